Context: an optimization exercise on an open-source flow, tuned for small area and a short achievable clock period. The choices shown serve that exercise and are no tape-out recipe. Where RTL was checked, it was by simulation tests only, not by an equivalence proof against the original. Order is by start time. A run may have started before the one above it ended, and the first run may already hold edits. Not every run is shown, and edits may drop behaviour that the tests do not exercise. The RTL of runs 2 to 5, 8, 9, 12, 13, 15, 18 to 20, 27, 30 and 31 was laid out without a check of its function. Power is estimated from default activity; no workload was simulated.

==> design/flow/config.mk <==
export PLATFORM = sky130hd
export DESIGN_NAME = mxu_pe
export DESIGN_NICKNAME = mxu_pe
export VERILOG_FILES = /design/flow/design.v
export SDC_FILE = /design/flow/constraint.sdc
export NUM_CORES = 4
export LEC_CHECK = 0
export CAP_MARGIN = 20
export CORE_MARGIN = 2
export CORE_UTILIZATION = 40
export SETUP_SLACK_MARGIN = 2.5
export SLEW_MARGIN = 20
==> design/flow/design.v <==
module mxu_pe_forward #(
    parameter Y_INDEX = 0   
) (
    input wire load_phase,   
    input wire [7:0] load_weight_target_y,   
    input wire [7:0] load_weight,   
    input wire [7:0] weight_mem,   
    input wire [7:0] activation,   
    input wire [23:0] partial_sum,   
    output wire [23:0] result,   
    output wire phase_out,   
    output wire [7:0] load_weight_target_y_out,   
    output wire [7:0] activation_out,   
    output wire [7:0] weight_out,   
    output wire [7:0] weight_mem_out   
);
  localparam NO_OP_PHASE = 1'b0;
  localparam PRELOAD_PHASE = 1'b1;
  wire [15:0] product;
  assign product = $signed(weight_mem) * $signed(activation);
  wire [23:0] product_ext;
  assign product_ext = {{8{product[15]}}, product};
  assign result = partial_sum + product_ext;
  assign phase_out = load_phase;
  assign load_weight_target_y_out = load_weight_target_y;
  assign weight_out = load_weight;
  assign activation_out = activation;
  assign weight_mem_out = (load_phase == PRELOAD_PHASE && load_weight_target_y == Y_INDEX) ? load_weight : weight_mem;
endmodule
module mxu_pe #(
    parameter Y_INDEX = 0   
) (
    input wire clk,   
    input wire rst_n,   
    input wire load_phase,   
    input wire [7:0] load_weight_target_y,   
    input wire [7:0] load_weight,   
    input wire [7:0] activation,   
    input wire [23:0] partial_sum,   
    output reg [23:0] result,   
    output reg phase_out,   
    output reg [7:0] load_weight_target_y_out,   
    output reg [7:0] weight_out,   
    output reg [7:0] activation_out_bw   
);
  reg [7:0] activation_reg;
  reg load_phase_reg;
  reg [7:0] load_weight_target_y_reg;
  reg [7:0] load_weight_reg;
  reg [23:0] partial_sum_reg;
  always @(posedge clk or negedge rst_n) begin
    if (!rst_n) begin
      activation_reg <= 8'b0;
      load_phase_reg <= 1'b0;
      load_weight_target_y_reg <= 8'b0;
      load_weight_reg <= 8'b0;
      partial_sum_reg <= 24'b0;
    end else begin
      activation_reg <= activation;
      load_phase_reg <= load_phase;
      load_weight_target_y_reg <= load_weight_target_y;
      load_weight_reg <= load_weight;
      partial_sum_reg <= partial_sum;
    end
  end
  wire [23:0] stage0_result;
  wire stage0_phase_out;
  wire [7:0] stage0_load_weight_target_y_out;
  wire [7:0] stage0_activation_out;
  wire [7:0] stage0_weight_out;
  wire [7:0] stage0_weight_mem_out;
  reg [23:0] stage1_result;
  reg stage1_phase_out;
  reg [7:0] stage1_load_weight_target_y_out;
  reg [7:0] stage1_activation_out;
  reg [7:0] stage1_weight_out;
  reg [7:0] stage1_weight_mem_out;
  reg [23:0] stage2_result;
  reg stage2_phase_out;
  reg [7:0] stage2_load_weight_target_y_out;
  reg [7:0] stage2_activation_out;
  reg [7:0] stage2_weight_out;
  reg [7:0] stage2_weight_mem_out;
  reg [7:0] stage3_activation_out;
  reg [7:0] stage3_weight_mem_out;
  reg [7:0] stage4_weight_mem_out;
  mxu_pe_forward #(
      .Y_INDEX(Y_INDEX)
  ) forward_pe (
      .load_phase(load_phase_reg),
      .load_weight_target_y(load_weight_target_y_reg),
      .load_weight(load_weight_reg),
      .weight_mem(stage4_weight_mem_out),
      .activation(activation_reg),
      .partial_sum(partial_sum_reg),
      .result(stage0_result),
      .phase_out(stage0_phase_out),
      .load_weight_target_y_out(stage0_load_weight_target_y_out),
      .activation_out(stage0_activation_out),
      .weight_out(stage0_weight_out),
      .weight_mem_out(stage0_weight_mem_out)
  );
  always @(posedge clk or negedge rst_n) begin
    if (!rst_n) begin
      stage1_result <= 24'b0;
      stage1_phase_out <= 1'b0;
      stage1_load_weight_target_y_out <= 8'b0;
      stage1_activation_out <= 8'b0;
      stage1_weight_out <= 8'b0;
      stage1_weight_mem_out <= 8'b0;
    end else begin
      stage1_result <= stage0_result;
      stage1_phase_out <= stage0_phase_out;
      stage1_load_weight_target_y_out <= stage0_load_weight_target_y_out;
      stage1_activation_out <= stage0_activation_out;
      stage1_weight_out <= stage0_weight_out;
      stage1_weight_mem_out <= stage0_weight_mem_out;
    end
  end
  always @(posedge clk or negedge rst_n) begin
    if (!rst_n) begin
      stage2_result <= 24'b0;
      stage2_phase_out <= 1'b0;
      stage2_load_weight_target_y_out <= 8'b0;
      stage2_activation_out <= 8'b0;
      stage2_weight_out <= 8'b0;
      stage2_weight_mem_out <= 8'b0;
    end else begin
      stage2_result <= stage1_result;
      stage2_phase_out <= stage1_phase_out;
      stage2_load_weight_target_y_out <= stage1_load_weight_target_y_out;
      stage2_activation_out <= stage1_activation_out;
      stage2_weight_out <= stage1_weight_out;
      stage2_weight_mem_out <= stage1_weight_mem_out;
    end
  end
  always @(posedge clk or negedge rst_n) begin
    if (!rst_n) begin
      stage3_activation_out <= 8'b0;
      stage3_weight_mem_out <= 8'b0;
    end else begin
      stage3_activation_out <= stage2_activation_out;
      stage3_weight_mem_out <= stage2_weight_mem_out;
    end
  end
  always @(posedge clk or negedge rst_n) begin
    if (!rst_n) begin
      stage4_weight_mem_out <= 8'b0;
    end else begin
      stage4_weight_mem_out <= stage3_weight_mem_out;
    end
  end
  always @(posedge clk or negedge rst_n) begin
    if (!rst_n) begin
      result <= 24'b0;
      phase_out <= 1'b0;
      load_weight_target_y_out <= 8'b0;
      weight_out <= 8'b0;
    end else begin
      result <= stage1_result;
      phase_out <= stage1_phase_out;
      load_weight_target_y_out <= stage1_load_weight_target_y_out;
      weight_out <= stage1_weight_out;
    end
  end
  always @(posedge clk or negedge rst_n) begin
    if (!rst_n) begin
      activation_out_bw <= 8'b0;
    end else begin
      activation_out_bw <= stage3_activation_out;
    end
  end
endmodule
==> design/flow/run.sh <==
#!/bin/bash
# synth_recipe.tcl (not shown) runs the flow's synth.tcl, then flattens the netlist and writes it again
# the make line also repeats each setting of config.mk as NAME=value (left out here)
make -C /OpenROAD-flow-scripts/flow DESIGN_CONFIG=/design/flow/config.mk WORK_HOME=/design/flow/orfs CLKGATE_MAP_FILE= SYNTH_SCRIPT=/design/flow/synth_recipe.tcl finish
==> design/flow/constraint.sdc <==
create_clock -name core_clock -period 6.2 [get_ports {clk}]
set_input_delay 1.2400 -clock core_clock [delete_from_list [all_inputs] [get_ports {clk}]]
set_output_delay 1.2400 -clock core_clock [all_outputs]
set_load 0.01 [all_outputs]
==> run summary, run 1 <==
Worst Hold Class register to register; core area between 20000 and 25000 um^2; final wirelength 16600 um; Max VDD drop 182 uV; Setup Crit Path Kind register to register; router iterations before antenna repair 4; clock latency (worst-skew pair) 0.44 ns; final period utilization 92.9%; Yosys reg bits 195; fmax 174 MHz; Distinct cells, synth between 40 and 50; die span in x 152 um; RSZ-0062 raised after global routing yes; launch point of the worst path activation_reg[4]; Placer Congestion 0.892; sequential element share of the synthesized area between 50% and 60%; Global Route Usage Sum between 15 and 20%; Worst Hold Launch stage1_result[16]; post-synthesis instance area 8800 um^2; initial antenna violation count 0; die height 152 um; Post-Syn Instances approximately 660; final number of hold-violating endpoints 0; top_reg_cell synth dfrtp_1; CP arrival roughly 6 ns; Final setup viols 0; Final Skew 0.0123 ns; pwr dens 282 nW/um^2; routed len/inst ~15 um; grt total ovfl 0; CTS tree yes; Critical Path Sink Type register; Clock Root Buffer clkbuf_16; DP HPWL 11200 um; Register Area 4900 um^2; CTS Hold Bufs 0; starting density of the core between 40 and 50%; Syn Area/Cell 13.3 um^2; Rows 54; # fillers 1771; Tightest Pin Transition 0.792 ns; CTS Buf Count 17; number of max-cap violations 0; asr flop ratio synth 100%; P&R area growth vs syn 34.7%; synth warn 1; Multi-input gate area 4120 um^2; vias in the first global route about 6000; Tmin final 5.76 ns; Worst Hold Margin 0.351 ns; die area 23200 um^2; Slew Viols, Final 0; EDFF count, synth 0; TritonCTS Sinks 195; H-tree levels 4; most frequent cells in the layout dfrtp_1 (181), clkdlybuf4s50_1 (98), inv_1 (93); io pins 100; Residual DRC 0; Critical Path Fanout Max 5; Worst EP required 6.50 ns; CP Launch Type register; status complete, no violations; Max Root-Sink Buffers 2; 1st-iter DRT viols 175; vias per cell 4.70; Final #Nets between 900 and 1000; layout cells sized above 1 23.1%; largest net degree at the start of global routing 85; vias 5321; leak pwr 0.00549 uW; worst flop-to-flop path startpoint activation_reg[4]; clock slew at reported path FFs approximately 0.080 ns; global-route wire length before repair 28300 um; Antenna Diode Count 0; Rel. slew slack 46.8%; Port Buffers 99; commonest non-fill, non-tap cell in the layout dfrtp_1; ANT nets after route 0; setup TNS 0 ns
## power breakdown
| group | switching (uW) | internal (uW) | total (uW) |
|---|---|---|---|
| Sequential | 46.2 | 1410 | 1460 |
| Combinational | 326 | 367 | 693 |
| Clock | 612 | 586 | 1200 |
## worst paths after layout
kind | end | slack, ns | cells after the start
min in group asynchronous | stage1_result[1] | 0.82 | 1
max in group asynchronous | activation_reg[5] | 4.14 | 2
setup / recovery | stage1_result[22] | 0.44 | 25
hold reg to reg | result[16] | 0.35 | 0
hold / removal | result[16] | 0.35 | 0
setup reg to reg | stage1_result[22] | 0.44 | 25
## cell type report
cell class,count,share of cell area [%]
inverter,100,3.19
sequential,195,41.3
tap,280,2.95
timing repair buffer,155,12.2
clock inverter,15,1.98
multi-input combinational,369,34.8
clock buffer,17,3.59
## routing by layer
| metal | up-vias | share of wire (%) | wire length, um | track usage [%] |
|---|---|---|---|---|
| met2 | 140 | 51 | 8400 | 26.0 |
| met3 | 36 | 4.7 | 788 | 3.67 |
| met4 | 0 | 2.7 | 443 | 6.59 |
| met5 | - | 0 | 0 | 0 |
| met1 | 2668 | 42 | 6990 | 18.2 |
| li1 | 2477 | - | - | - |
## through the flow
| stage | power (uW) | instance area (um^2) | setup WS [ns] | util, % | std cells |
|---|---|---|---|---|---|
| CTS | 3340 | 11600 | 0.561 | 53.7 | 1126 |
| floorplan | 1790 | 8930 | 0.713 | - | 663 |
| global placement | 2010 | 10300 | 0.229 | 47.5 | 1044 |
| finish | 3350 | 11900 | 0.440 | 54.7 | 1131 |
| detailed placement | 2040 | 10300 | 0.0592 | 47.5 | 1044 |
| global route | 3510 | 11900 | 0.245 | 54.7 | 1131 |
## kinds of logic after synthesis
family                   after synthesis  share of synthesized area [%]
adder cells (fa/ha/maj)              110                           20.4
buffers and inverters                100                           4.26
multiplexers                          10                           1.27
AND/OR/NAND/NOR                      130                           8.49
flip-flops                           195                           55.4
AO/OA/AOI/OAI                         84                           6.75
XOR/XNOR                              34                           3.38
## cell usage after synthesis, types with 2 or more instances
master    instances  area (um^2)
ha_1             54          676
a21oi_1          23          115
xnor2_1          25          219
a221oi_1          2         17.5
nor3_1            8         40.0
nor2b_1          11         68.8
and3_1            2         12.5
nand2_1          20         75.1
nand3b_1          3         22.5
a211oi_1          2         15.0
o21ai_0          13         65.1
and2_1           46          288
dfrtp_1         195         4880
xor2_1            9         78.8
inv_1           100          375
o21a_1            3         22.5
o21bai_1         12         90.1
o31ai_1           2         15.0
nor4_1            2         12.5
nor2_1           14         52.6
nand4b_1          2         17.5
nand2b_1          9         56.3
a211oi_2          2         25.0
mux2_2            9          101
o211ai_1          3         22.5
nand3_1           5         25.0
fa_1             56         1120
o21ai_1           3         15.0
a21o_1            9         67.6
## critical path, cell delays in order, from the launching register on
cell	delay (ns)
dfrtp_2	0.43
buf_12	0.14
and2_4	0.15
fa_1	0.52
inv_1	0.05
fa_1	0.47
inv_1	0.05
fa_1	0.47
inv_1	0.05
fa_1	0.49
inv_2	0.05
ha_4	0.30
nand2_4	0.06
o21ai_4	0.15
o41ai_4	0.09
buf_4	0.15
o21ba_4	0.19
xnor2_2	0.13
ha_1	0.31
a21o_1	0.18
a21o_1	0.20
a211o_1	0.30
a21oi_2	0.17
o21a_1	0.23
or2_4	0.18
o311ai_4	0.10
## repair_timing
action | CTS | global route
buffers inserted | 49 | 5
setup endpoints to repair | 19 | 19
resized for setup | 61 | 29
pin swaps | 41 | 23
gates cloned | 1 | 0
==> run 2: changes to the inputs <==
==> design/flow/design.v (replaced) <==
module mxu_pe_forward (
    input wire [7:0] w_lo,
    input wire [3:0] act_lo,
    input wire [7:0] w_hi,
    input wire [3:0] act_hi,
    output wire [23:0] mac_lo,
    output wire [23:0] mac_hi
);
  wire signed [12:0] p_lo = $signed(w_lo) * $signed({1'b0, act_lo});
  wire signed [11:0] p_hi = $signed(w_hi) * $signed(act_hi);
  assign mac_lo = {{11{p_lo[12]}}, p_lo};
  assign mac_hi = {{8{p_hi[11]}}, p_hi, 4'b0};
endmodule
module mxu_pe #(
    parameter Y_INDEX = 0   
) (
    input wire clk,
    input wire rst_n,
    input wire load_phase,
    input wire [7:0] load_weight_target_y,
    input wire [7:0] load_weight,
    input wire [7:0] activation,
    input wire [23:0] partial_sum,
    output reg [23:0] result,
    output reg phase_out,
    output reg [7:0] load_weight_target_y_out,
    output reg [7:0] weight_out,
    output reg [7:0] activation_out_bw
);
  reg ld1, ld2;
  reg [7:0] ty1, ty2;
  reg [7:0] lw1, lw2;
  reg [7:0] act1, act2, act3, act4;
  reg [23:0] ps1;
  reg [23:0] mac2;
  reg [7:0] w_cur, w_old, w_nx1, w_nx2;
  wire hit2 = ld2 && (ty2 == Y_INDEX);
  wire [23:0] mac_lo;
  wire [23:0] mac_hi;
  mxu_pe_forward mac (
      .w_lo(w_cur),
      .act_lo(act1[3:0]),
      .w_hi(w_old),
      .act_hi(act2[7:4]),
      .mac_lo(mac_lo),
      .mac_hi(mac_hi)
  );
  always @(posedge clk or negedge rst_n) begin
    if (!rst_n) begin
      ld1 <= 1'b0;
      ty1 <= 8'b0;
      lw1 <= 8'b0;
      ld2 <= 1'b0;
      ty2 <= 8'b0;
      lw2 <= 8'b0;
      phase_out <= 1'b0;
      load_weight_target_y_out <= 8'b0;
      weight_out <= 8'b0;
      act1 <= 8'b0;
      act2 <= 8'b0;
      act3 <= 8'b0;
      act4 <= 8'b0;
      activation_out_bw <= 8'b0;
      ps1 <= 24'b0;
      mac2 <= 24'b0;
      result <= 24'b0;
      w_cur <= 8'b0;
      w_old <= 8'b0;
      w_nx1 <= 8'b0;
      w_nx2 <= 8'b0;
    end else begin
      ld1 <= load_phase;
      ty1 <= load_weight_target_y;
      lw1 <= load_weight;
      ld2 <= ld1;
      ty2 <= ty1;
      lw2 <= lw1;
      phase_out <= ld2;
      load_weight_target_y_out <= ty2;
      weight_out <= lw2;
      act1 <= activation;
      act2 <= act1;
      act3 <= act2;
      act4 <= act3;
      activation_out_bw <= act4;
      ps1 <= partial_sum;
      mac2 <= ps1 + mac_lo;
      result <= mac2 + mac_hi;
      w_nx2 <= hit2 ? lw2 : w_old;
      w_nx1 <= w_nx2;
      w_cur <= w_nx1;
      w_old <= w_cur;
    end
  end
endmodule
==> run 2 against run 1 <==
  * Clock-buffer cell count stayed put
  * Critical path depth is 4 lower
  * Via count is 13% higher
  * Critical endpoint is now result[23]
  * Synthesized cell count is 12% higher
  * Clock skew is 0.0031 ns higher
  * Area after synthesis is 6.8% higher
  * Sequential power is 3% lower
  * Die area is 6.6% higher
  * Still clean on timing, DRC and antenna
  * Hold slack hardly changed
  * Wire length is 17% higher
  * Design area is 9.6% higher
  * Final cell count is 13% higher
==> run summary, run 2 <==
Rows 56 (was 54); final period utilization 81.0% (was 92.9%); Distinct cells, synth 59 (was 48); top_reg_cell synth dfrtp_1 (unchanged); Placer Congestion 0.835 (was 0.892); Overall Power 3330 uW (was 3350 uW); DP HPWL 13400 um (was 11200 um); leak pwr 0.00604 uW (was 0.00549 uW); CTS tree yes (unchanged); Yosys top cell by area dfrtp_1 (unchanged); Tmin final 5.02 ns (was 5.76 ns); synth cell count leaders dfrtp_1 (195), ha_1 (90), inv_1 (66), and2_1 (48), xnor2_1 (46) (was dfrtp_1 (195), inv_1 (100), fa_1 (56), ha_1 (54), and2_1 (46)); Clock Root Buffer clkbuf_16 (unchanged); Setup WS post-layout 1.18 ns (was 0.440 ns); critical path, cell by cell nand2_2, fa_1, fa_1, fa_2, inv_2, ha_4, inv_2, fa_2, nor2b_1, o21a_1, o211ai_1, nand3_1, o211ai_1, xnor2_2, buf_4, ha_1, and3_4, a2111oi_4, o211ai_1, o211ai_1, xnor2_1; count leader, synth dfrtp_1 (unchanged); clock latency (worst-skew pair) 0.43 ns (was 0.44 ns); number of max-cap violations 0 (unchanged); Max VDD drop 195 uV (was 182 uV); most frequent CP cell o211ai_1 (was fa_1); RSZ-0062 raised after global routing yes (unchanged); die area 24700 um^2 (was 23200 um^2); CTS Buf Count 17 (unchanged); H-tree levels 4 (unchanged); grt total ovfl 0 (unchanged); initial antenna violation count 0 (unchanged); clock slew at reported path FFs 0.09 ns (was 0.08 ns); R2R depth 21 (was 25); post-synth top area share 51.9% (was 55.4%); synth warn 1 (unchanged); Reg2Reg Setup Slack 1.18 ns (was 0.44 ns); Crit-path slowest cell fa_1 (unchanged); Post-Syn Instances 745 (was 663); io pins 100 (unchanged); worst reg2reg path endpoint result[23] (was stage1_result[22]); die height 157 um (was 152 um); asr flop ratio synth 100% (unchanged); Tightest Pin Transition 0.841 ns (was 0.792 ns); largest net degree at the start of global routing 110 (was 85); global-route wire length before repair 31900 um (was 28300 um); vias per cell 4.71 (was 4.70); EDFF count, synth 0 (unchanged); Worst Hold Class register to register (unchanged); vias 6011 (was 5321); Rel. slew slack 43.9% (was 46.8%); Syn Area/Cell 12.6 um^2 (was 13.3 um^2); die span in x 157 um (was 152 um); vias in the first global route 6316 (was 5959); post-synthesis instance area 9400 um^2 (was 8800 um^2); Worst Hold Launch mac2[3] (was stage1_result[16]); Critical Path Fanout Max 7 (was 5); pwr dens 256 nW/um^2 (was 282 nW/um^2); Setup Crit Path Kind register to register (unchanged); CP arrival 5.38 ns (was 6.06 ns); layout cells sized above 1 27.4% (was 23.1%); dpl ws 0.793 ns (was 0.0592 ns); Buf/Inv on CP 3 (was 6); core area 23300 um^2 (was 21700 um^2); Residual DRC 0 (unchanged); Antenna Diode Count 0 (unchanged); Worst EP required 6.56 ns (was 6.50 ns); Final setup viols 0 (unchanged); Max stage delay on crit path 0.51 ns (was 0.52 ns); ANT nets after route 0 (unchanged); router iterations before antenna repair 6 (was 4); Area contributors post-synth dfrtp_1 (52%), ha_1 (12%), fa_1 (7.7%) (was dfrtp_1 (55%), fa_1 (13%), ha_1 (7.7%)); Final Skew 0.0154 ns (was 0.0123 ns); P&R area growth vs syn 38.3% (was 34.7%); final number of hold-violating endpoints 0 (unchanged); Final #Nets 1120 (was 999); most frequent cells in the layout dfrtp_1 (186), clkdlybuf4s50_1 (98), buf_4 (63) (was dfrtp_1 (181), clkdlybuf4s50_1 (98), inv_1 (93)); Global Route Usage Sum 16.6% (was 15.1%); crit-path leading delay family adder cells (unchanged); Max Root-Sink Buffers 2 (unchanged); final core utilization 55.9% (was 54.7%); starting density of the core 40.4% (was 40.6%); TritonCTS Sinks 195 (unchanged); worst flop-to-flop path startpoint w_old[2] (was activation_reg[4]); Hold EP result[3] (was result[16]); routed len/inst 15.2 um (was 14.7 um); commonest non-fill, non-tap cell in the layout dfrtp_1 (unchanged); CP Launch Type register (unchanged); Critical Path Sink Type register (unchanged); status complete, no violations (unchanged); 1st-iter DRT viols 241 (was 175); setup TNS 0 ns (unchanged); # fillers 1965 (was 1771); sequential element share of the synthesized area 51.9% (was 55.4%); final wirelength 19400 um (was 16600 um); Slew Viols, Final 0 (unchanged); Port Buffers 99 (unchanged); worst hold path cell count 0 (unchanged); Yosys reg bits 195 (unchanged); fmax 199 MHz (was 174 MHz)
run 2: changes by cell type after synthesis, sizes merged, moves of 5 or more:
| cell | previous run | this run |
|---|---|---|
| inv | 100 | 66 |
| xor2 | 9 | 14 |
| nor2 | 15 | 28 |
| a21oi | 23 | 38 |
| o21a | 3 | 8 |
| fa | 56 | 36 |
| ha | 54 | 90 |
| nand2 | 21 | 28 |
| xnor2 | 25 | 46 |
| and3 | 3 | 8 |
| a21o | 9 | 21 |
run 2: final cells by class:
cell class	instances	area [um^2]	share of cell area, %
Clock buffer	17	425	3.27
Sequential cell	195	4890	37.6
Tap cell	319	399	3.07
Inverter	67	259	1.99
Multi-Input combinational cell	482	5120	39.4
Timing Repair Buffer	180	1670	12.9
Clock inverter	15	231	1.78
run 2: logic make-up after synthesis:
family	synth area share (%)
compound gates	10.2
flops	51.9
simple gates	8.52
mux	1.17
xor+xnor	5.83
fa+ha+maj	19.7
buf+inv	2.72
run 2: worst max-delay path by stage:
| stage | cells after the start | from | endpoint |
|---|---|---|---|
| floorplan | 20 | act1[3] | mac2[22] |
| global placement | 22 | act2[6] | result[23] |
| detailed placement | 22 | act2[6] | result[23] |
| CTS | 22 | w_old[0] | result[23] |
| global route | 22 | w_old[2] | result[23] |
| finish | 21 | w_old[2] | result[23] |
run 2: timing repair:
item | CTS | global route
gates resized for setup | 92 | 43
hold buffers | 0 | 0
setup endpoints to repair | 30 | 32
setup buffers | 68 | 11
cloned | 0 | 0
pin swaps | 80 | 47
run 2: per-layer routing:
layer  up-vias  GRT usage, %  wire (um)
li1       2919             -          -
met2        92          27.4       9510
met4         0          4.29        227
met3        15          3.19        590
met1      2985          22.8       9110
met5         -             0          0
run 2: report_power, final:
part / internal [uW] / switching [uW] / leakage, uW
Combinational: 384 / 316 / 0.00340
Sequential: 1380 / 42.1 / 0.00233
Clock: 586 / 623 / 0.000317
run 2: metrics by stage:
stage | instances | hold WS [ns] | area, um^2
2_1_floorplan | 745 | 0.331 | 9680
3_3_place_gp | 1164 | 0.332 | 11100
3_5_place_dp | 1164 | 0.335 | 11100
4_1_cts | 1264 | 0.352 | 12700
5_1_grt | 1275 | 0.354 | 13000
6_report | 1275 | 0.351 | 13000
==> run 3: changes to the inputs <==
--- a/design/flow/config.mk
+++ b/design/flow/config.mk
@@ -7,6 +7,6 @@
 export LEC_CHECK = 0
 export CAP_MARGIN = 20
 export CORE_MARGIN = 2
-export CORE_UTILIZATION = 40
-export SETUP_SLACK_MARGIN = 2.5
+export CORE_UTILIZATION = 60
+export SETUP_SLACK_MARGIN = 4.0
 export SLEW_MARGIN = 20
==> run 3 against run 2 <==
  * Global-route usage grew 11 points
  * Flip-flop and latch count is the same
  * Sequential power is essentially flat
  * Setup slack lost 0.16 ns
  * Die area shrank 33%
  * Area after synthesis is the same
  * Wire length grew 22%
  * Design area shrank 0.90%
  * Clock power is essentially flat
  * Final cell count shrank 8.9%
  * Clock-buffer cell count is the same
  * Largest power group unchanged
  * Highest routed layer unchanged
==> run summary, run 3 <==
Worst Hold Class register to register (unchanged); core area 15300 um^2 (was 23300 um^2); Post-Syn Instances 745 (unchanged); cell internal pwr 2290 uW (was 2350 uW); Tightest Pin Transition 0.698 ns (was 0.841 ns); clock power share 36.0% (was 36.3%); vias 6503 (was 6011); Max Root-Sink Buffers 2 (unchanged); post-synthesis instance area 9400 um^2 (unchanged); initial antenna violation count 0 (unchanged); final wirelength 23700 um (was 19400 um); 1st-iter DRT viols 382 (was 241); Overall Power 3290 uW (was 3330 uW); global-route wire length before repair 34500 um (was 31900 um); Syn Area/Cell 12.6 um^2 (unchanged); Tmin final 5.18 ns (was 5.02 ns); Port Buffers 99 (unchanged); vias per cell 5.60 (was 4.71); die height 129 um (was 157 um); Worst EP required 6.55 ns (was 6.56 ns); vias in the first global route 6778 (was 6316); Distinct cells, synth 59 (unchanged); combinational share of power 20.6% (was 21.0%); top_reg_cell synth dfrtp_1 (unchanged); critical path, cell by cell nand2b_4, fa_1, fa_1, fa_1, inv_2, ha_4, inv_2, fa_2, nor2b_1, o21a_1, o211ai_1, nand3_1, o211ai_1, xnor2_2, ha_1, a21oi_1, o21bai_1, a21o_1, a2111oi_4, o211ai_1, o211ai_1, xnor2_1 (was nand2_2, fa_1, fa_1, fa_2, inv_2, ha_4, inv_2, fa_2, nor2b_1, o21a_1, o211ai_1, nand3_1, o211ai_1, xnor2_2, buf_4, ha_1, and3_4, a2111oi_4, o211ai_1, o211ai_1, xnor2_1); grt total ovfl 0 (unchanged); TritonCTS Sinks 195 (unchanged); status complete, no violations (unchanged); Placer Congestion 0.870 (was 0.835); Residual DRC 0 (unchanged); Final setup viols 0 (unchanged); clock slew at reported path FFs 0.09 ns (about the same); Final #Nets 1115 (was 1120); synth warn 1 (unchanged); Antenna Diode Count 0 (unchanged); synth cell count leaders dfrtp_1 (195), ha_1 (90), inv_1 (66), and2_1 (48), xnor2_1 (46) (unchanged); EDFF count, synth 0 (unchanged); sequential element share of the synthesized area 51.9% (unchanged); Top Metal Used met4 (unchanged); Setup Crit Path Kind register to register (unchanged); Clock Root Buffer clkbuf_16 (unchanged); clock latency (worst-skew pair) 0.45 ns (was 0.43 ns); io pins 100 (unchanged); final period utilization 83.5% (was 81.0%); CTS tree yes (unchanged); Global Route Usage Sum 27.4% (was 16.6%); H-tree levels 4 (unchanged); number of max-cap violations 0 (unchanged); Slew Viols, Final 0 (unchanged); most frequent cells in the layout dfrtp_1 (185), inv_1 (55), buf_4 (51) (was dfrtp_1 (186), clkdlybuf4s50_1 (98), buf_4 (63)); Area contributors post-synth dfrtp_1 (52%), ha_1 (12%), fa_1 (7.7%) (unchanged); CP Launch Type register (unchanged); Sw Share 30.3% (was 29.5%); CTS Buf Count 17 (unchanged); largest net degree at the start of global routing 83 (was 110); final number of hold-violating endpoints 0 (unchanged); pwr dens 255 nW/um^2 (was 256 nW/um^2); count leader, synth dfrtp_1 (unchanged); Setup WS post-layout 1.02 ns (was 1.18 ns); Sequential Power Share 43.4% (was 42.6%); post-synth top area share 51.9% (unchanged); wire length on met3 997 um (was 590 um); dpl ws 0.727 ns (was 0.793 ns); RSZ-0062 raised after global routing yes (unchanged); Critical Path Fanout Max 4 (was 7); Critical Path Sink Type register (unchanged); commonest non-fill, non-tap cell in the layout dfrtp_1 (unchanged); met2 wire len 12700 um (was 9510 um); CTS Hold Bufs 0 (unchanged); Rel. slew slack 53.5% (was 43.9%); most frequent CP cell o211ai_1 (unchanged); Max stage delay on crit path 0.52 ns (was 0.51 ns); starting density of the core 61.6% (was 40.4%); Final Skew 0.0134 ns (was 0.0154 ns); Max VDD drop 213 uV (was 195 uV); die area 16700 um^2 (was 24700 um^2); Yosys top cell by area dfrtp_1 (unchanged); switching power 995 uW (was 981 uW); layout cells sized above 1 34.7% (was 27.4%); CP arrival 5.52 ns (was 5.38 ns); asr flop ratio synth 100% (unchanged); leak pwr 0.00605 uW (was 0.00604 uW); P&R area growth vs syn 37.0% (was 38.3%); met1 wire length 9220 um (was 9110 um); Yosys reg bits 195 (unchanged); die span in x 129 um (was 157 um); ANT nets after route 0 (unchanged); setup TNS 0 ns (unchanged); routed len/inst 20.4 um (was 15.2 um); DP HPWL 14100 um (was 13400 um); Crit-path slowest cell fa_1 (unchanged); fmax 193 MHz (was 199 MHz); Rows 45 (was 56); router iterations before antenna repair 5 (was 6)
## run 3: cell counts after synthesis
No cell type changed its count.
## run 3: cell type report
cell class,instances,area [um^2]
Inverter,67,259
Multi-Input combinational cell,482,5330
Timing Repair Buffer,175,1480
Clock buffer,17,425
Fill cell,730,2380
Sequential cell,195,4890
Tap cell,211,264
Clock inverter,15,224
## run 3: metal layers
layer,GRT usage (%),vias to the layer above
met1,33.7,3334
met4,11.2,0
li1,-,2908
met3,5.95,64
met2,47.2,197
met5,0,-
## run 3: stage by stage
stage	cells	cell area, um^2	hold slack (ns)	util (%)
floorplan	745	9720	0.331	-
global placement	1056	11000	0.332	72.0
detailed placement	1056	11000	0.335	72.0
CTS	1137	12300	0.349	80.7
global route	1162	12900	0.352	84.4
finish	1162	12900	0.347	84.4
## run 3: power groups by stage
stage	clock [uW]	sequential, uW	combinational [uW]
after CTS	1190	1420	593
after global routing	1250	1440	729
final	1180	1430	676
after detailed placement	0	1450	554
after floorplan	0	1470	292
after global placement	0	1440	543
## run 3: repair_timing
| item | in CTS | in global routing |
|---|---|---|
| resized for setup | 303 | 67 |
| pin swaps | 93 | 79 |
| endpoints found under the setup margin | 89 | 85 |
| buffers inserted | 49 | 25 |
## run 3: critical path: cells and delay by family (launching register included)
kind / cells / cell delay (ns)
compound gates: 9 / 1.51
xor+xnor: 2 / 0.36
fa+ha+maj: 6 / 2.28
buf+inv: 2 / 0.12
flops: 1 / 0.45
simple gates: 3 / 0.36
## run 3: final timing paths
path / to / cells past startpoint / slack (ns) / start
min: act4[5] / 0 / 0.35 / act3[5]
max: result[23] / 22 / 1.02 / w_old[0]
max in group asynchronous: w_cur[0] / 2 / 4.31 / rst_n
min reg2reg: act4[5] / 0 / 0.35 / act3[5]
min in group asynchronous: result[21] / 1 / 0.76 / rst_n
max reg2reg: result[23] / 22 / 1.02 / w_old[0]
## run 3: cell families after synthesis
kind of cell | Yosys count | synth area share [%]
buf+inv | 68 | 2.72
fa+ha+maj | 126 | 19.7
flops | 195 | 51.9
simple gates | 150 | 8.52
xor+xnor | 61 | 5.83
compound gates | 135 | 10.2
mux | 10 | 1.17
==> run 4: changes to the inputs <==
--- a/design/flow/design.v
+++ b/design/flow/design.v
@@ -1,15 +1,174 @@
-module mxu_pe_forward (
-    input wire [7:0] w_lo,
-    input wire [3:0] act_lo,
-    input wire [7:0] w_hi,
-    input wire [3:0] act_hi,
-    output wire [23:0] mac_lo,
-    output wire [23:0] mac_hi
+module mxu_pe_mac_lo (
+    input wire [7:0] w,
+    input wire [3:0] act,
+    input wire [11:0] ps,
+    output wire [11:0] lo,
+    output wire [1:0] t
 );
-  wire signed [12:0] p_lo = $signed(w_lo) * $signed({1'b0, act_lo});
-  wire signed [11:0] p_hi = $signed(w_hi) * $signed(act_hi);
-  assign mac_lo = {{11{p_lo[12]}}, p_lo};
-  assign mac_hi = {{8{p_hi[11]}}, p_hi, 4'b0};
+  wire neg0 = act[1];
+  wire one0 = act[0] ^ 1'b0;
+  wire two0 = (act[1] ^ act[0]) & ~(act[0] ^ 1'b0);
+  wire [8:0] pp0;
+  assign pp0[0] = ((one0 & w[0]) | (two0 & 1'b0)) ^ neg0;
+  assign pp0[1] = ((one0 & w[1]) | (two0 & w[0])) ^ neg0;
+  assign pp0[2] = ((one0 & w[2]) | (two0 & w[1])) ^ neg0;
+  assign pp0[3] = ((one0 & w[3]) | (two0 & w[2])) ^ neg0;
+  assign pp0[4] = ((one0 & w[4]) | (two0 & w[3])) ^ neg0;
+  assign pp0[5] = ((one0 & w[5]) | (two0 & w[4])) ^ neg0;
+  assign pp0[6] = ((one0 & w[6]) | (two0 & w[5])) ^ neg0;
+  assign pp0[7] = ((one0 & w[7]) | (two0 & w[6])) ^ neg0;
+  assign pp0[8] = ((one0 & w[7]) | (two0 & w[7])) ^ neg0;
+  wire neg1 = act[3];
+  wire one1 = act[2] ^ act[1];
+  wire two1 = (act[3] ^ act[2]) & ~(act[2] ^ act[1]);
+  wire [8:0] pp1;
+  assign pp1[0] = ((one1 & w[0]) | (two1 & 1'b0)) ^ neg1;
+  assign pp1[1] = ((one1 & w[1]) | (two1 & w[0])) ^ neg1;
+  assign pp1[2] = ((one1 & w[2]) | (two1 & w[1])) ^ neg1;
+  assign pp1[3] = ((one1 & w[3]) | (two1 & w[2])) ^ neg1;
+  assign pp1[4] = ((one1 & w[4]) | (two1 & w[3])) ^ neg1;
+  assign pp1[5] = ((one1 & w[5]) | (two1 & w[4])) ^ neg1;
+  assign pp1[6] = ((one1 & w[6]) | (two1 & w[5])) ^ neg1;
+  assign pp1[7] = ((one1 & w[7]) | (two1 & w[6])) ^ neg1;
+  assign pp1[8] = ((one1 & w[7]) | (two1 & w[7])) ^ neg1;
+  wire ls1 = ps[2] ^ pp0[2];
+  wire lc2 = ps[2] & pp0[2];
+  wire ls3 = ps[3] ^ pp0[3];
+  wire lc4 = ps[3] & pp0[3];
+  wire ls5 = ps[4] ^ pp0[4];
+  wire lc6 = ps[4] & pp0[4];
+  wire ls7 = ps[5] ^ pp0[5];
+  wire lc8 = ps[5] & pp0[5];
+  wire ls9 = ps[6] ^ pp0[6];
+  wire lc10 = ps[6] & pp0[6];
+  wire ls11 = ps[7] ^ pp0[7];
+  wire lc12 = ps[7] & pp0[7];
+  wire ls13 = ps[8] ^ ~pp0[8] ^ pp1[6];
+  wire lc14 = (ps[8] & ~pp0[8]) | (ps[8] & pp1[6]) | (~pp0[8] & pp1[6]);
+  wire ls15 = ps[9] ^ pp1[7];
+  wire lc16 = ps[9] & pp1[7];
+  wire ls17 = ps[0] ^ pp0[0];
+  wire lc18 = ps[0] & pp0[0];
+  wire ls19 = ps[1] ^ pp0[1];
+  wire lc20 = ps[1] & pp0[1];
+  wire ls21 = ls1 ^ pp1[0] ^ neg1;
+  wire lc22 = (ls1 & pp1[0]) | (ls1 & neg1) | (pp1[0] & neg1);
+  wire ls23 = ls3 ^ pp1[1] ^ lc2;
+  wire lc24 = (ls3 & pp1[1]) | (ls3 & lc2) | (pp1[1] & lc2);
+  wire ls25 = ls5 ^ pp1[2] ^ lc4;
+  wire lc26 = (ls5 & pp1[2]) | (ls5 & lc4) | (pp1[2] & lc4);
+  wire ls27 = ls7 ^ pp1[3] ^ lc6;
+  wire lc28 = (ls7 & pp1[3]) | (ls7 & lc6) | (pp1[3] & lc6);
+  wire ls29 = ls9 ^ pp1[4] ^ lc8;
+  wire lc30 = (ls9 & pp1[4]) | (ls9 & lc8) | (pp1[4] & lc8);
+  wire ls31 = ls11 ^ pp1[5] ^ lc10;
+  wire lc32 = (ls11 & pp1[5]) | (ls11 & lc10) | (pp1[5] & lc10);
+  wire ls33 = ls13 ^ 1'b1 ^ lc12;
+  wire lc34 = (ls13 & 1'b1) | (ls13 & lc12) | (1'b1 & lc12);
+  wire ls35 = ls15 ^ 1'b1 ^ lc14;
+  wire lc36 = (ls15 & 1'b1) | (ls15 & lc14) | (1'b1 & lc14);
+  wire ls37 = ps[10] ^ ~pp1[8] ^ lc16;
+  wire lc38 = (ps[10] & ~pp1[8]) | (ps[10] & lc16) | (~pp1[8] & lc16);
+  wire ls39 = ps[11] ^ 1'b1;
+  wire lc40 = ps[11] & 1'b1;
+  wire [13:0] ra = {1'b0, lc40, ls39, ls37, ls35, ls33, ls31, ls29, ls27, ls25, ls23, ls21, ls19, ls17};
+  wire [13:0] rb = {1'b0, 1'b0, lc38, lc36, lc34, lc32, lc30, lc28, lc26, lc24, lc22, lc20, lc18, neg0};
+  wire [13:0] sum = ra + rb;
+  assign lo = sum[11:0];
+  assign t = {sum[13], ~sum[12]};   
+endmodule
+module mxu_pe_mac_hi (
+    input wire [7:0] w,
+    input wire [7:0] act,
+    input wire [23:0] x,
+    input wire [1:0] t,
+    output wire [23:0] result
+);
+  wire neg2 = act[5];
+  wire one2 = act[4] ^ act[3];
+  wire two2 = (act[5] ^ act[4]) & ~(act[4] ^ act[3]);
+  wire [8:0] pp2;
+  assign pp2[0] = ((one2 & w[0]) | (two2 & 1'b0)) ^ neg2;
+  assign pp2[1] = ((one2 & w[1]) | (two2 & w[0])) ^ neg2;
+  assign pp2[2] = ((one2 & w[2]) | (two2 & w[1])) ^ neg2;
+  assign pp2[3] = ((one2 & w[3]) | (two2 & w[2])) ^ neg2;
+  assign pp2[4] = ((one2 & w[4]) | (two2 & w[3])) ^ neg2;
+  assign pp2[5] = ((one2 & w[5]) | (two2 & w[4])) ^ neg2;
+  assign pp2[6] = ((one2 & w[6]) | (two2 & w[5])) ^ neg2;
+  assign pp2[7] = ((one2 & w[7]) | (two2 & w[6])) ^ neg2;
+  assign pp2[8] = ((one2 & w[7]) | (two2 & w[7])) ^ neg2;
+  wire neg3 = act[7];
+  wire one3 = act[6] ^ act[5];
+  wire two3 = (act[7] ^ act[6]) & ~(act[6] ^ act[5]);
+  wire [8:0] pp3;
+  assign pp3[0] = ((one3 & w[0]) | (two3 & 1'b0)) ^ neg3;
+  assign pp3[1] = ((one3 & w[1]) | (two3 & w[0])) ^ neg3;
+  assign pp3[2] = ((one3 & w[2]) | (two3 & w[1])) ^ neg3;
+  assign pp3[3] = ((one3 & w[3]) | (two3 & w[2])) ^ neg3;
+  assign pp3[4] = ((one3 & w[4]) | (two3 & w[3])) ^ neg3;
+  assign pp3[5] = ((one3 & w[5]) | (two3 & w[4])) ^ neg3;
+  assign pp3[6] = ((one3 & w[6]) | (two3 & w[5])) ^ neg3;
+  assign pp3[7] = ((one3 & w[7]) | (two3 & w[6])) ^ neg3;
+  assign pp3[8] = ((one3 & w[7]) | (two3 & w[7])) ^ neg3;
+  wire hs1 = x[6] ^ pp2[2];
+  wire hc2 = x[6] & pp2[2];
+  wire hs3 = x[7] ^ pp2[3];
+  wire hc4 = x[7] & pp2[3];
+  wire hs5 = x[8] ^ pp2[4];
+  wire hc6 = x[8] & pp2[4];
+  wire hs7 = x[9] ^ pp2[5];
+  wire hc8 = x[9] & pp2[5];
+  wire hs9 = x[10] ^ pp2[6];
+  wire hc10 = x[10] & pp2[6];
+  wire hs11 = x[11] ^ pp2[7];
+  wire hc12 = x[11] & pp2[7];
+  wire hs13 = x[12] ^ ~pp2[8] ^ pp3[6];
+  wire hc14 = (x[12] & ~pp2[8]) | (x[12] & pp3[6]) | (~pp2[8] & pp3[6]);
+  wire hs15 = x[13] ^ pp3[7] ^ t[1];
+  wire hc16 = (x[13] & pp3[7]) | (x[13] & t[1]) | (pp3[7] & t[1]);
+  wire hs17 = x[4] ^ pp2[0];
+  wire hc18 = x[4] & pp2[0];
+  wire hs19 = x[5] ^ pp2[1];
+  wire hc20 = x[5] & pp2[1];
+  wire hs21 = hs1 ^ pp3[0] ^ neg3;
+  wire hc22 = (hs1 & pp3[0]) | (hs1 & neg3) | (pp3[0] & neg3);
+  wire hs23 = hs3 ^ pp3[1] ^ hc2;
+  wire hc24 = (hs3 & pp3[1]) | (hs3 & hc2) | (pp3[1] & hc2);
+  wire hs25 = hs5 ^ pp3[2] ^ hc4;
+  wire hc26 = (hs5 & pp3[2]) | (hs5 & hc4) | (pp3[2] & hc4);
+  wire hs27 = hs7 ^ pp3[3] ^ hc6;
+  wire hc28 = (hs7 & pp3[3]) | (hs7 & hc6) | (pp3[3] & hc6);
+  wire hs29 = hs9 ^ pp3[4] ^ hc8;
+  wire hc30 = (hs9 & pp3[4]) | (hs9 & hc8) | (pp3[4] & hc8);
+  wire hs31 = hs11 ^ pp3[5] ^ hc10;
+  wire hc32 = (hs11 & pp3[5]) | (hs11 & hc10) | (pp3[5] & hc10);
+  wire hs33 = hs13 ^ ~t[0] ^ hc12;
+  wire hc34 = (hs13 & ~t[0]) | (hs13 & hc12) | (~t[0] & hc12);
+  wire hs35 = hs15 ^ 1'b1 ^ hc14;
+  wire hc36 = (hs15 & 1'b1) | (hs15 & hc14) | (1'b1 & hc14);
+  wire hs37 = x[14] ^ ~pp3[8] ^ hc16;
+  wire hc38 = (x[14] & ~pp3[8]) | (x[14] & hc16) | (~pp3[8] & hc16);
+  wire hs39 = x[15] ^ 1'b1;
+  wire hc40 = x[15] & 1'b1;
+  wire hs41 = x[16] ^ 1'b1;
+  wire hc42 = x[16] & 1'b1;
+  wire hs43 = x[17] ^ 1'b1;
+  wire hc44 = x[17] & 1'b1;
+  wire hs45 = x[18] ^ 1'b1;
+  wire hc46 = x[18] & 1'b1;
+  wire hs47 = x[19] ^ 1'b1;
+  wire hc48 = x[19] & 1'b1;
+  wire hs49 = x[20] ^ 1'b1;
+  wire hc50 = x[20] & 1'b1;
+  wire hs51 = x[21] ^ 1'b1;
+  wire hc52 = x[21] & 1'b1;
+  wire hs53 = x[22] ^ 1'b1;
+  wire hc54 = x[22] & 1'b1;
+  wire hs55 = x[23] ^ 1'b1;
+  wire hc56 = x[23] & 1'b1;
+  wire [19:0] ra = {hs55, hs53, hs51, hs49, hs47, hs45, hs43, hs41, hs39, hs37, hs35, hs33, hs31, hs29, hs27, hs25, hs23, hs21, hs19, hs17};
+  wire [19:0] rb = {hc54, hc52, hc50, hc48, hc46, hc44, hc42, hc40, hc38, hc36, hc34, hc32, hc30, hc28, hc26, hc24, hc22, hc20, hc18, neg2};
+  assign result = {ra + rb, x[3:0]};
 endmodule
 module mxu_pe #(
     parameter Y_INDEX = 0   
@@ -33,17 +192,25 @@
   reg [7:0] act1, act2, act3, act4;
   reg [23:0] ps1;
   reg [23:0] mac2;
+  reg [1:0] mac2_t;
   reg [7:0] w_cur, w_old, w_nx1, w_nx2;
   wire hit2 = ld2 && (ty2 == Y_INDEX);
-  wire [23:0] mac_lo;
-  wire [23:0] mac_hi;
-  mxu_pe_forward mac (
-      .w_lo(w_cur),
-      .act_lo(act1[3:0]),
-      .w_hi(w_old),
-      .act_hi(act2[7:4]),
-      .mac_lo(mac_lo),
-      .mac_hi(mac_hi)
+  wire [11:0] lo1;
+  wire [1:0] t1;
+  wire [23:0] sum2;
+  mxu_pe_mac_lo mac_lo (
+      .w(w_cur),
+      .act(act1[3:0]),
+      .ps(ps1[11:0]),
+      .lo(lo1),
+      .t(t1)
+  );
+  mxu_pe_mac_hi mac_hi (
+      .w(w_old),
+      .act(act2),
+      .x(mac2),
+      .t(mac2_t),
+      .result(sum2)
   );
   always @(posedge clk or negedge rst_n) begin
     if (!rst_n) begin
@@ -63,6 +230,7 @@
       activation_out_bw <= 8'b0;
       ps1 <= 24'b0;
       mac2 <= 24'b0;
+      mac2_t <= 2'b0;
       result <= 24'b0;
       w_cur <= 8'b0;
       w_old <= 8'b0;
@@ -84,8 +252,9 @@
       act4 <= act3;
       activation_out_bw <= act4;
       ps1 <= partial_sum;
-      mac2 <= ps1 + mac_lo;
-      result <= mac2 + mac_hi;
+      mac2 <= {ps1[23:12], lo1};
+      mac2_t <= t1;
+      result <= sum2;
       w_nx2 <= hit2 ? lw2 : w_old;
       w_nx1 <= w_nx2;
       w_cur <= w_nx1;
--- a/design/flow/config.mk
+++ b/design/flow/config.mk
@@ -7,6 +7,6 @@
 export LEC_CHECK = 0
 export CAP_MARGIN = 20
 export CORE_MARGIN = 2
-export CORE_UTILIZATION = 60
-export SETUP_SLACK_MARGIN = 4.0
+export CORE_UTILIZATION = 40
+export SETUP_SLACK_MARGIN = 2.5
 export SLEW_MARGIN = 20
==> run 4 against run 3 <==
  * Via count shrank 12%
  * Wire length shrank 29%
  * Setup slack gained 1.5 ns
  * Still clean
  * Clock power shrank 3%
  * Total power grew 22%
  * Critical path type unchanged
  * Area after synthesis shrank 9.6%
  * Clock skew shrank 0.0022 ns
  * Clock-buffer cell count grew 1
==> run summary, run 4 <==
pwr dens 367 nW/um^2 (was 255 nW/um^2); setup TNS 0 ns (unchanged); commonest non-fill, non-tap cell in the layout dfrtp_1 (unchanged); fmax 272 MHz (was 193 MHz); die span in x 150 um (was 129 um); Critical Path Sink Type register (unchanged); starting density of the core 40.6% (was 61.6%); EDFF count, synth 0 (unchanged); post-synthesis instance area 8500 um^2 (was 9400 um^2); crit-path leading delay family compound AO/OA/AOI/OAI gates (was adder cells); routed len/inst 14.9 um (was 20.4 um); # fillers 1810 (was 730); asr flop ratio synth 100% (unchanged); TritonCTS Sinks 197 (was 195); Tightest Pin Transition 0.707 ns (was 0.698 ns); Worst Hold Class register to register (unchanged); Rows 53 (was 45); Syn Area/Cell 11.7 um^2 (was 12.6 um^2); most frequent cells in the layout dfrtp_1 (183), clkdlybuf4s50_1 (98), nand2_1 (69) (was dfrtp_1 (185), inv_1 (55), buf_4 (51)); Yosys top cell by area dfrtp_1 (unchanged); vias in the first global route 5517 (was 6778); global-route wire length before repair 26800 um (was 34500 um); clock latency (worst-skew pair) 0.43 ns (was 0.45 ns); Clock Root Buffer clkbuf_16 (unchanged); Port Buffers 99 (unchanged); critical path, cell by cell buf_6, nor2_4, a21oi_1, nor2_1, a221oi_2, ha_1, inv_1, fa_1, inv_1, ha_4, and3_4, and3_4, a211oi_4, o21ai_4, a2111oi_4, a311oi_2 (was nand2b_4, fa_1, fa_1, fa_1, inv_2, ha_4, inv_2, fa_2, nor2b_1, o21a_1, o211ai_1, nand3_1, o211ai_1, xnor2_2, ha_1, a21oi_1, o21bai_1, a21o_1, a2111oi_4, o211ai_1, o211ai_1, xnor2_1); H-tree levels 4 (unchanged); vias 5743 (was 6503); grt total ovfl 0 (unchanged); ANT nets after route 0 (unchanged); Antenna Diode Count 0 (unchanged); CP Launch Type register (unchanged); Residual DRC 0 (unchanged); Tmin final 3.68 ns (was 5.18 ns); Distinct cells, synth 52 (was 59); CTS tree yes (unchanged); Post-Syn Instances 724 (was 745); Area contributors post-synth dfrtp_1 (58%), ha_1 (7.7%), fa_1 (4.2%) (was dfrtp_1 (52%), ha_1 (12%), fa_1 (7.7%)); Final setup viols 0 (unchanged); die height 150 um (was 129 um); Worst EP required 6.50 ns (was 6.55 ns); DP HPWL 11400 um (was 14100 um); CTS Hold Bufs 0 (unchanged); Placer Congestion 0.854 (was 0.870); Max Root-Sink Buffers 2 (unchanged); synth warn 1 (unchanged); Global Route Usage Sum 15.3% (was 27.4%); Setup Crit Path Kind register to register (unchanged); CTS Buf Count 17 (unchanged); leak pwr 0.00488 uW (was 0.00605 uW); final period utilization 59.3% (was 83.5%); Critical Path Fanout Max 6 (was 4); Final Skew 0.0112 ns (was 0.0134 ns); vias per cell 5.06 (was 5.60); layout cells sized above 1 15.9% (was 34.7%); 1st-iter DRT viols 412 (was 382); io pins 100 (unchanged); post-synth top area share 58.0% (was 51.9%); Final #Nets 967 (was 1115); largest net degree at the start of global routing 91 (was 83); Overall Power 4010 uW (was 3290 uW); count leader, synth dfrtp_1 (unchanged); RSZ-0062 raised after global routing yes (unchanged); initial antenna violation count 0 (unchanged); die area 22400 um^2 (was 16700 um^2); Yosys reg bits 197 (was 195); Max VDD drop 200 uV (was 213 uV); synth cell count leaders dfrtp_1 (197), nand2_1 (70), ha_1 (52), inv_1 (50), a21oi_1 (49) (was dfrtp_1 (195), ha_1 (90), inv_1 (66), and2_1 (48), xnor2_1 (46)); status complete, no violations (unchanged); P&R area growth vs syn 28.5% (was 37.0%); clock slew at reported path FFs 0.08 ns (was 0.09 ns); Max stage delay on crit path 0.52 ns (about the same); CP arrival 3.97 ns (was 5.52 ns); top_reg_cell synth dfrtp_1 (unchanged); final number of hold-violating endpoints 0 (unchanged); number of max-cap violations 0 (unchanged); router iterations before antenna repair 6 (was 5); final wirelength 16800 um (was 23700 um); Buf/Inv on CP 3 (was 2); Reg2Reg Setup Slack 2.52 ns (was 1.02 ns); core area 21000 um^2 (was 15300 um^2); Rel. slew slack 52.8% (was 53.5%); Slew Viols, Final 0 (unchanged); sequential element share of the synthesized area 58.0% (was 51.9%); Crit-path slowest cell fa_1 (unchanged)
## run 4: cell count changes after synthesis, sizes merged, moves of 24 or more
cell and delta:
and2 -46, clkbuf +28, ha -38, nand2 +42, o21ai +33, xnor2 -24
## run 4: cells by family after synthesis
group	Yosys count	share of synthesized area, %
AOI/OAI and AO/OA	167	12.3
xor gates and xnor gates	33	3.40
adders and majority gates	84	13.5
buffers and inverters	83	3.67
DFF	197	58.0
muxes	12	1.56
and+or+nand+nor	148	7.48
## run 4: worst register-to-register path: cells and delay by family, from the launching register on
kind / cells / cell delay [ns]
fa+ha+maj: 3 / 1.03
simple gates: 4 / 0.68
buf+inv: 3 / 0.26
flops: 1 / 0.48
compound gates: 6 / 1.09
## run 4: area by class of cell
| cell class | count | area [um^2] | area share, % |
|---|---|---|---|
| flip-flops and latches | 197 | 4960 | 45.4 |
| multi-input cells | 444 | 3490 | 32.0 |
| repair buffers | 136 | 1300 | 11.9 |
| clock buffers | 18 | 439 | 4.02 |
| well taps | 275 | 344 | 3.15 |
| clock inverters | 14 | 204 | 1.87 |
| inverters | 50 | 188 | 1.72 |
## run 4: path summary, 6_finish.rpt
check / start / endpoint / cells after the start
setup / recovery: act2[4] / result[21] / 16
hold / removal: ld1 / ld2 / 0
setup reg to reg: act2[4] / result[21] / 16
hold reg to reg: ld1 / ld2 / 0
max in group asynchronous: rst_n / act2[6] / 2
min in group asynchronous: rst_n / act1[0] / 1
## run 4: power by group
| part | total, uW | switching, uW | internal (uW) |
|---|---|---|---|
| clock network | 1140 | 537 | 600 |
| logic | 1370 | 697 | 674 |
| registers | 1500 | 60.9 | 1440 |
| total | 4010 | 1300 | 2710 |
## run 4: through the flow
stage / instance area [um^2] / instances / hold WS (ns) / utilization [%] / setup slack [ns]
2_1_floorplan: 8520 / 724 / 0.331 / - / 2.51
3_3_place_gp: 9740 / 1068 / 0.332 / 46.5 / 2.06
3_5_place_dp: 9740 / 1068 / 0.335 / 46.5 / 1.95
4_1_cts: 10500 / 1113 / 0.351 / 50.2 / 2.50
5_1_grt: 10900 / 1134 / 0.354 / 52.1 / 2.42
6_report: 10900 / 1134 / 0.345 / 52.1 / 2.52
## run 4: what timing repair did
action	CTS	global route
setup endpoints to repair	18	13
pin swaps	3	17
gates resized for setup	20	55
setup buffers	13	21
## run 4: per-layer routing
| metal | up-vias | global-route usage [%] | part of all wire, % |
|---|---|---|---|
| li1 | 2707 | - | - |
| met1 | 2818 | 20.0 | 44 |
| met2 | 184 | 25.1 | 49 |
| met3 | 34 | 2.90 | 4.4 |
| met4 | 0 | 6.27 | 2.1 |
| met5 | - | 0 | 0 |
==> run 5: changes to the inputs <==
--- a/design/flow/config.mk
+++ b/design/flow/config.mk
@@ -7,6 +7,6 @@
 export LEC_CHECK = 0
 export CAP_MARGIN = 20
 export CORE_MARGIN = 2
-export CORE_UTILIZATION = 40
-export SETUP_SLACK_MARGIN = 2.5
+export CORE_UTILIZATION = 60
+export SETUP_SLACK_MARGIN = 4.0
 export SLEW_MARGIN = 20
==> run 5 against run 4 <==
  * Sequential power hardly changed
  * First-iteration DRC count is 3.9% higher
  * Area after synthesis stayed put
  * Non-clock buffer count is 28 higher
  * Critical path depth is 1 higher
  * Global-route usage is 10 points higher
  * Final cell count is 5.9% lower
  * Total power is 9.6% higher
  * Maximum frequency is 2.4% lower
  * Clock-buffer cell count stayed put
  * Critical endpoint is now result[17]
  * Largest power group is now combinational logic
==> run summary, run 5 <==
Reg2Reg Setup Slack 2.43 ns (was 2.52 ns); EDFF count, synth 0 (unchanged); Final setup viols 0 (unchanged); Final #Nets 995 (was 967); R2R depth 17 (was 16); 1st-iter DRT viols 428 (was 412); CTS Buf Count 17 (unchanged); ANT nets after route 0 (unchanged); die span in x 123 um (was 150 um); core area 13900 um^2 (was 21000 um^2); Port Buffers 99 (unchanged); die area 15100 um^2 (was 22400 um^2); Antenna Diode Count 0 (unchanged); global-route wire length before repair 29300 um (was 26800 um); router iterations before antenna repair 4 (was 6); CTS tree yes (unchanged); Hold EP act3[1] (was ld2); Distinct cells, synth 52 (unchanged); final number of hold-violating endpoints 0 (unchanged); most frequent cells in the layout dfrtp_1 (183), nand2_1 (65), clkdlybuf4s50_1 (49) (was dfrtp_1 (183), clkdlybuf4s50_1 (98), nand2_1 (69)); critical path, cell by cell and2_4, nand2_1, a21oi_1, nor2_1, a221oi_2, ha_1, inv_1, fa_1, inv_1, ha_4, and3_4, a31o_4, a211oi_4, buf_4, nor3_2, a2111oi_2, nor2_1 (was buf_6, nor2_4, a21oi_1, nor2_1, a221oi_2, ha_1, inv_1, fa_1, inv_1, ha_4, and3_4, and3_4, a211oi_4, o21ai_4, a2111oi_4, a311oi_2); commonest non-fill, non-tap cell in the layout dfrtp_1 (unchanged); worst flop-to-flop path startpoint act2[4] (unchanged); top_reg_cell synth dfrtp_1 (unchanged); Global Route Usage Sum 25.4% (was 15.3%); Worst Hold Class register to register (unchanged); synth cell count leaders dfrtp_1 (197), nand2_1 (70), ha_1 (52), inv_1 (50), a21oi_1 (49) (unchanged); dpl ws 1.92 ns (was 1.95 ns); worst reg2reg path endpoint result[17] (was result[21]); routed len/inst 17.9 um (was 14.9 um); Placer Congestion 0.943 (was 0.854); status complete, no violations (unchanged); Syn Area/Cell 11.7 um^2 (unchanged); clock slew at reported path FFs 0.07 ns (was 0.08 ns); DP HPWL 10800 um (was 11400 um); crit-path leading delay family compound AO/OA/AOI/OAI gates (unchanged); CP arrival 4.08 ns (was 3.97 ns); RSZ-0062 raised after global routing yes (unchanged); final wirelength 19100 um (was 16800 um); setup TNS 0 ns (unchanged); Tmin final 3.77 ns (was 3.68 ns); Yosys top cell by area dfrtp_1 (unchanged); io pins 100 (unchanged); Tightest Pin Transition 0.762 ns (was 0.707 ns); Crit-path slowest cell dfrtp_2 (was fa_1); CP Launch Type register (unchanged); vias in the first global route 6044 (was 5517); Setup WS post-layout 2.43 ns (was 2.52 ns); vias per cell 5.71 (was 5.06); vias 6091 (was 5743); post-synthesis instance area 8500 um^2 (unchanged); Slew Viols, Final 0 (unchanged); Overall Power 4390 uW (was 4010 uW); Critical Path Fanout Max 7 (was 6); Residual DRC 0 (unchanged); Setup Crit Path Kind register to register (unchanged); Worst Hold Launch act2[1] (was ld1); Critical Path Sink Type register (unchanged); Worst Hold Margin 0.349 ns (was 0.345 ns); Post-Syn Instances 724 (unchanged); Max Root-Sink Buffers 2 (unchanged); sequential element share of the synthesized area 58.0% (unchanged); initial antenna violation count 0 (unchanged); asr flop ratio synth 100% (unchanged); Final Skew 0.00938 ns (was 0.0112 ns); P&R area growth vs syn 33.1% (was 28.5%); clock latency (worst-skew pair) 0.44 ns (was 0.43 ns); Max stage delay on crit path 0.48 ns (was 0.52 ns); final period utilization 60.7% (was 59.3%); worst hold path cell count 0 (unchanged); synth warn 1 (unchanged); Area contributors post-synth dfrtp_1 (58%), ha_1 (7.7%), fa_1 (4.2%) (unchanged); Buf/Inv on CP 3 (unchanged); fmax 266 MHz (was 272 MHz); layout cells sized above 1 31.9% (was 15.9%); die height 123 um (was 150 um); count leader, synth dfrtp_1 (unchanged); Max VDD drop 268 uV (was 200 uV); TritonCTS Sinks 197 (unchanged); Clock Root Buffer clkbuf_16 (unchanged); leak pwr 0.00514 uW (was 0.00488 uW); Yosys reg bits 197 (unchanged); pwr dens 388 nW/um^2 (was 367 nW/um^2); CTS Hold Bufs 0 (unchanged); Worst EP required 6.52 ns (was 6.50 ns); grt total ovfl 0 (unchanged); H-tree levels 4 (unchanged); number of max-cap violations 0 (unchanged); largest net degree at the start of global routing 110 (was 91); Rel. slew slack 49.2% (was 52.8%); post-synth top area share 58.0% (unchanged); Rows 43 (was 53); starting density of the core 61.2% (was 40.6%)
[run 5: power by group]
group / internal (uW) / switching (uW)
clock network: 560 / 546
logic: 881 / 896
registers: 1440 / 69.2
[run 5: cells by family (layout without fill, tap and decap cells)]
| family | after synthesis | after routing | share of synthesized area [%] |
|---|---|---|---|
| multiplexers | 12 | 12 | 1.56 |
| adder cells (fa/ha/maj) | 84 | 84 | 13.5 |
| buffers and inverters | 83 | 246 | 3.67 |
| AO/OA/AOI/OAI | 167 | 167 | 12.3 |
| XOR/XNOR | 33 | 33 | 3.40 |
| flip-flops | 197 | 197 | 58.0 |
| AND/OR/NAND/NOR | 148 | 148 | 7.48 |
[run 5: worst max-delay path by stage]
stage	to	start	cells past startpoint	slack, ns
global route	result[17]	act2[6]	15	2.25
global placement	result[17]	act2[5]	13	2.02
floorplan	result[21]	act2[5]	15	2.64
finish	result[17]	act2[4]	17	2.43
CTS	result[21]	act2[6]	13	2.61
detailed placement	result[21]	act2[5]	13	1.92
[run 5: stage by stage]
stage          std cells  cell area (um^2)  utilization (%)
2_1_floorplan        724              8890                -
3_3_place_gp         973              9870             71.1
3_5_place_dp         973              9870             71.1
4_1_cts             1045             10800             78.1
5_1_grt             1067             11300             81.5
6_report            1067             11300             81.5
[run 5: per-layer routing]
layer	part of all wire, %	GRT usage, %	vias to the layer above
met5	0	0	-
met4	2.7	10.6	0
met3	5.5	4.89	62
met2	51	43.0	261
met1	41	32.3	3005
li1	-	-	2763
[run 5: layout make-up]
class | instances | area [um^2]
flip-flops and latches | 197 | 4960
multi-input cells | 444 | 3900
fillers | 745 | 2570
repair buffers | 164 | 1420
clock buffers | 18 | 439
well taps | 180 | 225
inverters | 50 | 188
clock inverters | 14 | 180
[run 5: timing repair]
action / in CTS / in global routing
endpoints found under the setup margin: 81 / 100
cloned: 2 / 0
hold endpoints to repair: 0 / 0
resized for setup: 265 / 74
buffers inserted: 38 / 22
pin swaps: 31 / 34
==> run 6: changes to the inputs <==
==> design/flow/design.v (replaced) <==
module mxu_pe_mac_lo (
    input wire [7:0] w,
    input wire one0, two0, neg0,
    input wire one1, two1, neg1,
    input wire [12:0] ps,
    output wire [12:0] lo,
    output wire t
);
  wire [8:0] pp0;
  assign pp0[0] = (one0 & w[0]) ^ neg0;
  assign pp0[1] = ((one0 & w[1]) | (two0 & w[0])) ^ neg0;
  assign pp0[2] = ((one0 & w[2]) | (two0 & w[1])) ^ neg0;
  assign pp0[3] = ((one0 & w[3]) | (two0 & w[2])) ^ neg0;
  assign pp0[4] = ((one0 & w[4]) | (two0 & w[3])) ^ neg0;
  assign pp0[5] = ((one0 & w[5]) | (two0 & w[4])) ^ neg0;
  assign pp0[6] = ((one0 & w[6]) | (two0 & w[5])) ^ neg0;
  assign pp0[7] = ((one0 & w[7]) | (two0 & w[6])) ^ neg0;
  assign pp0[8] = ((one0 & w[7]) | (two0 & w[7])) ^ neg0;
  wire [8:0] pp1;
  assign pp1[0] = (one1 & w[0]) ^ neg1;
  assign pp1[1] = ((one1 & w[1]) | (two1 & w[0])) ^ neg1;
  assign pp1[2] = ((one1 & w[2]) | (two1 & w[1])) ^ neg1;
  assign pp1[3] = ((one1 & w[3]) | (two1 & w[2])) ^ neg1;
  assign pp1[4] = ((one1 & w[4]) | (two1 & w[3])) ^ neg1;
  assign pp1[5] = ((one1 & w[5]) | (two1 & w[4])) ^ neg1;
  assign pp1[6] = ((one1 & w[6]) | (two1 & w[5])) ^ neg1;
  assign pp1[7] = ((one1 & w[7]) | (two1 & w[6])) ^ neg1;
  assign pp1[8] = ((one1 & w[7]) | (two1 & w[7])) ^ neg1;
  wire ls1 = ps[2] ^ neg1 ^ pp0[2];
  wire lc2 = (ps[2] & neg1) | (ps[2] & pp0[2]) | (neg1 & pp0[2]);
  wire ls3 = ps[3] ^ pp0[3] ^ pp1[1];
  wire lc4 = (ps[3] & pp0[3]) | (ps[3] & pp1[1]) | (pp0[3] & pp1[1]);
  wire ls5 = ps[4] ^ pp0[4] ^ pp1[2];
  wire lc6 = (ps[4] & pp0[4]) | (ps[4] & pp1[2]) | (pp0[4] & pp1[2]);
  wire ls7 = ps[5] ^ pp0[5] ^ pp1[3];
  wire lc8 = (ps[5] & pp0[5]) | (ps[5] & pp1[3]) | (pp0[5] & pp1[3]);
  wire ls9 = ps[6] ^ pp0[6] ^ pp1[4];
  wire lc10 = (ps[6] & pp0[6]) | (ps[6] & pp1[4]) | (pp0[6] & pp1[4]);
  wire ls11 = ps[7] ^ pp0[7] ^ pp1[5];
  wire lc12 = (ps[7] & pp0[7]) | (ps[7] & pp1[5]) | (pp0[7] & pp1[5]);
  wire ls13 = ~ps[8] ^ ~pp0[8] ^ pp1[6];
  wire lc14 = (~ps[8] & ~pp0[8]) | (~ps[8] & pp1[6]) | (~pp0[8] & pp1[6]);
  wire ls15 = ~ps[9] ^ pp1[7] ^ ps[8];
  wire lc16 = (~ps[9] & pp1[7]) | (~ps[9] & ps[8]) | (pp1[7] & ps[8]);
  wire ls17 = ps[10] ^ ~pp1[8] ^ ps[9];
  wire lc18 = (ps[10] & ~pp1[8]) | (ps[10] & ps[9]) | (~pp1[8] & ps[9]);
  wire [13:0] ra = {1'b0, ps[12], ~ps[11], ls17, ls15, ls13, ls11, ls9, ls7, ls5, ls3, ls1, ps[1], ps[0]};
  wire [13:0] rb = {1'b0, ps[11], lc18, lc16, lc14, lc12, lc10, lc8, lc6, lc4, lc2, pp1[0], pp0[1], pp0[0]};
  wire [13:0] sum = ra + rb + {13'b0, neg0};
  assign lo = sum[12:0];
  assign t = sum[13];
endmodule
module mxu_pe_mac_hi (
    input wire [7:0] w,
    input wire one2, two2, neg2,
    input wire one3, two3, neg3,
    input wire [23:0] x,
    input wire t,
    output wire [23:0] result
);
  wire [8:0] pp2;
  assign pp2[0] = (one2 & w[0]) ^ neg2;
  assign pp2[1] = ((one2 & w[1]) | (two2 & w[0])) ^ neg2;
  assign pp2[2] = ((one2 & w[2]) | (two2 & w[1])) ^ neg2;
  assign pp2[3] = ((one2 & w[3]) | (two2 & w[2])) ^ neg2;
  assign pp2[4] = ((one2 & w[4]) | (two2 & w[3])) ^ neg2;
  assign pp2[5] = ((one2 & w[5]) | (two2 & w[4])) ^ neg2;
  assign pp2[6] = ((one2 & w[6]) | (two2 & w[5])) ^ neg2;
  assign pp2[7] = ((one2 & w[7]) | (two2 & w[6])) ^ neg2;
  assign pp2[8] = ((one2 & w[7]) | (two2 & w[7])) ^ neg2;
  wire [8:0] pp3;
  assign pp3[0] = (one3 & w[0]) ^ neg3;
  assign pp3[1] = ((one3 & w[1]) | (two3 & w[0])) ^ neg3;
  assign pp3[2] = ((one3 & w[2]) | (two3 & w[1])) ^ neg3;
  assign pp3[3] = ((one3 & w[3]) | (two3 & w[2])) ^ neg3;
  assign pp3[4] = ((one3 & w[4]) | (two3 & w[3])) ^ neg3;
  assign pp3[5] = ((one3 & w[5]) | (two3 & w[4])) ^ neg3;
  assign pp3[6] = ((one3 & w[6]) | (two3 & w[5])) ^ neg3;
  assign pp3[7] = ((one3 & w[7]) | (two3 & w[6])) ^ neg3;
  assign pp3[8] = ((one3 & w[7]) | (two3 & w[7])) ^ neg3;
  wire hs1 = x[6] ^ neg3 ^ pp2[2];
  wire hc2 = (x[6] & neg3) | (x[6] & pp2[2]) | (neg3 & pp2[2]);
  wire hs3 = x[7] ^ pp2[3] ^ pp3[1];
  wire hc4 = (x[7] & pp2[3]) | (x[7] & pp3[1]) | (pp2[3] & pp3[1]);
  wire hs5 = x[8] ^ pp2[4] ^ pp3[2];
  wire hc6 = (x[8] & pp2[4]) | (x[8] & pp3[2]) | (pp2[4] & pp3[2]);
  wire hs7 = x[9] ^ pp2[5] ^ pp3[3];
  wire hc8 = (x[9] & pp2[5]) | (x[9] & pp3[3]) | (pp2[5] & pp3[3]);
  wire hs9 = x[10] ^ pp2[6] ^ pp3[4];
  wire hc10 = (x[10] & pp2[6]) | (x[10] & pp3[4]) | (pp2[6] & pp3[4]);
  wire hs11 = x[11] ^ pp2[7] ^ pp3[5];
  wire hc12 = (x[11] & pp2[7]) | (x[11] & pp3[5]) | (pp2[7] & pp3[5]);
  wire hs13 = x[12] ^ ~pp2[8] ^ pp3[6];
  wire hc14 = (x[12] & ~pp2[8]) | (x[12] & pp3[6]) | (~pp2[8] & pp3[6]);
  wire hs15 = ~x[13] ^ t ^ pp3[7];
  wire hc16 = (~x[13] & t) | (~x[13] & pp3[7]) | (t & pp3[7]);
  wire hs17 = x[14] ^ ~pp3[8] ^ x[13];
  wire hc18 = (x[14] & ~pp3[8]) | (x[14] & x[13]) | (~pp3[8] & x[13]);
  wire [19:0] ra = {~x[23], ~x[22], ~x[21], ~x[20], ~x[19], ~x[18], ~x[17], ~x[16], ~x[15], hs17, hs15, hs13, hs11, hs9, hs7, hs5, hs3, hs1, x[5], x[4]};
  wire [19:0] rb = {x[22], x[21], x[20], x[19], x[18], x[17], x[16], x[15], hc18, hc16, hc14, hc12, hc10, hc8, hc6, hc4, hc2, pp3[0], pp2[1], pp2[0]};
  wire [19:0] sum = ra + rb + {19'b0, neg2};
  assign result = {sum, x[3:0]};
endmodule
module mxu_pe #(
    parameter Y_INDEX = 0   
) (
    input wire clk,
    input wire rst_n,
    input wire load_phase,
    input wire [7:0] load_weight_target_y,
    input wire [7:0] load_weight,
    input wire [7:0] activation,
    input wire [23:0] partial_sum,
    output reg [23:0] result,
    output reg phase_out,
    output reg [7:0] load_weight_target_y_out,
    output reg [7:0] weight_out,
    output reg [7:0] activation_out_bw
);
  reg ld1, ld2;
  reg [7:0] ty1, ty2;
  reg [7:0] lw1, lw2;
  reg [7:0] act1, act2, act3, act4;
  reg two0_1, one1_1, two1_1;   
  reg one2_2, two2_2, one3_2, two3_2;   
  reg [23:0] ps1;
  reg [23:0] mac2;
  reg mac2_t;
  reg [7:0] w_cur, w_old, w_nx1, w_nx2;
  wire hit2 = ld2 && (ty2 == Y_INDEX);
  wire [12:0] lo1;
  wire t1;
  wire [23:0] x2 = {mac2[23:13], ~mac2[12], mac2[11:0]};
  wire [23:0] sum2;
  mxu_pe_mac_lo mac_lo (
      .w(w_cur),
      .one0(act1[0]),
      .two0(two0_1),
      .neg0(act1[1]),
      .one1(one1_1),
      .two1(two1_1),
      .neg1(act1[3]),
      .ps(ps1[12:0]),
      .lo(lo1),
      .t(t1)
  );
  mxu_pe_mac_hi mac_hi (
      .w(w_old),
      .one2(one2_2),
      .two2(two2_2),
      .neg2(act2[5]),
      .one3(one3_2),
      .two3(two3_2),
      .neg3(act2[7]),
      .x(x2),
      .t(mac2_t),
      .result(sum2)
  );
  always @(posedge clk or negedge rst_n) begin
    if (!rst_n) begin
      ld1 <= 1'b0;
      ty1 <= 8'b0;
      lw1 <= 8'b0;
      ld2 <= 1'b0;
      ty2 <= 8'b0;
      lw2 <= 8'b0;
      phase_out <= 1'b0;
      load_weight_target_y_out <= 8'b0;
      weight_out <= 8'b0;
      act1 <= 8'b0;
      act2 <= 8'b0;
      act3 <= 8'b0;
      act4 <= 8'b0;
      activation_out_bw <= 8'b0;
      two0_1 <= 1'b0;
      one1_1 <= 1'b0;
      two1_1 <= 1'b0;
      one2_2 <= 1'b0;
      two2_2 <= 1'b0;
      one3_2 <= 1'b0;
      two3_2 <= 1'b0;
      ps1 <= 24'b0;
      mac2 <= 24'b0;
      mac2_t <= 1'b0;
      result <= 24'b0;
      w_cur <= 8'b0;
      w_old <= 8'b0;
      w_nx1 <= 8'b0;
      w_nx2 <= 8'b0;
    end else begin
      ld1 <= load_phase;
      ty1 <= load_weight_target_y;
      lw1 <= load_weight;
      ld2 <= ld1;
      ty2 <= ty1;
      lw2 <= lw1;
      phase_out <= ld2;
      load_weight_target_y_out <= ty2;
      weight_out <= lw2;
      act1 <= activation;
      act2 <= act1;
      act3 <= act2;
      act4 <= act3;
      activation_out_bw <= act4;
      two0_1 <= activation[1] & ~activation[0];
      one1_1 <= activation[2] ^ activation[1];
      two1_1 <= (activation[3] ^ activation[2]) & ~(activation[2] ^ activation[1]);
      one2_2 <= act1[4] ^ act1[3];
      two2_2 <= (act1[5] ^ act1[4]) & ~(act1[4] ^ act1[3]);
      one3_2 <= act1[6] ^ act1[5];
      two3_2 <= (act1[7] ^ act1[6]) & ~(act1[6] ^ act1[5]);
      ps1 <= partial_sum;
      mac2 <= {ps1[23:13], ~lo1[12], lo1[11:0]};
      mac2_t <= t1;
      result <= sum2;
      w_nx2 <= hit2 ? lw2 : w_old;
      w_nx1 <= w_nx2;
      w_cur <= w_nx1;
      w_old <= w_cur;
    end
  end
endmodule
==> run 6 against run 5 <==
  * Clock-buffer cell count rose by 10
  * Total power fell by 10%
  * Register-to-register slack improved by 0.50 ns
  * Utilization fell by 0.32 points
  * Critical path type unchanged
  * Still clean on timing, DRC and antenna
  * Maximum frequency rose by 15%
  * Via count fell by 21%
  * Critical endpoint is now result[16]
==> run summary, run 6 <==
Rel. slew slack 59.2% (was 49.2%); pwr dens 380 nW/um^2 (was 388 nW/um^2); synth warn 1 (unchanged); io pins 100 (unchanged); number of max-cap violations 0 (unchanged); H-tree levels 1 (was 4); Port Buffers 99 (unchanged); Syn Area/Cell 13.7 um^2 (was 11.7 um^2); Slew Viols, Final 0 (unchanged); Antenna Diode Count 0 (unchanged); Synth Area in Adders 9.79% (was 13.5%); Yosys top cell by area dfrtp_1 (unchanged); 1st-iter DRT viols 244 (was 428); TritonCTS Sinks 203 (was 197); commonest non-fill, non-tap cell in the layout dfrtp_1 (unchanged); Critical Path Fanout Max 6 (was 7); Tmin final 3.27 ns (was 3.77 ns); Clock Root Buffer clkbuf_16 (unchanged); Critical Path Sink Type register (unchanged); Final setup viols 0 (unchanged); Compound-Gate Fraction of Synth Area 9.54% (was 12.3%); die area 14100 um^2 (was 15100 um^2); router iterations before antenna repair 4 (unchanged); Area contributors post-synth dfrtp_1 (64%), fa_1 (5.1%), ha_1 (4.7%) (was dfrtp_1 (58%), ha_1 (7.7%), fa_1 (4.2%)); synth cell count leaders dfrtp_1 (203), inv_1 (62), xnor2_1 (41), ha_1 (30), a22oi_1 (28) (was dfrtp_1 (197), nand2_1 (70), ha_1 (52), inv_1 (50), a21oi_1 (49)); dpl ws 2.88 ns (was 1.92 ns); Worst Hold Margin 0.338 ns (was 0.349 ns); Yosys reg bits 203 (was 197); Global Route Usage Sum 23.3% (was 25.4%); Worst EP required 6.57 ns (was 6.52 ns); vias per cell 5.24 (was 5.71); global-route wire length before repair 26100 um (was 29300 um); most frequent cells in the layout dfrtp_1 (190), inv_1 (54), clkdlybuf4s50_1 (49) (was dfrtp_1 (183), nand2_1 (65), clkdlybuf4s50_1 (49)); R2R depth 14 (was 17); CP arrival 3.64 ns (was 4.08 ns); final period utilization 52.7% (was 60.7%); clock latency (worst-skew pair) 0.49 ns (was 0.44 ns); Post-Syn Instances 578 (was 724); routed len/inst 17.4 um (was 17.9 um); fmax 306 MHz (was 266 MHz); clock slew at reported path FFs 0.06 ns (was 0.07 ns); Distinct cells, synth 51 (was 52); Final #Nets 829 (was 995); Max Root-Sink Buffers 3 (was 2); post-synthesis instance area 7920 um^2 (was 8500 um^2); largest net degree at the start of global routing 80 (was 110); setup TNS 0 ns (unchanged); CTS Buf Count 21 (was 17); leak pwr 0.00477 uW (was 0.00514 uW); CP Launch Type register (unchanged); simple-gate share of the synthesized area 4.15% (was 7.48%); Tightest Pin Transition 0.613 ns (was 0.762 ns); starting density of the core 62.0% (was 61.2%); layout cells sized above 1 31.2% (was 31.9%); status complete, no violations (unchanged); grt total ovfl 0 (unchanged); worst hold path cell count 0 (unchanged); CTS Hold Bufs 0 (unchanged); vias 4799 (was 6091); Worst Hold Class register to register (unchanged); top_reg_cell synth dfrtp_1 (unchanged); final wirelength 16000 um (was 19100 um); ANT nets after route 0 (unchanged); mux cell area share after synthesis 1.28% (was 1.56%); final core utilization 81.2% (was 81.5%); die height 119 um (was 123 um); Final Skew 0.0183 ns (was 0.00938 ns); Overall Power 3940 uW (was 4390 uW); Setup WS post-layout 2.93 ns (was 2.43 ns); final number of hold-violating endpoints 0 (unchanged); Setup Crit Path Kind register to register (unchanged); initial antenna violation count 0 (unchanged); core area 12800 um^2 (was 13900 um^2); post-synth top area share 64.1% (was 58.0%); asr flop ratio synth 100% (unchanged); largest family of logic cells by synthesized area adder cells (unchanged); sequential element share of the synthesized area 64.1% (was 58.0%); RSZ-0062 raised after global routing yes (unchanged); DP HPWL 9770 um (was 10800 um); EDFF count, synth 0 (unchanged); Max VDD drop 283 uV (was 268 uV); P&R area growth vs syn 30.9% (was 33.1%); Residual DRC 0 (unchanged); post-synthesis xor/xnor area fraction 7.41% (was 3.40%); CTS tree yes (unchanged); count leader, synth dfrtp_1 (unchanged); vias in the first global route 5191 (was 6044); die span in x 119 um (was 123 um); Rows 41 (was 43); Placer Congestion 0.906 (was 0.943)
## run 6: cell types whose count changed after synthesis, sizes merged, moves of 7 or more
cell    delta
nand2     -49
o21ai     -35
a22oi     +28
a21oi     -27
ha        -22
nor2      -21
clkbuf    -19
xnor2     +19
xor2      +15
maj3      -14
inv       +13
a221oi     -9
nand2b     -8
o22ai      -7
## run 6: layer usage
| layer | vias up | GRT usage [%] | routed length [um] |
|---|---|---|---|
| met4 | 0 | 6.85 | 351 |
| met5 | - | 0 | 0 |
| met2 | 157 | 40.2 | 8220 |
| met3 | 38 | 4.07 | 828 |
| li1 | 2208 | - | - |
| met1 | 2396 | 30.8 | 6560 |
## run 6: what timing repair did
item                       4_1_cts  5_1_grt
pin swaps                       34       28
buffers inserted                31        8
setup endpoints to repair       77      200
gates cloned                     0        0
resized for setup              246       32
## run 6: cell families (layout without fill, tap and decap cells)
family | count (synthesis) | after routing
AOI/OAI and AO/OA | 107 | 107
xor gates and xnor gates | 67 | 67
adders and majority gates | 50 | 50
buffers and inverters | 76 | 241
DFF | 203 | 203
muxes | 9 | 9
and+or+nand+nor | 66 | 66
## run 6: area by class of cell
| type | count | area, um^2 |
|---|---|---|
| fillers | 689 | 2400 |
| well taps | 172 | 215 |
| clock inverters | 10 | 87.6 |
| multi-input cells | 299 | 2980 |
| repair buffers | 140 | 1160 |
| inverters | 63 | 236 |
| flip-flops and latches | 203 | 5100 |
| clock buffers | 28 | 602 |
## run 6: final timing paths
check,startpoint,slack [ns],endpoint
min in group asynchronous,rst_n,0.76,act4[4]
worst min register to register,ty1[2],0.34,ty2[2]
worst min-delay path,ty1[2],0.34,ty2[2]
worst max-delay path,one2_2,2.93,result[16]
worst max register to register,one2_2,2.93,result[16]
max in group asynchronous,rst_n,4.41,act1[0]
## run 6: metrics by stage
step | instance area, um^2 | instances
3_5_place_dp | 9300 | 838
4_1_cts | 10200 | 907
2_1_floorplan | 8160 | 578
6_report | 10400 | 915
3_3_place_gp | 9300 | 838
5_1_grt | 10400 | 915
## run 6: report_power, final
group / total (uW) / internal, uW / switching, uW
Clock: 1230 / 728 / 499
Combinational: 1180 / 589 / 588
Sequential: 1540 / 1470 / 63.6
Total: 3940 / 2790 / 1150
## run 6: worst max-delay path, stage by stage, from the launching register on
cell	delay (ns)
dfrtp_2	0.46
a22oi_2	0.20
xor2_1	0.22
fa_1	0.46
inv_2	0.09
ha_4	0.20
a21o_1	0.17
or3_4	0.33
o221a_4	0.24
buf_4	0.14
buf_6	0.11
o21a_1	0.18
o21ai_2	0.14
a21oi_2	0.08
xor2_1	0.14
==> run 7: changes to the inputs <==
==> design/flow/flow/run.sh (new file) <==
#!/bin/bash
# Standard ORFS layout with smaller port buffers and a clock tree without dummy loads.
set -euo pipefail
export BUFFER_PORTS_ARGS="-buffer_cell sky130_fd_sc_hd__buf_1"
export CTS_ARGS="-sink_clustering_enable -repair_clock_nets -dont_use_dummy_load -buf_list sky130_fd_sc_hd__clkbuf_8"
bash standard.sh > standard_flow.log 2>&1
==> design/flow/standard.sh (new file) <==
#!/bin/bash
# synth_recipe.tcl (not shown) runs the flow's synth.tcl, then flattens the netlist and writes it again
# the make line also repeats each setting of config.mk as NAME=value (left out here)
make -C /OpenROAD-flow-scripts/flow DESIGN_CONFIG=/design/flow/config.mk WORK_HOME=/design/flow/orfs CLKGATE_MAP_FILE= SYNTH_SCRIPT=/design/flow/synth_recipe.tcl "${@:-finish}"
removed: design/flow/run.sh
==> run 7 against run 6 <==
  * First-iteration DRC count shrank 45%
  * Non-clock buffer count shrank 17
  * Synthesized cell count unchanged
  * Critical path type unchanged
==> run summary, run 7 <==
sequential element share of the synthesized area 64.1% (unchanged); DP HPWL 9570 um (was 9770 um); P&R area growth vs syn 20.9% (was 30.9%); ANT nets after route 0 (unchanged); largest net degree at the start of global routing 125 (was 80); Yosys reg bits 203 (unchanged); status complete, no violations (unchanged); Post-Syn Instances 578 (unchanged); Tmin final 3.23 ns (was 3.27 ns); Clock Root Buffer clkbuf_8 (was clkbuf_16); post-synthesis instance area 7920 um^2 (unchanged); # fillers 839 (was 689); CTS Buf Count 34 (was 21); EDFF count, synth 0 (unchanged); final period utilization 52.2% (was 52.7%); leak pwr 0.00440 uW (was 0.00477 uW); CTS Hold Bufs 0 (unchanged); synth warn 1 (unchanged); commonest non-fill, non-tap cell in the layout dfrtp_1 (unchanged); Syn Area/Cell 13.7 um^2 (unchanged); most frequent cells in the layout dfrtp_1 (191), buf_1 (59), inv_1 (56) (was dfrtp_1 (190), inv_1 (54), clkdlybuf4s50_1 (49)); final number of hold-violating endpoints 0 (unchanged); 1st-iter DRT viols 135 (was 244); Global Route Usage Sum 20.8% (was 23.3%); setup TNS 0 ns (unchanged); Final Skew 0.0307 ns (was 0.0183 ns); layout cells sized above 1 26.3% (was 31.2%); Final setup viols 0 (unchanged); Rel. slew slack 55.1% (was 59.2%); core area 12800 um^2 (unchanged); Area contributors post-synth dfrtp_1 (64%), fa_1 (5.1%), ha_1 (4.7%) (unchanged); die span in x 119 um (unchanged); TritonCTS Sinks 203 (unchanged); die height 119 um (unchanged); Yosys top cell by area dfrtp_1 (unchanged); Worst EP required 6.59 ns (was 6.57 ns); RSZ-0062 raised after global routing yes (unchanged); Multi-input gate area 2920 um^2 (was 2980 um^2); Critical Path Fanout Max 9 (was 6); global-route wire length before repair 23100 um (was 26100 um); Rows 41 (unchanged); grt total ovfl 0 (unchanged); router iterations before antenna repair 4 (unchanged); number of max-cap violations 0 (unchanged); synth cell count leaders dfrtp_1 (203), inv_1 (62), xnor2_1 (41), ha_1 (30), a22oi_1 (28) (unchanged); starting density of the core 62.0% (unchanged); Critical Path Sink Type register (unchanged); Max VDD drop 257 uV (was 283 uV); Tightest Pin Transition 0.673 ns (was 0.613 ns); count leader, synth dfrtp_1 (unchanged); H-tree levels 2 (was 1); CTS tree yes (unchanged); io pins 100 (unchanged); clock slew at reported path FFs 0.06 ns (about the same); vias 4606 (was 4799); Residual DRC 0 (unchanged); clock latency (worst-skew pair) 0.50 ns (was 0.49 ns); asr flop ratio synth 100% (unchanged); vias in the first global route 4969 (was 5191); CP Launch Type register (unchanged); Worst Hold Class register to register (unchanged); initial antenna violation count 0 (unchanged); vias per cell 5.15 (was 5.24); worst hold path cell count 0 (unchanged); fmax 309 MHz (was 306 MHz); Setup Crit Path Kind register to register (unchanged); Register Area 5090 um^2 (was 5100 um^2); pwr dens 364 nW/um^2 (was 380 nW/um^2); Distinct cells, synth 51 (unchanged); routed len/inst 15.4 um (was 17.4 um); Worst Hold Margin 0.336 ns (was 0.338 ns); Max Root-Sink Buffers 3 (unchanged); Slew Viols, Final 0 (unchanged); Port Buffers 99 (unchanged); Antenna Diode Count 0 (unchanged); CP arrival 3.62 ns (was 3.64 ns); die area 14100 um^2 (unchanged); post-synth top area share 64.1% (unchanged); R2R depth 12 (was 14); top_reg_cell synth dfrtp_1 (unchanged); Placer Congestion 0.858 (was 0.906); Final #Nets 825 (was 829); final wirelength 13800 um (was 16000 um)
run 7: power breakdown:
part           switching, uW  total (uW)  leakage [uW]  internal (uW)
Combinational            536        1030       0.00173            495
Clock                    430         913      0.000244            484
Sequential              65.7        1540       0.00243           1470
Total                   1030        3490       0.00440           2450
run 7: routing by layer:
| metal | routed length [um] | up-vias | track usage [%] |
|---|---|---|---|
| met5 | 0 | - | 0 |
| met4 | 287 | 0 | 7.89 |
| met3 | 667 | 23 | 4.98 |
| met2 | 6940 | 107 | 35.0 |
| met1 | 5910 | 2288 | 26.4 |
| li1 | - | 2188 | - |
run 7: per-stage QoR:
stage | std cells | setup WS, ns | instance area, um^2 | util [%] | power (uW)
final | 894 | 2.97 | 9570 | 74.9 | 3490
after global routing | 894 | 2.81 | 9570 | 74.9 | 3700
after CTS | 890 | 2.95 | 9390 | 73.5 | 3450
after detailed placement | 837 | 2.88 | 8690 | 68.0 | 2440
after global placement | 837 | 2.95 | 8690 | 68.0 | 2410
after floorplan | 578 | 3.13 | 8160 | - | 2220
run 7: worst paths after layout:
path	from	to	slack, ns
worst max-delay path	one3_2	result[22]	2.97
worst min-delay path	ty1[7]	ty2[7]	0.34
worst max register to register	one3_2	result[22]	2.97
worst min register to register	ty1[7]	ty2[7]	0.34
max in group asynchronous	rst_n	w_old[6]	4.31
min in group asynchronous	rst_n	act4[4]	0.77
run 7: logic make-up after synthesis:
logic type / after synthesis / share of synthesized area, %
xor gates and xnor gates: 67 / 7.41
AOI/OAI and AO/OA: 107 / 9.54
adders and majority gates: 50 / 9.79
and+or+nand+nor: 66 / 4.16
DFF: 203 / 64.1
buffers and inverters: 76 / 3.68
muxes: 9 / 1.28
run 7: timing repair:
action                                 in CTS  in global routing
buffers inserted                           19                  4
pin swaps                                  23                 27
endpoints found under the hold margin       0                  0
setup endpoints to repair                  77                193
gates resized for setup                    28                 62
run 7: layout make-up:
cell class	count	share of cell area (%)
repair buffers	123	6.64
clock buffers	34	4.89
multi-input cells	299	30.5
inverters	63	2.47
well taps	172	2.25
flip-flops and latches	203	53.2
run 7: worst max-delay path, cell delays in order, from the launching register on:
cell and delay [ns]:
dfrtp_2 0.46, a22oi_2 0.19, xor2_1 0.19, fa_1 0.44
inv_2 0.08, ha_4 0.20, a21o_1 0.17, or3_1 0.32
o221a_4 0.25, nor4b_4 0.30, o21ai_2 0.13, o41ai_2 0.25
xnor2_1 0.16
==> run 8: changes to the inputs <==
--- a/design/flow/design.v
+++ b/design/flow/design.v
@@ -44,11 +44,9 @@
   wire lc16 = (~ps[9] & pp1[7]) | (~ps[9] & ps[8]) | (pp1[7] & ps[8]);
   wire ls17 = ps[10] ^ ~pp1[8] ^ ps[9];
   wire lc18 = (ps[10] & ~pp1[8]) | (ps[10] & ps[9]) | (~pp1[8] & ps[9]);
-  wire [13:0] ra = {1'b0, ps[12], ~ps[11], ls17, ls15, ls13, ls11, ls9, ls7, ls5, ls3, ls1, ps[1], ps[0]};
-  wire [13:0] rb = {1'b0, ps[11], lc18, lc16, lc14, lc12, lc10, lc8, lc6, lc4, lc2, pp1[0], pp0[1], pp0[0]};
-  wire [13:0] sum = ra + rb + {13'b0, neg0};
-  assign lo = sum[12:0];
-  assign t = sum[13];
+  wire [12:0] ra = {ps[12], ~ps[11], ls17, ls15, ls13, ls11, ls9, ls7, ls5, ls3, ls1, ps[1], ps[0]};
+  wire [12:0] rb = {ps[11], lc18, lc16, lc14, lc12, lc10, lc8, lc6, lc4, lc2, pp1[0], pp0[1], pp0[0]};
+  mxu_pe_add13 add (.a(ra), .b(rb), .cin(neg0), .sum(lo), .cout(t));
 endmodule
 module mxu_pe_mac_hi (
     input wire [7:0] w,
@@ -96,10 +94,346 @@
   wire hc16 = (~x[13] & t) | (~x[13] & pp3[7]) | (t & pp3[7]);
   wire hs17 = x[14] ^ ~pp3[8] ^ x[13];
   wire hc18 = (x[14] & ~pp3[8]) | (x[14] & x[13]) | (~pp3[8] & x[13]);
-  wire [19:0] ra = {~x[23], ~x[22], ~x[21], ~x[20], ~x[19], ~x[18], ~x[17], ~x[16], ~x[15], hs17, hs15, hs13, hs11, hs9, hs7, hs5, hs3, hs1, x[5], x[4]};
-  wire [19:0] rb = {x[22], x[21], x[20], x[19], x[18], x[17], x[16], x[15], hc18, hc16, hc14, hc12, hc10, hc8, hc6, hc4, hc2, pp3[0], pp2[1], pp2[0]};
-  wire [19:0] sum = ra + rb + {19'b0, neg2};
-  assign result = {sum, x[3:0]};
+  wire [10:0] ra = {hs17, hs15, hs13, hs11, hs9, hs7, hs5, hs3, hs1, x[5], x[4]};
+  wire [10:0] rb = {hc16, hc14, hc12, hc10, hc8, hc6, hc4, hc2, pp3[0], pp2[1], pp2[0]};
+  wire [10:0] sum;
+  wire c_add;
+  mxu_pe_add11 add (.a(ra), .b(rb), .cin(neg2), .sum(sum), .cout(c_add));
+  wire c_fa = hc18;
+  wire [8:0] sel0, sel1, hi;
+  mxu_pe_hipre hipre (.xh(x[23:15]), .c(c_fa), .sel0(sel0), .sel1(sel1));
+  mxu_pe_mux9 himux (.sel0(sel0), .sel1(sel1), .s(c_add), .y(hi));
+  assign result = {hi, sum, x[3:0]};
+endmodule
+module mxu_pe_add13 (
+    input wire [12:0] a,
+    input wire [12:0] b,
+    input wire cin,
+    output wire [12:0] sum,
+    output wire cout
+);
+  wire [12:0] x;
+  wire gn0_1, pn0_1;
+  mxu_pe_pg0 u_pg0 (.a(a[0]), .b(b[0]), .gn(gn0_1), .pn(pn0_1));
+  mxu_pe_hx u_x0 (.a(a[0]), .b(b[0]), .x(x[0]));
+  wire gn0_2, pn0_2;
+  mxu_pe_pg0 u_pg1 (.a(a[1]), .b(b[1]), .gn(gn0_2), .pn(pn0_2));
+  mxu_pe_hx u_x1 (.a(a[1]), .b(b[1]), .x(x[1]));
+  wire gn0_3, pn0_3;
+  mxu_pe_pg0 u_pg2 (.a(a[2]), .b(b[2]), .gn(gn0_3), .pn(pn0_3));
+  mxu_pe_hx u_x2 (.a(a[2]), .b(b[2]), .x(x[2]));
+  wire gn0_4, pn0_4;
+  mxu_pe_pg0 u_pg3 (.a(a[3]), .b(b[3]), .gn(gn0_4), .pn(pn0_4));
+  mxu_pe_hx u_x3 (.a(a[3]), .b(b[3]), .x(x[3]));
+  wire gn0_5, pn0_5;
+  mxu_pe_pg0 u_pg4 (.a(a[4]), .b(b[4]), .gn(gn0_5), .pn(pn0_5));
+  mxu_pe_hx u_x4 (.a(a[4]), .b(b[4]), .x(x[4]));
+  wire gn0_6, pn0_6;
+  mxu_pe_pg0 u_pg5 (.a(a[5]), .b(b[5]), .gn(gn0_6), .pn(pn0_6));
+  mxu_pe_hx u_x5 (.a(a[5]), .b(b[5]), .x(x[5]));
+  wire gn0_7, pn0_7;
+  mxu_pe_pg0 u_pg6 (.a(a[6]), .b(b[6]), .gn(gn0_7), .pn(pn0_7));
+  mxu_pe_hx u_x6 (.a(a[6]), .b(b[6]), .x(x[6]));
+  wire gn0_8, pn0_8;
+  mxu_pe_pg0 u_pg7 (.a(a[7]), .b(b[7]), .gn(gn0_8), .pn(pn0_8));
+  mxu_pe_hx u_x7 (.a(a[7]), .b(b[7]), .x(x[7]));
+  wire gn0_9, pn0_9;
+  mxu_pe_pg0 u_pg8 (.a(a[8]), .b(b[8]), .gn(gn0_9), .pn(pn0_9));
+  mxu_pe_hx u_x8 (.a(a[8]), .b(b[8]), .x(x[8]));
+  wire gn0_10, pn0_10;
+  mxu_pe_pg0 u_pg9 (.a(a[9]), .b(b[9]), .gn(gn0_10), .pn(pn0_10));
+  mxu_pe_hx u_x9 (.a(a[9]), .b(b[9]), .x(x[9]));
+  wire gn0_11, pn0_11;
+  mxu_pe_pg0 u_pg10 (.a(a[10]), .b(b[10]), .gn(gn0_11), .pn(pn0_11));
+  mxu_pe_hx u_x10 (.a(a[10]), .b(b[10]), .x(x[10]));
+  wire gn0_12, pn0_12;
+  mxu_pe_pg0 u_pg11 (.a(a[11]), .b(b[11]), .gn(gn0_12), .pn(pn0_12));
+  mxu_pe_hx u_x11 (.a(a[11]), .b(b[11]), .x(x[11]));
+  wire gn0_13, pn0_13;
+  mxu_pe_pg0 u_pg12 (.a(a[12]), .b(b[12]), .gn(gn0_13), .pn(pn0_13));
+  mxu_pe_hx u_x12 (.a(a[12]), .b(b[12]), .x(x[12]));
+  wire cinn = ~cin;
+  wire g1_0 = ~cinn;
+  wire g1_1;
+  mxu_pe_gi u_n1_1 (.gnh(gn0_1), .pnh(pn0_1), .gnl(cinn), .g(g1_1));
+  wire g1_2 = ~gn0_2;
+  wire p1_2 = ~pn0_2;
+  wire g1_3, p1_3;
+  mxu_pe_gpi u_n1_3 (.gnh(gn0_3), .pnh(pn0_3), .gnl(gn0_2), .pnl(pn0_2), .g(g1_3), .p(p1_3));
+  wire g1_4 = ~gn0_4;
+  wire p1_4 = ~pn0_4;
+  wire g1_5, p1_5;
+  mxu_pe_gpi u_n1_5 (.gnh(gn0_5), .pnh(pn0_5), .gnl(gn0_4), .pnl(pn0_4), .g(g1_5), .p(p1_5));
+  wire g1_6 = ~gn0_6;
+  wire p1_6 = ~pn0_6;
+  wire g1_7, p1_7;
+  mxu_pe_gpi u_n1_7 (.gnh(gn0_7), .pnh(pn0_7), .gnl(gn0_6), .pnl(pn0_6), .g(g1_7), .p(p1_7));
+  wire g1_8 = ~gn0_8;
+  wire p1_8 = ~pn0_8;
+  wire g1_9, p1_9;
+  mxu_pe_gpi u_n1_9 (.gnh(gn0_9), .pnh(pn0_9), .gnl(gn0_8), .pnl(pn0_8), .g(g1_9), .p(p1_9));
+  wire g1_10 = ~gn0_10;
+  wire p1_10 = ~pn0_10;
+  wire g1_11, p1_11;
+  mxu_pe_gpi u_n1_11 (.gnh(gn0_11), .pnh(pn0_11), .gnl(gn0_10), .pnl(pn0_10), .g(g1_11), .p(p1_11));
+  wire g1_12 = ~gn0_12;
+  wire p1_12 = ~pn0_12;
+  wire g1_13, p1_13;
+  mxu_pe_gpi u_n1_13 (.gnh(gn0_13), .pnh(pn0_13), .gnl(gn0_12), .pnl(pn0_12), .g(g1_13), .p(p1_13));
+  wire g2_0 = ~g1_0;
+  wire g2_1 = ~g1_1;
+  wire g2_2;
+  mxu_pe_gt u_n2_2 (.gh(g1_2), .ph(p1_2), .gl(g1_1), .gn(g2_2));
+  wire g2_3;
+  mxu_pe_gt u_n2_3 (.gh(g1_3), .ph(p1_3), .gl(g1_1), .gn(g2_3));
+  wire g2_4 = ~g1_4;
+  wire p2_4 = ~p1_4;
+  wire g2_5 = ~g1_5;
+  wire p2_5 = ~p1_5;
+  wire g2_6, p2_6;
+  mxu_pe_gpt u_n2_6 (.gh(g1_6), .ph(p1_6), .gl(g1_5), .pl(p1_5), .gn(g2_6), .pn(p2_6));
+  wire g2_7, p2_7;
+  mxu_pe_gpt u_n2_7 (.gh(g1_7), .ph(p1_7), .gl(g1_5), .pl(p1_5), .gn(g2_7), .pn(p2_7));
+  wire g2_8 = ~g1_8;
+  wire p2_8 = ~p1_8;
+  wire g2_9 = ~g1_9;
+  wire p2_9 = ~p1_9;
+  wire g2_10, p2_10;
+  mxu_pe_gpt u_n2_10 (.gh(g1_10), .ph(p1_10), .gl(g1_9), .pl(p1_9), .gn(g2_10), .pn(p2_10));
+  wire g2_11, p2_11;
+  mxu_pe_gpt u_n2_11 (.gh(g1_11), .ph(p1_11), .gl(g1_9), .pl(p1_9), .gn(g2_11), .pn(p2_11));
+  wire g2_12 = ~g1_12;
+  wire p2_12 = ~p1_12;
+  wire g2_13 = ~g1_13;
+  wire p2_13 = ~p1_13;
+  wire g3_0 = ~g2_0;
+  wire g3_1 = ~g2_1;
+  wire g3_2 = ~g2_2;
+  wire g3_3 = ~g2_3;
+  wire g3_4;
+  mxu_pe_gi u_n3_4 (.gnh(g2_4), .pnh(p2_4), .gnl(g2_3), .g(g3_4));
+  wire g3_5;
+  mxu_pe_gi u_n3_5 (.gnh(g2_5), .pnh(p2_5), .gnl(g2_3), .g(g3_5));
+  wire g3_6;
+  mxu_pe_gi u_n3_6 (.gnh(g2_6), .pnh(p2_6), .gnl(g2_3), .g(g3_6));
+  wire g3_7;
+  mxu_pe_gi u_n3_7 (.gnh(g2_7), .pnh(p2_7), .gnl(g2_3), .g(g3_7));
+  wire g3_8 = ~g2_8;
+  wire p3_8 = ~p2_8;
+  wire g3_9 = ~g2_9;
+  wire p3_9 = ~p2_9;
+  wire g3_10 = ~g2_10;
+  wire p3_10 = ~p2_10;
+  wire g3_11 = ~g2_11;
+  wire p3_11 = ~p2_11;
+  wire g3_12, p3_12;
+  mxu_pe_gpi u_n3_12 (.gnh(g2_12), .pnh(p2_12), .gnl(g2_11), .pnl(p2_11), .g(g3_12), .p(p3_12));
+  wire g3_13, p3_13;
+  mxu_pe_gpi u_n3_13 (.gnh(g2_13), .pnh(p2_13), .gnl(g2_11), .pnl(p2_11), .g(g3_13), .p(p3_13));
+  wire g4_0 = ~g3_0;
+  wire g4_1 = ~g3_1;
+  wire g4_2 = ~g3_2;
+  wire g4_3 = ~g3_3;
+  wire g4_4 = ~g3_4;
+  wire g4_5 = ~g3_5;
+  wire g4_6 = ~g3_6;
+  wire g4_7 = ~g3_7;
+  wire g4_8;
+  mxu_pe_gt u_n4_8 (.gh(g3_8), .ph(p3_8), .gl(g3_7), .gn(g4_8));
+  wire g4_9;
+  mxu_pe_gt u_n4_9 (.gh(g3_9), .ph(p3_9), .gl(g3_7), .gn(g4_9));
+  wire g4_10;
+  mxu_pe_gt u_n4_10 (.gh(g3_10), .ph(p3_10), .gl(g3_7), .gn(g4_10));
+  wire g4_11;
+  mxu_pe_gt u_n4_11 (.gh(g3_11), .ph(p3_11), .gl(g3_7), .gn(g4_11));
+  wire g4_12;
+  mxu_pe_gt u_n4_12 (.gh(g3_12), .ph(p3_12), .gl(g3_7), .gn(g4_12));
+  wire g4_13;
+  mxu_pe_gt u_n4_13 (.gh(g3_13), .ph(p3_13), .gl(g3_7), .gn(g4_13));
+  assign sum[0] = ~(x[0] ^ g4_0);
+  assign sum[1] = ~(x[1] ^ g4_1);
+  assign sum[2] = ~(x[2] ^ g4_2);
+  assign sum[3] = ~(x[3] ^ g4_3);
+  assign sum[4] = ~(x[4] ^ g4_4);
+  assign sum[5] = ~(x[5] ^ g4_5);
+  assign sum[6] = ~(x[6] ^ g4_6);
+  assign sum[7] = ~(x[7] ^ g4_7);
+  assign sum[8] = ~(x[8] ^ g4_8);
+  assign sum[9] = ~(x[9] ^ g4_9);
+  assign sum[10] = ~(x[10] ^ g4_10);
+  assign sum[11] = ~(x[11] ^ g4_11);
+  assign sum[12] = ~(x[12] ^ g4_12);
+  assign cout = ~g4_13;
+endmodule
+module mxu_pe_add11 (
+    input wire [10:0] a,
+    input wire [10:0] b,
+    input wire cin,
+    output wire [10:0] sum,
+    output wire cout
+);
+  wire [10:0] x;
+  wire gn0_1, pn0_1;
+  mxu_pe_pg0 u_pg0 (.a(a[0]), .b(b[0]), .gn(gn0_1), .pn(pn0_1));
+  mxu_pe_hx u_x0 (.a(a[0]), .b(b[0]), .x(x[0]));
+  wire gn0_2, pn0_2;
+  mxu_pe_pg0 u_pg1 (.a(a[1]), .b(b[1]), .gn(gn0_2), .pn(pn0_2));
+  mxu_pe_hx u_x1 (.a(a[1]), .b(b[1]), .x(x[1]));
+  wire gn0_3, pn0_3;
+  mxu_pe_pg0 u_pg2 (.a(a[2]), .b(b[2]), .gn(gn0_3), .pn(pn0_3));
+  mxu_pe_hx u_x2 (.a(a[2]), .b(b[2]), .x(x[2]));
+  wire gn0_4, pn0_4;
+  mxu_pe_pg0 u_pg3 (.a(a[3]), .b(b[3]), .gn(gn0_4), .pn(pn0_4));
+  mxu_pe_hx u_x3 (.a(a[3]), .b(b[3]), .x(x[3]));
+  wire gn0_5, pn0_5;
+  mxu_pe_pg0 u_pg4 (.a(a[4]), .b(b[4]), .gn(gn0_5), .pn(pn0_5));
+  mxu_pe_hx u_x4 (.a(a[4]), .b(b[4]), .x(x[4]));
+  wire gn0_6, pn0_6;
+  mxu_pe_pg0 u_pg5 (.a(a[5]), .b(b[5]), .gn(gn0_6), .pn(pn0_6));
+  mxu_pe_hx u_x5 (.a(a[5]), .b(b[5]), .x(x[5]));
+  wire gn0_7, pn0_7;
+  mxu_pe_pg0 u_pg6 (.a(a[6]), .b(b[6]), .gn(gn0_7), .pn(pn0_7));
+  mxu_pe_hx u_x6 (.a(a[6]), .b(b[6]), .x(x[6]));
+  wire gn0_8, pn0_8;
+  mxu_pe_pg0 u_pg7 (.a(a[7]), .b(b[7]), .gn(gn0_8), .pn(pn0_8));
+  mxu_pe_hx u_x7 (.a(a[7]), .b(b[7]), .x(x[7]));
+  wire gn0_9, pn0_9;
+  mxu_pe_pg0 u_pg8 (.a(a[8]), .b(b[8]), .gn(gn0_9), .pn(pn0_9));
+  mxu_pe_hx u_x8 (.a(a[8]), .b(b[8]), .x(x[8]));
+  wire gn0_10, pn0_10;
+  mxu_pe_pg0 u_pg9 (.a(a[9]), .b(b[9]), .gn(gn0_10), .pn(pn0_10));
+  mxu_pe_hx u_x9 (.a(a[9]), .b(b[9]), .x(x[9]));
+  wire gn0_11, pn0_11;
+  mxu_pe_pg0 u_pg10 (.a(a[10]), .b(b[10]), .gn(gn0_11), .pn(pn0_11));
+  mxu_pe_hx u_x10 (.a(a[10]), .b(b[10]), .x(x[10]));
+  wire cinn = ~cin;
+  wire g1_0 = ~cinn;
+  wire g1_1;
+  mxu_pe_gi u_n1_1 (.gnh(gn0_1), .pnh(pn0_1), .gnl(cinn), .g(g1_1));
+  wire g1_2 = ~gn0_2;
+  wire p1_2 = ~pn0_2;
+  wire g1_3, p1_3;
+  mxu_pe_gpi u_n1_3 (.gnh(gn0_3), .pnh(pn0_3), .gnl(gn0_2), .pnl(pn0_2), .g(g1_3), .p(p1_3));
+  wire g1_4 = ~gn0_4;
+  wire p1_4 = ~pn0_4;
+  wire g1_5, p1_5;
+  mxu_pe_gpi u_n1_5 (.gnh(gn0_5), .pnh(pn0_5), .gnl(gn0_4), .pnl(pn0_4), .g(g1_5), .p(p1_5));
+  wire g1_6 = ~gn0_6;
+  wire p1_6 = ~pn0_6;
+  wire g1_7, p1_7;
+  mxu_pe_gpi u_n1_7 (.gnh(gn0_7), .pnh(pn0_7), .gnl(gn0_6), .pnl(pn0_6), .g(g1_7), .p(p1_7));
+  wire g1_8 = ~gn0_8;
+  wire p1_8 = ~pn0_8;
+  wire g1_9, p1_9;
+  mxu_pe_gpi u_n1_9 (.gnh(gn0_9), .pnh(pn0_9), .gnl(gn0_8), .pnl(pn0_8), .g(g1_9), .p(p1_9));
+  wire g1_10 = ~gn0_10;
+  wire p1_10 = ~pn0_10;
+  wire g1_11, p1_11;
+  mxu_pe_gpi u_n1_11 (.gnh(gn0_11), .pnh(pn0_11), .gnl(gn0_10), .pnl(pn0_10), .g(g1_11), .p(p1_11));
+  wire g2_0 = ~g1_0;
+  wire g2_1 = ~g1_1;
+  wire g2_2;
+  mxu_pe_gt u_n2_2 (.gh(g1_2), .ph(p1_2), .gl(g1_1), .gn(g2_2));
+  wire g2_3;
+  mxu_pe_gt u_n2_3 (.gh(g1_3), .ph(p1_3), .gl(g1_1), .gn(g2_3));
+  wire g2_4 = ~g1_4;
+  wire p2_4 = ~p1_4;
+  wire g2_5 = ~g1_5;
+  wire p2_5 = ~p1_5;
+  wire g2_6, p2_6;
+  mxu_pe_gpt u_n2_6 (.gh(g1_6), .ph(p1_6), .gl(g1_5), .pl(p1_5), .gn(g2_6), .pn(p2_6));
+  wire g2_7, p2_7;
+  mxu_pe_gpt u_n2_7 (.gh(g1_7), .ph(p1_7), .gl(g1_5), .pl(p1_5), .gn(g2_7), .pn(p2_7));
+  wire g2_8 = ~g1_8;
+  wire p2_8 = ~p1_8;
+  wire g2_9 = ~g1_9;
+  wire p2_9 = ~p1_9;
+  wire g2_10, p2_10;
+  mxu_pe_gpt u_n2_10 (.gh(g1_10), .ph(p1_10), .gl(g1_9), .pl(p1_9), .gn(g2_10), .pn(p2_10));
+  wire g2_11, p2_11;
+  mxu_pe_gpt u_n2_11 (.gh(g1_11), .ph(p1_11), .gl(g1_9), .pl(p1_9), .gn(g2_11), .pn(p2_11));
+  wire g3_0 = ~g2_0;
+  wire g3_1 = ~g2_1;
+  wire g3_2 = ~g2_2;
+  wire g3_3 = ~g2_3;
+  wire g3_4;
+  mxu_pe_gi u_n3_4 (.gnh(g2_4), .pnh(p2_4), .gnl(g2_3), .g(g3_4));
+  wire g3_5;
+  mxu_pe_gi u_n3_5 (.gnh(g2_5), .pnh(p2_5), .gnl(g2_3), .g(g3_5));
+  wire g3_6;
+  mxu_pe_gi u_n3_6 (.gnh(g2_6), .pnh(p2_6), .gnl(g2_3), .g(g3_6));
+  wire g3_7;
+  mxu_pe_gi u_n3_7 (.gnh(g2_7), .pnh(p2_7), .gnl(g2_3), .g(g3_7));
+  wire g3_8 = ~g2_8;
+  wire p3_8 = ~p2_8;
+  wire g3_9 = ~g2_9;
+  wire p3_9 = ~p2_9;
+  wire g3_10 = ~g2_10;
+  wire p3_10 = ~p2_10;
+  wire g3_11 = ~g2_11;
+  wire p3_11 = ~p2_11;
+  wire g4_0 = ~g3_0;
+  wire g4_1 = ~g3_1;
+  wire g4_2 = ~g3_2;
+  wire g4_3 = ~g3_3;
+  wire g4_4 = ~g3_4;
+  wire g4_5 = ~g3_5;
+  wire g4_6 = ~g3_6;
+  wire g4_7 = ~g3_7;
+  wire g4_8;
+  mxu_pe_gt u_n4_8 (.gh(g3_8), .ph(p3_8), .gl(g3_7), .gn(g4_8));
+  wire g4_9;
+  mxu_pe_gt u_n4_9 (.gh(g3_9), .ph(p3_9), .gl(g3_7), .gn(g4_9));
+  wire g4_10;
+  mxu_pe_gt u_n4_10 (.gh(g3_10), .ph(p3_10), .gl(g3_7), .gn(g4_10));
+  wire g4_11;
+  mxu_pe_gt u_n4_11 (.gh(g3_11), .ph(p3_11), .gl(g3_7), .gn(g4_11));
+  assign sum[0] = ~(x[0] ^ g4_0);
+  assign sum[1] = ~(x[1] ^ g4_1);
+  assign sum[2] = ~(x[2] ^ g4_2);
+  assign sum[3] = ~(x[3] ^ g4_3);
+  assign sum[4] = ~(x[4] ^ g4_4);
+  assign sum[5] = ~(x[5] ^ g4_5);
+  assign sum[6] = ~(x[6] ^ g4_6);
+  assign sum[7] = ~(x[7] ^ g4_7);
+  assign sum[8] = ~(x[8] ^ g4_8);
+  assign sum[9] = ~(x[9] ^ g4_9);
+  assign sum[10] = ~(x[10] ^ g4_10);
+  assign cout = ~g4_11;
+endmodule
+module mxu_pe_hipre (input wire [8:0] xh, input wire c, output wire [8:0] sel0,
+                     output wire [8:0] sel1);
+  wire [8:0] xh_m1 = xh - 9'd1;
+  wire [8:0] xh_p1 = xh + 9'd1;
+  assign sel0 = c ? xh : xh_m1;
+  assign sel1 = c ? xh_p1 : xh;
+endmodule
+module mxu_pe_mux9 (input wire [8:0] sel0, input wire [8:0] sel1, input wire s,
+                    output wire [8:0] y);
+  assign y = s ? sel1 : sel0;
+endmodule
+module mxu_pe_pg0 (input wire a, input wire b, output wire gn, output wire pn);
+  assign gn = ~(a & b);
+  assign pn = ~(a | b);
+endmodule
+module mxu_pe_hx (input wire a, input wire b, output wire x);
+  assign x = a ^ b;
+endmodule
+module mxu_pe_gpt (input wire gh, input wire ph, input wire gl, input wire pl,
+                   output wire gn, output wire pn);
+  assign gn = ~(gh | (ph & gl));
+  assign pn = ~(ph & pl);
+endmodule
+module mxu_pe_gpi (input wire gnh, input wire pnh, input wire gnl, input wire pnl,
+                   output wire g, output wire p);
+  assign g = ~(gnh & (pnh | gnl));
+  assign p = ~(pnh | pnl);
+endmodule
+module mxu_pe_gt (input wire gh, input wire ph, input wire gl, output wire gn);
+  assign gn = ~(gh | (ph & gl));
+endmodule
+module mxu_pe_gi (input wire gnh, input wire pnh, input wire gnl, output wire g);
+  assign g = ~(gnh & (pnh | gnl));
 endmodule
 module mxu_pe #(
     parameter Y_INDEX = 0   
--- a/design/flow/config.mk
+++ b/design/flow/config.mk
@@ -10,3 +10,4 @@
 export CORE_UTILIZATION = 60
 export SETUP_SLACK_MARGIN = 4.0
 export SLEW_MARGIN = 20
+export SYNTH_HIERARCHICAL = 1
==> run 8 against run 7 <==
  * Still clean
  * Flip-flop and latch count unchanged
  * Sequential power about the same
  * First-iteration DRC count up 58%
  * Design area up 4.1%
  * Critical path depth up 1
  * Synthesized cell count up 5.9%
  * Clock skew up 0.0016 ns
  * Largest cell class unchanged
  * Highest routed layer unchanged
==> run summary, run 8 <==
crit-path leading delay family buffers and inverters (was compound AO/OA/AOI/OAI gates); Critical Path Stages 13 (was 12); clock slew at reported path FFs 0.06 ns (about the same); CP arrival 3.16 ns (was 3.62 ns); Sequential Power Share 44.4% (was 44.2%); Critical Path Sink Type register (unchanged); # fillers 887 (was 839); critical path, cell by cell buf_6, o21ai_4, xnor2_2, fa_2, inv_1, nor2_2, nor2_2, a21oi_2, inv_1, a21oi_4, clkinvlp_4, buf_12, mux2_4 (was a22oi_2, xor2_1, fa_1, inv_2, ha_4, a21o_1, or3_1, o221a_4, nor4b_4, o21ai_2, o41ai_2, xnor2_1); largest net degree at the start of global routing 62 (was 125); top_reg_cell synth dfrtp_1 (unchanged); synth warn 7 (was 1); Setup Crit Path Kind register to register (unchanged); Setup WS post-layout 3.45 ns (was 2.97 ns); worst flop-to-flop path startpoint one3_2 (unchanged); RSZ-0062 raised after global routing yes (unchanged); Yosys reg bits 203 (unchanged); Reg2Reg Setup Slack 3.45 ns (was 2.97 ns); Crit-path slowest cell fa_2 (was dfrtp_2); CP Launch Type register (unchanged); Max VDD drop 201 uV (was 257 uV); Area contributors post-synth dfrtp_1 (62%), xnor2_1 (5.5%), xor2_1 (5.5%) (was dfrtp_1 (64%), fa_1 (5.1%), ha_1 (4.7%)); status complete, no violations (unchanged); asr flop ratio synth 100% (unchanged); Final setup viols 0 (unchanged); initial antenna violation count 0 (unchanged); leak pwr 0.00458 uW (was 0.00440 uW); synth cell count leaders dfrtp_1 (203), inv_1 (60), xnor2_1 (51), xor2_1 (51), nand2_1 (47) (was dfrtp_1 (203), inv_1 (62), xnor2_1 (41), ha_1 (30), a22oi_1 (28)); sequential element share of the synthesized area 62.0% (was 64.1%); Rel. slew slack 47.9% (was 55.1%); pwr dens 355 nW/um^2 (was 364 nW/um^2); post-synth top area share 62.0% (was 64.1%); Rows 42 (was 41); vias per cell 5.03 (was 5.15); clock power share 24.3% (was 26.2%); final period utilization 44.4% (was 52.2%); 1st-iter DRT viols 213 (was 135); die span in x 121 um (was 119 um); CTS tree yes (unchanged); Clock Root Buffer clkbuf_8 (unchanged); Worst Hold Class register to register (unchanged); CTS Buf Count 31 (was 34); R2R depth 13 (was 12); starting density of the core 61.6% (was 62.0%); clock latency (worst-skew pair) 0.55 ns (was 0.50 ns); Tmin final 2.75 ns (was 3.23 ns); CTS Hold Bufs 0 (unchanged); P&R area growth vs syn 21.7% (was 20.9%); Final Skew 0.0322 ns (was 0.0307 ns); Register Area 5110 um^2 (was 5090 um^2); DP HPWL 9490 um (was 9570 um); Multi-input gate area 3100 um^2 (was 2920 um^2); vias 4749 (was 4606); final wirelength 14400 um (was 13800 um); global-route wire length before repair 23800 um (was 23100 um); final number of hold-violating endpoints 0 (unchanged); final core utilization 75.0% (was 74.9%); commonest non-fill, non-tap cell in the layout dfrtp_1 (unchanged); router iterations before antenna repair 4 (unchanged); layout cells sized above 1 37.5% (was 26.3%); Final #Nets 841 (was 825); Antenna Diode Count 0 (unchanged); die area 14600 um^2 (was 14100 um^2); most frequent cells in the layout dfrtp_1 (184), buf_1 (53), inv_1 (52) (was dfrtp_1 (191), buf_1 (59), inv_1 (56)); H-tree levels 1 (was 2); dpl ws 3.18 ns (was 2.88 ns); ANT nets after route 0 (unchanged); post-synthesis instance area 8190 um^2 (was 7920 um^2); Global Route Usage Sum 20.8% (about the same); TritonCTS Sinks 203 (unchanged); grt total ovfl 0 (unchanged); fmax 363 MHz (was 309 MHz); switching power 1080 uW (was 1030 uW); Sw Share 30.4% (was 29.6%); Syn Area/Cell 13.4 um^2 (was 13.7 um^2); cell internal pwr 2460 uW (was 2450 uW); count leader, synth dfrtp_1 (unchanged); number of max-cap violations 0 (unchanged); die height 121 um (was 119 um); launch point of the worst path one3_2 (unchanged); Worst EP required 6.61 ns (was 6.59 ns); Critical Path Fanout Max 9 (unchanged); Distinct cells, synth 34 (was 51); Port Buffers 99 (unchanged); setup TNS 0 ns (unchanged); vias in the first global route 5008 (was 4969); core area 13300 um^2 (was 12800 um^2); crit path capture result[17] (was result[22]); Max stage delay on crit path 0.53 ns (was 0.46 ns); Buf/Inv on CP 5 (was 1); routed len/inst 15.3 um (was 15.4 um); Residual DRC 0 (unchanged); Post-Syn Instances 612 (was 578); Tightest Pin Transition 0.782 ns (was 0.673 ns); EDFF count, synth 0 (unchanged); Placer Congestion 0.809 (was 0.858); io pins 100 (unchanged); Max Root-Sink Buffers 3 (unchanged); Slew Viols, Final 0 (unchanged); Yosys top cell by area dfrtp_1 (unchanged); combinational share of power 31.3% (was 29.6%); worst reg2reg path endpoint result[17] (was result[22]); Overall Power 3540 uW (was 3490 uW)
-- run 8: cell count changes after synthesis, sizes merged, moves of 8 or more --
cell,delta
nand2,+26
xnor2,+10
a21o,-13
xor2,+25
buf,+16
nor2,+22
mux2,+8
ha,-28
clkbuf,-9
o21ai,+14
-- run 8: modules after synthesis, one instance, submodules excluded, a selection --
module	area (um^2)	flops+latches
mxu_pe	5290	203
mxu_pe_mac_lo	641	0
mxu_pe_hipre	344	0
mxu_pe_add13	181	0
mxu_pe_mux9	146	0
mxu_pe_gpi	12.5	0
mxu_pe_gpt	12.5	0
mxu_pe_hx	8.76	0
mxu_pe_gi	5.00	0
-- run 8: stage by stage --
step / hold slack (ns) / std cells / area [um^2]
6_report: 0.323 / 944 / 9970
5_1_grt: 0.303 / 944 / 9970
4_1_cts: 0.302 / 931 / 9600
3_5_place_dp: 0.335 / 870 / 8680
3_3_place_gp: 0.332 / 870 / 8680
2_1_floorplan: 0.331 / 612 / 8240
-- run 8: area by class of cell --
| type | instances | share of cell area [%] |
|---|---|---|
| clock buffers | 31 | 4.28 |
| repair buffers | 145 | 8.90 |
| inverters | 60 | 2.30 |
| well taps | 176 | 2.21 |
| flip-flops and latches | 203 | 51.2 |
| multi-input cells | 329 | 31.1 |
-- run 8: cells by family (layout without fill, tap and decap cells) --
kind of cell,count (synthesis),after routing,synth area share [%]
XOR/XNOR,102,102,10.9
buffers and inverters,80,236,4.94
AND/OR/NAND/NOR,108,108,5.99
adder cells (fa/ha/maj),20,20,4.71
AO/OA/AOI/OAI,81,81,8.54
multiplexers,18,18,2.87
flip-flops,203,203,62.0
-- run 8: repair_timing --
| action | in CTS | in global routing |
|---|---|---|
| gates resized for setup | 63 | 94 |
| pin swaps | 31 | 28 |
| buffers inserted | 30 | 13 |
| endpoints found under the setup margin | 77 | 137 |
-- run 8: power groups by stage --
stage | clock [uW] | sequential [uW] | combinational (uW)
final | 862 | 1570 | 1110
after detailed placement | 0 | 1590 | 816
after floorplan | 0 | 1600 | 629
after global routing | 948 | 1590 | 1210
after global placement | 0 | 1590 | 797
after CTS | 896 | 1570 | 975
-- run 8: how the worst min path moves through the flow --
stage | from | to | slack (ns) | cells after the start
finish | w_nx2[1] | w_nx1[1] | 0.32 | 0
global route | w_nx2[1] | w_nx1[1] | 0.30 | 0
CTS | w_nx2[2] | w_nx1[2] | 0.30 | 0
detailed placement | act4[3] | activation_out_bw[3] | 0.33 | 0
global placement | w_nx2[0] | w_nx1[0] | 0.33 | 0
floorplan | act1[2] | act2[2] | 0.33 | 0
-- run 8: routing by layer --
| layer | wire length [um] | part of all wire (%) | global-route usage (%) |
|---|---|---|---|
| met5 | 0 | 0 | 0 |
| met4 | 410 | 2.8 | 7.92 |
| met3 | 657 | 4.5 | 3.54 |
| met2 | 7220 | 50 | 34.6 |
| met1 | 6150 | 43 | 27.7 |
==> run 9: changes to the inputs <==
--- a/design/flow/config.mk
+++ b/design/flow/config.mk
@@ -8,6 +8,6 @@
 export CAP_MARGIN = 20
 export CORE_MARGIN = 2
 export CORE_UTILIZATION = 60
-export SETUP_SLACK_MARGIN = 4.0
+export SETUP_SLACK_MARGIN = 3.0
 export SLEW_MARGIN = 20
 export SYNTH_HIERARCHICAL = 1
==> run 9 against run 8 <==
  * Still clean
  * Wire length is 9.5% lower
  * Clock-buffer cell count stayed put
  * Synthesized cell count stayed put
  * Hold slack better by 0.010 ns
  * Setup slack worse by 0.26 ns
  * Total power is 8.9% lower
  * Via count is 4.6% lower
==> run summary, run 9 <==
Setup WS post-layout 3.18 ns (was 3.45 ns); Max VDD drop 213 uV (was 201 uV); CTS tree yes (unchanged); fmax 332 MHz (was 363 MHz); vias 4529 (was 4749); EDFF count, synth 0 (unchanged); P&R area growth vs syn 11.0% (was 21.7%); CTS Hold Bufs 0 (unchanged); Syn Area/Cell 13.4 um^2 (unchanged); Worst EP required 6.60 ns (was 6.61 ns); asr flop ratio synth 100% (unchanged); vias per cell 5.03 (about the same); Global Route Usage Sum 19.5% (was 20.8%); Rel. slew slack 37.8% (was 47.9%); simple-gate share of the synthesized area 5.99% (unchanged); Tmin final 3.02 ns (was 2.75 ns); cell internal pwr 2270 uW (was 2460 uW); 1st-iter DRT viols 195 (was 213); clock power share 26.3% (was 24.3%); DP HPWL 9350 um (was 9490 um); Residual DRC 0 (unchanged); Synth Area in Adders 4.71% (unchanged); global-route wire length before repair 22400 um (was 23800 um); clock slew at reported path FFs 0.05 ns (was 0.06 ns); post-synthesis instance area 8190 um^2 (unchanged); ANT nets after route 0 (unchanged); Compound-Gate Fraction of Synth Area 8.54% (unchanged); grt total ovfl 0 (unchanged); router iterations before antenna repair 4 (unchanged); worst flop-to-flop path startpoint one2_2 (was one3_2); sequential element share of the synthesized area 62.0% (unchanged); switching power 952 uW (was 1080 uW); Slew Viols, Final 0 (unchanged); count leader, synth dfrtp_1 (unchanged); dpl ws 2.94 ns (was 3.18 ns); final wirelength 13100 um (was 14400 um); RSZ-0062 raised after global routing no (was yes); combinational share of power 25.0% (was 31.3%); Antenna Diode Count 0 (unchanged); Sw Share 29.5% (was 30.4%); number of max-cap violations 0 (unchanged); worst hold path cell count 0 (unchanged); largest family of logic cells by synthesized area XOR/XNOR gates (unchanged); final period utilization 48.6% (was 44.4%); Worst Hold Class register to register (unchanged); Reg2Reg Setup Slack 3.18 ns (was 3.45 ns); Yosys reg bits 203 (unchanged); Distinct cells, synth 34 (unchanged); post-synth top area share 62.0% (unchanged); die area 14600 um^2 (unchanged); leak pwr 0.00411 uW (was 0.00458 uW); Post-Syn Instances 612 (unchanged); Max Root-Sink Buffers 3 (unchanged); Clock Root Buffer clkbuf_8 (unchanged); Rows 42 (unchanged); H-tree levels 1 (unchanged); post-synthesis xor/xnor area fraction 10.9% (unchanged); synth warn 7 (unchanged); commonest non-fill, non-tap cell in the layout dfrtp_1 (unchanged); routed len/inst 14.5 um (was 15.3 um); Worst Hold Launch act3[7] (was w_nx2[1]); largest net degree at the start of global routing 127 (was 62); worst reg2reg path endpoint result[17] (unchanged); Area contributors post-synth dfrtp_1 (62%), xnor2_1 (5.5%), xor2_1 (5.5%) (unchanged); Port Buffers 99 (unchanged); pwr dens 355 nW/um^2 (about the same); Final #Nets 797 (was 841); initial antenna violation count 0 (unchanged); core area 13300 um^2 (unchanged); die height 121 um (unchanged); Final Skew 0.0172 ns (was 0.0322 ns); Placer Congestion 0.885 (was 0.809); io pins 100 (unchanged); CTS Buf Count 31 (unchanged); setup TNS 0 ns (unchanged); Tightest Pin Transition 0.933 ns (was 0.782 ns); CP arrival 3.41 ns (was 3.16 ns); Yosys top cell by area dfrtp_1 (unchanged); Sequential Power Share 48.7% (was 44.4%); synth cell count leaders dfrtp_1 (203), inv_1 (60), xnor2_1 (51), xor2_1 (51), nand2_1 (47) (unchanged); die span in x 121 um (unchanged); most frequent cells in the layout dfrtp_1 (201), buf_1 (98), inv_1 (59) (was dfrtp_1 (184), buf_1 (53), inv_1 (52)); final core utilization 68.3% (was 75.0%); status complete, no violations (unchanged); vias in the first global route 4674 (was 5008); clock latency (worst-skew pair) 0.52 ns (was 0.55 ns); R2R depth 12 (was 13); top_reg_cell synth dfrtp_1 (unchanged); starting density of the core 61.6% (unchanged); CP Launch Type register (unchanged); final number of hold-violating endpoints 0 (unchanged); TritonCTS Sinks 203 (unchanged); Setup Crit Path Kind register to register (unchanged); mux cell area share after synthesis 2.87% (unchanged); Critical Path Sink Type register (unchanged); Hold EP act4[7] (was w_nx1[1]); Final setup viols 0 (unchanged); Critical Path Fanout Max 9 (unchanged); layout cells sized above 1 15.6% (was 37.5%)
## run 9: cell types whose count changed in the layout (fill, tap and decap cells not counted), sizes merged
cell,before,now
clkbuf,75,31
## run 9: cell families after synthesis
logic type                 count (synthesis)
and+or+nand+nor                          108
xor gates and xnor gates                 102
muxes                                     18
AOI/OAI and AO/OA                         81
buffers and inverters                     80
DFF                                      203
adders and majority gates                 20
## run 9: modules after synthesis (local to each module, per instance)
| module | area (um^2) | cells inside |
|---|---|---|
| mxu_pe_mac_lo | 641 | 61 |
| mxu_pe_pg0 | 7.51 | 2 |
| mxu_pe | 5290 | 231 |
| mxu_pe_hx | 8.76 | 1 |
| mxu_pe_gt | 8.76 | 1 |
| mxu_pe_mac_hi | 599 | 66 |
| mxu_pe_add13 | 181 | 31 |
| mxu_pe_mux9 | 146 | 10 |
| mxu_pe_gpi | 12.5 | 2 |
| mxu_pe_gpt | 12.5 | 2 |
| mxu_pe_hipre | 344 | 48 |
| mxu_pe_add11 | 156 | 27 |
| mxu_pe_gi | 5.00 | 1 |
## run 9: power groups by stage
stage | combinational, uW | clock, uW | sequential, uW
after global placement | 766 | 0 | 1590
after global routing | 910 | 944 | 1590
after detailed placement | 785 | 0 | 1590
after floorplan | 603 | 0 | 1600
after CTS | 793 | 884 | 1570
final | 806 | 848 | 1570
## run 9: worst max path at each step
stage	from	end	slack (ns)	cells after the start
final	one2_2	result[17]	3.18	12
after global routing	one2_2	result[17]	2.98	12
after CTS	act2[7]	result[17]	3.08	10
after detailed placement	act2[7]	result[17]	2.94	10
after global placement	act2[7]	result[16]	3.01	10
after floorplan	one2_2	result[15]	3.44	13
## run 9: worst max-delay path: stages, from the launching register on
cell        delay (ns)
dfrtp_1           0.51
a22oi_2           0.14
xor2_1            0.17
fa_1              0.49
inv_1             0.07
nor2_1            0.16
nor2_1            0.08
a21oi_2           0.27
o21ai_2           0.18
a21oi_2           0.24
clkinvlp_4        0.15
buf_12            0.16
mux2_4            0.29
## run 9: metrics by stage
step	hold WS (ns)	power [uW]	area, um^2	std cells
after floorplan	0.331	2210	8190	612
after global placement	0.331	2360	8620	868
after detailed placement	0.335	2380	8620	868
after CTS	0.338	3250	9050	899
after global routing	0.347	3440	9080	900
final	0.334	3220	9080	900
## run 9: timing repair
| action | in CTS | in global routing |
|---|---|---|
| endpoints found under the setup margin | 9 | 10 |
| setup buffers | 0 | 1 |
| resized for setup | 1 | 4 |
## run 9: metal layers
metal / vias to the layer above / global-route usage (%) / part of all wire (%)
li1: 2149 / - / -
met1: 2210 / 26.3 / 43
met2: 139 / 32.0 / 50
met3: 31 / 3.82 / 4.9
met4: 0 / 6.90 / 2.9
met5: - / 0 / 0
## run 9: cell type report
class / instances / area (um^2)
flip-flops and latches: 203 / 5080
fillers: 960 / 4210
multi-input cells: 329 / 2710
clock buffers: 31 / 427
repair buffers: 101 / 415
inverters: 60 / 229
well taps: 176 / 220
==> run 10: changes to the inputs <==
--- a/design/flow/design.v
+++ b/design/flow/design.v
@@ -26,26 +26,44 @@
   assign pp1[6] = ((one1 & w[6]) | (two1 & w[5])) ^ neg1;
   assign pp1[7] = ((one1 & w[7]) | (two1 & w[6])) ^ neg1;
   assign pp1[8] = ((one1 & w[7]) | (two1 & w[7])) ^ neg1;
-  wire ls1 = ps[2] ^ neg1 ^ pp0[2];
-  wire lc2 = (ps[2] & neg1) | (ps[2] & pp0[2]) | (neg1 & pp0[2]);
-  wire ls3 = ps[3] ^ pp0[3] ^ pp1[1];
-  wire lc4 = (ps[3] & pp0[3]) | (ps[3] & pp1[1]) | (pp0[3] & pp1[1]);
-  wire ls5 = ps[4] ^ pp0[4] ^ pp1[2];
-  wire lc6 = (ps[4] & pp0[4]) | (ps[4] & pp1[2]) | (pp0[4] & pp1[2]);
-  wire ls7 = ps[5] ^ pp0[5] ^ pp1[3];
-  wire lc8 = (ps[5] & pp0[5]) | (ps[5] & pp1[3]) | (pp0[5] & pp1[3]);
-  wire ls9 = ps[6] ^ pp0[6] ^ pp1[4];
-  wire lc10 = (ps[6] & pp0[6]) | (ps[6] & pp1[4]) | (pp0[6] & pp1[4]);
-  wire ls11 = ps[7] ^ pp0[7] ^ pp1[5];
-  wire lc12 = (ps[7] & pp0[7]) | (ps[7] & pp1[5]) | (pp0[7] & pp1[5]);
-  wire ls13 = ~ps[8] ^ ~pp0[8] ^ pp1[6];
-  wire lc14 = (~ps[8] & ~pp0[8]) | (~ps[8] & pp1[6]) | (~pp0[8] & pp1[6]);
-  wire ls15 = ~ps[9] ^ pp1[7] ^ ps[8];
-  wire lc16 = (~ps[9] & pp1[7]) | (~ps[9] & ps[8]) | (pp1[7] & ps[8]);
-  wire ls17 = ps[10] ^ ~pp1[8] ^ ps[9];
-  wire lc18 = (ps[10] & ~pp1[8]) | (ps[10] & ps[9]) | (~pp1[8] & ps[9]);
-  wire [12:0] ra = {ps[12], ~ps[11], ls17, ls15, ls13, ls11, ls9, ls7, ls5, ls3, ls1, ps[1], ps[0]};
-  wire [12:0] rb = {ps[11], lc18, lc16, lc14, lc12, lc10, lc8, lc6, lc4, lc2, pp1[0], pp0[1], pp0[0]};
+  wire ly3, ls1, lc2;
+  mxu_pe_hx u_ly3 (.a(ps[2]), .b(neg1), .x(ly3));
+  mxu_pe_hx u_ls1 (.a(ly3), .b(pp0[2]), .x(ls1));
+  mxu_pe_maj u_lc2 (.a(ps[2]), .b(neg1), .c(pp0[2]), .y(lc2));
+  wire ly6, ls4, lc5;
+  mxu_pe_hx u_ly6 (.a(ps[3]), .b(pp0[3]), .x(ly6));
+  mxu_pe_hx u_ls4 (.a(ly6), .b(pp1[1]), .x(ls4));
+  mxu_pe_maj u_lc5 (.a(ps[3]), .b(pp0[3]), .c(pp1[1]), .y(lc5));
+  wire ly9, ls7, lc8;
+  mxu_pe_hx u_ly9 (.a(ps[4]), .b(pp0[4]), .x(ly9));
+  mxu_pe_hx u_ls7 (.a(ly9), .b(pp1[2]), .x(ls7));
+  mxu_pe_maj u_lc8 (.a(ps[4]), .b(pp0[4]), .c(pp1[2]), .y(lc8));
+  wire ly12, ls10, lc11;
+  mxu_pe_hx u_ly12 (.a(ps[5]), .b(pp0[5]), .x(ly12));
+  mxu_pe_hx u_ls10 (.a(ly12), .b(pp1[3]), .x(ls10));
+  mxu_pe_maj u_lc11 (.a(ps[5]), .b(pp0[5]), .c(pp1[3]), .y(lc11));
+  wire ly15, ls13, lc14;
+  mxu_pe_hx u_ly15 (.a(ps[6]), .b(pp0[6]), .x(ly15));
+  mxu_pe_hx u_ls13 (.a(ly15), .b(pp1[4]), .x(ls13));
+  mxu_pe_maj u_lc14 (.a(ps[6]), .b(pp0[6]), .c(pp1[4]), .y(lc14));
+  wire ly18, ls16, lc17;
+  mxu_pe_hx u_ly18 (.a(ps[7]), .b(pp0[7]), .x(ly18));
+  mxu_pe_hx u_ls16 (.a(ly18), .b(pp1[5]), .x(ls16));
+  mxu_pe_maj u_lc17 (.a(ps[7]), .b(pp0[7]), .c(pp1[5]), .y(lc17));
+  wire ly21, ls19, lc20;
+  mxu_pe_hx u_ly21 (.a(~ps[8]), .b(~pp0[8]), .x(ly21));
+  mxu_pe_hx u_ls19 (.a(ly21), .b(pp1[6]), .x(ls19));
+  mxu_pe_maj u_lc20 (.a(~ps[8]), .b(~pp0[8]), .c(pp1[6]), .y(lc20));
+  wire ly24, ls22, lc23;
+  mxu_pe_hx u_ly24 (.a(~ps[9]), .b(pp1[7]), .x(ly24));
+  mxu_pe_hx u_ls22 (.a(ly24), .b(ps[8]), .x(ls22));
+  mxu_pe_maj u_lc23 (.a(~ps[9]), .b(pp1[7]), .c(ps[8]), .y(lc23));
+  wire ly27, ls25, lc26;
+  mxu_pe_hx u_ly27 (.a(ps[10]), .b(~pp1[8]), .x(ly27));
+  mxu_pe_hx u_ls25 (.a(ly27), .b(ps[9]), .x(ls25));
+  mxu_pe_maj u_lc26 (.a(ps[10]), .b(~pp1[8]), .c(ps[9]), .y(lc26));
+  wire [12:0] ra = {ps[12], ~ps[11], ls25, ls22, ls19, ls16, ls13, ls10, ls7, ls4, ls1, ps[1], ps[0]};
+  wire [12:0] rb = {ps[11], lc26, lc23, lc20, lc17, lc14, lc11, lc8, lc5, lc2, pp1[0], pp0[1], pp0[0]};
   mxu_pe_add13 add (.a(ra), .b(rb), .cin(neg0), .sum(lo), .cout(t));
 endmodule
 module mxu_pe_mac_hi (
@@ -76,34 +94,48 @@
   assign pp3[6] = ((one3 & w[6]) | (two3 & w[5])) ^ neg3;
   assign pp3[7] = ((one3 & w[7]) | (two3 & w[6])) ^ neg3;
   assign pp3[8] = ((one3 & w[7]) | (two3 & w[7])) ^ neg3;
-  wire hs1 = x[6] ^ neg3 ^ pp2[2];
-  wire hc2 = (x[6] & neg3) | (x[6] & pp2[2]) | (neg3 & pp2[2]);
-  wire hs3 = x[7] ^ pp2[3] ^ pp3[1];
-  wire hc4 = (x[7] & pp2[3]) | (x[7] & pp3[1]) | (pp2[3] & pp3[1]);
-  wire hs5 = x[8] ^ pp2[4] ^ pp3[2];
-  wire hc6 = (x[8] & pp2[4]) | (x[8] & pp3[2]) | (pp2[4] & pp3[2]);
-  wire hs7 = x[9] ^ pp2[5] ^ pp3[3];
-  wire hc8 = (x[9] & pp2[5]) | (x[9] & pp3[3]) | (pp2[5] & pp3[3]);
-  wire hs9 = x[10] ^ pp2[6] ^ pp3[4];
-  wire hc10 = (x[10] & pp2[6]) | (x[10] & pp3[4]) | (pp2[6] & pp3[4]);
-  wire hs11 = x[11] ^ pp2[7] ^ pp3[5];
-  wire hc12 = (x[11] & pp2[7]) | (x[11] & pp3[5]) | (pp2[7] & pp3[5]);
-  wire hs13 = x[12] ^ ~pp2[8] ^ pp3[6];
-  wire hc14 = (x[12] & ~pp2[8]) | (x[12] & pp3[6]) | (~pp2[8] & pp3[6]);
-  wire hs15 = ~x[13] ^ t ^ pp3[7];
-  wire hc16 = (~x[13] & t) | (~x[13] & pp3[7]) | (t & pp3[7]);
-  wire hs17 = x[14] ^ ~pp3[8] ^ x[13];
-  wire hc18 = (x[14] & ~pp3[8]) | (x[14] & x[13]) | (~pp3[8] & x[13]);
-  wire [10:0] ra = {hs17, hs15, hs13, hs11, hs9, hs7, hs5, hs3, hs1, x[5], x[4]};
-  wire [10:0] rb = {hc16, hc14, hc12, hc10, hc8, hc6, hc4, hc2, pp3[0], pp2[1], pp2[0]};
-  wire [10:0] sum;
-  wire c_add;
-  mxu_pe_add11 add (.a(ra), .b(rb), .cin(neg2), .sum(sum), .cout(c_add));
-  wire c_fa = hc18;
-  wire [8:0] sel0, sel1, hi;
-  mxu_pe_hipre hipre (.xh(x[23:15]), .c(c_fa), .sel0(sel0), .sel1(sel1));
-  mxu_pe_mux9 himux (.sel0(sel0), .sel1(sel1), .s(c_add), .y(hi));
-  assign result = {hi, sum, x[3:0]};
+  wire hy3, hs1, hc2;
+  mxu_pe_hx u_hy3 (.a(x[6]), .b(neg3), .x(hy3));
+  mxu_pe_hx u_hs1 (.a(hy3), .b(pp2[2]), .x(hs1));
+  mxu_pe_maj u_hc2 (.a(x[6]), .b(neg3), .c(pp2[2]), .y(hc2));
+  wire hy6, hs4, hc5;
+  mxu_pe_hx u_hy6 (.a(x[7]), .b(pp2[3]), .x(hy6));
+  mxu_pe_hx u_hs4 (.a(hy6), .b(pp3[1]), .x(hs4));
+  mxu_pe_maj u_hc5 (.a(x[7]), .b(pp2[3]), .c(pp3[1]), .y(hc5));
+  wire hy9, hs7, hc8;
+  mxu_pe_hx u_hy9 (.a(x[8]), .b(pp2[4]), .x(hy9));
+  mxu_pe_hx u_hs7 (.a(hy9), .b(pp3[2]), .x(hs7));
+  mxu_pe_maj u_hc8 (.a(x[8]), .b(pp2[4]), .c(pp3[2]), .y(hc8));
+  wire hy12, hs10, hc11;
+  mxu_pe_hx u_hy12 (.a(x[9]), .b(pp2[5]), .x(hy12));
+  mxu_pe_hx u_hs10 (.a(hy12), .b(pp3[3]), .x(hs10));
+  mxu_pe_maj u_hc11 (.a(x[9]), .b(pp2[5]), .c(pp3[3]), .y(hc11));
+  wire hy15, hs13, hc14;
+  mxu_pe_hx u_hy15 (.a(x[10]), .b(pp2[6]), .x(hy15));
+  mxu_pe_hx u_hs13 (.a(hy15), .b(pp3[4]), .x(hs13));
+  mxu_pe_maj u_hc14 (.a(x[10]), .b(pp2[6]), .c(pp3[4]), .y(hc14));
+  wire hy18, hs16, hc17;
+  mxu_pe_hx u_hy18 (.a(x[11]), .b(pp2[7]), .x(hy18));
+  mxu_pe_hx u_hs16 (.a(hy18), .b(pp3[5]), .x(hs16));
+  mxu_pe_maj u_hc17 (.a(x[11]), .b(pp2[7]), .c(pp3[5]), .y(hc17));
+  wire hy21, hs19, hc20;
+  mxu_pe_hx u_hy21 (.a(x[12]), .b(~pp2[8]), .x(hy21));
+  mxu_pe_hx u_hs19 (.a(hy21), .b(pp3[6]), .x(hs19));
+  mxu_pe_maj u_hc20 (.a(x[12]), .b(~pp2[8]), .c(pp3[6]), .y(hc20));
+  wire hy24, hs22, hc23;
+  mxu_pe_hx u_hy24 (.a(~x[13]), .b(t), .x(hy24));
+  mxu_pe_hx u_hs22 (.a(hy24), .b(pp3[7]), .x(hs22));
+  mxu_pe_maj u_hc23 (.a(~x[13]), .b(t), .c(pp3[7]), .y(hc23));
+  wire hy27, hs25, hc26;
+  mxu_pe_hx u_hy27 (.a(x[14]), .b(~pp3[8]), .x(hy27));
+  mxu_pe_hx u_hs25 (.a(hy27), .b(x[13]), .x(hs25));
+  mxu_pe_maj u_hc26 (.a(x[14]), .b(~pp3[8]), .c(x[13]), .y(hc26));
+  wire [19:0] ra = {~x[23], ~x[22], ~x[21], ~x[20], ~x[19], ~x[18], ~x[17], ~x[16], ~x[15], hs25, hs22, hs19, hs16, hs13, hs10, hs7, hs4, hs1, x[5], x[4]};
+  wire [19:0] rb = {x[22], x[21], x[20], x[19], x[18], x[17], x[16], x[15], hc26, hc23, hc20, hc17, hc14, hc11, hc8, hc5, hc2, pp3[0], pp2[1], pp2[0]};
+  wire [19:0] sum;
+  wire c_unused;
+  mxu_pe_add20 add (.a(ra), .b(rb), .cin(neg2), .sum(sum), .cout(c_unused));
+  assign result = {sum, x[3:0]};
 endmodule
 module mxu_pe_add13 (
     input wire [12:0] a,
@@ -265,14 +297,14 @@
   assign sum[12] = ~(x[12] ^ g4_12);
   assign cout = ~g4_13;
 endmodule
-module mxu_pe_add11 (
-    input wire [10:0] a,
-    input wire [10:0] b,
+module mxu_pe_add20 (
+    input wire [19:0] a,
+    input wire [19:0] b,
     input wire cin,
-    output wire [10:0] sum,
+    output wire [19:0] sum,
     output wire cout
 );
-  wire [10:0] x;
+  wire [19:0] x;
   wire gn0_1, pn0_1;
   mxu_pe_pg0 u_pg0 (.a(a[0]), .b(b[0]), .gn(gn0_1), .pn(pn0_1));
   mxu_pe_hx u_x0 (.a(a[0]), .b(b[0]), .x(x[0]));
@@ -306,6 +338,33 @@
   wire gn0_11, pn0_11;
   mxu_pe_pg0 u_pg10 (.a(a[10]), .b(b[10]), .gn(gn0_11), .pn(pn0_11));
   mxu_pe_hx u_x10 (.a(a[10]), .b(b[10]), .x(x[10]));
+  wire gn0_12, pn0_12;
+  mxu_pe_pg0 u_pg11 (.a(a[11]), .b(b[11]), .gn(gn0_12), .pn(pn0_12));
+  mxu_pe_hx u_x11 (.a(a[11]), .b(b[11]), .x(x[11]));
+  wire gn0_13, pn0_13;
+  mxu_pe_pg0 u_pg12 (.a(a[12]), .b(b[12]), .gn(gn0_13), .pn(pn0_13));
+  mxu_pe_hx u_x12 (.a(a[12]), .b(b[12]), .x(x[12]));
+  wire gn0_14, pn0_14;
+  mxu_pe_pg0 u_pg13 (.a(a[13]), .b(b[13]), .gn(gn0_14), .pn(pn0_14));
+  mxu_pe_hx u_x13 (.a(a[13]), .b(b[13]), .x(x[13]));
+  wire gn0_15, pn0_15;
+  mxu_pe_pg0 u_pg14 (.a(a[14]), .b(b[14]), .gn(gn0_15), .pn(pn0_15));
+  mxu_pe_hx u_x14 (.a(a[14]), .b(b[14]), .x(x[14]));
+  wire gn0_16, pn0_16;
+  mxu_pe_pg0 u_pg15 (.a(a[15]), .b(b[15]), .gn(gn0_16), .pn(pn0_16));
+  mxu_pe_hx u_x15 (.a(a[15]), .b(b[15]), .x(x[15]));
+  wire gn0_17, pn0_17;
+  mxu_pe_pg0 u_pg16 (.a(a[16]), .b(b[16]), .gn(gn0_17), .pn(pn0_17));
+  mxu_pe_hx u_x16 (.a(a[16]), .b(b[16]), .x(x[16]));
+  wire gn0_18, pn0_18;
+  mxu_pe_pg0 u_pg17 (.a(a[17]), .b(b[17]), .gn(gn0_18), .pn(pn0_18));
+  mxu_pe_hx u_x17 (.a(a[17]), .b(b[17]), .x(x[17]));
+  wire gn0_19, pn0_19;
+  mxu_pe_pg0 u_pg18 (.a(a[18]), .b(b[18]), .gn(gn0_19), .pn(pn0_19));
+  mxu_pe_hx u_x18 (.a(a[18]), .b(b[18]), .x(x[18]));
+  wire gn0_20, pn0_20;
+  mxu_pe_pg0 u_pg19 (.a(a[19]), .b(b[19]), .gn(gn0_20), .pn(pn0_20));
+  mxu_pe_hx u_x19 (.a(a[19]), .b(b[19]), .x(x[19]));
   wire cinn = ~cin;
   wire g1_0 = ~cinn;
   wire g1_1;
@@ -330,6 +389,24 @@
   wire p1_10 = ~pn0_10;
   wire g1_11, p1_11;
   mxu_pe_gpi u_n1_11 (.gnh(gn0_11), .pnh(pn0_11), .gnl(gn0_10), .pnl(pn0_10), .g(g1_11), .p(p1_11));
+  wire g1_12 = ~gn0_12;
+  wire p1_12 = ~pn0_12;
+  wire g1_13, p1_13;
+  mxu_pe_gpi u_n1_13 (.gnh(gn0_13), .pnh(pn0_13), .gnl(gn0_12), .pnl(pn0_12), .g(g1_13), .p(p1_13));
+  wire g1_14 = ~gn0_14;
+  wire p1_14 = ~pn0_14;
+  wire g1_15, p1_15;
+  mxu_pe_gpi u_n1_15 (.gnh(gn0_15), .pnh(pn0_15), .gnl(gn0_14), .pnl(pn0_14), .g(g1_15), .p(p1_15));
+  wire g1_16 = ~gn0_16;
+  wire p1_16 = ~pn0_16;
+  wire g1_17, p1_17;
+  mxu_pe_gpi u_n1_17 (.gnh(gn0_17), .pnh(pn0_17), .gnl(gn0_16), .pnl(pn0_16), .g(g1_17), .p(p1_17));
+  wire g1_18 = ~gn0_18;
+  wire p1_18 = ~pn0_18;
+  wire g1_19, p1_19;
+  mxu_pe_gpi u_n1_19 (.gnh(gn0_19), .pnh(pn0_19), .gnl(gn0_18), .pnl(pn0_18), .g(g1_19), .p(p1_19));
+  wire g1_20 = ~gn0_20;
+  wire p1_20 = ~pn0_20;
   wire g2_0 = ~g1_0;
   wire g2_1 = ~g1_1;
   wire g2_2;
@@ -352,6 +429,24 @@
   mxu_pe_gpt u_n2_10 (.gh(g1_10), .ph(p1_10), .gl(g1_9), .pl(p1_9), .gn(g2_10), .pn(p2_10));
   wire g2_11, p2_11;
   mxu_pe_gpt u_n2_11 (.gh(g1_11), .ph(p1_11), .gl(g1_9), .pl(p1_9), .gn(g2_11), .pn(p2_11));
+  wire g2_12 = ~g1_12;
+  wire p2_12 = ~p1_12;
+  wire g2_13 = ~g1_13;
+  wire p2_13 = ~p1_13;
+  wire g2_14, p2_14;
+  mxu_pe_gpt u_n2_14 (.gh(g1_14), .ph(p1_14), .gl(g1_13), .pl(p1_13), .gn(g2_14), .pn(p2_14));
+  wire g2_15, p2_15;
+  mxu_pe_gpt u_n2_15 (.gh(g1_15), .ph(p1_15), .gl(g1_13), .pl(p1_13), .gn(g2_15), .pn(p2_15));
+  wire g2_16 = ~g1_16;
+  wire p2_16 = ~p1_16;
+  wire g2_17 = ~g1_17;
+  wire p2_17 = ~p1_17;
+  wire g2_18, p2_18;
+  mxu_pe_gpt u_n2_18 (.gh(g1_18), .ph(p1_18), .gl(g1_17), .pl(p1_17), .gn(g2_18), .pn(p2_18));
+  wire g2_19, p2_19;
+  mxu_pe_gpt u_n2_19 (.gh(g1_19), .ph(p1_19), .gl(g1_17), .pl(p1_17), .gn(g2_19), .pn(p2_19));
+  wire g2_20 = ~g1_20;
+  wire p2_20 = ~p1_20;
   wire g3_0 = ~g2_0;
   wire g3_1 = ~g2_1;
   wire g3_2 = ~g2_2;
@@ -372,6 +467,24 @@
   wire p3_10 = ~p2_10;
   wire g3_11 = ~g2_11;
   wire p3_11 = ~p2_11;
+  wire g3_12, p3_12;
+  mxu_pe_gpi u_n3_12 (.gnh(g2_12), .pnh(p2_12), .gnl(g2_11), .pnl(p2_11), .g(g3_12), .p(p3_12));
+  wire g3_13, p3_13;
+  mxu_pe_gpi u_n3_13 (.gnh(g2_13), .pnh(p2_13), .gnl(g2_11), .pnl(p2_11), .g(g3_13), .p(p3_13));
+  wire g3_14, p3_14;
+  mxu_pe_gpi u_n3_14 (.gnh(g2_14), .pnh(p2_14), .gnl(g2_11), .pnl(p2_11), .g(g3_14), .p(p3_14));
+  wire g3_15, p3_15;
+  mxu_pe_gpi u_n3_15 (.gnh(g2_15), .pnh(p2_15), .gnl(g2_11), .pnl(p2_11), .g(g3_15), .p(p3_15));
+  wire g3_16 = ~g2_16;
+  wire p3_16 = ~p2_16;
+  wire g3_17 = ~g2_17;
+  wire p3_17 = ~p2_17;
+  wire g3_18 = ~g2_18;
+  wire p3_18 = ~p2_18;
+  wire g3_19 = ~g2_19;
+  wire p3_19 = ~p2_19;
+  wire g3_20, p3_20;
+  mxu_pe_gpi u_n3_20 (.gnh(g2_20), .pnh(p2_20), .gnl(g2_19), .pnl(p2_19), .g(g3_20), .p(p3_20));
   wire g4_0 = ~g3_0;
   wire g4_1 = ~g3_1;
   wire g4_2 = ~g3_2;
@@ -388,18 +501,71 @@
   mxu_pe_gt u_n4_10 (.gh(g3_10), .ph(p3_10), .gl(g3_7), .gn(g4_10));
   wire g4_11;
   mxu_pe_gt u_n4_11 (.gh(g3_11), .ph(p3_11), .gl(g3_7), .gn(g4_11));
-  assign sum[0] = ~(x[0] ^ g4_0);
-  assign sum[1] = ~(x[1] ^ g4_1);
-  assign sum[2] = ~(x[2] ^ g4_2);
-  assign sum[3] = ~(x[3] ^ g4_3);
-  assign sum[4] = ~(x[4] ^ g4_4);
-  assign sum[5] = ~(x[5] ^ g4_5);
-  assign sum[6] = ~(x[6] ^ g4_6);
-  assign sum[7] = ~(x[7] ^ g4_7);
-  assign sum[8] = ~(x[8] ^ g4_8);
-  assign sum[9] = ~(x[9] ^ g4_9);
-  assign sum[10] = ~(x[10] ^ g4_10);
-  assign cout = ~g4_11;
+  wire g4_12;
+  mxu_pe_gt u_n4_12 (.gh(g3_12), .ph(p3_12), .gl(g3_7), .gn(g4_12));
+  wire g4_13;
+  mxu_pe_gt u_n4_13 (.gh(g3_13), .ph(p3_13), .gl(g3_7), .gn(g4_13));
+  wire g4_14;
+  mxu_pe_gt u_n4_14 (.gh(g3_14), .ph(p3_14), .gl(g3_7), .gn(g4_14));
+  wire g4_15;
+  mxu_pe_gt u_n4_15 (.gh(g3_15), .ph(p3_15), .gl(g3_7), .gn(g4_15));
+  wire g4_16 = ~g3_16;
+  wire p4_16 = ~p3_16;
+  wire g4_17 = ~g3_17;
+  wire p4_17 = ~p3_17;
+  wire g4_18 = ~g3_18;
+  wire p4_18 = ~p3_18;
+  wire g4_19 = ~g3_19;
+  wire p4_19 = ~p3_19;
+  wire g4_20 = ~g3_20;
+  wire p4_20 = ~p3_20;
+  wire g5_0 = ~g4_0;
+  wire g5_1 = ~g4_1;
+  wire g5_2 = ~g4_2;
+  wire g5_3 = ~g4_3;
+  wire g5_4 = ~g4_4;
+  wire g5_5 = ~g4_5;
+  wire g5_6 = ~g4_6;
+  wire g5_7 = ~g4_7;
+  wire g5_8 = ~g4_8;
+  wire g5_9 = ~g4_9;
+  wire g5_10 = ~g4_10;
+  wire g5_11 = ~g4_11;
+  wire g5_12 = ~g4_12;
+  wire g5_13 = ~g4_13;
+  wire g5_14 = ~g4_14;
+  wire g5_15 = ~g4_15;
+  wire g5_16;
+  mxu_pe_gi u_n5_16 (.gnh(g4_16), .pnh(p4_16), .gnl(g4_15), .g(g5_16));
+  wire g5_17;
+  mxu_pe_gi u_n5_17 (.gnh(g4_17), .pnh(p4_17), .gnl(g4_15), .g(g5_17));
+  wire g5_18;
+  mxu_pe_gi u_n5_18 (.gnh(g4_18), .pnh(p4_18), .gnl(g4_15), .g(g5_18));
+  wire g5_19;
+  mxu_pe_gi u_n5_19 (.gnh(g4_19), .pnh(p4_19), .gnl(g4_15), .g(g5_19));
+  wire g5_20;
+  mxu_pe_gi u_n5_20 (.gnh(g4_20), .pnh(p4_20), .gnl(g4_15), .g(g5_20));
+  assign sum[0] = x[0] ^ g5_0;
+  assign sum[1] = x[1] ^ g5_1;
+  assign sum[2] = x[2] ^ g5_2;
+  assign sum[3] = x[3] ^ g5_3;
+  assign sum[4] = x[4] ^ g5_4;
+  assign sum[5] = x[5] ^ g5_5;
+  assign sum[6] = x[6] ^ g5_6;
+  assign sum[7] = x[7] ^ g5_7;
+  assign sum[8] = x[8] ^ g5_8;
+  assign sum[9] = x[9] ^ g5_9;
+  assign sum[10] = x[10] ^ g5_10;
+  assign sum[11] = x[11] ^ g5_11;
+  assign sum[12] = x[12] ^ g5_12;
+  assign sum[13] = x[13] ^ g5_13;
+  assign sum[14] = x[14] ^ g5_14;
+  assign sum[15] = x[15] ^ g5_15;
+  assign sum[16] = x[16] ^ g5_16;
+  assign sum[17] = x[17] ^ g5_17;
+  assign sum[18] = x[18] ^ g5_18;
+  assign sum[19] = x[19] ^ g5_19;
+  assign cout = g5_20;
 endmodule
 module mxu_pe_hipre (input wire [8:0] xh, input wire c, output wire [8:0] sel0,
                      output wire [8:0] sel1);
@@ -416,6 +582,9 @@
   assign gn = ~(a & b);
   assign pn = ~(a | b);
 endmodule
+module mxu_pe_maj (input wire a, input wire b, input wire c, output wire y);
+  assign y = (a & b) | (a & c) | (b & c);
+endmodule
 module mxu_pe_hx (input wire a, input wire b, output wire x);
   assign x = a ^ b;
 endmodule
--- a/design/flow/config.mk
+++ b/design/flow/config.mk
@@ -8,6 +8,6 @@
 export CAP_MARGIN = 20
 export CORE_MARGIN = 2
 export CORE_UTILIZATION = 60
-export SETUP_SLACK_MARGIN = 3.0
+export SETUP_SLACK_MARGIN = 4.0
 export SLEW_MARGIN = 20
 export SYNTH_HIERARCHICAL = 1
==> run 10 against run 9 <==
  * Still clean
  * Flip-flop and latch count did not move
  * Non-clock buffer count up 65
  * Via count grew 12%
  * Total power grew 13%
  * Largest cell class unchanged
==> run summary, run 10 <==
vias in the first global route 5119 (was 4674); vias 5068 (was 4529); # fillers 853 (was 960); RSZ-0062 raised after global routing yes (was no); die height 121 um (about the same); starting density of the core 61.6% (about the same); Residual DRC 0 (unchanged); Tmin final 2.48 ns (was 3.02 ns); Worst Hold Class register to register (unchanged); P&R area growth vs syn 24.6% (was 11.0%); post-synthesis instance area 8190 um^2 (about the same); final period utilization 40.0% (was 48.6%); Tightest Pin Transition 0.766 ns (was 0.933 ns); die span in x 121 um (about the same); Placer Congestion 0.788 (was 0.885); Global Route Usage Sum 19.6% (was 19.5%); Final setup viols 0 (unchanged); Setup Crit Path Kind register to register (unchanged); router iterations before antenna repair 4 (unchanged); leak pwr 0.00469 uW (was 0.00411 uW); DP Area 8730 um^2 (was 8620 um^2); Max stage delay on crit path 0.57 ns (was 0.51 ns); most frequent cells in the layout dfrtp_1 (186), xor2_1 (86), buf_4 (57) (was dfrtp_1 (201), buf_1 (98), inv_1 (59)); synth warn 7 (unchanged); Critical Path Fanout Max 7 (was 9); Clock Root Buffer clkbuf_8 (unchanged); pwr dens 358 nW/um^2 (was 355 nW/um^2); TritonCTS Sinks 203 (unchanged); Port Buffers 99 (unchanged); CTS tree yes (unchanged); number of max-cap violations 0 (unchanged); die area 14600 um^2 (about the same); Worst EP required 6.62 ns (was 6.60 ns); Setup WS post-layout 3.72 ns (was 3.18 ns); DP HPWL 9170 um (was 9350 um); Final Skew 0.0441 ns (was 0.0172 ns); Rows 42 (unchanged); Rel. slew slack 49.0% (was 37.8%); fmax 403 MHz (was 332 MHz); 1st-iter DRT viols 159 (was 195); dpl ws 3.38 ns (was 2.94 ns); io pins 100 (unchanged); initial antenna violation count 0 (unchanged); ANT nets after route 0 (unchanged); Max Root-Sink Buffers 3 (unchanged); clock slew at reported path FFs 0.06 ns (was 0.05 ns); core area 13300 um^2 (unchanged); critical path, cell by cell clkbuf_2, xnor2_4, xor2_2, nor2_2, nor2_1, a21oi_2, o21ai_4, a21oi_4, o21ai_2, xor2_1 (was a22oi_2, xor2_1, fa_1, inv_1, nor2_1, nor2_1, a21oi_2, o21ai_2, a21oi_2, clkinvlp_4, buf_12, mux2_4); routed len/inst 14.4 um (was 14.5 um); global-route wire length before repair 22900 um (was 22400 um); commonest non-fill, non-tap cell in the layout dfrtp_1 (unchanged); clock latency (worst-skew pair) 0.55 ns (was 0.52 ns); grt total ovfl 0 (unchanged); CP arrival 2.90 ns (was 3.41 ns); setup TNS 0 ns (unchanged); CP Launch Type register (unchanged); vias per cell 5.01 (was 5.03); Final #Nets 889 (was 797); final number of hold-violating endpoints 0 (unchanged); Antenna Diode Count 0 (unchanged); layout cells sized above 1 36.8% (was 15.6%); CTS Buf Count 31 (unchanged); Max VDD drop 251 uV (was 213 uV); largest net degree at the start of global routing 146 (was 127); status complete, no violations (unchanged); Slew Viols, Final 0 (unchanged); post-route cell area 10200 um^2 (was 9080 um^2); Critical Path Sink Type register (unchanged); final wirelength 14600 um (was 13100 um); Crit-path slowest cell dfrtp_4 (was dfrtp_1); Syn Area/Cell 12.5 um^2 (was 13.4 um^2); Post-Syn Instances 655 (was 612); H-tree levels 1 (unchanged)
run 10: area by class of cell:
| class | instances | area (um^2) | area share [%] |
|---|---|---|---|
| timing repair buffer | 166 | 1010 | 9.85 |
| sequential | 203 | 5110 | 50.0 |
| tap | 176 | 220 | 2.16 |
| multi-input combinational | 380 | 3240 | 31.7 |
| clock buffer | 31 | 427 | 4.18 |
| inverter | 56 | 210 | 2.06 |
run 10: timing repair:
item,CTS,global route
hold buffers,0,0
hold endpoints to repair,0,0
pin swaps,28,46
gates resized for setup,52,109
setup buffers,46,20
setup endpoints to repair,70,197
cloned,0,0
run 10: final timing paths:
check	slack [ns]	startpoint	depth (start not counted)	to
min	0.33	w_nx1[1]	0	w_cur[1]
max in group asynchronous	4.23	rst_n	2	w_old[7]
max	3.72	act2[5]	10	result[20]
min reg2reg	0.33	w_nx1[1]	0	w_cur[1]
min in group asynchronous	0.76	rst_n	1	result[21]
max reg2reg	3.72	act2[5]	10	result[20]
run 10: through the flow:
step	power [uW]	std cells	utilization (%)	hold slack, ns
after floorplan	2230	655	-	0.331
after global placement	2380	915	65.7	0.331
after detailed placement	2410	915	65.7	0.335
after CTS	3430	992	72.7	0.319
after global routing	3860	1012	76.8	0.304
final	3650	1012	76.8	0.326
run 10: routing by layer:
layer  GRT usage (%)  routed length, um
met1            24.0               5900
met2            34.9               7860
met3            4.23                593
met4            5.81                247
met5               0                  0
run 10: power by group:
| group | switching (uW) | internal [uW] | leakage (uW) |
|---|---|---|---|
| logic | 645 | 574 | 0.00205 |
| registers | 88.7 | 1480 | 0.00242 |
| clock network | 423 | 437 | 0.000223 |
| total | 1160 | 2500 | 0.00469 |
run 10: critical path, delay by kind of cell (launching register included):
family	cells	cell delay (ns)
AOI/OAI and AO/OA	4	0.72
DFF	1	0.57
xor gates and xnor gates	3	0.56
and+or+nand+nor	2	0.25
buffers and inverters	1	0.23
==> run 11: changes to the inputs <==
--- a/design/flow/config.mk
+++ b/design/flow/config.mk
@@ -8,6 +8,6 @@
 export CAP_MARGIN = 20
 export CORE_MARGIN = 2
 export CORE_UTILIZATION = 60
-export SETUP_SLACK_MARGIN = 4.0
+export SETUP_SLACK_MARGIN = 3.6
 export SLEW_MARGIN = 20
 export SYNTH_HIERARCHICAL = 1
==> run 11 against run 10 <==
  * Design area down 6.2%
  * Final cell count down 3.4%
  * Register-to-register slack about the same
  * Global-route usage down 0.64 points
  * Combinational power down 24%
  * Flip-flop and latch count unchanged
  * Clock power up 6.2%
  * Non-clock buffer count down 37
  * Critical path depth up 2
  * Largest cell class unchanged
==> run summary, run 11 <==
DP HPWL 9000 um (was 9170 um); layout cells sized above 1 24.6% (was 36.8%); Final setup viols 0 (unchanged); number of max-cap violations 0 (unchanged); Clock Root Buffer clkbuf_8 (unchanged); CTS Buf Count 34 (was 31); io pins 100 (unchanged); Critical Path Sink Type register (unchanged); Final Skew 0.0571 ns (was 0.0441 ns); Antenna Diode Count 0 (unchanged); synth warn 7 (unchanged); P&R area growth vs syn 16.9% (was 24.6%); ANT nets after route 0 (unchanged); CP Launch Type register (unchanged); global-route wire length before repair 21900 um (was 22900 um); commonest non-fill, non-tap cell in the layout dfrtp_1 (unchanged); Max stage delay on crit path 0.48 ns (was 0.57 ns); die span in x 121 um (unchanged); Rel. slew slack 47.5% (was 49.0%); leak pwr 0.00429 uW (was 0.00469 uW); CTS tree yes (unchanged); Max Root-Sink Buffers 3 (unchanged); Tmin final 2.48 ns (about the same); RSZ-0062 raised after global routing yes (unchanged); Crit-path slowest cell dfrtp_2 (was dfrtp_4); most frequent CP cell xor2_1; clock latency (worst-skew pair) 0.51 ns (was 0.55 ns); routed len/inst 13.3 um (was 14.4 um); router iterations before antenna repair 4 (unchanged); Max VDD drop 218 uV (was 251 uV); vias in the first global route 4878 (was 5119); Port Buffers 99 (unchanged); Syn Area/Cell 12.5 um^2 (unchanged); CP arrival 2.84 ns (was 2.90 ns); Rows 42 (unchanged); 1st-iter DRT viols 119 (was 159); Placer Congestion 0.772 (was 0.788); Worst Hold Class register to register (unchanged); Post-Syn Instances 655 (unchanged); Final #Nets 855 (was 889); final period utilization 40.1% (was 40.0%); die area 14600 um^2 (unchanged); vias 4841 (was 5068); die height 121 um (unchanged); fmax 403 MHz (about the same); core area 13300 um^2 (unchanged); grt total ovfl 0 (unchanged); post-synthesis instance area 8190 um^2 (unchanged); Slew Viols, Final 0 (unchanged); pwr dens 356 nW/um^2 (was 358 nW/um^2); largest net degree at the start of global routing 85 (was 146); status complete, no violations (unchanged); vias per cell 4.95 (was 5.01); initial antenna violation count 0 (unchanged); Setup Crit Path Kind register to register (unchanged); H-tree levels 2 (was 1); Overall Power 3410 uW (was 3650 uW); Critical Path Fanout Max 8 (was 7); Tightest Pin Transition 0.787 ns (was 0.766 ns); setup TNS 0 ns (unchanged); starting density of the core 61.6% (unchanged); Worst EP required 6.55 ns (was 6.62 ns); final number of hold-violating endpoints 0 (unchanged); CTS Hold Bufs 0 (unchanged); clock slew at reported path FFs 0.05 ns (was 0.06 ns); final core utilization 72.1% (was 76.8%); final wirelength 13100 um (was 14600 um); Global Route Usage Sum 19.0% (was 19.6%); most frequent cells in the layout dfrtp_1 (188), buf_1 (98), xor2_1 (87) (was dfrtp_1 (186), xor2_1 (86), buf_4 (57)); critical path, cell by cell o21ai_2, xor2_1, xor2_1, xor2_1, buf_4, nand2_1, o21ai_4, a21oi_4, o21ai_2, a21oi_4, o21ai_1, xor2_1 (was clkbuf_2, xnor2_4, xor2_2, nor2_2, nor2_1, a21oi_2, o21ai_4, a21oi_4, o21ai_2, xor2_1); TritonCTS Sinks 203 (unchanged); Residual DRC 0 (unchanged)
-- run 11: layout make-up --
cell class | count | area, um^2
sequential | 203 | 5100
timing repair buffer | 129 | 606
multi-input combinational | 380 | 2980
inverter | 56 | 210
clock buffer | 34 | 468
fill | 949 | 3710
tap | 176 | 220
-- run 11: final timing paths --
check / end / start / slack [ns] / depth (start not counted)
min: w_nx1[1] / w_nx2[1] / 0.31 / 0
min in group asynchronous: result[21] / rst_n / 0.87 / 1
max in group asynchronous: two2_2 / rst_n / 4.04 / 2
max reg2reg: result[23] / one2_2 / 3.72 / 12
max: result[23] / one2_2 / 3.72 / 12
min reg2reg: w_nx1[1] / w_nx2[1] / 0.31 / 0
-- run 11: power breakdown --
| part | internal (uW) | leakage (uW) | switching [uW] |
|---|---|---|---|
| sequential | 1480 | 0.00242 | 83.8 |
| combinational | 404 | 0.00163 | 523 |
| clock | 484 | 0.000244 | 430 |
| total | 2370 | 0.00429 | 1040 |
-- run 11: timing repair --
action	in CTS	in global routing
setup buffers	3	25
endpoints found under the setup margin	19	20
resized for setup	14	44
pin swaps	1	25
-- run 11: critical path: cells and delay by family, from the launching register on --
kind	cells	cell delay, ns
xor+xnor	4	0.74
simple gates	1	0.10
compound gates	6	0.89
flops	1	0.48
buf+inv	1	0.16
-- run 11: stage by stage --
step                setup WS, ns  std cells  hold WS, ns  area [um^2]
global route                3.56        978        0.313         9580
floorplan                   3.65        655        0.331         8200
finish                      3.72        978        0.314         9580
global placement            3.31        916        0.332         8660
detailed placement          3.23        916        0.335         8660
CTS                         3.60        953        0.317         9210
-- run 11: routing by layer --
layer,up-vias,track usage (%),wire (um)
li1,2371,-,-
met1,2342,23.3,5310
met2,105,32.9,6860
met3,23,4.37,611
met4,0,6.83,269
met5,-,0,0
==> run 12: changes to the inputs <==
--- a/design/flow/design.v
+++ b/design/flow/design.v
@@ -6,64 +6,140 @@
     output wire [12:0] lo,
     output wire t
 );
-  wire [8:0] pp0;
-  assign pp0[0] = (one0 & w[0]) ^ neg0;
-  assign pp0[1] = ((one0 & w[1]) | (two0 & w[0])) ^ neg0;
-  assign pp0[2] = ((one0 & w[2]) | (two0 & w[1])) ^ neg0;
-  assign pp0[3] = ((one0 & w[3]) | (two0 & w[2])) ^ neg0;
-  assign pp0[4] = ((one0 & w[4]) | (two0 & w[3])) ^ neg0;
-  assign pp0[5] = ((one0 & w[5]) | (two0 & w[4])) ^ neg0;
-  assign pp0[6] = ((one0 & w[6]) | (two0 & w[5])) ^ neg0;
-  assign pp0[7] = ((one0 & w[7]) | (two0 & w[6])) ^ neg0;
-  assign pp0[8] = ((one0 & w[7]) | (two0 & w[7])) ^ neg0;
-  wire [8:0] pp1;
-  assign pp1[0] = (one1 & w[0]) ^ neg1;
-  assign pp1[1] = ((one1 & w[1]) | (two1 & w[0])) ^ neg1;
-  assign pp1[2] = ((one1 & w[2]) | (two1 & w[1])) ^ neg1;
-  assign pp1[3] = ((one1 & w[3]) | (two1 & w[2])) ^ neg1;
-  assign pp1[4] = ((one1 & w[4]) | (two1 & w[3])) ^ neg1;
-  assign pp1[5] = ((one1 & w[5]) | (two1 & w[4])) ^ neg1;
-  assign pp1[6] = ((one1 & w[6]) | (two1 & w[5])) ^ neg1;
-  assign pp1[7] = ((one1 & w[7]) | (two1 & w[6])) ^ neg1;
-  assign pp1[8] = ((one1 & w[7]) | (two1 & w[7])) ^ neg1;
-  wire ly3, ls1, lc2;
-  mxu_pe_hx u_ly3 (.a(ps[2]), .b(neg1), .x(ly3));
-  mxu_pe_hx u_ls1 (.a(ly3), .b(pp0[2]), .x(ls1));
-  mxu_pe_maj u_lc2 (.a(ps[2]), .b(neg1), .c(pp0[2]), .y(lc2));
-  wire ly6, ls4, lc5;
-  mxu_pe_hx u_ly6 (.a(ps[3]), .b(pp0[3]), .x(ly6));
-  mxu_pe_hx u_ls4 (.a(ly6), .b(pp1[1]), .x(ls4));
-  mxu_pe_maj u_lc5 (.a(ps[3]), .b(pp0[3]), .c(pp1[1]), .y(lc5));
-  wire ly9, ls7, lc8;
-  mxu_pe_hx u_ly9 (.a(ps[4]), .b(pp0[4]), .x(ly9));
-  mxu_pe_hx u_ls7 (.a(ly9), .b(pp1[2]), .x(ls7));
-  mxu_pe_maj u_lc8 (.a(ps[4]), .b(pp0[4]), .c(pp1[2]), .y(lc8));
-  wire ly12, ls10, lc11;
-  mxu_pe_hx u_ly12 (.a(ps[5]), .b(pp0[5]), .x(ly12));
-  mxu_pe_hx u_ls10 (.a(ly12), .b(pp1[3]), .x(ls10));
-  mxu_pe_maj u_lc11 (.a(ps[5]), .b(pp0[5]), .c(pp1[3]), .y(lc11));
-  wire ly15, ls13, lc14;
-  mxu_pe_hx u_ly15 (.a(ps[6]), .b(pp0[6]), .x(ly15));
-  mxu_pe_hx u_ls13 (.a(ly15), .b(pp1[4]), .x(ls13));
-  mxu_pe_maj u_lc14 (.a(ps[6]), .b(pp0[6]), .c(pp1[4]), .y(lc14));
-  wire ly18, ls16, lc17;
-  mxu_pe_hx u_ly18 (.a(ps[7]), .b(pp0[7]), .x(ly18));
-  mxu_pe_hx u_ls16 (.a(ly18), .b(pp1[5]), .x(ls16));
-  mxu_pe_maj u_lc17 (.a(ps[7]), .b(pp0[7]), .c(pp1[5]), .y(lc17));
-  wire ly21, ls19, lc20;
-  mxu_pe_hx u_ly21 (.a(~ps[8]), .b(~pp0[8]), .x(ly21));
-  mxu_pe_hx u_ls19 (.a(ly21), .b(pp1[6]), .x(ls19));
-  mxu_pe_maj u_lc20 (.a(~ps[8]), .b(~pp0[8]), .c(pp1[6]), .y(lc20));
-  wire ly24, ls22, lc23;
-  mxu_pe_hx u_ly24 (.a(~ps[9]), .b(pp1[7]), .x(ly24));
-  mxu_pe_hx u_ls22 (.a(ly24), .b(ps[8]), .x(ls22));
-  mxu_pe_maj u_lc23 (.a(~ps[9]), .b(pp1[7]), .c(ps[8]), .y(lc23));
-  wire ly27, ls25, lc26;
-  mxu_pe_hx u_ly27 (.a(ps[10]), .b(~pp1[8]), .x(ly27));
-  mxu_pe_hx u_ls25 (.a(ly27), .b(ps[9]), .x(ls25));
-  mxu_pe_maj u_lc26 (.a(ps[10]), .b(~pp1[8]), .c(ps[9]), .y(lc26));
-  wire [12:0] ra = {ps[12], ~ps[11], ls25, ls22, ls19, ls16, ls13, ls10, ls7, ls4, ls1, ps[1], ps[0]};
-  wire [12:0] rb = {ps[11], lc26, lc23, lc20, lc17, lc14, lc11, lc8, lc5, lc2, pp1[0], pp0[1], pp0[0]};
+  wire [8:0] sel0;
+  assign sel0[0] = one0 & w[0];
+  assign sel0[1] = (one0 & w[1]) | (two0 & w[0]);
+  assign sel0[2] = (one0 & w[2]) | (two0 & w[1]);
+  assign sel0[3] = (one0 & w[3]) | (two0 & w[2]);
+  assign sel0[4] = (one0 & w[4]) | (two0 & w[3]);
+  assign sel0[5] = (one0 & w[5]) | (two0 & w[4]);
+  assign sel0[6] = (one0 & w[6]) | (two0 & w[5]);
+  assign sel0[7] = (one0 & w[7]) | (two0 & w[6]);
+  assign sel0[8] = (one0 & w[7]) | (two0 & w[7]);
+  wire [8:0] sel1;
+  assign sel1[0] = one1 & w[0];
+  assign sel1[1] = (one1 & w[1]) | (two1 & w[0]);
+  assign sel1[2] = (one1 & w[2]) | (two1 & w[1]);
+  assign sel1[3] = (one1 & w[3]) | (two1 & w[2]);
+  assign sel1[4] = (one1 & w[4]) | (two1 & w[3]);
+  assign sel1[5] = (one1 & w[5]) | (two1 & w[4]);
+  assign sel1[6] = (one1 & w[6]) | (two1 & w[5]);
+  assign sel1[7] = (one1 & w[7]) | (two1 & w[6]);
+  assign sel1[8] = (one1 & w[7]) | (two1 & w[7]);
+  wire ly1;
+  mxu_pe_hx u_ly1 (.a(ps[2]), .b(neg1), .x(ly1));
+  wire ly2;
+  mxu_pe_hx u_ly2 (.a(ly1), .b(neg0), .x(ly2));
+  wire ly3;
+  mxu_pe_hx u_ly3 (.a(sel0[2]), .b(ly2), .x(ly3));
+  wire ly4;
+  mxu_pe_hx u_ly4 (.a(sel0[2]), .b(neg0), .x(ly4));
+  wire lc5;
+  mxu_pe_maj u_lc5 (.a(ps[2]), .b(neg1), .c(ly4), .y(lc5));
+  wire ly6;
+  mxu_pe_hx u_ly6 (.a(neg0), .b(neg1), .x(ly6));
+  wire ly7;
+  mxu_pe_hx u_ly7 (.a(ps[3]), .b(ly6), .x(ly7));
+  wire ly8;
+  mxu_pe_hx u_ly8 (.a(sel0[3]), .b(sel1[1]), .x(ly8));
+  wire ly9;
+  mxu_pe_hx u_ly9 (.a(ly8), .b(ly7), .x(ly9));
+  wire ly10;
+  mxu_pe_hx u_ly10 (.a(sel0[3]), .b(neg0), .x(ly10));
+  wire ly11;
+  mxu_pe_hx u_ly11 (.a(sel1[1]), .b(neg1), .x(ly11));
+  wire lc12;
+  mxu_pe_maj u_lc12 (.a(ps[3]), .b(ly10), .c(ly11), .y(lc12));
+  wire ly13;
+  mxu_pe_hx u_ly13 (.a(ps[4]), .b(ly6), .x(ly13));
+  wire ly14;
+  mxu_pe_hx u_ly14 (.a(sel0[4]), .b(sel1[2]), .x(ly14));
+  wire ly15;
+  mxu_pe_hx u_ly15 (.a(ly14), .b(ly13), .x(ly15));
+  wire ly16;
+  mxu_pe_hx u_ly16 (.a(sel0[4]), .b(neg0), .x(ly16));
+  wire ly17;
+  mxu_pe_hx u_ly17 (.a(sel1[2]), .b(neg1), .x(ly17));
+  wire lc18;
+  mxu_pe_maj u_lc18 (.a(ps[4]), .b(ly16), .c(ly17), .y(lc18));
+  wire ly19;
+  mxu_pe_hx u_ly19 (.a(ps[5]), .b(ly6), .x(ly19));
+  wire ly20;
+  mxu_pe_hx u_ly20 (.a(sel0[5]), .b(sel1[3]), .x(ly20));
+  wire ly21;
+  mxu_pe_hx u_ly21 (.a(ly20), .b(ly19), .x(ly21));
+  wire ly22;
+  mxu_pe_hx u_ly22 (.a(sel0[5]), .b(neg0), .x(ly22));
+  wire ly23;
+  mxu_pe_hx u_ly23 (.a(sel1[3]), .b(neg1), .x(ly23));
+  wire lc24;
+  mxu_pe_maj u_lc24 (.a(ps[5]), .b(ly22), .c(ly23), .y(lc24));
+  wire ly25;
+  mxu_pe_hx u_ly25 (.a(ps[6]), .b(ly6), .x(ly25));
+  wire ly26;
+  mxu_pe_hx u_ly26 (.a(sel0[6]), .b(sel1[4]), .x(ly26));
+  wire ly27;
+  mxu_pe_hx u_ly27 (.a(ly26), .b(ly25), .x(ly27));
+  wire ly28;
+  mxu_pe_hx u_ly28 (.a(sel0[6]), .b(neg0), .x(ly28));
+  wire ly29;
+  mxu_pe_hx u_ly29 (.a(sel1[4]), .b(neg1), .x(ly29));
+  wire lc30;
+  mxu_pe_maj u_lc30 (.a(ps[6]), .b(ly28), .c(ly29), .y(lc30));
+  wire ly31;
+  mxu_pe_hx u_ly31 (.a(ps[7]), .b(ly6), .x(ly31));
+  wire ly32;
+  mxu_pe_hx u_ly32 (.a(sel0[7]), .b(sel1[5]), .x(ly32));
+  wire ly33;
+  mxu_pe_hx u_ly33 (.a(ly32), .b(ly31), .x(ly33));
+  wire ly34;
+  mxu_pe_hx u_ly34 (.a(sel0[7]), .b(neg0), .x(ly34));
+  wire ly35;
+  mxu_pe_hx u_ly35 (.a(sel1[5]), .b(neg1), .x(ly35));
+  wire lc36;
+  mxu_pe_maj u_lc36 (.a(ps[7]), .b(ly34), .c(ly35), .y(lc36));
+  wire ly37;
+  mxu_pe_hx u_ly37 (.a(neg1), .b(~neg0), .x(ly37));
+  wire ly38;
+  mxu_pe_hx u_ly38 (.a(~ps[8]), .b(ly37), .x(ly38));
+  wire ly39;
+  mxu_pe_hx u_ly39 (.a(sel0[8]), .b(sel1[6]), .x(ly39));
+  wire ly40;
+  mxu_pe_hx u_ly40 (.a(ly39), .b(ly38), .x(ly40));
+  wire ly41;
+  mxu_pe_hx u_ly41 (.a(sel0[8]), .b(~neg0), .x(ly41));
+  wire ly42;
+  mxu_pe_hx u_ly42 (.a(sel1[6]), .b(neg1), .x(ly42));
+  wire lc43;
+  mxu_pe_maj u_lc43 (.a(~ps[8]), .b(ly41), .c(ly42), .y(lc43));
+  wire ly44;
+  mxu_pe_hx u_ly44 (.a(~ps[9]), .b(ps[8]), .x(ly44));
+  wire ly45;
+  mxu_pe_hx u_ly45 (.a(ly44), .b(neg1), .x(ly45));
+  wire ly46;
+  mxu_pe_hx u_ly46 (.a(sel1[7]), .b(ly45), .x(ly46));
+  wire ly47;
+  mxu_pe_hx u_ly47 (.a(sel1[7]), .b(neg1), .x(ly47));
+  wire lc48;
+  mxu_pe_maj u_lc48 (.a(~ps[9]), .b(ps[8]), .c(ly47), .y(lc48));
+  wire ly49;
+  mxu_pe_hx u_ly49 (.a(ps[10]), .b(ps[9]), .x(ly49));
+  wire ly50;
+  mxu_pe_hx u_ly50 (.a(ly49), .b(~neg1), .x(ly50));
+  wire ly51;
+  mxu_pe_hx u_ly51 (.a(sel1[8]), .b(ly50), .x(ly51));
+  wire ly52;
+  mxu_pe_hx u_ly52 (.a(sel1[8]), .b(~neg1), .x(ly52));
+  wire lc53;
+  mxu_pe_maj u_lc53 (.a(ps[10]), .b(ps[9]), .c(ly52), .y(lc53));
+  wire ly54;
+  mxu_pe_hx u_ly54 (.a(sel0[0]), .b(neg0), .x(ly54));
+  wire ly55;
+  mxu_pe_hx u_ly55 (.a(sel0[1]), .b(neg0), .x(ly55));
+  wire ly56;
+  mxu_pe_hx u_ly56 (.a(sel1[0]), .b(neg1), .x(ly56));
+  wire [12:0] ra = {ps[12], ~ps[11], ly51, ly46, ly40, ly33, ly27, ly21, ly15, ly9, ly3, ps[1], ps[0]};
+  wire [12:0] rb = {ps[11], lc53, lc48, lc43, lc36, lc30, lc24, lc18, lc12, lc5, ly56, ly55, ly54};
   mxu_pe_add13 add (.a(ra), .b(rb), .cin(neg0), .sum(lo), .cout(t));
 endmodule
 module mxu_pe_mac_hi (
@@ -74,64 +150,140 @@
     input wire t,
     output wire [23:0] result
 );
-  wire [8:0] pp2;
-  assign pp2[0] = (one2 & w[0]) ^ neg2;
-  assign pp2[1] = ((one2 & w[1]) | (two2 & w[0])) ^ neg2;
-  assign pp2[2] = ((one2 & w[2]) | (two2 & w[1])) ^ neg2;
-  assign pp2[3] = ((one2 & w[3]) | (two2 & w[2])) ^ neg2;
-  assign pp2[4] = ((one2 & w[4]) | (two2 & w[3])) ^ neg2;
-  assign pp2[5] = ((one2 & w[5]) | (two2 & w[4])) ^ neg2;
-  assign pp2[6] = ((one2 & w[6]) | (two2 & w[5])) ^ neg2;
-  assign pp2[7] = ((one2 & w[7]) | (two2 & w[6])) ^ neg2;
-  assign pp2[8] = ((one2 & w[7]) | (two2 & w[7])) ^ neg2;
-  wire [8:0] pp3;
-  assign pp3[0] = (one3 & w[0]) ^ neg3;
-  assign pp3[1] = ((one3 & w[1]) | (two3 & w[0])) ^ neg3;
-  assign pp3[2] = ((one3 & w[2]) | (two3 & w[1])) ^ neg3;
-  assign pp3[3] = ((one3 & w[3]) | (two3 & w[2])) ^ neg3;
-  assign pp3[4] = ((one3 & w[4]) | (two3 & w[3])) ^ neg3;
-  assign pp3[5] = ((one3 & w[5]) | (two3 & w[4])) ^ neg3;
-  assign pp3[6] = ((one3 & w[6]) | (two3 & w[5])) ^ neg3;
-  assign pp3[7] = ((one3 & w[7]) | (two3 & w[6])) ^ neg3;
-  assign pp3[8] = ((one3 & w[7]) | (two3 & w[7])) ^ neg3;
-  wire hy3, hs1, hc2;
-  mxu_pe_hx u_hy3 (.a(x[6]), .b(neg3), .x(hy3));
-  mxu_pe_hx u_hs1 (.a(hy3), .b(pp2[2]), .x(hs1));
-  mxu_pe_maj u_hc2 (.a(x[6]), .b(neg3), .c(pp2[2]), .y(hc2));
-  wire hy6, hs4, hc5;
-  mxu_pe_hx u_hy6 (.a(x[7]), .b(pp2[3]), .x(hy6));
-  mxu_pe_hx u_hs4 (.a(hy6), .b(pp3[1]), .x(hs4));
-  mxu_pe_maj u_hc5 (.a(x[7]), .b(pp2[3]), .c(pp3[1]), .y(hc5));
-  wire hy9, hs7, hc8;
-  mxu_pe_hx u_hy9 (.a(x[8]), .b(pp2[4]), .x(hy9));
-  mxu_pe_hx u_hs7 (.a(hy9), .b(pp3[2]), .x(hs7));
-  mxu_pe_maj u_hc8 (.a(x[8]), .b(pp2[4]), .c(pp3[2]), .y(hc8));
-  wire hy12, hs10, hc11;
-  mxu_pe_hx u_hy12 (.a(x[9]), .b(pp2[5]), .x(hy12));
-  mxu_pe_hx u_hs10 (.a(hy12), .b(pp3[3]), .x(hs10));
-  mxu_pe_maj u_hc11 (.a(x[9]), .b(pp2[5]), .c(pp3[3]), .y(hc11));
-  wire hy15, hs13, hc14;
-  mxu_pe_hx u_hy15 (.a(x[10]), .b(pp2[6]), .x(hy15));
-  mxu_pe_hx u_hs13 (.a(hy15), .b(pp3[4]), .x(hs13));
-  mxu_pe_maj u_hc14 (.a(x[10]), .b(pp2[6]), .c(pp3[4]), .y(hc14));
-  wire hy18, hs16, hc17;
-  mxu_pe_hx u_hy18 (.a(x[11]), .b(pp2[7]), .x(hy18));
-  mxu_pe_hx u_hs16 (.a(hy18), .b(pp3[5]), .x(hs16));
-  mxu_pe_maj u_hc17 (.a(x[11]), .b(pp2[7]), .c(pp3[5]), .y(hc17));
-  wire hy21, hs19, hc20;
-  mxu_pe_hx u_hy21 (.a(x[12]), .b(~pp2[8]), .x(hy21));
-  mxu_pe_hx u_hs19 (.a(hy21), .b(pp3[6]), .x(hs19));
-  mxu_pe_maj u_hc20 (.a(x[12]), .b(~pp2[8]), .c(pp3[6]), .y(hc20));
-  wire hy24, hs22, hc23;
-  mxu_pe_hx u_hy24 (.a(~x[13]), .b(t), .x(hy24));
-  mxu_pe_hx u_hs22 (.a(hy24), .b(pp3[7]), .x(hs22));
-  mxu_pe_maj u_hc23 (.a(~x[13]), .b(t), .c(pp3[7]), .y(hc23));
-  wire hy27, hs25, hc26;
-  mxu_pe_hx u_hy27 (.a(x[14]), .b(~pp3[8]), .x(hy27));
-  mxu_pe_hx u_hs25 (.a(hy27), .b(x[13]), .x(hs25));
-  mxu_pe_maj u_hc26 (.a(x[14]), .b(~pp3[8]), .c(x[13]), .y(hc26));
-  wire [19:0] ra = {~x[23], ~x[22], ~x[21], ~x[20], ~x[19], ~x[18], ~x[17], ~x[16], ~x[15], hs25, hs22, hs19, hs16, hs13, hs10, hs7, hs4, hs1, x[5], x[4]};
-  wire [19:0] rb = {x[22], x[21], x[20], x[19], x[18], x[17], x[16], x[15], hc26, hc23, hc20, hc17, hc14, hc11, hc8, hc5, hc2, pp3[0], pp2[1], pp2[0]};
+  wire [8:0] sel2;
+  assign sel2[0] = one2 & w[0];
+  assign sel2[1] = (one2 & w[1]) | (two2 & w[0]);
+  assign sel2[2] = (one2 & w[2]) | (two2 & w[1]);
+  assign sel2[3] = (one2 & w[3]) | (two2 & w[2]);
+  assign sel2[4] = (one2 & w[4]) | (two2 & w[3]);
+  assign sel2[5] = (one2 & w[5]) | (two2 & w[4]);
+  assign sel2[6] = (one2 & w[6]) | (two2 & w[5]);
+  assign sel2[7] = (one2 & w[7]) | (two2 & w[6]);
+  assign sel2[8] = (one2 & w[7]) | (two2 & w[7]);
+  wire [8:0] sel3;
+  assign sel3[0] = one3 & w[0];
+  assign sel3[1] = (one3 & w[1]) | (two3 & w[0]);
+  assign sel3[2] = (one3 & w[2]) | (two3 & w[1]);
+  assign sel3[3] = (one3 & w[3]) | (two3 & w[2]);
+  assign sel3[4] = (one3 & w[4]) | (two3 & w[3]);
+  assign sel3[5] = (one3 & w[5]) | (two3 & w[4]);
+  assign sel3[6] = (one3 & w[6]) | (two3 & w[5]);
+  assign sel3[7] = (one3 & w[7]) | (two3 & w[6]);
+  assign sel3[8] = (one3 & w[7]) | (two3 & w[7]);
+  wire hy1;
+  mxu_pe_hx u_hy1 (.a(x[6]), .b(neg3), .x(hy1));
+  wire hy2;
+  mxu_pe_hx u_hy2 (.a(hy1), .b(neg2), .x(hy2));
+  wire hy3;
+  mxu_pe_hx u_hy3 (.a(sel2[2]), .b(hy2), .x(hy3));
+  wire hy4;
+  mxu_pe_hx u_hy4 (.a(sel2[2]), .b(neg2), .x(hy4));
+  wire hc5;
+  mxu_pe_maj u_hc5 (.a(x[6]), .b(neg3), .c(hy4), .y(hc5));
+  wire hy6;
+  mxu_pe_hx u_hy6 (.a(neg2), .b(neg3), .x(hy6));
+  wire hy7;
+  mxu_pe_hx u_hy7 (.a(x[7]), .b(hy6), .x(hy7));
+  wire hy8;
+  mxu_pe_hx u_hy8 (.a(sel2[3]), .b(sel3[1]), .x(hy8));
+  wire hy9;
+  mxu_pe_hx u_hy9 (.a(hy8), .b(hy7), .x(hy9));
+  wire hy10;
+  mxu_pe_hx u_hy10 (.a(sel2[3]), .b(neg2), .x(hy10));
+  wire hy11;
+  mxu_pe_hx u_hy11 (.a(sel3[1]), .b(neg3), .x(hy11));
+  wire hc12;
+  mxu_pe_maj u_hc12 (.a(x[7]), .b(hy10), .c(hy11), .y(hc12));
+  wire hy13;
+  mxu_pe_hx u_hy13 (.a(x[8]), .b(hy6), .x(hy13));
+  wire hy14;
+  mxu_pe_hx u_hy14 (.a(sel2[4]), .b(sel3[2]), .x(hy14));
+  wire hy15;
+  mxu_pe_hx u_hy15 (.a(hy14), .b(hy13), .x(hy15));
+  wire hy16;
+  mxu_pe_hx u_hy16 (.a(sel2[4]), .b(neg2), .x(hy16));
+  wire hy17;
+  mxu_pe_hx u_hy17 (.a(sel3[2]), .b(neg3), .x(hy17));
+  wire hc18;
+  mxu_pe_maj u_hc18 (.a(x[8]), .b(hy16), .c(hy17), .y(hc18));
+  wire hy19;
+  mxu_pe_hx u_hy19 (.a(x[9]), .b(hy6), .x(hy19));
+  wire hy20;
+  mxu_pe_hx u_hy20 (.a(sel2[5]), .b(sel3[3]), .x(hy20));
+  wire hy21;
+  mxu_pe_hx u_hy21 (.a(hy20), .b(hy19), .x(hy21));
+  wire hy22;
+  mxu_pe_hx u_hy22 (.a(sel2[5]), .b(neg2), .x(hy22));
+  wire hy23;
+  mxu_pe_hx u_hy23 (.a(sel3[3]), .b(neg3), .x(hy23));
+  wire hc24;
+  mxu_pe_maj u_hc24 (.a(x[9]), .b(hy22), .c(hy23), .y(hc24));
+  wire hy25;
+  mxu_pe_hx u_hy25 (.a(x[10]), .b(hy6), .x(hy25));
+  wire hy26;
+  mxu_pe_hx u_hy26 (.a(sel2[6]), .b(sel3[4]), .x(hy26));
+  wire hy27;
+  mxu_pe_hx u_hy27 (.a(hy26), .b(hy25), .x(hy27));
+  wire hy28;
+  mxu_pe_hx u_hy28 (.a(sel2[6]), .b(neg2), .x(hy28));
+  wire hy29;
+  mxu_pe_hx u_hy29 (.a(sel3[4]), .b(neg3), .x(hy29));
+  wire hc30;
+  mxu_pe_maj u_hc30 (.a(x[10]), .b(hy28), .c(hy29), .y(hc30));
+  wire hy31;
+  mxu_pe_hx u_hy31 (.a(x[11]), .b(hy6), .x(hy31));
+  wire hy32;
+  mxu_pe_hx u_hy32 (.a(sel2[7]), .b(sel3[5]), .x(hy32));
+  wire hy33;
+  mxu_pe_hx u_hy33 (.a(hy32), .b(hy31), .x(hy33));
+  wire hy34;
+  mxu_pe_hx u_hy34 (.a(sel2[7]), .b(neg2), .x(hy34));
+  wire hy35;
+  mxu_pe_hx u_hy35 (.a(sel3[5]), .b(neg3), .x(hy35));
+  wire hc36;
+  mxu_pe_maj u_hc36 (.a(x[11]), .b(hy34), .c(hy35), .y(hc36));
+  wire hy37;
+  mxu_pe_hx u_hy37 (.a(neg3), .b(~neg2), .x(hy37));
+  wire hy38;
+  mxu_pe_hx u_hy38 (.a(x[12]), .b(hy37), .x(hy38));
+  wire hy39;
+  mxu_pe_hx u_hy39 (.a(sel2[8]), .b(sel3[6]), .x(hy39));
+  wire hy40;
+  mxu_pe_hx u_hy40 (.a(hy39), .b(hy38), .x(hy40));
+  wire hy41;
+  mxu_pe_hx u_hy41 (.a(sel2[8]), .b(~neg2), .x(hy41));
+  wire hy42;
+  mxu_pe_hx u_hy42 (.a(sel3[6]), .b(neg3), .x(hy42));
+  wire hc43;
+  mxu_pe_maj u_hc43 (.a(x[12]), .b(hy41), .c(hy42), .y(hc43));
+  wire hy44;
+  mxu_pe_hx u_hy44 (.a(~x[13]), .b(t), .x(hy44));
+  wire hy45;
+  mxu_pe_hx u_hy45 (.a(hy44), .b(neg3), .x(hy45));
+  wire hy46;
+  mxu_pe_hx u_hy46 (.a(sel3[7]), .b(hy45), .x(hy46));
+  wire hy47;
+  mxu_pe_hx u_hy47 (.a(sel3[7]), .b(neg3), .x(hy47));
+  wire hc48;
+  mxu_pe_maj u_hc48 (.a(~x[13]), .b(t), .c(hy47), .y(hc48));
+  wire hy49;
+  mxu_pe_hx u_hy49 (.a(x[14]), .b(x[13]), .x(hy49));
+  wire hy50;
+  mxu_pe_hx u_hy50 (.a(hy49), .b(~neg3), .x(hy50));
+  wire hy51;
+  mxu_pe_hx u_hy51 (.a(sel3[8]), .b(hy50), .x(hy51));
+  wire hy52;
+  mxu_pe_hx u_hy52 (.a(sel3[8]), .b(~neg3), .x(hy52));
+  wire hc53;
+  mxu_pe_maj u_hc53 (.a(x[14]), .b(x[13]), .c(hy52), .y(hc53));
+  wire hy54;
+  mxu_pe_hx u_hy54 (.a(sel2[0]), .b(neg2), .x(hy54));
+  wire hy55;
+  mxu_pe_hx u_hy55 (.a(sel2[1]), .b(neg2), .x(hy55));
+  wire hy56;
+  mxu_pe_hx u_hy56 (.a(sel3[0]), .b(neg3), .x(hy56));
+  wire [19:0] ra = {~x[23], ~x[22], ~x[21], ~x[20], ~x[19], ~x[18], ~x[17], ~x[16], ~x[15], hy51, hy46, hy40, hy33, hy27, hy21, hy15, hy9, hy3, x[5], x[4]};
+  wire [19:0] rb = {x[22], x[21], x[20], x[19], x[18], x[17], x[16], x[15], hc53, hc48, hc43, hc36, hc30, hc24, hc18, hc12, hc5, hy56, hy55, hy54};
   wire [19:0] sum;
   wire c_unused;
   mxu_pe_add20 add (.a(ra), .b(rb), .cin(neg2), .sum(sum), .cout(c_unused));
==> run 12 against run 11 <==
  * Still clean on timing, DRC and antenna
  * Sequential share of layout area fell by 0.95 points
  * Clock skew barely moved
  * Design area increased by 1.8%
  * Clock-buffer cell count grew 1
  * Highest routed layer unchanged
==> run summary, run 12 <==
Max stage delay on crit path 0.54 ns (was 0.48 ns); die height 122 um (was 121 um); io pins 100 (unchanged); TritonCTS Sinks 203 (unchanged); Worst EP required 6.59 ns (was 6.55 ns); number of max-cap violations 0 (unchanged); RSZ-0062 raised after global routing yes (unchanged); die span in x 122 um (was 121 um); CP arrival 2.88 ns (was 2.84 ns); most frequent CP cell xor2_1 (unchanged); final number of hold-violating endpoints 0 (unchanged); core area 13800 um^2 (was 13300 um^2); CP Launch Type register (unchanged); Rel. slew slack 34.6% (was 47.5%); vias in the first global route 4933 (was 4878); pwr dens 354 nW/um^2 (was 356 nW/um^2); starting density of the core 61.0% (was 61.6%); grt total ovfl 0 (unchanged); global-route wire length before repair 22800 um (was 21900 um); Max Root-Sink Buffers 3 (unchanged); Final setup viols 0 (unchanged); vias 4921 (was 4841); layout cells sized above 1 20.3% (was 24.6%); DP HPWL 9790 um (was 9000 um); commonest non-fill, non-tap cell in the layout dfrtp_1 (unchanged); most frequent cells in the layout dfrtp_1 (197), xor2_1 (144), buf_1 (98) (was dfrtp_1 (188), buf_1 (98), xor2_1 (87)); largest net degree at the start of global routing 131 (was 85); Slew Viols, Final 0 (unchanged); Clock Root Buffer clkbuf_8 (unchanged); clock slew at reported path FFs 0.06 ns (was 0.05 ns); setup TNS 0 ns (unchanged); Residual DRC 0 (unchanged); vias per cell 4.88 (was 4.95); Critical Path Fanout Max 7 (was 8); leak pwr 0.00467 uW (was 0.00429 uW); Overall Power 3460 uW (was 3410 uW); router iterations before antenna repair 4 (unchanged); Global Route Usage Sum 19.7% (was 19.0%); Buf/Inv on CP 0 (was 1); H-tree levels 2 (unchanged); Post-Syn Instances 677 (was 655); Final #Nets 881 (was 855); CTS tree yes (unchanged); Crit-path slowest cell dfrtp_4 (was dfrtp_2); 1st-iter DRT viols 196 (was 119); CTS Buf Count 35 (was 34); Rows 43 (was 42); Syn Area/Cell 12.4 um^2 (was 12.5 um^2); Antenna Diode Count 0 (unchanged); initial antenna violation count 0 (unchanged); final period utilization 40.2% (was 40.1%); Setup Crit Path Kind register to register (unchanged); Worst Hold Class register to register (unchanged); ANT nets after route 0 (unchanged); post-synthesis instance area 8410 um^2 (was 8190 um^2); synth warn 7 (unchanged); P&R area growth vs syn 16.0% (was 16.9%); critical path, cell by cell xor2_4, xor2_1, xor2_1, nor2_1, nor2_2, nand2_2, nor2_2, a21oi_4, o21ai_1, xor2_1 (was o21ai_2, xor2_1, xor2_1, xor2_1, buf_4, nand2_1, o21ai_4, a21oi_4, o21ai_2, a21oi_4, o21ai_1, xor2_1); Tmin final 2.49 ns (was 2.48 ns); fmax 401 MHz (was 403 MHz); crit-path leading delay family XOR/XNOR gates (was compound AO/OA/AOI/OAI gates); status complete, no violations (unchanged); final wirelength 14200 um (was 13100 um); Placer Congestion 0.869 (was 0.772); Final Skew 0.0574 ns (was 0.0571 ns); Port Buffers 99 (unchanged); Max VDD drop 286 uV (was 218 uV); clock latency (worst-skew pair) 0.51 ns (about the same); Tightest Pin Transition 0.981 ns (was 0.787 ns); routed len/inst 14.1 um (was 13.3 um); Critical Path Sink Type register (unchanged); die area 15000 um^2 (was 14600 um^2)
==> run 12: changes by cell type in the layout (fill, tap and decap cells not counted), moves of 9 or more <==
cell | previous run | this run
a22o_1 | 0 | 28
a22oi_1 | 18 | 0
a22oi_2 | 10 | 0
dfrtp_1 | 188 | 197
dfrtp_2 | 15 | 2
xnor2_1 | 44 | 17
xor2_1 | 87 | 144
==> run 12: final cells by class <==
| class | instances | area (um^2) |
|---|---|---|
| fillers | 1017 | 4020 |
| clock buffers | 35 | 482 |
| well taps | 180 | 225 |
| flip-flops and latches | 203 | 5100 |
| inverters | 60 | 225 |
| repair buffers | 128 | 616 |
| multi-input cells | 402 | 3110 |
==> run 12: per-layer routing <==
layer	GRT usage, %	vias up	share of wire [%]
li1	-	2446	-
met2	33.0	103	50
met1	24.8	2344	43
met4	7.61	0	2.3
met3	4.83	28	4.2
met5	0	-	0
==> run 12: timing repair <==
| action | 4_1_cts | 5_1_grt |
|---|---|---|
| hold buffers | 0 | 0 |
| cloned | 0 | 0 |
| pin swaps | 1 | 13 |
| gates resized for setup | 11 | 16 |
| endpoints found under the setup margin | 19 | 18 |
| endpoints found under the hold margin | 0 | 0 |
| setup buffers | 6 | 22 |
==> run 12: power by group <==
group	total (uW)	leakage (uW)	switching (uW)	internal, uW
clock network	937	0.000252	440	497
logic	953	0.00199	555	398
registers	1570	0.00244	82.5	1480
==> run 12: final timing paths <==
kind	from	end	slack, ns	cells past startpoint
max	act2[5]	result[20]	3.71	10
min	act4[0]	activation_out_bw[0]	0.30	0
max reg2reg	act2[5]	result[20]	3.71	10
min reg2reg	act4[0]	activation_out_bw[0]	0.30	0
max in group asynchronous	rst_n	act1[3]	4.00	2
min in group asynchronous	rst_n	load_weight_target_y_out[7]	0.90	1
==> run 12: stage by stage <==
stage	setup slack (ns)	cell area [um^2]	util, %	instances	hold WS, ns
3_5_place_dp	3.19	8950	65.0	945	0.335
4_1_cts	3.61	9530	69.2	986	0.305
2_1_floorplan	3.63	8430	-	677	0.331
6_report	3.71	9750	70.8	1008	0.301
3_3_place_gp	3.35	8950	65.0	945	0.332
5_1_grt	3.56	9750	70.8	1008	0.308
==> run 13: changes to the inputs <==
--- a/design/flow/design.v
+++ b/design/flow/design.v
@@ -6,140 +6,46 @@
     output wire [12:0] lo,
     output wire t
 );
-  wire [8:0] sel0;
-  assign sel0[0] = one0 & w[0];
-  assign sel0[1] = (one0 & w[1]) | (two0 & w[0]);
-  assign sel0[2] = (one0 & w[2]) | (two0 & w[1]);
-  assign sel0[3] = (one0 & w[3]) | (two0 & w[2]);
-  assign sel0[4] = (one0 & w[4]) | (two0 & w[3]);
-  assign sel0[5] = (one0 & w[5]) | (two0 & w[4]);
-  assign sel0[6] = (one0 & w[6]) | (two0 & w[5]);
-  assign sel0[7] = (one0 & w[7]) | (two0 & w[6]);
-  assign sel0[8] = (one0 & w[7]) | (two0 & w[7]);
-  wire [8:0] sel1;
-  assign sel1[0] = one1 & w[0];
-  assign sel1[1] = (one1 & w[1]) | (two1 & w[0]);
-  assign sel1[2] = (one1 & w[2]) | (two1 & w[1]);
-  assign sel1[3] = (one1 & w[3]) | (two1 & w[2]);
-  assign sel1[4] = (one1 & w[4]) | (two1 & w[3]);
-  assign sel1[5] = (one1 & w[5]) | (two1 & w[4]);
-  assign sel1[6] = (one1 & w[6]) | (two1 & w[5]);
-  assign sel1[7] = (one1 & w[7]) | (two1 & w[6]);
-  assign sel1[8] = (one1 & w[7]) | (two1 & w[7]);
-  wire ly1;
-  mxu_pe_hx u_ly1 (.a(ps[2]), .b(neg1), .x(ly1));
-  wire ly2;
-  mxu_pe_hx u_ly2 (.a(ly1), .b(neg0), .x(ly2));
-  wire ly3;
-  mxu_pe_hx u_ly3 (.a(sel0[2]), .b(ly2), .x(ly3));
-  wire ly4;
-  mxu_pe_hx u_ly4 (.a(sel0[2]), .b(neg0), .x(ly4));
-  wire lc5;
-  mxu_pe_maj u_lc5 (.a(ps[2]), .b(neg1), .c(ly4), .y(lc5));
-  wire ly6;
-  mxu_pe_hx u_ly6 (.a(neg0), .b(neg1), .x(ly6));
-  wire ly7;
-  mxu_pe_hx u_ly7 (.a(ps[3]), .b(ly6), .x(ly7));
-  wire ly8;
-  mxu_pe_hx u_ly8 (.a(sel0[3]), .b(sel1[1]), .x(ly8));
-  wire ly9;
-  mxu_pe_hx u_ly9 (.a(ly8), .b(ly7), .x(ly9));
-  wire ly10;
-  mxu_pe_hx u_ly10 (.a(sel0[3]), .b(neg0), .x(ly10));
-  wire ly11;
-  mxu_pe_hx u_ly11 (.a(sel1[1]), .b(neg1), .x(ly11));
-  wire lc12;
-  mxu_pe_maj u_lc12 (.a(ps[3]), .b(ly10), .c(ly11), .y(lc12));
-  wire ly13;
-  mxu_pe_hx u_ly13 (.a(ps[4]), .b(ly6), .x(ly13));
-  wire ly14;
-  mxu_pe_hx u_ly14 (.a(sel0[4]), .b(sel1[2]), .x(ly14));
-  wire ly15;
-  mxu_pe_hx u_ly15 (.a(ly14), .b(ly13), .x(ly15));
-  wire ly16;
-  mxu_pe_hx u_ly16 (.a(sel0[4]), .b(neg0), .x(ly16));
-  wire ly17;
-  mxu_pe_hx u_ly17 (.a(sel1[2]), .b(neg1), .x(ly17));
-  wire lc18;
-  mxu_pe_maj u_lc18 (.a(ps[4]), .b(ly16), .c(ly17), .y(lc18));
-  wire ly19;
-  mxu_pe_hx u_ly19 (.a(ps[5]), .b(ly6), .x(ly19));
-  wire ly20;
-  mxu_pe_hx u_ly20 (.a(sel0[5]), .b(sel1[3]), .x(ly20));
-  wire ly21;
-  mxu_pe_hx u_ly21 (.a(ly20), .b(ly19), .x(ly21));
-  wire ly22;
-  mxu_pe_hx u_ly22 (.a(sel0[5]), .b(neg0), .x(ly22));
-  wire ly23;
-  mxu_pe_hx u_ly23 (.a(sel1[3]), .b(neg1), .x(ly23));
-  wire lc24;
-  mxu_pe_maj u_lc24 (.a(ps[5]), .b(ly22), .c(ly23), .y(lc24));
-  wire ly25;
-  mxu_pe_hx u_ly25 (.a(ps[6]), .b(ly6), .x(ly25));
-  wire ly26;
-  mxu_pe_hx u_ly26 (.a(sel0[6]), .b(sel1[4]), .x(ly26));
-  wire ly27;
-  mxu_pe_hx u_ly27 (.a(ly26), .b(ly25), .x(ly27));
-  wire ly28;
-  mxu_pe_hx u_ly28 (.a(sel0[6]), .b(neg0), .x(ly28));
-  wire ly29;
-  mxu_pe_hx u_ly29 (.a(sel1[4]), .b(neg1), .x(ly29));
-  wire lc30;
-  mxu_pe_maj u_lc30 (.a(ps[6]), .b(ly28), .c(ly29), .y(lc30));
-  wire ly31;
-  mxu_pe_hx u_ly31 (.a(ps[7]), .b(ly6), .x(ly31));
-  wire ly32;
-  mxu_pe_hx u_ly32 (.a(sel0[7]), .b(sel1[5]), .x(ly32));
-  wire ly33;
-  mxu_pe_hx u_ly33 (.a(ly32), .b(ly31), .x(ly33));
-  wire ly34;
-  mxu_pe_hx u_ly34 (.a(sel0[7]), .b(neg0), .x(ly34));
-  wire ly35;
-  mxu_pe_hx u_ly35 (.a(sel1[5]), .b(neg1), .x(ly35));
-  wire lc36;
-  mxu_pe_maj u_lc36 (.a(ps[7]), .b(ly34), .c(ly35), .y(lc36));
-  wire ly37;
-  mxu_pe_hx u_ly37 (.a(neg1), .b(~neg0), .x(ly37));
-  wire ly38;
-  mxu_pe_hx u_ly38 (.a(~ps[8]), .b(ly37), .x(ly38));
-  wire ly39;
-  mxu_pe_hx u_ly39 (.a(sel0[8]), .b(sel1[6]), .x(ly39));
-  wire ly40;
-  mxu_pe_hx u_ly40 (.a(ly39), .b(ly38), .x(ly40));
-  wire ly41;
-  mxu_pe_hx u_ly41 (.a(sel0[8]), .b(~neg0), .x(ly41));
-  wire ly42;
-  mxu_pe_hx u_ly42 (.a(sel1[6]), .b(neg1), .x(ly42));
-  wire lc43;
-  mxu_pe_maj u_lc43 (.a(~ps[8]), .b(ly41), .c(ly42), .y(lc43));
-  wire ly44;
-  mxu_pe_hx u_ly44 (.a(~ps[9]), .b(ps[8]), .x(ly44));
-  wire ly45;
-  mxu_pe_hx u_ly45 (.a(ly44), .b(neg1), .x(ly45));
-  wire ly46;
-  mxu_pe_hx u_ly46 (.a(sel1[7]), .b(ly45), .x(ly46));
-  wire ly47;
-  mxu_pe_hx u_ly47 (.a(sel1[7]), .b(neg1), .x(ly47));
-  wire lc48;
-  mxu_pe_maj u_lc48 (.a(~ps[9]), .b(ps[8]), .c(ly47), .y(lc48));
-  wire ly49;
-  mxu_pe_hx u_ly49 (.a(ps[10]), .b(ps[9]), .x(ly49));
-  wire ly50;
-  mxu_pe_hx u_ly50 (.a(ly49), .b(~neg1), .x(ly50));
-  wire ly51;
-  mxu_pe_hx u_ly51 (.a(sel1[8]), .b(ly50), .x(ly51));
-  wire ly52;
-  mxu_pe_hx u_ly52 (.a(sel1[8]), .b(~neg1), .x(ly52));
-  wire lc53;
-  mxu_pe_maj u_lc53 (.a(ps[10]), .b(ps[9]), .c(ly52), .y(lc53));
-  wire ly54;
-  mxu_pe_hx u_ly54 (.a(sel0[0]), .b(neg0), .x(ly54));
-  wire ly55;
-  mxu_pe_hx u_ly55 (.a(sel0[1]), .b(neg0), .x(ly55));
-  wire ly56;
-  mxu_pe_hx u_ly56 (.a(sel1[0]), .b(neg1), .x(ly56));
-  wire [12:0] ra = {ps[12], ~ps[11], ly51, ly46, ly40, ly33, ly27, ly21, ly15, ly9, ly3, ps[1], ps[0]};
-  wire [12:0] rb = {ps[11], lc53, lc48, lc43, lc36, lc30, lc24, lc18, lc12, lc5, ly56, ly55, ly54};
+  wire [8:0] pp0;
+  assign pp0[0] = (one0 & w[0]) ^ neg0;
+  assign pp0[1] = ((one0 & w[1]) | (two0 & w[0])) ^ neg0;
+  assign pp0[2] = ((one0 & w[2]) | (two0 & w[1])) ^ neg0;
+  assign pp0[3] = ((one0 & w[3]) | (two0 & w[2])) ^ neg0;
+  assign pp0[4] = ((one0 & w[4]) | (two0 & w[3])) ^ neg0;
+  assign pp0[5] = ((one0 & w[5]) | (two0 & w[4])) ^ neg0;
+  assign pp0[6] = ((one0 & w[6]) | (two0 & w[5])) ^ neg0;
+  assign pp0[7] = ((one0 & w[7]) | (two0 & w[6])) ^ neg0;
+  assign pp0[8] = ((one0 & w[7]) | (two0 & w[7])) ^ neg0;
+  wire [8:0] pp1;
+  assign pp1[0] = (one1 & w[0]) ^ neg1;
+  assign pp1[1] = ((one1 & w[1]) | (two1 & w[0])) ^ neg1;
+  assign pp1[2] = ((one1 & w[2]) | (two1 & w[1])) ^ neg1;
+  assign pp1[3] = ((one1 & w[3]) | (two1 & w[2])) ^ neg1;
+  assign pp1[4] = ((one1 & w[4]) | (two1 & w[3])) ^ neg1;
+  assign pp1[5] = ((one1 & w[5]) | (two1 & w[4])) ^ neg1;
+  assign pp1[6] = ((one1 & w[6]) | (two1 & w[5])) ^ neg1;
+  assign pp1[7] = ((one1 & w[7]) | (two1 & w[6])) ^ neg1;
+  assign pp1[8] = ((one1 & w[7]) | (two1 & w[7])) ^ neg1;
+  wire ls1 = ps[2] ^ neg1 ^ pp0[2];
+  wire lc2 = (ps[2] & neg1) | (ps[2] & pp0[2]) | (neg1 & pp0[2]);
+  wire ls3 = ps[3] ^ pp0[3] ^ pp1[1];
+  wire lc4 = (ps[3] & pp0[3]) | (ps[3] & pp1[1]) | (pp0[3] & pp1[1]);
+  wire ls5 = ps[4] ^ pp0[4] ^ pp1[2];
+  wire lc6 = (ps[4] & pp0[4]) | (ps[4] & pp1[2]) | (pp0[4] & pp1[2]);
+  wire ls7 = ps[5] ^ pp0[5] ^ pp1[3];
+  wire lc8 = (ps[5] & pp0[5]) | (ps[5] & pp1[3]) | (pp0[5] & pp1[3]);
+  wire ls9 = ps[6] ^ pp0[6] ^ pp1[4];
+  wire lc10 = (ps[6] & pp0[6]) | (ps[6] & pp1[4]) | (pp0[6] & pp1[4]);
+  wire ls11 = ps[7] ^ pp0[7] ^ pp1[5];
+  wire lc12 = (ps[7] & pp0[7]) | (ps[7] & pp1[5]) | (pp0[7] & pp1[5]);
+  wire ls13 = ~ps[8] ^ ~pp0[8] ^ pp1[6];
+  wire lc14 = (~ps[8] & ~pp0[8]) | (~ps[8] & pp1[6]) | (~pp0[8] & pp1[6]);
+  wire ls15 = ~ps[9] ^ pp1[7] ^ ps[8];
+  wire lc16 = (~ps[9] & pp1[7]) | (~ps[9] & ps[8]) | (pp1[7] & ps[8]);
+  wire ls17 = ps[10] ^ ~pp1[8] ^ ps[9];
+  wire lc18 = (ps[10] & ~pp1[8]) | (ps[10] & ps[9]) | (~pp1[8] & ps[9]);
+  wire [12:0] ra = {ps[12], ~ps[11], ls17, ls15, ls13, ls11, ls9, ls7, ls5, ls3, ls1, ps[1], ps[0]};
+  wire [12:0] rb = {ps[11], lc18, lc16, lc14, lc12, lc10, lc8, lc6, lc4, lc2, pp1[0], pp0[1], pp0[0]};
   mxu_pe_add13 add (.a(ra), .b(rb), .cin(neg0), .sum(lo), .cout(t));
 endmodule
 module mxu_pe_mac_hi (
@@ -150,140 +56,46 @@
     input wire t,
     output wire [23:0] result
 );
-  wire [8:0] sel2;
-  assign sel2[0] = one2 & w[0];
-  assign sel2[1] = (one2 & w[1]) | (two2 & w[0]);
-  assign sel2[2] = (one2 & w[2]) | (two2 & w[1]);
-  assign sel2[3] = (one2 & w[3]) | (two2 & w[2]);
-  assign sel2[4] = (one2 & w[4]) | (two2 & w[3]);
-  assign sel2[5] = (one2 & w[5]) | (two2 & w[4]);
-  assign sel2[6] = (one2 & w[6]) | (two2 & w[5]);
-  assign sel2[7] = (one2 & w[7]) | (two2 & w[6]);
-  assign sel2[8] = (one2 & w[7]) | (two2 & w[7]);
-  wire [8:0] sel3;
-  assign sel3[0] = one3 & w[0];
-  assign sel3[1] = (one3 & w[1]) | (two3 & w[0]);
-  assign sel3[2] = (one3 & w[2]) | (two3 & w[1]);
-  assign sel3[3] = (one3 & w[3]) | (two3 & w[2]);
-  assign sel3[4] = (one3 & w[4]) | (two3 & w[3]);
-  assign sel3[5] = (one3 & w[5]) | (two3 & w[4]);
-  assign sel3[6] = (one3 & w[6]) | (two3 & w[5]);
-  assign sel3[7] = (one3 & w[7]) | (two3 & w[6]);
-  assign sel3[8] = (one3 & w[7]) | (two3 & w[7]);
-  wire hy1;
-  mxu_pe_hx u_hy1 (.a(x[6]), .b(neg3), .x(hy1));
-  wire hy2;
-  mxu_pe_hx u_hy2 (.a(hy1), .b(neg2), .x(hy2));
-  wire hy3;
-  mxu_pe_hx u_hy3 (.a(sel2[2]), .b(hy2), .x(hy3));
-  wire hy4;
-  mxu_pe_hx u_hy4 (.a(sel2[2]), .b(neg2), .x(hy4));
-  wire hc5;
-  mxu_pe_maj u_hc5 (.a(x[6]), .b(neg3), .c(hy4), .y(hc5));
-  wire hy6;
-  mxu_pe_hx u_hy6 (.a(neg2), .b(neg3), .x(hy6));
-  wire hy7;
-  mxu_pe_hx u_hy7 (.a(x[7]), .b(hy6), .x(hy7));
-  wire hy8;
-  mxu_pe_hx u_hy8 (.a(sel2[3]), .b(sel3[1]), .x(hy8));
-  wire hy9;
-  mxu_pe_hx u_hy9 (.a(hy8), .b(hy7), .x(hy9));
-  wire hy10;
-  mxu_pe_hx u_hy10 (.a(sel2[3]), .b(neg2), .x(hy10));
-  wire hy11;
-  mxu_pe_hx u_hy11 (.a(sel3[1]), .b(neg3), .x(hy11));
-  wire hc12;
-  mxu_pe_maj u_hc12 (.a(x[7]), .b(hy10), .c(hy11), .y(hc12));
-  wire hy13;
-  mxu_pe_hx u_hy13 (.a(x[8]), .b(hy6), .x(hy13));
-  wire hy14;
-  mxu_pe_hx u_hy14 (.a(sel2[4]), .b(sel3[2]), .x(hy14));
-  wire hy15;
-  mxu_pe_hx u_hy15 (.a(hy14), .b(hy13), .x(hy15));
-  wire hy16;
-  mxu_pe_hx u_hy16 (.a(sel2[4]), .b(neg2), .x(hy16));
-  wire hy17;
-  mxu_pe_hx u_hy17 (.a(sel3[2]), .b(neg3), .x(hy17));
-  wire hc18;
-  mxu_pe_maj u_hc18 (.a(x[8]), .b(hy16), .c(hy17), .y(hc18));
-  wire hy19;
-  mxu_pe_hx u_hy19 (.a(x[9]), .b(hy6), .x(hy19));
-  wire hy20;
-  mxu_pe_hx u_hy20 (.a(sel2[5]), .b(sel3[3]), .x(hy20));
-  wire hy21;
-  mxu_pe_hx u_hy21 (.a(hy20), .b(hy19), .x(hy21));
-  wire hy22;
-  mxu_pe_hx u_hy22 (.a(sel2[5]), .b(neg2), .x(hy22));
-  wire hy23;
-  mxu_pe_hx u_hy23 (.a(sel3[3]), .b(neg3), .x(hy23));
-  wire hc24;
-  mxu_pe_maj u_hc24 (.a(x[9]), .b(hy22), .c(hy23), .y(hc24));
-  wire hy25;
-  mxu_pe_hx u_hy25 (.a(x[10]), .b(hy6), .x(hy25));
-  wire hy26;
-  mxu_pe_hx u_hy26 (.a(sel2[6]), .b(sel3[4]), .x(hy26));
-  wire hy27;
-  mxu_pe_hx u_hy27 (.a(hy26), .b(hy25), .x(hy27));
-  wire hy28;
-  mxu_pe_hx u_hy28 (.a(sel2[6]), .b(neg2), .x(hy28));
-  wire hy29;
-  mxu_pe_hx u_hy29 (.a(sel3[4]), .b(neg3), .x(hy29));
-  wire hc30;
-  mxu_pe_maj u_hc30 (.a(x[10]), .b(hy28), .c(hy29), .y(hc30));
-  wire hy31;
-  mxu_pe_hx u_hy31 (.a(x[11]), .b(hy6), .x(hy31));
-  wire hy32;
-  mxu_pe_hx u_hy32 (.a(sel2[7]), .b(sel3[5]), .x(hy32));
-  wire hy33;
-  mxu_pe_hx u_hy33 (.a(hy32), .b(hy31), .x(hy33));
-  wire hy34;
-  mxu_pe_hx u_hy34 (.a(sel2[7]), .b(neg2), .x(hy34));
-  wire hy35;
-  mxu_pe_hx u_hy35 (.a(sel3[5]), .b(neg3), .x(hy35));
-  wire hc36;
-  mxu_pe_maj u_hc36 (.a(x[11]), .b(hy34), .c(hy35), .y(hc36));
-  wire hy37;
-  mxu_pe_hx u_hy37 (.a(neg3), .b(~neg2), .x(hy37));
-  wire hy38;
-  mxu_pe_hx u_hy38 (.a(x[12]), .b(hy37), .x(hy38));
-  wire hy39;
-  mxu_pe_hx u_hy39 (.a(sel2[8]), .b(sel3[6]), .x(hy39));
-  wire hy40;
-  mxu_pe_hx u_hy40 (.a(hy39), .b(hy38), .x(hy40));
-  wire hy41;
-  mxu_pe_hx u_hy41 (.a(sel2[8]), .b(~neg2), .x(hy41));
-  wire hy42;
-  mxu_pe_hx u_hy42 (.a(sel3[6]), .b(neg3), .x(hy42));
-  wire hc43;
-  mxu_pe_maj u_hc43 (.a(x[12]), .b(hy41), .c(hy42), .y(hc43));
-  wire hy44;
-  mxu_pe_hx u_hy44 (.a(~x[13]), .b(t), .x(hy44));
-  wire hy45;
-  mxu_pe_hx u_hy45 (.a(hy44), .b(neg3), .x(hy45));
-  wire hy46;
-  mxu_pe_hx u_hy46 (.a(sel3[7]), .b(hy45), .x(hy46));
-  wire hy47;
-  mxu_pe_hx u_hy47 (.a(sel3[7]), .b(neg3), .x(hy47));
-  wire hc48;
-  mxu_pe_maj u_hc48 (.a(~x[13]), .b(t), .c(hy47), .y(hc48));
-  wire hy49;
-  mxu_pe_hx u_hy49 (.a(x[14]), .b(x[13]), .x(hy49));
-  wire hy50;
-  mxu_pe_hx u_hy50 (.a(hy49), .b(~neg3), .x(hy50));
-  wire hy51;
-  mxu_pe_hx u_hy51 (.a(sel3[8]), .b(hy50), .x(hy51));
-  wire hy52;
-  mxu_pe_hx u_hy52 (.a(sel3[8]), .b(~neg3), .x(hy52));
-  wire hc53;
-  mxu_pe_maj u_hc53 (.a(x[14]), .b(x[13]), .c(hy52), .y(hc53));
-  wire hy54;
-  mxu_pe_hx u_hy54 (.a(sel2[0]), .b(neg2), .x(hy54));
-  wire hy55;
-  mxu_pe_hx u_hy55 (.a(sel2[1]), .b(neg2), .x(hy55));
-  wire hy56;
-  mxu_pe_hx u_hy56 (.a(sel3[0]), .b(neg3), .x(hy56));
-  wire [19:0] ra = {~x[23], ~x[22], ~x[21], ~x[20], ~x[19], ~x[18], ~x[17], ~x[16], ~x[15], hy51, hy46, hy40, hy33, hy27, hy21, hy15, hy9, hy3, x[5], x[4]};
-  wire [19:0] rb = {x[22], x[21], x[20], x[19], x[18], x[17], x[16], x[15], hc53, hc48, hc43, hc36, hc30, hc24, hc18, hc12, hc5, hy56, hy55, hy54};
+  wire [8:0] pp2;
+  assign pp2[0] = (one2 & w[0]) ^ neg2;
+  assign pp2[1] = ((one2 & w[1]) | (two2 & w[0])) ^ neg2;
+  assign pp2[2] = ((one2 & w[2]) | (two2 & w[1])) ^ neg2;
+  assign pp2[3] = ((one2 & w[3]) | (two2 & w[2])) ^ neg2;
+  assign pp2[4] = ((one2 & w[4]) | (two2 & w[3])) ^ neg2;
+  assign pp2[5] = ((one2 & w[5]) | (two2 & w[4])) ^ neg2;
+  assign pp2[6] = ((one2 & w[6]) | (two2 & w[5])) ^ neg2;
+  assign pp2[7] = ((one2 & w[7]) | (two2 & w[6])) ^ neg2;
+  assign pp2[8] = ((one2 & w[7]) | (two2 & w[7])) ^ neg2;
+  wire [8:0] pp3;
+  assign pp3[0] = (one3 & w[0]) ^ neg3;
+  assign pp3[1] = ((one3 & w[1]) | (two3 & w[0])) ^ neg3;
+  assign pp3[2] = ((one3 & w[2]) | (two3 & w[1])) ^ neg3;
+  assign pp3[3] = ((one3 & w[3]) | (two3 & w[2])) ^ neg3;
+  assign pp3[4] = ((one3 & w[4]) | (two3 & w[3])) ^ neg3;
+  assign pp3[5] = ((one3 & w[5]) | (two3 & w[4])) ^ neg3;
+  assign pp3[6] = ((one3 & w[6]) | (two3 & w[5])) ^ neg3;
+  assign pp3[7] = ((one3 & w[7]) | (two3 & w[6])) ^ neg3;
+  assign pp3[8] = ((one3 & w[7]) | (two3 & w[7])) ^ neg3;
+  wire hs1 = x[6] ^ neg3 ^ pp2[2];
+  wire hc2 = (x[6] & neg3) | (x[6] & pp2[2]) | (neg3 & pp2[2]);
+  wire hs3 = x[7] ^ pp2[3] ^ pp3[1];
+  wire hc4 = (x[7] & pp2[3]) | (x[7] & pp3[1]) | (pp2[3] & pp3[1]);
+  wire hs5 = x[8] ^ pp2[4] ^ pp3[2];
+  wire hc6 = (x[8] & pp2[4]) | (x[8] & pp3[2]) | (pp2[4] & pp3[2]);
+  wire hs7 = x[9] ^ pp2[5] ^ pp3[3];
+  wire hc8 = (x[9] & pp2[5]) | (x[9] & pp3[3]) | (pp2[5] & pp3[3]);
+  wire hs9 = x[10] ^ pp2[6] ^ pp3[4];
+  wire hc10 = (x[10] & pp2[6]) | (x[10] & pp3[4]) | (pp2[6] & pp3[4]);
+  wire hs11 = x[11] ^ pp2[7] ^ pp3[5];
+  wire hc12 = (x[11] & pp2[7]) | (x[11] & pp3[5]) | (pp2[7] & pp3[5]);
+  wire hs13 = x[12] ^ ~pp2[8] ^ pp3[6];
+  wire hc14 = (x[12] & ~pp2[8]) | (x[12] & pp3[6]) | (~pp2[8] & pp3[6]);
+  wire hs15 = ~x[13] ^ t ^ pp3[7];
+  wire hc16 = (~x[13] & t) | (~x[13] & pp3[7]) | (t & pp3[7]);
+  wire hs17 = x[14] ^ ~pp3[8] ^ x[13];
+  wire hc18 = (x[14] & ~pp3[8]) | (x[14] & x[13]) | (~pp3[8] & x[13]);
+  wire [19:0] ra = {~x[23], ~x[22], ~x[21], ~x[20], ~x[19], ~x[18], ~x[17], ~x[16], ~x[15], hs17, hs15, hs13, hs11, hs9, hs7, hs5, hs3, hs1, x[5], x[4]};
+  wire [19:0] rb = {x[22], x[21], x[20], x[19], x[18], x[17], x[16], x[15], hc18, hc16, hc14, hc12, hc10, hc8, hc6, hc4, hc2, pp3[0], pp2[1], pp2[0]};
   wire [19:0] sum;
   wire c_unused;
   mxu_pe_add20 add (.a(ra), .b(rb), .cin(neg2), .sum(sum), .cout(c_unused));
==> run 13 against run 12 <==
  * Register-to-register slack worse by 0.09 ns
  * Total power fell by 1.9%
  * Synthesized cell count is 6.1% lower
  * Sequential share of layout area up 1.0 points
  * Non-clock buffer count shrank 3
  * Setup slack worse by 0.093 ns
  * Highest routed layer unchanged
  * Still clean on timing, DRC and antenna
==> run summary, run 13 <==
commonest non-fill, non-tap cell in the layout dfrtp_1 (unchanged); Max Root-Sink Buffers 3 (unchanged); die span in x 121 um (was 122 um); P&R area growth vs syn 16.5% (was 16.0%); CTS tree yes (unchanged); Rel. slew slack 38.8% (was 34.6%); Slew Viols, Final 0 (unchanged); starting density of the core 61.8% (was 61.0%); pwr dens 354 nW/um^2 (about the same); Max VDD drop 187 uV (was 286 uV); Clock Root Buffer clkbuf_8 (unchanged); Crit-path slowest cell fa_2 (was dfrtp_4); router iterations before antenna repair 4 (unchanged); Overall Power 3390 uW (was 3460 uW); CP Launch Type register (unchanged); clock slew at reported path FFs 0.06 ns (about the same); CTS Buf Count 30 (was 35); Non-Filler Instances 951 (was 1008); final period utilization 41.7% (was 40.2%); number of max-cap violations 0 (unchanged); clock power share 24.5% (was 27.1%); initial antenna violation count 0 (unchanged); grt total ovfl 0 (unchanged); Final setup viols 0 (unchanged); Antenna Diode Count 0 (unchanged); dpl ws 3.24 ns (was 3.19 ns); largest net degree at the start of global routing 129 (was 131); RSZ-0062 raised after global routing yes (unchanged); Setup Crit Path Kind register to register (unchanged); worst reg2reg path endpoint result[19] (was result[20]); leak pwr 0.00434 uW (was 0.00467 uW); Critical Path Fanout Max 6 (was 7); Tmin final 2.58 ns (was 2.49 ns); CTS Hold Bufs 0 (unchanged); Sequential Power Share 46.2% (was 45.3%); critical path, cell by cell buf_6, a22oi_2, xnor2_2, fa_2, nor2_1, nor2_2, nand2_1, o21ai_4, a21oi_4, buf_4, xnor2_2 (was xor2_4, xor2_1, xor2_1, nor2_1, nor2_2, nand2_2, nor2_2, a21oi_4, o21ai_1, xor2_1); Rows 42 (was 43); core area 13300 um^2 (was 13800 um^2); worst flop-to-flop path startpoint one2_2 (was act2[5]); placed instance count 896 (was 945); clock latency (worst-skew pair) 0.53 ns (was 0.51 ns); io pins 100 (unchanged); Final #Nets 846 (was 881); Placer Congestion 0.844 (was 0.869); Port Buffers 99 (unchanged); setup TNS 0 ns (unchanged); Post-Syn Instances 636 (was 677); synth warn 7 (unchanged); status complete, no violations (unchanged); Sw Share 31.2% (about the same); Tightest Pin Transition 0.917 ns (was 0.981 ns); vias 4705 (was 4921); switching power 1060 uW (was 1080 uW); crit-path leading delay family adder cells (was XOR/XNOR gates); Hold EP w_nx1[2] (was activation_out_bw[0]); Buf/Inv on CP 2 (was 0); die height 121 um (was 122 um); Global Route Usage Sum 18.9% (was 19.7%); layout cells sized above 1 25.5% (was 20.3%); final wirelength 13700 um (was 14200 um); Worst Hold Margin 0.328 ns (was 0.301 ns); combinational share of power 29.3% (was 27.6%); Worst Hold Launch w_nx2[2] (was act4[0]); Final Skew 0.0369 ns (was 0.0574 ns); routed len/inst 14.4 um (was 14.1 um); Syn Area/Cell 12.9 um^2 (was 12.4 um^2); Residual DRC 0 (unchanged); CP arrival 2.96 ns (was 2.88 ns); cell internal pwr 2330 uW (was 2380 uW); ANT nets after route 0 (unchanged); most frequent cells in the layout dfrtp_1 (187), buf_1 (98), inv_1 (72) (was dfrtp_1 (197), xor2_1 (144), buf_1 (98)); Max stage delay on crit path 0.61 ns (was 0.54 ns); Reg2Reg Setup Slack 3.62 ns (was 3.71 ns); most frequent CP cell xnor2_2 (was xor2_1); DP HPWL 9440 um (was 9790 um); vias per cell 4.95 (was 4.88); R2R depth 11 (was 10); Setup WS post-layout 3.62 ns (was 3.71 ns); final number of hold-violating endpoints 0 (unchanged); vias in the first global route 4835 (was 4933); fmax 387 MHz (was 401 MHz); Worst EP required 6.58 ns (was 6.59 ns); post-synthesis instance area 8220 um^2 (was 8410 um^2); Critical Path Sink Type register (unchanged); 1st-iter DRT viols 212 (was 196); global-route wire length before repair 22200 um (was 22800 um); die area 14700 um^2 (was 15000 um^2); Worst Hold Class register to register (unchanged); TritonCTS Sinks 203 (unchanged); worst hold path cell count 0 (unchanged); H-tree levels 1 (was 2)
==> run 13: per-layer routing <==
layer | share of wire [%] | vias to the layer above | track usage [%]
li1 | - | 2257 | -
met1 | 42 | 2325 | 24.5
met2 | 52 | 103 | 32.3
met3 | 4.4 | 20 | 3.90
met4 | 1.8 | 0 | 5.38
met5 | 0 | - | 0
==> run 13: worst max-delay path by stage <==
stage	start	slack [ns]	cells past startpoint	endpoint
CTS	w_old[2]	3.60	10	result[16]
floorplan	act2[5]	3.63	11	result[20]
global placement	one2_2	3.37	11	result[23]
detailed placement	act2[7]	3.24	11	result[22]
finish	one2_2	3.62	11	result[19]
global route	one2_2	3.50	11	result[21]
==> run 13: per-stage QoR <==
stage / instance area (um^2) / utilization [%]
after floorplan: 8230 / -
after global placement: 8700 / 65.5
after detailed placement: 8700 / 65.5
after CTS: 9190 / 69.1
after global routing: 9580 / 72.0
final: 9580 / 72.0
==> run 13: area by class of cell <==
type / instances / area, um^2
repair buffers: 125 / 614
fillers: 945 / 3720
inverters: 73 / 274
flip-flops and latches: 203 / 5100
well taps: 176 / 220
clock buffers: 30 / 413
multi-input cells: 344 / 2960
==> run 13: power by group through the flow <==
stage | logic (uW) | registers (uW) | clock network [uW]
after global routing | 1100 | 1580 | 917
after detailed placement | 807 | 1590 | 0
after floorplan | 608 | 1600 | 0
final | 993 | 1560 | 832
after CTS | 849 | 1570 | 861
after global placement | 787 | 1580 | 0
==> run 13: what timing repair did <==
item	CTS	global route
cloned	0	0
resized for setup	17	56
pin swaps	3	31
setup buffers	3	22
endpoints found under the setup margin	17	20
==> run 14: changes to the inputs <==
==> design/flow/design.v: back to that of run 10 <==
==> design/flow/flow/run.sh (replaced) <==
#!/bin/bash
# Standard ORFS layout with smaller port buffers and a clock tree without dummy loads.
set -euo pipefail
export BUFFER_PORTS_ARGS="-buffer_cell sky130_fd_sc_hd__buf_1"
export CTS_ARGS="-sink_clustering_enable -sink_clustering_size 30 -sink_clustering_max_diameter 80 -repair_clock_nets -dont_use_dummy_load -buf_list {sky130_fd_sc_hd__clkbuf_16}"
bash standard.sh > standard_flow.log 2>&1
==> run 14 against run 13 <==
  * Non-clock buffer count rose by 2
  * Clock power decreased by 17%
  * Combinational power shrank 6.3%
  * Die area is 0.30% lower
  * First-iteration DRC count decreased by 24%
  * Maximum frequency increased by 5.0%
  * Setup slack better by 0.12 ns
  * Critical path depth is the same
  * Utilization down 1.6 points
  * Clock skew increased by 0.0040 ns
==> run summary, run 14 <==
status complete, no violations (unchanged); vias in the first global route 4645 (was 4835); most frequent cells in the layout dfrtp_1 (187), buf_1 (98), xor2_1 (87) (was dfrtp_1 (187), buf_1 (98), inv_1 (72)); worst reg2reg path endpoint result[22] (was result[19]); die span in x 121 um (about the same); TritonCTS Sinks 203 (unchanged); Worst Hold Class register to register (unchanged); largest net degree at the start of global routing 85 (was 129); Rows 42 (unchanged); RSZ-0062 raised after global routing yes (unchanged); Tmin final 2.46 ns (was 2.58 ns); post-synthesis instance area 8190 um^2 (was 8220 um^2); Rel. slew slack 46.9% (was 38.8%); synth warn 7 (unchanged); die height 121 um (about the same); Worst Hold Launch ty1[1] (was w_nx2[2]); Hold EP ty2[1] (was w_nx1[2]); ANT nets after route 0 (unchanged); placed instance count 916 (was 896); Final Skew 0.0409 ns (was 0.0369 ns); worst hold path cell count 0 (unchanged); starting density of the core 61.6% (was 61.8%); pwr dens 340 nW/um^2 (was 354 nW/um^2); core area 13300 um^2 (unchanged); router iterations before antenna repair 4 (unchanged); initial antenna violation count 0 (unchanged); final number of hold-violating endpoints 0 (unchanged); CP arrival 2.80 ns (was 2.96 ns); fmax 406 MHz (was 387 MHz); leak pwr 0.00417 uW (was 0.00434 uW); die area 14600 um^2 (was 14700 um^2); crit-path leading delay family compound AO/OA/AOI/OAI gates (was adder cells); CTS Buf Count 11 (was 30); Final #Nets 830 (was 846); Residual DRC 0 (unchanged); final wirelength 12700 um (was 13700 um); io pins 100 (unchanged); final period utilization 39.7% (was 41.7%); Max Root-Sink Buffers 3 (unchanged); H-tree levels 1 (unchanged); P&R area growth vs syn 14.3% (was 16.5%); Syn Area/Cell 12.5 um^2 (was 12.9 um^2); number of max-cap violations 0 (unchanged); clock slew at reported path FFs 0.10 ns (was 0.06 ns); clock latency (worst-skew pair) 0.45 ns (was 0.53 ns); Antenna Diode Count 0 (unchanged); DP HPWL 9000 um (was 9440 um); layout cells sized above 1 22.0% (was 25.5%); 1st-iter DRT viols 162 (was 212); Final setup viols 0 (unchanged); Crit-path slowest cell dfrtp_2 (was fa_2); Tightest Pin Transition 0.796 ns (was 0.917 ns); Post-Syn Instances 655 (was 636); Placer Congestion 0.772 (was 0.844); Slew Viols, Final 0 (unchanged); setup TNS 0 ns (unchanged); Non-Filler Instances 953 (was 951); vias per cell 4.94 (was 4.95); routed len/inst 13.3 um (was 14.4 um); worst flop-to-flop path startpoint one2_2 (unchanged); grt total ovfl 0 (unchanged); Clock Root Buffer clkbuf_16 (was clkbuf_8); critical path, cell by cell a22oi_1, xnor2_1, xor2_1, xor2_2, nor2_2, o21ai_4, a21oi_2, o21ai_4, a21oi_4, o21ai_1, xor2_1 (was buf_6, a22oi_2, xnor2_2, fa_2, nor2_1, nor2_2, nand2_1, o21ai_4, a21oi_4, buf_4, xnor2_2); Port Buffers 99 (unchanged); CP Launch Type register (unchanged); CTS Hold Bufs 0 (unchanged); global-route wire length before repair 21200 um (was 22200 um); Critical Path Fanout Max 8 (was 6); commonest non-fill, non-tap cell in the layout dfrtp_1 (unchanged); Worst EP required 6.54 ns (was 6.58 ns); CTS tree yes (unchanged); Buf/Inv on CP 0 (was 2); R2R depth 11 (unchanged); Critical Path Sink Type register (unchanged); Max stage delay on crit path 0.50 ns (was 0.61 ns); vias 4708 (was 4705); Global Route Usage Sum 18.0% (was 18.9%); Reg2Reg Setup Slack 3.74 ns (was 3.62 ns); Setup Crit Path Kind register to register (unchanged); Max VDD drop 235 uV (was 187 uV)
[run 14: cell count changes in the layout (fill, tap and decap cells not counted), sizes merged]
| cell | change |
|---|---|
| clkbuf | -17 |
| fa | -18 |
| inv | -17 |
| maj3 | +18 |
| xnor2 | -1 |
| xor2 | +37 |
[run 14: metrics by stage]
| step | instance area, um^2 | total power (uW) | setup slack (ns) | utilization (%) | hold slack (ns) |
|---|---|---|---|---|---|
| floorplan | 8200 | 2210 | 3.65 | - | 0.331 |
| global placement | 8660 | 2360 | 3.31 | 65.2 | 0.332 |
| detailed placement | 8660 | 2380 | 3.23 | 65.2 | 0.335 |
| CTS | 9010 | 3120 | 3.61 | 67.7 | 0.345 |
| global route | 9370 | 3380 | 3.57 | 70.4 | 0.356 |
| finish | 9370 | 3180 | 3.74 | 70.4 | 0.344 |
[run 14: area by class of cell]
cell class | count | area (um^2)
tap | 176 | 220
inverter | 56 | 210
fill | 972 | 3930
clock buffer | 11 | 275
sequential | 203 | 5100
multi-input combinational | 380 | 2970
timing repair buffer | 127 | 591
[run 14: routing by layer]
layer	vias to the layer above	share of wire, %	global-route usage [%]	routed length [um]
met1	2302	42	23.0	5280
met2	80	53	33.0	6750
li1	2313	-	-	-
met5	-	0	0	0
met3	13	3.8	2.54	481
met4	0	1.6	3.49	201
[run 14: what timing repair did]
action | in CTS | in global routing
setup buffers | 2 | 24
setup endpoints to repair | 19 | 19
pin swaps | 1 | 27
resized for setup | 13 | 44
[run 14: worst max path at each step]
stage                       endpoint  cells after the start     start
after floorplan           result[20]                     12    two2_2
after global placement        lw1[3]                      2     rst_n
after detailed placement      lw2[3]                      2     rst_n
after CTS                 result[12]                     11  w_old[5]
after global routing      result[20]                     11    one3_2
final                     result[22]                     11    one2_2
[run 14: report_power, final]
part	internal, uW	switching, uW	total (uW)	leakage [uW]
combinational	404	526	930	0.00161
sequential	1480	83.0	1560	0.00242
clock	319	371	690	0.000136
total	2200	980	3180	0.00417
==> run 15: changes to the inputs <==
--- a/design/flow/design.v
+++ b/design/flow/design.v
@@ -2,136 +2,282 @@
     input wire [7:0] w,
     input wire one0, two0, neg0,
     input wire one1, two1, neg1,
+    input wire nn,   
     input wire [12:0] ps,
     output wire [12:0] lo,
     output wire t
 );
-  wire [8:0] pp0;
-  assign pp0[0] = (one0 & w[0]) ^ neg0;
-  assign pp0[1] = ((one0 & w[1]) | (two0 & w[0])) ^ neg0;
-  assign pp0[2] = ((one0 & w[2]) | (two0 & w[1])) ^ neg0;
-  assign pp0[3] = ((one0 & w[3]) | (two0 & w[2])) ^ neg0;
-  assign pp0[4] = ((one0 & w[4]) | (two0 & w[3])) ^ neg0;
-  assign pp0[5] = ((one0 & w[5]) | (two0 & w[4])) ^ neg0;
-  assign pp0[6] = ((one0 & w[6]) | (two0 & w[5])) ^ neg0;
-  assign pp0[7] = ((one0 & w[7]) | (two0 & w[6])) ^ neg0;
-  assign pp0[8] = ((one0 & w[7]) | (two0 & w[7])) ^ neg0;
-  wire [8:0] pp1;
-  assign pp1[0] = (one1 & w[0]) ^ neg1;
-  assign pp1[1] = ((one1 & w[1]) | (two1 & w[0])) ^ neg1;
-  assign pp1[2] = ((one1 & w[2]) | (two1 & w[1])) ^ neg1;
-  assign pp1[3] = ((one1 & w[3]) | (two1 & w[2])) ^ neg1;
-  assign pp1[4] = ((one1 & w[4]) | (two1 & w[3])) ^ neg1;
-  assign pp1[5] = ((one1 & w[5]) | (two1 & w[4])) ^ neg1;
-  assign pp1[6] = ((one1 & w[6]) | (two1 & w[5])) ^ neg1;
-  assign pp1[7] = ((one1 & w[7]) | (two1 & w[6])) ^ neg1;
-  assign pp1[8] = ((one1 & w[7]) | (two1 & w[7])) ^ neg1;
-  wire ly3, ls1, lc2;
-  mxu_pe_hx u_ly3 (.a(ps[2]), .b(neg1), .x(ly3));
-  mxu_pe_hx u_ls1 (.a(ly3), .b(pp0[2]), .x(ls1));
-  mxu_pe_maj u_lc2 (.a(ps[2]), .b(neg1), .c(pp0[2]), .y(lc2));
-  wire ly6, ls4, lc5;
-  mxu_pe_hx u_ly6 (.a(ps[3]), .b(pp0[3]), .x(ly6));
-  mxu_pe_hx u_ls4 (.a(ly6), .b(pp1[1]), .x(ls4));
-  mxu_pe_maj u_lc5 (.a(ps[3]), .b(pp0[3]), .c(pp1[1]), .y(lc5));
-  wire ly9, ls7, lc8;
-  mxu_pe_hx u_ly9 (.a(ps[4]), .b(pp0[4]), .x(ly9));
-  mxu_pe_hx u_ls7 (.a(ly9), .b(pp1[2]), .x(ls7));
-  mxu_pe_maj u_lc8 (.a(ps[4]), .b(pp0[4]), .c(pp1[2]), .y(lc8));
-  wire ly12, ls10, lc11;
-  mxu_pe_hx u_ly12 (.a(ps[5]), .b(pp0[5]), .x(ly12));
-  mxu_pe_hx u_ls10 (.a(ly12), .b(pp1[3]), .x(ls10));
-  mxu_pe_maj u_lc11 (.a(ps[5]), .b(pp0[5]), .c(pp1[3]), .y(lc11));
-  wire ly15, ls13, lc14;
-  mxu_pe_hx u_ly15 (.a(ps[6]), .b(pp0[6]), .x(ly15));
-  mxu_pe_hx u_ls13 (.a(ly15), .b(pp1[4]), .x(ls13));
-  mxu_pe_maj u_lc14 (.a(ps[6]), .b(pp0[6]), .c(pp1[4]), .y(lc14));
-  wire ly18, ls16, lc17;
-  mxu_pe_hx u_ly18 (.a(ps[7]), .b(pp0[7]), .x(ly18));
-  mxu_pe_hx u_ls16 (.a(ly18), .b(pp1[5]), .x(ls16));
-  mxu_pe_maj u_lc17 (.a(ps[7]), .b(pp0[7]), .c(pp1[5]), .y(lc17));
-  wire ly21, ls19, lc20;
-  mxu_pe_hx u_ly21 (.a(~ps[8]), .b(~pp0[8]), .x(ly21));
-  mxu_pe_hx u_ls19 (.a(ly21), .b(pp1[6]), .x(ls19));
-  mxu_pe_maj u_lc20 (.a(~ps[8]), .b(~pp0[8]), .c(pp1[6]), .y(lc20));
-  wire ly24, ls22, lc23;
-  mxu_pe_hx u_ly24 (.a(~ps[9]), .b(pp1[7]), .x(ly24));
-  mxu_pe_hx u_ls22 (.a(ly24), .b(ps[8]), .x(ls22));
-  mxu_pe_maj u_lc23 (.a(~ps[9]), .b(pp1[7]), .c(ps[8]), .y(lc23));
-  wire ly27, ls25, lc26;
-  mxu_pe_hx u_ly27 (.a(ps[10]), .b(~pp1[8]), .x(ly27));
-  mxu_pe_hx u_ls25 (.a(ly27), .b(ps[9]), .x(ls25));
-  mxu_pe_maj u_lc26 (.a(ps[10]), .b(~pp1[8]), .c(ps[9]), .y(lc26));
-  wire [12:0] ra = {ps[12], ~ps[11], ls25, ls22, ls19, ls16, ls13, ls10, ls7, ls4, ls1, ps[1], ps[0]};
-  wire [12:0] rb = {ps[11], lc26, lc23, lc20, lc17, lc14, lc11, lc8, lc5, lc2, pp1[0], pp0[1], pp0[0]};
+  wire [8:0] sel0;
+  assign sel0[0] = one0 & w[0];
+  assign sel0[1] = (one0 & w[1]) | (two0 & w[0]);
+  assign sel0[2] = (one0 & w[2]) | (two0 & w[1]);
+  assign sel0[3] = (one0 & w[3]) | (two0 & w[2]);
+  assign sel0[4] = (one0 & w[4]) | (two0 & w[3]);
+  assign sel0[5] = (one0 & w[5]) | (two0 & w[4]);
+  assign sel0[6] = (one0 & w[6]) | (two0 & w[5]);
+  assign sel0[7] = (one0 & w[7]) | (two0 & w[6]);
+  assign sel0[8] = (one0 & w[7]) | (two0 & w[7]);
+  wire [8:0] sel1;
+  assign sel1[0] = one1 & w[0];
+  assign sel1[1] = (one1 & w[1]) | (two1 & w[0]);
+  assign sel1[2] = (one1 & w[2]) | (two1 & w[1]);
+  assign sel1[3] = (one1 & w[3]) | (two1 & w[2]);
+  assign sel1[4] = (one1 & w[4]) | (two1 & w[3]);
+  assign sel1[5] = (one1 & w[5]) | (two1 & w[4]);
+  assign sel1[6] = (one1 & w[6]) | (two1 & w[5]);
+  assign sel1[7] = (one1 & w[7]) | (two1 & w[6]);
+  assign sel1[8] = (one1 & w[7]) | (two1 & w[7]);
+  wire ly1;
+  mxu_pe_hx u_ly1 (.a(ps[2]), .b(neg1), .x(ly1));
+  wire ly2;
+  mxu_pe_hx u_ly2 (.a(ly1), .b(neg0), .x(ly2));
+  wire ly3;
+  mxu_pe_hx u_ly3 (.a(sel0[2]), .b(ly2), .x(ly3));
+  wire ly4;
+  mxu_pe_hx u_ly4 (.a(sel0[2]), .b(neg0), .x(ly4));
+  wire lc5;
+  mxu_pe_maj u_lc5 (.a(ps[2]), .b(neg1), .c(ly4), .y(lc5));
+  wire ly6;
+  mxu_pe_hx u_ly6 (.a(ps[3]), .b(nn), .x(ly6));
+  wire ly7;
+  mxu_pe_hx u_ly7 (.a(sel0[3]), .b(sel1[1]), .x(ly7));
+  wire ly8;
+  mxu_pe_hx u_ly8 (.a(ly7), .b(ly6), .x(ly8));
+  wire ly9;
+  mxu_pe_hx u_ly9 (.a(sel0[3]), .b(neg0), .x(ly9));
+  wire ly10;
+  mxu_pe_hx u_ly10 (.a(sel1[1]), .b(neg1), .x(ly10));
+  wire lc11;
+  mxu_pe_maj u_lc11 (.a(ps[3]), .b(ly9), .c(ly10), .y(lc11));
+  wire ly12;
+  mxu_pe_hx u_ly12 (.a(ps[4]), .b(nn), .x(ly12));
+  wire ly13;
+  mxu_pe_hx u_ly13 (.a(sel0[4]), .b(sel1[2]), .x(ly13));
+  wire ly14;
+  mxu_pe_hx u_ly14 (.a(ly13), .b(ly12), .x(ly14));
+  wire ly15;
+  mxu_pe_hx u_ly15 (.a(sel0[4]), .b(neg0), .x(ly15));
+  wire ly16;
+  mxu_pe_hx u_ly16 (.a(sel1[2]), .b(neg1), .x(ly16));
+  wire lc17;
+  mxu_pe_maj u_lc17 (.a(ps[4]), .b(ly15), .c(ly16), .y(lc17));
+  wire ly18;
+  mxu_pe_hx u_ly18 (.a(ps[5]), .b(nn), .x(ly18));
+  wire ly19;
+  mxu_pe_hx u_ly19 (.a(sel0[5]), .b(sel1[3]), .x(ly19));
+  wire ly20;
+  mxu_pe_hx u_ly20 (.a(ly19), .b(ly18), .x(ly20));
+  wire ly21;
+  mxu_pe_hx u_ly21 (.a(sel0[5]), .b(neg0), .x(ly21));
+  wire ly22;
+  mxu_pe_hx u_ly22 (.a(sel1[3]), .b(neg1), .x(ly22));
+  wire lc23;
+  mxu_pe_maj u_lc23 (.a(ps[5]), .b(ly21), .c(ly22), .y(lc23));
+  wire ly24;
+  mxu_pe_hx u_ly24 (.a(ps[6]), .b(nn), .x(ly24));
+  wire ly25;
+  mxu_pe_hx u_ly25 (.a(sel0[6]), .b(sel1[4]), .x(ly25));
+  wire ly26;
+  mxu_pe_hx u_ly26 (.a(ly25), .b(ly24), .x(ly26));
+  wire ly27;
+  mxu_pe_hx u_ly27 (.a(sel0[6]), .b(neg0), .x(ly27));
+  wire ly28;
+  mxu_pe_hx u_ly28 (.a(sel1[4]), .b(neg1), .x(ly28));
+  wire lc29;
+  mxu_pe_maj u_lc29 (.a(ps[6]), .b(ly27), .c(ly28), .y(lc29));
+  wire ly30;
+  mxu_pe_hx u_ly30 (.a(ps[7]), .b(nn), .x(ly30));
+  wire ly31;
+  mxu_pe_hx u_ly31 (.a(sel0[7]), .b(sel1[5]), .x(ly31));
+  wire ly32;
+  mxu_pe_hx u_ly32 (.a(ly31), .b(ly30), .x(ly32));
+  wire ly33;
+  mxu_pe_hx u_ly33 (.a(sel0[7]), .b(neg0), .x(ly33));
+  wire ly34;
+  mxu_pe_hx u_ly34 (.a(sel1[5]), .b(neg1), .x(ly34));
+  wire lc35;
+  mxu_pe_maj u_lc35 (.a(ps[7]), .b(ly33), .c(ly34), .y(lc35));
+  wire ly36;
+  mxu_pe_hx u_ly36 (.a(~ps[8]), .b(~nn), .x(ly36));
+  wire ly37;
+  mxu_pe_hx u_ly37 (.a(sel0[8]), .b(sel1[6]), .x(ly37));
+  wire ly38;
+  mxu_pe_hx u_ly38 (.a(ly37), .b(ly36), .x(ly38));
+  wire ly39;
+  mxu_pe_hx u_ly39 (.a(sel0[8]), .b(~neg0), .x(ly39));
+  wire ly40;
+  mxu_pe_hx u_ly40 (.a(sel1[6]), .b(neg1), .x(ly40));
+  wire lc41;
+  mxu_pe_maj u_lc41 (.a(~ps[8]), .b(ly39), .c(ly40), .y(lc41));
+  wire ly42;
+  mxu_pe_hx u_ly42 (.a(~ps[9]), .b(ps[8]), .x(ly42));
+  wire ly43;
+  mxu_pe_hx u_ly43 (.a(ly42), .b(neg1), .x(ly43));
+  wire ly44;
+  mxu_pe_hx u_ly44 (.a(sel1[7]), .b(ly43), .x(ly44));
+  wire ly45;
+  mxu_pe_hx u_ly45 (.a(sel1[7]), .b(neg1), .x(ly45));
+  wire lc46;
+  mxu_pe_maj u_lc46 (.a(~ps[9]), .b(ps[8]), .c(ly45), .y(lc46));
+  wire ly47;
+  mxu_pe_hx u_ly47 (.a(ps[10]), .b(ps[9]), .x(ly47));
+  wire ly48;
+  mxu_pe_hx u_ly48 (.a(ly47), .b(~neg1), .x(ly48));
+  wire ly49;
+  mxu_pe_hx u_ly49 (.a(sel1[8]), .b(ly48), .x(ly49));
+  wire ly50;
+  mxu_pe_hx u_ly50 (.a(sel1[8]), .b(~neg1), .x(ly50));
+  wire lc51;
+  mxu_pe_maj u_lc51 (.a(ps[10]), .b(ps[9]), .c(ly50), .y(lc51));
+  wire ly52;
+  mxu_pe_hx u_ly52 (.a(sel0[0]), .b(neg0), .x(ly52));
+  wire ly53;
+  mxu_pe_hx u_ly53 (.a(sel0[1]), .b(neg0), .x(ly53));
+  wire ly54;
+  mxu_pe_hx u_ly54 (.a(sel1[0]), .b(neg1), .x(ly54));
+  wire [12:0] ra = {ps[12], ~ps[11], ly49, ly44, ly38, ly32, ly26, ly20, ly14, ly8, ly3, ps[1], ps[0]};
+  wire [12:0] rb = {ps[11], lc51, lc46, lc41, lc35, lc29, lc23, lc17, lc11, lc5, ly54, ly53, ly52};
   mxu_pe_add13 add (.a(ra), .b(rb), .cin(neg0), .sum(lo), .cout(t));
 endmodule
 module mxu_pe_mac_hi (
     input wire [7:0] w,
     input wire one2, two2, neg2,
     input wire one3, two3, neg3,
+    input wire nn,   
     input wire [23:0] x,
     input wire t,
     output wire [23:0] result
 );
-  wire [8:0] pp2;
-  assign pp2[0] = (one2 & w[0]) ^ neg2;
-  assign pp2[1] = ((one2 & w[1]) | (two2 & w[0])) ^ neg2;
-  assign pp2[2] = ((one2 & w[2]) | (two2 & w[1])) ^ neg2;
-  assign pp2[3] = ((one2 & w[3]) | (two2 & w[2])) ^ neg2;
-  assign pp2[4] = ((one2 & w[4]) | (two2 & w[3])) ^ neg2;
-  assign pp2[5] = ((one2 & w[5]) | (two2 & w[4])) ^ neg2;
-  assign pp2[6] = ((one2 & w[6]) | (two2 & w[5])) ^ neg2;
-  assign pp2[7] = ((one2 & w[7]) | (two2 & w[6])) ^ neg2;
-  assign pp2[8] = ((one2 & w[7]) | (two2 & w[7])) ^ neg2;
-  wire [8:0] pp3;
-  assign pp3[0] = (one3 & w[0]) ^ neg3;
-  assign pp3[1] = ((one3 & w[1]) | (two3 & w[0])) ^ neg3;
-  assign pp3[2] = ((one3 & w[2]) | (two3 & w[1])) ^ neg3;
-  assign pp3[3] = ((one3 & w[3]) | (two3 & w[2])) ^ neg3;
-  assign pp3[4] = ((one3 & w[4]) | (two3 & w[3])) ^ neg3;
-  assign pp3[5] = ((one3 & w[5]) | (two3 & w[4])) ^ neg3;
-  assign pp3[6] = ((one3 & w[6]) | (two3 & w[5])) ^ neg3;
-  assign pp3[7] = ((one3 & w[7]) | (two3 & w[6])) ^ neg3;
-  assign pp3[8] = ((one3 & w[7]) | (two3 & w[7])) ^ neg3;
-  wire hy3, hs1, hc2;
-  mxu_pe_hx u_hy3 (.a(x[6]), .b(neg3), .x(hy3));
-  mxu_pe_hx u_hs1 (.a(hy3), .b(pp2[2]), .x(hs1));
-  mxu_pe_maj u_hc2 (.a(x[6]), .b(neg3), .c(pp2[2]), .y(hc2));
-  wire hy6, hs4, hc5;
-  mxu_pe_hx u_hy6 (.a(x[7]), .b(pp2[3]), .x(hy6));
-  mxu_pe_hx u_hs4 (.a(hy6), .b(pp3[1]), .x(hs4));
-  mxu_pe_maj u_hc5 (.a(x[7]), .b(pp2[3]), .c(pp3[1]), .y(hc5));
-  wire hy9, hs7, hc8;
-  mxu_pe_hx u_hy9 (.a(x[8]), .b(pp2[4]), .x(hy9));
-  mxu_pe_hx u_hs7 (.a(hy9), .b(pp3[2]), .x(hs7));
-  mxu_pe_maj u_hc8 (.a(x[8]), .b(pp2[4]), .c(pp3[2]), .y(hc8));
-  wire hy12, hs10, hc11;
-  mxu_pe_hx u_hy12 (.a(x[9]), .b(pp2[5]), .x(hy12));
-  mxu_pe_hx u_hs10 (.a(hy12), .b(pp3[3]), .x(hs10));
-  mxu_pe_maj u_hc11 (.a(x[9]), .b(pp2[5]), .c(pp3[3]), .y(hc11));
-  wire hy15, hs13, hc14;
-  mxu_pe_hx u_hy15 (.a(x[10]), .b(pp2[6]), .x(hy15));
-  mxu_pe_hx u_hs13 (.a(hy15), .b(pp3[4]), .x(hs13));
-  mxu_pe_maj u_hc14 (.a(x[10]), .b(pp2[6]), .c(pp3[4]), .y(hc14));
-  wire hy18, hs16, hc17;
-  mxu_pe_hx u_hy18 (.a(x[11]), .b(pp2[7]), .x(hy18));
-  mxu_pe_hx u_hs16 (.a(hy18), .b(pp3[5]), .x(hs16));
-  mxu_pe_maj u_hc17 (.a(x[11]), .b(pp2[7]), .c(pp3[5]), .y(hc17));
-  wire hy21, hs19, hc20;
-  mxu_pe_hx u_hy21 (.a(x[12]), .b(~pp2[8]), .x(hy21));
-  mxu_pe_hx u_hs19 (.a(hy21), .b(pp3[6]), .x(hs19));
-  mxu_pe_maj u_hc20 (.a(x[12]), .b(~pp2[8]), .c(pp3[6]), .y(hc20));
-  wire hy24, hs22, hc23;
-  mxu_pe_hx u_hy24 (.a(~x[13]), .b(t), .x(hy24));
-  mxu_pe_hx u_hs22 (.a(hy24), .b(pp3[7]), .x(hs22));
-  mxu_pe_maj u_hc23 (.a(~x[13]), .b(t), .c(pp3[7]), .y(hc23));
-  wire hy27, hs25, hc26;
-  mxu_pe_hx u_hy27 (.a(x[14]), .b(~pp3[8]), .x(hy27));
-  mxu_pe_hx u_hs25 (.a(hy27), .b(x[13]), .x(hs25));
-  mxu_pe_maj u_hc26 (.a(x[14]), .b(~pp3[8]), .c(x[13]), .y(hc26));
-  wire [19:0] ra = {~x[23], ~x[22], ~x[21], ~x[20], ~x[19], ~x[18], ~x[17], ~x[16], ~x[15], hs25, hs22, hs19, hs16, hs13, hs10, hs7, hs4, hs1, x[5], x[4]};
-  wire [19:0] rb = {x[22], x[21], x[20], x[19], x[18], x[17], x[16], x[15], hc26, hc23, hc20, hc17, hc14, hc11, hc8, hc5, hc2, pp3[0], pp2[1], pp2[0]};
+  wire [8:0] sel2;
+  assign sel2[0] = one2 & w[0];
+  assign sel2[1] = (one2 & w[1]) | (two2 & w[0]);
+  assign sel2[2] = (one2 & w[2]) | (two2 & w[1]);
+  assign sel2[3] = (one2 & w[3]) | (two2 & w[2]);
+  assign sel2[4] = (one2 & w[4]) | (two2 & w[3]);
+  assign sel2[5] = (one2 & w[5]) | (two2 & w[4]);
+  assign sel2[6] = (one2 & w[6]) | (two2 & w[5]);
+  assign sel2[7] = (one2 & w[7]) | (two2 & w[6]);
+  assign sel2[8] = (one2 & w[7]) | (two2 & w[7]);
+  wire [8:0] sel3;
+  assign sel3[0] = one3 & w[0];
+  assign sel3[1] = (one3 & w[1]) | (two3 & w[0]);
+  assign sel3[2] = (one3 & w[2]) | (two3 & w[1]);
+  assign sel3[3] = (one3 & w[3]) | (two3 & w[2]);
+  assign sel3[4] = (one3 & w[4]) | (two3 & w[3]);
+  assign sel3[5] = (one3 & w[5]) | (two3 & w[4]);
+  assign sel3[6] = (one3 & w[6]) | (two3 & w[5]);
+  assign sel3[7] = (one3 & w[7]) | (two3 & w[6]);
+  assign sel3[8] = (one3 & w[7]) | (two3 & w[7]);
+  wire hy1;
+  mxu_pe_hx u_hy1 (.a(x[6]), .b(neg3), .x(hy1));
+  wire hy2;
+  mxu_pe_hx u_hy2 (.a(hy1), .b(neg2), .x(hy2));
+  wire hy3;
+  mxu_pe_hx u_hy3 (.a(sel2[2]), .b(hy2), .x(hy3));
+  wire hy4;
+  mxu_pe_hx u_hy4 (.a(sel2[2]), .b(neg2), .x(hy4));
+  wire hc5;
+  mxu_pe_maj u_hc5 (.a(x[6]), .b(neg3), .c(hy4), .y(hc5));
+  wire hy6;
+  mxu_pe_hx u_hy6 (.a(x[7]), .b(nn), .x(hy6));
+  wire hy7;
+  mxu_pe_hx u_hy7 (.a(sel2[3]), .b(sel3[1]), .x(hy7));
+  wire hy8;
+  mxu_pe_hx u_hy8 (.a(hy7), .b(hy6), .x(hy8));
+  wire hy9;
+  mxu_pe_hx u_hy9 (.a(sel2[3]), .b(neg2), .x(hy9));
+  wire hy10;
+  mxu_pe_hx u_hy10 (.a(sel3[1]), .b(neg3), .x(hy10));
+  wire hc11;
+  mxu_pe_maj u_hc11 (.a(x[7]), .b(hy9), .c(hy10), .y(hc11));
+  wire hy12;
+  mxu_pe_hx u_hy12 (.a(x[8]), .b(nn), .x(hy12));
+  wire hy13;
+  mxu_pe_hx u_hy13 (.a(sel2[4]), .b(sel3[2]), .x(hy13));
+  wire hy14;
+  mxu_pe_hx u_hy14 (.a(hy13), .b(hy12), .x(hy14));
+  wire hy15;
+  mxu_pe_hx u_hy15 (.a(sel2[4]), .b(neg2), .x(hy15));
+  wire hy16;
+  mxu_pe_hx u_hy16 (.a(sel3[2]), .b(neg3), .x(hy16));
+  wire hc17;
+  mxu_pe_maj u_hc17 (.a(x[8]), .b(hy15), .c(hy16), .y(hc17));
+  wire hy18;
+  mxu_pe_hx u_hy18 (.a(x[9]), .b(nn), .x(hy18));
+  wire hy19;
+  mxu_pe_hx u_hy19 (.a(sel2[5]), .b(sel3[3]), .x(hy19));
+  wire hy20;
+  mxu_pe_hx u_hy20 (.a(hy19), .b(hy18), .x(hy20));
+  wire hy21;
+  mxu_pe_hx u_hy21 (.a(sel2[5]), .b(neg2), .x(hy21));
+  wire hy22;
+  mxu_pe_hx u_hy22 (.a(sel3[3]), .b(neg3), .x(hy22));
+  wire hc23;
+  mxu_pe_maj u_hc23 (.a(x[9]), .b(hy21), .c(hy22), .y(hc23));
+  wire hy24;
+  mxu_pe_hx u_hy24 (.a(x[10]), .b(nn), .x(hy24));
+  wire hy25;
+  mxu_pe_hx u_hy25 (.a(sel2[6]), .b(sel3[4]), .x(hy25));
+  wire hy26;
+  mxu_pe_hx u_hy26 (.a(hy25), .b(hy24), .x(hy26));
+  wire hy27;
+  mxu_pe_hx u_hy27 (.a(sel2[6]), .b(neg2), .x(hy27));
+  wire hy28;
+  mxu_pe_hx u_hy28 (.a(sel3[4]), .b(neg3), .x(hy28));
+  wire hc29;
+  mxu_pe_maj u_hc29 (.a(x[10]), .b(hy27), .c(hy28), .y(hc29));
+  wire hy30;
+  mxu_pe_hx u_hy30 (.a(x[11]), .b(nn), .x(hy30));
+  wire hy31;
+  mxu_pe_hx u_hy31 (.a(sel2[7]), .b(sel3[5]), .x(hy31));
+  wire hy32;
+  mxu_pe_hx u_hy32 (.a(hy31), .b(hy30), .x(hy32));
+  wire hy33;
+  mxu_pe_hx u_hy33 (.a(sel2[7]), .b(neg2), .x(hy33));
+  wire hy34;
+  mxu_pe_hx u_hy34 (.a(sel3[5]), .b(neg3), .x(hy34));
+  wire hc35;
+  mxu_pe_maj u_hc35 (.a(x[11]), .b(hy33), .c(hy34), .y(hc35));
+  wire hy36;
+  mxu_pe_hx u_hy36 (.a(x[12]), .b(~nn), .x(hy36));
+  wire hy37;
+  mxu_pe_hx u_hy37 (.a(sel2[8]), .b(sel3[6]), .x(hy37));
+  wire hy38;
+  mxu_pe_hx u_hy38 (.a(hy37), .b(hy36), .x(hy38));
+  wire hy39;
+  mxu_pe_hx u_hy39 (.a(sel2[8]), .b(~neg2), .x(hy39));
+  wire hy40;
+  mxu_pe_hx u_hy40 (.a(sel3[6]), .b(neg3), .x(hy40));
+  wire hc41;
+  mxu_pe_maj u_hc41 (.a(x[12]), .b(hy39), .c(hy40), .y(hc41));
+  wire hy42;
+  mxu_pe_hx u_hy42 (.a(~x[13]), .b(t), .x(hy42));
+  wire hy43;
+  mxu_pe_hx u_hy43 (.a(hy42), .b(neg3), .x(hy43));
+  wire hy44;
+  mxu_pe_hx u_hy44 (.a(sel3[7]), .b(hy43), .x(hy44));
+  wire hy45;
+  mxu_pe_hx u_hy45 (.a(sel3[7]), .b(neg3), .x(hy45));
+  wire hc46;
+  mxu_pe_maj u_hc46 (.a(~x[13]), .b(t), .c(hy45), .y(hc46));
+  wire hy47;
+  mxu_pe_hx u_hy47 (.a(x[14]), .b(x[13]), .x(hy47));
+  wire hy48;
+  mxu_pe_hx u_hy48 (.a(hy47), .b(~neg3), .x(hy48));
+  wire hy49;
+  mxu_pe_hx u_hy49 (.a(sel3[8]), .b(hy48), .x(hy49));
+  wire hy50;
+  mxu_pe_hx u_hy50 (.a(sel3[8]), .b(~neg3), .x(hy50));
+  wire hc51;
+  mxu_pe_maj u_hc51 (.a(x[14]), .b(x[13]), .c(hy50), .y(hc51));
+  wire hy52;
+  mxu_pe_hx u_hy52 (.a(sel2[0]), .b(neg2), .x(hy52));
+  wire hy53;
+  mxu_pe_hx u_hy53 (.a(sel2[1]), .b(neg2), .x(hy53));
+  wire hy54;
+  mxu_pe_hx u_hy54 (.a(sel3[0]), .b(neg3), .x(hy54));
+  wire [19:0] ra = {~x[23], ~x[22], ~x[21], ~x[20], ~x[19], ~x[18], ~x[17], ~x[16], ~x[15], hy49, hy44, hy38, hy32, hy26, hy20, hy14, hy8, hy3, x[5], x[4]};
+  wire [19:0] rb = {x[22], x[21], x[20], x[19], x[18], x[17], x[16], x[15], hc51, hc46, hc41, hc35, hc29, hc23, hc17, hc11, hc5, hy54, hy53, hy52};
   wire [19:0] sum;
   wire c_unused;
   mxu_pe_add20 add (.a(ra), .b(rb), .cin(neg2), .sum(sum), .cout(c_unused));
@@ -626,6 +772,7 @@
   reg [7:0] act1, act2, act3, act4;
   reg two0_1, one1_1, two1_1;   
   reg one2_2, two2_2, one3_2, two3_2;   
+  reg nn_1, nn_2;   
   reg [23:0] ps1;
   reg [23:0] mac2;
   reg mac2_t;
@@ -643,6 +790,7 @@
       .one1(one1_1),
       .two1(two1_1),
       .neg1(act1[3]),
+      .nn(nn_1),
       .ps(ps1[12:0]),
       .lo(lo1),
       .t(t1)
@@ -655,6 +803,7 @@
       .one3(one3_2),
       .two3(two3_2),
       .neg3(act2[7]),
+      .nn(nn_2),
       .x(x2),
       .t(mac2_t),
       .result(sum2)
@@ -682,6 +831,8 @@
       two2_2 <= 1'b0;
       one3_2 <= 1'b0;
       two3_2 <= 1'b0;
+      nn_1 <= 1'b0;
+      nn_2 <= 1'b0;
       ps1 <= 24'b0;
       mac2 <= 24'b0;
       mac2_t <= 1'b0;
@@ -712,6 +863,8 @@
       two2_2 <= (act1[5] ^ act1[4]) & ~(act1[4] ^ act1[3]);
       one3_2 <= act1[6] ^ act1[5];
       two3_2 <= (act1[7] ^ act1[6]) & ~(act1[6] ^ act1[5]);
+      nn_1 <= activation[1] ^ activation[3];
+      nn_2 <= act1[5] ^ act1[7];
       ps1 <= partial_sum;
       mac2 <= {ps1[23:13], ~lo1[12], lo1[11:0]};
       mac2_t <= t1;
==> run 15 against run 14 <==
  * Die area is 3.0% higher
  * Non-clock buffer count decreased by 7
  * Hold slack got worse by 0.0055 ns
  * Setup slack got worse by 0.057 ns
  * Clock power hardly changed
  * Register-to-register slack got worse by 0.06 ns
  * Utilization down 1.7 points
  * Largest cell class unchanged
  * Final cell count rose by 2.6%
  * Clock skew fell by 0.016 ns
  * Still clean
  * Critical path type unchanged
  * Clock-buffer cell count is the same
  * Sequential share of layout area fell by 0.29 points
  * Wire length rose by 10%
  * Highest routed layer unchanged
==> run summary, run 15 <==
Tmin final 2.52 ns (was 2.46 ns); router iterations before antenna repair 6 (was 4); die height 123 um (was 121 um); die span in x 123 um (was 121 um); wire length on met3 424 um (was 481 um); final period utilization 40.6% (was 39.7%); P&R area growth vs syn 12.5% (was 14.3%); most frequent cells in the layout dfrtp_1 (195), xor2_1 (141), buf_1 (98) (was dfrtp_1 (187), buf_1 (98), xor2_1 (87)); clock slew at reported path FFs 0.10 ns (about the same); commonest non-fill, non-tap cell in the layout dfrtp_1 (unchanged); Placer Congestion 0.784 (was 0.772); CTS Buf Count 11 (unchanged); final wirelength 14000 um (was 12700 um); CTS Hold Bufs 0 (unchanged); Top Metal Used met4 (unchanged); combinational share of power 29.4% (was 29.2%); global-route wire length before repair 23100 um (was 21200 um); Worst Hold Margin 0.338 ns (was 0.344 ns); switching power 1010 uW (was 980 uW); CP Launch Type register (unchanged); Max VDD drop 283 uV (was 235 uV); TritonCTS Sinks 205 (was 203); ANT nets after route 0 (unchanged); Residual DRC 0 (unchanged); RSZ-0062 raised after global routing no (was yes); clock latency (worst-skew pair) 0.46 ns (was 0.45 ns); largest net degree at the start of global routing 125 (was 85); Global Route Usage Sum 19.6% (was 18.0%); starting density of the core 61.1% (was 61.6%); pwr dens 338 nW/um^2 (was 340 nW/um^2); grt total ovfl 0 (unchanged); Critical Path Sink Type register (unchanged); CP arrival 2.84 ns (was 2.80 ns); met1 wire length 6050 um (was 5280 um); Final setup viols 0 (unchanged); met2 wire len 7270 um (was 6750 um); Final #Nets 851 (was 830); cell internal pwr 2210 uW (was 2200 uW); Clock Root Buffer clkbuf_16 (unchanged); Tightest Pin Transition 0.860 ns (was 0.796 ns); status complete, no violations (unchanged); H-tree levels 1 (unchanged); Worst EP required 6.52 ns (was 6.54 ns); CTS tree yes (unchanged); DP HPWL 10200 um (was 9000 um); die area 15000 um^2 (was 14600 um^2); initial antenna violation count 0 (unchanged); final core utilization 68.7% (was 70.4%); final number of hold-violating endpoints 0 (unchanged); leak pwr 0.00454 uW (was 0.00417 uW); Port Buffers 99 (unchanged); Sequential Power Share 49.1% (about the same); vias 4838 (was 4708); Worst Hold Class register to register (unchanged); synth warn 7 (unchanged); Sw Share 31.3% (was 30.8%); Antenna Diode Count 0 (unchanged); clock power share 21.4% (was 21.7%); routed len/inst 14.3 um (was 13.3 um); Rel. slew slack 42.6% (was 46.9%); Syn Area/Cell 12.4 um^2 (was 12.5 um^2); Max Root-Sink Buffers 3 (unchanged); Post-Syn Instances 679 (was 655); io pins 100 (unchanged); number of max-cap violations 0 (unchanged); Final Skew 0.0253 ns (was 0.0409 ns); fmax 397 MHz (was 406 MHz); Rows 43 (was 42); setup TNS 0 ns (unchanged); layout cells sized above 1 17.2% (was 22.0%); post-synthesis instance area 8450 um^2 (was 8190 um^2); Setup Crit Path Kind register to register (unchanged); vias in the first global route 4767 (was 4645); 1st-iter DRT viols 214 (was 162); Slew Viols, Final 0 (unchanged); vias per cell 4.95 (was 4.94); Critical Path Fanout Max 10 (was 8); core area 13800 um^2 (was 13300 um^2)
## run 15: path summary, 6_finish.rpt
kind | from | to | slack, ns | depth (start not counted)
hold reg to reg | act3[2] | act4[2] | 0.34 | 0
min in group asynchronous | rst_n | phase_out | 0.91 | 1
hold / removal | act3[2] | act4[2] | 0.34 | 0
max in group asynchronous | rst_n | act1[3] | 4.12 | 2
setup reg to reg | act2[7] | result[14] | 3.68 | 10
setup / recovery | act2[7] | result[14] | 3.68 | 10
## run 15: critical path: stages (launching register included)
cell	delay, ns
dfrtp_4	0.56
xor2_2	0.20
xor2_1	0.22
xor2_1	0.30
nor2_1	0.11
nor2_1	0.20
a21oi_4	0.11
o21ai_4	0.25
buf_4	0.23
a21oi_2	0.08
xnor2_1	0.12
## run 15: repair_timing
action	4_1_cts	5_1_grt
resized for setup	8	23
endpoints found under the setup margin	20	13
pin swaps	1	13
buffers inserted	2	17
## run 15: per-layer routing
layer | global-route usage (%) | vias up
li1 | - | 2377
met1 | 25.9 | 2352
met2 | 34.8 | 89
met3 | 2.56 | 20
met4 | 4.38 | 0
met5 | 0 | -
## run 15: cell type report
type | instances | area, um^2
sequential | 205 | 5150
fill | 1015 | 4320
multi-input combinational | 400 | 3080
timing repair buffer | 120 | 546
clock buffer | 11 | 275
inverter | 62 | 233
tap | 180 | 225
## run 15: power by group through the flow
stage                     clock network [uW]  registers (uW)  logic [uW]
after floorplan                            0            1620         611
after global placement                     0            1600         797
after detailed placement                   0            1610         829
after CTS                                716            1580         876
after global routing                     761            1600        1050
final                                    690            1580         947
## run 15: metrics by stage
stage               setup WS (ns)  instances  total power, uW  area, um^2
floorplan                    3.63        679             2230        8450
global placement             3.28        948             2400        8970
detailed placement           3.13        948             2440        8970
CTS                          3.60        961             3180        9300
global route                 3.53        978             3410        9500
finish                       3.68        978             3220        9500
==> run 16: changes to the inputs <==
==> design/flow/design.v: back to that of run 10 <==
--- a/design/flow/config.mk
+++ b/design/flow/config.mk
@@ -7,7 +7,7 @@
 export LEC_CHECK = 0
 export CAP_MARGIN = 20
 export CORE_MARGIN = 2
-export CORE_UTILIZATION = 60
+export CORE_UTILIZATION = 70
 export SETUP_SLACK_MARGIN = 3.6
 export SLEW_MARGIN = 20
 export SYNTH_HIERARCHICAL = 1
==> run 16 against run 15 <==
  * Largest power group unchanged
  * Still clean
  * Total power is 0.90% lower
  * Area after synthesis decreased by 3.0%
  * Critical path depth increased by 1
  * Clock skew up 0.0040 ns
  * Global-route usage up 1.3 points
  * Combinational power is 2.2% higher
  * Wire length down 1.6%
  * Sequential share of layout area grew 0.26 points
  * Non-clock buffer count up 3
  * Critical path type unchanged
  * Register-to-register slack worse by 0.07 ns
  * Largest cell class unchanged
  * Synthesized cell count shrank 3.5%
==> run summary, run 16 <==
Max VDD drop 306 uV (was 283 uV); initial antenna violation count 0 (unchanged); grt total ovfl 0 (unchanged); layout cells sized above 1 22.4% (was 17.2%); leak pwr 0.00418 uW (was 0.00454 uW); Post-Syn Instances 655 (was 679); global-route wire length before repair 21500 um (was 23100 um); 1st-iter DRT viols 305 (was 214); clock slew at reported path FFs 0.11 ns (was 0.10 ns); DP HPWL 9010 um (was 10200 um); synth warn 7 (unchanged); final period utilization 41.8% (was 40.6%); P&R area growth vs syn 14.2% (was 12.5%); Tmin final 2.59 ns (was 2.52 ns); final wirelength 13800 um (was 14000 um); CP Launch Type register (unchanged); Rel. slew slack 44.7% (was 42.6%); CTS Buf Count 10 (was 11); die area 12600 um^2 (was 15000 um^2); Sequential Power Share 49.1% (about the same); DP Area 8630 um^2 (was 8970 um^2); largest net degree at the start of global routing 140 (was 125); setup TNS 0 ns (unchanged); Buf/Inv on CP 1 (unchanged); die height 112 um (was 123 um); vias 4828 (was 4838); fmax 386 MHz (was 397 MHz); clock power share 20.5% (was 21.4%); Rows 39 (was 43); worst hold path cell count 0 (unchanged); post-route cell area 9360 um^2 (was 9500 um^2); most frequent CP cell o21ai_2; Placer Congestion 0.780 (was 0.784); Worst Hold Launch w_nx2[2] (was act3[2]); Max Root-Sink Buffers 3 (unchanged); Hold EP w_nx1[2] (was act4[2]); core area 11400 um^2 (was 13800 um^2); cell internal pwr 2180 uW (was 2210 uW); status complete, no violations (unchanged); starting density of the core 71.8% (was 61.1%); Final setup viols 0 (unchanged); crit-path leading delay family compound AO/OA/AOI/OAI gates (was XOR/XNOR gates); Sw Share 31.8% (was 31.3%); H-tree levels 1 (unchanged); clock latency (worst-skew pair) 0.46 ns (about the same); routed len/inst 15.0 um (was 14.3 um); router iterations before antenna repair 4 (was 6); CP arrival 2.91 ns (was 2.84 ns); vias in the first global route 4725 (was 4767); final number of hold-violating endpoints 0 (unchanged); combinational share of power 30.4% (was 29.4%); Final Skew 0.0293 ns (was 0.0253 ns); TritonCTS Sinks 203 (was 205); worst reg2reg path endpoint result[23] (was result[14]); Residual DRC 0 (unchanged); Clock Root Buffer clkbuf_16 (unchanged); Antenna Diode Count 0 (unchanged); die span in x 112 um (was 123 um); critical path, cell by cell buf_2, a22oi_2, xnor2_1, maj3_2, nor2_4, o21ai_2, a21oi_2, o21ai_4, a21oi_4, o21ai_2, xor2_1 (was xor2_2, xor2_1, xor2_1, nor2_1, nor2_1, a21oi_4, o21ai_4, buf_4, a21oi_2, xnor2_1); post-synthesis instance area 8190 um^2 (was 8450 um^2); Final #Nets 825 (was 851); Max stage delay on crit path 0.44 ns (was 0.56 ns); switching power 1010 uW (about the same); Critical Path Stages 11 (was 10); ANT nets after route 0 (unchanged); R2R depth 11 (was 10); number of max-cap violations 0 (unchanged); pwr dens 341 nW/um^2 (was 338 nW/um^2); Worst EP required 6.52 ns (about the same); Tightest Pin Transition 0.830 ns (was 0.860 ns); vias per cell 5.28 (was 4.95); Port Buffers 99 (unchanged); RSZ-0062 raised after global routing yes (was no); Critical Path Fanout Max 5 (was 10); commonest non-fill, non-tap cell in the layout dfrtp_1 (unchanged); Global Route Usage Sum 20.9% (was 19.6%); worst flop-to-flop path startpoint one3_2 (was act2[7]); CTS tree yes (unchanged); Reg2Reg Setup Slack 3.61 ns (was 3.68 ns); most frequent cells in the layout dfrtp_1 (192), buf_1 (98), xor2_1 (85) (was dfrtp_1 (195), xor2_1 (141), buf_1 (98)); Syn Area/Cell 12.5 um^2 (was 12.4 um^2); Crit-path slowest cell dfrtp_2 (was dfrtp_4); Slew Viols, Final 0 (unchanged); io pins 100 (unchanged); Setup Crit Path Kind register to register (unchanged); Worst Hold Class register to register (unchanged); Critical Path Sink Type register (unchanged)
-- run 16: worst max path at each step --
stage	start	endpoint	slack (ns)
2_1_floorplan	two2_2	result[20]	3.65
5_1_grt	act1[0]	mac2[12]	3.48
4_1_cts	one2_2	result[20]	3.63
6_report	one3_2	result[23]	3.61
3_3_place_gp	act2[5]	result[23]	3.42
3_5_place_dp	act2[5]	result[20]	3.29
-- run 16: per-stage QoR --
stage / power [uW] / util [%] / setup slack, ns / std cells / hold WS (ns)
floorplan: 2210 / - / 3.65 / 655 / 0.331
global placement: 2350 / 75.6 / 3.42 / 882 / 0.332
detailed placement: 2390 / 75.6 / 3.29 / 882 / 0.335
CTS: 3090 / 78.5 / 3.63 / 896 / 0.351
global route: 3370 / 82.0 / 3.48 / 915 / 0.348
finish: 3190 / 82.0 / 3.61 / 915 / 0.343
-- run 16: power groups by stage --
| stage | combinational (uW) | sequential, uW | clock, uW |
|---|---|---|---|
| floorplan | 607 | 1600 | 0 |
| global placement | 768 | 1580 | 0 |
| detailed placement | 795 | 1590 | 0 |
| CTS | 847 | 1560 | 678 |
| global route | 1060 | 1580 | 720 |
| finish | 968 | 1570 | 653 |
-- run 16: layout make-up --
class                      instances  area, um^2
inverter                          56         210
multi-input combinational        380        3040
sequential                       203        5090
timing repair buffer             123         582
fill                             635        2060
tap                              143         179
clock buffer                      10         250
-- run 16: layer usage --
layer	GRT usage [%]	part of all wire, %	up-vias
met3	3.19	4.3	24
met1	27.8	41	2380
met4	4.07	1.7	0
li1	-	-	2301
met5	0	0	-
met2	37.3	53	123
-- run 16: repair_timing --
item	4_1_cts	5_1_grt
resized for setup	14	54
setup buffers	4	19
setup endpoints to repair	19	19
pin swaps	2	24
hold buffers	0	0
==> run 17: changes to the inputs <==
--- a/design/flow/config.mk
+++ b/design/flow/config.mk
@@ -7,7 +7,7 @@
 export LEC_CHECK = 0
 export CAP_MARGIN = 20
 export CORE_MARGIN = 2
-export CORE_UTILIZATION = 70
-export SETUP_SLACK_MARGIN = 3.6
+export CORE_UTILIZATION = 60
+export SETUP_SLACK_MARGIN = 3.8
 export SLEW_MARGIN = 20
 export SYNTH_HIERARCHICAL = 1
==> run 17 against run 16 <==
  * Utilization decreased by 8.8 points
  * First-iteration DRC count fell by 58%
  * Design area is 3.9% higher
  * Combinational power increased by 11%
  * Global-route usage down 2.1 points
  * Hold slack gained 0.0097 ns
  * Wire length increased by 0.28%
==> run summary, run 17 <==
H-tree levels 1 (unchanged); ANT nets after route 0 (unchanged); layout cells sized above 1 26.8% (was 22.4%); pwr dens 341 nW/um^2 (about the same); routed len/inst 14.1 um (was 15.0 um); Sequential Power Share 47.2% (was 49.1%); clock power share 20.5% (about the same); largest net degree at the start of global routing 130 (was 140); global-route wire length before repair 22200 um (was 21500 um); Sw Share 30.8% (was 31.8%); RSZ-0062 raised after global routing yes (unchanged); Multi-input gate area 3050 um^2 (was 3040 um^2); status complete, no violations (unchanged); vias per cell 5.00 (was 5.28); Max Root-Sink Buffers 3 (unchanged); die area 14600 um^2 (was 12600 um^2); Worst Hold Margin 0.353 ns (was 0.343 ns); Critical Path Fanout Max 6 (was 5); Rel. slew slack 57.5% (was 44.7%); most frequent cells in the layout dfrtp_1 (183), buf_1 (98), xor2_1 (89) (was dfrtp_1 (192), buf_1 (98), xor2_1 (85)); Worst EP required 6.50 ns (was 6.52 ns); CP arrival 2.84 ns (was 2.91 ns); io pins 100 (unchanged); Final setup viols 0 (unchanged); Rows 42 (was 39); grt total ovfl 0 (unchanged); switching power 1020 uW (was 1010 uW); number of max-cap violations 0 (unchanged); Tightest Pin Transition 0.638 ns (was 0.830 ns); Antenna Diode Count 0 (unchanged); CP Launch Type register (unchanged); TritonCTS Sinks 203 (unchanged); Critical Path Sink Type register (unchanged); fmax 393 MHz (was 386 MHz); DP HPWL 9360 um (was 9010 um); Post-Syn Instances 655 (unchanged); 1st-iter DRT viols 129 (was 305); CTS Buf Count 11 (was 10); cell internal pwr 2290 uW (was 2180 uW); die span in x 121 um (was 112 um); final number of hold-violating endpoints 0 (unchanged); final wirelength 13800 um (about the same); Register Area 5110 um^2 (was 5090 um^2); core area 13300 um^2 (was 11400 um^2); final period utilization 41.0% (was 41.8%); Global Route Usage Sum 18.8% (was 20.9%); setup TNS 0 ns (unchanged); leak pwr 0.00433 uW (was 0.00418 uW); Slew Viols, Final 0 (unchanged); Max VDD drop 335 uV (was 306 uV); Worst Hold Class register to register (unchanged); vias 4893 (was 4828); Setup Crit Path Kind register to register (unchanged); initial antenna violation count 0 (unchanged); Final #Nets 856 (was 825); CTS tree yes (unchanged); Tmin final 2.54 ns (was 2.59 ns); clock latency (worst-skew pair) 0.45 ns (was 0.46 ns); combinational share of power 32.3% (was 30.4%); die height 121 um (was 112 um); clock slew at reported path FFs 0.10 ns (was 0.11 ns); starting density of the core 61.6% (was 71.8%); Clock Root Buffer clkbuf_16 (unchanged); synth warn 7 (unchanged); Overall Power 3310 uW (was 3190 uW); Port Buffers 99 (unchanged); commonest non-fill, non-tap cell in the layout dfrtp_1 (unchanged); Final Skew 0.0343 ns (was 0.0293 ns); Syn Area/Cell 12.5 um^2 (unchanged); post-synthesis instance area 8190 um^2 (unchanged); P&R area growth vs syn 18.7% (was 14.2%); Placer Congestion 0.813 (was 0.780); Residual DRC 0 (unchanged); # fillers 909 (was 635); router iterations before antenna repair 4 (unchanged); vias in the first global route 4926 (was 4725)
run 17: worst max-delay path, stage by stage, from the launching register on:
cell     delay (ns)
dfrtp_2        0.49
buf_2          0.20
a22oi_2        0.19
xnor2_1        0.13
maj3_2         0.38
nor2_1         0.24
nor2_4         0.07
nand2_2        0.13
nor2_2         0.06
a21oi_4        0.23
o21ai_2        0.10
xor2_1         0.16
run 17: repair_timing:
item | 4_1_cts | 5_1_grt
setup buffers | 38 | 14
hold endpoints to repair | 0 | 0
endpoints found under the setup margin | 20 | 20
gates resized for setup | 42 | 45
pin swaps | 24 | 34
hold buffers | 0 | 0
run 17: power by group through the flow:
stage	logic [uW]	clock network (uW)	registers, uW
6_report	1070	680	1560
5_1_grt	1180	760	1580
4_1_cts	979	712	1560
3_5_place_dp	814	0	1590
3_3_place_gp	790	0	1580
2_1_floorplan	623	0	1600
run 17: final timing paths:
kind / cells after the start / from / endpoint / slack (ns)
hold / removal: 0 / ps1[16] / mac2[16] / 0.35
min in group asynchronous: 1 / rst_n / mac2[22] / 0.68
setup / recovery: 11 / one3_2 / result[21] / 3.66
max in group asynchronous: 3 / rst_n / w_old[7] / 4.23
setup reg to reg: 11 / one3_2 / result[21] / 3.66
hold reg to reg: 0 / ps1[16] / mac2[16] / 0.35
run 17: final cells by class:
| type | count | area share, % |
|---|---|---|
| Clock buffer | 11 | 2.83 |
| Multi-Input combinational cell | 380 | 31.3 |
| Sequential cell | 203 | 52.5 |
| Inverter | 56 | 2.16 |
| Timing Repair Buffer | 153 | 8.85 |
| Tap cell | 176 | 2.26 |
run 17: metal layers:
| metal | track usage (%) | routed length, um | vias up |
|---|---|---|---|
| li1 | - | - | 2363 |
| met1 | 23.1 | 5600 | 2405 |
| met2 | 34.9 | 7460 | 101 |
| met3 | 2.58 | 440 | 24 |
| met4 | 4.87 | 311 | 0 |
| met5 | 0 | 0 | - |
run 17: through the flow:
step           setup WS [ns]  cells  utilization, %  instance area, um^2
5_1_grt                 3.55    979            73.1                 9720
3_5_place_dp            3.41    915            65.5                 8710
4_1_cts                 3.79    964            70.8                 9410
3_3_place_gp            3.54    915            65.5                 8710
2_1_floorplan           3.77    655               -                 8240
6_report                3.66    979            73.1                 9720
==> run 18: changes to the inputs <==
--- a/design/flow/design.v
+++ b/design/flow/design.v
@@ -1,35 +1,38 @@
 module mxu_pe_mac_lo (
     input wire [7:0] w,
-    input wire one0, two0, neg0,
-    input wire one1, two1, neg1,
+    input wire p1_0, n1_0, n2_0,   
+    input wire p1_1, n1_1, p2_1, n2_1,
     input wire [12:0] ps,
     output wire [12:0] lo,
     output wire t
 );
+  wire p2_0 = 1'b0;
   wire [8:0] pp0;
-  assign pp0[0] = (one0 & w[0]) ^ neg0;
-  assign pp0[1] = ((one0 & w[1]) | (two0 & w[0])) ^ neg0;
-  assign pp0[2] = ((one0 & w[2]) | (two0 & w[1])) ^ neg0;
-  assign pp0[3] = ((one0 & w[3]) | (two0 & w[2])) ^ neg0;
-  assign pp0[4] = ((one0 & w[4]) | (two0 & w[3])) ^ neg0;
-  assign pp0[5] = ((one0 & w[5]) | (two0 & w[4])) ^ neg0;
-  assign pp0[6] = ((one0 & w[6]) | (two0 & w[5])) ^ neg0;
-  assign pp0[7] = ((one0 & w[7]) | (two0 & w[6])) ^ neg0;
-  assign pp0[8] = ((one0 & w[7]) | (two0 & w[7])) ^ neg0;
+  wire negz0 = n1_0 | n2_0;
+  assign pp0[0] = (p1_0 & w[0]) | (n1_0 & ~w[0]) | n2_0;
+  assign pp0[1] = (p1_0 & w[1]) | (n1_0 & ~w[1]) | (p2_0 & w[0]) | (n2_0 & ~w[0]);
+  assign pp0[2] = (p1_0 & w[2]) | (n1_0 & ~w[2]) | (p2_0 & w[1]) | (n2_0 & ~w[1]);
+  assign pp0[3] = (p1_0 & w[3]) | (n1_0 & ~w[3]) | (p2_0 & w[2]) | (n2_0 & ~w[2]);
+  assign pp0[4] = (p1_0 & w[4]) | (n1_0 & ~w[4]) | (p2_0 & w[3]) | (n2_0 & ~w[3]);
+  assign pp0[5] = (p1_0 & w[5]) | (n1_0 & ~w[5]) | (p2_0 & w[4]) | (n2_0 & ~w[4]);
+  assign pp0[6] = (p1_0 & w[6]) | (n1_0 & ~w[6]) | (p2_0 & w[5]) | (n2_0 & ~w[5]);
+  assign pp0[7] = (p1_0 & w[7]) | (n1_0 & ~w[7]) | (p2_0 & w[6]) | (n2_0 & ~w[6]);
+  assign pp0[8] = (p1_0 & w[7]) | (n1_0 & ~w[7]) | (p2_0 & w[7]) | (n2_0 & ~w[7]);
   wire [8:0] pp1;
-  assign pp1[0] = (one1 & w[0]) ^ neg1;
-  assign pp1[1] = ((one1 & w[1]) | (two1 & w[0])) ^ neg1;
-  assign pp1[2] = ((one1 & w[2]) | (two1 & w[1])) ^ neg1;
-  assign pp1[3] = ((one1 & w[3]) | (two1 & w[2])) ^ neg1;
-  assign pp1[4] = ((one1 & w[4]) | (two1 & w[3])) ^ neg1;
-  assign pp1[5] = ((one1 & w[5]) | (two1 & w[4])) ^ neg1;
-  assign pp1[6] = ((one1 & w[6]) | (two1 & w[5])) ^ neg1;
-  assign pp1[7] = ((one1 & w[7]) | (two1 & w[6])) ^ neg1;
-  assign pp1[8] = ((one1 & w[7]) | (two1 & w[7])) ^ neg1;
+  wire negz1 = n1_1 | n2_1;
+  assign pp1[0] = (p1_1 & w[0]) | (n1_1 & ~w[0]) | n2_1;
+  assign pp1[1] = (p1_1 & w[1]) | (n1_1 & ~w[1]) | (p2_1 & w[0]) | (n2_1 & ~w[0]);
+  assign pp1[2] = (p1_1 & w[2]) | (n1_1 & ~w[2]) | (p2_1 & w[1]) | (n2_1 & ~w[1]);
+  assign pp1[3] = (p1_1 & w[3]) | (n1_1 & ~w[3]) | (p2_1 & w[2]) | (n2_1 & ~w[2]);
+  assign pp1[4] = (p1_1 & w[4]) | (n1_1 & ~w[4]) | (p2_1 & w[3]) | (n2_1 & ~w[3]);
+  assign pp1[5] = (p1_1 & w[5]) | (n1_1 & ~w[5]) | (p2_1 & w[4]) | (n2_1 & ~w[4]);
+  assign pp1[6] = (p1_1 & w[6]) | (n1_1 & ~w[6]) | (p2_1 & w[5]) | (n2_1 & ~w[5]);
+  assign pp1[7] = (p1_1 & w[7]) | (n1_1 & ~w[7]) | (p2_1 & w[6]) | (n2_1 & ~w[6]);
+  assign pp1[8] = (p1_1 & w[7]) | (n1_1 & ~w[7]) | (p2_1 & w[7]) | (n2_1 & ~w[7]);
   wire ly3, ls1, lc2;
-  mxu_pe_hx u_ly3 (.a(ps[2]), .b(neg1), .x(ly3));
+  mxu_pe_hx u_ly3 (.a(ps[2]), .b(negz1), .x(ly3));
   mxu_pe_hx u_ls1 (.a(ly3), .b(pp0[2]), .x(ls1));
-  mxu_pe_maj u_lc2 (.a(ps[2]), .b(neg1), .c(pp0[2]), .y(lc2));
+  mxu_pe_maj u_lc2 (.a(ps[2]), .b(negz1), .c(pp0[2]), .y(lc2));
   wire ly6, ls4, lc5;
   mxu_pe_hx u_ly6 (.a(ps[3]), .b(pp0[3]), .x(ly6));
   mxu_pe_hx u_ls4 (.a(ly6), .b(pp1[1]), .x(ls4));
@@ -64,40 +67,42 @@
   mxu_pe_maj u_lc26 (.a(ps[10]), .b(~pp1[8]), .c(ps[9]), .y(lc26));
   wire [12:0] ra = {ps[12], ~ps[11], ls25, ls22, ls19, ls16, ls13, ls10, ls7, ls4, ls1, ps[1], ps[0]};
   wire [12:0] rb = {ps[11], lc26, lc23, lc20, lc17, lc14, lc11, lc8, lc5, lc2, pp1[0], pp0[1], pp0[0]};
-  mxu_pe_add13 add (.a(ra), .b(rb), .cin(neg0), .sum(lo), .cout(t));
+  mxu_pe_add13 add (.a(ra), .b(rb), .cin(negz0), .sum(lo), .cout(t));
 endmodule
 module mxu_pe_mac_hi (
     input wire [7:0] w,
-    input wire one2, two2, neg2,
-    input wire one3, two3, neg3,
+    input wire p1_2, n1_2, p2_2, n2_2,
+    input wire p1_3, n1_3, p2_3, n2_3,
     input wire [23:0] x,
     input wire t,
     output wire [23:0] result
 );
   wire [8:0] pp2;
-  assign pp2[0] = (one2 & w[0]) ^ neg2;
-  assign pp2[1] = ((one2 & w[1]) | (two2 & w[0])) ^ neg2;
-  assign pp2[2] = ((one2 & w[2]) | (two2 & w[1])) ^ neg2;
-  assign pp2[3] = ((one2 & w[3]) | (two2 & w[2])) ^ neg2;
-  assign pp2[4] = ((one2 & w[4]) | (two2 & w[3])) ^ neg2;
-  assign pp2[5] = ((one2 & w[5]) | (two2 & w[4])) ^ neg2;
-  assign pp2[6] = ((one2 & w[6]) | (two2 & w[5])) ^ neg2;
-  assign pp2[7] = ((one2 & w[7]) | (two2 & w[6])) ^ neg2;
-  assign pp2[8] = ((one2 & w[7]) | (two2 & w[7])) ^ neg2;
+  wire negz2 = n1_2 | n2_2;
+  assign pp2[0] = (p1_2 & w[0]) | (n1_2 & ~w[0]) | n2_2;
+  assign pp2[1] = (p1_2 & w[1]) | (n1_2 & ~w[1]) | (p2_2 & w[0]) | (n2_2 & ~w[0]);
+  assign pp2[2] = (p1_2 & w[2]) | (n1_2 & ~w[2]) | (p2_2 & w[1]) | (n2_2 & ~w[1]);
+  assign pp2[3] = (p1_2 & w[3]) | (n1_2 & ~w[3]) | (p2_2 & w[2]) | (n2_2 & ~w[2]);
+  assign pp2[4] = (p1_2 & w[4]) | (n1_2 & ~w[4]) | (p2_2 & w[3]) | (n2_2 & ~w[3]);
+  assign pp2[5] = (p1_2 & w[5]) | (n1_2 & ~w[5]) | (p2_2 & w[4]) | (n2_2 & ~w[4]);
+  assign pp2[6] = (p1_2 & w[6]) | (n1_2 & ~w[6]) | (p2_2 & w[5]) | (n2_2 & ~w[5]);
+  assign pp2[7] = (p1_2 & w[7]) | (n1_2 & ~w[7]) | (p2_2 & w[6]) | (n2_2 & ~w[6]);
+  assign pp2[8] = (p1_2 & w[7]) | (n1_2 & ~w[7]) | (p2_2 & w[7]) | (n2_2 & ~w[7]);
   wire [8:0] pp3;
-  assign pp3[0] = (one3 & w[0]) ^ neg3;
-  assign pp3[1] = ((one3 & w[1]) | (two3 & w[0])) ^ neg3;
-  assign pp3[2] = ((one3 & w[2]) | (two3 & w[1])) ^ neg3;
-  assign pp3[3] = ((one3 & w[3]) | (two3 & w[2])) ^ neg3;
-  assign pp3[4] = ((one3 & w[4]) | (two3 & w[3])) ^ neg3;
-  assign pp3[5] = ((one3 & w[5]) | (two3 & w[4])) ^ neg3;
-  assign pp3[6] = ((one3 & w[6]) | (two3 & w[5])) ^ neg3;
-  assign pp3[7] = ((one3 & w[7]) | (two3 & w[6])) ^ neg3;
-  assign pp3[8] = ((one3 & w[7]) | (two3 & w[7])) ^ neg3;
+  wire negz3 = n1_3 | n2_3;
+  assign pp3[0] = (p1_3 & w[0]) | (n1_3 & ~w[0]) | n2_3;
+  assign pp3[1] = (p1_3 & w[1]) | (n1_3 & ~w[1]) | (p2_3 & w[0]) | (n2_3 & ~w[0]);
+  assign pp3[2] = (p1_3 & w[2]) | (n1_3 & ~w[2]) | (p2_3 & w[1]) | (n2_3 & ~w[1]);
+  assign pp3[3] = (p1_3 & w[3]) | (n1_3 & ~w[3]) | (p2_3 & w[2]) | (n2_3 & ~w[2]);
+  assign pp3[4] = (p1_3 & w[4]) | (n1_3 & ~w[4]) | (p2_3 & w[3]) | (n2_3 & ~w[3]);
+  assign pp3[5] = (p1_3 & w[5]) | (n1_3 & ~w[5]) | (p2_3 & w[4]) | (n2_3 & ~w[4]);
+  assign pp3[6] = (p1_3 & w[6]) | (n1_3 & ~w[6]) | (p2_3 & w[5]) | (n2_3 & ~w[5]);
+  assign pp3[7] = (p1_3 & w[7]) | (n1_3 & ~w[7]) | (p2_3 & w[6]) | (n2_3 & ~w[6]);
+  assign pp3[8] = (p1_3 & w[7]) | (n1_3 & ~w[7]) | (p2_3 & w[7]) | (n2_3 & ~w[7]);
   wire hy3, hs1, hc2;
-  mxu_pe_hx u_hy3 (.a(x[6]), .b(neg3), .x(hy3));
+  mxu_pe_hx u_hy3 (.a(x[6]), .b(negz3), .x(hy3));
   mxu_pe_hx u_hs1 (.a(hy3), .b(pp2[2]), .x(hs1));
-  mxu_pe_maj u_hc2 (.a(x[6]), .b(neg3), .c(pp2[2]), .y(hc2));
+  mxu_pe_maj u_hc2 (.a(x[6]), .b(negz3), .c(pp2[2]), .y(hc2));
   wire hy6, hs4, hc5;
   mxu_pe_hx u_hy6 (.a(x[7]), .b(pp2[3]), .x(hy6));
   mxu_pe_hx u_hs4 (.a(hy6), .b(pp3[1]), .x(hs4));
@@ -134,7 +139,7 @@
   wire [19:0] rb = {x[22], x[21], x[20], x[19], x[18], x[17], x[16], x[15], hc26, hc23, hc20, hc17, hc14, hc11, hc8, hc5, hc2, pp3[0], pp2[1], pp2[0]};
   wire [19:0] sum;
   wire c_unused;
-  mxu_pe_add20 add (.a(ra), .b(rb), .cin(neg2), .sum(sum), .cout(c_unused));
+  mxu_pe_add20 add (.a(ra), .b(rb), .cin(negz2), .sum(sum), .cout(c_unused));
   assign result = {sum, x[3:0]};
 endmodule
 module mxu_pe_add13 (
@@ -624,8 +629,21 @@
   reg [7:0] ty1, ty2;
   reg [7:0] lw1, lw2;
   reg [7:0] act1, act2, act3, act4;
-  reg two0_1, one1_1, two1_1;   
-  reg one2_2, two2_2, one3_2, two3_2;   
+  reg p1_0, n1_0, n2_0, p1_1, n1_1, p2_1, n2_1;   
+  reg p1_2, n1_2, p2_2, n2_2, p1_3, n1_3, p2_3, n2_3;   
+  function [3:0] booth_enc;   
+    input [2:0] b;
+    reg one, two;
+    begin
+      one = b[1] ^ b[0];
+      two = (b[2] ^ b[1]) & ~(b[1] ^ b[0]);
+      booth_enc = {one & ~b[2], one & b[2], two & ~b[2], two & b[2]};
+    end
+  endfunction
+  wire [3:0] enc0 = booth_enc({activation[1:0], 1'b0});
+  wire [3:0] enc1 = booth_enc(activation[3:1]);
+  wire [3:0] enc2 = booth_enc(act1[5:3]);
+  wire [3:0] enc3 = booth_enc(act1[7:5]);
   reg [23:0] ps1;
   reg [23:0] mac2;
   reg mac2_t;
@@ -637,24 +655,27 @@
   wire [23:0] sum2;
   mxu_pe_mac_lo mac_lo (
       .w(w_cur),
-      .one0(act1[0]),
-      .two0(two0_1),
-      .neg0(act1[1]),
-      .one1(one1_1),
-      .two1(two1_1),
-      .neg1(act1[3]),
+      .p1_0(p1_0),
+      .n1_0(n1_0),
+      .n2_0(n2_0),
+      .p1_1(p1_1),
+      .n1_1(n1_1),
+      .p2_1(p2_1),
+      .n2_1(n2_1),
       .ps(ps1[12:0]),
       .lo(lo1),
       .t(t1)
   );
   mxu_pe_mac_hi mac_hi (
       .w(w_old),
-      .one2(one2_2),
-      .two2(two2_2),
-      .neg2(act2[5]),
-      .one3(one3_2),
-      .two3(two3_2),
-      .neg3(act2[7]),
+      .p1_2(p1_2),
+      .n1_2(n1_2),
+      .p2_2(p2_2),
+      .n2_2(n2_2),
+      .p1_3(p1_3),
+      .n1_3(n1_3),
+      .p2_3(p2_3),
+      .n2_3(n2_3),
       .x(x2),
       .t(mac2_t),
       .result(sum2)
@@ -675,13 +696,10 @@
       act3 <= 8'b0;
       act4 <= 8'b0;
       activation_out_bw <= 8'b0;
-      two0_1 <= 1'b0;
-      one1_1 <= 1'b0;
-      two1_1 <= 1'b0;
-      one2_2 <= 1'b0;
-      two2_2 <= 1'b0;
-      one3_2 <= 1'b0;
-      two3_2 <= 1'b0;
+      {p1_0, n1_0, n2_0} <= 3'b0;
+      {p1_1, n1_1, p2_1, n2_1} <= 4'b0;
+      {p1_2, n1_2, p2_2, n2_2} <= 4'b0;
+      {p1_3, n1_3, p2_3, n2_3} <= 4'b0;
       ps1 <= 24'b0;
       mac2 <= 24'b0;
       mac2_t <= 1'b0;
@@ -705,13 +723,10 @@
       act3 <= act2;
       act4 <= act3;
       activation_out_bw <= act4;
-      two0_1 <= activation[1] & ~activation[0];
-      one1_1 <= activation[2] ^ activation[1];
-      two1_1 <= (activation[3] ^ activation[2]) & ~(activation[2] ^ activation[1]);
-      one2_2 <= act1[4] ^ act1[3];
-      two2_2 <= (act1[5] ^ act1[4]) & ~(act1[4] ^ act1[3]);
-      one3_2 <= act1[6] ^ act1[5];
-      two3_2 <= (act1[7] ^ act1[6]) & ~(act1[6] ^ act1[5]);
+      {p1_0, n1_0, n2_0} <= {enc0[3:2], enc0[0]};
+      {p1_1, n1_1, p2_1, n2_1} <= enc1;
+      {p1_2, n1_2, p2_2, n2_2} <= enc2;
+      {p1_3, n1_3, p2_3, n2_3} <= enc3;
       ps1 <= partial_sum;
       mac2 <= {ps1[23:13], ~lo1[12], lo1[11:0]};
       mac2_t <= t1;
--- a/design/flow/config.mk
+++ b/design/flow/config.mk
@@ -8,6 +8,6 @@
 export CAP_MARGIN = 20
 export CORE_MARGIN = 2
 export CORE_UTILIZATION = 60
-export SETUP_SLACK_MARGIN = 3.8
+export SETUP_SLACK_MARGIN = 3.6
 export SLEW_MARGIN = 20
 export SYNTH_HIERARCHICAL = 1
==> run 18 against run 17 <==
  * Still clean
  * Total power up 6.4%
  * Design area rose by 0.67%
  * Utilization is 2.9 points lower
  * Non-clock buffer count decreased by 17
  * Synthesized cell count rose by 6.6%
  * Critical path type unchanged
==> run summary, run 18 <==
final core utilization 70.3% (was 73.1%); R2R depth 11 (unchanged); Setup WS post-layout 3.54 ns (was 3.66 ns); 1st-iter DRT viols 217 (was 129); router iterations before antenna repair 4 (unchanged); Final Skew 0.0559 ns (was 0.0343 ns); worst reg2reg path endpoint result[22] (was result[21]); CTS tree yes (unchanged); setup TNS 0 ns (unchanged); most frequent cells in the layout dfrtp_1 (190), buf_1 (98), xor2_1 (85) (was dfrtp_1 (183), buf_1 (98), xor2_1 (89)); Multi-input gate area 3100 um^2 (was 3050 um^2); clock latency (worst-skew pair) 0.47 ns (was 0.45 ns); final period utilization 42.9% (was 41.0%); vias in the first global route 5104 (was 4926); io pins 100 (unchanged); Max Root-Sink Buffers 3 (unchanged); Critical Path Sink Type register (unchanged); placed instance count 957 (was 915); H-tree levels 1 (unchanged); Worst Hold Class register to register (unchanged); clock slew at reported path FFs 0.11 ns (was 0.10 ns); fmax 376 MHz (was 393 MHz); Non-Filler Instances 1004 (was 979); DP HPWL 10400 um (was 9360 um); routed len/inst 15.2 um (was 14.1 um); RSZ-0062 raised after global routing yes (unchanged); Setup Crit Path Kind register to register (unchanged); Worst Hold Margin 0.302 ns (was 0.353 ns); grt total ovfl 0 (unchanged); layout cells sized above 1 21.4% (was 26.8%); Register Area 5310 um^2 (was 5110 um^2); Reg2Reg Setup Slack 3.54 ns (was 3.66 ns); Final #Nets 877 (was 856); die height 124 um (was 121 um); post-synthesis instance area 8580 um^2 (was 8190 um^2); Worst Hold Launch ty1[5] (was ps1[16]); pwr dens 360 nW/um^2 (was 341 nW/um^2); Tightest Pin Transition 0.777 ns (was 0.638 ns); Slew Viols, Final 0 (unchanged); global-route wire length before repair 24000 um (was 22200 um); crit path capture result[22] (was result[21]); CP Launch Type register (unchanged); largest net degree at the start of global routing 154 (was 130); Max VDD drop 283 uV (was 335 uV); starting density of the core 61.6% (about the same); Rel. slew slack 48.2% (was 57.5%); Syn Area/Cell 12.3 um^2 (was 12.5 um^2); die area 15300 um^2 (was 14600 um^2); final wirelength 15300 um (was 13800 um); Port Buffers 99 (unchanged); vias per cell 5.09 (was 5.00); vias 5112 (was 4893); core area 13900 um^2 (was 13300 um^2); status complete, no violations (unchanged); P&R area growth vs syn 14.1% (was 18.7%); Rows 43 (was 42); commonest non-fill, non-tap cell in the layout dfrtp_1 (unchanged); Tmin final 2.66 ns (was 2.54 ns); Global Route Usage Sum 20.1% (was 18.8%); Residual DRC 0 (unchanged); Clock Root Buffer clkbuf_16 (unchanged); Antenna Diode Count 0 (unchanged); worst flop-to-flop path startpoint w_old[7] (was one3_2); Placer Congestion 0.832 (was 0.813); Final setup viols 0 (unchanged); Worst EP required 6.60 ns (was 6.50 ns); die span in x 124 um (was 121 um); leak pwr 0.00449 uW (was 0.00433 uW); launch point of the worst path w_old[7] (was one3_2); Critical Path Fanout Max 5 (was 6); final number of hold-violating endpoints 0 (unchanged); ANT nets after route 0 (unchanged); Post-Syn Instances 698 (was 655); CTS Buf Count 11 (unchanged); synth warn 7 (unchanged); TritonCTS Sinks 211 (was 203); number of max-cap violations 0 (unchanged); CP arrival 3.06 ns (was 2.84 ns); dpl ws 3.28 ns (was 3.41 ns); initial antenna violation count 0 (unchanged); # fillers 1027 (was 909)
-- run 18: metal layers --
metal	up-vias	part of all wire, %	GRT usage [%]
li1	2461	-	-
met1	2549	43	26.8
met3	18	3.2	2.40
met5	-	0	0
met4	0	1.5	5.04
met2	84	53	35.4
-- run 18: final cells by class --
cell class	count	area share, %
Tap cell	180	2.30
Timing Repair Buffer	136	6.81
Clock buffer	11	2.81
Inverter	57	2.19
Sequential cell	211	54.2
Multi-Input combinational cell	409	31.7
-- run 18: power breakdown --
group          total, uW  internal [uW]  leakage, uW  switching, uW
Combinational       1190            507      0.00184            683
Sequential          1630           1540      0.00252           85.0
Clock                709            320     0.000136            389
Total               3530           2370      0.00449           1160
-- run 18: through the flow --
| step | power [uW] | cell area [um^2] |
|---|---|---|
| floorplan | 2400 | 8580 |
| global placement | 2590 | 9080 |
| detailed placement | 2630 | 9080 |
| CTS | 3470 | 9580 |
| global route | 3740 | 9790 |
| finish | 3530 | 9790 |
-- run 18: repair_timing --
item                                    in CTS  in global routing
buffers inserted                            17                 19
pin swaps                                    8                 28
hold buffers                                 0                  0
endpoints found under the setup margin      20                 19
gates resized for setup                     24                 29
-- run 18: worst max-delay path, stage by stage (launching register included) --
cell     delay [ns]
dfrtp_2        0.46
or2_0          0.21
a221o_1        0.35
xor2_1         0.21
xor2_1         0.29
nand2_1        0.18
o21ai_4        0.22
a21oi_2        0.09
o21ai_2        0.17
a21oi_4        0.08
o21ai_2        0.15
xor2_1         0.16
-- run 18: worst min path at each step --
stage	end	slack [ns]	cells past startpoint
6_report	ty2[5]	0.30	0
5_1_grt	ty2[4]	0.32	0
4_1_cts	ty2[5]	0.30	0
3_5_place_dp	activation_out_bw[6]	0.33	0
3_3_place_gp	lw2[0]	0.33	0
2_1_floorplan	act2[0]	0.33	0
==> run 19: changes to the inputs <==
--- a/design/flow/config.mk
+++ b/design/flow/config.mk
@@ -8,6 +8,6 @@
 export CAP_MARGIN = 20
 export CORE_MARGIN = 2
 export CORE_UTILIZATION = 60
-export SETUP_SLACK_MARGIN = 3.6
+export SETUP_SLACK_MARGIN = 3.9
 export SLEW_MARGIN = 20
 export SYNTH_HIERARCHICAL = 1
==> run 19 against run 18 <==
  * Design area increased by 5.3%
  * Utilization rose by 3.7 points
  * Highest routed layer unchanged
  * Largest power group unchanged
  * Largest cell class unchanged
  * Register-to-register slack improved by 0.18 ns
  * Still clean on timing, DRC and antenna
  * Via count increased by 2.1%
  * Die area unchanged
  * Flip-flop and latch count did not move
  * Critical endpoint is now result[21]
==> run summary, run 19 <==
status complete, no violations (unchanged); TritonCTS Sinks 211 (unchanged); largest net degree at the start of global routing 98 (was 154); Register Area 5310 um^2 (about the same); starting density of the core 61.6% (unchanged); Final Skew 0.0407 ns (was 0.0559 ns); die span in x 124 um (unchanged); Overall Power 3680 uW (was 3530 uW); Reg2Reg Setup Slack 3.72 ns (was 3.54 ns); number of max-cap violations 0 (unchanged); io pins 100 (unchanged); pwr dens 357 nW/um^2 (was 360 nW/um^2); vias in the first global route 5253 (was 5104); combinational share of power 35.7% (was 33.7%); Non-Filler Instances 1042 (was 1004); H-tree levels 1 (unchanged); final period utilization 40.0% (was 42.9%); Final setup viols 0 (unchanged); clock slew at reported path FFs 0.10 ns (was 0.11 ns); post-synthesis instance area 8580 um^2 (unchanged); P&R area growth vs syn 20.2% (was 14.1%); die height 124 um (unchanged); routed len/inst 15.3 um (was 15.2 um); Multi-input gate area 3280 um^2 (was 3100 um^2); Global Route Usage Sum 21.4% (was 20.1%); router iterations before antenna repair 4 (unchanged); initial antenna violation count 0 (unchanged); Final #Nets 915 (was 877); vias per cell 5.01 (was 5.09); commonest non-fill, non-tap cell in the layout dfrtp_1 (unchanged); Rel. slew slack 55.3% (was 48.2%); core area 13900 um^2 (unchanged); Syn Area/Cell 12.3 um^2 (unchanged); Clock Root Buffer clkbuf_16 (unchanged); Max Root-Sink Buffers 3 (unchanged); switching power 1190 uW (was 1160 uW); leak pwr 0.00473 uW (was 0.00449 uW); ANT nets after route 0 (unchanged); Rows 43 (unchanged); Residual DRC 0 (unchanged); final wirelength 15900 um (was 15300 um); Sw Share 32.2% (was 32.8%); Antenna Diode Count 0 (unchanged); DP Area 9160 um^2 (was 9080 um^2); grt total ovfl 0 (unchanged); RSZ-0062 raised after global routing yes (unchanged); Critical Path Sink Type register (unchanged); CP arrival 2.84 ns (was 3.06 ns); Worst EP required 6.55 ns (was 6.60 ns); # fillers 983 (was 1027); Worst Hold Class register to register (unchanged); cell internal pwr 2490 uW (was 2370 uW); Slew Viols, Final 0 (unchanged); CP Launch Type register (unchanged); synth warn 7 (unchanged); die area 15300 um^2 (unchanged); CTS tree yes (unchanged); most frequent cells in the layout dfrtp_1 (191), buf_1 (98), xor2_1 (81) (was dfrtp_1 (190), buf_1 (98), xor2_1 (85)); CTS Buf Count 12 (was 11); placed instance count 958 (was 957); clock power share 20.0% (was 20.1%); clock latency (worst-skew pair) 0.46 ns (was 0.47 ns); Setup Crit Path Kind register to register (unchanged); Worst Hold Margin 0.344 ns (was 0.302 ns); 1st-iter DRT viols 239 (was 217); Max VDD drop 265 uV (was 283 uV); Port Buffers 99 (unchanged); Post-Syn Instances 698 (unchanged); final number of hold-violating endpoints 0 (unchanged); CTS Hold Bufs 0 (unchanged); Tmin final 2.48 ns (was 2.66 ns); vias 5219 (was 5112); global-route wire length before repair 25400 um (was 24000 um); DP HPWL 10600 um (was 10400 um); post-route cell area 10300 um^2 (was 9790 um^2); fmax 403 MHz (was 376 MHz); setup TNS 0 ns (unchanged); Placer Congestion 0.831 (was 0.832); Critical Path Fanout Max 5 (unchanged); Tightest Pin Transition 0.670 ns (was 0.777 ns); Sequential Power Share 44.3% (was 46.2%); layout cells sized above 1 27.8% (was 21.4%)
-- run 19: critical path: stages (launching register included) --
cell and delay [ns]:
dfrtp_2 0.41, or2b_1 0.30, a221o_1 0.35, maj3_2 0.37
nor2_4 0.14, nor2_4 0.07, a21oi_4 0.16, o21ai_2 0.08
a21oi_4 0.23, o21ai_1 0.10, xor2_1 0.16
-- run 19: cell type report --
| class | count | area share, % |
|---|---|---|
| flip-flops and latches | 211 | 51.5 |
| multi-input cells | 409 | 31.8 |
| inverters | 57 | 2.10 |
| repair buffers | 173 | 9.57 |
| clock buffers | 12 | 2.91 |
| well taps | 180 | 2.18 |
-- run 19: path summary, 6_finish.rpt --
path / from / endpoint / depth (start not counted)
min in group asynchronous: rst_n / activation_out_bw[6] / 1
worst max-delay path: w_old[7] / result[21] / 10
worst max register to register: w_old[7] / result[21] / 10
worst min-delay path: w_nx2[1] / w_nx1[1] / 0
max in group asynchronous: rst_n / w_cur[3] / 2
worst min register to register: w_nx2[1] / w_nx1[1] / 0
-- run 19: repair_timing --
action	CTS	global route
gates resized for setup	52	39
pin swaps	45	36
setup endpoints to repair	23	95
setup buffers	53	19
-- run 19: routing by layer --
metal  vias to the layer above  track usage [%]  part of all wire, %
li1                       2538                -                    -
met1                      2562             29.5                   44
met2                        96             35.9                   50
met3                        23             3.55                  3.9
met4                         0             5.04                  1.8
met5                         -                0                    0
-- run 19: power groups by stage --
stage | Sequential [uW] | Combinational [uW] | Clock (uW)
5_1_grt | 1650 | 1430 | 814
4_1_cts | 1630 | 1210 | 763
2_1_floorplan | 1670 | 771 | 0
6_report | 1630 | 1310 | 735
3_3_place_gp | 1660 | 972 | 0
3_5_place_dp | 1660 | 1000 | 0
-- run 19: through the flow --
stage | utilization (%) | worst slack [ns]
floorplan | - | 3.79
global placement | 65.8 | 3.57
CTS | 72.0 | 3.69
global route | 74.0 | 3.60
detailed placement | 65.8 | 3.49
finish | 74.0 | 3.72
==> run 20: changes to the inputs <==
--- a/design/flow/design.v
+++ b/design/flow/design.v
@@ -9,26 +9,26 @@
   wire p2_0 = 1'b0;
   wire [8:0] pp0;
   wire negz0 = n1_0 | n2_0;
-  assign pp0[0] = (p1_0 & w[0]) | (n1_0 & ~w[0]) | n2_0;
-  assign pp0[1] = (p1_0 & w[1]) | (n1_0 & ~w[1]) | (p2_0 & w[0]) | (n2_0 & ~w[0]);
-  assign pp0[2] = (p1_0 & w[2]) | (n1_0 & ~w[2]) | (p2_0 & w[1]) | (n2_0 & ~w[1]);
-  assign pp0[3] = (p1_0 & w[3]) | (n1_0 & ~w[3]) | (p2_0 & w[2]) | (n2_0 & ~w[2]);
-  assign pp0[4] = (p1_0 & w[4]) | (n1_0 & ~w[4]) | (p2_0 & w[3]) | (n2_0 & ~w[3]);
-  assign pp0[5] = (p1_0 & w[5]) | (n1_0 & ~w[5]) | (p2_0 & w[4]) | (n2_0 & ~w[4]);
-  assign pp0[6] = (p1_0 & w[6]) | (n1_0 & ~w[6]) | (p2_0 & w[5]) | (n2_0 & ~w[5]);
-  assign pp0[7] = (p1_0 & w[7]) | (n1_0 & ~w[7]) | (p2_0 & w[6]) | (n2_0 & ~w[6]);
-  assign pp0[8] = (p1_0 & w[7]) | (n1_0 & ~w[7]) | (p2_0 & w[7]) | (n2_0 & ~w[7]);
+  mxu_pe_bsel0 u_pp0_0 (.p1(p1_0), .n1(n1_0), .n2(n2_0), .wa(w[0]), .y(pp0[0]));
+  mxu_pe_bsel u_pp0_1 (.p1(p1_0), .n1(n1_0), .p2(p2_0), .n2(n2_0), .wa(w[1]), .wb(w[0]), .y(pp0[1]));
+  mxu_pe_bsel u_pp0_2 (.p1(p1_0), .n1(n1_0), .p2(p2_0), .n2(n2_0), .wa(w[2]), .wb(w[1]), .y(pp0[2]));
+  mxu_pe_bsel u_pp0_3 (.p1(p1_0), .n1(n1_0), .p2(p2_0), .n2(n2_0), .wa(w[3]), .wb(w[2]), .y(pp0[3]));
+  mxu_pe_bsel u_pp0_4 (.p1(p1_0), .n1(n1_0), .p2(p2_0), .n2(n2_0), .wa(w[4]), .wb(w[3]), .y(pp0[4]));
+  mxu_pe_bsel u_pp0_5 (.p1(p1_0), .n1(n1_0), .p2(p2_0), .n2(n2_0), .wa(w[5]), .wb(w[4]), .y(pp0[5]));
+  mxu_pe_bsel u_pp0_6 (.p1(p1_0), .n1(n1_0), .p2(p2_0), .n2(n2_0), .wa(w[6]), .wb(w[5]), .y(pp0[6]));
+  mxu_pe_bsel u_pp0_7 (.p1(p1_0), .n1(n1_0), .p2(p2_0), .n2(n2_0), .wa(w[7]), .wb(w[6]), .y(pp0[7]));
+  mxu_pe_bsel u_pp0_8 (.p1(p1_0), .n1(n1_0), .p2(p2_0), .n2(n2_0), .wa(w[7]), .wb(w[7]), .y(pp0[8]));
   wire [8:0] pp1;
   wire negz1 = n1_1 | n2_1;
-  assign pp1[0] = (p1_1 & w[0]) | (n1_1 & ~w[0]) | n2_1;
-  assign pp1[1] = (p1_1 & w[1]) | (n1_1 & ~w[1]) | (p2_1 & w[0]) | (n2_1 & ~w[0]);
-  assign pp1[2] = (p1_1 & w[2]) | (n1_1 & ~w[2]) | (p2_1 & w[1]) | (n2_1 & ~w[1]);
-  assign pp1[3] = (p1_1 & w[3]) | (n1_1 & ~w[3]) | (p2_1 & w[2]) | (n2_1 & ~w[2]);
-  assign pp1[4] = (p1_1 & w[4]) | (n1_1 & ~w[4]) | (p2_1 & w[3]) | (n2_1 & ~w[3]);
-  assign pp1[5] = (p1_1 & w[5]) | (n1_1 & ~w[5]) | (p2_1 & w[4]) | (n2_1 & ~w[4]);
-  assign pp1[6] = (p1_1 & w[6]) | (n1_1 & ~w[6]) | (p2_1 & w[5]) | (n2_1 & ~w[5]);
-  assign pp1[7] = (p1_1 & w[7]) | (n1_1 & ~w[7]) | (p2_1 & w[6]) | (n2_1 & ~w[6]);
-  assign pp1[8] = (p1_1 & w[7]) | (n1_1 & ~w[7]) | (p2_1 & w[7]) | (n2_1 & ~w[7]);
+  mxu_pe_bsel0 u_pp1_0 (.p1(p1_1), .n1(n1_1), .n2(n2_1), .wa(w[0]), .y(pp1[0]));
+  mxu_pe_bsel u_pp1_1 (.p1(p1_1), .n1(n1_1), .p2(p2_1), .n2(n2_1), .wa(w[1]), .wb(w[0]), .y(pp1[1]));
+  mxu_pe_bsel u_pp1_2 (.p1(p1_1), .n1(n1_1), .p2(p2_1), .n2(n2_1), .wa(w[2]), .wb(w[1]), .y(pp1[2]));
+  mxu_pe_bsel u_pp1_3 (.p1(p1_1), .n1(n1_1), .p2(p2_1), .n2(n2_1), .wa(w[3]), .wb(w[2]), .y(pp1[3]));
+  mxu_pe_bsel u_pp1_4 (.p1(p1_1), .n1(n1_1), .p2(p2_1), .n2(n2_1), .wa(w[4]), .wb(w[3]), .y(pp1[4]));
+  mxu_pe_bsel u_pp1_5 (.p1(p1_1), .n1(n1_1), .p2(p2_1), .n2(n2_1), .wa(w[5]), .wb(w[4]), .y(pp1[5]));
+  mxu_pe_bsel u_pp1_6 (.p1(p1_1), .n1(n1_1), .p2(p2_1), .n2(n2_1), .wa(w[6]), .wb(w[5]), .y(pp1[6]));
+  mxu_pe_bsel u_pp1_7 (.p1(p1_1), .n1(n1_1), .p2(p2_1), .n2(n2_1), .wa(w[7]), .wb(w[6]), .y(pp1[7]));
+  mxu_pe_bsel u_pp1_8 (.p1(p1_1), .n1(n1_1), .p2(p2_1), .n2(n2_1), .wa(w[7]), .wb(w[7]), .y(pp1[8]));
   wire ly3, ls1, lc2;
   mxu_pe_hx u_ly3 (.a(ps[2]), .b(negz1), .x(ly3));
   mxu_pe_hx u_ls1 (.a(ly3), .b(pp0[2]), .x(ls1));
@@ -79,26 +79,26 @@
 );
   wire [8:0] pp2;
   wire negz2 = n1_2 | n2_2;
-  assign pp2[0] = (p1_2 & w[0]) | (n1_2 & ~w[0]) | n2_2;
-  assign pp2[1] = (p1_2 & w[1]) | (n1_2 & ~w[1]) | (p2_2 & w[0]) | (n2_2 & ~w[0]);
-  assign pp2[2] = (p1_2 & w[2]) | (n1_2 & ~w[2]) | (p2_2 & w[1]) | (n2_2 & ~w[1]);
-  assign pp2[3] = (p1_2 & w[3]) | (n1_2 & ~w[3]) | (p2_2 & w[2]) | (n2_2 & ~w[2]);
-  assign pp2[4] = (p1_2 & w[4]) | (n1_2 & ~w[4]) | (p2_2 & w[3]) | (n2_2 & ~w[3]);
-  assign pp2[5] = (p1_2 & w[5]) | (n1_2 & ~w[5]) | (p2_2 & w[4]) | (n2_2 & ~w[4]);
-  assign pp2[6] = (p1_2 & w[6]) | (n1_2 & ~w[6]) | (p2_2 & w[5]) | (n2_2 & ~w[5]);
-  assign pp2[7] = (p1_2 & w[7]) | (n1_2 & ~w[7]) | (p2_2 & w[6]) | (n2_2 & ~w[6]);
-  assign pp2[8] = (p1_2 & w[7]) | (n1_2 & ~w[7]) | (p2_2 & w[7]) | (n2_2 & ~w[7]);
+  mxu_pe_bsel0 u_pp2_0 (.p1(p1_2), .n1(n1_2), .n2(n2_2), .wa(w[0]), .y(pp2[0]));
+  mxu_pe_bsel u_pp2_1 (.p1(p1_2), .n1(n1_2), .p2(p2_2), .n2(n2_2), .wa(w[1]), .wb(w[0]), .y(pp2[1]));
+  mxu_pe_bsel u_pp2_2 (.p1(p1_2), .n1(n1_2), .p2(p2_2), .n2(n2_2), .wa(w[2]), .wb(w[1]), .y(pp2[2]));
+  mxu_pe_bsel u_pp2_3 (.p1(p1_2), .n1(n1_2), .p2(p2_2), .n2(n2_2), .wa(w[3]), .wb(w[2]), .y(pp2[3]));
+  mxu_pe_bsel u_pp2_4 (.p1(p1_2), .n1(n1_2), .p2(p2_2), .n2(n2_2), .wa(w[4]), .wb(w[3]), .y(pp2[4]));
+  mxu_pe_bsel u_pp2_5 (.p1(p1_2), .n1(n1_2), .p2(p2_2), .n2(n2_2), .wa(w[5]), .wb(w[4]), .y(pp2[5]));
+  mxu_pe_bsel u_pp2_6 (.p1(p1_2), .n1(n1_2), .p2(p2_2), .n2(n2_2), .wa(w[6]), .wb(w[5]), .y(pp2[6]));
+  mxu_pe_bsel u_pp2_7 (.p1(p1_2), .n1(n1_2), .p2(p2_2), .n2(n2_2), .wa(w[7]), .wb(w[6]), .y(pp2[7]));
+  mxu_pe_bsel u_pp2_8 (.p1(p1_2), .n1(n1_2), .p2(p2_2), .n2(n2_2), .wa(w[7]), .wb(w[7]), .y(pp2[8]));
   wire [8:0] pp3;
   wire negz3 = n1_3 | n2_3;
-  assign pp3[0] = (p1_3 & w[0]) | (n1_3 & ~w[0]) | n2_3;
-  assign pp3[1] = (p1_3 & w[1]) | (n1_3 & ~w[1]) | (p2_3 & w[0]) | (n2_3 & ~w[0]);
-  assign pp3[2] = (p1_3 & w[2]) | (n1_3 & ~w[2]) | (p2_3 & w[1]) | (n2_3 & ~w[1]);
-  assign pp3[3] = (p1_3 & w[3]) | (n1_3 & ~w[3]) | (p2_3 & w[2]) | (n2_3 & ~w[2]);
-  assign pp3[4] = (p1_3 & w[4]) | (n1_3 & ~w[4]) | (p2_3 & w[3]) | (n2_3 & ~w[3]);
-  assign pp3[5] = (p1_3 & w[5]) | (n1_3 & ~w[5]) | (p2_3 & w[4]) | (n2_3 & ~w[4]);
-  assign pp3[6] = (p1_3 & w[6]) | (n1_3 & ~w[6]) | (p2_3 & w[5]) | (n2_3 & ~w[5]);
-  assign pp3[7] = (p1_3 & w[7]) | (n1_3 & ~w[7]) | (p2_3 & w[6]) | (n2_3 & ~w[6]);
-  assign pp3[8] = (p1_3 & w[7]) | (n1_3 & ~w[7]) | (p2_3 & w[7]) | (n2_3 & ~w[7]);
+  mxu_pe_bsel0 u_pp3_0 (.p1(p1_3), .n1(n1_3), .n2(n2_3), .wa(w[0]), .y(pp3[0]));
+  mxu_pe_bsel u_pp3_1 (.p1(p1_3), .n1(n1_3), .p2(p2_3), .n2(n2_3), .wa(w[1]), .wb(w[0]), .y(pp3[1]));
+  mxu_pe_bsel u_pp3_2 (.p1(p1_3), .n1(n1_3), .p2(p2_3), .n2(n2_3), .wa(w[2]), .wb(w[1]), .y(pp3[2]));
+  mxu_pe_bsel u_pp3_3 (.p1(p1_3), .n1(n1_3), .p2(p2_3), .n2(n2_3), .wa(w[3]), .wb(w[2]), .y(pp3[3]));
+  mxu_pe_bsel u_pp3_4 (.p1(p1_3), .n1(n1_3), .p2(p2_3), .n2(n2_3), .wa(w[4]), .wb(w[3]), .y(pp3[4]));
+  mxu_pe_bsel u_pp3_5 (.p1(p1_3), .n1(n1_3), .p2(p2_3), .n2(n2_3), .wa(w[5]), .wb(w[4]), .y(pp3[5]));
+  mxu_pe_bsel u_pp3_6 (.p1(p1_3), .n1(n1_3), .p2(p2_3), .n2(n2_3), .wa(w[6]), .wb(w[5]), .y(pp3[6]));
+  mxu_pe_bsel u_pp3_7 (.p1(p1_3), .n1(n1_3), .p2(p2_3), .n2(n2_3), .wa(w[7]), .wb(w[6]), .y(pp3[7]));
+  mxu_pe_bsel u_pp3_8 (.p1(p1_3), .n1(n1_3), .p2(p2_3), .n2(n2_3), .wa(w[7]), .wb(w[7]), .y(pp3[8]));
   wire hy3, hs1, hc2;
   mxu_pe_hx u_hy3 (.a(x[6]), .b(negz3), .x(hy3));
   mxu_pe_hx u_hs1 (.a(hy3), .b(pp2[2]), .x(hs1));
@@ -572,6 +572,16 @@
   assign sum[19] = x[19] ^ g5_19;
   assign cout = g5_20;
 endmodule
+module mxu_pe_bsel (input wire p1, input wire n1, input wire p2, input wire n2,
+                    input wire wa, input wire wb, output wire y);
+  wire a = ~((p1 & wa) | (n1 & ~wa));
+  wire b = ~((p2 & wb) | (n2 & ~wb));
+  assign y = ~(a & b);
+endmodule
+module mxu_pe_bsel0 (input wire p1, input wire n1, input wire n2, input wire wa,
+                     output wire y);
+  assign y = (p1 & wa) | (n1 & ~wa) | n2;
+endmodule
 module mxu_pe_hipre (input wire [8:0] xh, input wire c, output wire [8:0] sel0,
                      output wire [8:0] sel1);
   wire [8:0] xh_m1 = xh - 9'd1;
--- a/design/flow/config.mk
+++ b/design/flow/config.mk
@@ -8,6 +8,6 @@
 export CAP_MARGIN = 20
 export CORE_MARGIN = 2
 export CORE_UTILIZATION = 60
-export SETUP_SLACK_MARGIN = 3.9
+export SETUP_SLACK_MARGIN = 3.6
 export SLEW_MARGIN = 20
 export SYNTH_HIERARCHICAL = 1
==> run 20 against run 19 <==
  * Still clean
  * Register-to-register slack worse by 0.03 ns
  * Wire length down 4.6%
  * Utilization is 3.4 points lower
  * Critical path type unchanged
  * Critical endpoint is now result[22]
  * Largest cell class unchanged
  * Highest routed layer unchanged
==> run summary, run 20 <==
Tightest Pin Transition 0.802 ns (was 0.670 ns); Post-Syn Instances 697 (was 698); # fillers 973 (was 983); Setup WS post-layout 3.69 ns (was 3.72 ns); CP Launch Type register (unchanged); DP HPWL 11100 um (was 10600 um); post-synthesis instance area 8610 um^2 (was 8580 um^2); vias per cell 5.07 (was 5.01); layout cells sized above 1 18.2% (was 27.8%); M2 GR Usage 38.8% (was 35.9%); M1 GR Usage 25.3% (was 29.5%); Buf/Inv on CP 1 (was 0); Global Route Usage Sum 20.9% (was 21.4%); Final Skew 0.0318 ns (was 0.0407 ns); Critical Path Fanout Max 7 (was 5); Crit-path slowest cell dfrtp_2 (unchanged); Antenna Diode Count 0 (unchanged); core area 13900 um^2 (unchanged); global-route wire length before repair 24900 um (was 25400 um); 1st-iter DRT viols 178 (was 239); die span in x 124 um (about the same); leak pwr 0.00451 uW (was 0.00473 uW); H-tree levels 1 (unchanged); Multi-input gate area 3230 um^2 (was 3280 um^2); grt total ovfl 0 (unchanged); number of max-cap violations 0 (unchanged); most frequent cells in the layout dfrtp_1 (193), buf_1 (98), xor2_1 (84) (was dfrtp_1 (191), buf_1 (98), xor2_1 (81)); Max Root-Sink Buffers 3 (unchanged); final number of hold-violating endpoints 0 (unchanged); die area 15300 um^2 (about the same); met3 GRT Util 3.43% (was 3.55%); clock latency (worst-skew pair) 0.46 ns (about the same); synth warn 7 (unchanged); routed len/inst 15.0 um (was 15.3 um); Register Area 5300 um^2 (was 5310 um^2); final period utilization 40.6% (was 40.0%); critical path, cell by cell buf_4, mux2i_1, nand2_1, maj3_2, nor2_2, nor2_2, a21oi_4, o21ai_2, a21oi_4, o21ai_1, xor2_1 (was or2b_1, a221o_1, maj3_2, nor2_4, nor2_4, a21oi_4, o21ai_2, a21oi_4, o21ai_1, xor2_1); P&R area growth vs syn 14.2% (was 20.2%); Placer Congestion 0.862 (was 0.831); Overall Power 3470 uW (was 3680 uW); final wirelength 15200 um (was 15900 um); CTS Hold Bufs 0 (unchanged); die height 124 um (about the same); Syn Area/Cell 12.4 um^2 (was 12.3 um^2); Rel. slew slack 46.5% (was 55.3%); router iterations before antenna repair 4 (unchanged); Rows 43 (unchanged); io pins 100 (unchanged); Tmin final 2.51 ns (was 2.48 ns); clock slew at reported path FFs 0.11 ns (was 0.10 ns); Worst Hold Class register to register (unchanged); Final setup viols 0 (unchanged); Residual DRC 0 (unchanged); CTS Buf Count 11 (was 12); TritonCTS Sinks 211 (unchanged); ANT nets after route 0 (unchanged); Max VDD drop 412 uV (was 265 uV); initial antenna violation count 0 (unchanged); busiest layer in global routing met2 (unchanged); Clock Root Buffer clkbuf_16 (unchanged); setup TNS 0 ns (unchanged); Critical Path Sink Type register (unchanged); crit-path leading delay family compound AO/OA/AOI/OAI gates (unchanged); fmax 398 MHz (was 403 MHz); commonest non-fill, non-tap cell in the layout dfrtp_1 (unchanged); CP arrival 2.83 ns (was 2.84 ns); Slew Viols, Final 0 (unchanged); RSZ-0062 raised after global routing yes (unchanged); Final #Nets 886 (was 915); status complete, no violations (unchanged); Port Buffers 99 (unchanged); CTS tree yes (unchanged); largest net degree at the start of global routing 153 (was 98); Setup Crit Path Kind register to register (unchanged); Worst EP required 6.52 ns (was 6.55 ns); starting density of the core 61.8% (was 61.6%); pwr dens 353 nW/um^2 (was 357 nW/um^2); vias in the first global route 5241 (was 5253); Max stage delay on crit path 0.50 ns (was 0.41 ns); dpl ws 3.26 ns (was 3.49 ns); vias 5137 (was 5219)
run 20: report_power, final:
group | switching (uW) | leakage (uW) | internal [uW]
registers | 91.8 | 0.00253 | 1540
clock network | 387 | 0.000136 | 320
logic | 652 | 0.00185 | 478
run 20: what timing repair did:
item | in CTS | in global routing
pin swaps | 2 | 12
endpoints found under the setup margin | 18 | 20
setup buffers | 3 | 19
resized for setup | 14 | 32
run 20: metrics by stage:
step	instance area [um^2]	hold WS (ns)	utilization [%]	instances
detailed placement	9230	0.335	66.3	980
finish	9840	0.337	70.6	1013
CTS	9580	0.349	68.8	994
floorplan	8640	0.331	-	704
global route	9840	0.349	70.6	1013
global placement	9230	0.332	66.3	980
run 20: final timing paths:
| kind | start | endpoint | slack [ns] | depth (start not counted) |
|---|---|---|---|---|
| setup / recovery | w_old[7] | result[22] | 3.69 | 11 |
| hold / removal | ld1 | ld2 | 0.34 | 0 |
| setup reg to reg | w_old[7] | result[22] | 3.69 | 11 |
| hold reg to reg | ld1 | ld2 | 0.34 | 0 |
| max in group asynchronous | rst_n | w_old[5] | 4.06 | 2 |
| min in group asynchronous | rst_n | result[23] | 0.88 | 1 |
run 20: metal layers:
layer  wire length, um  share of wire (%)
met5                 0                  0
met4               372                2.4
met3               510                3.4
met2              8200                 54
met1              6130                 40
run 20: cell type report:
type | count | share of cell area, %
sequential | 211 | 53.9
multi-input combinational | 429 | 32.9
timing repair buffer | 122 | 5.86
clock buffer | 11 | 2.80
inverter | 60 | 2.29
tap | 180 | 2.29
==> run 21: changes to the inputs <==
==> design/flow/design.v: back to that of run 10 <==
--- a/design/flow/config.mk
+++ b/design/flow/config.mk
@@ -8,6 +8,7 @@
 export CAP_MARGIN = 20
 export CORE_MARGIN = 2
 export CORE_UTILIZATION = 60
+export GPL_TIMING_DRIVEN = 1
 export SETUP_SLACK_MARGIN = 3.6
 export SLEW_MARGIN = 20
 export SYNTH_HIERARCHICAL = 1
==> run 21 against run 20 <==
  * Still clean
  * Maximum frequency is 2.1% higher
  * Area after synthesis decreased by 4.9%
  * First-iteration DRC count is 9.0% lower
  * Flip-flop and latch count down 8
  * Critical path type unchanged
==> run summary, run 21 <==
number of max-cap violations 0 (unchanged); synth warn 7 (unchanged); setup TNS 0 ns (unchanged); 1st-iter DRT viols 162 (was 178); die height 121 um (was 124 um); Post-Syn Instances 655 (was 697); post-route cell area 9370 um^2 (was 9840 um^2); core area 13300 um^2 (was 13900 um^2); H-tree levels 1 (unchanged); io pins 100 (unchanged); CP arrival 2.80 ns (was 2.83 ns); initial antenna violation count 0 (unchanged); Crit-path slowest cell dfrtp_2 (unchanged); Antenna Diode Count 0 (unchanged); vias 4708 (was 5137); CP Launch Type register (unchanged); post-synthesis instance area 8190 um^2 (was 8610 um^2); Clock Root Buffer clkbuf_16 (unchanged); Port Buffers 99 (unchanged); routed len/inst 13.3 um (was 15.0 um); worst flop-to-flop path startpoint one2_2 (was w_old[7]); CTS tree yes (unchanged); final period utilization 39.7% (was 40.6%); Tightest Pin Transition 0.796 ns (was 0.802 ns); Final #Nets 830 (was 886); die area 14600 um^2 (was 15300 um^2); CTS Hold Bufs 0 (unchanged); Final Skew 0.0409 ns (was 0.0318 ns); largest net degree at the start of global routing 85 (was 153); Rel. slew slack 46.9% (was 46.5%); Worst Hold Launch ty1[1] (was ld1); Tmin final 2.46 ns (was 2.51 ns); Slew Viols, Final 0 (unchanged); DP HPWL 9000 um (was 11100 um); grt total ovfl 0 (unchanged); status complete, no violations (unchanged); Max VDD drop 235 uV (was 412 uV); fmax 406 MHz (was 398 MHz); most frequent cells in the layout dfrtp_1 (187), buf_1 (98), xor2_1 (87) (was dfrtp_1 (193), buf_1 (98), xor2_1 (84)); vias per cell 4.94 (was 5.07); P&R area growth vs syn 14.3% (was 14.2%); Critical Path Sink Type register (unchanged); Rows 42 (was 43); DP Area 8660 um^2 (was 9230 um^2); Placer Congestion 0.772 (was 0.862); router iterations before antenna repair 4 (unchanged); Max Root-Sink Buffers 3 (unchanged); leak pwr 0.00417 uW (was 0.00451 uW); commonest non-fill, non-tap cell in the layout dfrtp_1 (unchanged); Critical Path Fanout Max 8 (was 7); Worst EP required 6.54 ns (was 6.52 ns); vias in the first global route 4645 (was 5241); Global Route Usage Sum 18.0% (was 20.9%); ANT nets after route 0 (unchanged); CTS Buf Count 11 (unchanged); Max stage delay on crit path 0.50 ns (about the same); pwr dens 340 nW/um^2 (was 353 nW/um^2); Setup Crit Path Kind register to register (unchanged); clock slew at reported path FFs 0.10 ns (was 0.11 ns); # fillers 972 (was 973); starting density of the core 61.6% (was 61.8%); TritonCTS Sinks 203 (was 211); Final setup viols 0 (unchanged); layout cells sized above 1 22.0% (was 18.2%); clock latency (worst-skew pair) 0.45 ns (was 0.46 ns); Register Area 5100 um^2 (was 5300 um^2); Residual DRC 0 (unchanged); final wirelength 12700 um (was 15200 um); Multi-input gate area 2970 um^2 (was 3230 um^2); final number of hold-violating endpoints 0 (unchanged); launch point of the worst path one2_2 (was w_old[7]); RSZ-0062 raised after global routing yes (unchanged); Syn Area/Cell 12.5 um^2 (was 12.4 um^2); global-route wire length before repair 21200 um (was 24900 um); Worst Hold Class register to register (unchanged); critical path, cell by cell a22oi_1, xnor2_1, xor2_1, xor2_2, nor2_2, o21ai_4, a21oi_2, o21ai_4, a21oi_4, o21ai_1, xor2_1 (was buf_4, mux2i_1, nand2_1, maj3_2, nor2_2, nor2_2, a21oi_4, o21ai_2, a21oi_4, o21ai_1, xor2_1); die span in x 121 um (was 124 um)
## run 21: cell types whose count changed in the layout (fill, tap and decap cells not counted), sizes merged, moves of 7 or more
cell / delta
mux2i: -64
nand2: -26
a22oi: +28
dfrtp: -8
conb: -8
xnor2: +32
o21ai: +7
nor2b: -8
## run 21: final timing paths
kind / to / depth (start not counted) / slack [ns]
worst max-delay path: result[22] / 11 / 3.74
worst min-delay path: ty2[1] / 0 / 0.34
worst max register to register: result[22] / 11 / 3.74
worst min register to register: ty2[1] / 0 / 0.34
max in group asynchronous: two2_2 / 2 / 4.02
min in group asynchronous: result[23] / 1 / 0.88
## run 21: repair_timing
| action | in CTS | in global routing |
|---|---|---|
| pin swaps | 1 | 27 |
| gates resized for setup | 13 | 44 |
| cloned | 0 | 0 |
| endpoints found under the setup margin | 19 | 19 |
| setup buffers | 2 | 24 |
## run 21: final cells by class
type	instances	share of cell area, %
flip-flops and latches	203	54.5
well taps	176	2.35
multi-input cells	380	31.7
inverters	56	2.24
clock buffers	11	2.94
repair buffers	127	6.31
## run 21: critical path, delay by kind of cell, from the launching register on
family	cells	cell delay [ns]
flops	1	0.50
compound gates	6	0.92
xor+xnor	4	0.73
simple gates	1	0.19
## run 21: metrics by stage
step / hold slack (ns) / utilization (%) / total power, uW / cells / worst slack [ns]
after floorplan: 0.331 / - / 2210 / 655 / 3.65
after global placement: 0.332 / 65.2 / 2360 / 916 / 3.31
after detailed placement: 0.335 / 65.2 / 2380 / 916 / 3.23
after CTS: 0.345 / 67.7 / 3120 / 929 / 3.61
after global routing: 0.356 / 70.4 / 3380 / 953 / 3.57
final: 0.344 / 70.4 / 3180 / 953 / 3.74
## run 21: layer usage
metal | wire length, um | part of all wire [%] | track usage [%] | up-vias
li1 | - | - | - | 2313
met1 | 5280 | 42 | 23.0 | 2302
met2 | 6750 | 53 | 33.0 | 80
met3 | 481 | 3.8 | 2.54 | 13
met4 | 201 | 1.6 | 3.49 | 0
met5 | 0 | 0 | 0 | -
## run 21: power breakdown
group	leakage [uW]	internal (uW)	switching, uW
Sequential	0.00242	1480	83.0
Combinational	0.00161	404	526
Clock	0.000136	319	371
Total	0.00417	2200	980
==> run 22: changes to the inputs <==
==> design/flow/flow/run.sh (replaced) <==
#!/bin/bash
# Standard ORFS layout with smaller port buffers, a clock tree without dummy loads, and
# useful skew between the two MAC pipeline stages (flow/skew.tcl, before global routing).
set -euo pipefail
export BUFFER_PORTS_ARGS="-buffer_cell sky130_fd_sc_hd__buf_1"
export CTS_ARGS="-sink_clustering_enable -sink_clustering_size 30 -sink_clustering_max_diameter 80 -repair_clock_nets -dont_use_dummy_load -buf_list {sky130_fd_sc_hd__clkbuf_16}"
bash standard.sh "PRE_GLOBAL_ROUTE_TCL=$PWD/flow/skew.tcl" finish > standard_flow.log 2>&1
==> design/flow/flow/skew.tcl (new file) <==
# Useful skew between the two MAC stages (registers with no path from an input or to an
# output only).  Runs before global routing, after clock tree synthesis.
#  - early: the stage-2 launch registers (w_old, act2 and the stage-2 Booth encodings) are
#    clocked by their own buffer straight from the clock port net, ahead of the tree leaves;
#  - late: the stage-1 adder's capture registers (mac2[12:0], mac2_t) are clocked by a buffer
#    hanging off a tree leaf, behind the other leaves.
# All registers with a path from an input port or to an output port stay on the tree leaves.
set block [ord::get_db_block]
set db [ord::get_db]

proc group_insts {block patterns} {
  set out {}
  foreach inst [$block getInsts] {
    set n [$inst getName]
    foreach p $patterns {
      if {[string match $p $n]} { lappend out $inst; break }
    }
  }
  return $out
}

proc centroid {insts} {
  set sx 0; set sy 0; set k 0
  foreach i $insts {
    set loc [$i getLocation]
    set sx [expr {$sx + [lindex $loc 0]}]
    set sy [expr {$sy + [lindex $loc 1]}]
    incr k
  }
  return [list [expr {$sx / $k}] [expr {$sy / $k}]]
}

proc add_clock_buffer {block db name master_name in_net insts} {
  set master [$db findMaster $master_name]
  set buf [odb::dbInst_create $block $master $name]
  set net [odb::dbNet_create $block "${name}_net"]
  $net setSigType CLOCK
  [$buf findITerm A] connect $in_net
  [$buf findITerm X] connect $net
  foreach i $insts {
    set it [$i findITerm CLK]
    $it disconnect
    $it connect $net
  }
  set c [centroid $insts]
  $buf setLocation [lindex $c 0] [lindex $c 1]
  $buf setPlacementStatus PLACED
  puts "skew: $name drives [llength $insts] registers from [$in_net getName]"
  return $buf
}

set early [group_insts $block {w_old* act2* one2_2* two2_2* one3_2* two3_2*}]
# mac2[23:13] only copy ps1[23:13]; the stage-1 adder results are mac2[12:0] and mac2_t
set late {}
foreach inst [$block getInsts] {
  set n [$inst getName]
  if {[regexp {^mac2\[([0-9]+)\]} $n -> bit] && $bit <= 12} { lappend late $inst }
  if {[string match {mac2_t*} $n]} { lappend late $inst }
}

# the net of the clock port
set clk_net [[$block findBTerm clk] getNet]
# a tree leaf net: the one now clocking the first late register
set leaf_net [[[lindex $late 0] findITerm CLK] getNet]

add_clock_buffer $block $db clkbuf_early sky130_fd_sc_hd__clkbuf_16 $clk_net $early
add_clock_buffer $block $db clkbuf_late sky130_fd_sc_hd__clkbuf_16 $leaf_net $late

detailed_placement
check_placement
--- a/design/flow/config.mk
+++ b/design/flow/config.mk
@@ -8,7 +8,6 @@
 export CAP_MARGIN = 20
 export CORE_MARGIN = 2
 export CORE_UTILIZATION = 60
-export GPL_TIMING_DRIVEN = 1
 export SETUP_SLACK_MARGIN = 3.6
 export SLEW_MARGIN = 20
 export SYNTH_HIERARCHICAL = 1
==> run 22 against run 21 <==
  * Via count shrank 1.2%
  * Final cell count is 1.5% lower
  * Register-to-register slack lost 0.02 ns
  * Critical path type unchanged
  * Clock skew increased by 0.26 ns
  * Utilization shrank 1.4 points
  * Setup slack got worse by 0.020 ns
  * Critical endpoint is now mac2[11]
  * Largest cell class unchanged
  * Hold slack got worse by 0.27 ns
==> run summary, run 22 <==
status complete, no violations (unchanged); Rows 42 (unchanged); final number of hold-violating endpoints 0 (unchanged); Max VDD drop 234 uV (was 235 uV); Setup WS post-layout 3.72 ns (was 3.74 ns); Final setup viols 0 (unchanged); Tmin final 2.48 ns (was 2.46 ns); Worst Hold Class register to register (unchanged); starting density of the core 61.6% (unchanged); Non-Filler Instances 939 (was 953); vias 4653 (was 4708); routed len/inst 13.4 um (was 13.3 um); final wirelength 12600 um (was 12700 um); 1st-iter DRT viols 142 (was 162); most frequent CP cell buf_4; Slew Viols, Final 0 (unchanged); Antenna Diode Count 0 (unchanged); dpl ws 3.23 ns (unchanged); H-tree levels 1 (unchanged); RSZ-0062 raised after global routing yes (unchanged); io pins 100 (unchanged); pwr dens 345 nW/um^2 (was 340 nW/um^2); Syn Area/Cell 12.5 um^2 (unchanged); die area 14600 um^2 (unchanged); vias in the first global route 4690 (was 4645); Final #Nets 816 (was 830); CTS Buf Count 11 (unchanged); setup TNS 0 ns (unchanged); Crit-path slowest cell dfrtp_2 (unchanged); Residual DRC 0 (unchanged); CTS Hold Bufs 0 (unchanged); crit-path leading delay family XOR/XNOR gates (was compound AO/OA/AOI/OAI gates); Buf/Inv on CP 2 (was 0); largest net degree at the start of global routing 85 (unchanged); Placer Congestion 0.772 (unchanged); die height 121 um (unchanged); most frequent cells in the layout dfrtp_1 (194), buf_1 (98), xor2_1 (90) (was dfrtp_1 (187), buf_1 (98), xor2_1 (87)); post-synthesis instance area 8190 um^2 (unchanged); CTS tree yes (unchanged); router iterations before antenna repair 4 (unchanged); Critical Path Fanout Max 6 (was 8); leak pwr 0.00410 uW (was 0.00417 uW); Setup Crit Path Kind register to register (unchanged); clock latency (worst-skew pair) 0.45 ns (about the same); Worst EP required 6.52 ns (was 6.54 ns); Critical Path Sink Type register (unchanged); DP HPWL 9000 um (unchanged); CP Launch Type register (unchanged); layout cells sized above 1 16.9% (was 22.0%); met1 wire length 5260 um (was 5280 um); final period utilization 40.0% (was 39.7%); Register Area 5090 um^2 (was 5100 um^2); placed instance count 916 (unchanged); Final Skew 0.299 ns (was 0.0409 ns); initial antenna violation count 0 (unchanged); P&R area growth vs syn 12.0% (was 14.3%); commonest non-fill, non-tap cell in the layout dfrtp_1 (unchanged); Worst Hold Margin 0.0709 ns (was 0.344 ns); DP Area 8660 um^2 (unchanged); Post-Syn Instances 655 (unchanged); post-route cell area 9180 um^2 (was 9370 um^2); TritonCTS Sinks 203 (unchanged); Clock Root Buffer clkbuf_16 (unchanged); Top Metal Used met4 (unchanged); die span in x 121 um (unchanged); Global Route Usage Sum 18.3% (was 18.0%); core area 13300 um^2 (unchanged); synth warn 7 (unchanged); vias per cell 4.96 (was 4.94); Rel. slew slack 46.2% (was 46.9%); Multi-input gate area 2850 um^2 (was 2970 um^2); critical path, cell by cell buf_4, a22oi_2, xnor2_2, xor2_1, xor2_2, nor2_1, nor2_2, nand2_1, o21ai_4, buf_4, a21oi_2, xnor2_1 (was a22oi_1, xnor2_1, xor2_1, xor2_2, nor2_2, o21ai_4, a21oi_2, o21ai_4, a21oi_4, o21ai_1, xor2_1); grt total ovfl 0 (unchanged); fmax 403 MHz (was 406 MHz); Port Buffers 99 (unchanged); ANT nets after route 0 (unchanged); wire length on met3 490 um (was 481 um); global-route wire length before repair 21500 um (was 21200 um); number of max-cap violations 0 (unchanged); clock slew at reported path FFs 0.10 ns (about the same); CP arrival 2.80 ns (about the same); met2 wire len 6650 um (was 6750 um); # fillers 990 (was 972); Max Root-Sink Buffers 3 (unchanged); Tightest Pin Transition 0.807 ns (was 0.796 ns); Max stage delay on crit path 0.45 ns (was 0.50 ns)
[run 22: final cells by class]
type | instances | area share [%]
Clock buffer | 11 | 3.00
Tap cell | 176 | 2.40
Buffer | 2 | 0.545
Inverter | 56 | 2.29
Timing Repair Buffer | 111 | 5.20
Sequential cell | 203 | 55.5
Multi-Input combinational cell | 380 | 31.1
[run 22: layer usage]
layer,GRT usage [%],vias to the layer above
li1,-,2290
met1,23.4,2266
met2,33.4,85
met3,2.54,12
met4,3.71,0
met5,0,-
[run 22: path summary, 6_finish.rpt]
check                              from    endpoint  slack (ns)  cells past startpoint
worst max-delay path             two0_1    mac2[11]        3.72                     12
worst min-delay path            act2[4]     act3[4]        0.07                      0
worst max register to register   two0_1    mac2[11]        3.72                     12
worst min register to register  act2[4]     act3[4]        0.07                      0
max in group asynchronous         rst_n     act2[2]        3.98                      2
min in group asynchronous         rst_n  result[23]        0.89                      1
[run 22: power by group]
part / total (uW) / switching (uW) / internal [uW]
sequential: 1560 / 80.6 / 1480
clock: 760 / 385 / 374
combinational: 846 / 496 / 350
total: 3170 / 962 / 2200
[run 22: what timing repair did]
item	CTS	global route
pin swaps	1	2
hold endpoints to repair	0	0
gates resized for setup	13	15
endpoints found under the setup margin	19	20
setup buffers	2	8
[run 22: stage by stage]
| stage | util, % | total power, uW |
|---|---|---|
| floorplan | - | 2210 |
| global route | 69.0 | 3370 |
| finish | 69.0 | 3170 |
| global placement | 65.2 | 2360 |
| CTS | 67.7 | 3120 |
| detailed placement | 65.2 | 2380 |
==> run 23: changes to the inputs <==
--- a/design/flow/flow/skew.tcl
+++ b/design/flow/flow/skew.tcl
@@ -2,8 +2,8 @@
 # output only).  Runs before global routing, after clock tree synthesis.
 #  - early: the stage-2 launch registers (w_old, act2 and the stage-2 Booth encodings) are
 #    clocked by their own buffer straight from the clock port net, ahead of the tree leaves;
-#  - late: the stage-1 adder's capture registers (mac2[12:0], mac2_t) are clocked by a buffer
-#    hanging off a tree leaf, behind the other leaves.
+#  - late: the stage-1 capture registers (mac2, mac2_t) are clocked by a buffer hanging off a
+#    tree leaf, behind the other leaves.
 # All registers with a path from an input port or to an output port stay on the tree leaves.
 set block [ord::get_db_block]
 set db [ord::get_db]
@@ -50,13 +50,7 @@
 }
 
 set early [group_insts $block {w_old* act2* one2_2* two2_2* one3_2* two3_2*}]
-# mac2[23:13] only copy ps1[23:13]; the stage-1 adder results are mac2[12:0] and mac2_t
-set late {}
-foreach inst [$block getInsts] {
-  set n [$inst getName]
-  if {[regexp {^mac2\[([0-9]+)\]} $n -> bit] && $bit <= 12} { lappend late $inst }
-  if {[string match {mac2_t*} $n]} { lappend late $inst }
-}
+set late [group_insts $block {mac2*}]
 
 # the net of the clock port
 set clk_net [[$block findBTerm clk] getNet]
==> run 23 against run 22 <==
  * Still clean on timing, DRC and antenna
  * Hold slack better by 0.0052 ns
  * Setup slack better by 0.15 ns
  * Global-route usage up 0.29 points
  * Clock-buffer cell count unchanged
  * Final cell count down 0.85%
==> run summary, run 23 <==
leak pwr 0.00406 uW (was 0.00410 uW); Port Buffers 99 (unchanged); Global Route Usage Sum 18.6% (was 18.3%); CTS tree yes (unchanged); # fillers 994 (was 990); Syn Area/Cell 12.5 um^2 (unchanged); Non-Filler Instances 931 (was 939); Max VDD drop 239 uV (was 234 uV); Sequential Power Share 49.3% (about the same); critical path, cell by cell xor2_1, xor2_1, xor2_1, nor2_1, nor2_1, nand2_1, nor2_1, a21oi_2, xnor2_1, inv_1 (was buf_4, a22oi_2, xnor2_2, xor2_1, xor2_2, nor2_1, nor2_2, nand2_1, o21ai_4, buf_4, a21oi_2, xnor2_1); CP Launch Type register (unchanged); Max Root-Sink Buffers 3 (unchanged); switching power 970 uW (was 962 uW); core area 13300 um^2 (unchanged); Reg2Reg Setup Slack 3.87 ns (was 3.72 ns); combinational share of power 26.2% (was 26.7%); Critical Path Sink Type register (unchanged); Setup Crit Path Kind register to register (unchanged); initial antenna violation count 0 (unchanged); setup TNS 0 ns (unchanged); final number of hold-violating endpoints 0 (unchanged); Final Skew 0.300 ns (was 0.299 ns); commonest non-fill, non-tap cell in the layout dfrtp_1 (unchanged); router iterations before antenna repair 4 (unchanged); vias 4623 (was 4653); vias per cell 4.97 (was 4.96); Rows 42 (unchanged); CP arrival 2.89 ns (was 2.80 ns); status complete, no violations (unchanged); RSZ-0062 raised after global routing no (was yes); Placer Congestion 0.772 (unchanged); number of max-cap violations 0 (unchanged); Crit-path slowest cell dfrtp_1 (was dfrtp_2); 1st-iter DRT viols 105 (was 142); P&R area growth vs syn 10.9% (was 12.0%); Sw Share 30.7% (was 30.4%); clock slew at reported path FFs 0.11 ns (was 0.10 ns); die span in x 121 um (unchanged); final wirelength 12700 um (was 12600 um); DP HPWL 9000 um (unchanged); Tightest Pin Transition 0.811 ns (was 0.807 ns); final period utilization 37.6% (was 40.0%); clock latency (worst-skew pair) 0.45 ns (about the same); io pins 100 (unchanged); post-route cell area 9080 um^2 (was 9180 um^2); Buf/Inv on CP 1 (was 2); Rel. slew slack 45.9% (was 46.2%); Slew Viols, Final 0 (unchanged); largest net degree at the start of global routing 85 (unchanged); Worst Hold Class register to register (unchanged); synth warn 7 (unchanged); Register Area 5090 um^2 (about the same); crit-path leading delay family XOR/XNOR gates (unchanged); H-tree levels 1 (unchanged); fmax 428 MHz (was 403 MHz); placed instance count 916 (unchanged); Max stage delay on crit path 0.79 ns (was 0.45 ns); ANT nets after route 0 (unchanged); die height 121 um (unchanged); Overall Power 3160 uW (was 3170 uW); TritonCTS Sinks 203 (unchanged); die area 14600 um^2 (unchanged); global-route wire length before repair 21700 um (was 21500 um); CTS Buf Count 11 (unchanged); Antenna Diode Count 0 (unchanged); Residual DRC 0 (unchanged); Multi-input gate area 2820 um^2 (was 2850 um^2); clock power share 24.5% (was 24.0%); vias in the first global route 4714 (was 4690); Final #Nets 808 (was 816); layout cells sized above 1 14.8% (was 16.9%); Clock Root Buffer clkbuf_16 (unchanged); Final setup viols 0 (unchanged); post-synthesis instance area 8190 um^2 (unchanged); most frequent cells in the layout dfrtp_1 (197), buf_1 (98), xor2_1 (91) (was dfrtp_1 (194), buf_1 (98), xor2_1 (90)); final core utilization 68.3% (was 69.0%); Post-Syn Instances 655 (unchanged); starting density of the core 61.6% (unchanged); Tmin final 2.33 ns (was 2.48 ns); cell internal pwr 2190 uW (was 2200 uW); pwr dens 348 nW/um^2 (was 345 nW/um^2); routed len/inst 13.6 um (was 13.4 um); grt total ovfl 0 (unchanged); Worst EP required 6.76 ns (was 6.52 ns); DP Area 8660 um^2 (unchanged); Critical Path Fanout Max 15 (was 6)
## run 23: cell type report
cell class,count,share of cell area (%)
inverters,56,2.31
clock buffers,11,3.03
multi-input cells,380,31.1
repair buffers,103,4.59
plain buffers,2,0.551
well taps,176,2.42
flip-flops and latches,203,56.0
## run 23: what timing repair did
action / in CTS / in global routing
pin swaps: 1 / 0
setup buffers: 2 / 0
setup endpoints to repair: 19 / 15
hold buffers: 0 / 0
resized for setup: 13 / 6
hold endpoints to repair: 0 / 0
## run 23: routing by layer
metal	routed length, um	up-vias	track usage, %
li1	-	2270	-
met1	5290	2252	23.6
met2	6710	89	34.1
met3	478	12	2.54
met4	198	0	3.71
met5	0	-	0
## run 23: worst paths after layout
check / start / endpoint / cells past startpoint
worst max-delay path: act1[3] / mac2[12] / 10
worst min-delay path: act2[4] / act3[4] / 0
worst max register to register: act1[3] / mac2[12] / 10
worst min register to register: act2[4] / act3[4] / 0
max in group asynchronous: rst_n / act2[2] / 2
min in group asynchronous: rst_n / mac2[19] / 1
## run 23: power by group through the flow
stage / Clock (uW) / Sequential (uW) / Combinational [uW]
final: 774 / 1560 / 829
after global routing: 851 / 1580 / 937
after CTS: 721 / 1560 / 840
after detailed placement: 0 / 1590 / 795
after global placement: 0 / 1580 / 773
after floorplan: 0 / 1600 / 607
## run 23: metrics by stage
step	hold WS (ns)	setup WS, ns
CTS	0.345	3.61
finish	0.0761	3.87
global placement	0.332	3.31
detailed placement	0.335	3.23
global route	0.0719	3.62
floorplan	0.331	3.65
==> run 24: changes to the inputs <==
--- a/design/flow/flow/skew.tcl
+++ b/design/flow/flow/skew.tcl
@@ -2,8 +2,8 @@
 # output only).  Runs before global routing, after clock tree synthesis.
 #  - early: the stage-2 launch registers (w_old, act2 and the stage-2 Booth encodings) are
 #    clocked by their own buffer straight from the clock port net, ahead of the tree leaves;
-#  - late: the stage-1 capture registers (mac2, mac2_t) are clocked by a buffer hanging off a
-#    tree leaf, behind the other leaves.
+#  - late: the stage-1 adder's capture registers (mac2[12:0], mac2_t) are clocked by a buffer
+#    hanging off a tree leaf, behind the other leaves.
 # All registers with a path from an input port or to an output port stay on the tree leaves.
 set block [ord::get_db_block]
 set db [ord::get_db]
@@ -50,7 +50,13 @@
 }
 
 set early [group_insts $block {w_old* act2* one2_2* two2_2* one3_2* two3_2*}]
-set late [group_insts $block {mac2*}]
+# mac2[23:13] only copy ps1[23:13]; the stage-1 adder results are mac2[12:0] and mac2_t
+set late {}
+foreach inst [$block getInsts] {
+  set n [$inst getName]
+  if {[regexp {^mac2\[([0-9]+)\]} $n -> bit] && $bit <= 12} { lappend late $inst }
+  if {[string match {mac2_t*} $n]} { lappend late $inst }
+}
 
 # the net of the clock port
 set clk_net [[$block findBTerm clk] getNet]
@@ -58,7 +64,20 @@
 set leaf_net [[[lindex $late 0] findITerm CLK] getNet]
 
 add_clock_buffer $block $db clkbuf_early sky130_fd_sc_hd__clkbuf_16 $clk_net $early
-add_clock_buffer $block $db clkbuf_late sky130_fd_sc_hd__clkbuf_16 $leaf_net $late
+set late_buf [add_clock_buffer $block $db clkbuf_late sky130_fd_sc_hd__clkbuf_16 $leaf_net $late]
+# one more buffer in front of it for extra delay
+set pre_master [$db findMaster sky130_fd_sc_hd__clkbuf_2]
+set pre [odb::dbInst_create $block $pre_master clkbuf_late_pre]
+set pre_net [odb::dbNet_create $block clkbuf_late_pre_net]
+$pre_net setSigType CLOCK
+set a_it [$late_buf findITerm A]
+$a_it disconnect
+[$pre findITerm A] connect $leaf_net
+[$pre findITerm X] connect $pre_net
+$a_it connect $pre_net
+set loc [$late_buf getLocation]
+$pre setLocation [lindex $loc 0] [lindex $loc 1]
+$pre setPlacementStatus PLACED
 
 detailed_placement
 check_placement
==> run 24 against run 23 <==
  * Still clean
  * Wire length is 0.75% lower
  * Utilization is 0.72 points higher
  * Critical path depth up 2
  * Flip-flop and latch count unchanged
  * Sequential power about the same
  * Clock power is 1% lower
  * Setup slack lost 0.15 ns
  * Combinational power rose by 2%
  * Design area grew 1.1%
  * Area after synthesis stayed put
  * Maximum frequency shrank 6.2%
  * Via count up 0.35%
  * Critical path type unchanged
  * Largest power group unchanged
  * Highest routed layer unchanged
==> run summary, run 24 <==
status complete, no violations (unchanged); Worst EP required 6.51 ns (was 6.76 ns); Rows 42 (unchanged); vias per cell 4.94 (was 4.97); clock slew at reported path FFs 0.10 ns (was 0.11 ns); Worst Hold Class register to register (unchanged); H-tree levels 1 (unchanged); DP HPWL 9000 um (unchanged); routed len/inst 13.4 um (was 13.6 um); clock power share 24.1% (was 24.5%); clock latency (worst-skew pair) 0.45 ns (about the same); CTS tree yes (unchanged); Crit-path slowest cell dfrtp_2 (was dfrtp_1); Max VDD drop 233 uV (was 239 uV); Max stage delay on crit path 0.45 ns (was 0.79 ns); Overall Power 3170 uW (was 3160 uW); layout cells sized above 1 17.0% (was 14.8%); Clock Root Buffer clkbuf_16 (unchanged); RSZ-0062 raised after global routing yes (was no); Critical Path Sink Type register (unchanged); synth warn 7 (unchanged); CP Launch Type register (unchanged); fmax 402 MHz (was 428 MHz); switching power 963 uW (was 970 uW); CTS Hold Bufs 0 (unchanged); Port Buffers 99 (unchanged); Final setup viols 0 (unchanged); io pins 100 (unchanged); die area 14600 um^2 (unchanged); critical path, cell by cell buf_4, a22oi_2, xnor2_2, xor2_1, xor2_2, nor2_1, nor2_2, nand2_1, o21ai_4, buf_4, a21oi_2, xnor2_1 (was xor2_1, xor2_1, xor2_1, nor2_1, nor2_1, nand2_1, nor2_1, a21oi_2, xnor2_1, inv_1); Critical Path Fanout Max 6 (was 15); commonest non-fill, non-tap cell in the layout dfrtp_1 (unchanged); Slew Viols, Final 0 (unchanged); Post-Syn Instances 655 (unchanged); leak pwr 0.00410 uW (was 0.00406 uW); Syn Area/Cell 12.5 um^2 (unchanged); setup TNS 0 ns (unchanged); grt total ovfl 0 (unchanged); # fillers 989 (was 994); starting density of the core 61.6% (unchanged); largest net degree at the start of global routing 85 (unchanged); router iterations before antenna repair 4 (unchanged); Setup Crit Path Kind register to register (unchanged); Sequential Power Share 49.2% (was 49.3%); cell internal pwr 2210 uW (was 2190 uW); CTS Buf Count 11 (unchanged); combinational share of power 26.7% (was 26.2%); initial antenna violation count 0 (unchanged); Global Route Usage Sum 18.3% (was 18.6%); Sw Share 30.4% (was 30.7%); Residual DRC 0 (unchanged); Final #Nets 817 (was 808); ANT nets after route 0 (unchanged); Tightest Pin Transition 0.810 ns (was 0.811 ns); Max Root-Sink Buffers 3 (unchanged); 1st-iter DRT viols 128 (was 105); CP arrival 2.80 ns (was 2.89 ns); Rel. slew slack 46.0% (was 45.9%); Placer Congestion 0.772 (unchanged); Final Skew 0.298 ns (was 0.300 ns); die span in x 121 um (unchanged); die height 121 um (unchanged); most frequent cells in the layout dfrtp_1 (194), buf_1 (98), xor2_1 (90) (was dfrtp_1 (197), buf_1 (98), xor2_1 (91)); vias 4639 (was 4623); number of max-cap violations 0 (unchanged); TritonCTS Sinks 203 (unchanged); most frequent CP cell buf_4; global-route wire length before repair 21500 um (was 21700 um); Antenna Diode Count 0 (unchanged); pwr dens 345 nW/um^2 (was 348 nW/um^2); vias in the first global route 4700 (was 4714); post-synthesis instance area 8190 um^2 (unchanged); final number of hold-violating endpoints 0 (unchanged); final period utilization 40.1% (was 37.6%); core area 13300 um^2 (unchanged); P&R area growth vs syn 12.0% (was 10.9%); final wirelength 12600 um (was 12700 um); Tmin final 2.49 ns (was 2.33 ns)
==> run 24: changes by cell type in the layout (fill, tap and decap cells not counted) <==
cell,previous run,this run
dfrtp_1,197,194
nor2_2,2,4
buf_4,2,10
nor2_1,53,51
a22oi_1,25,22
clkbuf_2,0,1
xor2_2,1,2
dfrtp_2,6,9
a22oi_2,3,6
xor2_1,91,90
==> run 24: path summary, 6_finish.rpt <==
kind                          from         end  slack (ns)  cells after the start
max                         two0_1    mac2[11]        3.71                     12
min                        act2[4]     act3[4]        0.07                      0
max reg2reg                 two0_1    mac2[11]        3.71                     12
min reg2reg                act2[4]     act3[4]        0.07                      0
max in group asynchronous    rst_n     act2[2]        3.97                      2
min in group asynchronous    rst_n  result[23]        0.90                      1
==> run 24: final cells by class <==
cell class	instances	area, um^2	area share, %
sequential	203	5090	55.5
multi-input combinational	380	2850	31.1
timing repair buffer	111	477	5.19
clock buffer	11	275	3.00
tap	176	220	2.40
inverter	56	210	2.29
buffer	3	55.1	0.600
==> run 24: power groups by stage <==
stage / combinational [uW] / sequential (uW) / clock, uW
global placement: 773 / 1580 / 0
detailed placement: 795 / 1590 / 0
CTS: 840 / 1560 / 721
global route: 954 / 1580 / 843
finish: 846 / 1560 / 765
floorplan: 607 / 1600 / 0
==> run 24: through the flow <==
step	hold slack [ns]	cells	util (%)	area, um^2	setup WS, ns
after floorplan	0.331	655	-	8200	3.65
after global placement	0.332	916	65.2	8660	3.31
after detailed placement	0.335	916	65.2	8660	3.23
after CTS	0.345	929	67.7	9010	3.61
after global routing	0.0653	940	69.0	9180	3.45
final	0.0711	940	69.0	9180	3.71
==> run 24: per-layer routing <==
layer	global-route usage [%]	wire, um	vias to the layer above
li1	-	-	2291
met1	23.4	5270	2255
met2	33.4	6620	81
met3	2.54	493	12
met4	3.78	200	0
met5	0	0	-
==> run 24: timing repair <==
action / CTS / global route
setup buffers: 2 / 8
endpoints found under the setup margin: 19 / 20
cloned: 0 / 0
gates resized for setup: 13 / 15
pin swaps: 1 / 2
==> run 24: worst max-delay path, delay by kind of cell, from the launching register on <==
family / cells / cell delay [ns]
AOI/OAI and AO/OA: 3 / 0.49
xor gates and xnor gates: 4 / 0.72
and+or+nand+nor: 3 / 0.37
buffers and inverters: 2 / 0.33
DFF: 1 / 0.45
==> run 25: changes to the inputs <==
--- a/design/flow/flow/skew.tcl
+++ b/design/flow/flow/skew.tcl
@@ -54,7 +54,7 @@
 set late {}
 foreach inst [$block getInsts] {
   set n [$inst getName]
-  if {[regexp {^mac2\[([0-9]+)\]} $n -> bit] && $bit <= 12} { lappend late $inst }
+  if {[regexp {^mac2\\?\[([0-9]+)\\?\]} $n -> bit] && $bit <= 12} { lappend late $inst }
   if {[string match {mac2_t*} $n]} { lappend late $inst }
 }
 
@@ -64,20 +64,7 @@
 set leaf_net [[[lindex $late 0] findITerm CLK] getNet]
 
 add_clock_buffer $block $db clkbuf_early sky130_fd_sc_hd__clkbuf_16 $clk_net $early
-set late_buf [add_clock_buffer $block $db clkbuf_late sky130_fd_sc_hd__clkbuf_16 $leaf_net $late]
-# one more buffer in front of it for extra delay
-set pre_master [$db findMaster sky130_fd_sc_hd__clkbuf_2]
-set pre [odb::dbInst_create $block $pre_master clkbuf_late_pre]
-set pre_net [odb::dbNet_create $block clkbuf_late_pre_net]
-$pre_net setSigType CLOCK
-set a_it [$late_buf findITerm A]
-$a_it disconnect
-[$pre findITerm A] connect $leaf_net
-[$pre findITerm X] connect $pre_net
-$a_it connect $pre_net
-set loc [$late_buf getLocation]
-$pre setLocation [lindex $loc 0] [lindex $loc 1]
-$pre setPlacementStatus PLACED
+add_clock_buffer $block $db clkbuf_late sky130_fd_sc_hd__clkbuf_16 $leaf_net $late
 
 detailed_placement
 check_placement
==> run 25 against run 24 <==
  * Highest routed layer unchanged
  * Area after synthesis unchanged
  * Maximum frequency increased by 7.3%
  * Sequential power barely moved
  * Sequential share of layout area increased by 0.37 points
  * Still clean
  * Non-clock buffer count shrank 5
  * Global-route usage grew 0.081 points
  * Clock-buffer cell count unchanged
  * Critical path depth is 1 lower
  * Clock skew up 0.0026 ns
  * First-iteration DRC count is 5.5% lower
  * Synthesized cell count did not move
  * Wire length grew 0.30%
==> run summary, run 25 <==
CP arrival 2.83 ns (was 2.80 ns); die height 121 um (unchanged); Rows 42 (unchanged); post-route cell area 9110 um^2 (was 9180 um^2); TritonCTS Sinks 203 (unchanged); die span in x 121 um (unchanged); most frequent CP cell nor2_1 (was buf_4); Max VDD drop 240 uV (was 233 uV); DP Area 8660 um^2 (unchanged); R2R depth 11 (was 12); Antenna Diode Count 0 (unchanged); layout cells sized above 1 15.4% (was 17.0%); synth warn 7 (unchanged); CTS Hold Bufs 0 (unchanged); final period utilization 37.4% (was 40.1%); H-tree levels 1 (unchanged); initial antenna violation count 0 (unchanged); clock latency (worst-skew pair) 0.45 ns (about the same); vias in the first global route 4711 (was 4700); clock slew at reported path FFs 0.09 ns (was 0.10 ns); setup TNS 0 ns (unchanged); Tightest Pin Transition 0.805 ns (was 0.810 ns); RSZ-0062 raised after global routing no (was yes); crit-path leading delay family XOR/XNOR gates (unchanged); pwr dens 347 nW/um^2 (was 345 nW/um^2); critical path, cell by cell a22oi_1, xnor2_2, xor2_1, xor2_2, nor2_1, nor2_1, nand2_1, o21ai_4, buf_4, a21oi_2, xnor2_1 (was buf_4, a22oi_2, xnor2_2, xor2_1, xor2_2, nor2_1, nor2_2, nand2_1, o21ai_4, buf_4, a21oi_2, xnor2_1); worst hold path cell count 0 (unchanged); routed len/inst 13.5 um (was 13.4 um); Critical Path Stages 11 (was 12); Critical Path Fanout Max 10 (was 6); starting density of the core 61.6% (unchanged); leak pwr 0.00407 uW (was 0.00410 uW); final number of hold-violating endpoints 0 (unchanged); Tmin final 2.32 ns (was 2.49 ns); die area 14600 um^2 (unchanged); 1st-iter DRT viols 121 (was 128); Final #Nets 812 (was 817); CTS tree yes (unchanged); ANT nets after route 0 (unchanged); Rel. slew slack 46.3% (was 46.0%); Max stage delay on crit path 0.48 ns (was 0.45 ns); Worst Hold Class register to register (unchanged); vias per cell 4.93 (was 4.94); most frequent cells in the layout dfrtp_1 (196), buf_1 (98), xor2_1 (91) (was dfrtp_1 (194), buf_1 (98), xor2_1 (90)); Syn Area/Cell 12.5 um^2 (unchanged); io pins 100 (unchanged); Max Root-Sink Buffers 3 (unchanged); Placer Congestion 0.772 (unchanged); P&R area growth vs syn 11.2% (was 12.0%); Slew Viols, Final 0 (unchanged); Final setup viols 0 (unchanged); Post-Syn Instances 655 (unchanged); Buf/Inv on CP 1 (was 2); Overall Power 3160 uW (was 3170 uW); DP HPWL 9000 um (unchanged); Critical Path Sink Type register (unchanged); grt total ovfl 0 (unchanged); commonest non-fill, non-tap cell in the layout dfrtp_1 (unchanged); router iterations before antenna repair 4 (unchanged); largest net degree at the start of global routing 85 (unchanged); number of max-cap violations 0 (unchanged); global-route wire length before repair 21600 um (was 21500 um); CTS Buf Count 11 (unchanged); Setup Crit Path Kind register to register (unchanged); Global Route Usage Sum 18.4% (was 18.3%); Clock Root Buffer clkbuf_16 (unchanged); Crit-path slowest cell dfrtp_1 (was dfrtp_2); post-synthesis instance area 8190 um^2 (unchanged); Final Skew 0.301 ns (was 0.298 ns); vias 4610 (was 4639); CP Launch Type register (unchanged); Port Buffers 99 (unchanged); core area 13300 um^2 (unchanged); final wirelength 12600 um (about the same); Worst EP required 6.71 ns (was 6.51 ns); Residual DRC 0 (unchanged); status complete, no violations (unchanged); Worst Hold Margin 0.0748 ns (was 0.0711 ns); fmax 431 MHz (was 402 MHz)
==> run 25: cell count changes in the layout (fill, tap and decap cells not counted), sizes merged <==
cell and delta:
clkbuf -1, buf -4
==> run 25: report_power, final <==
group          internal [uW]  total, uW  switching [uW]
registers               1480       1560            81.1
logic                    346        840             494
clock network            375        764             389
total                   2200       3160             964
==> run 25: through the flow <==
stage	utilization, %	worst slack [ns]	instances
2_1_floorplan	-	3.65	655
3_3_place_gp	65.2	3.31	916
3_5_place_dp	65.2	3.23	916
4_1_cts	67.7	3.61	929
5_1_grt	68.6	3.63	935
6_report	68.6	3.88	935
==> run 25: repair_timing <==
| item | CTS | global route |
|---|---|---|
| pin swaps | 1 | 1 |
| gates resized for setup | 13 | 7 |
| setup endpoints to repair | 19 | 15 |
| setup buffers | 2 | 4 |
==> run 25: final timing paths <==
path / from / endpoint / slack, ns
setup / recovery: act1[0] / mac2[11] / 3.88
hold / removal: act2[4] / act3[4] / 0.07
setup reg to reg: act1[0] / mac2[11] / 3.88
hold reg to reg: act2[4] / act3[4] / 0.07
max in group asynchronous: rst_n / w_old[1] / 3.97
min in group asynchronous: rst_n / result[23] / 0.90
==> run 25: worst register-to-register path: stages, from the launching register on <==
cell and delay, ns:
dfrtp_1 0.48, a22oi_1 0.28, xnor2_2 0.16, xor2_1 0.25, xor2_2 0.22, nor2_1 0.10
nor2_1 0.20, nand2_1 0.12, o21ai_4 0.25, buf_4 0.17, a21oi_2 0.05, xnor2_1 0.11
==> run 25: cell type report <==
type | count | area, um^2
inverters | 56 | 210
fillers | 994 | 4180
flip-flops and latches | 203 | 5090
multi-input cells | 380 | 2820
well taps | 176 | 220
repair buffers | 107 | 447
plain buffers | 2 | 50.0
clock buffers | 11 | 275
==> run 25: per-layer routing <==
metal  wire [um]  vias up  GRT usage [%]
met2        6680       74           34.0
met5           0        -              0
li1            -     2277              -
met4         198        0           3.71
met3         447       12           2.54
met1        5300     2247           23.1
==> run 26: changes to the inputs <==
--- a/design/flow/flow/skew.tcl
+++ b/design/flow/flow/skew.tcl
@@ -64,7 +64,20 @@
 set leaf_net [[[lindex $late 0] findITerm CLK] getNet]
 
 add_clock_buffer $block $db clkbuf_early sky130_fd_sc_hd__clkbuf_16 $clk_net $early
-add_clock_buffer $block $db clkbuf_late sky130_fd_sc_hd__clkbuf_16 $leaf_net $late
+set late_buf [add_clock_buffer $block $db clkbuf_late sky130_fd_sc_hd__clkbuf_16 $leaf_net $late]
+# one more buffer in front of it for extra delay
+set pre_master [$db findMaster sky130_fd_sc_hd__clkbuf_2]
+set pre [odb::dbInst_create $block $pre_master clkbuf_late_pre]
+set pre_net [odb::dbNet_create $block clkbuf_late_pre_net]
+$pre_net setSigType CLOCK
+set a_it [$late_buf findITerm A]
+$a_it disconnect
+[$pre findITerm A] connect $leaf_net
+[$pre findITerm X] connect $pre_net
+$a_it connect $pre_net
+set loc [$late_buf getLocation]
+$pre setLocation [lindex $loc 0] [lindex $loc 1]
+$pre setPlacementStatus PLACED
 
 detailed_placement
 check_placement
==> run 26 against run 25 <==
  * Still clean on timing, DRC and antenna
  * Final cell count is 0.32% lower
  * Sequential share of layout area is 0.23 points higher
  * Total power is 0.26% lower
  * Combinational power is 2% lower
  * Sequential power hardly changed
  * Register-to-register slack hardly changed
  * Clock power is 0.8% higher
  * Area after synthesis stayed put
  * Utilization is 0.32 points lower
  * Global-route usage hardly changed
  * Flip-flop and latch count stayed put
  * Highest routed layer unchanged
==> run summary, run 26 <==
clock latency (worst-skew pair) 0.73 ns (was 0.45 ns); Final #Nets 809 (was 812); clock power share 24.4% (was 24.2%); io pins 100 (unchanged); Port Buffers 99 (unchanged); most frequent CP cell a21oi_4 (was nor2_1); global-route wire length before repair 21600 um (about the same); DP HPWL 9000 um (unchanged); vias per cell 4.94 (was 4.93); Critical Path Fanout Max 5 (was 10); routed len/inst 13.4 um (was 13.5 um); synth warn 7 (unchanged); Max Root-Sink Buffers 3 (unchanged); core area 13300 um^2 (unchanged); vias 4605 (was 4610); Rel. slew slack 45.8% (was 46.3%); Residual DRC 0 (unchanged); final period utilization 37.3% (was 37.4%); cell internal pwr 2200 uW (about the same); router iterations before antenna repair 5 (was 4); critical path, cell by cell maj3_2, nor2_1, o21ai_4, a21oi_4, o21ai_2, a21oi_4, o21ai_1, xor2_1 (was a22oi_1, xnor2_2, xor2_1, xor2_2, nor2_1, nor2_1, nand2_1, o21ai_4, buf_4, a21oi_2, xnor2_1); Buf/Inv on CP 0 (was 1); CTS Buf Count 11 (unchanged); largest net degree at the start of global routing 85 (unchanged); post-synthesis instance area 8190 um^2 (unchanged); die span in x 121 um (unchanged); final number of hold-violating endpoints 0 (unchanged); Tmin final 2.31 ns (was 2.32 ns); Post-Syn Instances 655 (unchanged); CP arrival 2.65 ns (was 2.83 ns); Syn Area/Cell 12.5 um^2 (unchanged); Global Route Usage Sum 18.4% (about the same); starting density of the core 61.6% (unchanged); Final setup viols 0 (unchanged); Clock Root Buffer clkbuf_16 (unchanged); 1st-iter DRT viols 126 (was 121); final core utilization 68.2% (was 68.6%); fmax 433 MHz (was 431 MHz); Setup Crit Path Kind register to register (unchanged); Crit-path slowest cell dfrtp_1 (unchanged); pwr dens 348 nW/um^2 (was 347 nW/um^2); initial antenna violation count 0 (unchanged); clock slew at reported path FFs 0.10 ns (was 0.09 ns); number of max-cap violations 0 (unchanged); Max VDD drop 239 uV (was 240 uV); most frequent cells in the layout dfrtp_1 (198), buf_1 (98), xor2_1 (92) (was dfrtp_1 (196), buf_1 (98), xor2_1 (91)); Critical Path Sink Type register (unchanged); layout cells sized above 1 14.6% (was 15.4%); P&R area growth vs syn 10.7% (was 11.2%); Rows 42 (unchanged); Placer Congestion 0.772 (unchanged); setup TNS 0 ns (unchanged); RSZ-0062 raised after global routing no (unchanged); Final Skew 0.329 ns (was 0.301 ns); H-tree levels 1 (unchanged); vias in the first global route 4712 (was 4711); TritonCTS Sinks 203 (unchanged); Worst Hold Class register to register (unchanged); commonest non-fill, non-tap cell in the layout dfrtp_1 (unchanged); leak pwr 0.00405 uW (was 0.00407 uW); Sequential Power Share 49.4% (was 49.3%); die height 121 um (unchanged); status complete, no violations (unchanged); crit-path leading delay family compound AO/OA/AOI/OAI gates (was XOR/XNOR gates); Slew Viols, Final 0 (unchanged); Worst EP required 6.54 ns (was 6.71 ns); Worst Hold Margin 0.0753 ns (was 0.0748 ns); switching power 961 uW (was 964 uW); Sw Share 30.4% (was 30.5%); die area 14600 um^2 (unchanged); combinational share of power 26.2% (was 26.5%); final wirelength 12500 um (was 12600 um); ANT nets after route 0 (unchanged); CTS tree yes (unchanged); grt total ovfl 0 (unchanged); Tightest Pin Transition 0.813 ns (was 0.805 ns); CP Launch Type register (unchanged); Max stage delay on crit path 0.39 ns (was 0.48 ns); Antenna Diode Count 0 (unchanged)
run 26: metrics by stage:
stage	instances	setup slack [ns]	power, uW	cell area [um^2]
after floorplan	655	3.65	2210	8200
after global placement	916	3.31	2360	8660
after detailed placement	916	3.23	2380	8660
after CTS	929	3.61	3120	9010
after global routing	932	3.65	3360	9070
final	932	3.89	3160	9070
run 26: routing by layer:
metal / GRT usage, % / vias to the layer above / wire, um
li1: - / 2274 / -
met4: 3.85 / 0 / 198
met1: 23.2 / 2235 / 5250
met2: 33.8 / 84 / 6600
met5: 0 / - / 0
met3: 2.54 / 12 / 470
run 26: what timing repair did:
action / CTS / global route
buffers inserted: 2 / 0
hold buffers: 0 / 0
resized for setup: 13 / 3
pin swaps: 1 / 0
setup endpoints to repair: 19 / 14
run 26: worst paths after layout:
check | startpoint | to | slack [ns] | depth (start not counted)
worst max-delay path | mac2[11] | result[22] | 3.89 | 8
worst min-delay path | act2[4] | act3[4] | 0.08 | 0
worst max register to register | mac2[11] | result[22] | 3.89 | 8
worst min register to register | act2[4] | act3[4] | 0.08 | 0
max in group asynchronous | rst_n | act2[2] | 3.97 | 2
min in group asynchronous | rst_n | result[23] | 0.90 | 1
run 26: final cells by class:
type	instances	area, um^2
fill	994	4220
multi-input combinational	380	2810
inverter	56	210
clock buffer	11	275
buffer	3	55.1
tap	176	220
sequential	203	5090
timing repair buffer	103	417
run 26: power groups by stage:
stage / logic [uW] / registers, uW / clock network, uW
final: 827 / 1560 / 770
after CTS: 840 / 1560 / 721
after floorplan: 607 / 1600 / 0
after global placement: 773 / 1580 / 0
after global routing: 936 / 1580 / 848
after detailed placement: 795 / 1590 / 0
==> run 27: changes to the inputs <==
--- a/design/flow/design.v
+++ b/design/flow/design.v
@@ -2,6 +2,7 @@
     input wire [7:0] w,
     input wire one0, two0, neg0,
     input wire one1, two1, neg1,
+    input wire one0_n, two0_n, one1_n, two1_n,   
     input wire [12:0] ps,
     output wire [12:0] lo,
     output wire t
@@ -12,20 +13,20 @@
   assign pp0[2] = ((one0 & w[2]) | (two0 & w[1])) ^ neg0;
   assign pp0[3] = ((one0 & w[3]) | (two0 & w[2])) ^ neg0;
   assign pp0[4] = ((one0 & w[4]) | (two0 & w[3])) ^ neg0;
-  assign pp0[5] = ((one0 & w[5]) | (two0 & w[4])) ^ neg0;
-  assign pp0[6] = ((one0 & w[6]) | (two0 & w[5])) ^ neg0;
-  assign pp0[7] = ((one0 & w[7]) | (two0 & w[6])) ^ neg0;
-  assign pp0[8] = ((one0 & w[7]) | (two0 & w[7])) ^ neg0;
+  assign pp0[5] = ((~one0_n & w[5]) | (~two0_n & w[4])) ^ neg0;
+  assign pp0[6] = ((~one0_n & w[6]) | (~two0_n & w[5])) ^ neg0;
+  assign pp0[7] = ((~one0_n & w[7]) | (~two0_n & w[6])) ^ neg0;
+  assign pp0[8] = ((~one0_n & w[7]) | (~two0_n & w[7])) ^ neg0;
   wire [8:0] pp1;
   assign pp1[0] = (one1 & w[0]) ^ neg1;
   assign pp1[1] = ((one1 & w[1]) | (two1 & w[0])) ^ neg1;
   assign pp1[2] = ((one1 & w[2]) | (two1 & w[1])) ^ neg1;
   assign pp1[3] = ((one1 & w[3]) | (two1 & w[2])) ^ neg1;
   assign pp1[4] = ((one1 & w[4]) | (two1 & w[3])) ^ neg1;
-  assign pp1[5] = ((one1 & w[5]) | (two1 & w[4])) ^ neg1;
-  assign pp1[6] = ((one1 & w[6]) | (two1 & w[5])) ^ neg1;
-  assign pp1[7] = ((one1 & w[7]) | (two1 & w[6])) ^ neg1;
-  assign pp1[8] = ((one1 & w[7]) | (two1 & w[7])) ^ neg1;
+  assign pp1[5] = ((~one1_n & w[5]) | (~two1_n & w[4])) ^ neg1;
+  assign pp1[6] = ((~one1_n & w[6]) | (~two1_n & w[5])) ^ neg1;
+  assign pp1[7] = ((~one1_n & w[7]) | (~two1_n & w[6])) ^ neg1;
+  assign pp1[8] = ((~one1_n & w[7]) | (~two1_n & w[7])) ^ neg1;
   wire ly3, ls1, lc2;
   mxu_pe_hx u_ly3 (.a(ps[2]), .b(neg1), .x(ly3));
   mxu_pe_hx u_ls1 (.a(ly3), .b(pp0[2]), .x(ls1));
@@ -70,6 +71,7 @@
     input wire [7:0] w,
     input wire one2, two2, neg2,
     input wire one3, two3, neg3,
+    input wire one2_n, two2_n, one3_n, two3_n,   
     input wire [23:0] x,
     input wire t,
     output wire [23:0] result
@@ -80,20 +82,20 @@
   assign pp2[2] = ((one2 & w[2]) | (two2 & w[1])) ^ neg2;
   assign pp2[3] = ((one2 & w[3]) | (two2 & w[2])) ^ neg2;
   assign pp2[4] = ((one2 & w[4]) | (two2 & w[3])) ^ neg2;
-  assign pp2[5] = ((one2 & w[5]) | (two2 & w[4])) ^ neg2;
-  assign pp2[6] = ((one2 & w[6]) | (two2 & w[5])) ^ neg2;
-  assign pp2[7] = ((one2 & w[7]) | (two2 & w[6])) ^ neg2;
-  assign pp2[8] = ((one2 & w[7]) | (two2 & w[7])) ^ neg2;
+  assign pp2[5] = ((~one2_n & w[5]) | (~two2_n & w[4])) ^ neg2;
+  assign pp2[6] = ((~one2_n & w[6]) | (~two2_n & w[5])) ^ neg2;
+  assign pp2[7] = ((~one2_n & w[7]) | (~two2_n & w[6])) ^ neg2;
+  assign pp2[8] = ((~one2_n & w[7]) | (~two2_n & w[7])) ^ neg2;
   wire [8:0] pp3;
   assign pp3[0] = (one3 & w[0]) ^ neg3;
   assign pp3[1] = ((one3 & w[1]) | (two3 & w[0])) ^ neg3;
   assign pp3[2] = ((one3 & w[2]) | (two3 & w[1])) ^ neg3;
   assign pp3[3] = ((one3 & w[3]) | (two3 & w[2])) ^ neg3;
   assign pp3[4] = ((one3 & w[4]) | (two3 & w[3])) ^ neg3;
-  assign pp3[5] = ((one3 & w[5]) | (two3 & w[4])) ^ neg3;
-  assign pp3[6] = ((one3 & w[6]) | (two3 & w[5])) ^ neg3;
-  assign pp3[7] = ((one3 & w[7]) | (two3 & w[6])) ^ neg3;
-  assign pp3[8] = ((one3 & w[7]) | (two3 & w[7])) ^ neg3;
+  assign pp3[5] = ((~one3_n & w[5]) | (~two3_n & w[4])) ^ neg3;
+  assign pp3[6] = ((~one3_n & w[6]) | (~two3_n & w[5])) ^ neg3;
+  assign pp3[7] = ((~one3_n & w[7]) | (~two3_n & w[6])) ^ neg3;
+  assign pp3[8] = ((~one3_n & w[7]) | (~two3_n & w[7])) ^ neg3;
   wire hy3, hs1, hc2;
   mxu_pe_hx u_hy3 (.a(x[6]), .b(neg3), .x(hy3));
   mxu_pe_hx u_hs1 (.a(hy3), .b(pp2[2]), .x(hs1));
@@ -626,6 +628,8 @@
   reg [7:0] act1, act2, act3, act4;
   reg two0_1, one1_1, two1_1;   
   reg one2_2, two2_2, one3_2, two3_2;   
+  reg one0_1n, two0_1n, one1_1n, two1_1n;
+  reg one2_2n, two2_2n, one3_2n, two3_2n;
   reg [23:0] ps1;
   reg [23:0] mac2;
   reg mac2_t;
@@ -642,6 +646,10 @@
       .neg0(act1[1]),
       .one1(one1_1),
       .two1(two1_1),
+      .one0_n(one0_1n),
+      .two0_n(two0_1n),
+      .one1_n(one1_1n),
+      .two1_n(two1_1n),
       .neg1(act1[3]),
       .ps(ps1[12:0]),
       .lo(lo1),
@@ -654,6 +662,10 @@
       .neg2(act2[5]),
       .one3(one3_2),
       .two3(two3_2),
+      .one2_n(one2_2n),
+      .two2_n(two2_2n),
+      .one3_n(one3_2n),
+      .two3_n(two3_2n),
       .neg3(act2[7]),
       .x(x2),
       .t(mac2_t),
@@ -682,6 +694,8 @@
       two2_2 <= 1'b0;
       one3_2 <= 1'b0;
       two3_2 <= 1'b0;
+      {one0_1n, two0_1n, one1_1n, two1_1n} <= 4'b0;
+      {one2_2n, two2_2n, one3_2n, two3_2n} <= 4'b0;
       ps1 <= 24'b0;
       mac2 <= 24'b0;
       mac2_t <= 1'b0;
@@ -712,6 +726,14 @@
       two2_2 <= (act1[5] ^ act1[4]) & ~(act1[4] ^ act1[3]);
       one3_2 <= act1[6] ^ act1[5];
       two3_2 <= (act1[7] ^ act1[6]) & ~(act1[6] ^ act1[5]);
+      one0_1n <= ~activation[0];
+      two0_1n <= ~(activation[1] & ~activation[0]);
+      one1_1n <= ~(activation[2] ^ activation[1]);
+      two1_1n <= ~((activation[3] ^ activation[2]) & ~(activation[2] ^ activation[1]));
+      one2_2n <= ~(act1[4] ^ act1[3]);
+      two2_2n <= ~((act1[5] ^ act1[4]) & ~(act1[4] ^ act1[3]));
+      one3_2n <= ~(act1[6] ^ act1[5]);
+      two3_2n <= ~((act1[7] ^ act1[6]) & ~(act1[6] ^ act1[5]));
       ps1 <= partial_sum;
       mac2 <= {ps1[23:13], ~lo1[12], lo1[11:0]};
       mac2_t <= t1;
==> run 27 against run 26 <==
  * Largest power group unchanged
  * Die area rose by 2.0%
  * Still clean
  * Sequential share of layout area rose by 0.23 points
  * Area after synthesis rose by 2.1%
  * Via count rose by 3.1%
==> run summary, run 27 <==
io pins 100 (unchanged); Final #Nets 842 (was 809); vias in the first global route 4646 (was 4712); grt total ovfl 0 (unchanged); largest net degree at the start of global routing 212 (was 85); Reg2Reg Setup Slack 3.83 ns (was 3.89 ns); DP HPWL 9300 um (was 9000 um); CTS Buf Count 11 (unchanged); CP arrival 2.70 ns (was 2.65 ns); global-route wire length before repair 21800 um (was 21600 um); Critical Path Sink Type register (unchanged); vias 4748 (was 4605); final period utilization 38.3% (was 37.3%); 1st-iter DRT viols 143 (was 126); Worst Hold Class register to register (unchanged); number of max-cap violations 0 (unchanged); commonest non-fill, non-tap cell in the layout dfrtp_1 (unchanged); TritonCTS Sinks 211 (was 203); vias per cell 4.90 (was 4.94); Setup Crit Path Kind register to register (unchanged); clock latency (worst-skew pair) 0.73 ns (about the same); Final Skew 0.300 ns (was 0.329 ns); core area 13800 um^2 (was 13300 um^2); CTS Hold Bufs 0 (unchanged); final core utilization 68.2% (about the same); clock slew at reported path FFs 0.11 ns (was 0.10 ns); Clock Root Buffer clkbuf_16 (unchanged); synth warn 7 (unchanged); Max Root-Sink Buffers 3 (unchanged); Placer Congestion 0.773 (was 0.772); Global Route Usage Sum 18.6% (was 18.4%); Slew Viols, Final 0 (unchanged); status complete, no violations (unchanged); die span in x 122 um (was 121 um); Tmin final 2.37 ns (was 2.31 ns); post-synthesis instance area 8370 um^2 (was 8190 um^2); H-tree levels 1 (unchanged); P&R area growth vs syn 12.2% (was 10.7%); Residual DRC 0 (unchanged); starting density of the core 60.7% (was 61.6%); Worst EP required 6.53 ns (was 6.54 ns); Syn Area/Cell 12.4 um^2 (was 12.5 um^2); CP Launch Type register (unchanged); Tightest Pin Transition 0.734 ns (was 0.813 ns); layout cells sized above 1 14.6% (about the same); final number of hold-violating endpoints 0 (unchanged); # fillers 1047 (was 994); Final setup viols 0 (unchanged); Antenna Diode Count 0 (unchanged); Rel. slew slack 51.1% (was 45.8%); die area 14900 um^2 (was 14600 um^2); fmax 421 MHz (was 433 MHz); ANT nets after route 0 (unchanged); Critical Path Fanout Max 5 (unchanged); routed len/inst 13.6 um (was 13.4 um); final wirelength 13200 um (was 12500 um); setup TNS 0 ns (unchanged); Rows 43 (was 42); Max VDD drop 231 uV (was 239 uV); Port Buffers 99 (unchanged); most frequent cells in the layout dfrtp_1 (207), xor2_1 (104), buf_1 (98) (was dfrtp_1 (198), buf_1 (98), xor2_1 (92)); pwr dens 346 nW/um^2 (was 348 nW/um^2); router iterations before antenna repair 4 (was 5); RSZ-0062 raised after global routing no (unchanged); leak pwr 0.00428 uW (was 0.00405 uW); die height 122 um (was 121 um); CTS tree yes (unchanged); initial antenna violation count 0 (unchanged); Post-Syn Instances 675 (was 655)
[run 27: changes by cell type in the layout (fill, tap and decap cells not counted), sizes merged, moves of 2 or more]
cell / change
o21a: +2
o22ai: +12
xnor2: -12
a22oi: -12
nand2: +10
xor2: +12
inv: +14
buf: +5
dfrtp: +8
o21ai: -5
[run 27: area by class of cell]
cell class / count / area, um^2 / share of cell area [%]
Sequential cell: 211 / 5290 / 56.3
Multi-Input combinational cell: 386 / 2810 / 29.9
Timing Repair Buffer: 108 / 475 / 5.06
Clock buffer: 11 / 275 / 2.93
Inverter: 70 / 263 / 2.80
Tap cell: 180 / 225 / 2.40
Buffer: 3 / 55.1 / 0.586
[run 27: power breakdown]
group	internal (uW)	leakage [uW]	total (uW)	switching (uW)
clock network	380	0.000164	790	410
logic	345	0.00159	842	496
registers	1530	0.00253	1620	85.4
[run 27: timing repair]
action                     4_1_cts  5_1_grt
resized for setup                9        3
buffers inserted                 7        0
pin swaps                        1        0
cloned                           0        0
setup endpoints to repair       19        2
[run 27: path summary, 6_finish.rpt]
check	end	start	depth (start not counted)
max in group asynchronous	act2[5]	rst_n	3
setup / recovery	result[21]	mac2[6]	9
hold / removal	act3[6]	act2[6]	0
setup reg to reg	result[21]	mac2[6]	9
min in group asynchronous	mac2[1]	rst_n	2
hold reg to reg	act3[6]	act2[6]	0
[run 27: layer usage]
metal  vias to the layer above  track usage [%]  share of wire [%]
li1                       2356                -                  -
met1                      2292             25.0                 44
met2                        88             32.5                 51
met3                        12             2.62                3.9
met4                         0             3.88                1.4
met5                         -                0                  0
[run 27: critical path, stage by stage, from the launching register on]
cell     delay (ns)
dfrtp_1        0.39
xor2_1         0.15
xor2_1         0.18
nor2_1         0.18
nor2_1         0.08
a21oi_2        0.32
o21ai_4        0.08
a21oi_2        0.28
o21ai_1        0.13
xor2_1         0.17
[run 27: through the flow]
stage	instances	total power [uW]	cell area, um^2	hold WS, ns	worst slack [ns]
detailed placement	947	2450	8930	0.335	3.21
global placement	947	2420	8930	0.331	3.38
global route	969	3460	9390	0.0673	3.65
floorplan	675	2260	8370	0.331	3.70
CTS	965	3200	9300	0.332	3.62
finish	969	3250	9390	0.0751	3.83
==> run 28: changes to the inputs <==
==> design/flow/design.v: back to that of run 10 <==
--- a/design/flow/config.mk
+++ b/design/flow/config.mk
@@ -8,6 +8,6 @@
 export CAP_MARGIN = 20
 export CORE_MARGIN = 2
 export CORE_UTILIZATION = 60
-export SETUP_SLACK_MARGIN = 3.6
+export SETUP_SLACK_MARGIN = 3.4
 export SLEW_MARGIN = 20
 export SYNTH_HIERARCHICAL = 1
==> run 28 against run 27 <==
  * Still clean
  * Hold slack improved by 0.0084 ns
  * Setup slack worse by 0.10 ns
  * Global-route usage increased by 0.60 points
  * Sequential power shrank 4%
  * Flip-flop and latch count shrank 8
  * First-iteration DRC count rose by 73%
  * Wire length is essentially flat
  * Clock power fell by 1%
  * Maximum frequency down 4.1%
  * Register-to-register slack got worse by 0.10 ns
  * Sequential share of layout area increased by 0.056 points
  * Highest routed layer unchanged
==> run summary, run 28 <==
Worst Hold Margin 0.0835 ns (was 0.0751 ns); Worst Hold Launch act2[6] (unchanged); Clock Root Buffer clkbuf_16 (unchanged); initial antenna violation count 0 (unchanged); routed len/inst 14.2 um (was 13.6 um); worst flop-to-flop path startpoint mac2[6] (unchanged); Worst EP required 6.54 ns (was 6.53 ns); Global Route Usage Sum 19.2% (was 18.6%); Max Root-Sink Buffers 3 (unchanged); 1st-iter DRT viols 248 (was 143); P&R area growth vs syn 10.1% (was 12.2%); M2 GR Usage 34.2% (was 32.5%); Setup Crit Path Kind register to register (unchanged); router iterations before antenna repair 4 (unchanged); vias per cell 5.05 (was 4.90); die area 14600 um^2 (was 14900 um^2); final period utilization 40.0% (was 38.3%); number of max-cap violations 0 (unchanged); Critical Path Fanout Max 9 (was 5); R2R depth 9 (unchanged); Tmin final 2.48 ns (was 2.37 ns); M1 GR Usage 25.1% (was 25.0%); TritonCTS Sinks 203 (was 211); CTS Hold Bufs 0 (unchanged); worst hold path cell count 0 (unchanged); leak pwr 0.00404 uW (was 0.00428 uW); status complete, no violations (unchanged); layout cells sized above 1 13.5% (was 14.6%); pwr dens 349 nW/um^2 (was 346 nW/um^2); final core utilization 67.8% (was 68.2%); post-cts sizing count 6 (was 9); die height 121 um (was 122 um); global-route wire length before repair 22300 um (was 21800 um); Critical Path Sink Type register (unchanged); Sequential Power Share 49.6% (was 49.8%); largest net degree at the start of global routing 142 (was 212); Slew Viols, Final 0 (unchanged); clock latency (worst-skew pair) 0.71 ns (was 0.73 ns); commonest non-fill, non-tap cell in the layout dfrtp_1 (unchanged); combinational share of power 25.6% (was 25.9%); Post-CTS Setup Inserts 0 (was 7); busiest layer in global routing met2 (unchanged); vias 4691 (was 4748); RSZ-0062 raised after global routing no (unchanged); post-synthesis instance area 8190 um^2 (was 8370 um^2); met3 GRT Util 2.77% (was 2.62%); CTS tree yes (unchanged); cell internal pwr 2180 uW (was 2260 uW); DP HPWL 9460 um (was 9300 um); CP Launch Type register (unchanged); io pins 100 (unchanged); synth warn 7 (unchanged); Rel. slew slack 42.6% (was 51.1%); final number of hold-violating endpoints 0 (unchanged); Max VDD drop 265 uV (was 231 uV); clock slew at reported path FFs 0.10 ns (was 0.11 ns); Syn Area/Cell 12.5 um^2 (was 12.4 um^2); Placer Congestion 0.821 (was 0.773); CP arrival 2.82 ns (was 2.70 ns); Port Buffers 99 (unchanged); Rows 42 (was 43); ANT nets after route 0 (unchanged); Final Skew 0.300 ns (about the same); fmax 404 MHz (was 421 MHz); CTS Buf Count 11 (unchanged); launch point of the worst path mac2[6] (unchanged); starting density of the core 61.6% (was 60.7%); Residual DRC 0 (unchanged); Antenna Diode Count 0 (unchanged); grt total ovfl 0 (unchanged); Register Area 5080 um^2 (was 5290 um^2); Post-Syn Instances 655 (was 675); most frequent cells in the layout dfrtp_1 (201), buf_1 (98), xor2_1 (92) (was dfrtp_1 (207), xor2_1 (104), buf_1 (98)); switching power 972 uW (was 991 uW); Multi-input gate area 2780 um^2 (was 2810 um^2); Sw Share 30.9% (was 30.5%); Final setup viols 0 (unchanged); # fillers 989 (was 1047); final wirelength 13200 um (about the same); vias in the first global route 4733 (was 4646); core area 13300 um^2 (was 13800 um^2); Tightest Pin Transition 0.861 ns (was 0.734 ns); H-tree levels 1 (unchanged); Final #Nets 806 (was 842); die span in x 121 um (was 122 um); Worst Hold Class register to register (unchanged); clock power share 24.8% (was 24.3%); setup TNS 0 ns (unchanged)
[run 28: power by group through the flow]
stage	combinational, uW	clock [uW]	sequential, uW
4_1_cts	820	719	1560
6_report	806	780	1560
2_1_floorplan	602	0	1600
5_1_grt	911	855	1580
3_3_place_gp	774	0	1590
3_5_place_dp	801	0	1590
[run 28: final cells by class]
class / instances / area share, %
multi-input combinational: 380 / 30.8
inverter: 56 / 2.33
timing repair buffer: 100 / 4.38
buffer: 3 / 0.610
tap: 176 / 2.44
clock buffer: 11 / 3.05
sequential: 203 / 56.3
[run 28: layer usage]
layer / routed length, um / vias up / part of all wire [%]
met4: 232 / 0 / 1.8
met3: 465 / 17 / 3.5
li1: - / 2276 / -
met2: 6840 / 91 / 52
met5: 0 / - / 0
met1: 5640 / 2307 / 43
[run 28: worst paths after layout]
path | end | slack (ns)
max | result[20] | 3.72
max reg2reg | result[20] | 3.72
min reg2reg | act3[6] | 0.08
max in group asynchronous | w_old[7] | 3.77
min in group asynchronous | mac2[4] | 0.68
min | act3[6] | 0.08
[run 28: critical path, stage by stage (launching register included)]
cell	delay, ns
dfrtp_1	0.40
xor2_1	0.15
xor2_1	0.18
nor2_1	0.18
nor2_1	0.09
a21oi_2	0.30
o21ai_4	0.18
a21oi_2	0.31
o21ai_1	0.14
xor2_1	0.17
[run 28: stage by stage]
| step | power [uW] | cell area (um^2) | setup WS [ns] | std cells |
|---|---|---|---|---|
| floorplan | 2200 | 8190 | 3.41 | 655 |
| global placement | 2360 | 8660 | 3.11 | 915 |
| finish | 3150 | 9020 | 3.72 | 929 |
| detailed placement | 2390 | 8660 | 2.99 | 915 |
| global route | 3350 | 9020 | 3.49 | 929 |
| CTS | 3100 | 8960 | 3.40 | 926 |
==> run 29: changes to the inputs <==
--- a/design/flow/config.mk
+++ b/design/flow/config.mk
@@ -8,6 +8,6 @@
 export CAP_MARGIN = 20
 export CORE_MARGIN = 2
 export CORE_UTILIZATION = 60
-export SETUP_SLACK_MARGIN = 3.4
+export SETUP_SLACK_MARGIN = 3.8
 export SLEW_MARGIN = 20
 export SYNTH_HIERARCHICAL = 1
==> run 29 against run 28 <==
  * Largest power group unchanged
  * Final cell count rose by 4.5%
  * Maximum frequency rose by 6.2%
  * Die area did not move
  * Non-clock buffer count rose by 42
  * Design area rose by 6.0%
  * Critical path depth rose by 2
  * Setup slack improved by 0.15 ns
  * Synthesized cell count did not move
  * Clock power fell by 2%
  * Flip-flop and latch count did not move
  * Area after synthesis did not move
  * Critical path type unchanged
==> run summary, run 29 <==
Rel. slew slack 73.3% (was 42.6%); worst flop-to-flop path startpoint mac2[12] (was mac2[6]); final wirelength 14000 um (was 13200 um); Critical Path Sink Type register (unchanged); router iterations before antenna repair 5 (was 4); Clock Root Buffer clkbuf_16 (unchanged); status complete, no violations (unchanged); most frequent cells in the layout dfrtp_1 (189), buf_1 (98), xor2_1 (90) (was dfrtp_1 (201), buf_1 (98), xor2_1 (92)); Crit-path slowest cell dfrtp_1 (unchanged); final number of hold-violating endpoints 0 (unchanged); Max Root-Sink Buffers 3 (unchanged); Multi-input gate area 2920 um^2 (was 2780 um^2); P&R area growth vs syn 16.7% (was 10.1%); 1st-iter DRT viols 145 (was 248); Rows 42 (unchanged); Slew Viols, Final 0 (unchanged); Critical Path Stages 11 (was 9); post-synthesis instance area 8190 um^2 (unchanged); Buf/Inv on CP 2 (was 0); die area 14600 um^2 (unchanged); io pins 100 (unchanged); TritonCTS Sinks 203 (unchanged); fmax 429 MHz (was 404 MHz); Syn Area/Cell 12.5 um^2 (unchanged); R2R depth 11 (was 9); routed len/inst 14.5 um (was 14.2 um); crit-path leading delay family compound AO/OA/AOI/OAI gates (unchanged); CP arrival 2.63 ns (was 2.82 ns); CTS Buf Count 11 (unchanged); ANT nets after route 0 (unchanged); clock latency (worst-skew pair) 0.71 ns (about the same); grt total ovfl 0 (unchanged); Global Route Usage Sum 19.4% (was 19.2%); final period utilization 37.6% (was 40.0%); Placer Congestion 0.813 (was 0.821); critical path, cell by cell inv_2, xor2_2, xor2_1, buf_4, nor2_4, o21ai_4, a21oi_2, o21ai_2, a21oi_4, o21ai_2, xor2_1 (was xor2_1, xor2_1, nor2_1, nor2_1, a21oi_2, o21ai_4, a21oi_2, o21ai_1, xor2_1); global-route wire length before repair 22700 um (was 22300 um); Final Skew 0.300 ns (about the same); commonest non-fill, non-tap cell in the layout dfrtp_1 (unchanged); Max VDD drop 332 uV (was 265 uV); RSZ-0062 raised after global routing yes (was no); layout cells sized above 1 22.9% (was 13.5%); vias in the first global route 5022 (was 4733); clock slew at reported path FFs 0.09 ns (was 0.10 ns); Worst EP required 6.50 ns (was 6.54 ns); Residual DRC 0 (unchanged); Tmin final 2.33 ns (was 2.48 ns); # fillers 937 (was 989); Tightest Pin Transition 0.401 ns (was 0.861 ns); Antenna Diode Count 0 (unchanged); Critical Path Fanout Max 5 (was 9); leak pwr 0.00430 uW (was 0.00404 uW); vias 4834 (was 4691); setup TNS 0 ns (unchanged); crit path capture result[20] (unchanged); Final #Nets 848 (was 806); Register Area 5100 um^2 (was 5080 um^2); vias per cell 4.98 (was 5.05); Post-Syn Instances 655 (unchanged); dpl ws 3.41 ns (was 2.99 ns); launch point of the worst path mac2[12] (was mac2[6]); die height 121 um (unchanged); CP Launch Type register (unchanged); pwr dens 349 nW/um^2 (about the same); initial antenna violation count 0 (unchanged); Port Buffers 99 (unchanged); die span in x 121 um (unchanged); DP HPWL 9360 um (was 9460 um); largest net degree at the start of global routing 130 (was 142); synth warn 7 (unchanged); CTS tree yes (unchanged); number of max-cap violations 0 (unchanged); Setup Crit Path Kind register to register (unchanged); Final setup viols 0 (unchanged); Worst Hold Class register to register (unchanged); H-tree levels 1 (unchanged); Setup WS post-layout 3.87 ns (was 3.72 ns); starting density of the core 61.6% (unchanged); core area 13300 um^2 (unchanged); Reg2Reg Setup Slack 3.87 ns (was 3.72 ns); Max stage delay on crit path 0.34 ns (was 0.40 ns); worst reg2reg path endpoint result[20] (unchanged)
## run 29: worst min path at each step
stage	start	endpoint	slack (ns)	depth (start not counted)
after floorplan	act1[2]	act2[2]	0.33	0
after CTS	ps1[17]	mac2[17]	0.35	0
after global routing	act2[3]	act3[3]	0.06	0
after detailed placement	act4[2]	activation_out_bw[2]	0.33	0
final	act2[3]	act3[3]	0.08	0
after global placement	act2[6]	act3[6]	0.33	0
## run 29: metrics by stage
stage | cell area [um^2] | instances | power, uW | hold slack [ns] | utilization [%]
CTS | 9410 | 964 | 3260 | 0.354 | 70.8
floorplan | 8240 | 655 | 2220 | 0.331 | -
global route | 9570 | 971 | 3540 | 0.0624 | 71.9
global placement | 8710 | 915 | 2370 | 0.331 | 65.5
finish | 9570 | 971 | 3340 | 0.0784 | 71.9
detailed placement | 8710 | 915 | 2400 | 0.335 | 65.5
## run 29: metal layers
layer / vias up / global-route usage (%) / routed length, um
met4: 0 / 5.52 / 217
met1: 2363 / 23.6 / 5710
met3: 18 / 2.58 / 472
met2: 97 / 35.9 / 7640
met5: - / 0 / 0
li1: 2356 / - / -
## run 29: area by class of cell
class	instances	area share (%)
Sequential cell	203	53.3
Multi-Input combinational cell	380	30.5
Timing Repair Buffer	142	8.23
Clock buffer	11	2.88
Tap cell	176	2.30
Inverter	56	2.20
Buffer	3	0.576
## run 29: timing repair
item,CTS,global route
setup buffers,38,2
hold buffers,0,0
hold endpoints to repair,0,0
gates resized for setup,42,7
pin swaps,24,3
setup endpoints to repair,20,19
cloned,0,1
## run 29: where the power goes
group	switching [uW]	internal [uW]	total (uW)
Combinational	547	460	1010
Clock	389	379	768
Sequential	84.2	1480	1560
Total	1020	2320	3340
==> run 30: changes to the inputs <==
--- a/design/flow/design.v
+++ b/design/flow/design.v
@@ -31,29 +31,29 @@
   mxu_pe_hx u_ls1 (.a(ly3), .b(pp0[2]), .x(ls1));
   mxu_pe_maj u_lc2 (.a(ps[2]), .b(neg1), .c(pp0[2]), .y(lc2));
   wire ly6, ls4, lc5;
-  mxu_pe_hx u_ly6 (.a(ps[3]), .b(pp0[3]), .x(ly6));
-  mxu_pe_hx u_ls4 (.a(ly6), .b(pp1[1]), .x(ls4));
-  mxu_pe_maj u_lc5 (.a(ps[3]), .b(pp0[3]), .c(pp1[1]), .y(lc5));
+  mxu_pe_hx u_ly6 (.a(pp0[3]), .b(pp1[1]), .x(ly6));
+  mxu_pe_hx u_ls4 (.a(ly6), .b(ps[3]), .x(ls4));
+  mxu_pe_maj u_lc5 (.a(pp0[3]), .b(pp1[1]), .c(ps[3]), .y(lc5));
   wire ly9, ls7, lc8;
-  mxu_pe_hx u_ly9 (.a(ps[4]), .b(pp0[4]), .x(ly9));
-  mxu_pe_hx u_ls7 (.a(ly9), .b(pp1[2]), .x(ls7));
-  mxu_pe_maj u_lc8 (.a(ps[4]), .b(pp0[4]), .c(pp1[2]), .y(lc8));
+  mxu_pe_hx u_ly9 (.a(pp0[4]), .b(pp1[2]), .x(ly9));
+  mxu_pe_hx u_ls7 (.a(ly9), .b(ps[4]), .x(ls7));
+  mxu_pe_maj u_lc8 (.a(pp0[4]), .b(pp1[2]), .c(ps[4]), .y(lc8));
   wire ly12, ls10, lc11;
-  mxu_pe_hx u_ly12 (.a(ps[5]), .b(pp0[5]), .x(ly12));
-  mxu_pe_hx u_ls10 (.a(ly12), .b(pp1[3]), .x(ls10));
-  mxu_pe_maj u_lc11 (.a(ps[5]), .b(pp0[5]), .c(pp1[3]), .y(lc11));
+  mxu_pe_hx u_ly12 (.a(pp0[5]), .b(pp1[3]), .x(ly12));
+  mxu_pe_hx u_ls10 (.a(ly12), .b(ps[5]), .x(ls10));
+  mxu_pe_maj u_lc11 (.a(pp0[5]), .b(pp1[3]), .c(ps[5]), .y(lc11));
   wire ly15, ls13, lc14;
-  mxu_pe_hx u_ly15 (.a(ps[6]), .b(pp0[6]), .x(ly15));
-  mxu_pe_hx u_ls13 (.a(ly15), .b(pp1[4]), .x(ls13));
-  mxu_pe_maj u_lc14 (.a(ps[6]), .b(pp0[6]), .c(pp1[4]), .y(lc14));
+  mxu_pe_hx u_ly15 (.a(pp0[6]), .b(pp1[4]), .x(ly15));
+  mxu_pe_hx u_ls13 (.a(ly15), .b(ps[6]), .x(ls13));
+  mxu_pe_maj u_lc14 (.a(pp0[6]), .b(pp1[4]), .c(ps[6]), .y(lc14));
   wire ly18, ls16, lc17;
-  mxu_pe_hx u_ly18 (.a(ps[7]), .b(pp0[7]), .x(ly18));
-  mxu_pe_hx u_ls16 (.a(ly18), .b(pp1[5]), .x(ls16));
-  mxu_pe_maj u_lc17 (.a(ps[7]), .b(pp0[7]), .c(pp1[5]), .y(lc17));
+  mxu_pe_hx u_ly18 (.a(pp0[7]), .b(pp1[5]), .x(ly18));
+  mxu_pe_hx u_ls16 (.a(ly18), .b(ps[7]), .x(ls16));
+  mxu_pe_maj u_lc17 (.a(pp0[7]), .b(pp1[5]), .c(ps[7]), .y(lc17));
   wire ly21, ls19, lc20;
-  mxu_pe_hx u_ly21 (.a(~ps[8]), .b(~pp0[8]), .x(ly21));
-  mxu_pe_hx u_ls19 (.a(ly21), .b(pp1[6]), .x(ls19));
-  mxu_pe_maj u_lc20 (.a(~ps[8]), .b(~pp0[8]), .c(pp1[6]), .y(lc20));
+  mxu_pe_hx u_ly21 (.a(~pp0[8]), .b(pp1[6]), .x(ly21));
+  mxu_pe_hx u_ls19 (.a(ly21), .b(~ps[8]), .x(ls19));
+  mxu_pe_maj u_lc20 (.a(~pp0[8]), .b(pp1[6]), .c(~ps[8]), .y(lc20));
   wire ly24, ls22, lc23;
   mxu_pe_hx u_ly24 (.a(~ps[9]), .b(pp1[7]), .x(ly24));
   mxu_pe_hx u_ls22 (.a(ly24), .b(ps[8]), .x(ls22));
@@ -99,29 +99,29 @@
   mxu_pe_hx u_hs1 (.a(hy3), .b(pp2[2]), .x(hs1));
   mxu_pe_maj u_hc2 (.a(x[6]), .b(neg3), .c(pp2[2]), .y(hc2));
   wire hy6, hs4, hc5;
-  mxu_pe_hx u_hy6 (.a(x[7]), .b(pp2[3]), .x(hy6));
-  mxu_pe_hx u_hs4 (.a(hy6), .b(pp3[1]), .x(hs4));
-  mxu_pe_maj u_hc5 (.a(x[7]), .b(pp2[3]), .c(pp3[1]), .y(hc5));
+  mxu_pe_hx u_hy6 (.a(pp2[3]), .b(pp3[1]), .x(hy6));
+  mxu_pe_hx u_hs4 (.a(hy6), .b(x[7]), .x(hs4));
+  mxu_pe_maj u_hc5 (.a(pp2[3]), .b(pp3[1]), .c(x[7]), .y(hc5));
   wire hy9, hs7, hc8;
-  mxu_pe_hx u_hy9 (.a(x[8]), .b(pp2[4]), .x(hy9));
-  mxu_pe_hx u_hs7 (.a(hy9), .b(pp3[2]), .x(hs7));
-  mxu_pe_maj u_hc8 (.a(x[8]), .b(pp2[4]), .c(pp3[2]), .y(hc8));
+  mxu_pe_hx u_hy9 (.a(pp2[4]), .b(pp3[2]), .x(hy9));
+  mxu_pe_hx u_hs7 (.a(hy9), .b(x[8]), .x(hs7));
+  mxu_pe_maj u_hc8 (.a(pp2[4]), .b(pp3[2]), .c(x[8]), .y(hc8));
   wire hy12, hs10, hc11;
-  mxu_pe_hx u_hy12 (.a(x[9]), .b(pp2[5]), .x(hy12));
-  mxu_pe_hx u_hs10 (.a(hy12), .b(pp3[3]), .x(hs10));
-  mxu_pe_maj u_hc11 (.a(x[9]), .b(pp2[5]), .c(pp3[3]), .y(hc11));
+  mxu_pe_hx u_hy12 (.a(pp2[5]), .b(pp3[3]), .x(hy12));
+  mxu_pe_hx u_hs10 (.a(hy12), .b(x[9]), .x(hs10));
+  mxu_pe_maj u_hc11 (.a(pp2[5]), .b(pp3[3]), .c(x[9]), .y(hc11));
   wire hy15, hs13, hc14;
-  mxu_pe_hx u_hy15 (.a(x[10]), .b(pp2[6]), .x(hy15));
-  mxu_pe_hx u_hs13 (.a(hy15), .b(pp3[4]), .x(hs13));
-  mxu_pe_maj u_hc14 (.a(x[10]), .b(pp2[6]), .c(pp3[4]), .y(hc14));
+  mxu_pe_hx u_hy15 (.a(pp2[6]), .b(pp3[4]), .x(hy15));
+  mxu_pe_hx u_hs13 (.a(hy15), .b(x[10]), .x(hs13));
+  mxu_pe_maj u_hc14 (.a(pp2[6]), .b(pp3[4]), .c(x[10]), .y(hc14));
   wire hy18, hs16, hc17;
-  mxu_pe_hx u_hy18 (.a(x[11]), .b(pp2[7]), .x(hy18));
-  mxu_pe_hx u_hs16 (.a(hy18), .b(pp3[5]), .x(hs16));
-  mxu_pe_maj u_hc17 (.a(x[11]), .b(pp2[7]), .c(pp3[5]), .y(hc17));
+  mxu_pe_hx u_hy18 (.a(pp2[7]), .b(pp3[5]), .x(hy18));
+  mxu_pe_hx u_hs16 (.a(hy18), .b(x[11]), .x(hs16));
+  mxu_pe_maj u_hc17 (.a(pp2[7]), .b(pp3[5]), .c(x[11]), .y(hc17));
   wire hy21, hs19, hc20;
-  mxu_pe_hx u_hy21 (.a(x[12]), .b(~pp2[8]), .x(hy21));
-  mxu_pe_hx u_hs19 (.a(hy21), .b(pp3[6]), .x(hs19));
-  mxu_pe_maj u_hc20 (.a(x[12]), .b(~pp2[8]), .c(pp3[6]), .y(hc20));
+  mxu_pe_hx u_hy21 (.a(~pp2[8]), .b(pp3[6]), .x(hy21));
+  mxu_pe_hx u_hs19 (.a(hy21), .b(x[12]), .x(hs19));
+  mxu_pe_maj u_hc20 (.a(~pp2[8]), .b(pp3[6]), .c(x[12]), .y(hc20));
   wire hy24, hs22, hc23;
   mxu_pe_hx u_hy24 (.a(~x[13]), .b(t), .x(hy24));
   mxu_pe_hx u_hs22 (.a(hy24), .b(pp3[7]), .x(hs22));
--- a/design/flow/config.mk
+++ b/design/flow/config.mk
@@ -8,6 +8,6 @@
 export CAP_MARGIN = 20
 export CORE_MARGIN = 2
 export CORE_UTILIZATION = 60
-export SETUP_SLACK_MARGIN = 3.8
+export SETUP_SLACK_MARGIN = 3.6
 export SLEW_MARGIN = 20
 export SYNTH_HIERARCHICAL = 1
==> run 30 against run 29 <==
  * Still clean
  * Global-route usage shrank 0.74 points
  * Die area grew 0.24%
  * Maximum frequency down 3.8%
  * Combinational power is 18% lower
  * Total power decreased by 5.1%
  * Design area down 4.7%
  * Hold slack worse by 0.027 ns
  * Sequential power hardly changed
  * Final cell count is 3.9% lower
  * Utilization down 3.4 points
  * Via count fell by 3.5%
==> run summary, run 30 <==
Port Buffers 99 (unchanged); initial antenna violation count 0 (unchanged); 1st-iter DRT viols 185 (was 145); Rel. slew slack 57.9% (was 73.3%); clock slew at reported path FFs 0.10 ns (was 0.09 ns); vias 4663 (was 4834); Antenna Diode Count 0 (unchanged); final period utilization 39.1% (was 37.6%); post-synthesis instance area 8210 um^2 (was 8190 um^2); Global Route Usage Sum 18.6% (was 19.4%); Placer Congestion 0.836 (was 0.813); final number of hold-violating endpoints 0 (unchanged); synth warn 7 (unchanged); Syn Area/Cell 12.5 um^2 (about the same); global-route wire length before repair 21800 um (was 22700 um); dpl ws 3.26 ns (was 3.41 ns); CP Launch Type register (unchanged); Max Root-Sink Buffers 3 (unchanged); ANT nets after route 0 (unchanged); die area 14600 um^2 (about the same); final wirelength 12900 um (was 14000 um); Setup Crit Path Kind register to register (unchanged); H-tree levels 1 (unchanged); Worst Hold Class register to register (unchanged); routed len/inst 13.8 um (was 14.5 um); RSZ-0062 raised after global routing no (was yes); Final Skew 0.330 ns (was 0.300 ns); DP Area 8680 um^2 (was 8710 um^2); Critical Path Sink Type register (unchanged); Overall Power 3170 uW (was 3340 uW); clock latency (worst-skew pair) 0.75 ns (was 0.71 ns); setup TNS 0 ns (unchanged); vias per cell 5.00 (was 4.98); CP arrival 2.78 ns (was 2.63 ns); Slew Viols, Final 0 (unchanged); Final #Nets 810 (was 848); grt total ovfl 0 (unchanged); pwr dens 348 nW/um^2 (was 349 nW/um^2); Setup WS post-layout 3.78 ns (was 3.87 ns); die span in x 121 um (about the same); Final setup viols 0 (unchanged); TritonCTS Sinks 203 (unchanged); Worst EP required 6.55 ns (was 6.50 ns); # fillers 996 (was 937); Tmin final 2.42 ns (was 2.33 ns); fmax 412 MHz (was 429 MHz); vias in the first global route 4789 (was 5022); post-route cell area 9120 um^2 (was 9570 um^2); status complete, no violations (unchanged); io pins 100 (unchanged); starting density of the core 61.8% (was 61.6%); Clock Root Buffer clkbuf_16 (unchanged); Residual DRC 0 (unchanged); commonest non-fill, non-tap cell in the layout dfrtp_1 (unchanged); Post-Syn Instances 655 (unchanged); CTS Buf Count 11 (unchanged); layout cells sized above 1 15.2% (was 22.9%); CTS tree yes (unchanged); Critical Path Fanout Max 5 (unchanged); core area 13300 um^2 (unchanged); Tightest Pin Transition 0.631 ns (was 0.401 ns); number of max-cap violations 0 (unchanged); leak pwr 0.00407 uW (was 0.00430 uW); Rows 42 (unchanged); die height 121 um (about the same); most frequent cells in the layout dfrtp_1 (196), buf_1 (98), xor2_1 (92) (was dfrtp_1 (189), buf_1 (98), xor2_1 (90)); Max VDD drop 272 uV (was 332 uV); largest net degree at the start of global routing 204 (was 130); router iterations before antenna repair 4 (was 5); DP HPWL 8990 um (was 9360 um); P&R area growth vs syn 11.0% (was 16.7%)
## run 30: per-layer routing
| metal | up-vias | track usage (%) | wire length (um) |
|---|---|---|---|
| met3 | 26 | 2.49 | 439 |
| met2 | 90 | 33.0 | 6510 |
| met5 | - | 0 | 0 |
| li1 | 2287 | - | - |
| met1 | 2260 | 23.7 | 5540 |
| met4 | 0 | 6.18 | 362 |
## run 30: what timing repair did
action                     CTS  global route
gates resized for setup     14             0
buffers inserted             3             0
hold buffers                 0             0
setup endpoints to repair   20             0
## run 30: worst paths after layout
kind,from,end,slack [ns],cells after the start
setup / recovery,mac2_t,result[20],3.78,9
hold / removal,act2[1],act3[1],0.05,0
setup reg to reg,mac2_t,result[20],3.78,9
hold reg to reg,act2[1],act3[1],0.05,0
max in group asynchronous,rst_n,w_old[6],4.18,3
min in group asynchronous,rst_n,mac2[12],0.53,2
## run 30: critical path: stages, from the launching register on
cell	delay [ns]
dfrtp_1	0.40
xor2_1	0.18
xor2_1	0.27
nor2_1	0.09
nor2_1	0.24
nand2_1	0.19
nor2_1	0.22
a21oi_4	0.11
o21ai_1	0.17
xor2_1	0.14
## run 30: layout make-up
type | instances | area, um^2 | area share [%]
clock buffer | 11 | 275 | 3.02
inverter | 56 | 210 | 2.31
multi-input combinational | 380 | 2820 | 30.9
timing repair buffer | 104 | 445 | 4.89
sequential | 203 | 5090 | 55.8
buffer | 3 | 55.1 | 0.604
tap | 176 | 220 | 2.42
## run 30: per-stage QoR
step / hold slack [ns] / std cells / util [%]
floorplan: 0.331 / 655 / -
global placement: 0.331 / 915 / 65.3
detailed placement: 0.335 / 915 / 65.3
CTS: 0.352 / 929 / 67.9
global route: 0.0559 / 933 / 68.6
finish: 0.0514 / 933 / 68.6
## run 30: where the power goes
group,leakage (uW),switching [uW],total (uW),internal [uW]
clock,0.000164,398,777,380
sequential,0.00244,82.6,1560,1480
combinational,0.00147,493,830,337
==> run 31: changes to the inputs <==
--- a/design/flow/flow/skew.tcl
+++ b/design/flow/flow/skew.tcl
@@ -78,6 +78,17 @@
 set loc [$late_buf getLocation]
 $pre setLocation [lindex $loc 0] [lindex $loc 1]
 $pre setPlacementStatus PLACED
+# and a second one, for more delay
+set pre2 [odb::dbInst_create $block $pre_master clkbuf_late_pre2]
+set pre2_net [odb::dbNet_create $block clkbuf_late_pre2_net]
+$pre2_net setSigType CLOCK
+set pa_it [$pre findITerm A]
+$pa_it disconnect
+[$pre2 findITerm A] connect $leaf_net
+[$pre2 findITerm X] connect $pre2_net
+$pa_it connect $pre2_net
+$pre2 setLocation [lindex $loc 0] [lindex $loc 1]
+$pre2 setPlacementStatus PLACED
 
 detailed_placement
 check_placement
==> run 31 against run 30 <==
  * Still clean on timing, DRC and antenna
  * Global-route usage barely moved
  * Maximum frequency grew 0.50%
  * First-iteration DRC count rose by 4.9%
  * Hold slack improved by 0.00075 ns
  * Clock-buffer cell count stayed put
  * Clock skew increased by 0.087 ns
==> run summary, run 31 <==
clock power share 24.7% (was 24.5%); initial antenna violation count 0 (unchanged); Setup WS post-layout 3.79 ns (was 3.78 ns); fmax 414 MHz (was 412 MHz); Syn Area/Cell 12.5 um^2 (unchanged); Rel. slew slack 58.0% (was 57.9%); CTS tree yes (unchanged); Non-Filler Instances 934 (was 933); 1st-iter DRT viols 194 (was 185); io pins 100 (unchanged); P&R area growth vs syn 11.1% (was 11.0%); vias in the first global route 4798 (was 4789); Antenna Diode Count 0 (unchanged); Max VDD drop 272 uV (about the same); vias 4693 (was 4663); Rows 42 (unchanged); final number of hold-violating endpoints 0 (unchanged); Port Buffers 99 (unchanged); Sequential Power Share 49.1% (was 49.3%); Critical Path Fanout Max 5 (unchanged); Worst Hold Margin 0.0521 ns (was 0.0514 ns); # fillers 992 (was 996); core area 13300 um^2 (unchanged); placed instance count 915 (unchanged); Sw Share 30.7% (about the same); routed len/inst 13.7 um (was 13.8 um); router iterations before antenna repair 4 (unchanged); final wirelength 12800 um (was 12900 um); ANT nets after route 0 (unchanged); Tightest Pin Transition 0.630 ns (was 0.631 ns); RSZ-0062 raised after global routing no (unchanged); final period utilization 38.9% (was 39.1%); Setup Crit Path Kind register to register (unchanged); Placer Congestion 0.836 (unchanged); Post-Syn Instances 655 (unchanged); die span in x 121 um (unchanged); synth warn 7 (unchanged); combinational share of power 26.2% (about the same); most frequent cells in the layout dfrtp_1 (196), buf_1 (98), xor2_1 (92) (unchanged); layout cells sized above 1 15.7% (was 15.2%); pwr dens 348 nW/um^2 (about the same); commonest non-fill, non-tap cell in the layout dfrtp_1 (unchanged); status complete, no violations (unchanged); Worst Hold Class register to register (unchanged); Clock Root Buffer clkbuf_16 (unchanged); CTS Buf Count 11 (unchanged); Final #Nets 811 (was 810); DP HPWL 8990 um (unchanged); post-route cell area 9130 um^2 (was 9120 um^2); clock slew at reported path FFs 0.10 ns (about the same); switching power 978 uW (was 973 uW); H-tree levels 1 (unchanged); Final Skew 0.417 ns (was 0.330 ns); setup TNS 0 ns (unchanged); clock latency (worst-skew pair) 0.83 ns (was 0.75 ns); TritonCTS Sinks 203 (unchanged); cell internal pwr 2200 uW (about the same); CP arrival 2.77 ns (was 2.78 ns); starting density of the core 61.8% (unchanged); Slew Viols, Final 0 (unchanged); grt total ovfl 0 (unchanged); CTS Hold Bufs 0 (unchanged); Residual DRC 0 (unchanged); Crit-path slowest cell dfrtp_1 (unchanged); dpl ws 3.26 ns (unchanged); die area 14600 um^2 (unchanged); Final setup viols 0 (unchanged); Global Route Usage Sum 18.6% (about the same); vias per cell 5.02 (was 5.00); leak pwr 0.00407 uW (about the same); CP Launch Type register (unchanged); most frequent CP cell xor2_1; die height 121 um (unchanged); number of max-cap violations 0 (unchanged); global-route wire length before repair 21800 um (about the same); Max stage delay on crit path 0.40 ns (about the same); post-synthesis instance area 8210 um^2 (unchanged); Worst EP required 6.55 ns (about the same); crit-path leading delay family simple AND/OR/NAND/NOR gates (unchanged); Tmin final 2.41 ns (was 2.42 ns); largest net degree at the start of global routing 204 (unchanged); critical path, cell by cell xor2_1, xor2_1, nor2_1, nor2_2, nand2_1, nor2_1, a21oi_4, o21ai_1, xor2_1 (was xor2_1, xor2_1, nor2_1, nor2_1, nand2_1, nor2_1, a21oi_4, o21ai_1, xor2_1); Buf/Inv on CP 0 (unchanged); DP Area 8680 um^2 (unchanged); Max Root-Sink Buffers 3 (unchanged); Critical Path Sink Type register (unchanged)
-- run 31: cell types whose count changed in the layout (fill, tap and decap cells not counted), sizes merged --
cell	previous run	this run
clkbuf	15	16
-- run 31: layout make-up --
cell class	count	area, um^2	share of cell area [%]
inverters	56	210	2.30
well taps	176	220	2.41
clock buffers	11	275	3.02
flip-flops and latches	203	5090	55.7
multi-input cells	380	2830	31.0
repair buffers	104	445	4.88
plain buffers	4	60.1	0.658
-- run 31: power by group through the flow --
| stage | Sequential, uW | Clock, uW | Combinational (uW) |
|---|---|---|---|
| final | 1560 | 785 | 833 |
| after global routing | 1580 | 866 | 937 |
| after global placement | 1590 | 0 | 767 |
| after CTS | 1560 | 718 | 840 |
| after floorplan | 1600 | 0 | 601 |
| after detailed placement | 1590 | 0 | 794 |
-- run 31: what timing repair did --
item	in CTS	in global routing
buffers inserted	3	0
gates resized for setup	14	3
pin swaps	3	0
setup endpoints to repair	20	4
-- run 31: final timing paths --
path                       cells after the start  startpoint          to  slack (ns)
hold reg to reg                                0     act2[1]     act3[1]        0.05
min in group asynchronous                      2       rst_n    mac2[12]        0.44
max in group asynchronous                      3       rst_n    w_old[6]        4.19
hold / removal                                 0     act2[1]     act3[1]        0.05
setup reg to reg                               9      mac2_t  result[20]        3.79
setup / recovery                               9      mac2_t  result[20]        3.79
-- run 31: stage by stage --
| step | util (%) | total power (uW) |
|---|---|---|
| floorplan | - | 2200 |
| global placement | 65.3 | 2350 |
| detailed placement | 65.3 | 2380 |
| CTS | 67.9 | 3120 |
| global route | 68.7 | 3380 |
| finish | 68.7 | 3180 |
-- run 31: per-layer routing --
| layer | global-route usage (%) | up-vias | wire, um |
|---|---|---|---|
| li1 | - | 2291 | - |
| met1 | 23.7 | 2276 | 5470 |
| met2 | 33.0 | 100 | 6520 |
| met5 | 0 | - | 0 |
| met3 | 2.58 | 26 | 484 |
| met4 | 6.18 | 0 | 337 |

## afterwards: timing with drivers on the ports
How much do the figures lean on ideal ports? The routed layouts below were timed once more, with nothing changed but the port constraints.
Step 1 (the two cells are an assumption about what drives the block):
set clk [get_ports {clk}]
set_driving_cell -lib_cell sky130_fd_sc_hd__clkbuf_16 $clk
set_driving_cell -lib_cell sky130_fd_sc_hd__buf_2 [delete_from_list [all_inputs] $clk]
Step 2, shift: input delay + t, output delay - t, t = (earliest + latest rising clock arrival at the registers) / 2. This alone moves slack from input paths to output paths.
Three values: no drivers, after step 1, after step 2; two values: the first two.
run | shift t [ns] | setup slack, ns | clock arrival spread, ns | worst register clock-pin slew, ns | pins driven straight from the clock port
run 1 | 0.478 | 0.440 / 0.440 / 0.440 | 0.019 / 0.019 | 0.09 / 0.09 | 1
run 2 | 0.473 | 1.180 / 1.180 / 1.180 | 0.019 / 0.020 | 0.09 / 0.09 | 1
run 3 | 0.485 | 1.023 / 1.023 / 1.023 | 0.014 / 0.014 | 0.09 / 0.09 | 1
run 4 | 0.472 | 2.524 / 2.524 / 2.524 | 0.014 / 0.014 | 0.08 / 0.08 | 1
run 5 | 0.475 | 2.434 / 2.434 / 2.434 | 0.010 / 0.009 | 0.08 / 0.08 | 1
run 6 | 0.520 | 2.930 / 2.930 / 2.930 | 0.019 / 0.019 | 0.07 / 0.07 | 1
run 7 | 0.518 | 2.966 / 2.966 / 2.966 | 0.034 / 0.034 | 0.06 / 0.06 | 1
run 8 | 0.572 | 3.448 / 3.448 / 3.448 | 0.032 / 0.032 | 0.06 / 0.06 | 1
run 9 | 0.553 | 3.184 / 3.184 / 3.184 | 0.019 / 0.019 | 0.06 / 0.06 | 1
run 10 | 0.562 | 3.721 / 3.721 / 3.676 | 0.051 / 0.052 | 0.06 / 0.06 | 1
run 11 | 0.522 | 3.716 / 3.716 / 3.537 | 0.059 / 0.059 | 0.06 / 0.06 | 1
run 12 | 0.522 | 3.708 / 3.708 / 3.493 | 0.060 / 0.060 | 0.06 / 0.06 | 1
run 13 | 0.553 | 3.615 / 3.615 / 3.615 | 0.039 / 0.039 | 0.07 / 0.07 | 1
run 14 | 0.473 | 3.737 / 3.737 / 3.562 | 0.041 / 0.041 | 0.10 / 0.10 | 1
run 15 | 0.484 | 3.680 / 3.680 / 3.655 | 0.026 / 0.026 | 0.10 / 0.10 | 1
run 16 | 0.478 | 3.609 / 3.609 / 3.609 | 0.029 / 0.030 | 0.11 / 0.11 | 1
run 17 | 0.476 | 3.658 / 3.658 / 3.658 | 0.036 / 0.036 | 0.10 / 0.10 | 1
run 18 | 0.484 | 3.538 / 3.538 / 3.538 | 0.057 / 0.057 | 0.11 / 0.11 | 1
run 19 | 0.482 | 3.718 / 3.718 / 3.718 | 0.041 / 0.041 | 0.10 / 0.10 | 1
run 20 | 0.491 | 3.686 / 3.686 / 3.588 | 0.032 / 0.032 | 0.11 / 0.11 | 1
run 21 | 0.473 | 3.737 / 3.737 / 3.562 | 0.041 / 0.041 | 0.10 / 0.10 | 1
run 22 | 0.399 | 3.717 / 3.717 / 3.604 | 0.398 / 0.397 | 0.10 / 0.10 | 2
run 23 | 0.453 | 3.866 / 3.866 / 3.547 | 0.504 / 0.504 | 0.11 / 0.11 | 2
run 24 | 0.455 | 3.712 / 3.712 / 3.546 | 0.507 / 0.507 | 0.10 / 0.10 | 2
run 25 | 0.435 | 3.881 / 3.881 / 3.563 | 0.471 / 0.471 | 0.10 / 0.10 | 2
run 26 | 0.493 | 3.888 / 3.888 / 3.503 | 0.586 / 0.586 | 0.10 / 0.10 | 2
run 27 | 0.497 | 3.825 / 3.825 / 3.603 | 0.573 / 0.572 | 0.11 / 0.11 | 2
run 28 | 0.486 | 3.723 / 3.723 / 3.316 | 0.555 / 0.556 | 0.10 / 0.10 | 2
run 29 | 0.488 | 3.868 / 3.868 / 3.818 | 0.558 / 0.559 | 0.09 / 0.09 | 2
run 30 | 0.501 | 3.775 / 3.775 / 3.710 | 0.599 / 0.600 | 0.10 / 0.10 | 2
run 31 | 0.544 | 3.787 / 3.787 / 3.668 | 0.686 / 0.685 | 0.10 / 0.10 | 2
In 10 of these runs the clock reaches the registers at very different times; t lies between them, and the last value is a rough guide only. For run 28, which loses most, drivers alone change the setup slack by 0.000 ns; drivers and shift together by -0.407 ns. Setup slack includes reset recovery checks.
